This design comes from an exercise in tuning for a short achievable clock period and few clock cycles on the open sky130 flow, not from production work. At most, simulation tests tie the RTL to the original design; equivalence was not proved. The runs stand in the order in which they began. Some may have run side by side, so a run need not build on the results above it, and the first need not be the original design. The series may have gaps, and a smaller design here may also do less where the tests do not look. Function not checked in runs 2, 3, 7, 9 to 11, 18 and 21: the RTL went through the layout flow alone. In runs 8 to 13, 15, 18 to 21, 24, 27 to 31 and 34 to 37 the design's own scripts or RTL, not TritonCTS, make the clock network. No driver is modelled on the clock port, so clock power and skew are understated where the tree is cut down; a real chip needs a root buffer or a tree. Power is estimated from default activity; no workload was simulated.

==> flow/design.v <==
module TopLevel(
  input        CLK,
  input        reset,
  input        start,
  output       halt,
  output [7:0] mem_addr,
  output       mem_re,
  output       mem_we,
  output [7:0] mem_wdata,
  input  [7:0] mem_rdata
);
  localparam logic [3:0] K_NONE = 4'd0, K_RLO = 4'd1, K_RHI = 4'd2,
                         K_WLO = 4'd3, K_WHI = 4'd4, K_RPAT = 4'd5,
                         K_RSTR = 4'd6, K_W193 = 4'd7, K_W192 = 4'd8,
                         K_W194 = 4'd9;
  function automatic logic [5:0] last_step(input logic [1:0] p);
    last_step = (p == 2'd2) ? 6'd35 : 6'd59;
  endfunction
  function automatic logic [15:0] encode(input logic [10:0] d);
    logic p1, p2, p4, p8, p16;
    p8  = ^d[10:4];
    p4  = (^d[10:7]) ^ (^d[3:1]);
    p2  = d[10]^d[9]^d[6]^d[5]^d[3]^d[2]^d[0];
    p1  = d[10]^d[8]^d[6]^d[4]^d[3]^d[1]^d[0];
    p16 = ^d ^ p8 ^ p4 ^ p2 ^ p1;
    encode = {d[10:4], p8, d[3:1], p4, d[0], p2, p1, p16};
  endfunction
  function automatic logic [15:0] decode(input logic [15:0] c);
    logic [3:0]  s;
    logic        par, dbl;
    logic [15:0] e;
    logic [10:0] d;
    s = '0;
    for (int k = 1; k < 16; k++)
      if (c[k]) s = s ^ 4'(k);
    par = ^c;
    e = par ? (16'h1 << s) : 16'h0;
    e = c ^ e;
    d = {e[15:9], e[7:5], e[3]};
    dbl = !par && (s != 4'd0);
    if (dbl) begin
      if (s == 4'd11) d = d ^ 11'h030;
      if (s == 4'd13) d = d ^ 11'h090;
      if (s == 4'd14) d = d ^ 11'h0a0;
    end
    decode = {dbl, 4'b0, d};
  endfunction
  function automatic logic [3:0] in_hits(input logic [7:0] b, input logic [4:0] pt);
    logic [3:0] h;
    for (int o = 0; o < 4; o++)
      h[o] = (b[7-o -: 5] == pt);
    in_hits = h;
  endfunction
  function automatic logic [3:0] cross_hits(input logic [7:0] a, input logic [7:0] b, input logic [4:0] pt);
    logic [15:0] w;
    logic [3:0]  h;
    w = {a, b};
    for (int o = 0; o < 4; o++)
      h[o] = (w[11-o -: 5] == pt);
    cross_hits = h;
  endfunction
  function automatic logic [2:0] cnt4(input logic [3:0] h);
    cnt4 = {2'b0, h[0]} + {2'b0, h[1]} + {2'b0, h[2]} + {2'b0, h[3]};
  endfunction
  logic       halt_r;
  logic [1:0] prog_r;           
  logic [5:0] step_r;           
  logic       re_r, we_r;
  logic [7:0] addr_r, wdata_r;
  logic [3:0] kind_r;
  logic [7:0]  lo_r;            
  logic [15:0] raw_r;           
  logic [15:0] proc_r;          
  logic [4:0]  pat_r;           
  logic [7:0]  cur_r, prev_r;   
  logic [7:0]  c1_r;            
  logic [5:0]  c2_r;            
  logic [6:0]  cx_r;            
  wire        run   = !halt_r;
  wire        last  = (step_r == last_step(prog_r));
  wire [1:0]  prog_n = (prog_r == 2'd0) ? 2'd1 : 2'd2;
  wire        vld   = (prog_r == 2'd2) && run && (step_r >= 6'd2) && (step_r <= 6'd33);
  wire        first = (step_r == 6'd2);
  wire [3:0]  hin   = in_hits(cur_r, pat_r);
  wire [3:0]  hx    = first ? 4'b0 : cross_hits(prev_r, cur_r, pat_r);
  wire [7:0]  c1_n  = c1_r + (vld ? {5'b0, cnt4(hin)} : 8'd0);
  wire [5:0]  c2_n  = c2_r + (vld ? {5'b0, |hin} : 6'd0);
  wire [6:0]  cx_n  = cx_r + (vld ? {4'b0, cnt4(hx)} : 7'd0);
  wire        hit_rd = |in_hits(mem_rdata, pat_r);
  logic [1:0] np;
  logic [5:0] ns;
  always_comb begin
    if (halt_r) begin
      np = prog_r; ns = 6'd1;                     
    end else if (last) begin
      np = prog_n; ns = 6'd0;                     
    end else begin
      np = prog_r; ns = step_r + 6'd1;
    end
  end
  logic       n_re, n_we;
  logic [7:0] n_addr;
  logic [3:0] n_kind;
  logic [7:0] ib, ob, oi, ot;
  always_comb begin
    n_re = 1'b0; n_we = 1'b0; n_addr = 8'd0; n_kind = K_NONE;
    ib = (np == 2'd0) ? 8'd0  : 8'd64;
    ob = (np == 2'd0) ? 8'd30 : 8'd94;
    ot = {2'b0, ns} - 8'd2;
    oi = {2'b0, ot[7:2]} + 8'd1;
    if (np == 2'd2) begin
      if (ns == 6'd0) begin
        n_re = 1'b1; n_addr = 8'd160; n_kind = K_RPAT;
      end else if (ns <= 6'd32) begin
        n_re = 1'b1; n_addr = 8'd127 + {2'b0, ns}; n_kind = K_RSTR;
      end else if (ns == 6'd33) begin
        n_we = 1'b1; n_addr = 8'd193; n_kind = K_W193;
      end else if (ns == 6'd34) begin
        n_we = 1'b1; n_addr = 8'd192; n_kind = K_W192;
      end else begin
        n_we = 1'b1; n_addr = 8'd194; n_kind = K_W194;
      end
    end else if (ns == 6'd0) begin
      n_re = 1'b1; n_addr = ib; n_kind = K_RLO;
    end else if (ns == 6'd1) begin
      n_re = 1'b1; n_addr = ib + 8'd1; n_kind = K_RHI;
    end else if (ns >= 6'd58) begin
      n_we = 1'b1; n_addr = ob + 8'd28 + {7'b0, ns[0]}; n_kind = ns[0] ? K_WHI : K_WLO;
    end else begin
      case (ot[1:0])
        2'd0: begin n_re = 1'b1; n_addr = ib + {oi[6:0], 1'b0};        n_kind = K_RLO; end
        2'd1: begin n_re = 1'b1; n_addr = ib + {oi[6:0], 1'b0} + 8'd1; n_kind = K_RHI; end
        2'd2: begin n_we = 1'b1; n_addr = ob + {oi[6:0], 1'b0} - 8'd2; n_kind = K_WLO; end
        default: begin n_we = 1'b1; n_addr = ob + {oi[6:0], 1'b0} - 8'd1; n_kind = K_WHI; end
      endcase
    end
  end
  logic [7:0] wdata_n;
  always_comb begin
    case (n_kind)
      K_WLO:   wdata_n = proc_r[7:0];
      K_WHI:   wdata_n = proc_r[15:8];
      K_W193:  wdata_n = {2'b0, c2_n} + {7'b0, hit_rd};
      K_W192:  wdata_n = c1_n;
      K_W194:  wdata_n = c1_r + {1'b0, cx_r};
      default: wdata_n = 8'h00;
    endcase
  end
  always_ff @(posedge CLK) begin
    if (reset) begin
      halt_r <= 1'b1;
      prog_r <= 2'd0;
      step_r <= 6'd0;
      re_r   <= 1'b1;
      we_r   <= 1'b0;
      addr_r <= 8'd0;
      kind_r <= K_RLO;
    end else if (halt_r) begin
      if (start) begin
        halt_r <= 1'b0;
        step_r <= 6'd1;
        re_r   <= n_re;
        we_r   <= n_we;
        addr_r <= n_addr;
        kind_r <= n_kind;
      end
    end else begin
      if (last) begin
        halt_r <= 1'b1;
        prog_r <= prog_n;
        step_r <= 6'd0;
      end else
        step_r <= step_r + 6'd1;
      re_r   <= n_re;
      we_r   <= n_we;
      addr_r <= n_addr;
      kind_r <= n_kind;
    end
  end
  always_ff @(posedge CLK) begin
    wdata_r <= wdata_n;
    if (kind_r == K_RLO)  lo_r  <= mem_rdata;
    if (kind_r == K_RHI)  raw_r <= {mem_rdata, lo_r};
    proc_r <= (prog_r == 2'd0) ? encode(raw_r[10:0]) : decode(raw_r);
    if (kind_r == K_RPAT) pat_r <= mem_rdata[4:0];
    if (kind_r == K_RSTR) begin
      cur_r  <= mem_rdata;
      prev_r <= cur_r;
    end
    if (kind_r == K_RPAT) begin
      c1_r <= '0; c2_r <= '0; cx_r <= '0;
    end else begin
      c1_r <= c1_n; c2_r <= c2_n; cx_r <= cx_n;
    end
  end
  assign halt      = halt_r;
  assign mem_addr  = addr_r;
  assign mem_re    = re_r;
  assign mem_we    = we_r;
  assign mem_wdata = wdata_r;
endmodule
==> flow/run.sh <==
#!/bin/bash
# synth_recipe.tcl (not shown) runs the flow's synth.tcl, then flattens the netlist and writes it again
# the make line also repeats each setting of config.mk as NAME=value (left out here)
make -C /OpenROAD-flow-scripts/flow DESIGN_CONFIG=/design/flow/config.mk WORK_HOME=/design/flow/orfs CLKGATE_MAP_FILE= SYNTH_SCRIPT=/design/flow/synth_recipe.tcl finish
==> flow/config.mk <==
export PLATFORM = sky130hd
export DESIGN_NAME = TopLevel
export DESIGN_NICKNAME = TopLevel
export VERILOG_FILES = /design/flow/design.v
export SDC_FILE = /design/flow/constraint.sdc
export NUM_CORES = 4
export LEC_CHECK = 0
export CAP_MARGIN = 40
export CORE_MARGIN = 2
export CORE_UTILIZATION = 25
export SLEW_MARGIN = 40
export SYNTH_MEMORY_MAX_BITS = 16384
==> flow/constraint.sdc <==
create_clock -name core_clock -period 10.0 [get_ports {CLK}]
set_input_delay 2.0000 -clock core_clock [delete_from_list [all_inputs] [get_ports {CLK}]]
set_output_delay 2.0000 -clock core_clock [all_outputs]
set_load 0.01 [all_outputs]
==> qor.csv, run 1 <==
metric;value;unit
outcome;no timing/DRC/antenna violations;
clock_latency;0.37;ns
dp_hpwl;12900;µm
crit_arrival;4.83;ns
ys.flop_type;dfxtp_1;
antenna_found_initial;0;
p_total;1115;µW
hold_path.class;flop to flop;
p_int;776.0;µW
ys_async_sr_fraction;0;
p_comb_frac;0.193;
drtIter0Drc;449;
yosys.area.top_type;dfxtp_1;
portBuffers;29;
fill_cells;2980;
cts_setup_buffers;0;
io_pins;30;
finalSetupViolCount;0;
startpoint;mem_rdata[3];
cp_slowest_stage_delay;0.68;ns
cts_max_path_buffers;2;
postSynthCellCount;792;
power.net_switching;339.0;µW
numCtsBuffers;9;
grt_max_degree;27;
synth_commonest_cells;xnor2_1, xor2_1, dfxtp_1;
cts.htree.levels;3;
final.setup.tns;0;ns
area_delta_synth_final;13.51;%
clock-skew-final;0.01676;ns
rows;62;
report.final.slew_viol_count;0;
ys_types;89;
critPathSlowestCell;clkdlybuf4s50_1;
critPathLaunchType;input port;
drc;0;
power_leakage;0.003078;µW
grt_pass1_vias;5484;
initial_core_util;0.2545;
relSlewSlack;0.4528;
fmax;218.2;MHz
ctsResizeCount;0;
yosysTopAreaCellShare;0.1859;
rr_worst_depth;14;
ant_nets;0;
grt_pass1_wl;28650;µm
r2r_start;step_r[0]$_SDFFE_PP0P_;
seqPwrFrac;0.455;
endpoint;wdata_r[5]$_DFF_P_;
rrSetupSlack;5.48;ns
cp.required;10.25;ns
tightest_slew;0.8146;ns
cts_tree;done;
crit_fanout;8;
hold_path_startpoint;lo_r[5]$_DFFE_PN_;
p_per_area;134.1;nW/µm²
avgViaCountPerCell;4.713;
n_antenna_cell;0;
netlist_area;7323;µm²
first_pass_iters;5;
layout_min_cycle_time;4.582;ns
yosys_register_bits;109;
drv_cap;0;
yosysWarnings;1;
layout-drive-gt1-share;0.06807;
path_clk_slew;0.08;ns
ys_seq_area_frac;0.3540;
timing_hold_violations_final;0;
r2r-end;addr_r[6]$_SDFFE_PP0P_;
wirelength;17390;µm
die-area;30680;µm²
vias;5618;
holdWs;0.4260;ns
avgRoutedWirePerCell;14.59;µm
root_buffer;clkbuf_16;
synth_nets;845;
nets;856;
yosysMostFrequentCell;xnor2_1;
p_clk_frac;0.352;
fp.dieH;175.2;µm
hold_buffers;0;
place_congestion;0.8722;
cp_cell_sequence;clkdlybuf4s50_1 > xnor2_1 > nand3_1 > o311ai_1 > ha_1 > nand3_1 > nor3_1 > xnor2_1 > mux2_1 > a221o_1;
grt_setup_unrepaired;no;
yosys-top-cells-area;dfxtp_1, edfxtp_1, xnor2_1, xor2_1, ha_1;
die_x;175.2;µm
setup_ws;5.418;ns
synth_edf_count;41;
dp_slack;4.828;ns
swShare;0.3040;
cts_sinks;109;
end_kind;flop;
grt_overflow_total;0;
synth.avg_cell_area;9.247;µm²
critPathKind;input port to flop;
finalCritPeriodShare;0.4582;
grt_usage;0.1152;
irDropWorstVdd;67.67;µV
core;28780;µm²
-- placed cells by master, fill, tap and decap left out, types with 5 or more instances in the layout --
master and count:
mux2_1 7, a21oi_1 29, inv_1 30, ha_1 37, a21o_1 7, nor3_1 27
a31oi_1 8, or2_2 5, o21ai_0 38, edfxtp_1 41, nand4_1 9, xnor2_1 71
nor2_1 64, nor2b_1 8, a211oi_1 5, nand2_1 66, and2_1 13, mux2i_1 6
clkbuf_16 10, buf_4 8, nand3_1 18, nand3b_1 6, a221o_1 9, xor2_1 70
o22ai_1 9, dfxtp_1 68, inv_8 5, fa_1 5, clkdlybuf4s50_1 29
-- worst min path at each step --
stage                               endpoint  slack [ns]  cells after the start
after floorplan           raw_r[0]$_DFFE_PN_        0.40                      0
after global placement    raw_r[6]$_DFFE_PN_        0.40                      0
after detailed placement  raw_r[5]$_DFFE_PN_        0.41                      0
after CTS                 raw_r[7]$_DFFE_PN_        0.43                      0
after global routing      raw_r[6]$_DFFE_PN_        0.43                      0
final                     raw_r[5]$_DFFE_PN_        0.43                      0
-- cell type report --
cell class	count	area (µm²)	share of cell area
Clock buffer	10	250.2	0.03010
Timing Repair Buffer	37	350.3	0.04214
Sequential cell	109	2592	0.3119
Inverter	30	112.6	0.01355
Multi-Input combinational cell	616	4454	0.5358
Clock inverter	6	72.57	0.008730
Tap cell	384	480.5	0.05780
-- kinds of logic after synthesis --
kind of cell    Yosys count  synth area share
xor+xnor                143            0.1739
buf+inv                  67           0.04237
simple gates            255            0.1772
fa+ha+maj                42           0.07688
compound gates          160            0.1515
mux                      16           0.02409
flops                   109            0.3540
-- power groups by stage --
stage / registers [µW] / logic (µW) / clock network [µW]
floorplan: 509 / 162 / 0
global placement: 518 / 210 / 0
detailed placement: 518 / 213 / 0
CTS: 508 / 214 / 403
global route: 512 / 240 / 422
finish: 508 / 215 / 392
-- metal layers --
metal  wire length [µm]  GRT usage  up-vias
met2               8066     0.1854      103
met3                554    0.02089       25
met4                350    0.03576        0
met5                  0          0        -
met1               8415     0.1563     2662
li1                   -          -     2828
-- critical path: cells and delay by family --
family	cells	cell delay [ns]
and+or+nand+nor	3	0.48
adders and majority gates	1	0.27
buffers and inverters	1	0.68
muxes	1	0.29
xor gates and xnor gates	2	0.25
AOI/OAI and AO/OA	2	0.85
-- flip-flops by register name, summed over array words and instances (netlist names), 7 cells and up --
register / flops
raw_r: 16
cur_r: 8
proc_r: 16
lo_r: 8
wdata_r: 8
addr_r: 8
c1_r: 8
cx_r: 7
-- per-stage QoR --
stage | instance area (µm²) | instances | util
after detailed placement | 7990 | 1176 | 0.2776
after floorplan | 7323 | 792 | -
after CTS | 8313 | 1192 | 0.2888
final | 8313 | 1192 | 0.2888
after global routing | 8313 | 1192 | 0.2888
after global placement | 7990 | 1176 | 0.2776
Testbench counts, summed over its fixed seeds: cycles 5,024.
==> inputs of run 2 (changes only) <==
==> flow/design.v (replaced) <==
module TopLevel(
  input        CLK,
  input        reset,
  input        start,
  output       halt,
  output [7:0] mem_addr,
  output       mem_re,
  output       mem_we,
  output [7:0] mem_wdata,
  input  [7:0] mem_rdata
);
  localparam logic [3:0] K_NONE = 4'd0, K_RLO = 4'd1, K_RHI = 4'd2,
                         K_WLO = 4'd3, K_WHI = 4'd4, K_RPAT = 4'd5,
                         K_RSTR = 4'd6, K_W193 = 4'd7, K_W192 = 4'd8,
                         K_W194 = 4'd9;
  function automatic logic [15:0] encode(input logic [10:0] d);
    logic p1, p2, p4, p8, p16;
    p8  = ^d[10:4];
    p4  = (^d[10:7]) ^ (^d[3:1]);
    p2  = d[10]^d[9]^d[6]^d[5]^d[3]^d[2]^d[0];
    p1  = d[10]^d[8]^d[6]^d[4]^d[3]^d[1]^d[0];
    p16 = ^d ^ p8 ^ p4 ^ p2 ^ p1;
    encode = {d[10:4], p8, d[3:1], p4, d[0], p2, p1, p16};
  endfunction
  function automatic logic [15:0] decode(input logic [15:0] c);
    logic [3:0]  s;
    logic        par, dbl;
    logic [15:0] e;
    logic [10:0] d;
    s = '0;
    for (int k = 1; k < 16; k++)
      if (c[k]) s = s ^ 4'(k);
    par = ^c;
    e = par ? (16'h1 << s) : 16'h0;
    e = c ^ e;
    d = {e[15:9], e[7:5], e[3]};
    dbl = !par && (s != 4'd0);
    if (dbl) begin
      if (s == 4'd11) d = d ^ 11'h030;
      if (s == 4'd13) d = d ^ 11'h090;
      if (s == 4'd14) d = d ^ 11'h0a0;
    end
    decode = {dbl, 4'b0, d};
  endfunction
  function automatic logic [3:0] in_hits(input logic [7:0] b, input logic [4:0] pt);
    logic [3:0] h;
    for (int o = 0; o < 4; o++)
      h[o] = (b[7-o -: 5] == pt);
    in_hits = h;
  endfunction
  function automatic logic [3:0] cross_hits(input logic [7:0] a, input logic [7:0] b, input logic [4:0] pt);
    logic [15:0] w;
    logic [3:0]  h;
    w = {a, b};
    for (int o = 0; o < 4; o++)
      h[o] = (w[11-o -: 5] == pt);
    cross_hits = h;
  endfunction
  function automatic logic [2:0] cnt4(input logic [3:0] h);
    cnt4 = {2'b0, h[0]} + {2'b0, h[1]} + {2'b0, h[2]} + {2'b0, h[3]};
  endfunction
  logic       halt_r;
  logic [1:0] prog_r;           
  logic       re_r, we_r;
  logic [7:0] addr_r, wdata_r;
  logic [3:0] kind_r;
  logic       last_r;           
  logic       nx_re, nx_we, nx_lst;
  logic [7:0] nx_addr;
  logic [3:0] nx_kind;
  logic [5:0] a_step;
  logic [7:0]  lo_r;            
  logic [15:0] raw_r;           
  logic [15:0] proc_r;          
  logic [4:0]  pat_r;           
  logic [7:0]  cur_r, prev_r;   
  logic        vld_r, first_r, pk_pat;
  logic [7:0]  c1_r;            
  logic [5:0]  c2_r;            
  logic [6:0]  cx_r;            
  wire [1:0]  prog_n = (prog_r == 2'd0) ? 2'd1 : 2'd2;
  logic       t_re, t_we, t_lst;
  logic [7:0] t_addr;
  logic [3:0] t_kind;
  logic [7:0] ib, ob, oi, ot;
  always_comb begin
    t_re = 1'b0; t_we = 1'b0; t_addr = 8'd0; t_kind = K_NONE; t_lst = 1'b0;
    ib = (prog_r == 2'd0) ? 8'd0  : 8'd64;
    ob = (prog_r == 2'd0) ? 8'd30 : 8'd94;
    ot = {2'b0, a_step} - 8'd2;
    oi = {2'b0, ot[7:2]} + 8'd1;
    if (prog_r == 2'd2) begin
      if (a_step <= 6'd32) begin
        t_re = 1'b1; t_addr = 8'd127 + {2'b0, a_step}; t_kind = K_RSTR;
      end else if (a_step == 6'd33) begin
        t_we = 1'b1; t_addr = 8'd193; t_kind = K_W193;
      end else if (a_step == 6'd34) begin
        t_we = 1'b1; t_addr = 8'd192; t_kind = K_W192;
      end else begin
        t_we = 1'b1; t_addr = 8'd194; t_kind = K_W194; t_lst = 1'b1;
      end
    end else if (a_step >= 6'd58) begin
      t_we = 1'b1; t_addr = ob + 8'd28 + {7'b0, a_step[0]}; t_kind = a_step[0] ? K_WHI : K_WLO;
      t_lst = a_step[0];
    end else begin
      case (ot[1:0])
        2'd0: begin t_re = 1'b1; t_addr = ib + {oi[6:0], 1'b0};        t_kind = K_RLO; end
        2'd1: begin t_re = 1'b1; t_addr = ib + {oi[6:0], 1'b0} + 8'd1; t_kind = K_RHI; end
        2'd2: begin t_we = 1'b1; t_addr = ob + {oi[6:0], 1'b0} - 8'd2; t_kind = K_WLO; end
        default: begin t_we = 1'b1; t_addr = ob + {oi[6:0], 1'b0} - 8'd1; t_kind = K_WHI; end
      endcase
    end
  end
  wire [3:0]  hin   = in_hits(cur_r, pat_r);
  wire [3:0]  hx    = first_r ? 4'b0 : cross_hits(prev_r, cur_r, pat_r);
  wire [7:0]  c1_n  = c1_r + (vld_r ? {5'b0, cnt4(hin)} : 8'd0);
  wire [5:0]  c2_n  = c2_r + (vld_r ? {5'b0, |hin} : 6'd0);
  wire [6:0]  cx_n  = cx_r + (vld_r ? {4'b0, cnt4(hx)} : 7'd0);
  wire        hit_rd = |in_hits(mem_rdata, pat_r);
  wire [7:0]  w193_0 = {2'b0, c2_n};
  wire [7:0]  w193_1 = {2'b0, c2_n} + 8'd1;
  logic [7:0] wdata_n;
  always_comb begin
    case (nx_kind)
      K_WLO:   wdata_n = proc_r[7:0];
      K_WHI:   wdata_n = proc_r[15:8];
      K_W193:  wdata_n = hit_rd ? w193_1 : w193_0;
      K_W192:  wdata_n = c1_n;
      K_W194:  wdata_n = c1_r + {1'b0, cx_r};
      default: wdata_n = 8'h00;
    endcase
  end
  wire adv = halt_r ? start : !last_r;       
  always_ff @(posedge CLK) begin
    if (reset || (!halt_r && last_r)) begin
      halt_r  <= 1'b1;
      last_r  <= 1'b0;
      a_step  <= 6'd2;
      re_r    <= 1'b1;
      we_r    <= 1'b0;
      nx_re   <= 1'b1;
      nx_we   <= 1'b0;
      nx_lst  <= 1'b0;
      if (reset || prog_r == 2'd2) begin      
        prog_r  <= reset ? 2'd0 : 2'd2;
        addr_r  <= reset ? 8'd0 : 8'd160;
        kind_r  <= reset ? K_RLO : K_RPAT;
        nx_addr <= reset ? 8'd1 : 8'd128;
        nx_kind <= reset ? K_RHI : K_RSTR;
      end else begin
        prog_r  <= prog_n;
        addr_r  <= (prog_r == 2'd0) ? 8'd64 : 8'd160;
        kind_r  <= (prog_r == 2'd0) ? K_RLO : K_RPAT;
        nx_addr <= (prog_r == 2'd0) ? 8'd65 : 8'd128;
        nx_kind <= (prog_r == 2'd0) ? K_RHI : K_RSTR;
      end
    end else if (adv) begin
      halt_r  <= 1'b0;
      re_r    <= nx_re;
      we_r    <= nx_we;
      addr_r  <= nx_addr;
      kind_r  <= nx_kind;
      last_r  <= nx_lst;
      nx_re   <= t_re;
      nx_we   <= t_we;
      nx_addr <= t_addr;
      nx_kind <= t_kind;
      nx_lst  <= t_lst;
      a_step  <= a_step + 6'd1;
    end
  end
  always_ff @(posedge CLK) begin
    wdata_r <= wdata_n;
    if (kind_r == K_RLO)  lo_r  <= mem_rdata;
    if (kind_r == K_RHI)  raw_r <= {mem_rdata, lo_r};
    proc_r <= (prog_r == 2'd0) ? encode(raw_r[10:0]) : decode(raw_r);
    if (kind_r == K_RPAT) pat_r <= mem_rdata[4:0];
    if (kind_r == K_RSTR) begin
      cur_r  <= mem_rdata;
      prev_r <= cur_r;
    end
    pk_pat  <= (kind_r == K_RPAT);
    vld_r   <= (kind_r == K_RSTR);
    first_r <= (kind_r == K_RSTR) && pk_pat;
    if (kind_r == K_RPAT) begin
      c1_r <= '0; c2_r <= '0; cx_r <= '0;
    end else begin
      c1_r <= c1_n; c2_r <= c2_n; cx_r <= cx_n;
    end
  end
  assign halt      = halt_r;
  assign mem_addr  = addr_r;
  assign mem_re    = re_r;
  assign mem_we    = we_r;
  assign mem_wdata = wdata_r;
endmodule
==> flow/flow/run.sh (new file) <==
#!/bin/bash
# Standard ORFS layout, with timing repair aimed well below the 10 ns
# constraint (the clock period and I/O constraints are unchanged) and port
# buffers that are plain buffers. Each tool's output goes to its own log.
set -euo pipefail
bash standard.sh \
  SETUP_SLACK_MARGIN=7.3 \
  MATCH_CELL_FOOTPRINT=0 \
  "BUFFER_PORTS_ARGS=-buffer_cell sky130_fd_sc_hd__buf_4" \
  finish > make_finish.log 2>&1
==> flow/standard.sh (new file) <==
#!/bin/bash
# synth_recipe.tcl (not shown) runs the flow's synth.tcl, then flattens the netlist and writes it again
# the make line also repeats each setting of config.mk as NAME=value (left out here)
make -C /OpenROAD-flow-scripts/flow DESIGN_CONFIG=/design/flow/config.mk WORK_HOME=/design/flow/orfs CLKGATE_MAP_FILE= SYNTH_SCRIPT=/design/flow/synth_recipe.tcl "${@:-finish}"
--- a/flow/config.mk
+++ b/flow/config.mk
@@ -5,8 +5,10 @@
 export SDC_FILE = /design/flow/constraint.sdc
 export NUM_CORES = 4
 export LEC_CHECK = 0
+export ABC_CLOCK_PERIOD_IN_PS = 2000
 export CAP_MARGIN = 40
 export CORE_MARGIN = 2
 export CORE_UTILIZATION = 25
+export SETUP_SLACK_MARGIN = 5
 export SLEW_MARGIN = 40
 export SYNTH_MEMORY_MAX_BITS = 16384
removed: flow/run.sh
==> qor.csv, run 2 <==
metric;value;unit;change
synth_commonest_cells;xnor2_1, edfxtp_1, nor2_1;;
critPathLaunchType;flop;;
place_area;8175;µm²;+2.3%
p_comb_frac;0.190;;-0.003
crit_fanout;4;;-4
grt_usage;0.1134;;-0.001791
io_pins;30;;unchanged
fill_cells;2883;;-3.3%
regArea;3258;µm²;+26%
relSlewSlack;0.5385;;+0.08577
reg.largest.list;proc_r: 16 flops, raw_r: 16 flops;;
drc;0;;unchanged
yosysMostFrequentCell;xnor2_1;;
power_leakage;0.003592;µW;+17%
ys_seq_area_frac;0.4369;;+0.08292
cp.required;10.28;ns;+0.03 ns
numCtsBuffers;17;;+8
p_int;1144;µW;+47%
dp_hpwl;11940;µm;-7.4%
report.final.slew_viol_count;0;;unchanged
finalCritPeriodShare;0.3552;;-0.1030
first_pass_iters;5;;unchanged
cts.htree.levels;4;;+1
portBuffers;29;;unchanged
cts_sinks;128;;+17%
core;28940;µm²;+0.54%
tightest_slew;0.6908;ns;-0.1238 ns
power.net_switching;454.8;µW;+34%
die-area;30990;µm²;+1.0%
initial_core_util;0.2557;;+0.001273
multi_input_area;4354;µm²;-2.2%
clock_latency;0.42;ns;+0.05 ns
layout_common_cells;xnor2_1, edfxtp_1, buf_4, nor2_1, nand2_1;;
layout_commonest_cell;xnor2_1;;
swShare;0.2845;;-0.01954
p_total;1599;µW;+43%
cts_max_path_buffers;2;;unchanged
ant_nets;0;;unchanged
grt_use_met3;0.02089;;about the same
p_per_area;166.6;nW/µm²;+24%
grt_util_met1;0.1505;;-0.005841
met2_usage;0.1858;;+0.0004169
place_congestion;0.8342;;-4.4%
root_buffer;clkbuf_16;;
fmax;281.5;MHz;+29%
grt_pass1_vias;5442;;-0.77%
yosys_register_bits;128;;+17%
grt_overflow_total;0;;unchanged
grt_max_degree;28;;+3.7%
yosys-top-cells-area;edfxtp_1, dfxtp_1, xnor2_1, xor2_1, ha_1;;
synth_nets;789;;-6.6%
grt_setup_unrepaired;yes;;
finalSetupViolCount;0;;unchanged
antenna_found_initial;0;;unchanged
yosysTopAreaCellShare;0.2719;;+0.08601
area_delta_synth_final;29.66;%;
yosys.area.top_type;edfxtp_1;;
cts_tree;done;;
ys_async_sr_fraction;0;;unchanged
crit_arrival;3.84;ns;-0.99 ns
top_usage_layer;met2;;
stdcell_area;9594;µm²;+15%
outcome;no timing/DRC/antenna violations;;
ys_types;60;;-33%
n_antenna_cell;0;;unchanged
vias;5561;;-1.0%
ys.flop_type;edfxtp_1;;
p_clk_frac;0.415;;+0.063
avgRoutedWirePerCell;14.52;µm;-0.46%
critPathKind;flop to flop;;
synth.avg_cell_area;9.999;µm²;+8.1%
final.setup.tns;0;ns;unchanged
netlist_area;7400;µm²;+1.0%
layout-drive-gt1-share;0.2651;;+0.1970
nets;866;;+1.2%
end_kind;flop;;
hold_path.class;flop to flop;;
avgViaCountPerCell;4.581;;-2.8%
yosysWarnings;1;;unchanged
drtIter0Drc;298;;-34%
postSynthCellCount;740;;-6.6%
rows;62;;unchanged
die_x;176.0;µm;+0.51%
drv_cap;0;;unchanged
grt_pass1_wl;27880;µm;-2.7%
clock-skew-final;0.01736;ns;+0.0006007 ns
timing_hold_violations_final;0;;unchanged
wirelength;17630;µm;+1.4%
synth_edf_count;67;;+63%
layout_min_cycle_time;3.552;ns;-1.030 ns
fp.dieH;176.0;µm;+0.51%
seqPwrFrac;0.396;;-0.059
irDropWorstVdd;111.0;µV;+64%
path_clk_slew;0.07;ns;about the same
[run 2: cell count changes after synthesis, moves of 11 or more]
| cell | change |
|---|---|
| edfxtp_1 | +26 |
| a22oi_1 | +11 |
| nand2b_1 | +11 |
| xnor2_1 | +12 |
| nand2_1 | -14 |
| xor2_1 | -20 |
| o21ai_0 | -11 |
[run 2: cells by family after synthesis]
group                      Yosys count  share of synthesized area
buffers and inverters               56                    0.03027
xor gates and xnor gates           140                     0.1799
AOI/OAI and AO/OA                  135                     0.1167
muxes                                7                   0.009469
and+or+nand+nor                    236                     0.1574
DFF                                128                     0.4369
adders and majority gates           38                    0.06933
[run 2: layer usage]
metal  up-vias  share of wire
li1       2741              -
met3        18          0.033
met4         0          0.014
met2       112           0.48
met5         -              0
met1      2690           0.48
[run 2: area by class of cell]
| type | count | share of cell area |
|---|---|---|
| sequential | 128 | 0.3396 |
| clock inverter | 14 | 0.02021 |
| tap | 384 | 0.05008 |
| multi-input combinational | 556 | 0.4538 |
| inverter | 24 | 0.01056 |
| clock buffer | 18 | 0.04473 |
| timing repair buffer | 90 | 0.08099 |
[run 2: path summary, 6_finish.rpt]
path / startpoint / endpoint / slack, ns / depth (start not counted)
setup / recovery: pat_r[1]$_DFFE_PP_ / wdata_r[3]$_DFF_P_ / 6.45 / 17
setup reg to reg: pat_r[1]$_DFFE_PP_ / wdata_r[3]$_DFF_P_ / 6.45 / 17
hold / removal: lo_r[0]$_DFFE_PN_ / raw_r[0]$_DFFE_PN_ / 0.42 / 0
hold reg to reg: lo_r[0]$_DFFE_PN_ / raw_r[0]$_DFFE_PN_ / 0.42 / 0
[run 2: metrics by stage]
| step | util | setup WS [ns] | instances | hold WS (ns) |
|---|---|---|---|---|
| 6_report | 0.3316 | 6.448 | 1214 | 0.4202 |
| 5_1_grt | 0.3316 | 6.269 | 1214 | 0.4278 |
| 4_1_cts | 0.3190 | 6.488 | 1188 | 0.4205 |
| 3_5_place_dp | 0.2825 | 6.242 | 1127 | 0.4045 |
| 3_3_place_gp | 0.2825 | 6.283 | 1127 | 0.4028 |
| 2_1_floorplan | - | 6.578 | 740 | 0.4003 |
[run 2: repair_timing]
item | 4_1_cts | 5_1_grt
gates cloned | 0 | 0
hold buffers | 0 | 0
gates resized for setup | 58 | 40
endpoints found under the setup margin | 53 | 48
pin swaps | 28 | 29
buffers inserted | 29 | 26
[run 2: worst max-delay path: stages (launching register included)]
cell and delay [ns]:
edfxtp_1 0.40, buf_4 0.17, xor2_1 0.14, nor3_1 0.19, nand3_1 0.15, fa_1 0.57
inv_2 0.05, ha_4 0.15, ha_4 0.26, nand2_4 0.05, inv_2 0.07, ha_4 0.19
a21o_1 0.16, a21oi_2 0.19, xor2_1 0.25, o22ai_1 0.15, a21oi_2 0.18, o21ai_2 0.08
[run 2: power by group through the flow]
stage | sequential (µW) | clock, µW | combinational, µW
floorplan | 634 | 0 | 202
detailed placement | 645 | 0 | 264
finish | 632 | 663 | 303
global placement | 644 | 0 | 261
CTS | 633 | 673 | 282
global route | 637 | 697 | 332
==> inputs of run 3 (changes only) <==
==> flow/run.sh (new file) <==
#!/bin/bash
# synth_recipe.tcl (not shown) runs the flow's synth.tcl, then flattens the netlist and writes it again
# the make line also repeats each setting of config.mk as NAME=value (left out here)
make -C /OpenROAD-flow-scripts/flow DESIGN_CONFIG=/design/flow/config.mk WORK_HOME=/design/flow/orfs CLKGATE_MAP_FILE= SYNTH_SCRIPT=/design/flow/synth_recipe.tcl finish
removed: flow/flow/run.sh
removed: flow/standard.sh
==> qor.csv, run 3 <==
metric;value;unit;change
outcome;no timing/DRC/antenna violations;;
avgViaCountPerCell;4.463;;-2.6%
dp_slack;5.251;ns;-0.9912 ns
place_congestion;0.8827;;+5.8%
reg.largest.list;proc_r: 16 flops, raw_r: 16 flops;;
initial_core_util;0.2557;;unchanged
core;28940;µm²;unchanged
yosysWarnings;1;;unchanged
synth_compound_area_frac;0.1167;;unchanged
n_antenna_cell;0;;unchanged
netlist_area;7400;µm²;unchanged
drtIter0Drc;310;;+4.0%
grt_usage;0.1058;;-0.007584
startpoint;reset;;
crit_arrival;4.55;ns;+0.71 ns
hold_path_startpoint;lo_r[1]$_DFFE_PN_;;
wirelength;15780;µm;-10%
grt_use_met3;0.02584;;+0.004953
fmax;232.9;MHz;-17%
ctsResizeCount;0;;-100%
dp_hpwl;11540;µm;-3.4%
synth_top_family_by_area;XOR/XNOR gates;;
p_clk_frac;0.415;;about the same
layout.cells.non_filler;1158;;-4.6%
root_buffer;clkbuf_16;;
path_clk_slew;0.06;ns;about the same
power_leakage;0.003177;µW;-12%
report.final.slew_viol_count;0;;unchanged
yosys_register_bits;128;;unchanged
p_int;1112;µW;-2.8%
avgRoutedWirePerCell;13.63;µm;-6.1%
power.net_switching;417.8;µW;-8.1%
cp_cell_sequence;clkdlybuf4s50_1 > nor2_2 > clkinv_1 > a31oi_1 > mux2i_1 > o221ai_1;;
synth.avg_cell_area;9.999;µm²;unchanged
ys.flop_type;edfxtp_1;;
met2_usage;0.1647;;-0.02108
drc;0;;unchanged
grt_max_degree;28;;unchanged
r2r_start;pat_r[0]$_DFFE_PP_;;
io_pins;30;;unchanged
tightest_slew;0.6759;ns;-0.01489 ns
relSlewSlack;0.5462;;+0.007638
cts_sinks;128;;unchanged
worst-path-buf-inv;2;;-1
nets;810;;-6.5%
ys_async_sr_fraction;0;;unchanged
dp_cells;1126;;-0.089%
layout_min_cycle_time;4.294;ns;+0.7425 ns
cp_slowest_stage_delay;0.64;ns;+0.07 ns
fp.dieH;176.0;µm;unchanged
postSynthCellCount;740;;unchanged
synth_edf_count;67;;unchanged
ys_types;60;;unchanged
clock-skew-final;0.006928;ns;-0.01044 ns
ant_nets;0;;unchanged
p_comb_frac;0.172;;-0.018
hold_buffers;0;;unchanged
irDropWorstVdd;121.8;µV;+9.7%
cp.required;10.26;ns;-0.02 ns
final.setup.tns;0;ns;unchanged
cts_max_path_buffers;2;;unchanged
critPathKind;input port to flop;;
numCtsBuffers;17;;unchanged
p_per_area;175.6;nW/µm²;+5.4%
yosys.area_share.adder;0.06933;;unchanged
area_delta_synth_final;17.72;%;
layout-drive-gt1-share;0.07106;;-0.1940
fill_cells;2949;;+2.3%
grt_overflow_total;0;;unchanged
timing_hold_violations_final;0;;unchanged
cp_top_family;buffers and inverters;;
grt_pass1_wl;26030;µm;-6.6%
finalSetupViolCount;0;;unchanged
critPathSlowestCell;clkinv_1;;
antenna_found_initial;0;;unchanged
yosysMostFrequentCell;xnor2_1;;
grt_util_met1;0.1410;;-0.009510
seqPwrFrac;0.414;;+0.018
cts.htree.levels;4;;unchanged
layout_common_cells;xnor2_1, edfxtp_1, nor2_1, dfxtp_1, nand2_1;;
drv_cap;0;;unchanged
yosys.area.top_type;edfxtp_1;;
cts_setup_buffers;0;;-100%
end_kind;flop;;
rows;62;;unchanged
top_usage_layer;met2;;
hold_path.class;flop to flop;;
critPathLaunchType;input port;;
die_x;176.0;µm;unchanged
clock_latency;0.42;ns;about the same
synthSimpleGateAreaFrac;0.1574;;unchanged
cts_tree;done;;
synth.area.mux_share;0.009469;;unchanged
vias;5168;;-7.1%
ys_seq_area_frac;0.4369;;unchanged
portBuffers;29;;unchanged
finalCritPeriodShare;0.4294;;+0.07425
synth_xor_area_frac;0.1799;;unchanged
yosys-top-cells-area;edfxtp_1, dfxtp_1, xnor2_1, xor2_1, ha_1;;
die-area;30990;µm²;unchanged
first_pass_iters;5;;unchanged
grt_pass1_vias;5071;;-6.8%
yosysTopAreaCellShare;0.2719;;unchanged
grt_setup_unrepaired;no;;
synth_commonest_cells;xnor2_1, edfxtp_1, nor2_1;;
holdWs;0.4139;ns;-0.006353 ns
setup_ws;5.706;ns;-0.7425 ns
crit_fanout;18;;+14
layout_commonest_cell;xnor2_1;;
swShare;0.2731;;-0.01135
synth_nets;789;;unchanged
[run 3: changes by cell type in the layout (fill, tap and decap cells not counted), moves of 10 or more]
cell	delta
dfxtp_2	-11
buf_4	-58
ha_1	+10
dfxtp_1	+14
clkdlybuf4s50_1	+29
buf_6	-27
[run 3: per-stage QoR]
stage	area (µm²)	total power, µW	utilization
floorplan	7400	827.2	-
global placement	8087	901.5	0.2795
detailed placement	8092	905.8	0.2796
CTS	8700	1544	0.3007
global route	8711	1603	0.3010
finish	8711	1530	0.3010
[run 3: worst paths after layout]
| check | to | slack [ns] | cells past startpoint |
|---|---|---|---|
| worst max-delay path | nx_addr[6]$_DFFE_PP_ | 5.71 | 6 |
| worst min-delay path | raw_r[1]$_DFFE_PN_ | 0.41 | 0 |
| worst max register to register | wdata_r[7]$_DFF_P_ | 5.86 | 17 |
| worst min register to register | raw_r[1]$_DFFE_PN_ | 0.41 | 0 |
[run 3: logic make-up after synthesis]
family / Yosys count
multiplexers: 7
XOR/XNOR: 140
buffers and inverters: 56
adder cells (fa/ha/maj): 38
AND/OR/NAND/NOR: 236
flip-flops: 128
AO/OA/AOI/OAI: 135
[run 3: area by class of cell]
class	count	area (µm²)	share of cell area
tap	384	480.5	0.05516
multi-input combinational	556	3971	0.4559
sequential	128	3233	0.3712
timing repair buffer	34	327.8	0.03763
clock inverter	15	182.7	0.02097
inverter	24	90.09	0.01034
clock buffer	17	425.4	0.04884
[run 3: power groups by stage]
| stage | Clock [µW] | Sequential (µW) | Combinational [µW] |
|---|---|---|---|
| 3_3_place_gp | 0 | 643 | 258 |
| 2_1_floorplan | 0 | 633 | 194 |
| 3_5_place_dp | 0 | 644 | 262 |
| 5_1_grt | 673 | 639 | 292 |
| 4_1_cts | 648 | 633 | 263 |
| 6_report | 634 | 633 | 263 |
[run 3: routing by layer]
metal / up-vias / part of all wire
met5: - / 0
met4: 0 / 0.019
met3: 19 / 0.042
met2: 97 / 0.46
met1: 2421 / 0.48
li1: 2631 / -
==> inputs of run 4 (changes only) <==
--- a/flow/design.v
+++ b/flow/design.v
@@ -73,7 +73,7 @@
   logic [15:0] raw_r;           
   logic [15:0] proc_r;          
   logic [4:0]  pat_r;           
-  logic [7:0]  cur_r, prev_r;   
+  logic [7:0]  cur_r;           
   logic        vld_r, first_r, pk_pat;
   logic [7:0]  c1_r;            
   logic [5:0]  c2_r;            
@@ -111,51 +111,39 @@
       endcase
     end
   end
-  wire [3:0]  hin   = in_hits(cur_r, pat_r);
-  wire [3:0]  hx    = first_r ? 4'b0 : cross_hits(prev_r, cur_r, pat_r);
-  wire [7:0]  c1_n  = c1_r + (vld_r ? {5'b0, cnt4(hin)} : 8'd0);
-  wire [5:0]  c2_n  = c2_r + (vld_r ? {5'b0, |hin} : 6'd0);
-  wire [6:0]  cx_n  = cx_r + (vld_r ? {4'b0, cnt4(hx)} : 7'd0);
-  wire        hit_rd = |in_hits(mem_rdata, pat_r);
-  wire [7:0]  w193_0 = {2'b0, c2_n};
-  wire [7:0]  w193_1 = {2'b0, c2_n} + 8'd1;
+  wire [3:0]  hit_in = in_hits(mem_rdata, pat_r);
+  wire [3:0]  hit_x  = cross_hits(cur_r, mem_rdata, pat_r);
+  wire        hit_any = |hit_in;
+  logic [3:0] hin_r, hx_r;
+  logic [5:0] c2p1_r;           
+  wire [7:0]  c1_n  = c1_r + (vld_r ? {5'b0, cnt4(hin_r)} : 8'd0);
+  wire [6:0]  cx_n  = cx_r + ((vld_r && !first_r) ? {4'b0, cnt4(hx_r)} : 7'd0);
+  logic [1:0] ip;
+  always_comb begin
+    if (reset)                    ip = 2'd0;
+    else if (halt_r || !last_r)   ip = prog_r;
+    else                          ip = prog_n;
+  end
+  wire [7:0] ip_addr  = (ip == 2'd0) ? 8'd0  : (ip == 2'd1) ? 8'd64 : 8'd160;
+  wire [3:0] ip_kind  = (ip == 2'd2) ? K_RPAT : K_RLO;
+  wire [7:0] ip_naddr = (ip == 2'd0) ? 8'd1  : (ip == 2'd1) ? 8'd65 : 8'd128;
+  wire [3:0] ip_nkind = (ip == 2'd2) ? K_RSTR : K_RHI;
+  wire go   = !reset && (halt_r ? start : !last_r);    
   logic [7:0] wdata_n;
   always_comb begin
     case (nx_kind)
       K_WLO:   wdata_n = proc_r[7:0];
       K_WHI:   wdata_n = proc_r[15:8];
-      K_W193:  wdata_n = hit_rd ? w193_1 : w193_0;
+      K_W193:  wdata_n = {2'b0, hit_any ? c2p1_r : c2_r};
       K_W192:  wdata_n = c1_n;
       K_W194:  wdata_n = c1_r + {1'b0, cx_r};
       default: wdata_n = 8'h00;
     endcase
   end
-  wire adv = halt_r ? start : !last_r;       
   always_ff @(posedge CLK) begin
-    if (reset || (!halt_r && last_r)) begin
-      halt_r  <= 1'b1;
-      last_r  <= 1'b0;
-      a_step  <= 6'd2;
-      re_r    <= 1'b1;
-      we_r    <= 1'b0;
-      nx_re   <= 1'b1;
-      nx_we   <= 1'b0;
-      nx_lst  <= 1'b0;
-      if (reset || prog_r == 2'd2) begin      
-        prog_r  <= reset ? 2'd0 : 2'd2;
-        addr_r  <= reset ? 8'd0 : 8'd160;
-        kind_r  <= reset ? K_RLO : K_RPAT;
-        nx_addr <= reset ? 8'd1 : 8'd128;
-        nx_kind <= reset ? K_RHI : K_RSTR;
-      end else begin
-        prog_r  <= prog_n;
-        addr_r  <= (prog_r == 2'd0) ? 8'd64 : 8'd160;
-        kind_r  <= (prog_r == 2'd0) ? K_RLO : K_RPAT;
-        nx_addr <= (prog_r == 2'd0) ? 8'd65 : 8'd128;
-        nx_kind <= (prog_r == 2'd0) ? K_RHI : K_RSTR;
-      end
-    end else if (adv) begin
-      halt_r  <= 1'b0;
+    halt_r  <= reset || (halt_r ? !start : last_r);
+    prog_r  <= reset ? 2'd0 : ip;
+    if (go) begin
       re_r    <= nx_re;
       we_r    <= nx_we;
       addr_r  <= nx_addr;
@@ -167,6 +155,18 @@
       nx_kind <= t_kind;
       nx_lst  <= t_lst;
       a_step  <= a_step + 6'd1;
+    end else begin
+      re_r    <= 1'b1;
+      we_r    <= 1'b0;
+      addr_r  <= ip_addr;
+      kind_r  <= ip_kind;
+      last_r  <= 1'b0;
+      nx_re   <= 1'b1;
+      nx_we   <= 1'b0;
+      nx_addr <= ip_naddr;
+      nx_kind <= ip_nkind;
+      nx_lst  <= 1'b0;
+      a_step  <= 6'd2;
     end
   end
   always_ff @(posedge CLK) begin
@@ -176,16 +176,20 @@
     proc_r <= (prog_r == 2'd0) ? encode(raw_r[10:0]) : decode(raw_r);
     if (kind_r == K_RPAT) pat_r <= mem_rdata[4:0];
     if (kind_r == K_RSTR) begin
-      cur_r  <= mem_rdata;
-      prev_r <= cur_r;
+      cur_r <= mem_rdata;
+      hin_r <= hit_in;
+      hx_r  <= hit_x;
     end
     pk_pat  <= (kind_r == K_RPAT);
     vld_r   <= (kind_r == K_RSTR);
     first_r <= (kind_r == K_RSTR) && pk_pat;
     if (kind_r == K_RPAT) begin
-      c1_r <= '0; c2_r <= '0; cx_r <= '0;
+      c1_r <= '0; c2_r <= '0; c2p1_r <= 6'd1; cx_r <= '0;
     end else begin
-      c1_r <= c1_n; c2_r <= c2_n; cx_r <= cx_n;
+      c1_r <= c1_n; cx_r <= cx_n;
+      if (kind_r == K_RSTR && hit_any) begin
+        c2_r <= c2p1_r; c2p1_r <= c2p1_r + 6'd1;
+      end
     end
   end
   assign halt      = halt_r;
==> flow/flow/run.sh (new file) <==
#!/bin/bash
# Standard ORFS layout, with timing repair aimed well below the 10 ns
# constraint (the clock period and I/O constraints are unchanged) and port
# buffers that are plain buffers. Each tool's output goes to its own log.
set -euo pipefail
bash standard.sh \
  SETUP_SLACK_MARGIN=7.3 \
  MATCH_CELL_FOOTPRINT=0 \
  "BUFFER_PORTS_ARGS=-buffer_cell sky130_fd_sc_hd__buf_4" \
  finish > make_finish.log 2>&1
==> flow/standard.sh (new file) <==
#!/bin/bash
# synth_recipe.tcl (not shown) runs the flow's synth.tcl, then flattens the netlist and writes it again
# the make line also repeats each setting of config.mk as NAME=value (left out here)
make -C /OpenROAD-flow-scripts/flow DESIGN_CONFIG=/design/flow/config.mk WORK_HOME=/design/flow/orfs CLKGATE_MAP_FILE= SYNTH_SCRIPT=/design/flow/synth_recipe.tcl "${@:-finish}"
removed: flow/run.sh
==> qor.csv, run 4 <==
metric;value;unit;change
outcome;no timing/DRC/antenna violations;;
yosys_register_bits;134;;+4.7%
ys_seq_area_frac;0.4338;;-0.003093
ys_types;68;;+13%
layout_commonest_cell;dfxtp_1;;
worst-path-buf-inv;2;;unchanged
cts_tree;done;;
hold_path.class;flop to flop;;
core;27930;µm²;-3.5%
cp_cell_sequence;buf_12 > xnor2_4 > nand3_2 > nor3_4 > buf_6 > o41a_4 > nand4_1 > xor2_1 > nor2_1;;
synth_edf_count;41;;-39%
hold_depth;1;;+1
p_int;1086;µW;-2.3%
synth_commonest_cells;dfxtp_1, xnor2_1, nor2_1;;
final.setup.tns;0;ns;unchanged
ys.flop_type;dfxtp_1;;
p_clk_frac;0.474;;+0.059
synth_xor_area_frac;0.1632;;-0.01670
numCtsBuffers;17;;unchanged
irDropWorstVdd;123.0;µV;+1.0%
avgRoutedWirePerCell;14.84;µm;+8.9%
grt_usage;0.1146;;+0.008775
report.final.slew_viol_count;0;;unchanged
wl_met1;8312;µm;+9.7%
cts.htree.levels;4;;unchanged
power.net_switching;368.6;µW;-12%
synthSimpleGateAreaFrac;0.1578;;+0.0003516
postSynthCellCount;728;;-1.6%
synth.area.mux_share;0.02545;;+0.01598
layout.cells.non_filler;1168;;+0.86%
relSlewSlack;0.4684;;-0.07778
synth_top_family_by_area;XOR/XNOR gates;;
yosys.area_share.adder;0.06845;;-0.0008820
hold_buffers;0;;unchanged
critPathKind;input port to flop;;
grt_pass1_vias;5121;;+0.99%
timing_hold_violations_final;0;;unchanged
met3_length;559;µm;-16%
portBuffers;29;;unchanged
nets;824;;+1.7%
clock-skew-final;0.01672;ns;+0.009795 ns
first_pass_iters;5;;unchanged
top_layer_used;met4;;
final_util;0.3363;;+0.03524
critPathSlowestCell;o41a_4;;
layout-drive-gt1-share;0.2557;;+0.1846
netlist_area;7129;µm²;-3.7%
grt_overflow_total;0;;unchanged
fp.dieH;172.9;µm;-1.8%
cp_slowest_stage_delay;0.48;ns;-0.16 ns
rows;61;;-1.6%
ant_nets;0;;unchanged
drc;0;;unchanged
stdcell_area;9394;µm²;+7.8%
cp.required;10.29;ns;+0.03 ns
yosys.area.top_type;dfxtp_1;;
yosysMostFrequentCell;dfxtp_1;;
initial_core_util;0.2552;;-0.0005113
end_kind;flop;;
power_leakage;0.003597;µW;+13%
crit_cells;9;;+3
finalSetupViolCount;0;;unchanged
avgViaCountPerCell;4.579;;+2.6%
wirelength;17340;µm;+9.8%
ys_async_sr_fraction;0;;unchanged
crit_arrival;3.41;ns;-1.14 ns
path_clk_slew;0.06;ns;about the same
reg.largest.list;proc_r: 16 flops, raw_r: 16 flops;;
vias;5348;;+3.5%
cts_max_path_buffers;2;;unchanged
yosysWarnings;1;;unchanged
die-area;29880;µm²;-3.6%
drtIter0Drc;320;;+3.2%
synth_compound_area_frac;0.1214;;+0.004774
yosysTopAreaCellShare;0.2611;;-0.01075
seqPwrFrac;0.412;;-0.002
swShare;0.2534;;-0.01974
layout_min_cycle_time;3.116;ns;-1.178 ns
finalCritPeriodShare;0.3116;;-0.1178
cp_top_family;compound AO/OA/AOI/OAI gates;;
fmax;320.9;MHz;+38%
crit_fanout;5;;-13
synth_nets;775;;-1.8%
n_antenna_cell;0;;unchanged
place_congestion;0.8393;;-4.9%
cts_sinks;134;;+4.7%
grt_pass1_wl;27530;µm;+5.8%
dp_slack;6.159;ns;+0.9081 ns
p_per_area;154.9;nW/µm²;-12%
dp_cells;1106;;-1.8%
io_pins;30;;unchanged
grt_max_degree;22;;-21%
drv_cap;0;;unchanged
fill_cells;2833;;-3.9%
yosys-top-cells-area;dfxtp_1, edfxtp_1, xnor2_1, ha_1, xor2_1;;
synth.avg_cell_area;9.793;µm²;-2.1%
area_delta_synth_final;31.77;%;
root_buffer;clkbuf_16;;
layout_common_cells;dfxtp_1, nor2_1, xnor2_1, nand2_1, edfxtp_1;;
critPathLaunchType;input port;;
antenna_found_initial;0;;unchanged
p_comb_frac;0.115;;-0.057
dp_hpwl;11710;µm;+1.5%
place_area;7915;µm²;-2.2%
die_x;172.9;µm;-1.8%
setup_ws;6.884;ns;+1.178 ns
grt_setup_unrepaired;yes;;
rr_worst_depth;12;;-5
clock_latency;0.42;ns;about the same
met2_length;8207;µm;+13%
tightest_slew;0.7913;ns;+0.1154 ns
[run 4: per-layer routing]
layer	GRT usage	up-vias
li1	-	2641
met1	0.1563	2587
met2	0.1813	103
met3	0.02199	17
met4	0.03955	0
met5	0	-
[run 4: cell families (layout without fill, tap and decap cells)]
family                     count (synthesis)  after routing
and+or+nand+nor                          231            231
muxes                                     18             18
AOI/OAI and AO/OA                        130            131
buffers and inverters                     54            115
xor gates and xnor gates                 125            125
adders and majority gates                 36             36
DFF                                      134            134
[run 4: per-stage QoR]
stage               total power [µW]  hold WS, ns
floorplan                      712.6       0.3899
global placement               748.4       0.3983
detailed placement             749.4       0.3969
CTS                             1454       0.4114
global route                    1509       0.4253
finish                          1455       0.4086
[run 4: timing repair]
action,in CTS,in global routing
pin swaps,32,15
endpoints found under the hold margin,0,0
setup endpoints to repair,51,49
resized for setup,86,46
buffers inserted,18,10
cloned,2,0
[run 4: path summary, 6_finish.rpt]
kind                            end  slack [ns]                from
min reg2reg         re_r$_SDFF_PN1_        0.41    nx_re$_SDFF_PN1_
max          c2p1_r[4]$_SDFFE_PP0P_        6.88        mem_rdata[4]
min                 re_r$_SDFF_PN1_        0.41    nx_re$_SDFF_PN1_
max reg2reg      wdata_r[7]$_DFF_P_        7.00  hin_r[0]$_DFFE_PP_
[run 4: power groups by stage]
stage               logic, µW  registers (µW)  clock network (µW)
floorplan                 110             602                   0
global placement          138             610                   0
detailed placement        140             610                   0
CTS                       155             599                 700
global route              183             601                 726
finish                    167             599                 689
[run 4: area by class of cell]
cell class                 count  area, µm²  area share
clock buffer                  18      429.2     0.04568
clock inverter                14      215.2     0.02291
inverter                      20      83.83    0.008924
multi-input combinational    541       4414      0.4699
sequential                   134       3132      0.3334
tap                          378      473.0     0.05035
timing repair buffer          62      641.9     0.06833
timing repair inverter         1      5.005   0.0005328
[run 4: worst reg2reg max path, stage by stage (launching register included)]
cell,delay [ns]
edfxtp_1,0.40
fa_1,0.55
ha_2,0.19
ha_4,0.19
and2_4,0.14
ha_4,0.25
a21o_1,0.12
a21oi_2,0.08
nor2_2,0.11
and3_4,0.20
o22ai_2,0.08
or4_1,0.50
o211ai_1,0.09
Testbench counts for the RTL of run 4, summed over its fixed seeds: cycles 5,024.
==> inputs of run 5 (changes only) <==
--- a/flow/config.mk
+++ b/flow/config.mk
@@ -9,6 +9,8 @@
 export CAP_MARGIN = 40
 export CORE_MARGIN = 2
 export CORE_UTILIZATION = 25
+export CTS_CLUSTER_DIAMETER = 300
+export CTS_CLUSTER_SIZE = 40
 export SETUP_SLACK_MARGIN = 5
 export SLEW_MARGIN = 40
 export SYNTH_MEMORY_MAX_BITS = 16384
==> qor.csv, run 5 <==
metric;value;unit;change
outcome;no timing/DRC/antenna violations;;
drc;0;;unchanged
cts.htree.levels;4;;unchanged
grt_max_degree;22;;unchanged
cts_sinks;134;;unchanged
critPathLaunchType;input port;;
final_util;0.3363;;unchanged
ys_async_sr_fraction;0;;unchanged
finalCritPeriodShare;0.3116;;unchanged
tightest_slew;0.7913;ns;unchanged
antenna_found_initial;0;;unchanged
path_clk_slew;0.06;ns;about the same
grt_util_met1;0.1563;;unchanged
startpoint;mem_rdata[4];;
netlist_area;7129;µm²;unchanged
synth.avg_cell_area;9.793;µm²;unchanged
fmax;320.9;MHz;unchanged
critPathKind;input port to flop;;
p_total;1455;µW;unchanged
synth_edf_count;41;;unchanged
layout.cells.non_filler;1168;;unchanged
ant_nets;0;;unchanged
regArea;3132;µm²;unchanged
die_x;172.9;µm;unchanged
wirelength;17340;µm;unchanged
cts_max_path_buffers;2;;unchanged
crit_fanout;5;;unchanged
p_per_area;154.9;nW/µm²;unchanged
final.setup.tns;0;ns;unchanged
irDropWorstVdd;123.0;µV;unchanged
postSynthCellCount;728;;unchanged
layout_common_cells;dfxtp_1, nor2_1, xnor2_1, nand2_1, edfxtp_1;;
first_pass_iters;5;;unchanged
layout_min_cycle_time;3.116;ns;unchanged
numCtsBuffers;17;;unchanged
finalSetupViolCount;0;;unchanged
met2_usage;0.1813;;unchanged
hold_path_startpoint;nx_re$_SDFF_PN1_;;
nets;824;;unchanged
root_buffer;clkbuf_16;;
cts_tree;done;;
yosys-top-cells-area;dfxtp_1, edfxtp_1, xnor2_1, ha_1, xor2_1;;
end_kind;flop;;
rr_worst_depth;12;;unchanged
drv_cap;0;;unchanged
n_antenna_cell;0;;unchanged
grt_setup_unrepaired;yes;;
yosysMostFrequentCell;dfxtp_1;;
power_leakage;0.003597;µW;unchanged
yosys_register_bits;134;;unchanged
clock-skew-final;0.01672;ns;unchanged
hold_path.class;flop to flop;;
place_congestion;0.8393;;unchanged
clock_latency;0.42;ns;about the same
io_pins;30;;unchanged
dp_hpwl;11710;µm;unchanged
avgViaCountPerCell;4.579;;unchanged
top_usage_layer;met2;;
report.final.slew_viol_count;0;;unchanged
vias;5348;;unchanged
synth_commonest_cells;dfxtp_1, xnor2_1, nor2_1;;
layout-drive-gt1-share;0.2557;;unchanged
portBuffers;29;;unchanged
core;27930;µm²;unchanged
grt_use_met3;0.02199;;unchanged
yosysTopAreaCellShare;0.2611;;unchanged
rrSetupSlack;7.00;ns;about the same
synth_nets;775;;unchanged
timing_hold_violations_final;0;;unchanged
yosys.area.top_type;dfxtp_1;;
layout_commonest_cell;dfxtp_1;;
ys.flop_type;dfxtp_1;;
yosysWarnings;1;;unchanged
crit_arrival;3.41;ns;about the same
grt_pass1_wl;27530;µm;unchanged
area_delta_synth_final;31.77;%;unchanged
r2r_start;hin_r[0]$_DFFE_PP_;;
relSlewSlack;0.4684;;unchanged
grt_usage;0.1146;;unchanged
grt_pass1_vias;5121;;unchanged
ys_seq_area_frac;0.4338;;unchanged
reg.largest.list;proc_r: 16 flops, raw_r: 16 flops;;
grt_overflow_total;0;;unchanged
initial_core_util;0.2552;;unchanged
hold_buffers;0;;unchanged
multi_input_area;4414;µm²;unchanged
dp_cells;1106;;unchanged
fill_cells;2833;;unchanged
r2r-end;wdata_r[7]$_DFF_P_;;
rows;61;;unchanged
endpoint;c2p1_r[4]$_SDFFE_PP0P_;;
drtIter0Drc;320;;unchanged
die-area;29880;µm²;unchanged
cp.required;10.29;ns;about the same
fp.dieH;172.9;µm;unchanged
ys_types;68;;unchanged
avgRoutedWirePerCell;14.84;µm;unchanged
==> run 5: final cells by class <==
class | instances | share of cell area
multi-input combinational | 541 | 0.4699
sequential | 134 | 0.3334
timing repair buffer | 62 | 0.06833
tap | 378 | 0.05035
clock buffer | 18 | 0.04568
clock inverter | 14 | 0.02291
inverter | 20 | 0.008924
timing repair inverter | 1 | 0.0005328
==> run 5: timing repair <==
action	in CTS	in global routing
gates resized for setup	86	46
pin swaps	32	15
cloned	2	0
setup endpoints to repair	51	49
buffers inserted	18	10
==> run 5: how the worst min path moves through the flow <==
stage / cells past startpoint / to
after global routing: 0 / raw_r[2]$_DFFE_PN_
after global placement: 1 / re_r$_SDFF_PN1_
after CTS: 1 / re_r$_SDFF_PN1_
final: 1 / re_r$_SDFF_PN1_
after floorplan: 1 / re_r$_SDFF_PN1_
after detailed placement: 1 / re_r$_SDFF_PN1_
==> run 5: power breakdown <==
| part | switching (µW) | total (µW) | internal (µW) |
|---|---|---|---|
| Sequential | 17.1 | 599 | 582 |
| Clock | 263 | 689 | 426 |
| Combinational | 88.6 | 167 | 78.1 |
==> run 5: worst max-delay path, cell delays in order <==
cell,delay [ns]
buf_12,0.13
xnor2_4,0.12
nand3_2,0.13
nor3_4,0.06
buf_6,0.13
o41a_4,0.48
nand4_1,0.14
xor2_1,0.15
nor2_1,0.06
==> run 5: kinds of logic after synthesis <==
| family | after synthesis | synth area share |
|---|---|---|
| mux | 18 | 0.02545 |
| simple gates | 231 | 0.1578 |
| flops | 134 | 0.4338 |
| compound gates | 130 | 0.1214 |
| fa+ha+maj | 36 | 0.06845 |
| xor+xnor | 125 | 0.1632 |
| buf+inv | 54 | 0.02983 |
==> run 5: stage by stage <==
| stage | instance area, µm² | hold slack [ns] | setup slack, ns |
|---|---|---|---|
| floorplan | 7390 | 0.3899 | 6.603 |
| global placement | 7910 | 0.3983 | 6.180 |
| detailed placement | 7915 | 0.3969 | 6.159 |
| CTS | 9077 | 0.4114 | 6.951 |
| global route | 9394 | 0.4253 | 6.840 |
| finish | 9394 | 0.4086 | 6.884 |
==> run 5: layer usage <==
metal	vias up	routed length, µm
met2	103	8207
met1	2587	8312
li1	2641	-
met3	17	559
met5	-	0
met4	0	257
==> inputs of run 6 (changes only) <==
--- a/flow/config.mk
+++ b/flow/config.mk
@@ -8,9 +8,9 @@
 export ABC_CLOCK_PERIOD_IN_PS = 2000
 export CAP_MARGIN = 40
 export CORE_MARGIN = 2
-export CORE_UTILIZATION = 25
-export CTS_CLUSTER_DIAMETER = 300
-export CTS_CLUSTER_SIZE = 40
+export CORE_UTILIZATION = 60
+export CTS_CLUSTER_DIAMETER = 150
+export CTS_CLUSTER_SIZE = 30
 export SETUP_SLACK_MARGIN = 5
 export SLEW_MARGIN = 40
 export SYNTH_MEMORY_MAX_BITS = 16384
==> qor.csv, run 6 <==
metric;value;unit;change
fp.dieH;113.0;µm;-35%
wirelength;16030;µm;-7.6%
end_kind;flop;;
first_pass_iters;16;;+11
p_int;965.7;µW;-11%
synth_xor_area_frac;0.1632;;unchanged
synthSimpleGateAreaFrac;0.1578;;unchanged
synth_compound_area_frac;0.1214;;unchanged
n_antenna_cell;0;;unchanged
grt_usage;0.2541;;+0.1395
outcome;no timing/DRC/antenna violations;;
tightest_slew;0.7150;ns;-0.07635 ns
ant_nets;0;;unchanged
startpoint;mem_rdata[4];;
finalCritPeriodShare;0.3138;;+0.002218
crit_arrival;3.44;ns;+0.03 ns
p_clk_frac;0.418;;-0.056
final_util;0.7603;;+0.4240
timing_hold_violations_final;0;;unchanged
grt_overflow_total;0;;unchanged
die_x;113.0;µm;-35%
layout-drive-gt1-share;0.2330;;-0.02266
drc;0;;unchanged
cp.required;10.30;ns;about the same
place_area;7614;µm²;-3.8%
seqPwrFrac;0.462;;+0.050
cts_tree;done;;
rows;39;;-36%
avgRoutedWirePerCell;17.35;µm;+17%
area_delta_synth_final;22.82;%;
rrSetupSlack;7.00;ns;about the same
ys.flop_type;dfxtp_1;;
cts.htree.levels;4;;unchanged
fmax;318.6;MHz;-0.71%
die-area;12770;µm²;-57%
grt_setup_unrepaired;yes;;
netlist_area;7129;µm²;unchanged
report.final.slew_viol_count;0;;unchanged
core;11520;µm²;-59%
synth_top_family_by_area;XOR/XNOR gates;;
reg.largest.list;proc_r: 16 flops, raw_r: 16 flops;;
ys_types;68;;unchanged
portBuffers;29;;unchanged
clock-skew-final;0.007235;ns;-0.009488 ns
cts_sinks;134;;unchanged
synth_commonest_cells;dfxtp_1, xnor2_1, nor2_1;;
cts_max_path_buffers;2;;unchanged
swShare;0.2538;;+0.0004079
postSynthCellCount;728;;unchanged
synth_nets;775;;unchanged
synth.avg_cell_area;9.793;µm²;unchanged
irDropWorstVdd;105.2;µV;-15%
power_leakage;0.003470;µW;-3.5%
final.setup.tns;0;ns;unchanged
rr_worst_depth;12;;unchanged
layout_common_cells;dfxtp_1, nor2_1, xnor2_1, nand2_1, edfxtp_1;;
grt_max_degree;22;;unchanged
p_per_area;147.8;nW/µm²;-4.5%
vias;5367;;+0.36%
yosys.area.top_type;dfxtp_1;;
p_comb_frac;0.120;;+0.005
io_pins;30;;unchanged
ys_seq_area_frac;0.4338;;unchanged
layout_commonest_cell;dfxtp_1;;
drv_cap;0;;unchanged
numCtsBuffers;17;;unchanged
initial_core_util;0.6191;;+0.3639
power.net_switching;328.5;µW;-11%
yosysWarnings;1;;unchanged
crit_fanout;5;;unchanged
grt_pass1_wl;25540;µm;-7.2%
relSlewSlack;0.5227;;+0.05430
stdcell_area;8756;µm²;-6.8%
synth_edf_count;41;;unchanged
nets;815;;-1.1%
grt_pass1_vias;5042;;-1.5%
clock_latency;0.41;ns;about the same
critPathKind;input port to flop;;
holdWs;0.4118;ns;+0.003203 ns
r2r_start;hin_r[3]$_DFFE_PP_;;
setup_ws;6.862;ns;-0.02218 ns
avgViaCountPerCell;5.808;;+27%
yosysMostFrequentCell;dfxtp_1;;
hold_path.class;flop to flop;;
yosys_register_bits;134;;unchanged
yosysTopAreaCellShare;0.2611;;unchanged
path_clk_slew;0.06;ns;about the same
finalSetupViolCount;0;;unchanged
dp_slack;6.176;ns;+0.01761 ns
endpoint;c2_r[0]$_SDFFE_PP0P_;;
yosys.area_share.adder;0.06845;;unchanged
yosys-top-cells-area;dfxtp_1, edfxtp_1, xnor2_1, ha_1, xor2_1;;
drtIter0Drc;367;;+15%
place_congestion;0.8874;;+5.7%
dp_hpwl;10850;µm;-7.3%
root_buffer;clkbuf_16;;
ys_async_sr_fraction;0;;unchanged
synth.area.mux_share;0.02545;;unchanged
layout_min_cycle_time;3.138;ns;+0.02218 ns
critPathLaunchType;input port;;
antenna_found_initial;0;;unchanged
r2r-end;wdata_r[7]$_DFF_P_;;
-- run 6: worst max-delay path, stage by stage --
cell and delay [ns]:
buf_12 0.12, xnor2_4 0.12, nand3_2 0.12, nor3_4 0.05, buf_6 0.13, o41a_4 0.53
buf_4 0.16, mux2i_1 0.15, nor2_1 0.06
-- run 6: worst min-delay path by stage --
| stage | from | endpoint | slack (ns) | depth (start not counted) |
|---|---|---|---|---|
| 2_1_floorplan | nx_re$_SDFF_PN1_ | re_r$_SDFF_PN1_ | 0.39 | 1 |
| 3_3_place_gp | nx_re$_SDFF_PN1_ | re_r$_SDFF_PN1_ | 0.40 | 1 |
| 3_5_place_dp | lo_r[0]$_DFFE_PN_ | raw_r[0]$_DFFE_PN_ | 0.41 | 0 |
| 4_1_cts | nx_re$_SDFF_PN1_ | re_r$_SDFF_PN1_ | 0.42 | 1 |
| 5_1_grt | lo_r[3]$_DFFE_PN_ | raw_r[3]$_DFFE_PN_ | 0.43 | 0 |
| 6_report | nx_re$_SDFF_PN1_ | re_r$_SDFF_PN1_ | 0.41 | 1 |
-- run 6: logic make-up (layout without fill, tap and decap cells) --
group,count (synthesis),in the layout
AOI/OAI and AO/OA,130,131
xor gates and xnor gates,125,125
adders and majority gates,36,36
buffers and inverters,54,106
DFF,134,134
muxes,18,18
and+or+nand+nor,231,231
-- run 6: power groups by stage --
stage	clock network, µW	registers (µW)	logic [µW]
3_5_place_dp	0	609	138
3_3_place_gp	0	608	136
2_1_floorplan	0	602	110
6_report	541	598	155
4_1_cts	550	598	150
5_1_grt	574	600	170
-- run 6: repair_timing --
item                                    CTS  global route
gates cloned                              2             0
buffers inserted                         13             7
pin swaps                                30            19
endpoints found under the setup margin   46            51
hold endpoints to repair                  0             0
gates resized for setup                  71            31
hold buffers                              0             0
-- run 6: stage by stage --
stage,power [µW],cells
final,1294,924
after global routing,1344,924
after CTS,1298,917
after detailed placement,747.3,870
after global placement,744.4,870
after floorplan,712.6,728
-- run 6: cell type report --
type / instances / area (µm²)
multi-input combinational: 541 / 4320
fill: 776 / 2760
timing repair inverter: 1 / 5.005
tap: 143 / 178.9
clock inverter: 13 / 86.33
clock buffer: 19 / 432.9
sequential: 134 / 3123
timing repair buffer: 53 / 529.3
inverter: 20 / 80.08
-- run 6: routing by layer --
layer	wire [µm]	share of wire	global-route usage
met1	7147	0.45	0.3423
met2	7864	0.49	0.4124
met4	286	0.018	0.09756
met5	0	0	0
met3	729	0.045	0.04499
==> inputs of run 7 (changes only) <==
--- a/flow/design.v
+++ b/flow/design.v
@@ -115,7 +115,8 @@
   wire [3:0]  hit_x  = cross_hits(cur_r, mem_rdata, pat_r);
   wire        hit_any = |hit_in;
   logic [3:0] hin_r, hx_r;
-  logic [5:0] c2p1_r;           
+  logic       hany_r;           
+  logic [5:0] c2p1_r, c2p2_r;   
   wire [7:0]  c1_n  = c1_r + (vld_r ? {5'b0, cnt4(hin_r)} : 8'd0);
   wire [6:0]  cx_n  = cx_r + ((vld_r && !first_r) ? {4'b0, cnt4(hx_r)} : 7'd0);
   logic [1:0] ip;
@@ -134,7 +135,8 @@
     case (nx_kind)
       K_WLO:   wdata_n = proc_r[7:0];
       K_WHI:   wdata_n = proc_r[15:8];
-      K_W193:  wdata_n = {2'b0, hit_any ? c2p1_r : c2_r};
+      K_W193:  wdata_n = {2'b0, hit_any ? (hany_r ? c2p2_r : c2p1_r)
+                                        : (hany_r ? c2p1_r : c2_r)};
       K_W192:  wdata_n = c1_n;
       K_W194:  wdata_n = c1_r + {1'b0, cx_r};
       default: wdata_n = 8'h00;
@@ -179,16 +181,17 @@
       cur_r <= mem_rdata;
       hin_r <= hit_in;
       hx_r  <= hit_x;
+      hany_r <= hit_any;
     end
     pk_pat  <= (kind_r == K_RPAT);
     vld_r   <= (kind_r == K_RSTR);
     first_r <= (kind_r == K_RSTR) && pk_pat;
     if (kind_r == K_RPAT) begin
-      c1_r <= '0; c2_r <= '0; c2p1_r <= 6'd1; cx_r <= '0;
+      c1_r <= '0; c2_r <= '0; c2p1_r <= 6'd1; c2p2_r <= 6'd2; cx_r <= '0;
     end else begin
       c1_r <= c1_n; cx_r <= cx_n;
-      if (kind_r == K_RSTR && hit_any) begin
-        c2_r <= c2p1_r; c2p1_r <= c2p1_r + 6'd1;
+      if (vld_r && hany_r) begin
+        c2_r <= c2p1_r; c2p1_r <= c2p2_r; c2p2_r <= c2p2_r + 6'd1;
       end
     end
   end
--- a/flow/config.mk
+++ b/flow/config.mk
@@ -8,9 +8,7 @@
 export ABC_CLOCK_PERIOD_IN_PS = 2000
 export CAP_MARGIN = 40
 export CORE_MARGIN = 2
-export CORE_UTILIZATION = 60
-export CTS_CLUSTER_DIAMETER = 150
-export CTS_CLUSTER_SIZE = 30
+export CORE_UTILIZATION = 25
 export SETUP_SLACK_MARGIN = 5
 export SLEW_MARGIN = 40
 export SYNTH_MEMORY_MAX_BITS = 16384
==> qor.csv, run 7 <==
metric;value;unit;change
dp_hpwl;11850;µm;+9.2%
finalCritPeriodShare;0.3092;;-0.004629
drv_cap;0;;unchanged
power.net_switching;371.2;µW;+13%
avgRoutedWirePerCell;13.90;µm;-20%
irDropWorstVdd;83.35;µV;-21%
fp.dieH;177.3;µm;+57%
p_comb_frac;0.118;;-0.002
cp_cell_sequence;buf_12 > xnor2_4 > nand3_2 > nor3_4 > nor4_4 > buf_6 > xor2_1 > nor2_1 > o31ai_1;;
yosys-top-cells-area;dfxtp_1, edfxtp_1, xnor2_1, xor2_1, ha_1;;
n_antenna_cell;0;;unchanged
area_delta_synth_final;27.38;%;
p_clk_frac;0.441;;+0.023
crit_fanout;7;;+2
grt_pass1_vias;5414;;+7.4%
critPathLaunchType;input port;;
cts_max_path_buffers;2;;unchanged
yosys.area.top_type;dfxtp_1;;
drc;0;;unchanged
final_util;0.3227;;-0.4377
layout-drive-gt1-share;0.2408;;+0.007772
cp_top_family;simple AND/OR/NAND/NOR gates;;
layout_min_cycle_time;3.092;ns;-0.04629 ns
grt_overflow_total;0;;unchanged
wirelength;17140;µm;+7.0%
final.setup.tns;0;ns;unchanged
end_kind;flop;;
drtIter0Drc;227;;-38%
outcome;no timing/DRC/antenna violations;;
synth_edf_count;42;;+2.4%
grt_max_degree;37;;+68%
numCtsBuffers;17;;unchanged
rrSetupSlack;7.15;ns;+0.15 ns
synth_commonest_cells;dfxtp_1, xnor2_1, nand2_1;;
yosysMostFrequentCell;dfxtp_1;;
grt_pass1_wl;27910;µm;+9.3%
clock-skew-final;0.01112;ns;+0.003889 ns
cts.htree.levels;4;;unchanged
multi_input_area;4501;µm²;+4.2%
yosys_register_bits;141;;+5.2%
regArea;3282;µm²;+5.1%
postSynthCellCount;789;;+8.4%
ys_async_sr_fraction;0;;unchanged
tightest_slew;0.7679;ns;+0.05293 ns
nets;877;;+7.6%
ys_seq_area_frac;0.4320;;-0.001836
first_pass_iters;5;;-11
cts_tree;done;;
p_per_area;148.3;nW/µm²;+0.35%
critPathSlowestCell;nor4_4;;
synth_nets;836;;+7.9%
rows;63;;+62%
holdWs;0.4136;ns;+0.001832 ns
cp.required;10.33;ns;+0.03 ns
layout_commonest_cell;dfxtp_1;;
yosysTopAreaCellShare;0.2640;;+0.002856
die_x;177.3;µm;+57%
critPathKind;input port to flop;;
rr_worst_depth;11;;-1
vias;5589;;+4.1%
ys_types;60;;-12%
report.final.slew_viol_count;0;;unchanged
hold_depth;1;;unchanged
layout_common_cells;dfxtp_1, nand2_1, nor2_1, xnor2_1, edfxtp_1;;
die-area;31430;µm²;+150%
netlist_area;7507;µm²;+5.3%
core;29640;µm²;+160%
crit_cells;9;;unchanged
worst-path-buf-inv;2;;-1
fill_cells;3035;;+290%
crit_arrival;3.42;ns;-0.02 ns
cp_slowest_stage_delay;0.39;ns;-0.14 ns
timing_hold_violations_final;0;;unchanged
initial_core_util;0.2533;;-0.3658
seqPwrFrac;0.440;;-0.022
cts_sinks;141;;+5.2%
grt_setup_unrepaired;yes;;
antenna_found_initial;0;;unchanged
fmax;323.4;MHz;+1.5%
yosysWarnings;1;;unchanged
relSlewSlack;0.4841;;-0.03857
io_pins;30;;unchanged
clock_latency;0.43;ns;+0.02 ns
grt_usage;0.1120;;-0.1421
p_int;1047;µW;+8.4%
avgViaCountPerCell;4.533;;-22%
root_buffer;clkbuf_16;;
swShare;0.2617;;+0.007891
reg.largest.list;proc_r: 16 flops, raw_r: 16 flops;;
portBuffers;29;;unchanged
path_clk_slew;0.06;ns;about the same
ant_nets;0;;unchanged
hold_path.class;flop to flop;;
place_congestion;0.8334;;-6.1%
ys.flop_type;dfxtp_1;;
synth.avg_cell_area;9.515;µm²;-2.8%
power_leakage;0.003643;µW;+5.0%
finalSetupViolCount;0;;unchanged
==> run 7: cells by family (layout without fill, tap and decap cells) <==
family                     Yosys count  after routing  share of synthesized area
AOI/OAI and AO/OA                  147            147                     0.1260
DFF                                141            141                     0.4320
and+or+nand+nor                    260            260                     0.1647
muxes                               11             11                    0.01500
buffers and inverters               62            116                    0.03383
xor gates and xnor gates           132            132                     0.1635
adders and majority gates           36             36                    0.06500
==> run 7: final cells by class <==
class | instances | area share
clock buffer | 18 | 0.04592
tap | 390 | 0.05103
inverter | 19 | 0.008243
timing repair buffer | 65 | 0.06516
multi-input combinational | 586 | 0.4706
clock inverter | 14 | 0.01583
sequential | 141 | 0.3432
==> run 7: through the flow <==
stage	area, µm²	total power (µW)	worst slack [ns]	cells
2_1_floorplan	7661	742.5	6.632	789
3_3_place_gp	8185	778.1	6.394	1170
3_5_place_dp	8185	779.5	6.338	1170
4_1_cts	9193	1419	6.938	1217
5_1_grt	9563	1476	6.822	1233
6_report	9563	1418	6.908	1233
==> run 7: final timing paths <==
check,from,end
worst max register to register,hin_r[0]$_DFFE_PP_,wdata_r[4]$_DFF_P_
worst min-delay path,nx_re$_SDFF_PN1_,re_r$_SDFF_PN1_
worst max-delay path,mem_rdata[1],wdata_r[4]$_DFF_P_
worst min register to register,nx_re$_SDFF_PN1_,re_r$_SDFF_PN1_
==> run 7: repair_timing <==
item / CTS / global route
pin swaps: 18 / 24
hold buffers: 0 / 0
resized for setup: 81 / 46
cloned: 1 / 0
setup endpoints to repair: 32 / 44
buffers inserted: 14 / 16
==> run 7: power groups by stage <==
stage               clock, µW  sequential [µW]  combinational, µW
global route              664              627                185
global placement            0              638                140
finish                    626              625                168
floorplan                   0              633                110
detailed placement          0              638                141
CTS                       640              625                154
==> run 7: metal layers <==
| metal | track usage | routed length [µm] |
|---|---|---|
| met1 | 0.1489 | 8172 |
| met2 | 0.1806 | 8065 |
| met3 | 0.02421 | 647 |
| met4 | 0.03689 | 258 |
| met5 | 0 | 0 |
==> inputs of run 8 (changes only) <==
==> flow/design.v (replaced) <==
module TopLevel(
  input        CLK,
  input        reset,
  input        start,
  output       halt,
  output [7:0] mem_addr,
  output       mem_re,
  output       mem_we,
  output [7:0] mem_wdata,
  input  [7:0] mem_rdata
);
  localparam logic [2:0] K_RLO = 3'd0, K_RHI = 3'd1, K_WLO = 3'd2, K_WHI = 3'd3,
                         K_RPAT = 3'd4, K_RSTR = 3'd5, K_NONE = 3'd6, K_WP3 = 3'd7;
  function automatic logic [15:0] encode(input logic [10:0] d);
    logic p1, p2, p4, p8, p16;
    p8  = ^d[10:4];
    p4  = (^d[10:7]) ^ (^d[3:1]);
    p2  = d[10]^d[9]^d[6]^d[5]^d[3]^d[2]^d[0];
    p1  = d[10]^d[8]^d[6]^d[4]^d[3]^d[1]^d[0];
    p16 = ^d ^ p8 ^ p4 ^ p2 ^ p1;
    encode = {d[10:4], p8, d[3:1], p4, d[0], p2, p1, p16};
  endfunction
  function automatic logic [15:0] decode(input logic [15:0] c);
    logic [3:0]  s;
    logic        par, dbl;
    logic [15:0] e;
    logic [10:0] d;
    s = '0;
    for (int k = 1; k < 16; k++)
      if (c[k]) s = s ^ 4'(k);
    par = ^c;
    e = par ? (16'h1 << s) : 16'h0;
    e = c ^ e;
    d = {e[15:9], e[7:5], e[3]};
    dbl = !par && (s != 4'd0);
    if (dbl) begin
      if (s == 4'd11) d = d ^ 11'h030;
      if (s == 4'd13) d = d ^ 11'h090;
      if (s == 4'd14) d = d ^ 11'h0a0;
    end
    decode = {dbl, 4'b0, d};
  endfunction
  function automatic logic [3:0] in_hits(input logic [7:0] b, input logic [4:0] pt);
    logic [3:0] h;
    for (int o = 0; o < 4; o++)
      h[o] = (b[7-o -: 5] == pt);
    in_hits = h;
  endfunction
  function automatic logic [3:0] cross_hits(input logic [7:0] a, input logic [7:0] b, input logic [4:0] pt);
    logic [15:0] w;
    logic [3:0]  h;
    w = {a, b};
    for (int o = 0; o < 4; o++)
      h[o] = (w[11-o -: 5] == pt);
    cross_hits = h;
  endfunction
  function automatic logic [2:0] cnt4(input logic [3:0] h);
    cnt4 = {2'b0, h[0]} + {2'b0, h[1]} + {2'b0, h[2]} + {2'b0, h[3]};
  endfunction
  logic       halt_r;
  logic [1:0] prog_r;           
  logic       re_r, we_r;
  logic [7:0] addr_r, wdata_r;
  logic [2:0] kind_r;
  logic       last_r;           
  logic       nx_re, nx_we, nx_lst;
  logic [7:0] nx_addr;
  logic [2:0] nx_kind;
  logic [5:0] a_step;
  logic [7:0] rp, wp;
  wire        p3     = (prog_r == 2'd2);
  wire [1:0]  prog_n = (prog_r == 2'd0) ? 2'd1 : 2'd2;
  wire [5:0]  s  = a_step;
  wire        t_wr  = p3 ? (s >= 6'd34) : ((s >= 6'd58) || s[0]);
  wire        t_rd  = p3 ? (s <= 6'd32) : !((s >= 6'd58) || s[0]);
  wire        t_hi  = (s >= 6'd58) ? s[0] : !s[1];
  wire [2:0]  t_kind = p3 ? (t_rd ? K_RSTR : t_wr ? K_WP3 : K_NONE) : {1'b0, t_wr, t_hi};
  wire [7:0]  t_p3w  = (s == 6'd34) ? 8'd193 : (s == 6'd35) ? 8'd192 : 8'd194;
  wire [7:0]  t_addr = t_rd ? rp : (p3 ? t_p3w : wp);
  wire        t_lst  = p3 ? (s == 6'd36) : (s == 6'd59);
  logic [15:0] raw_r;           
  logic [7:0]  hi_r;            
  logic [4:0]  pat_r;           
  logic        pk_pat, s1_vld, s1_first, s2_vld, hany_r;
  logic [2:0]  hcnt_r, xcnt_r;  
  logic [7:0]  c1_r;            
  logic [5:0]  c2_r;            
  logic [6:0]  cx_r;            
  wire [15:0] code    = (prog_r == 2'd0) ? encode(raw_r[10:0]) : decode(raw_r);
  wire [3:0]  hit_cur = in_hits(raw_r[7:0], pat_r);
  wire [3:0]  hit_x   = s1_first ? 4'b0 : cross_hits(raw_r[15:8], raw_r[7:0], pat_r);
  logic [7:0] wdata_n;
  always_comb begin
    case (nx_kind)
      K_WLO:   wdata_n = code[7:0];
      K_WHI:   wdata_n = hi_r;
      K_WP3:   case (nx_addr[1:0])
                 2'd1:    wdata_n = {2'b0, c2_r} + {7'b0, hany_r} + {7'b0, |hit_cur};
                 2'd0:    wdata_n = c1_r + {5'b0, hcnt_r};
                 default: wdata_n = c1_r + {1'b0, cx_r};
               endcase
      default: wdata_n = 8'h00;
    endcase
  end
  function automatic logic [7:0] first_addr(input logic [1:0] p, input logic [1:0] k);
    case (p)
      2'd0:    first_addr = {6'd0, k};
      2'd1:    first_addr = 8'd64 + {6'd0, k};
      default: first_addr = (k == 2'd0) ? 8'd160 : 8'd127 + {6'd0, k};
    endcase
  endfunction
  function automatic logic [2:0] first_kind(input logic [1:0] p, input logic [1:0] k);
    if (p == 2'd2) first_kind = (k == 2'd0) ? K_RPAT : K_RSTR;
    else           first_kind = k[0] ? K_RHI : K_RLO;
  endfunction
  wire [1:0] ip = (halt_r || !last_r) ? prog_r : prog_n;    
  always_ff @(posedge CLK) begin
    if (reset) begin
      halt_r  <= 1'b1;
      prog_r  <= 2'd0;
      last_r  <= 1'b0;
      re_r    <= 1'b1;
      we_r    <= 1'b0;
      addr_r  <= first_addr(2'd0, 2'd0);
      kind_r  <= first_kind(2'd0, 2'd0);
      nx_re   <= 1'b1;
      nx_we   <= 1'b0;
      nx_lst  <= 1'b0;
      nx_addr <= first_addr(2'd0, 2'd1);
      nx_kind <= first_kind(2'd0, 2'd1);
      a_step  <= 6'd2;
      rp      <= first_addr(2'd0, 2'd2);
      wp      <= 8'd30;
    end else if (halt_r || last_r) begin
      halt_r  <= halt_r ? !start : 1'b1;
      prog_r  <= ip;
      last_r  <= 1'b0;
      re_r    <= 1'b1;
      we_r    <= 1'b0;
      nx_re   <= 1'b1;
      nx_we   <= 1'b0;
      nx_lst  <= 1'b0;
      wp      <= (ip == 2'd0) ? 8'd30 : 8'd94;
      if (halt_r && start) begin
        addr_r  <= first_addr(ip, 2'd1);
        kind_r  <= first_kind(ip, 2'd1);
        nx_addr <= first_addr(ip, 2'd2);
        nx_kind <= first_kind(ip, 2'd2);
        a_step  <= 6'd3;
        rp      <= first_addr(ip, 2'd3);
      end else begin
        addr_r  <= first_addr(ip, 2'd0);
        kind_r  <= first_kind(ip, 2'd0);
        nx_addr <= first_addr(ip, 2'd1);
        nx_kind <= first_kind(ip, 2'd1);
        a_step  <= 6'd2;
        rp      <= first_addr(ip, 2'd2);
      end
    end else begin
      re_r    <= nx_re;
      we_r    <= nx_we;
      addr_r  <= nx_addr;
      kind_r  <= nx_kind;
      last_r  <= nx_lst;
      nx_re   <= t_rd;
      nx_we   <= t_wr;
      nx_addr <= t_addr;
      nx_kind <= t_kind;
      nx_lst  <= t_lst;
      a_step  <= a_step + 6'd1;
      if (t_rd) rp <= rp + 8'd1;
      if (t_wr) wp <= wp + 8'd1;
    end
  end
  always_ff @(posedge CLK) begin
    wdata_r <= wdata_n;
    if (nx_kind == K_WLO) hi_r <= code[15:8];
    if (kind_r == K_RLO || kind_r == K_RSTR) raw_r[7:0] <= mem_rdata;
    if (kind_r == K_RHI) raw_r[15:8] <= mem_rdata;
    if (kind_r == K_RSTR) raw_r[15:8] <= raw_r[7:0];
    if (kind_r == K_RPAT) pat_r <= mem_rdata[4:0];
    pk_pat   <= (kind_r == K_RPAT);
    s1_vld   <= (kind_r == K_RSTR);
    s1_first <= (kind_r == K_RSTR) && pk_pat;
    hany_r   <= |hit_cur;
    hcnt_r   <= cnt4(hit_cur);
    xcnt_r   <= cnt4(hit_x);
    s2_vld   <= s1_vld;
    if (kind_r == K_RPAT) begin
      c1_r <= '0; c2_r <= '0; cx_r <= '0;
    end else if (s2_vld) begin
      c1_r <= c1_r + {5'b0, hcnt_r};
      c2_r <= c2_r + {5'b0, hany_r};
      cx_r <= cx_r + {4'b0, xcnt_r};
    end
  end
  assign halt      = halt_r;
  assign mem_addr  = addr_r;
  assign mem_re    = re_r;
  assign mem_we    = we_r;
  assign mem_wdata = wdata_r;
endmodule
==> flow/flow/run.sh (replaced) <==
#!/bin/bash
# Standard ORFS layout (standard.sh) with three changes to how it is
# made; the clock period and I/O constraints are unchanged:
#  - timing repair aims at a 7.3 ns setup margin instead of stopping at the
#    10 ns constraint, and may resize cells across footprints;
#  - port buffers are sky130_fd_sc_hd__buf_4;
#  - at the end of the CTS step, flow/cts_tree.tcl replaces the clock tree
#    with a balanced two-level tree of clkbuf_16 (4 fed by the clock port,
#    12 leaf buffers).
# make's output goes to make_finish.log; each ORFS step keeps its own log
# under orfs/logs.
set -euo pipefail
bash standard.sh \
  SETUP_SLACK_MARGIN=7.3 \
  MATCH_CELL_FOOTPRINT=0 \
  "BUFFER_PORTS_ARGS=-buffer_cell sky130_fd_sc_hd__buf_4" \
  POST_CTS_TCL=$PWD/flow/cts_tree.tcl \
  finish > make_finish.log 2>&1
==> flow/flow/cts_tree.tcl (new file) <==
# POST_CTS hook: replace the clock tree that clock_tree_synthesis built with a
# balanced two-level tree of clkbuf_16. The flip-flops are split into NLEAF
# equal groups by location (by x, then by y, in turn), each driven by a leaf
# buffer at its centre; the leaves are split the same way among NBUF first
# level buffers, which the clock port drives. Timing is then repaired as the
# CTS step does.
set nbuf 4
set nleaf 12
if {[info exists ::env(MAN_CTS_NBUF)]} { set nbuf $::env(MAN_CTS_NBUF) }
if {[info exists ::env(MAN_CTS_NLEAF)]} { set nleaf $::env(MAN_CTS_NLEAF) }
set ::block [ord::get_db_block]
set ::db [ord::get_db]
set block $::block
set db $::db
set clk_net [[[$block findBTerm CLK] getNet] getName]
set root [$block findNet $clk_net]

# walk the tree from the port: buffers to remove, and the sink pins
set ::bufs {}
set ::sinks {}
proc walk {net} {
  global bufs sinks
  foreach it [$net getITerms] {
    if {[$it isOutputSignal]} { continue }
    set inst [$it getInst]
    set m [[$inst getMaster] getName]
    if {[string match "sky130_fd_sc_hd__clkbuf_*" $m] || [string match "sky130_fd_sc_hd__buf_*" $m] || [string match "sky130_fd_sc_hd__clkinv*" $m]} {
      lappend bufs $inst
      foreach o [$inst getITerms] {
        if {[$o isOutputSignal] && [$o getNet] ne "NULL"} {
          # an inverter may only be an unloaded dummy load
          if {[string match "sky130_fd_sc_hd__clkinv*" $m] && [llength [[$o getNet] getITerms]] > 1} {
            error "inverter in clock tree"
          }
          walk [$o getNet]
        }
      }
    } else {
      lappend sinks $it
    }
  }
}
walk $root
puts "man_cts: [llength $::bufs] clock buffers removed, [llength $::sinks] sinks"

# remove the buffers and their output nets
foreach inst $::bufs {
  foreach o [$inst getITerms] {
    if {[$o isOutputSignal] && [$o getNet] ne "NULL"} {
      set n [$o getNet]
      foreach it [$n getITerms] { $it disconnect }
      odb::dbNet_destroy $n
    }
  }
  odb::dbInst_destroy $inst
}

# split the sinks into nbuf equal groups by location
proc center {it} {
  set b [[$it getInst] getBBox]
  return [list [expr {([$b xMin] + [$b xMax]) / 2}] [expr {([$b yMin] + [$b yMax]) / 2}]]
}
set pts {}
foreach it $::sinks { lappend pts [concat [center $it] [list $it]] }
proc split_groups {pts n axis} {
  if {$n <= 1} { return [list $pts] }
  set s [lsort -integer -index $axis $pts]
  set h [expr {[llength $s] * ($n / 2) / $n}]
  set a [lrange $s 0 [expr {$h - 1}]]
  set b [lrange $s $h end]
  set na [expr {$n / 2}]
  set nb [expr {$n - $na}]
  return [concat [split_groups $a $na [expr {1 - $axis}]] [split_groups $b $nb [expr {1 - $axis}]]]
}
set groups [split_groups $pts $nbuf 0]

set ::master [$db findMaster sky130_fd_sc_hd__clkbuf_16]
proc add_buf {name cx cy in_net} {
  global block master
  set inst [odb::dbInst_create $block $master $name]
  $inst setLocation [expr {$cx - [$master getWidth] / 2}] [expr {$cy - [$master getHeight] / 2}]
  $inst setPlacementStatus PLACED
  [$inst findITerm A] connect $in_net
  set net [odb::dbNet_create $block "${name}_net"]
  $net setSigType CLOCK
  [$inst findITerm X] connect $net
  return $net
}
proc centroid {g} {
  set sx 0; set sy 0
  foreach p $g { incr sx [lindex $p 0]; incr sy [lindex $p 1] }
  return [list [expr {$sx / [llength $g]}] [expr {$sy / [llength $g]}]]
}
# leaf groups of flip-flops, then the leaves split among the first level
set leaves [split_groups $pts $nleaf 0]
set lpts {}
set j 0
foreach g $leaves { lappend lpts [concat [centroid $g] [list $j]]; incr j }
set tops [split_groups $lpts $nbuf 0]
set i 0
foreach t $tops {
  set c [centroid $t]
  set tnet [add_buf "clkbuf_man_$i" [lindex $c 0] [lindex $c 1] $root]
  puts "man_cts: clkbuf_man_$i at ($c) drives [llength $t] leaf buffers"
  foreach lp $t {
    set j [lindex $lp 2]
    set g [lindex $leaves $j]
    set lnet [add_buf "clkbuf_man_${i}_$j" [lindex $lp 0] [lindex $lp 1] $tnet]
    foreach p $g { [lindex $p 2] connect $lnet }
    puts "man_cts: clkbuf_man_${i}_$j drives [llength $g] sinks"
  }
  incr i
}

detailed_placement
check_placement -verbose
estimate_parasitics -placement
report_clock_min_period
report_worst_slack -max
repair_timing_helper
detailed_placement
check_placement -verbose
estimate_parasitics -placement
report_worst_slack -max
report_worst_slack -min
==> qor.csv, run 8 <==
metric;value;unit;change
fp.dieH;169.8;µm;-4.2%
rrSetupSlack;7.13;ns;-0.02 ns
dp_cells;1055;;-9.8%
end_kind;flop;;
grt_overflow_total;0;;unchanged
first_pass_iters;5;;unchanged
place_congestion;0.8458;;+1.5%
ys.flop_type;dfxtp_1;;
yosys_register_bits;122;;-13%
holdWs;0.3287;ns;-0.08486 ns
crit_fanout;4;;-3
fmax;349.0;MHz;+7.9%
final.setup.tns;0;ns;unchanged
grt_pass1_vias;5223;;-3.5%
power.net_switching;418.3;µW;+13%
cp_top_family;compound AO/OA/AOI/OAI gates;;
synth_nets;773;;-7.5%
r2r_start;raw_r[3]$_DFFE_PP_;;
relSlewSlack;0.4658;;-0.01831
layout_common_cells;nor2_1, dfxtp_1, xnor2_1, nand2_1, buf_4;;
nets;827;;-5.7%
grt_setup_unrepaired;yes;;
yosys.area.top_type;dfxtp_1;;
swShare;0.2986;;+0.03692
ant_nets;0;;unchanged
worst-path-buf-inv;4;;+2
clock-skew-final;0.02193;ns;+0.01080 ns
antenna_found_initial;0;;unchanged
drtIter0Drc;276;;+22%
yosysMostFrequentCell;dfxtp_1;;
rr_worst_depth;16;;+5
finalCritPeriodShare;0.2865;;-0.02270
ys_async_sr_fraction;0;;unchanged
p_total;1401;µW;-1.2%
regMostFlops;raw_r;;
yosysTopAreaCellShare;0.2710;;+0.007038
grt_usage;0.1182;;+0.006178
critPathSlowestCell;edfxtp_1;;
die_x;169.8;µm;-4.2%
layout_min_cycle_time;2.865;ns;-0.2270 ns
avgRoutedWirePerCell;14.98;µm;+7.8%
seqPwrFrac;0.403;;-0.037
timing_hold_violations_final;0;;unchanged
critPathKind;flop to flop;;
synth.avg_cell_area;9.436;µm²;-0.83%
irDropWorstVdd;81.68;µV;-2.0%
wirelength;16840;µm;-1.7%
hold_path.class;flop to flop;;
netlist_area;6869;µm²;-8.5%
cp.required;10.15;ns;-0.18 ns
layout-drive-gt1-share;0.2158;;-0.02497
critPathLaunchType;flop;;
report.final.slew_viol_count;0;;unchanged
p_clk_frac;0.341;;-0.100
avgViaCountPerCell;4.697;;+3.6%
die-area;28820;µm²;-8.3%
postSynthCellCount;728;;-7.7%
fill_cells;2751;;-9.4%
portBuffers;29;;unchanged
drv_cap;0;;unchanged
yosys-top-cells-area;dfxtp_1, edfxtp_1, xnor2_1, xor2_1, ha_1;;
crit_arrival;3.01;ns;-0.41 ns
p_comb_frac;0.256;;+0.138
layout.cells.non_filler;1124;;-8.8%
dp_hpwl;11430;µm;-3.6%
synth_edf_count;29;;-31%
final_util;0.3134;;-0.009236
clock_latency;0.28;ns;-0.15 ns
startpoint;raw_r[3]$_DFFE_PP_;;
area_delta_synth_final;22.97;%;
ys_seq_area_frac;0.3978;;-0.03419
largest_reg_flops;16;;
endpoint;wdata_r[2]$_DFF_P_;;
power_leakage;0.003302;µW;-9.4%
ys_types;62;;+3.3%
drc;0;;unchanged
finalSetupViolCount;0;;unchanged
rows;60;;-4.8%
crit_cells;16;;+7
p_per_area;165.8;nW/µm²;+12%
synth_commonest_cells;dfxtp_1, nor2_1, xnor2_1;;
initial_core_util;0.2549;;+0.001582
yosysWarnings;1;;unchanged
cts_sinks;122;;-13%
cp_cell_sequence;buf_4 > xor2_1 > nor3_1 > nand3_1 > nand3_2 > inv_2 > fa_2 > inv_2 > ha_4 > buf_4 > xnor2_2 > a211oi_2 > a21oi_2 > nor2_1 > a221oi_1 > o21ai_1;;
path_clk_slew;0.07;ns;about the same
r2r-end;wdata_r[2]$_DFF_P_;;
p_int;982.5;µW;-6.2%
tightest_slew;0.7996;ns;+0.03173 ns
grt_max_degree;22;;-41%
outcome;no timing/DRC/antenna violations;;
grt_pass1_wl;27220;µm;-2.5%
cp_slowest_stage_delay;0.46;ns;+0.07 ns
io_pins;30;;unchanged
n_antenna_cell;0;;unchanged
core;26950;µm²;-9.1%
vias;5279;;-5.5%
## run 8: worst min path at each step
stage | start | depth (start not counted) | endpoint
2_1_floorplan | s1_vld$_DFF_P_ | 0 | s2_vld$_DFF_P_
3_3_place_gp | s1_vld$_DFF_P_ | 0 | s2_vld$_DFF_P_
3_5_place_dp | s1_vld$_DFF_P_ | 0 | s2_vld$_DFF_P_
5_1_grt | s1_vld$_DFF_P_ | 0 | s2_vld$_DFF_P_
6_report | s1_vld$_DFF_P_ | 0 | s2_vld$_DFF_P_
## run 8: per-stage QoR
| step | instance area, µm² | setup slack (ns) |
|---|---|---|
| floorplan | 6933 | 7.082 |
| global placement | 7363 | 6.717 |
| detailed placement | 7371 | 6.697 |
| global route | 8447 | 6.962 |
| finish | 8447 | 7.135 |
## run 8: kinds of logic (layout without fill, tap and decap cells)
logic type,after synthesis,count (layout),share of synthesized area
AO/OA/AOI/OAI,113,113,0.1040
XOR/XNOR,134,134,0.1909
adder cells (fa/ha/maj),34,34,0.06849
buffers and inverters,66,121,0.04025
flip-flops,122,122,0.3978
multiplexers,24,24,0.03643
AND/OR/NAND/NOR,235,235,0.1621
## run 8: final cells by class
type / count / area [µm²] / area share
Multi-Input combinational cell: 540 / 4030 / 0.4771
Sequential cell: 122 / 2759 / 0.3266
Timing Repair Buffer: 82 / 729.5 / 0.08636
Tap cell: 341 / 426.7 / 0.05051
Buffer: 16 / 400.4 / 0.04740
Inverter: 20 / 75.07 / 0.008888
Clock inverter: 3 / 26.28 / 0.003111
## run 8: power groups by stage
| stage | sequential (µW) | clock (µW) | combinational (µW) |
|---|---|---|---|
| global placement | 586 | 0 | 300 |
| global route | 567 | 511 | 392 |
| detailed placement | 587 | 0 | 307 |
| floorplan | 556 | 0 | 272 |
| finish | 564 | 478 | 359 |
## run 8: metal layers
layer  up-vias  part of all wire  track usage
met3        37             0.043      0.01796
li1       2592                 -            -
met1      2517              0.45       0.1526
met4         0             0.032      0.04608
met5         -                 0            0
met2       133              0.48       0.1988
Testbench counts for the RTL of run 8, summed over its fixed seeds: cycles 5,056.
==> inputs of run 9 (changes only) <==
==> flow/design.v (replaced) <==
module TopLevel(
  input        CLK,
  input        reset,
  input        start,
  output       halt,
  output [7:0] mem_addr,
  output       mem_re,
  output       mem_we,
  output [7:0] mem_wdata,
  input  [7:0] mem_rdata
);
  localparam logic [2:0] K_RLO = 3'd0, K_RHI = 3'd1, K_WLO = 3'd2, K_WHI = 3'd3,
                         K_RPAT = 3'd4, K_RSTR = 3'd5, K_NONE = 3'd6, K_WP3 = 3'd7;
  function automatic logic [15:0] encode(input logic [10:0] d);
    logic p1, p2, p4, p8, p16;
    p8  = ^d[10:4];
    p4  = (^d[10:7]) ^ (^d[3:1]);
    p2  = d[10]^d[9]^d[6]^d[5]^d[3]^d[2]^d[0];
    p1  = d[10]^d[8]^d[6]^d[4]^d[3]^d[1]^d[0];
    p16 = ^d ^ p8 ^ p4 ^ p2 ^ p1;
    encode = {d[10:4], p8, d[3:1], p4, d[0], p2, p1, p16};
  endfunction
  function automatic logic [15:0] decode(input logic [15:0] c);
    logic [3:0]  s;
    logic        par, dbl;
    logic [15:0] e;
    logic [10:0] d;
    s = '0;
    for (int k = 1; k < 16; k++)
      if (c[k]) s = s ^ 4'(k);
    par = ^c;
    e = par ? (16'h1 << s) : 16'h0;
    e = c ^ e;
    d = {e[15:9], e[7:5], e[3]};
    dbl = !par && (s != 4'd0);
    if (dbl) begin
      if (s == 4'd11) d = d ^ 11'h030;
      if (s == 4'd13) d = d ^ 11'h090;
      if (s == 4'd14) d = d ^ 11'h0a0;
    end
    decode = {dbl, 4'b0, d};
  endfunction
  function automatic logic [3:0] in_hits(input logic [7:0] b, input logic [4:0] pt);
    logic [3:0] h;
    for (int o = 0; o < 4; o++)
      h[o] = (b[7-o -: 5] == pt);
    in_hits = h;
  endfunction
  function automatic logic [3:0] cross_hits(input logic [7:0] a, input logic [7:0] b, input logic [4:0] pt);
    logic [15:0] w;
    logic [3:0]  h;
    w = {a, b};
    for (int o = 0; o < 4; o++)
      h[o] = (w[11-o -: 5] == pt);
    cross_hits = h;
  endfunction
  function automatic logic [2:0] cnt4(input logic [3:0] h);
    cnt4 = {2'b0, h[0]} + {2'b0, h[1]} + {2'b0, h[2]} + {2'b0, h[3]};
  endfunction
  logic       halt_r;
  logic [1:0] prog_r;           
  logic       re_r, we_r;
  logic [7:0] addr_r, wdata_r;
  logic [2:0] kind_r;
  logic       last_r;           
  logic [5:0] a_step;
  logic [4:0] rp;
  logic [7:0] wp;
  wire        p3     = (prog_r == 2'd2);
  wire [1:0]  prog_n = (prog_r == 2'd0) ? 2'd1 : 2'd2;
  wire [5:0]  s  = a_step;
  wire        t_wr  = p3 ? (s >= 6'd34) : ((s >= 6'd58) || s[0]);
  wire        t_rd  = p3 ? (s <= 6'd32) : !((s >= 6'd58) || s[0]);
  wire        t_hi  = (s >= 6'd58) ? s[0] : !s[1];
  wire [2:0]  t_kind = p3 ? (t_rd ? K_RSTR : t_wr ? K_WP3 : K_NONE) : {1'b0, t_wr, t_hi};
  wire [7:0]  t_p3w  = (s == 6'd34) ? 8'd193 : (s == 6'd35) ? 8'd192 : 8'd194;
  wire [7:0]  t_rda  = {p3, prog_r[0], 1'b0, rp};
  wire [7:0]  t_addr = t_rd ? t_rda : (p3 ? t_p3w : wp);
  wire        t_lst  = p3 ? (s == 6'd36) : (s == 6'd59);
  logic [15:0] raw_r;           
  logic [7:0]  hi_r;            
  logic [4:0]  pat_r;           
  logic [7:0]  c1_r;            
  logic [5:0]  c2_r;            
  logic [6:0]  cx_r;            
  wire [15:0] code    = (prog_r == 2'd0) ? encode(raw_r[10:0]) : decode(raw_r);
  wire        cnt_on  = p3 && !halt_r && (a_step >= 6'd3) && (a_step <= 6'd34);
  wire        first   = (a_step == 6'd3);
  wire [3:0]  hit_cur = in_hits(raw_r[7:0], pat_r);
  wire [3:0]  hit_x   = first ? 4'b0 : cross_hits(raw_r[15:8], raw_r[7:0], pat_r);
  wire [7:0]  c1_n    = c1_r + (cnt_on ? {5'b0, cnt4(hit_cur)} : 8'd0);
  wire [5:0]  c2_n    = c2_r + {5'b0, cnt_on && (|hit_cur)};
  wire [6:0]  cx_n    = cx_r + (cnt_on ? {4'b0, cnt4(hit_x)} : 7'd0);
  logic [7:0] wdata_n;
  always_comb begin
    case (t_kind)
      K_WLO:   wdata_n = code[7:0];
      K_WHI:   wdata_n = hi_r;
      K_WP3:   case (s[1:0])
                 2'd2:    wdata_n = {2'b0, c2_n};        
                 2'd3:    wdata_n = c1_r;                
                 default: wdata_n = c1_r + {1'b0, cx_r};  
               endcase
      default: wdata_n = 8'h00;
    endcase
  end
  function automatic logic [7:0] first_addr(input logic [1:0] p, input logic k);
    case (p)
      2'd0:    first_addr = {7'd0, k};
      2'd1:    first_addr = {7'd32, k};
      default: first_addr = k ? 8'd128 : 8'd160;
    endcase
  endfunction
  function automatic logic [2:0] first_kind(input logic [1:0] p, input logic k);
    if (p == 2'd2) first_kind = k ? K_RSTR : K_RPAT;
    else           first_kind = k ? K_RHI : K_RLO;
  endfunction
  wire [1:0] ip = (halt_r || !last_r) ? prog_r : prog_n;    
  always_ff @(posedge CLK) begin
    if (reset) begin
      halt_r  <= 1'b1;
      prog_r  <= 2'd0;
      last_r  <= 1'b0;
      re_r    <= 1'b1;
      we_r    <= 1'b0;
      addr_r  <= first_addr(2'd0, 1'b0);
      kind_r  <= first_kind(2'd0, 1'b0);
      a_step  <= 6'd1;
      rp      <= 5'd1;
      wp      <= 8'd30;
    end else if (halt_r || last_r) begin
      halt_r  <= halt_r ? !start : 1'b1;
      prog_r  <= ip;
      last_r  <= 1'b0;
      re_r    <= 1'b1;
      we_r    <= 1'b0;
      wp      <= (ip == 2'd0) ? 8'd30 : 8'd94;
      if (halt_r && start) begin
        addr_r  <= first_addr(ip, 1'b1);
        kind_r  <= first_kind(ip, 1'b1);
        a_step  <= 6'd2;
        rp      <= (ip == 2'd2) ? 5'd1 : 5'd2;
      end else begin
        addr_r  <= first_addr(ip, 1'b0);
        kind_r  <= first_kind(ip, 1'b0);
        a_step  <= 6'd1;
        rp      <= (ip == 2'd2) ? 5'd0 : 5'd1;
      end
    end else begin
      re_r    <= t_rd;
      we_r    <= t_wr;
      addr_r  <= t_addr;
      kind_r  <= t_kind;
      last_r  <= t_lst;
      a_step  <= a_step + 6'd1;
      if (t_rd) rp <= rp + 5'd1;
      if (t_wr) wp <= wp + 8'd1;
    end
  end
  always_ff @(posedge CLK) begin
    wdata_r <= wdata_n;
    if (t_kind == K_WLO) hi_r <= code[15:8];
    if (kind_r == K_RLO || kind_r == K_RSTR) raw_r[7:0] <= mem_rdata;
    if (kind_r == K_RHI) raw_r[15:8] <= mem_rdata;
    if (kind_r == K_RSTR) raw_r[15:8] <= raw_r[7:0];
    if (kind_r == K_RPAT) pat_r <= mem_rdata[4:0];
    if (kind_r == K_RPAT) begin
      c1_r <= '0; c2_r <= '0; cx_r <= '0;
    end else begin
      c1_r <= c1_n; c2_r <= c2_n; cx_r <= cx_n;
    end
  end
  assign halt      = halt_r;
  assign mem_addr  = addr_r;
  assign mem_re    = re_r;
  assign mem_we    = we_r;
  assign mem_wdata = wdata_r;
endmodule
--- a/flow/flow/run.sh
+++ b/flow/flow/run.sh
@@ -5,11 +5,12 @@
 #    10 ns constraint, and may resize cells across footprints;
 #  - port buffers are sky130_fd_sc_hd__buf_4;
 #  - at the end of the CTS step, flow/cts_tree.tcl replaces the clock tree
-#    with a balanced two-level tree of clkbuf_16 (4 fed by the clock port,
-#    12 leaf buffers).
+#    with a balanced one-level tree: the clock port feeds 4 clkbuf_16, each
+#    driving a quarter of the flip-flops.
 # make's output goes to make_finish.log; each ORFS step keeps its own log
 # under orfs/logs.
 set -euo pipefail
+export MAN_CTS_NBUF=4 MAN_CTS_NLEAF=0
 bash standard.sh \
   SETUP_SLACK_MARGIN=7.3 \
   MATCH_CELL_FOOTPRINT=0 \
--- a/flow/flow/cts_tree.tcl
+++ b/flow/flow/cts_tree.tcl
@@ -1,5 +1,6 @@
 # POST_CTS hook: replace the clock tree that clock_tree_synthesis built with a
-# balanced two-level tree of clkbuf_16. The flip-flops are split into NLEAF
+# balanced two-level tree of clkbuf_16 (or, with NLEAF 0, a one-level tree of
+# NBUF buffers). The flip-flops are split into NLEAF
 # equal groups by location (by x, then by y, in turn), each driven by a leaf
 # buffer at its centre; the leaves are split the same way among NBUF first
 # level buffers, which the clock port drives. Timing is then repaired as the
@@ -91,6 +92,18 @@
   foreach p $g { incr sx [lindex $p 0]; incr sy [lindex $p 1] }
   return [list [expr {$sx / [llength $g]}] [expr {$sy / [llength $g]}]]
 }
+if {$nleaf == 0} {
+  # one level: the clock port drives nbuf buffers, each driving its group
+  set i 0
+  foreach g [split_groups $pts $nbuf 0] {
+    set c [centroid $g]
+    set net [add_buf "clkbuf_man_$i" [lindex $c 0] [lindex $c 1] $root]
+    foreach p $g { [lindex $p 2] connect $net }
+    puts "man_cts: clkbuf_man_$i at ($c) drives [llength $g] sinks"
+    incr i
+  }
+  set tops {}
+} else {
 # leaf groups of flip-flops, then the leaves split among the first level
 set leaves [split_groups $pts $nleaf 0]
 set lpts {}
@@ -111,6 +124,7 @@
   }
   incr i
 }
+}
 
 detailed_placement
 check_placement -verbose
==> qor.csv, run 9 <==
metric;value;unit;change
outcome;no timing/DRC/antenna violations;;
rrSetupSlack;6.74;ns;-0.39 ns
nets;738;;-11%
cts_sinks;94;;-23%
multi_input_area;3953;µm²;-1.9%
die_x;157.9;µm;-7.0%
synth_commonest_cells;dfxtp_1, nor2_1, xor2_1;;
regMostFlops;raw_r;;
p_total;942.9;µW;-33%
cp.required;10.05;ns;-0.10 ns
grt_setup_unrepaired;yes;;
first_pass_iters;4;;-1
dp_hpwl;10450;µm;-8.5%
crit_arrival;3.31;ns;+0.30 ns
yosys_register_bits;94;;-23%
avgViaCountPerCell;4.627;;-1.5%
grt_use_met3;0.01725;;-0.0007110
top_usage_layer;met2;;
report.final.slew_viol_count;0;;unchanged
layout_commonest_cell;nor2_1;;
relSlewSlack;0.5038;;+0.03798
yosysTopAreaCellShare;0.2196;;-0.05140
avgRoutedWirePerCell;14.60;µm;-2.6%
die-area;24950;µm²;-13%
p_per_area;127.3;nW/µm²;-23%
endpoint;cx_r[6]$_SDFF_PN0_;;
yosysMostFrequentCell;dfxtp_1;;
grt_pass1_vias;4744;;-9.2%
stdcell_area;7405;µm²;-12%
r2r_start;pat_r[2]$_DFFE_PN_;;
synth_nets;689;;-11%
vias;4687;;-11%
area_delta_synth_final;24.98;%;
drv_cap;0;;unchanged
antenna_found_initial;0;;unchanged
yosys-top-cells-area;dfxtp_1, edfxtp_1, xor2_1, xnor2_1, ha_1;;
grt_usage;0.1201;;+0.001855
place_congestion;0.8240;;-2.6%
ys_async_sr_fraction;0;;unchanged
layout.cells.non_filler;1013;;-9.9%
place_area;6529;µm²;-11%
r2r-end;cx_r[6]$_SDFF_PN0_;;
grt_util_met1;0.1541;;+0.001507
ys_types;58;;-6.5%
yosysWarnings;1;;unchanged
layout_common_cells;nor2_1, buf_4, xor2_1, xnor2_1, nand2_1;;
grt_pass1_wl;23940;µm;-12%
tightest_slew;0.7428;ns;-0.05685 ns
ant_nets;0;;unchanged
grt_overflow_total;0;;unchanged
timing_hold_violations_final;0;;unchanged
fmax;306.9;MHz;-12%
rows;56;;-6.7%
power_leakage;0.002745;µW;-17%
crit_fanout;5;;+1
postSynthCellCount;646;;-11%
ys_seq_area_frac;0.3666;;-0.03118
core;23400;µm²;-13%
grt_max_degree;27;;+23%
fp.dieH;157.9;µm;-7.0%
final.setup.tns;0;ns;unchanged
drc;0;;unchanged
regArea;2198;µm²;-20%
end_kind;flop;;
n_antenna_cell;0;;unchanged
yosys.area.top_type;dfxtp_1;;
startpoint;pat_r[2]$_DFFE_PN_;;
io_pins;30;;unchanged
clock-skew-final;0.02433;ns;+0.002407 ns
synth_edf_count;29;;unchanged
synth.avg_cell_area;9.171;µm²;-2.8%
hold_path.class;flop to flop;;
netlist_area;5924;µm²;-14%
irDropWorstVdd;103.7;µV;+27%
largest_reg_flops;16;;unchanged
finalSetupViolCount;0;;unchanged
critPathLaunchType;flop;;
layout-drive-gt1-share;0.2853;;+0.06947
path_clk_slew;0.09;ns;+0.02 ns
portBuffers;29;;unchanged
drtIter0Drc;185;;-33%
fill_cells;2413;;-12%
clock_latency;0.17;ns;-0.11 ns
dp_cells;960;;-9.0%
initial_core_util;0.2532;;-0.001720
ys.flop_type;dfxtp_1;;
rr_worst_depth;15;;-1
layout_min_cycle_time;3.258;ns;+0.3928 ns
critPathKind;flop to flop;;
met2_usage;0.2114;;+0.01263
finalCritPeriodShare;0.3258;;+0.03928
wirelength;14790;µm;-12%
## run 9: layout make-up
| type | instances | share of cell area |
|---|---|---|
| timing repair buffer | 78 | 0.09074 |
| tap | 319 | 0.05390 |
| inverter | 19 | 0.009970 |
| clock inverter | 1 | 0.001183 |
| sequential | 94 | 0.2969 |
| buffer | 4 | 0.01352 |
| multi-input combinational | 498 | 0.5338 |
## run 9: cell families after synthesis
kind of cell / Yosys count / share of synthesized area
and+or+nand+nor: 216 / 0.1723
xor gates and xnor gates: 123 / 0.2015
AOI/OAI and AO/OA: 115 / 0.1242
DFF: 94 / 0.3666
buffers and inverters: 55 / 0.04118
adders and majority gates: 32 / 0.07392
muxes: 11 / 0.02028
## run 9: worst min path at each step
stage | start | endpoint | slack (ns) | cells past startpoint
after detailed placement | hi_r[4]$_SDFFCE_PN0P_ | wdata_r[4]$_DFF_P_ | 0.47 | 2
after floorplan | hi_r[4]$_SDFFCE_PN0P_ | wdata_r[4]$_DFF_P_ | 0.44 | 2
after global routing | rp[4]$_SDFFE_PP0P_ | addr_r[4]$_SDFF_PP0_ | 0.50 | 2
after global placement | rp[4]$_SDFFE_PP0P_ | addr_r[4]$_SDFF_PP0_ | 0.47 | 2
final | rp[4]$_SDFFE_PP0P_ | addr_r[4]$_SDFF_PP0_ | 0.47 | 2
## run 9: metal layers
layer | up-vias | wire length, µm
met5 | - | 0
met4 | 0 | 239
met3 | 16 | 506
met2 | 72 | 7338
met1 | 2278 | 6701
li1 | 2321 | -
## run 9: worst max-delay path, cell delays in order (launching register included)
cell       delay [ns]
edfxtp_1         0.47
buf_4            0.18
xor2_1           0.16
nor3_1           0.21
nand4_1          0.16
fa_1             0.52
inv_2            0.06
ha_4             0.24
and2_4           0.14
ha_4             0.12
inv_2            0.03
fa_2             0.35
nor2b_4          0.16
o2111ai_2        0.12
xor2_1           0.16
nor2_1           0.05
## run 9: per-stage QoR
stage | util | setup WS, ns | hold slack [ns]
floorplan | - | 6.953 | 0.4375
global placement | 0.2787 | 6.443 | 0.4654
detailed placement | 0.2790 | 6.433 | 0.4746
global route | 0.3164 | 6.583 | 0.5029
finish | 0.3164 | 6.742 | 0.4748
## run 9: power breakdown
group          leakage, µW  total, µW  internal (µW)  switching (µW)
combinational      0.00188        326            143             183
sequential        0.000809        441            418            22.6
clock            0.0000538        177           75.8             101
total              0.00275        943            637             306
==> inputs of run 10 (changes only) <==
--- a/flow/flow/run.sh
+++ b/flow/flow/run.sh
@@ -10,7 +10,7 @@
 # make's output goes to make_finish.log; each ORFS step keeps its own log
 # under orfs/logs.
 set -euo pipefail
-export MAN_CTS_NBUF=4 MAN_CTS_NLEAF=0
+export MAN_CTS_NBUF=4 MAN_CTS_NLEAF=8
 bash standard.sh \
   SETUP_SLACK_MARGIN=7.3 \
   MATCH_CELL_FOOTPRINT=0 \
==> qor.csv, run 10 <==
metric;value;unit;change
dp_hpwl;10450;µm;unchanged
crit_fanout;5;;unchanged
p_per_area;145.3;nW/µm²;+14%
initial_core_util;0.2532;;unchanged
drc;0;;unchanged
cp.required;10.14;ns;+0.09 ns
core;23400;µm²;unchanged
rows;56;;unchanged
antenna_found_initial;0;;unchanged
grt_setup_unrepaired;yes;;
cts_sinks;94;;unchanged
dp_slack;6.433;ns;unchanged
report.final.slew_viol_count;0;;unchanged
wirelength;15350;µm;+3.8%
synth_nets;689;;unchanged
die-area;24950;µm²;unchanged
synth.avg_cell_area;9.171;µm²;unchanged
ys_seq_area_frac;0.3666;;unchanged
yosysWarnings;1;;unchanged
grt_pass1_wl;24250;µm;+1.3%
synth_edf_count;29;;unchanged
ys_async_sr_fraction;0;;unchanged
crit_arrival;3.43;ns;+0.12 ns
io_pins;30;;unchanged
drtIter0Drc;190;;+2.7%
fmax;303.8;MHz;-1.0%
drv_cap;0;;unchanged
avgViaCountPerCell;4.680;;+1.1%
finalCritPeriodShare;0.3292;;+0.003370
netlist_area;5924;µm²;unchanged
fp.dieH;157.9;µm;unchanged
nets;750;;+1.6%
hold_path.class;flop to flop;;
grt_max_degree;27;;unchanged
place_congestion;0.8240;;unchanged
layout_commonest_cell;nor2_1;;
synth_commonest_cells;dfxtp_1, nor2_1, xor2_1;;
place_area;6529;µm²;unchanged
rr_worst_depth;16;;+1
path_clk_slew;0.06;ns;-0.03 ns
outcome;no timing/DRC/antenna violations;;
portBuffers;29;;unchanged
ys_types;58;;unchanged
clock-skew-final;0.01999;ns;-0.004339 ns
critPathLaunchType;flop;;
ys.flop_type;dfxtp_1;;
area_delta_synth_final;29.63;%;
relSlewSlack;0.5130;;+0.009225
endpoint;c1_r[4]$_SDFF_PN0_;;
largest_reg_flops;16;;unchanged
yosys.area.top_type;dfxtp_1;;
finalSetupViolCount;0;;unchanged
n_antenna_cell;0;;unchanged
yosys-top-cells-area;dfxtp_1, edfxtp_1, xor2_1, xnor2_1, ha_1;;
yosysTopAreaCellShare;0.2196;;unchanged
clock_latency;0.27;ns;+0.10 ns
layout_min_cycle_time;3.292;ns;+0.03370 ns
end_kind;flop;;
regMostFlops;raw_r;;
postSynthCellCount;646;;unchanged
tightest_slew;0.7290;ns;-0.01381 ns
yosysMostFrequentCell;dfxtp_1;;
rrSetupSlack;6.71;ns;-0.03 ns
stdcell_area;7680;µm²;+3.7%
startpoint;pat_r[2]$_DFFE_PN_;;
critPathKind;flop to flop;;
r2r-end;c1_r[4]$_SDFF_PN0_;;
grt_overflow_total;0;;unchanged
r2r_start;pat_r[2]$_DFFE_PN_;;
timing_hold_violations_final;0;;unchanged
yosys_register_bits;94;;unchanged
ant_nets;0;;unchanged
irDropWorstVdd;163.1;µV;+57%
layout-drive-gt1-share;0.3017;;+0.01640
avgRoutedWirePerCell;14.98;µm;+2.6%
power_leakage;0.002877;µW;+4.8%
die_x;157.9;µm;unchanged
grt_pass1_vias;4794;;+1.1%
setup_ws;6.708;ns;-0.03370 ns
layout_common_cells;nor2_1, buf_4, xor2_1, xnor2_1, nand2_1;;
final.setup.tns;0;ns;unchanged
first_pass_iters;5;;+1
vias;4797;;+2.3%
grt_usage;0.1220;;+0.001909
run 10: cell counts after synthesis:
No cell type changed its count.
run 10: per-stage QoR:
| step | cells | utilization | hold WS [ns] | total power, µW |
|---|---|---|---|---|
| after detailed placement | 960 | 0.2790 | 0.4746 | 733.4 |
| final | 1025 | 0.3282 | 0.4714 | 1116 |
| after global placement | 960 | 0.2787 | 0.4654 | 732.8 |
| after floorplan | 646 | - | 0.4375 | 669.9 |
| after global routing | 1025 | 0.3282 | 0.4967 | 1173 |
run 10: area by class of cell:
| type | count | area [µm²] |
|---|---|---|
| Clock inverter | 1 | 8.758 |
| Sequential cell | 94 | 2201 |
| Buffer | 12 | 300.3 |
| Fill cell | 2383 | 15720 |
| Tap cell | 319 | 399.1 |
| Timing Repair Buffer | 83 | 716.9 |
| Multi-Input combinational cell | 497 | 3983 |
| Inverter | 19 | 71.32 |
run 10: report_power, final:
| part | switching, µW | internal (µW) | total [µW] |
|---|---|---|---|
| clock network | 132 | 214 | 346 |
| logic | 185 | 144 | 329 |
| registers | 22.7 | 419 | 442 |
run 10: logic make-up (layout without fill, tap and decap cells):
family                   Yosys count  in the layout  share of synthesized area
multiplexers                      11             11                    0.02028
XOR/XNOR                         123            123                     0.2015
AND/OR/NAND/NOR                  216            216                     0.1723
flip-flops                        94             94                     0.3666
adder cells (fa/ha/maj)           32             32                    0.07392
AO/OA/AOI/OAI                    115            115                     0.1242
buffers and inverters             55            115                    0.04118
run 10: how the worst min path moves through the flow:
stage	depth (start not counted)	startpoint	to	slack, ns
5_1_grt	2	rp[4]$_SDFFE_PP0P_	addr_r[4]$_SDFF_PP0_	0.50
3_5_place_dp	2	hi_r[4]$_SDFFCE_PN0P_	wdata_r[4]$_DFF_P_	0.47
6_report	2	rp[4]$_SDFFE_PP0P_	addr_r[4]$_SDFF_PP0_	0.47
3_3_place_gp	2	rp[4]$_SDFFE_PP0P_	addr_r[4]$_SDFF_PP0_	0.47
2_1_floorplan	2	hi_r[4]$_SDFFCE_PN0P_	wdata_r[4]$_DFF_P_	0.44
run 10: critical path, stage by stage, from the launching register on:
cell,delay (ns)
edfxtp_1,0.49
buf_6,0.17
xor2_1,0.15
nor3_2,0.27
nand3_2,0.14
fa_1,0.51
inv_2,0.05
ha_4,0.24
and2_4,0.13
ha_4,0.12
inv_2,0.04
fa_2,0.37
nor2b_4,0.16
buf_6,0.12
o21ai_2,0.05
xor2_1,0.13
nor2_1,0.06
run 10: layer usage:
layer,share of wire,track usage,wire (µm)
met2,0.49,0.2145,7569
met3,0.046,0.02272,709
met5,0,0,0
met1,0.44,0.1529,6725
met4,0.023,0.03260,350
==> inputs of run 11 (changes only) <==
--- a/flow/design.v
+++ b/flow/design.v
@@ -84,21 +84,20 @@
   logic [5:0]  c2_r;            
   logic [6:0]  cx_r;            
   wire [15:0] code    = (prog_r == 2'd0) ? encode(raw_r[10:0]) : decode(raw_r);
-  wire        cnt_on  = p3 && !halt_r && (a_step >= 6'd3) && (a_step <= 6'd34);
+  logic        hany_r;          
+  logic [2:0]  hcnt_r, xcnt_r;  
+  wire        acc_on  = p3 && !halt_r && (a_step >= 6'd4) && (a_step <= 6'd35);
   wire        first   = (a_step == 6'd3);
   wire [3:0]  hit_cur = in_hits(raw_r[7:0], pat_r);
   wire [3:0]  hit_x   = first ? 4'b0 : cross_hits(raw_r[15:8], raw_r[7:0], pat_r);
-  wire [7:0]  c1_n    = c1_r + (cnt_on ? {5'b0, cnt4(hit_cur)} : 8'd0);
-  wire [5:0]  c2_n    = c2_r + {5'b0, cnt_on && (|hit_cur)};
-  wire [6:0]  cx_n    = cx_r + (cnt_on ? {4'b0, cnt4(hit_x)} : 7'd0);
   logic [7:0] wdata_n;
   always_comb begin
     case (t_kind)
       K_WLO:   wdata_n = code[7:0];
       K_WHI:   wdata_n = hi_r;
       K_WP3:   case (s[1:0])
-                 2'd2:    wdata_n = {2'b0, c2_n};        
-                 2'd3:    wdata_n = c1_r;                
+                 2'd2:    wdata_n = {2'b0, c2_r} + {7'b0, hany_r} + {7'b0, |hit_cur};  
+                 2'd3:    wdata_n = c1_r + {5'b0, hcnt_r};   
                  default: wdata_n = c1_r + {1'b0, cx_r};  
                endcase
       default: wdata_n = 8'h00;
@@ -164,10 +163,15 @@
     if (kind_r == K_RHI) raw_r[15:8] <= mem_rdata;
     if (kind_r == K_RSTR) raw_r[15:8] <= raw_r[7:0];
     if (kind_r == K_RPAT) pat_r <= mem_rdata[4:0];
+    hany_r <= |hit_cur;
+    hcnt_r <= cnt4(hit_cur);
+    xcnt_r <= cnt4(hit_x);
     if (kind_r == K_RPAT) begin
       c1_r <= '0; c2_r <= '0; cx_r <= '0;
-    end else begin
-      c1_r <= c1_n; c2_r <= c2_n; cx_r <= cx_n;
+    end else if (acc_on) begin
+      c1_r <= c1_r + {5'b0, hcnt_r};
+      c2_r <= c2_r + {5'b0, hany_r};
+      cx_r <= cx_r + {4'b0, xcnt_r};
     end
   end
   assign halt      = halt_r;
--- a/flow/flow/run.sh
+++ b/flow/flow/run.sh
@@ -10,7 +10,7 @@
 # make's output goes to make_finish.log; each ORFS step keeps its own log
 # under orfs/logs.
 set -euo pipefail
-export MAN_CTS_NBUF=4 MAN_CTS_NLEAF=8
+export MAN_CTS_NBUF=4 MAN_CTS_NLEAF=0
 bash standard.sh \
   SETUP_SLACK_MARGIN=7.3 \
   MATCH_CELL_FOOTPRINT=0 \
==> qor.csv, run 11 <==
metric;value;unit;change
outcome;no timing/DRC/antenna violations;;
multi_input_area;4178;µm²;+4.9%
io_pins;30;;unchanged
critPathKind;flop to flop;;
tightest_slew;0.7137;ns;-0.01529 ns
ant_nets;0;;unchanged
ys_seq_area_frac;0.3597;;-0.006888
initial_core_util;0.2552;;+0.002088
path_clk_slew;0.12;ns;+0.06 ns
fmax;326.8;MHz;+7.6%
die_x;164.3;µm;+4.1%
power.net_switching;360.4;µW;+6.2%
synth.area.mux_share;0.02180;;+0.001528
synthSimpleGateAreaFrac;0.1721;;-0.0002488
yosys_register_bits;101;;+7.4%
die-area;27010;µm²;+8.3%
layout.cells.non_filler;1089;;+6.2%
avgRoutedWirePerCell;15.71;µm;+4.9%
p_per_area;135.7;nW/µm²;-6.6%
seqPwrFrac;0.434;;+0.038
grt_usage;0.1267;;+0.004685
yosys-top-cells-area;dfxtp_1, edfxtp_1, xnor2_1, xor2_1, ha_1;;
synth.avg_cell_area;9.182;µm²;+0.12%
end_kind;flop;;
core;25180;µm²;+7.6%
crit_arrival;3.14;ns;-0.29 ns
layout_min_cycle_time;3.060;ns;-0.2313 ns
first_pass_iters;5;;unchanged
irDropWorstVdd;92.35;µV;-43%
drtIter0Drc;326;;+72%
ys.flop_type;dfxtp_1;;
postSynthCellCount;700;;+8.4%
yosys.area.top_type;dfxtp_1;;
ys_types;70;;+21%
grt_pass1_vias;5013;;+4.6%
synth_nets;744;;+8.0%
wirelength;17110;µm;+11%
relSlewSlack;0.5225;;+0.009434
regMostFlops;raw_r;;
synth_edf_count;29;;unchanged
p_comb_frac;0.381;;+0.086
finalCritPeriodShare;0.3060;;-0.02313
largest_reg_flops;16;;unchanged
critPathLaunchType;flop;;
synth_compound_area_frac;0.1312;;+0.007023
cp.required;10.08;ns;-0.06 ns
swShare;0.3358;;+0.03178
antenna_found_initial;0;;unchanged
report.final.slew_viol_count;0;;unchanged
clock_latency;0.18;ns;-0.09 ns
vias;5253;;+9.5%
rows;58;;+3.6%
n_antenna_cell;0;;unchanged
fp.dieH;164.3;µm;+4.1%
yosys.area_share.adder;0.07125;;-0.002670
crit_fanout;4;;-1
hold_path.class;flop to flop;;
nets;803;;+7.1%
timing_hold_violations_final;0;;unchanged
dp_cells;1024;;+6.7%
synth_commonest_cells;dfxtp_1, xnor2_1, nand2_1, nor2_1, xor2_1;;
drv_cap;0;;unchanged
drc;0;;unchanged
regArea;2335;µm²;+6.1%
stdcell_area;7908;µm²;+3.0%
final.setup.tns;0;ns;unchanged
finalSetupViolCount;0;;unchanged
grt_overflow_total;0;;unchanged
yosysTopAreaCellShare;0.2243;;+0.004614
synth_xor_area_frac;0.2025;;+0.0009744
layout-drive-gt1-share;0.2411;;-0.06059
grt_setup_unrepaired;yes;;
place_congestion;0.8335;;+1.2%
netlist_area;6427;µm²;+8.5%
p_int;712.9;µW;-8.2%
p_clk_frac;0.184;;-0.126
power_leakage;0.003068;µW;+6.6%
grt_pass1_wl;27040;µm;+11%
ys_async_sr_fraction;0;;unchanged
avgViaCountPerCell;4.824;;+3.1%
portBuffers;29;;unchanged
layout_commonest_cell;xnor2_1;;
clock-skew-final;0.02751;ns;+0.007519 ns
grt_max_degree;27;;unchanged
place_area;6944;µm²;+6.4%
synth_top_family_by_area;XOR/XNOR gates;;
layout_common_cells;xnor2_1, nand2_1, buf_4, dfxtp_1, nor2_1;;
cts_sinks;101;;+7.4%
yosysWarnings;1;;unchanged
dp_hpwl;11530;µm;+10%
yosysMostFrequentCell;dfxtp_1;;
area_delta_synth_final;23.03;%;
fill_cells;2546;;+6.8%
run 11: changes by cell type in the layout (fill, tap and decap cells not counted), sizes merged, moves of 11 or more:
| cell | before | now |
|---|---|---|
| nand2 | 52 | 63 |
| xor2 | 61 | 50 |
| xnor2 | 59 | 77 |
| o21ai | 21 | 32 |
| a21oi | 47 | 34 |
run 11: worst paths after layout:
check	from	end	slack, ns	cells past startpoint
min	rp[4]$_SDFFE_PP0P_	addr_r[4]$_SDFF_PP0_	0.48	2
max reg2reg	raw_r[4]$_DFFE_PP_	wdata_r[4]$_DFF_P_	6.94	15
max	raw_r[4]$_DFFE_PP_	wdata_r[4]$_DFF_P_	6.94	15
min reg2reg	rp[4]$_SDFFE_PP0P_	addr_r[4]$_SDFF_PP0_	0.48	2
run 11: through the flow:
stage	hold slack, ns	power, µW	worst slack [ns]	utilization
floorplan	0.4410	719.8	7.079	-
global placement	0.4566	786.8	6.776	0.2756
detailed placement	0.4666	790.9	6.712	0.2758
global route	0.5077	1130	6.807	0.3140
finish	0.4757	1073	6.940	0.3140
run 11: cells by family after synthesis:
logic type               count (synthesis)
flip-flops                             101
AO/OA/AOI/OAI                          131
buffers and inverters                   60
XOR/XNOR                               130
AND/OR/NAND/NOR                        232
adder cells (fa/ha/maj)                 33
multiplexers                            13
run 11: power groups by stage:
stage	sequential, µW	combinational [µW]	clock [µW]
final	466	409	198
after global routing	469	443	219
after detailed placement	484	307	0
after global placement	484	303	0
after floorplan	467	253	0
run 11: per-layer routing:
layer / GRT usage / wire [µm]
met1: 0.1739 / 8013
met3: 0.01641 / 633
met5: 0 / 0
met4: 0.03429 / 248
met2: 0.2086 / 8213
run 11: worst max-delay path: stages, from the launching register on:
cell      delay, ns
edfxtp_1       0.49
buf_4          0.18
xor2_1         0.16
nor3_1         0.24
nand3_1        0.19
nand3_2        0.14
inv_2          0.04
fa_2           0.35
inv_2          0.07
ha_4           0.12
nand3_2        0.09
xnor2_1        0.14
a22oi_1        0.18
a21boi_1       0.09
a221o_1        0.27
a211o_1        0.22
run 11: layout make-up:
type,instances,area share
Clock inverter,2,0.002532
Buffer,4,0.01266
Inverter,22,0.01076
Timing Repair Buffer,89,0.09826
Multi-Input combinational cell,541,0.5283
Tap cell,330,0.05222
Sequential cell,101,0.2953
==> inputs of run 12 (changes only) <==
--- a/flow/design.v
+++ b/flow/design.v
@@ -84,8 +84,8 @@
   logic [5:0]  c2_r;            
   logic [6:0]  cx_r;            
   wire [15:0] code    = (prog_r == 2'd0) ? encode(raw_r[10:0]) : decode(raw_r);
-  logic        hany_r;          
   logic [2:0]  hcnt_r, xcnt_r;  
+  wire        hit_on  = p3 && !halt_r && (a_step >= 6'd3) && (a_step <= 6'd34);
   wire        acc_on  = p3 && !halt_r && (a_step >= 6'd4) && (a_step <= 6'd35);
   wire        first   = (a_step == 6'd3);
   wire [3:0]  hit_cur = in_hits(raw_r[7:0], pat_r);
@@ -96,25 +96,18 @@
       K_WLO:   wdata_n = code[7:0];
       K_WHI:   wdata_n = hi_r;
       K_WP3:   case (s[1:0])
-                 2'd2:    wdata_n = {2'b0, c2_r} + {7'b0, hany_r} + {7'b0, |hit_cur};  
+                 2'd2:    wdata_n = {2'b0, (|hit_cur) ? c2_r + 6'd1 : c2_r};    
                  2'd3:    wdata_n = c1_r + {5'b0, hcnt_r};   
                  default: wdata_n = c1_r + {1'b0, cx_r};  
                endcase
       default: wdata_n = 8'h00;
     endcase
   end
-  function automatic logic [7:0] first_addr(input logic [1:0] p, input logic k);
-    case (p)
-      2'd0:    first_addr = {7'd0, k};
-      2'd1:    first_addr = {7'd32, k};
-      default: first_addr = k ? 8'd128 : 8'd160;
-    endcase
-  endfunction
-  function automatic logic [2:0] first_kind(input logic [1:0] p, input logic k);
-    if (p == 2'd2) first_kind = k ? K_RSTR : K_RPAT;
-    else           first_kind = k ? K_RHI : K_RLO;
-  endfunction
   wire [1:0] ip = (halt_r || !last_r) ? prog_r : prog_n;    
+  wire [7:0] ip_addr  = (ip == 2'd0) ? 8'd0 : (ip == 2'd1) ? 8'd64 : 8'd160;
+  wire [7:0] ip_delta = (ip == 2'd2) ? 8'h20 : 8'h01;
+  wire [2:0] ip_kind  = (ip == 2'd2) ? K_RPAT : K_RLO;
+  wire       go1      = halt_r && start;
   always_ff @(posedge CLK) begin
     if (reset) begin
       halt_r  <= 1'b1;
@@ -122,10 +115,10 @@
       last_r  <= 1'b0;
       re_r    <= 1'b1;
       we_r    <= 1'b0;
-      addr_r  <= first_addr(2'd0, 1'b0);
-      kind_r  <= first_kind(2'd0, 1'b0);
-      a_step  <= 6'd1;
-      rp      <= 5'd1;
+      addr_r  <= 8'd0;
+      kind_r  <= K_RLO;
+      a_step  <= 6'd2;
+      rp      <= 5'd2;
       wp      <= 8'd30;
     end else if (halt_r || last_r) begin
       halt_r  <= halt_r ? !start : 1'b1;
@@ -133,18 +126,11 @@
       last_r  <= 1'b0;
       re_r    <= 1'b1;
       we_r    <= 1'b0;
+      addr_r  <= ip_addr ^ (go1 ? ip_delta : 8'h00);
+      kind_r  <= {ip_kind[2:1], go1};
+      a_step  <= 6'd2;
+      rp      <= (ip == 2'd2) ? 5'd1 : 5'd2;
       wp      <= (ip == 2'd0) ? 8'd30 : 8'd94;
-      if (halt_r && start) begin
-        addr_r  <= first_addr(ip, 1'b1);
-        kind_r  <= first_kind(ip, 1'b1);
-        a_step  <= 6'd2;
-        rp      <= (ip == 2'd2) ? 5'd1 : 5'd2;
-      end else begin
-        addr_r  <= first_addr(ip, 1'b0);
-        kind_r  <= first_kind(ip, 1'b0);
-        a_step  <= 6'd1;
-        rp      <= (ip == 2'd2) ? 5'd0 : 5'd1;
-      end
     end else begin
       re_r    <= t_rd;
       we_r    <= t_wr;
@@ -163,15 +149,16 @@
     if (kind_r == K_RHI) raw_r[15:8] <= mem_rdata;
     if (kind_r == K_RSTR) raw_r[15:8] <= raw_r[7:0];
     if (kind_r == K_RPAT) pat_r <= mem_rdata[4:0];
-    hany_r <= |hit_cur;
     hcnt_r <= cnt4(hit_cur);
     xcnt_r <= cnt4(hit_x);
     if (kind_r == K_RPAT) begin
       c1_r <= '0; c2_r <= '0; cx_r <= '0;
-    end else if (acc_on) begin
-      c1_r <= c1_r + {5'b0, hcnt_r};
-      c2_r <= c2_r + {5'b0, hany_r};
-      cx_r <= cx_r + {4'b0, xcnt_r};
+    end else begin
+      if (acc_on) begin
+        c1_r <= c1_r + {5'b0, hcnt_r};
+        cx_r <= cx_r + {4'b0, xcnt_r};
+      end
+      if (hit_on && (|hit_cur)) c2_r <= c2_r + 6'd1;
     end
   end
   assign halt      = halt_r;
--- a/flow/config.mk
+++ b/flow/config.mk
@@ -8,7 +8,7 @@
 export ABC_CLOCK_PERIOD_IN_PS = 2000
 export CAP_MARGIN = 40
 export CORE_MARGIN = 2
-export CORE_UTILIZATION = 25
+export CORE_UTILIZATION = 35
 export SETUP_SLACK_MARGIN = 5
 export SLEW_MARGIN = 40
 export SYNTH_MEMORY_MAX_BITS = 16384
==> qor.csv, run 12 <==
metric;value;unit;change
grt_overflow_total;0;;unchanged
swShare;0.3020;;-0.03374
largest_reg_flops;16;;unchanged
worst-path-buf-inv;1;;-2
ys_async_sr_fraction;0;;unchanged
yosysTopAreaCellShare;0.2131;;-0.01116
synth_commonest_cells;nor2_1, dfxtp_1, xnor2_1;;
critPathSlowestCell;dfxtp_4;;
layout_min_cycle_time;2.670;ns;-0.3900 ns
relSlewSlack;0.5130;;-0.009493
yosys_register_bits;100;;-0.99%
regMostFlops;raw_r;;
avgViaCountPerCell;5.274;;+9.3%
ant_nets;0;;unchanged
crit_cells;1;;-14
cp_top_family;flip-flops;;
p_comb_frac;0.305;;-0.076
n_antenna_cell;0;;unchanged
clock-skew-final;0.01992;ns;-0.007592 ns
outcome;no timing/DRC/antenna violations;;
power.net_switching;288.6;µW;-20%
nets;781;;-2.7%
grt_pass1_vias;4906;;-2.1%
rows;50;;-14%
ys_types;72;;+2.9%
finalCritPeriodShare;0.2670;;-0.03900
grt_usage;0.1641;;+0.03739
wirelength;16480;µm;-3.7%
timing_hold_violations_final;0;;unchanged
cp_cell_sequence;buf_6;;
endpoint;mem_wdata[6];;
grt_use_met3;0.01750;;+0.001082
clock_latency;0.18;ns;about the same
startpoint;wdata_r[6]$_DFF_P_;;
portBuffers;29;;unchanged
grt_pass1_wl;26360;µm;-2.5%
report.final.slew_viol_count;0;;unchanged
die_x;142.1;µm;-14%
hold_path.class;flop to flop;;
drc;0;;unchanged
p_int;667.0;µW;-6.4%
r2r-end;wdata_r[5]$_DFF_P_;;
netlist_area;6670;µm²;+3.8%
postSynthCellCount;706;;+0.86%
power_leakage;0.003004;µW;-2.1%
irDropWorstVdd;79.37;µV;-14%
top_usage_layer;met2;;
fp.dieH;142.1;µm;-14%
p_clk_frac;0.230;;+0.046
critPathKind;flop to primary output;;
path_clk_slew;0.11;ns;about the same
tightest_slew;0.7291;ns;+0.01537 ns
end_kind;primary output;;
die-area;20180;µm²;-25%
finalSetupViolCount;0;;unchanged
dp_hpwl;11770;µm;+2.1%
rr_worst_depth;8;;-7
first_pass_iters;5;;unchanged
crit_fanout;1;;-3
cts_sinks;100;;-0.99%
vias;5142;;-2.1%
yosysWarnings;1;;unchanged
rrSetupSlack;7.41;ns;+0.47 ns
ys_seq_area_frac;0.3437;;-0.01609
grt_setup_unrepaired;yes;;
core;18710;µm²;-26%
synth_nets;746;;+0.27%
layout-drive-gt1-share;0.1795;;-0.06162
grt_max_degree;27;;unchanged
p_per_area;125.2;nW/µm²;-7.8%
critPathLaunchType;flop;;
layout_common_cells;nor2_1, dfxtp_1, xnor2_1, nand2_1, buf_4;;
r2r_start;raw_r[3]$_DFFE_PP_;;
synth_edf_count;29;;unchanged
antenna_found_initial;0;;unchanged
cp.required;8.00;ns;-2.08 ns
initial_core_util;0.3566;;+0.1013
io_pins;30;;unchanged
drtIter0Drc;278;;-15%
yosys.area.top_type;dfxtp_1;;
area_delta_synth_final;14.43;%;
fmax;374.5;MHz;+15%
grt_util_met1;0.2326;;+0.05869
seqPwrFrac;0.466;;+0.032
yosysMostFrequentCell;nor2_1;;
drv_cap;0;;unchanged
ys.flop_type;dfxtp_1;;
place_area;7015;µm²;+1.0%
layout_commonest_cell;nor2_1;;
fill_cells;1817;;-29%
synth.avg_cell_area;9.448;µm²;+2.9%
yosys-top-cells-area;dfxtp_1, edfxtp_1, xnor2_1, xor2_1, ha_1;;
final.setup.tns;0;ns;unchanged
met2_usage;0.2599;;+0.05122
place_congestion;0.9157;;+9.9%
avgRoutedWirePerCell;16.91;µm;+7.6%
stdcell_area;7632;µm²;-3.5%
cp_slowest_stage_delay;0.38;ns;-0.11 ns
crit_arrival;0.67;ns;-2.47 ns
run 12: changes by cell type after synthesis, moves of 5 or more:
cell | previous run | this run
clkbuf_1 | 26 | 18
xnor2_1 | 69 | 62
mux2i_1 | 5 | 18
o21ai_1 | 8 | 2
nand2_1 | 62 | 53
and3_1 | 9 | 4
inv_1 | 22 | 15
o22ai_1 | 9 | 4
o21ai_0 | 24 | 30
buf_2 | 6 | 13
nor3_1 | 21 | 12
nor2_1 | 62 | 73
run 12: cell type report:
class | count | area (µm²) | share of cell area
multi-input cells | 552 | 4239 | 0.5554
plain buffers | 4 | 100.1 | 0.01311
flip-flops and latches | 100 | 2312 | 0.3030
clock inverters | 2 | 38.79 | 0.005082
inverters | 15 | 58.81 | 0.007705
repair buffers | 68 | 590.6 | 0.07738
well taps | 234 | 292.8 | 0.03836
run 12: power by group through the flow:
stage / sequential, µW / clock, µW / combinational, µW
finish: 445 / 219 / 291
floorplan: 446 / 0 / 217
detailed placement: 463 / 0 / 252
global route: 446 / 238 / 316
global placement: 463 / 0 / 251
run 12: layer usage:
layer,part of all wire,wire length (µm),up-vias
met5,0,0,-
met4,0.025,415,0
met3,0.039,635,22
met2,0.47,7668,116
met1,0.47,7763,2446
li1,-,-,2558
run 12: worst min-delay path by stage:
stage,startpoint,endpoint,cells after the start
3_5_place_dp,rp[3]$_SDFFE_PP0P_,addr_r[3]$_SDFF_PP0_,2
3_3_place_gp,rp[4]$_SDFFE_PP0P_,addr_r[4]$_SDFF_PP0_,2
6_report,rp[4]$_SDFFE_PP0P_,addr_r[4]$_SDFF_PP0_,2
2_1_floorplan,rp[4]$_SDFFE_PP0P_,addr_r[4]$_SDFF_PP0_,2
5_1_grt,rp[4]$_SDFFE_PP0P_,addr_r[4]$_SDFF_PP0_,2
run 12: per-stage QoR:
stage | cells | utilization | total power, µW | worst slack (ns) | hold slack [ns]
finish | 975 | 0.4080 | 955.6 | 7.330 | 0.4823
global route | 975 | 0.4080 | 999.7 | 7.175 | 0.5044
global placement | 932 | 0.3748 | 713.1 | 7.153 | 0.4831
detailed placement | 932 | 0.3751 | 714.7 | 7.100 | 0.4798
floorplan | 706 | - | 662.9 | 7.309 | 0.4430
run 12: cells by family after synthesis:
| logic type | share of synthesized area |
|---|---|
| xor gates and xnor gates | 0.2099 |
| buffers and inverters | 0.03901 |
| and+or+nand+nor | 0.1594 |
| DFF | 0.3437 |
| adders and majority gates | 0.06003 |
| muxes | 0.04596 |
| AOI/OAI and AO/OA | 0.1420 |
Testbench counts for the RTL of run 12, summed over its fixed seeds: cycles 5,056.
==> inputs of run 13 (changes only) <==
--- a/flow/config.mk
+++ b/flow/config.mk
@@ -8,7 +8,7 @@
 export ABC_CLOCK_PERIOD_IN_PS = 2000
 export CAP_MARGIN = 40
 export CORE_MARGIN = 2
-export CORE_UTILIZATION = 35
+export CORE_UTILIZATION = 25
 export SETUP_SLACK_MARGIN = 5
 export SLEW_MARGIN = 40
 export SYNTH_MEMORY_MAX_BITS = 16384
==> qor.csv, run 13 <==
metric;value;unit;change
final_util;0.2957;;-0.1123
end_kind;primary output;;
clock-skew-final;0.01631;ns;-0.003608 ns
whs_endpoint;addr_r[4]$_SDFF_PP0_;;
ys_async_sr_fraction;0;;unchanged
synth_edf_count;29;;unchanged
seqPwrFrac;0.474;;+0.008
irDropWorstVdd;73.89;µV;-6.9%
rr_worst_depth;8;;unchanged
grt_use_met3;0.01654;;-0.0009521
synth_commonest_cells;nor2_1, dfxtp_1, xnor2_1;;
place_congestion;0.8343;;-8.9%
relSlewSlack;0.4962;;-0.01678
hold_depth;2;;unchanged
yosys.area_share.adder;0.06003;;unchanged
grt_usage;0.1178;;-0.04628
r2r_start;raw_r[4]$_DFFE_PP_;;
cp.required;8.00;ns;about the same
antenna_found_initial;0;;unchanged
grt_overflow_total;0;;unchanged
vias;5212;;+1.4%
io_pins;30;;unchanged
p_int;660.1;µW;-1.0%
nets;782;;+0.13%
grt_max_degree;27;;unchanged
rrSetupSlack;7.45;ns;+0.04 ns
drv_cap;0;;unchanged
avgViaCountPerCell;4.844;;-8.2%
synth_compound_area_frac;0.1420;;unchanged
synthSimpleGateAreaFrac;0.1594;;unchanged
cp_cell_sequence;buf_6;;
rows;59;;+18%
clock_latency;0.18;ns;about the same
cts_sinks;100;;unchanged
final.setup.tns;0;ns;unchanged
hold_path_startpoint;rp[4]$_SDFFE_PP0P_;;
ys_types;72;;unchanged
drtIter0Drc;395;;+42%
grt_util_met1;0.1613;;-0.07130
regMostFlops;raw_r;;
initial_core_util;0.2552;;-0.1013
grt_pass1_vias;5028;;+2.5%
outcome;no timing/DRC/antenna violations;;
wirelength;16650;µm;+0.99%
p_total;940.1;µW;-1.6%
r2r-end;wdata_r[5]$_DFF_P_;;
n_antenna_cell;0;;unchanged
area_delta_synth_final;15.85;%;
power.net_switching;280.0;µW;-3.0%
p_comb_frac;0.303;;-0.002
crit_arrival;0.68;ns;about the same
hold_path.class;flop to flop;;
layout_commonest_cell;nor2_1;;
netlist_area;6670;µm²;unchanged
synth.avg_cell_area;9.448;µm²;unchanged
critPathLaunchType;flop;;
finalCritPeriodShare;0.2683;;+0.001227
finalSetupViolCount;0;;unchanged
layout_min_cycle_time;2.683;ns;+0.01227 ns
layout-drive-gt1-share;0.1862;;+0.006748
fmax;372.8;MHz;-0.46%
path_clk_slew;0.11;ns;about the same
swShare;0.2978;;-0.004182
synth_nets;746;;unchanged
crit_fanout;1;;unchanged
yosys-top-cells-area;dfxtp_1, edfxtp_1, xnor2_1, xor2_1, ha_1;;
yosysMostFrequentCell;nor2_1;;
worst-path-buf-inv;1;;unchanged
critPathKind;flop to primary output;;
die-area;28000;µm²;+39%
report.final.slew_viol_count;0;;unchanged
ys.flop_type;dfxtp_1;;
ys_seq_area_frac;0.3437;;unchanged
yosys.area.top_type;dfxtp_1;;
met2_usage;0.1936;;-0.06628
tightest_slew;0.7529;ns;+0.02389 ns
cp_top_family;flip-flops;;
yosysTopAreaCellShare;0.2131;;unchanged
avgRoutedWirePerCell;15.47;µm;-8.5%
fp.dieH;167.3;µm;+18%
grt_setup_unrepaired;yes;;
crit_cells;1;;unchanged
synth_xor_area_frac;0.2099;;unchanged
synth_top_family_by_area;XOR/XNOR gates;;
p_per_area;121.7;nW/µm²;-2.8%
dp_hpwl;12030;µm;+2.2%
portBuffers;29;;unchanged
die_x;167.3;µm;+18%
critPathSlowestCell;dfxtp_4;;
p_clk_frac;0.223;;-0.007
synth.area.mux_share;0.04596;;unchanged
timing_hold_violations_final;0;;unchanged
postSynthCellCount;706;;unchanged
grt_pass1_wl;26750;µm;+1.5%
top_usage_layer;met2;;
ant_nets;0;;unchanged
layout_common_cells;nor2_1, xnor2_1, dfxtp_1, nand2_1, buf_4;;
core;26130;µm²;+40%
power_leakage;0.002993;µW;-0.37%
largest_reg_flops;16;;unchanged
holdWs;0.4790;ns;-0.003351 ns
yosysWarnings;1;;unchanged
yosys_register_bits;100;;unchanged
cp_slowest_stage_delay;0.38;ns;about the same
drc;0;;unchanged
first_pass_iters;23;;+18
==> run 13: cell type report <==
type | count | area [µm²]
Buffer | 4 | 100.1
Clock inverter | 1 | 30.03
Fill cell | 2731 | 18410
Inverter | 15 | 58.81
Multi-Input combinational cell | 552 | 4219
Sequential cell | 100 | 2315
Tap cell | 335 | 419.2
Timing Repair Buffer | 69 | 585.6
==> run 13: cells by family (layout without fill, tap and decap cells) <==
family                   after synthesis  count (layout)
AO/OA/AOI/OAI                        140             140
XOR/XNOR                             128             128
adder cells (fa/ha/maj)               29              29
buffers and inverters                 54              89
flip-flops                           100             100
multiplexers                          29              29
AND/OR/NAND/NOR                      226             226
==> run 13: worst max path at each step <==
stage                                    start              endpoint  slack (ns)
after detailed placement  a_step[1]$_SDFF_PP1_     xcnt_r[1]$_DFF_P_        6.96
after floorplan                          reset  addr_r[5]$_SDFF_PP0_        7.31
final                       wdata_r[6]$_DFF_P_          mem_wdata[6]        7.32
after global placement    a_step[1]$_SDFF_PP1_     xcnt_r[1]$_DFF_P_        6.97
after global routing        raw_r[5]$_DFFE_PP_    wdata_r[3]$_DFF_P_        7.27
==> run 13: routing by layer <==
metal	routed length, µm	vias up
li1	-	2554
met1	7862	2511
met2	7906	133
met3	651	14
met4	227	0
met5	0	-
==> run 13: power by group through the flow <==
stage	sequential (µW)	clock (µW)	combinational [µW]
6_report	446	210	284
5_1_grt	447	229	308
3_5_place_dp	463	0	253
3_3_place_gp	463	0	251
2_1_floorplan	446	0	217
==> run 13: per-stage QoR <==
step           cell area, µm²  setup slack [ns]  instances
2_1_floorplan            6690             7.309        706
5_1_grt                  7727             7.270       1076
6_report                 7727             7.317       1076
3_3_place_gp             7138             6.966       1033
3_5_place_dp             7142             6.959       1033
==> inputs of run 14 (changes only) <==
--- a/flow/config.mk
+++ b/flow/config.mk
@@ -8,7 +8,8 @@
 export ABC_CLOCK_PERIOD_IN_PS = 2000
 export CAP_MARGIN = 40
 export CORE_MARGIN = 2
-export CORE_UTILIZATION = 25
+export CORE_UTILIZATION = 55
+export PLACE_DENSITY = 0.7
 export SETUP_SLACK_MARGIN = 5
 export SLEW_MARGIN = 40
 export SYNTH_MEMORY_MAX_BITS = 16384
==> qor.csv, run 14 <==
metric;value;unit;change
outcome;no timing/DRC/antenna violations;;
fp.dieH;114.1;µm;-32%
met2_usage;0.4381;;+0.2445
end_kind;flop;;
cp_top_family;compound AO/OA/AOI/OAI gates;;
drtIter0Drc;509;;+29%
finalSetupViolCount;0;;unchanged
die_x;114.1;µm;-32%
grt_pass1_vias;5122;;+1.9%
grt_util_met1;0.3313;;+0.1700
crit_arrival;2.76;ns;+2.08 ns
first_pass_iters;6;;-74%
hold_path.class;flop to flop;;
area_delta_synth_final;11.05;%;
worst-path-buf-inv;1;;unchanged
yosys.area.top_type;dfxtp_1;;
synth_nets;746;;unchanged
layout_common_cells;nor2_1, xnor2_1, dfxtp_1, nand2_1, xor2_1;;
die-area;13020;µm²;-53%
crit_fanout;8;;+7
drv_cap;0;;unchanged
ys.flop_type;dfxtp_1;;
layout-drive-gt1-share;0.1760;;-0.01025
top_usage_layer;met2;;
ys_seq_area_frac;0.3437;;unchanged
power_leakage;0.002950;µW;-1.4%
yosys_register_bits;100;;unchanged
layout.cells.non_filler;880;;-18%
hold_depth;2;;unchanged
initial_core_util;0.5600;;+0.3047
finalCritPeriodShare;0.2720;;+0.003752
nets;771;;-1.4%
r2r_start;pat_r[1]$_DFFE_PN_;;
critPathSlowestCell;edfxtp_1;;
cp_slowest_stage_delay;0.59;ns;+0.21 ns
ys_types;72;;unchanged
cts_sinks;100;;unchanged
tightest_slew;0.7681;ns;+0.01518 ns
final.setup.tns;0;ns;unchanged
cp.required;10.04;ns;+2.04 ns
dp_hpwl;11550;µm;-4.0%
vias;5258;;+0.88%
netlist_area;6670;µm²;unchanged
dp_slack;7.081;ns;+0.1220 ns
p_per_area;126.1;nW/µm²;+3.6%
synth_commonest_cells;nor2_1, dfxtp_1, xnor2_1;;
dp_cells;844;;-18%
grt_setup_unrepaired;yes;;
yosysTopAreaCellShare;0.2131;;unchanged
postSynthCellCount;706;;unchanged
wirelength;16130;µm;-3.1%
ys_async_sr_fraction;0;;unchanged
grt_overflow_total;0;;unchanged
grt_use_met3;0.02276;;+0.006219
ant_nets;0;;unchanged
n_antenna_cell;0;;unchanged
hold_path_startpoint;rp[4]$_SDFFE_PP0P_;;
clock_latency;0.17;ns;about the same
fmax;367.6;MHz;-1.4%
largest_reg_flops;16;;unchanged
rr_worst_depth;10;;+2
regMostFlops;raw_r;;
layout_commonest_cell;nor2_1;;
io_pins;30;;unchanged
timing_hold_violations_final;0;;unchanged
avgRoutedWirePerCell;18.32;µm;+18%
relSlewSlack;0.4869;;-0.009317
portBuffers;29;;unchanged
rows;40;;-32%
critPathLaunchType;flop;;
whs_endpoint;addr_r[4]$_SDFF_PP0_;;
r2r-end;wdata_r[3]$_DFF_P_;;
synth.avg_cell_area;9.448;µm²;unchanged
avgViaCountPerCell;5.975;;+23%
critPathMostFrequentCell;o21ai_0;;
drc;0;;unchanged
grt_max_degree;27;;unchanged
synth_edf_count;29;;unchanged
place_congestion;0.9067;;+8.7%
yosys-top-cells-area;dfxtp_1, edfxtp_1, xnor2_1, xor2_1, ha_1;;
antenna_found_initial;0;;unchanged
grt_usage;0.2566;;+0.1388
grt_pass1_wl;26340;µm;-1.5%
path_clk_slew;0.11;ns;about the same
clock-skew-final;0.01451;ns;-0.001800 ns
rrSetupSlack;7.28;ns;-0.17 ns
report.final.slew_viol_count;0;;unchanged
yosysMostFrequentCell;nor2_1;;
critPathKind;flop to flop;;
yosysWarnings;1;;unchanged
layout_min_cycle_time;2.720;ns;+0.03752 ns
setup_ws;7.280;ns;-0.03752 ns
cp_cell_sequence;xor2_1 > nor2_1 > and4_1 > inv_1 > ha_1 > o21ai_0 > o21ai_0 > xnor2_1 > a222oi_1 > o221ai_1;;
core;11910;µm²;-54%
irDropWorstVdd;100.5;µV;+36%
## run 14: cell counts after synthesis
No cell type changed its count.
## run 14: report_power, final
| group | internal (µW) | leakage (µW) | switching, µW | total [µW] |
|---|---|---|---|---|
| clock network | 80.8 | 0.0000672 | 117 | 198 |
| registers | 430 | 0.000854 | 14.6 | 445 |
| logic | 130 | 0.00203 | 161 | 291 |
## run 14: cells by family after synthesis
group | Yosys count | synth area share
multiplexers | 29 | 0.04596
AO/OA/AOI/OAI | 140 | 0.1420
XOR/XNOR | 128 | 0.2099
flip-flops | 100 | 0.3437
buffers and inverters | 54 | 0.03901
adder cells (fa/ha/maj) | 29 | 0.06003
AND/OR/NAND/NOR | 226 | 0.1594
## run 14: worst register-to-register path, stage by stage, from the launching register on
cell	delay [ns]
edfxtp_1	0.59
xor2_1	0.23
nor2_1	0.10
and4_1	0.24
inv_1	0.06
ha_1	0.20
o21ai_0	0.20
o21ai_0	0.18
xnor2_1	0.17
a222oi_1	0.41
o221ai_1	0.21
## run 14: final cells by class
class / count / area [µm²]
clock inverters: 4 / 27.53
multi-input cells: 552 / 4222
well taps: 147 / 183.9
inverters: 15 / 58.81
flip-flops and latches: 100 / 2312
plain buffers: 4 / 100.1
repair buffers: 58 / 503.0
fillers: 1003 / 4504
## run 14: worst max path at each step
stage | startpoint | end | cells past startpoint
finish | pat_r[1]$_DFFE_PN_ | wdata_r[3]$_DFF_P_ | 10
global route | pat_r[1]$_DFFE_PN_ | wdata_r[3]$_DFF_P_ | 10
detailed placement | a_step[1]$_SDFF_PP1_ | xcnt_r[1]$_DFF_P_ | 6
global placement | reset | wp[2]$_SDFFE_PP1P_ | 3
floorplan | reset | addr_r[5]$_SDFF_PP0_ | 6
## run 14: per-layer routing
| metal | vias up | wire length (µm) |
|---|---|---|
| li1 | 2531 | - |
| met4 | 0 | 556 |
| met2 | 172 | 7926 |
| met3 | 26 | 702 |
| met5 | - | 0 |
| met1 | 2529 | 6938 |
## run 14: through the flow
stage	hold WS (ns)	util	total power (µW)	instance area, µm²
floorplan	0.4430	-	662.9	6690
global placement	0.4657	0.5789	709.5	6895
detailed placement	0.4664	0.5795	715.6	6903
global route	0.4996	0.6218	976.2	7407
finish	0.4853	0.6218	933.8	7407
==> inputs of run 15 (changes only) <==
--- a/flow/design.v
+++ b/flow/design.v
@@ -108,6 +108,7 @@
   wire [7:0] ip_delta = (ip == 2'd2) ? 8'h20 : 8'h01;
   wire [2:0] ip_kind  = (ip == 2'd2) ? K_RPAT : K_RLO;
   wire       go1      = halt_r && start;
+  wire idle = halt_r || last_r;    
   always_ff @(posedge CLK) begin
     if (reset) begin
       halt_r  <= 1'b1;
@@ -117,10 +118,7 @@
       we_r    <= 1'b0;
       addr_r  <= 8'd0;
       kind_r  <= K_RLO;
-      a_step  <= 6'd2;
-      rp      <= 5'd2;
-      wp      <= 8'd30;
-    end else if (halt_r || last_r) begin
+    end else if (idle) begin
       halt_r  <= halt_r ? !start : 1'b1;
       prog_r  <= ip;
       last_r  <= 1'b0;
@@ -128,15 +126,20 @@
       we_r    <= 1'b0;
       addr_r  <= ip_addr ^ (go1 ? ip_delta : 8'h00);
       kind_r  <= {ip_kind[2:1], go1};
-      a_step  <= 6'd2;
-      rp      <= (ip == 2'd2) ? 5'd1 : 5'd2;
-      wp      <= (ip == 2'd0) ? 8'd30 : 8'd94;
     end else begin
       re_r    <= t_rd;
       we_r    <= t_wr;
       addr_r  <= t_addr;
       kind_r  <= t_kind;
       last_r  <= t_lst;
+    end
+  end
+  always_ff @(posedge CLK) begin
+    if (idle) begin
+      a_step  <= 6'd2;
+      rp      <= (ip == 2'd2) ? 5'd1 : 5'd2;
+      wp      <= (ip == 2'd0) ? 8'd30 : 8'd94;
+    end else begin
       a_step  <= a_step + 6'd1;
       if (t_rd) rp <= rp + 5'd1;
       if (t_wr) wp <= wp + 8'd1;
--- a/flow/config.mk
+++ b/flow/config.mk
@@ -8,8 +8,7 @@
 export ABC_CLOCK_PERIOD_IN_PS = 2000
 export CAP_MARGIN = 40
 export CORE_MARGIN = 2
-export CORE_UTILIZATION = 55
-export PLACE_DENSITY = 0.7
+export CORE_UTILIZATION = 25
 export SETUP_SLACK_MARGIN = 5
 export SLEW_MARGIN = 40
 export SYNTH_MEMORY_MAX_BITS = 16384
==> qor.csv, run 15 <==
metric;value;unit;change
irDropWorstVdd;96.28;µV;-4.2%
hold_path_startpoint;hi_r[0]$_DFFE_PP_;;
netlist_area;6461;µm²;-3.1%
critPathLaunchType;flop;;
top_layer_used;met4;;
met2_length;7574;µm;-4.4%
tightest_slew;0.7908;ns;+0.02268 ns
wirelength;15730;µm;-2.4%
path_clk_slew;0.12;ns;about the same
n_antenna_cell;0;;unchanged
clock-skew-final;0.01454;ns;+0.00003210 ns
finalSetupViolCount;0;;unchanged
yosys_register_bits;100;;unchanged
cp_top_family;flip-flops;;
yosys-top-cells-area;edfxtp_1, dfxtp_1, xnor2_1, xor2_1, ha_1;;
antenna_found_initial;0;;unchanged
drc;0;;unchanged
grt_pass1_vias;4634;;-9.5%
wl_met1;7506;µm;+8.2%
layout-drive-gt1-share;0.1881;;+0.01213
vias;4908;;-6.7%
fp.dieH;164.8;µm;+44%
hold_path.class;flop to flop;;
synth_edf_count;42;;+45%
p_total;991.1;µW;+6.1%
cp_cell_sequence;buf_6;;
place_area;6944;µm²;+0.60%
cp_slowest_stage_delay;0.37;ns;-0.22 ns
timing_hold_violations_final;0;;unchanged
grt_overflow_total;0;;unchanged
crit_arrival;0.65;ns;-2.11 ns
synth.avg_cell_area;9.644;µm²;+2.1%
area_delta_synth_final;16.89;%;
synth_commonest_cells;nor2_1, xnor2_1, dfxtp_1;;
ys_types;71;;-1.4%
p_per_area;131.2;nW/µm²;+4.1%
layout_min_cycle_time;2.649;ns;-0.07126 ns
grt_usage;0.1149;;-0.1417
nets;746;;-3.2%
core;25250;µm²;+110%
outcome;no timing/DRC/antenna violations;;
synth_nets;710;;-4.8%
grt_setup_unrepaired;yes;;
io_pins;30;;unchanged
grt_pass1_wl;24950;µm;-5.3%
largest_reg_flops;16;;unchanged
final.setup.tns;0;ns;unchanged
avgRoutedWirePerCell;15.17;µm;-17%
yosysWarnings;1;;unchanged
critPathKind;flop to primary output;;
fmax;377.5;MHz;+2.7%
clock_latency;0.17;ns;about the same
ys.flop_type;dfxtp_1;;
regMostFlops;raw_r;;
avgViaCountPerCell;4.733;;-21%
die_x;164.8;µm;+44%
crit_fanout;1;;-7
relSlewSlack;0.4717;;-0.01515
layout_commonest_cell;nor2_1;;
yosys.area.top_type;edfxtp_1;;
initial_core_util;0.2558;;-0.3041
fill_cells;2674;;+170%
dp_hpwl;11380;µm;-1.5%
first_pass_iters;4;;-2
worst-path-buf-inv;1;;unchanged
layout_common_cells;nor2_1, xnor2_1, buf_4, xor2_1, nand2_1;;
critPathSlowestCell;dfxtp_2;;
die-area;27150;µm²;+110%
ys_async_sr_fraction;0;;unchanged
rows;58;;+45%
yosysMostFrequentCell;nor2_1;;
postSynthCellCount;670;;-5.1%
multi_input_area;3914;µm²;-7.3%
startpoint;wdata_r[0]$_DFF_P_;;
r2r_start;raw_r[9]$_DFFE_PP_;;
ant_nets;0;;unchanged
drv_cap;0;;unchanged
drtIter0Drc;349;;-31%
grt_max_degree;27;;unchanged
finalCritPeriodShare;0.2649;;-0.007126
cts_sinks;100;;unchanged
met3_length;439;µm;-37%
cp.required;8.00;ns;-2.04 ns
report.final.slew_viol_count;0;;unchanged
yosysTopAreaCellShare;0.1952;;-0.01790
stdcell_area;7552;µm²;+2.0%
place_congestion;0.8869;;-2.2%
portBuffers;29;;unchanged
ys_seq_area_frac;0.3749;;+0.03125
regArea;2446;µm²;+5.8%
power_leakage;0.002936;µW;-0.48%
end_kind;primary output;;
run 15: changes by cell type after synthesis, sizes merged, moves of 6 or more:
cell	before	now
a21o	7	13
dfxtp	71	58
edfxtp	29	42
mux2i	19	9
nand2	53	46
nand4	11	5
o21ai	34	15
run 15: per-layer routing:
metal,vias to the layer above,GRT usage
li1,2430,-
met1,2375,0.1603
met2,87,0.1906
met3,16,0.01406
met4,0,0.02451
met5,-,0
run 15: metrics by stage:
stage	hold slack, ns	utilization	instances	setup WS, ns
2_1_floorplan	0.4486	-	670	7.329
3_3_place_gp	0.4611	0.2744	993	7.153
3_5_place_dp	0.4620	0.2750	993	7.136
5_1_grt	0.5238	0.2990	1037	7.288
6_report	0.4917	0.2990	1037	7.351
run 15: power by group:
group | switching [µW] | leakage [µW] | internal, µW | total, µW
registers | 24.9 | 0.000885 | 451 | 476
logic | 162 | 0.00198 | 131 | 292
clock network | 118 | 0.0000725 | 105 | 223
total | 304 | 0.00294 | 687 | 991
run 15: cell families (layout without fill, tap and decap cells):
family          count (synthesis)  after routing  synth area share
flops                         100            100            0.3749
compound gates                124            124            0.1323
xor+xnor                      132            132            0.2053
fa+ha+maj                      29             29           0.06197
mux                            19             19           0.03137
buf+inv                        49             86           0.03408
simple gates                  217            217            0.1601
run 15: final cells by class:
| cell class | count | share of cell area |
|---|---|---|
| tap | 330 | 0.05467 |
| inverter | 12 | 0.005964 |
| buffer | 4 | 0.01325 |
| timing repair buffer | 67 | 0.07770 |
| clock inverter | 3 | 0.006296 |
| multi-input combinational | 521 | 0.5182 |
| sequential | 100 | 0.3239 |
run 15: final timing paths:
kind,endpoint,slack (ns),cells after the start
setup / recovery,mem_wdata[0],7.35,1
hold / removal,wdata_r[0]$_DFF_P_,0.49,1
setup reg to reg,wdata_r[6]$_DFF_P_,7.41,7
hold reg to reg,wdata_r[0]$_DFF_P_,0.49,1
run 15: worst register-to-register path, delay by kind of cell, from the launching register on:
family	cells	cell delay [ns]
compound gates	2	0.50
simple gates	3	0.51
xor+xnor	2	0.91
flops	1	0.52
Testbench counts for the RTL of run 15, summed over its fixed seeds: cycles 5,056.
==> inputs of run 16 (changes only) <==
--- a/flow/flow/run.sh
+++ b/flow/flow/run.sh
@@ -12,7 +12,7 @@
 set -euo pipefail
 export MAN_CTS_NBUF=4 MAN_CTS_NLEAF=0
 bash standard.sh \
-  SETUP_SLACK_MARGIN=7.3 \
+  SETUP_SLACK_MARGIN=7.6 \
   MATCH_CELL_FOOTPRINT=0 \
   "BUFFER_PORTS_ARGS=-buffer_cell sky130_fd_sc_hd__buf_4" \
   POST_CTS_TCL=$PWD/flow/cts_tree.tcl \
==> qor.csv, run 16 <==
metric;value;unit;change
ys_async_sr_fraction;0;;unchanged
dp_hpwl;11330;µm;-0.47%
crit_arrival;0.67;ns;+0.02 ns
netlist_area;6461;µm²;unchanged
clock_latency;0.18;ns;about the same
finalSetupViolCount;0;;unchanged
portBuffers;29;;unchanged
rrSetupSlack;7.42;ns;about the same
synth_compound_area_frac;0.1323;;unchanged
largest_reg_flops;16;;unchanged
synth_edf_count;42;;unchanged
die_x;164.8;µm;unchanged
io_pins;30;;unchanged
drtIter0Drc;422;;+21%
layout_min_cycle_time;2.667;ns;+0.01829 ns
hold_depth;1;;unchanged
final.setup.tns;0;ns;unchanged
layout_commonest_cell;buf_4;;
synth_nets;710;;unchanged
hold_path_startpoint;hi_r[0]$_DFFE_PP_;;
fp.dieH;164.8;µm;unchanged
drv_cap;0;;unchanged
synth_xor_area_frac;0.2053;;unchanged
yosys.area_share.adder;0.06197;;unchanged
yosys-top-cells-area;edfxtp_1, dfxtp_1, xnor2_1, xor2_1, ha_1;;
synth.area.mux_share;0.03137;;unchanged
fmax;374.9;MHz;-0.69%
critPathLaunchType;flop;;
whs_endpoint;wdata_r[0]$_DFF_P_;;
power_leakage;0.003419;µW;+16%
cp.required;8.00;ns;about the same
rows;58;;unchanged
worst-path-buf-inv;1;;unchanged
grt_pass1_wl;26780;µm;+7.3%
finalCritPeriodShare;0.2667;;+0.001829
yosys_register_bits;100;;unchanged
drc;0;;unchanged
grt_overflow_total;0;;unchanged
antenna_found_initial;0;;unchanged
yosysTopAreaCellShare;0.1952;;unchanged
grt_setup_unrepaired;yes;;
grt_usage;0.1242;;+0.009334
first_pass_iters;4;;unchanged
p_per_area;128.1;nW/µm²;-2.4%
relSlewSlack;0.4842;;+0.01245
yosys.area.top_type;edfxtp_1;;
irDropWorstVdd;99.30;µV;+3.1%
outcome;no timing/DRC/antenna violations;;
die-area;27150;µm²;unchanged
rr_worst_depth;9;;+2
cp_top_family;flip-flops;;
avgRoutedWirePerCell;16.04;µm;+5.8%
ys_types;71;;unchanged
ys.flop_type;dfxtp_1;;
cts_sinks;100;;unchanged
timing_hold_violations_final;0;;unchanged
cp_slowest_stage_delay;0.38;ns;about the same
initial_core_util;0.2558;;unchanged
postSynthCellCount;670;;unchanged
grt_max_degree;27;;unchanged
core;25250;µm²;unchanged
grt_pass1_vias;4868;;+5.0%
synth.avg_cell_area;9.644;µm²;unchanged
crit_fanout;1;;unchanged
report.final.slew_viol_count;0;;unchanged
synthSimpleGateAreaFrac;0.1601;;unchanged
r2r-end;wdata_r[7]$_DFF_P_;;
p_total;1112;µW;+12%
ys_seq_area_frac;0.3749;;unchanged
r2r_start;raw_r[9]$_DFFE_PP_;;
clock-skew-final;0.01706;ns;+0.002511 ns
critPathKind;flop to primary output;;
layout_common_cells;buf_4, xnor2_1, nor2_1, edfxtp_1, xor2_1;;
end_kind;primary output;;
critPathSlowestCell;dfxtp_4;;
ant_nets;0;;unchanged
synth_top_family_by_area;XOR/XNOR gates;;
wirelength;17390;µm;+11%
n_antenna_cell;0;;unchanged
path_clk_slew;0.11;ns;about the same
holdWs;0.4962;ns;+0.004506 ns
yosysWarnings;1;;unchanged
area_delta_synth_final;34.28;%;
cp_cell_sequence;buf_6;;
tightest_slew;0.7722;ns;-0.01863 ns
setup_ws;7.333;ns;-0.01829 ns
synth_commonest_cells;nor2_1, xnor2_1, dfxtp_1;;
layout-drive-gt1-share;0.3515;;+0.1633
regMostFlops;raw_r;;
avgViaCountPerCell;4.775;;+0.89%
dp_slack;7.123;ns;-0.01272 ns
yosysMostFrequentCell;nor2_1;;
nets;792;;+6.2%
place_congestion;0.8157;;-8.0%
hold_path.class;flop to flop;;
vias;5176;;+5.5%
==> run 16: kinds of logic (layout without fill, tap and decap cells) <==
kind of cell | after synthesis | count (layout)
AOI/OAI and AO/OA | 124 | 124
xor gates and xnor gates | 132 | 132
adders and majority gates | 29 | 29
buffers and inverters | 49 | 133
DFF | 100 | 100
muxes | 19 | 19
and+or+nand+nor | 217 | 217
==> run 16: worst max path at each step <==
| stage | cells past startpoint | from | slack [ns] | to |
|---|---|---|---|---|
| after floorplan | 3 | reset | 7.36 | last_r$_SDFF_PP0_ |
| after global placement | 3 | reset | 7.15 | addr_r[3]$_SDFF_PP0_ |
| after detailed placement | 3 | reset | 7.12 | addr_r[3]$_SDFF_PP0_ |
| after global routing | 1 | wdata_r[0]$_DFF_P_ | 7.32 | mem_wdata[0] |
| final | 1 | wdata_r[0]$_DFF_P_ | 7.33 | mem_wdata[0] |
==> run 16: report_power, final <==
| group | total [µW] | leakage, µW | switching, µW | internal (µW) |
|---|---|---|---|---|
| sequential | 472 | 0.000888 | 20.5 | 451 |
| combinational | 429 | 0.00246 | 226 | 203 |
| clock | 211 | 0.0000755 | 118 | 92.8 |
| total | 1110 | 0.00342 | 364 | 747 |
==> run 16: routing by layer <==
metal / GRT usage / wire [µm] / share of wire
met1: 0.1702 / 8027 / 0.46
met2: 0.2130 / 8659 / 0.50
met3: 0.01507 / 517 / 0.030
met4: 0.02055 / 186 / 0.011
met5: 0 / 0 / 0
==> run 16: through the flow <==
step                std cells  utilization  cell area (µm²)
global route             1084       0.3435             8676
floorplan                 670            -             6528
finish                   1084       0.3435             8676
global placement          993       0.2766             6984
detailed placement        993       0.2766             6984
==> run 16: final cells by class <==
type / count / area, µm²
Fill cell: 2509 / 16580
Multi-Input combinational cell: 521 / 4569
Sequential cell: 100 / 2459
Timing Repair Buffer: 113 / 1051
Tap cell: 330 / 412.9
Buffer: 4 / 100.1
Inverter: 12 / 45.04
Clock inverter: 4 / 38.79
==> inputs of run 17 (changes only) <==
--- a/flow/flow/run.sh
+++ b/flow/flow/run.sh
@@ -12,7 +12,7 @@
 set -euo pipefail
 export MAN_CTS_NBUF=4 MAN_CTS_NLEAF=0
 bash standard.sh \
-  SETUP_SLACK_MARGIN=7.6 \
+  SETUP_SLACK_MARGIN=8.0 \
   MATCH_CELL_FOOTPRINT=0 \
   "BUFFER_PORTS_ARGS=-buffer_cell sky130_fd_sc_hd__buf_4" \
   POST_CTS_TCL=$PWD/flow/cts_tree.tcl \
==> qor.csv, run 17 <==
metric;value;unit;change
clock-skew-final;0.01927;ns;+0.002211 ns
critPathLaunchType;flop;;
cp_slowest_stage_delay;0.38;ns;about the same
p_per_area;129.9;nW/µm²;+1.3%
crit_arrival;0.67;ns;about the same
yosys-top-cells-area;edfxtp_1, dfxtp_1, xnor2_1, xor2_1, ha_1;;
postSynthCellCount;670;;unchanged
ant_nets;0;;unchanged
swShare;0.3197;;-0.008153
io_pins;30;;unchanged
p_comb_frac;0.390;;+0.004
irDropWorstVdd;119.5;µV;+20%
yosysTopAreaCellShare;0.1952;;unchanged
worst-path-buf-inv;1;;unchanged
relSlewSlack;0.5755;;+0.09132
crit_fanout;1;;unchanged
regMostFlops;raw_r;;
p_int;846.1;µW;+13%
report.final.slew_viol_count;0;;unchanged
layout.cells.non_filler;1124;;+3.7%
place_congestion;0.8523;;+4.5%
area_delta_synth_final;48.22;%;
power.net_switching;397.6;µW;+9.1%
seqPwrFrac;0.380;;-0.044
place_area;7345;µm²;+5.2%
portBuffers;29;;unchanged
ys_async_sr_fraction;0;;unchanged
yosysWarnings;1;;unchanged
final.setup.tns;0;ns;unchanged
yosys.area.top_type;edfxtp_1;;
vias;5421;;+4.7%
synth_edf_count;42;;unchanged
ys.flop_type;dfxtp_1;;
layout-drive-gt1-share;0.4395;;+0.08809
antenna_found_initial;0;;unchanged
netlist_area;6461;µm²;unchanged
yosys_register_bits;100;;unchanged
grt_pass1_wl;29420;µm;+9.9%
layout_common_cells;buf_4, buf_6, nor2_1, xnor2_1, edfxtp_1;;
nets;831;;+4.9%
n_antenna_cell;0;;unchanged
grt_max_degree;28;;+3.7%
p_clk_frac;0.230;;+0.040
layout_min_cycle_time;2.669;ns;+0.002080 ns
drv_cap;0;;unchanged
cp_cell_sequence;buf_6;;
cts_sinks;100;;unchanged
outcome;no timing/DRC/antenna violations;;
path_clk_slew;0.12;ns;about the same
avgViaCountPerCell;4.823;;+1.0%
initial_core_util;0.2558;;unchanged
fp.dieH;164.8;µm;unchanged
critPathKind;flop to primary output;;
synth_commonest_cells;nor2_1, xnor2_1, dfxtp_1;;
core;25250;µm²;unchanged
grt_pass1_vias;5361;;+10%
grt_setup_unrepaired;yes;;
die_x;164.8;µm;unchanged
grt_overflow_total;0;;unchanged
dp_hpwl;11830;µm;+4.5%
first_pass_iters;5;;+1
dp_cells;993;;unchanged
cp_top_family;flip-flops;;
grt_usage;0.1381;;+0.01388
critPathSlowestCell;dfxtp_2;;
yosysMostFrequentCell;nor2_1;;
fmax;374.7;MHz;about the same
clock_latency;0.19;ns;about the same
finalSetupViolCount;0;;unchanged
avgRoutedWirePerCell;16.79;µm;+4.7%
power_leakage;0.003778;µW;+10%
cp.required;8.00;ns;about the same
hold_path.class;flop to flop;;
wirelength;18870;µm;+8.5%
tightest_slew;0.6349;ns;-0.1373 ns
drtIter0Drc;350;;-17%
finalCritPeriodShare;0.2669;;about the same
synth_nets;710;;unchanged
end_kind;primary output;;
timing_hold_violations_final;0;;unchanged
rows;58;;unchanged
largest_reg_flops;16;;unchanged
ys_seq_area_frac;0.3749;;unchanged
ys_types;71;;unchanged
die-area;27150;µm²;unchanged
drc;0;;unchanged
layout_commonest_cell;buf_4;;
stdcell_area;9577;µm²;+10%
synth.avg_cell_area;9.644;µm²;unchanged
run 17: kinds of logic (layout without fill, tap and decap cells):
kind of cell | after synthesis | count (layout) | share of synthesized area
adders and majority gates | 29 | 29 | 0.06197
DFF | 100 | 100 | 0.3749
and+or+nand+nor | 217 | 217 | 0.1601
muxes | 19 | 19 | 0.03137
AOI/OAI and AO/OA | 124 | 124 | 0.1323
buffers and inverters | 49 | 173 | 0.03408
xor gates and xnor gates | 132 | 132 | 0.2053
run 17: worst paths after layout:
kind                           start  slack [ns]                  to  cells past startpoint
setup / recovery  wdata_r[0]$_DFF_P_        7.33        mem_wdata[0]                      1
hold / removal     hi_r[0]$_DFFE_PP_        0.52  wdata_r[0]$_DFF_P_                      1
setup reg to reg  raw_r[9]$_DFFE_PP_        7.50  wdata_r[0]$_DFF_P_                     10
hold reg to reg    hi_r[0]$_DFFE_PP_        0.52  wdata_r[0]$_DFF_P_                      1
run 17: layout make-up:
class	instances	area, µm²
Inverter	12	47.55
Multi-Input combinational cell	521	4921
Buffer	4	100.1
Tap cell	330	412.9
Clock inverter	5	107.6
Timing Repair Buffer	152	1525
Fill cell	2377	15680
Sequential cell	100	2462
run 17: metrics by stage:
step / worst slack (ns) / hold WS, ns / util / power (µW)
floorplan: 7.364 / 0.4485 / - / 723.0
global placement: 7.123 / 0.4693 / 0.2905 / 784.0
detailed placement: 7.109 / 0.4759 / 0.2908 / 784.9
global route: 7.312 / 0.5479 / 0.3792 / 1296
finish: 7.331 / 0.5222 / 0.3792 / 1244
run 17: per-layer routing:
metal	up-vias	GRT usage	wire [µm]
met1	2640	0.1869	8415
met2	149	0.2284	9184
met3	31	0.02310	830
li1	2601	-	-
met4	0	0.03636	442
met5	-	0	0
run 17: worst reg2reg max path, stage by stage, from the launching register on:
cell and delay, ns:
edfxtp_1 0.50, buf_6 0.16, buf_6 0.10, xnor3_2 0.33, buf_4 0.19, buf_6 0.12, xnor2_4 0.15, xnor3_1 0.41
o21ai_1 0.12, a21oi_1 0.06, a221o_1 0.27
run 17: power groups by stage:
stage          clock (µW)  sequential, µW  combinational, µW
2_1_floorplan           0             475                248
3_3_place_gp            0             494                290
3_5_place_dp            0             494                291
5_1_grt               305             476                515
6_report              286             473                486
==> inputs of run 18 (changes only) <==
--- a/flow/design.v
+++ b/flow/design.v
@@ -64,8 +64,6 @@
   logic [2:0] kind_r;
   logic       last_r;           
   logic [5:0] a_step;
-  logic [4:0] rp;
-  logic [7:0] wp;
   wire        p3     = (prog_r == 2'd2);
   wire [1:0]  prog_n = (prog_r == 2'd0) ? 2'd1 : 2'd2;
   wire [5:0]  s  = a_step;
@@ -74,8 +72,10 @@
   wire        t_hi  = (s >= 6'd58) ? s[0] : !s[1];
   wire [2:0]  t_kind = p3 ? (t_rd ? K_RSTR : t_wr ? K_WP3 : K_NONE) : {1'b0, t_wr, t_hi};
   wire [7:0]  t_p3w  = (s == 6'd34) ? 8'd193 : (s == 6'd35) ? 8'd192 : 8'd194;
-  wire [7:0]  t_rda  = {p3, prog_r[0], 1'b0, rp};
-  wire [7:0]  t_addr = t_rd ? t_rda : (p3 ? t_p3w : wp);
+  wire [4:0]  t_rdo  = p3 ? s[4:0] - 5'd1 : s[5:1] + 5'd1;
+  wire [7:0]  t_rda  = {p3, prog_r[0], 1'b0, t_rdo};
+  wire [7:0]  t_wra  = ((prog_r == 2'd0) ? 8'd29 : 8'd93) + {3'b0, s[5:1]} + {7'b0, s == 6'd59};
+  wire [7:0]  t_addr = t_rd ? t_rda : (p3 ? t_p3w : t_wra);
   wire        t_lst  = p3 ? (s == 6'd36) : (s == 6'd59);
   logic [15:0] raw_r;           
   logic [7:0]  hi_r;            
@@ -134,17 +134,8 @@
       last_r  <= t_lst;
     end
   end
-  always_ff @(posedge CLK) begin
-    if (idle) begin
-      a_step  <= 6'd2;
-      rp      <= (ip == 2'd2) ? 5'd1 : 5'd2;
-      wp      <= (ip == 2'd0) ? 8'd30 : 8'd94;
-    end else begin
-      a_step  <= a_step + 6'd1;
-      if (t_rd) rp <= rp + 5'd1;
-      if (t_wr) wp <= wp + 8'd1;
-    end
-  end
+  always_ff @(posedge CLK)
+    a_step <= idle ? 6'd2 : a_step + 6'd1;
   always_ff @(posedge CLK) begin
     wdata_r <= wdata_n;
     if (t_kind == K_WLO) hi_r <= code[15:8];
--- a/flow/flow/run.sh
+++ b/flow/flow/run.sh
@@ -12,7 +12,7 @@
 set -euo pipefail
 export MAN_CTS_NBUF=4 MAN_CTS_NLEAF=0
 bash standard.sh \
-  SETUP_SLACK_MARGIN=8.0 \
+  SETUP_SLACK_MARGIN=7.3 \
   MATCH_CELL_FOOTPRINT=0 \
   "BUFFER_PORTS_ARGS=-buffer_cell sky130_fd_sc_hd__buf_4" \
   POST_CTS_TCL=$PWD/flow/cts_tree.tcl \
==> qor.csv, run 18 <==
metric;value;unit;change
p_int;576.5;µW;-32%
critPathKind;input port to flop;;
grt_setup_unrepaired;yes;;
crit_fanout;10;;+9
fp.dieH;158.3;µm;-3.9%
place_congestion;0.8630;;+1.3%
largest_reg_flops;16;;unchanged
n_antenna_cell;0;;unchanged
drv_cap;0;;unchanged
p_per_area;119.5;nW/µm²;-8.0%
grt_max_degree;27;;-3.6%
dp_hpwl;10460;µm;-12%
cp_cell_sequence;buf_4 > or3_4 > nor2_4 > inv_1;;
avgRoutedWirePerCell;14.41;µm;-14%
setup_ws;7.338;ns;+0.006660 ns
critPathSlowestCell;or3_4;;
relSlewSlack;0.5161;;-0.05939
ant_nets;0;;unchanged
avgViaCountPerCell;4.587;;-4.9%
grt_pass1_wl;22870;µm;-22%
yosys_register_bits;87;;-13%
initial_core_util;0.2545;;-0.001355
report.final.slew_viol_count;0;;unchanged
p_clk_frac;0.214;;-0.016
place_area;6424;µm²;-13%
synth_nets;668;;-5.9%
rows;56;;-3.4%
cp_slowest_stage_delay;0.42;ns;+0.04 ns
dp_slack;7.018;ns;-0.09130 ns
finalSetupViolCount;0;;unchanged
regMostFlops;raw_r;;
clock-skew-final;0.01200;ns;-0.007267 ns
power_leakage;0.002734;µW;-28%
swShare;0.3086;;-0.01111
path_clk_slew;0.10;ns;-0.02 ns
final.setup.tns;0;ns;unchanged
clock_latency;0.16;ns;-0.03 ns
layout_commonest_cell;nor2_1;;
layout_min_cycle_time;2.662;ns;-0.006660 ns
yosysMostFrequentCell;nor2_1;;
area_delta_synth_final;17.14;%;
stdcell_area;6977;µm²;-27%
irDropWorstVdd;93.55;µV;-22%
grt_overflow_total;0;;unchanged
synth_edf_count;29;;-31%
yosys-top-cells-area;dfxtp_1, edfxtp_1, xnor2_1, xor2_1, ha_1;;
nets;703;;-15%
seqPwrFrac;0.479;;+0.099
postSynthCellCount;625;;-6.7%
ys_async_sr_fraction;0;;unchanged
yosys.area.top_type;dfxtp_1;;
layout-drive-gt1-share;0.2163;;-0.2232
cts_sinks;87;;-13%
grt_pass1_vias;4299;;-20%
p_total;833.8;µW;-33%
synth.avg_cell_area;9.529;µm²;-1.2%
antenna_found_initial;0;;unchanged
grt_usage;0.1153;;-0.02280
fmax;375.6;MHz;+0.25%
p_comb_frac;0.308;;-0.082
outcome;no timing/DRC/antenna violations;;
ys.flop_type;dfxtp_1;;
wirelength;14120;µm;-25%
die-area;25070;µm²;-7.6%
ys_types;75;;+5.6%
drc;0;;unchanged
yosysWarnings;1;;unchanged
ys_seq_area_frac;0.3412;;-0.03373
power.net_switching;257.3;µW;-35%
synth_commonest_cells;nor2_1, xnor2_1, dfxtp_1;;
timing_hold_violations_final;0;;unchanged
finalCritPeriodShare;0.2662;;-0.0006660
layout_common_cells;nor2_1, xnor2_1, xor2_1, buf_4, dfxtp_1;;
portBuffers;29;;unchanged
vias;4495;;-17%
final_util;0.2981;;-0.08109
first_pass_iters;5;;unchanged
tightest_slew;0.7238;ns;+0.08898 ns
io_pins;30;;unchanged
netlist_area;5956;µm²;-7.8%
cp.required;10.06;ns;+2.06 ns
drtIter0Drc;280;;-20%
core;23400;µm²;-7.3%
crit_arrival;2.72;ns;+2.05 ns
yosysTopAreaCellShare;0.1950;;-0.0002395
die_x;158.3;µm;-3.9%
hold_path.class;flop to flop;;
end_kind;flop;;
critPathLaunchType;input port;;
run 18: per-stage QoR:
step                cells  hold slack, ns
finish                980          0.5433
global route          980          0.5654
global placement      940          0.5099
floorplan             625          0.4542
detailed placement    940          0.5160
run 18: kinds of logic after synthesis:
| kind of cell | share of synthesized area |
|---|---|
| mux | 0.04118 |
| fa+ha+maj | 0.07353 |
| flops | 0.3412 |
| buf+inv | 0.04097 |
| xor+xnor | 0.2120 |
| compound gates | 0.1305 |
| simple gates | 0.1607 |
run 18: cell type report:
cell class / instances / area (µm²)
buffer: 4 / 100.1
sequential: 87 / 2059
fill: 2490 / 16430
inverter: 16 / 60.06
tap: 319 / 399.1
multi-input combinational: 487 / 3787
timing repair buffer: 64 / 551.8
clock inverter: 3 / 18.77
run 18: per-layer routing:
metal  vias up  global-route usage  wire length [µm]
met5         -                   0                 0
li1       2250                   -                 -
met3        13             0.01606               634
met4         0             0.02531               187
met2        91              0.1915              6728
met1      2141              0.1592              6573
run 18: power groups by stage:
stage          clock, µW  combinational (µW)  sequential [µW]
2_1_floorplan          0                 183              398
3_3_place_gp           0                 216              413
3_5_place_dp           0                 218              414
5_1_grt              198                 280              401
6_report             178                 256              399
run 18: final timing paths:
kind | cells past startpoint | end | from | slack (ns)
hold / removal | 2 | wdata_r[2]$_DFF_P_ | hi_r[2]$_DFFE_PP_ | 0.54
hold reg to reg | 2 | wdata_r[2]$_DFF_P_ | hi_r[2]$_DFFE_PP_ | 0.54
setup reg to reg | 7 | wdata_r[7]$_DFF_P_ | raw_r[8]$_DFFE_PP_ | 7.34
setup / recovery | 4 | re_r$_SDFF_PP1_ | reset | 7.34
run 18: critical path: cells and delay by family:
family	cells	cell delay, ns
simple gates	2	0.52
buf+inv	2	0.19
==> inputs of run 19 (changes only) <==
--- a/flow/design.v
+++ b/flow/design.v
@@ -87,7 +87,7 @@
   logic [2:0]  hcnt_r, xcnt_r;  
   wire        hit_on  = p3 && !halt_r && (a_step >= 6'd3) && (a_step <= 6'd34);
   wire        acc_on  = p3 && !halt_r && (a_step >= 6'd4) && (a_step <= 6'd35);
-  wire        first   = (a_step == 6'd3);
+  logic       first;            
   wire [3:0]  hit_cur = in_hits(raw_r[7:0], pat_r);
   wire [3:0]  hit_x   = first ? 4'b0 : cross_hits(raw_r[15:8], raw_r[7:0], pat_r);
   logic [7:0] wdata_n;
@@ -134,8 +134,10 @@
       last_r  <= t_lst;
     end
   end
-  always_ff @(posedge CLK)
+  always_ff @(posedge CLK) begin
     a_step <= idle ? 6'd2 : a_step + 6'd1;
+    first  <= !idle && (a_step == 6'd2);
+  end
   always_ff @(posedge CLK) begin
     wdata_r <= wdata_n;
     if (t_kind == K_WLO) hi_r <= code[15:8];
==> qor.csv, run 19 <==
metric;value;unit;change
rows;57;;+1.8%
layout.cells.non_filler;994;;+1.4%
die-area;25900;µm²;+3.3%
tightest_slew;0.7563;ns;+0.03250 ns
drv_cap;0;;unchanged
critPathKind;input port to flop;;
drtIter0Drc;371;;+33%
ys_async_sr_fraction;0;;unchanged
n_antenna_cell;0;;unchanged
crit_arrival;2.78;ns;+0.06 ns
grt_pass1_wl;23540;µm;+2.9%
timing_hold_violations_final;0;;unchanged
netlist_area;6158;µm²;+3.4%
synth_nets;668;;unchanged
p_per_area;135.1;nW/µm²;+13%
hold_path.class;flop to flop;;
synth.avg_cell_area;9.853;µm²;+3.4%
final.setup.tns;0;ns;unchanged
stdcell_area;7192;µm²;+3.1%
outcome;no timing/DRC/antenna violations;;
first_pass_iters;5;;unchanged
initial_core_util;0.2540;;-0.0005179
avgRoutedWirePerCell;14.89;µm;+3.3%
yosysWarnings;1;;unchanged
dp_hpwl;10510;µm;+0.56%
fmax;373.6;MHz;-0.54%
cts_sinks;88;;+1.1%
clock_latency;0.18;ns;+0.02 ns
yosysMostFrequentCell;xnor2_1;;
ys.flop_type;dfxtp_1;;
finalCritPeriodShare;0.2677;;+0.001446
dp_cells;943;;+0.32%
startpoint;reset;;
relSlewSlack;0.4947;;-0.02136
fp.dieH;161.0;µm;+1.6%
core;24250;µm²;+3.6%
area_delta_synth_final;16.78;%;
clock-skew-final;0.02723;ns;+0.01523 ns
holdWs;0.5418;ns;-0.001512 ns
synth_commonest_cells;xnor2_1, nor2_1, dfxtp_1;;
power_leakage;0.002793;µW;+2.2%
layout_commonest_cell;xnor2_1;;
synth_edf_count;29;;unchanged
grt_usage;0.1131;;-0.002182
report.final.slew_viol_count;0;;unchanged
place_congestion;0.8444;;-2.2%
yosys-top-cells-area;dfxtp_1, edfxtp_1, xnor2_1, ha_1, xor2_1;;
regMostFlops;raw_r;;
layout-drive-gt1-share;0.2388;;+0.02247
ant_nets;0;;unchanged
grt_max_degree;27;;unchanged
finalSetupViolCount;0;;unchanged
layout_common_cells;xnor2_1, nor2_1, buf_4, dfxtp_1, nand2_1;;
io_pins;30;;unchanged
ys_types;76;;+1.3%
r2r_start;raw_r[9]$_DFFE_PP_;;
crit_fanout;8;;-2
end_kind;flop;;
layout_min_cycle_time;2.677;ns;+0.01446 ns
cp.required;10.10;ns;+0.04 ns
grt_setup_unrepaired;no;;
nets;712;;+1.3%
antenna_found_initial;0;;unchanged
irDropWorstVdd;83.52;µV;-11%
portBuffers;29;;unchanged
avgViaCountPerCell;4.658;;+1.6%
critPathLaunchType;input port;;
hold_path_startpoint;cx_r[6]$_SDFFE_PN0P_;;
drc;0;;unchanged
yosys.area.top_type;dfxtp_1;;
wirelength;14800;µm;+4.8%
largest_reg_flops;16;;unchanged
yosys_register_bits;88;;+1.1%
final_util;0.2966;;-0.001524
die_x;161.0;µm;+1.6%
ys_seq_area_frac;0.3332;;-0.007979
grt_overflow_total;0;;unchanged
fill_cells;2589;;+4.0%
vias;4630;;+3.0%
place_area;6590;µm²;+2.6%
path_clk_slew;0.11;ns;about the same
grt_pass1_vias;4389;;+2.1%
yosysTopAreaCellShare;0.1918;;-0.003166
postSynthCellCount;625;;unchanged
## run 19: cell types whose count changed after synthesis, moves of 6 or more
cell,before,now
xor2_1,50,31
nor4_1,0,9
o21ai_1,0,6
nand2_1,26,34
nor2_1,78,70
o21ai_0,19,7
## run 19: worst paths after layout
kind / to / slack, ns / cells past startpoint
max: kind_r[0]$_SDFF_PP0_ / 7.32 / 4
min: cx_r[6]$_SDFFE_PN0P_ / 0.54 / 2
max reg2reg: wdata_r[3]$_DFF_P_ / 7.41 / 7
min reg2reg: cx_r[6]$_SDFFE_PN0P_ / 0.54 / 2
## run 19: power by group
group          switching, µW  total, µW  internal [µW]
sequential              21.5        416            395
combinational            188        343            155
clock                    107        212            105
## run 19: cells by family after synthesis
kind of cell | count (synthesis) | share of synthesized area
xor gates and xnor gates | 127 | 0.2343
muxes | 17 | 0.02946
and+or+nand+nor | 202 | 0.1615
buffers and inverters | 50 | 0.04409
adders and majority gates | 32 | 0.07111
DFF | 88 | 0.3332
AOI/OAI and AO/OA | 109 | 0.1264
## run 19: area by class of cell
class | count | area (µm²) | area share
plain buffers | 4 | 100.1 | 0.01392
clock inverters | 3 | 50.05 | 0.006959
inverters | 13 | 48.80 | 0.006785
multi-input cells | 487 | 3876 | 0.5390
flip-flops and latches | 88 | 2077 | 0.2888
well taps | 324 | 405.4 | 0.05637
repair buffers | 75 | 634.4 | 0.08820
## run 19: critical path: stages
cell	delay, ns
buf_4	0.14
or3_4	0.41
a21oi_2	0.11
a21o_1	0.11
## run 19: through the flow
step,setup WS [ns],power [µW]
5_1_grt,7.286,1026
6_report,7.323,971.3
3_5_place_dp,7.110,741.0
2_1_floorplan,7.252,675.0
3_3_place_gp,7.116,738.4
## run 19: routing by layer
layer | track usage | part of all wire | vias to the layer above
met4 | 0.02313 | 0.012 | 0
met5 | 0 | 0 | -
met2 | 0.1769 | 0.46 | 117
met1 | 0.1646 | 0.49 | 2224
li1 | - | - | 2275
met3 | 0.01808 | 0.043 | 14
Testbench counts for the RTL of run 19, summed over its fixed seeds: cycles 5,056.
==> inputs of run 20 (changes only) <==
--- a/flow/config.mk
+++ b/flow/config.mk
@@ -5,7 +5,7 @@
 export SDC_FILE = /design/flow/constraint.sdc
 export NUM_CORES = 4
 export LEC_CHECK = 0
-export ABC_CLOCK_PERIOD_IN_PS = 2000
+export ABC_CLOCK_PERIOD_IN_PS = 1000
 export CAP_MARGIN = 40
 export CORE_MARGIN = 2
 export CORE_UTILIZATION = 25
==> qor.csv, run 20 <==
metric;value;unit;change
first_pass_iters;5;;unchanged
layout_commonest_cell;xnor2_1;;
fp.dieH;161.0;µm;unchanged
clock-skew-final;0.02723;ns;unchanged
synth_commonest_cells;xnor2_1, nor2_1, dfxtp_1;;
report.final.slew_viol_count;0;;unchanged
io_pins;30;;unchanged
p_int;655.4;µW;unchanged
finalCritPeriodShare;0.2677;;unchanged
portBuffers;29;;unchanged
hold_path.class;flop to flop;;
regArea;2077;µm²;unchanged
fill_cells;2589;;unchanged
nets;712;;unchanged
drv_cap;0;;unchanged
yosys-top-cells-area;dfxtp_1, edfxtp_1, xnor2_1, ha_1, xor2_1;;
yosys.area.top_type;dfxtp_1;;
crit_arrival;2.78;ns;about the same
layout_common_cells;xnor2_1, nor2_1, buf_4, dfxtp_1, nand2_1;;
avgViaCountPerCell;4.658;;unchanged
ant_nets;0;;unchanged
ys_async_sr_fraction;0;;unchanged
layout-drive-gt1-share;0.2388;;unchanged
swShare;0.3252;;unchanged
grt_usage;0.1131;;unchanged
multi_input_area;3876;µm²;unchanged
outcome;no timing/DRC/antenna violations;;
yosysTopAreaCellShare;0.1918;;unchanged
critPathKind;input port to flop;;
netlist_area;6158;µm²;unchanged
finalSetupViolCount;0;;unchanged
clock_latency;0.18;ns;about the same
p_comb_frac;0.353;;about the same
cts_sinks;88;;unchanged
drtIter0Drc;371;;unchanged
grt_pass1_vias;4389;;unchanged
die_x;161.0;µm;unchanged
core;24250;µm²;unchanged
yosysMostFrequentCell;xnor2_1;;
place_area;6590;µm²;unchanged
initial_core_util;0.2540;;unchanged
stdcell_area;7192;µm²;unchanged
die-area;25900;µm²;unchanged
postSynthCellCount;625;;unchanged
crit_fanout;8;;unchanged
synth_edf_count;29;;unchanged
fmax;373.6;MHz;unchanged
drc;0;;unchanged
antenna_found_initial;0;;unchanged
critPathLaunchType;input port;;
p_total;971.3;µW;unchanged
rows;57;;unchanged
p_per_area;135.1;nW/µm²;unchanged
p_clk_frac;0.218;;about the same
layout_min_cycle_time;2.677;ns;unchanged
wirelength;14800;µm;unchanged
grt_setup_unrepaired;no;;
relSlewSlack;0.4947;;unchanged
dp_hpwl;10510;µm;unchanged
setup_ws;7.323;ns;unchanged
n_antenna_cell;0;;unchanged
ys_seq_area_frac;0.3332;;unchanged
dp_slack;7.110;ns;unchanged
grt_overflow_total;0;;unchanged
place_congestion;0.8444;;unchanged
area_delta_synth_final;16.78;%;unchanged
yosys_register_bits;88;;unchanged
timing_hold_violations_final;0;;unchanged
tightest_slew;0.7563;ns;unchanged
yosysWarnings;1;;unchanged
end_kind;flop;;
power_leakage;0.002793;µW;unchanged
irDropWorstVdd;83.52;µV;unchanged
ys.flop_type;dfxtp_1;;
regMostFlops;raw_r;;
final.setup.tns;0;ns;unchanged
seqPwrFrac;0.429;;about the same
vias;4630;;unchanged
synth.avg_cell_area;9.853;µm²;unchanged
path_clk_slew;0.11;ns;about the same
grt_max_degree;27;;unchanged
power.net_switching;315.8;µW;unchanged
grt_pass1_wl;23540;µm;unchanged
largest_reg_flops;16;;unchanged
ys_types;76;;unchanged
synth_nets;668;;unchanged
avgRoutedWirePerCell;14.89;µm;unchanged
cp.required;10.10;ns;about the same
run 20: cell counts in the layout (fill, tap and decap cells not counted):
Identical to the previous run, type by type.
run 20: kinds of logic (layout without fill, tap and decap cells):
logic type,count (synthesis),after routing,share of synthesized area
AOI/OAI and AO/OA,109,109,0.1264
xor gates and xnor gates,127,127,0.2343
adders and majority gates,32,32,0.07111
buffers and inverters,50,95,0.04409
DFF,88,88,0.3332
muxes,17,17,0.02946
and+or+nand+nor,202,202,0.1615
run 20: final timing paths:
path                                              to  cells past startpoint                 start  slack (ns)
worst max-delay path            kind_r[0]$_SDFF_PP0_                      4                 reset        7.32
worst min-delay path            cx_r[6]$_SDFFE_PN0P_                      2  cx_r[6]$_SDFFE_PN0P_        0.54
worst max register to register    wdata_r[3]$_DFF_P_                      7    raw_r[9]$_DFFE_PP_        7.41
worst min register to register  cx_r[6]$_SDFFE_PN0P_                      2  cx_r[6]$_SDFFE_PN0P_        0.54
run 20: stage by stage:
stage	util	cells	hold slack, ns
floorplan	-	625	0.4697
global placement	0.2718	943	0.5080
detailed placement	0.2718	943	0.5200
global route	0.2966	994	0.5738
finish	0.2966	994	0.5418
run 20: layout make-up:
cell class                 count  area share
inverter                      13    0.006785
tap                          324     0.05637
clock inverter                 3    0.006959
timing repair buffer          75     0.08820
sequential                    88      0.2888
multi-input combinational    487      0.5390
buffer                         4     0.01392
run 20: power groups by stage:
| stage | Clock, µW | Sequential [µW] | Combinational, µW |
|---|---|---|---|
| after floorplan | 0 | 415 | 260 |
| after global placement | 0 | 433 | 305 |
| after detailed placement | 0 | 434 | 307 |
| after global routing | 232 | 419 | 375 |
| final | 212 | 416 | 343 |
run 20: layer usage:
metal  global-route usage  part of all wire
met1               0.1646              0.49
met3              0.01808             0.043
met4              0.02313             0.012
met5                    0                 0
met2               0.1769              0.46
run 20: worst max-delay path, stage by stage:
cell,delay (ns)
buf_4,0.14
or3_4,0.41
a21oi_2,0.11
a21o_1,0.11
==> inputs of run 21 (changes only) <==
--- a/flow/design.v
+++ b/flow/design.v
@@ -57,7 +57,8 @@
   function automatic logic [2:0] cnt4(input logic [3:0] h);
     cnt4 = {2'b0, h[0]} + {2'b0, h[1]} + {2'b0, h[2]} + {2'b0, h[3]};
   endfunction
-  logic       halt_r;
+  logic       halt_r;           
+  logic       run_r;            
   logic [1:0] prog_r;           
   logic       re_r, we_r;
   logic [7:0] addr_r, wdata_r;
@@ -85,8 +86,8 @@
   logic [6:0]  cx_r;            
   wire [15:0] code    = (prog_r == 2'd0) ? encode(raw_r[10:0]) : decode(raw_r);
   logic [2:0]  hcnt_r, xcnt_r;  
-  wire        hit_on  = p3 && !halt_r && (a_step >= 6'd3) && (a_step <= 6'd34);
-  wire        acc_on  = p3 && !halt_r && (a_step >= 6'd4) && (a_step <= 6'd35);
+  wire        hit_on  = p3 && run_r && (a_step >= 6'd3) && (a_step <= 6'd34);
+  wire        acc_on  = p3 && run_r && (a_step >= 6'd4) && (a_step <= 6'd35);
   logic       first;            
   wire [3:0]  hit_cur = in_hits(raw_r[7:0], pat_r);
   wire [3:0]  hit_x   = first ? 4'b0 : cross_hits(raw_r[15:8], raw_r[7:0], pat_r);
@@ -103,15 +104,16 @@
       default: wdata_n = 8'h00;
     endcase
   end
-  wire [1:0] ip = (halt_r || !last_r) ? prog_r : prog_n;    
+  wire [1:0] ip = (!run_r || !last_r) ? prog_r : prog_n;    
   wire [7:0] ip_addr  = (ip == 2'd0) ? 8'd0 : (ip == 2'd1) ? 8'd64 : 8'd160;
   wire [7:0] ip_delta = (ip == 2'd2) ? 8'h20 : 8'h01;
   wire [2:0] ip_kind  = (ip == 2'd2) ? K_RPAT : K_RLO;
-  wire       go1      = halt_r && start;
-  wire idle = halt_r || last_r;    
+  wire       go1      = !run_r && start;
+  wire idle = !run_r || last_r;    
   always_ff @(posedge CLK) begin
     if (reset) begin
       halt_r  <= 1'b1;
+      run_r   <= 1'b0;
       prog_r  <= 2'd0;
       last_r  <= 1'b0;
       re_r    <= 1'b1;
@@ -119,7 +121,8 @@
       addr_r  <= 8'd0;
       kind_r  <= K_RLO;
     end else if (idle) begin
-      halt_r  <= halt_r ? !start : 1'b1;
+      halt_r  <= run_r ? 1'b1 : !start;
+      run_r   <= run_r ? 1'b0 : start;
       prog_r  <= ip;
       last_r  <= 1'b0;
       re_r    <= 1'b1;
--- a/flow/flow/run.sh
+++ b/flow/flow/run.sh
@@ -1,7 +1,7 @@
 #!/bin/bash
 # Standard ORFS layout (standard.sh) with three changes to how it is
 # made; the clock period and I/O constraints are unchanged:
-#  - timing repair aims at a 7.3 ns setup margin instead of stopping at the
+#  - timing repair aims at a 7.6 ns setup margin instead of stopping at the
 #    10 ns constraint, and may resize cells across footprints;
 #  - port buffers are sky130_fd_sc_hd__buf_4;
 #  - at the end of the CTS step, flow/cts_tree.tcl replaces the clock tree
@@ -12,7 +12,7 @@
 set -euo pipefail
 export MAN_CTS_NBUF=4 MAN_CTS_NLEAF=0
 bash standard.sh \
-  SETUP_SLACK_MARGIN=7.3 \
+  SETUP_SLACK_MARGIN=7.6 \
   MATCH_CELL_FOOTPRINT=0 \
   "BUFFER_PORTS_ARGS=-buffer_cell sky130_fd_sc_hd__buf_4" \
   POST_CTS_TCL=$PWD/flow/cts_tree.tcl \
--- a/flow/config.mk
+++ b/flow/config.mk
@@ -5,7 +5,7 @@
 export SDC_FILE = /design/flow/constraint.sdc
 export NUM_CORES = 4
 export LEC_CHECK = 0
-export ABC_CLOCK_PERIOD_IN_PS = 1000
+export ABC_CLOCK_PERIOD_IN_PS = 2000
 export CAP_MARGIN = 40
 export CORE_MARGIN = 2
 export CORE_UTILIZATION = 25
==> qor.csv, run 21 <==
metric;value;unit;change
outcome;no timing/DRC/antenna violations;;
ys.flop_type;dfxtp_1;;
grt_usage;0.1197;;+0.006600
rr_worst_depth;8;;+1
clock-skew-final;0.01433;ns;-0.01290 ns
grt_pass1_vias;4590;;+4.6%
drc;0;;unchanged
finalSetupViolCount;0;;unchanged
avgRoutedWirePerCell;15.35;µm;+3.1%
largest_reg_flops;16;;unchanged
fill_cells;2440;;-5.8%
critPathSlowestCell;or2_4;;
critPathKind;input port to flop;;
initial_core_util;0.2520;;-0.001975
cp_slowest_stage_delay;0.25;ns;-0.16 ns
crit_fanout;3;;-5
die_x;159.9;µm;-0.66%
drtIter0Drc;396;;+6.7%
die-area;25560;µm²;-1.3%
wirelength;16040;µm;+8.4%
hold_path.class;flop to flop;;
timing_hold_violations_final;0;;unchanged
yosysMostFrequentCell;dfxtp_1;;
ys_async_sr_fraction;0;;unchanged
crit_arrival;2.80;ns;+0.02 ns
ys_types;69;;-9.2%
grt_max_degree;24;;-11%
critPathLaunchType;input port;;
rows;57;;unchanged
area_delta_synth_final;33.96;%;
fp.dieH;159.9;µm;-0.66%
yosysTopAreaCellShare;0.1977;;+0.005942
synth_nets;670;;+0.30%
relSlewSlack;0.5012;;+0.006489
dp_hpwl;10750;µm;+2.2%
regMostFlops;raw_r;;
synth.avg_cell_area;9.688;µm²;-1.7%
vias;4846;;+4.7%
netlist_area;6075;µm²;-1.4%
grt_pass1_wl;24960;µm;+6.0%
fmax;372.2;MHz;-0.36%
grt_setup_unrepaired;yes;;
grt_overflow_total;0;;unchanged
synth_commonest_cells;dfxtp_1, xnor2_1, nor2_1;;
cp_cell_sequence;buf_8 > or2_4 > nor2_4 > o21ai_1 > a21oi_1 > a31o_2;;
core;24110;µm²;-0.59%
layout_commonest_cell;buf_4;;
place_congestion;0.9020;;+6.8%
n_antenna_cell;0;;unchanged
tightest_slew;0.7466;ns;-0.009713 ns
clock_latency;0.17;ns;about the same
irDropWorstVdd;104.1;µV;+25%
ant_nets;0;;unchanged
io_pins;30;;unchanged
avgViaCountPerCell;4.637;;-0.44%
ys_seq_area_frac;0.3411;;+0.007894
yosys_register_bits;89;;+1.1%
first_pass_iters;6;;+1
nets;763;;+7.2%
layout-drive-gt1-share;0.3675;;+0.1287
grt_util_met1;0.1623;;-0.002292
path_clk_slew;0.10;ns;about the same
report.final.slew_viol_count;0;;unchanged
postSynthCellCount;627;;+0.32%
grt_use_met3;0.01584;;-0.002234
yosys.area.top_type;dfxtp_1;;
hold_depth;2;;unchanged
portBuffers;29;;unchanged
drv_cap;0;;unchanged
stdcell_area;8138;µm²;+13%
final.setup.tns;0;ns;unchanged
place_area;6579;µm²;-0.17%
p_per_area;124.6;nW/µm²;-7.8%
top_usage_layer;met2;;
antenna_found_initial;0;;unchanged
yosysWarnings;1;;unchanged
power_leakage;0.003231;µW;+16%
layout_min_cycle_time;2.687;ns;+0.009780 ns
finalCritPeriodShare;0.2687;;+0.0009780
end_kind;flop;;
synth_edf_count;29;;unchanged
cts_sinks;89;;+1.1%
met2_usage;0.2066;;+0.02967
yosys-top-cells-area;dfxtp_1, edfxtp_1, xnor2_1, xor2_1, ha_1;;
layout_common_cells;buf_4, xnor2_1, nor2_1, xor2_1, dfxtp_1;;
cp.required;10.11;ns;about the same
-- run 21: changes by cell type after synthesis, sizes merged, moves of 5 or more --
cell   before  now
xnor2      84   70
nand2      34   27
xor2       37   53
or3         3   10
inv        13   18
a31oi       1    7
nor4        9    4
nor2       74   58
o21ai      14   30
a22o        8    1
nand3      12   18
-- run 21: cell type report --
class                           instances  area, µm²  area share
Buffer                                  4      100.1     0.01230
Multi-Input combinational cell        482       4290      0.5272
Tap cell                              324      405.4     0.04982
Timing Repair Buffer                  125       1109      0.1362
Sequential cell                        89       2116      0.2600
Inverter                               18      75.07    0.009225
Clock inverter                          3      42.54    0.005228
-- run 21: stage by stage --
step	setup slack, ns	cells	hold WS [ns]	util	power, µW
2_1_floorplan	7.105	627	0.4703	-	637.9
3_3_place_gp	7.040	945	0.4947	0.2727	690.6
3_5_place_dp	7.004	945	0.4909	0.2729	694.2
5_1_grt	7.295	1045	0.5688	0.3376	1057
6_report	7.313	1045	0.5199	0.3376	1014
-- run 21: power breakdown --
| part | leakage [µW] | switching, µW | internal, µW |
|---|---|---|---|
| Combinational | 0.00239 | 205 | 191 |
| Sequential | 0.000773 | 15.4 | 392 |
| Clock | 0.0000724 | 107 | 103 |
-- run 21: final timing paths --
check	start	end	slack [ns]
setup / recovery	reset	addr_r[5]$_SDFF_PP0_	7.31
hold / removal	cx_r[0]$_SDFFE_PN0P_	cx_r[0]$_SDFFE_PN0P_	0.52
hold reg to reg	cx_r[0]$_SDFFE_PN0P_	cx_r[0]$_SDFFE_PN0P_	0.52
setup reg to reg	raw_r[0]$_DFFE_PP_	wdata_r[7]$_DFF_P_	7.56
-- run 21: cells by family after synthesis --
family          count (synthesis)  share of synthesized area
simple gates                  186                     0.1588
xor+xnor                      125                     0.2227
compound gates                121                     0.1294
flops                          89                     0.3411
buf+inv                        56                    0.04428
fa+ha+maj                      32                    0.07209
mux                            18                    0.03172
-- run 21: routing by layer --
layer	routed length (µm)	vias to the layer above	share of wire
li1	-	2380	-
met1	7360	2365	0.46
met2	8045	88	0.50
met3	435	13	0.027
met4	194	0	0.012
met5	0	-	0
-- run 21: worst max-delay path, delay by kind of cell --
| family | cells | cell delay, ns |
|---|---|---|
| AO/OA/AOI/OAI | 3 | 0.35 |
| AND/OR/NAND/NOR | 2 | 0.34 |
| buffers and inverters | 1 | 0.10 |
==> inputs of run 22 (changes only) <==
--- a/flow/design.v
+++ b/flow/design.v
@@ -57,8 +57,7 @@
   function automatic logic [2:0] cnt4(input logic [3:0] h);
     cnt4 = {2'b0, h[0]} + {2'b0, h[1]} + {2'b0, h[2]} + {2'b0, h[3]};
   endfunction
-  logic       halt_r;           
-  logic       run_r;            
+  logic       halt_r;
   logic [1:0] prog_r;           
   logic       re_r, we_r;
   logic [7:0] addr_r, wdata_r;
@@ -86,8 +85,8 @@
   logic [6:0]  cx_r;            
   wire [15:0] code    = (prog_r == 2'd0) ? encode(raw_r[10:0]) : decode(raw_r);
   logic [2:0]  hcnt_r, xcnt_r;  
-  wire        hit_on  = p3 && run_r && (a_step >= 6'd3) && (a_step <= 6'd34);
-  wire        acc_on  = p3 && run_r && (a_step >= 6'd4) && (a_step <= 6'd35);
+  wire        hit_on  = p3 && !halt_r && (a_step >= 6'd3) && (a_step <= 6'd34);
+  wire        acc_on  = p3 && !halt_r && (a_step >= 6'd4) && (a_step <= 6'd35);
   logic       first;            
   wire [3:0]  hit_cur = in_hits(raw_r[7:0], pat_r);
   wire [3:0]  hit_x   = first ? 4'b0 : cross_hits(raw_r[15:8], raw_r[7:0], pat_r);
@@ -104,16 +103,15 @@
       default: wdata_n = 8'h00;
     endcase
   end
-  wire [1:0] ip = (!run_r || !last_r) ? prog_r : prog_n;    
+  wire [1:0] ip = (halt_r || !last_r) ? prog_r : prog_n;    
   wire [7:0] ip_addr  = (ip == 2'd0) ? 8'd0 : (ip == 2'd1) ? 8'd64 : 8'd160;
   wire [7:0] ip_delta = (ip == 2'd2) ? 8'h20 : 8'h01;
   wire [2:0] ip_kind  = (ip == 2'd2) ? K_RPAT : K_RLO;
-  wire       go1      = !run_r && start;
-  wire idle = !run_r || last_r;    
+  wire       go1      = halt_r && start;
+  wire idle = halt_r || last_r;    
   always_ff @(posedge CLK) begin
     if (reset) begin
       halt_r  <= 1'b1;
-      run_r   <= 1'b0;
       prog_r  <= 2'd0;
       last_r  <= 1'b0;
       re_r    <= 1'b1;
@@ -121,8 +119,7 @@
       addr_r  <= 8'd0;
       kind_r  <= K_RLO;
     end else if (idle) begin
-      halt_r  <= run_r ? 1'b1 : !start;
-      run_r   <= run_r ? 1'b0 : start;
+      halt_r  <= halt_r ? !start : 1'b1;
       prog_r  <= ip;
       last_r  <= 1'b0;
       re_r    <= 1'b1;
--- a/flow/flow/run.sh
+++ b/flow/flow/run.sh
@@ -1,7 +1,7 @@
 #!/bin/bash
 # Standard ORFS layout (standard.sh) with three changes to how it is
 # made; the clock period and I/O constraints are unchanged:
-#  - timing repair aims at a 7.6 ns setup margin instead of stopping at the
+#  - timing repair aims at a 7.3 ns setup margin instead of stopping at the
 #    10 ns constraint, and may resize cells across footprints;
 #  - port buffers are sky130_fd_sc_hd__buf_4;
 #  - at the end of the CTS step, flow/cts_tree.tcl replaces the clock tree
==> qor.csv, run 22 <==
metric;value;unit;change
yosys-top-cells-area;dfxtp_1, edfxtp_1, xnor2_1, ha_1, xor2_1;;
p_per_area;139.4;nW/µm²;+12%
report.final.slew_viol_count;0;;unchanged
cp.required;8.00;ns;-2.11 ns
netlist_area;6158;µm²;+1.4%
hold_path.class;flop to flop;;
path_clk_slew;0.10;ns;about the same
io_pins;30;;unchanged
endpoint;halt;;
grt_pass1_wl;25130;µm;+0.69%
regArea;2083;µm²;-1.5%
end_kind;primary output;;
final.setup.tns;0;ns;unchanged
layout_min_cycle_time;2.638;ns;-0.04903 ns
clock-skew-final;0.02396;ns;+0.009634 ns
crit_arrival;0.64;ns;-2.16 ns
portBuffers;29;;unchanged
fill_cells;2450;;+0.41%
postSynthCellCount;625;;-0.32%
power_leakage;0.003195;µW;-1.1%
dp_hpwl;10570;µm;-1.7%
tightest_slew;0.7984;ns;+0.05182 ns
setup_ws;7.362;ns;+0.04903 ns
layout_common_cells;buf_4, xnor2_1, nor2_1, dfxtp_1, buf_6;;
irDropWorstVdd;81.92;µV;-21%
multi_input_area;4382;µm²;+2.1%
largest_reg_flops;16;;unchanged
holdWs;0.5298;ns;+0.009884 ns
grt_max_degree;27;;+13%
yosys.area.top_type;dfxtp_1;;
synth_commonest_cells;xnor2_1, nor2_1, dfxtp_1;;
finalCritPeriodShare;0.2638;;-0.004903
die_x;161.0;µm;+0.67%
first_pass_iters;6;;unchanged
synth_edf_count;29;;unchanged
ys_types;76;;+10%
drc;0;;unchanged
r2r-end;hi_r[1]$_DFFE_PP_;;
crit_fanout;2;;-1
outcome;no timing/DRC/antenna violations;;
hold_path_startpoint;a_step[0]$_SDFF_PN0_;;
n_antenna_cell;0;;unchanged
place_area;6620;µm²;+0.63%
grt_overflow_total;0;;unchanged
antenna_found_initial;0;;unchanged
relSlewSlack;0.4666;;-0.03462
core;24250;µm²;+0.59%
dp_slack;6.961;ns;-0.04270 ns
cts_sinks;88;;-1.1%
nets;751;;-1.6%
final_util;0.3347;;-0.002863
rows;57;;unchanged
yosysTopAreaCellShare;0.1918;;-0.005942
rr_worst_depth;9;;+1
grt_usage;0.1215;;+0.001792
hold_depth;1;;-1
layout-drive-gt1-share;0.3606;;-0.006982
synth_nets;668;;-0.30%
timing_hold_violations_final;0;;unchanged
ys_async_sr_fraction;0;;unchanged
cp_cell_sequence;buf_6;;
wirelength;16100;µm;+0.41%
crit_cells;1;;-5
stdcell_area;8117;µm²;-0.26%
startpoint;halt_r$_SDFFE_PP1N_;;
ys_seq_area_frac;0.3332;;-0.007894
grt_setup_unrepaired;yes;;
clock_latency;0.18;ns;about the same
regMostFlops;raw_r;;
avgViaCountPerCell;4.708;;+1.5%
fmax;379.1;MHz;+1.9%
r2r_start;raw_r[1]$_DFFE_PP_;;
critPathKind;flop to primary output;;
rrSetupSlack;7.51;ns;-0.05 ns
vias;4868;;+0.45%
yosys_register_bits;88;;-1.1%
cp_top_family;flip-flops;;
finalSetupViolCount;0;;unchanged
area_delta_synth_final;31.80;%;
critPathLaunchType;flop;;
place_congestion;0.8294;;-8.0%
critPathSlowestCell;dfxtp_4;;
avgRoutedWirePerCell;15.57;µm;+1.5%
ant_nets;0;;unchanged
yosysWarnings;1;;unchanged
synth.avg_cell_area;9.853;µm²;+1.7%
drv_cap;0;;unchanged
drtIter0Drc;407;;+2.8%
layout_commonest_cell;buf_4;;
fp.dieH;161.0;µm;+0.67%
yosysMostFrequentCell;xnor2_1;;
ys.flop_type;dfxtp_1;;
worst-path-buf-inv;1;;unchanged
cp_slowest_stage_delay;0.36;ns;+0.11 ns
die-area;25900;µm²;+1.3%
initial_core_util;0.2540;;+0.001975
grt_pass1_vias;4604;;+0.31%
==> run 22: metrics by stage <==
stage	instances	power, µW
finish	1034	1131
global placement	942	740.2
detailed placement	942	743.7
floorplan	625	676.1
global route	1034	1185
==> run 22: layout make-up <==
cell class	count	area share
multi-input cells	489	0.5398
flip-flops and latches	88	0.2567
clock inverters	4	0.007245
plain buffers	4	0.01233
well taps	324	0.04995
inverters	13	0.006012
repair buffers	112	0.1279
==> run 22: logic make-up after synthesis <==
kind of cell | synth area share
fa+ha+maj | 0.07111
compound gates | 0.1264
xor+xnor | 0.2343
simple gates | 0.1615
mux | 0.02946
flops | 0.3332
buf+inv | 0.04409
==> run 22: worst min path at each step <==
stage / end / slack, ns
floorplan: wdata_r[6]$_DFF_P_ / 0.47
global placement: wdata_r[3]$_DFF_P_ / 0.51
detailed placement: cx_r[6]$_SDFFE_PN0P_ / 0.52
global route: a_step[0]$_SDFF_PN0_ / 0.58
finish: a_step[0]$_SDFF_PN0_ / 0.53
==> run 22: power by group <==
part	switching [µW]	internal [µW]	leakage (µW)	total, µW
clock network	114	108	0.0000785	222
logic	257	238	0.00235	495
registers	19.1	395	0.000762	414
==> run 22: per-layer routing <==
layer / wire, µm / up-vias / GRT usage
met5: 0 / - / 0
met1: 7489 / 2358 / 0.1700
li1: - / 2366 / -
met3: 753 / 14 / 0.01679
met4: 218 / 0 / 0.02841
met2: 7641 / 130 / 0.1986
Testbench counts for the RTL of run 22, summed over its fixed seeds: cycles 5,056.
==> inputs of run 23 (changes only) <==
--- a/flow/flow/run.sh
+++ b/flow/flow/run.sh
@@ -1,7 +1,7 @@
 #!/bin/bash
 # Standard ORFS layout (standard.sh) with three changes to how it is
 # made; the clock period and I/O constraints are unchanged:
-#  - timing repair aims at a 7.3 ns setup margin instead of stopping at the
+#  - timing repair aims at a 7.6 ns setup margin instead of stopping at the
 #    10 ns constraint, and may resize cells across footprints;
 #  - port buffers are sky130_fd_sc_hd__buf_4;
 #  - at the end of the CTS step, flow/cts_tree.tcl replaces the clock tree
==> qor.csv, run 23 <==
metric;value;unit;change
outcome;no timing/DRC/antenna violations;;
yosys_register_bits;88;;unchanged
layout_common_cells;buf_4, xnor2_1, nor2_1, dfxtp_1, buf_6;;
rrSetupSlack;7.51;ns;about the same
drv_cap;0;;unchanged
yosysWarnings;1;;unchanged
p_per_area;139.4;nW/µm²;unchanged
grt_usage;0.1215;;unchanged
report.final.slew_viol_count;0;;unchanged
end_kind;primary output;;
yosys-top-cells-area;dfxtp_1, edfxtp_1, xnor2_1, ha_1, xor2_1;;
dp_cells;942;;unchanged
power_leakage;0.003195;µW;unchanged
antenna_found_initial;0;;unchanged
grt_max_degree;27;;unchanged
ys_types;76;;unchanged
ys_async_sr_fraction;0;;unchanged
finalCritPeriodShare;0.2638;;unchanged
layout_min_cycle_time;2.638;ns;unchanged
crit_fanout;2;;unchanged
area_delta_synth_final;31.80;%;unchanged
final.setup.tns;0;ns;unchanged
io_pins;30;;unchanged
clock_latency;0.18;ns;about the same
finalSetupViolCount;0;;unchanged
netlist_area;6158;µm²;unchanged
grt_setup_unrepaired;yes;;
critPathLaunchType;flop;;
yosys.area.top_type;dfxtp_1;;
dp_hpwl;10570;µm;unchanged
nets;751;;unchanged
portBuffers;29;;unchanged
yosysTopAreaCellShare;0.1918;;unchanged
n_antenna_cell;0;;unchanged
ys_seq_area_frac;0.3332;;unchanged
first_pass_iters;6;;unchanged
crit_arrival;0.64;ns;about the same
cp_cell_sequence;buf_6;;
fmax;379.1;MHz;unchanged
path_clk_slew;0.10;ns;about the same
p_total;1131;µW;unchanged
synth_edf_count;29;;unchanged
grt_pass1_wl;25130;µm;unchanged
rows;57;;unchanged
hold_path.class;flop to flop;;
cts_sinks;88;;unchanged
synth.avg_cell_area;9.853;µm²;unchanged
layout-drive-gt1-share;0.3606;;unchanged
drtIter0Drc;407;;unchanged
critPathSlowestCell;dfxtp_4;;
die-area;25900;µm²;unchanged
postSynthCellCount;625;;unchanged
irDropWorstVdd;81.92;µV;unchanged
layout.cells.non_filler;1034;;unchanged
regMostFlops;raw_r;;
final_util;0.3347;;unchanged
ant_nets;0;;unchanged
stdcell_area;8117;µm²;unchanged
avgRoutedWirePerCell;15.57;µm;unchanged
yosysMostFrequentCell;xnor2_1;;
ys.flop_type;dfxtp_1;;
grt_pass1_vias;4604;;unchanged
timing_hold_violations_final;0;;unchanged
synth_nets;668;;unchanged
tightest_slew;0.7984;ns;unchanged
synth_commonest_cells;xnor2_1, nor2_1, dfxtp_1;;
layout_commonest_cell;buf_4;;
initial_core_util;0.2540;;unchanged
vias;4868;;unchanged
critPathKind;flop to primary output;;
die_x;161.0;µm;unchanged
core;24250;µm²;unchanged
largest_reg_flops;16;;unchanged
place_congestion;0.8294;;unchanged
cp_slowest_stage_delay;0.36;ns;about the same
cp_top_family;flip-flops;;
cp.required;8.00;ns;about the same
avgViaCountPerCell;4.708;;unchanged
worst-path-buf-inv;1;;unchanged
relSlewSlack;0.4666;;unchanged
grt_overflow_total;0;;unchanged
clock-skew-final;0.02396;ns;unchanged
place_area;6620;µm²;unchanged
drc;0;;unchanged
fp.dieH;161.0;µm;unchanged
wirelength;16100;µm;unchanged
[run 23: layout make-up]
type,count,area (µm²)
Timing Repair Buffer,112,1039
Inverter,13,48.80
Sequential cell,88,2083
Buffer,4,100.1
Multi-Input combinational cell,489,4382
Fill cell,2450,16130
Tap cell,324,405.4
Clock inverter,4,58.81
[run 23: worst paths after layout]
check	start	endpoint	cells past startpoint
setup reg to reg	raw_r[1]$_DFFE_PP_	hi_r[1]$_DFFE_PP_	9
hold reg to reg	a_step[0]$_SDFF_PN0_	a_step[0]$_SDFF_PN0_	1
hold / removal	a_step[0]$_SDFF_PN0_	a_step[0]$_SDFF_PN0_	1
setup / recovery	halt_r$_SDFFE_PP1N_	halt	1
[run 23: power breakdown]
part	leakage (µW)	switching [µW]	internal, µW
logic	0.00235	257	238
clock network	0.0000785	114	108
registers	0.000762	19.1	395
[run 23: logic make-up after synthesis]
family,Yosys count,share of synthesized area
compound gates,109,0.1264
xor+xnor,127,0.2343
mux,17,0.02946
simple gates,202,0.1615
buf+inv,50,0.04409
flops,88,0.3332
fa+ha+maj,32,0.07111
[run 23: layer usage]
metal | up-vias | GRT usage | routed length (µm)
met1 | 2358 | 0.1700 | 7489
met4 | 0 | 0.02841 | 218
li1 | 2366 | - | -
met5 | - | 0 | 0
met2 | 130 | 0.1986 | 7641
met3 | 14 | 0.01679 | 753
[run 23: per-stage QoR]
stage	setup WS, ns	hold slack [ns]
finish	7.362	0.5298
global route	7.333	0.5847
detailed placement	6.961	0.5235
global placement	7.082	0.5066
floorplan	7.253	0.4697
==> inputs of run 24 (changes only) <==
--- a/flow/design.v
+++ b/flow/design.v
@@ -59,13 +59,13 @@
   endfunction
   logic       halt_r;
   logic [1:0] prog_r;           
+  logic [1:0] cur_r;            
   logic       re_r, we_r;
   logic [7:0] addr_r, wdata_r;
   logic [2:0] kind_r;
   logic       last_r;           
   logic [5:0] a_step;
-  wire        p3     = (prog_r == 2'd2);
-  wire [1:0]  prog_n = (prog_r == 2'd0) ? 2'd1 : 2'd2;
+  wire        p3     = (cur_r == 2'd2);
   wire [5:0]  s  = a_step;
   wire        t_wr  = p3 ? (s >= 6'd34) : ((s >= 6'd58) || s[0]);
   wire        t_rd  = p3 ? (s <= 6'd32) : !((s >= 6'd58) || s[0]);
@@ -73,8 +73,8 @@
   wire [2:0]  t_kind = p3 ? (t_rd ? K_RSTR : t_wr ? K_WP3 : K_NONE) : {1'b0, t_wr, t_hi};
   wire [7:0]  t_p3w  = (s == 6'd34) ? 8'd193 : (s == 6'd35) ? 8'd192 : 8'd194;
   wire [4:0]  t_rdo  = p3 ? s[4:0] - 5'd1 : s[5:1] + 5'd1;
-  wire [7:0]  t_rda  = {p3, prog_r[0], 1'b0, t_rdo};
-  wire [7:0]  t_wra  = ((prog_r == 2'd0) ? 8'd29 : 8'd93) + {3'b0, s[5:1]} + {7'b0, s == 6'd59};
+  wire [7:0]  t_rda  = {p3, cur_r[0], 1'b0, t_rdo};
+  wire [7:0]  t_wra  = ((cur_r == 2'd0) ? 8'd29 : 8'd93) + {3'b0, s[5:1]} + {7'b0, s == 6'd59};
   wire [7:0]  t_addr = t_rd ? t_rda : (p3 ? t_p3w : t_wra);
   wire        t_lst  = p3 ? (s == 6'd36) : (s == 6'd59);
   logic [15:0] raw_r;           
@@ -83,7 +83,7 @@
   logic [7:0]  c1_r;            
   logic [5:0]  c2_r;            
   logic [6:0]  cx_r;            
-  wire [15:0] code    = (prog_r == 2'd0) ? encode(raw_r[10:0]) : decode(raw_r);
+  wire [15:0] code    = (cur_r == 2'd0) ? encode(raw_r[10:0]) : decode(raw_r);
   logic [2:0]  hcnt_r, xcnt_r;  
   wire        hit_on  = p3 && !halt_r && (a_step >= 6'd3) && (a_step <= 6'd34);
   wire        acc_on  = p3 && !halt_r && (a_step >= 6'd4) && (a_step <= 6'd35);
@@ -103,25 +103,22 @@
       default: wdata_n = 8'h00;
     endcase
   end
-  wire [1:0] ip = (halt_r || !last_r) ? prog_r : prog_n;    
-  wire [7:0] ip_addr  = (ip == 2'd0) ? 8'd0 : (ip == 2'd1) ? 8'd64 : 8'd160;
-  wire [7:0] ip_delta = (ip == 2'd2) ? 8'h20 : 8'h01;
-  wire [2:0] ip_kind  = (ip == 2'd2) ? K_RPAT : K_RLO;
+  wire [7:0] ip_addr  = (prog_r == 2'd0) ? 8'd0 : (prog_r == 2'd1) ? 8'd64 : 8'd160;
+  wire [7:0] ip_delta = (prog_r == 2'd2) ? 8'h20 : 8'h01;
+  wire [2:0] ip_kind  = (prog_r == 2'd2) ? K_RPAT : K_RLO;
   wire       go1      = halt_r && start;
   wire idle = halt_r || last_r;    
   always_ff @(posedge CLK) begin
     if (reset) begin
       halt_r  <= 1'b1;
       prog_r  <= 2'd0;
-      last_r  <= 1'b0;
       re_r    <= 1'b1;
       we_r    <= 1'b0;
       addr_r  <= 8'd0;
       kind_r  <= K_RLO;
     end else if (idle) begin
       halt_r  <= halt_r ? !start : 1'b1;
-      prog_r  <= ip;
-      last_r  <= 1'b0;
+      if (go1) prog_r <= (prog_r == 2'd0) ? 2'd1 : 2'd2;
       re_r    <= 1'b1;
       we_r    <= 1'b0;
       addr_r  <= ip_addr ^ (go1 ? ip_delta : 8'h00);
@@ -131,8 +128,11 @@
       we_r    <= t_wr;
       addr_r  <= t_addr;
       kind_r  <= t_kind;
-      last_r  <= t_lst;
     end
+  end
+  always_ff @(posedge CLK) begin
+    if (go1) cur_r <= prog_r;
+    last_r <= !idle && t_lst;
   end
   always_ff @(posedge CLK) begin
     a_step <= idle ? 6'd2 : a_step + 6'd1;
==> qor.csv, run 24 <==
metric;value;unit;change
end_kind;primary output;;
yosys-top-cells-area;dfxtp_1, edfxtp_1, xnor2_1, xor2_1, ha_1;;
yosysMostFrequentCell;xnor2_1;;
synth_nets;657;;-1.6%
yosysTopAreaCellShare;0.1965;;+0.004711
clock_latency;0.16;ns;-0.02 ns
dp_hpwl;10380;µm;-1.8%
layout_commonest_cell;buf_4;;
die-area;25300;µm²;-2.3%
worst-path-buf-inv;1;;unchanged
crit_arrival;0.65;ns;about the same
cts_sinks;90;;+2.3%
portBuffers;29;;unchanged
grt_overflow_total;0;;unchanged
largest_reg_flops;16;;unchanged
finalCritPeriodShare;0.2652;;+0.001439
path_clk_slew;0.09;ns;about the same
ys.flop_type;dfxtp_1;;
final_util;0.3498;;+0.01503
netlist_area;6011;µm²;-2.4%
fmax;377.1;MHz;-0.54%
cp_cell_sequence;buf_6;;
grt_max_degree;27;;unchanged
cp.required;8.00;ns;about the same
cp_top_family;flip-flops;;
dp_slack;6.929;ns;-0.03161 ns
fp.dieH;159.1;µm;-1.2%
clock-skew-final;0.01077;ns;-0.01320 ns
final.setup.tns;0;ns;unchanged
critPathKind;flop to primary output;;
n_antenna_cell;0;;unchanged
layout_min_cycle_time;2.652;ns;+0.01439 ns
place_congestion;0.8529;;+2.8%
ant_nets;0;;unchanged
area_delta_synth_final;36.99;%;
rows;56;;-1.8%
io_pins;30;;unchanged
regMostFlops;raw_r;;
p_total;1278;µW;+13%
drv_cap;0;;unchanged
drtIter0Drc;312;;-23%
wirelength;16890;µm;+4.9%
avgViaCountPerCell;4.711;;about the same
outcome;no timing/DRC/antenna violations;;
cp_slowest_stage_delay;0.37;ns;about the same
critPathSlowestCell;dfxtp_4;;
yosysWarnings;1;;unchanged
critPathLaunchType;flop;;
power_leakage;0.003274;µW;+2.5%
layout-drive-gt1-share;0.3703;;+0.009703
grt_pass1_wl;26230;µm;+4.4%
grt_pass1_vias;4816;;+4.6%
hold_path.class;flop to flop;;
grt_setup_unrepaired;yes;;
core;23540;µm²;-2.9%
die_x;159.1;µm;-1.2%
tightest_slew;0.8885;ns;+0.09010 ns
ys_types;68;;-11%
yosys.area.top_type;dfxtp_1;;
timing_hold_violations_final;0;;unchanged
setup_ws;7.348;ns;-0.01439 ns
nets;758;;+0.93%
finalSetupViolCount;0;;unchanged
initial_core_util;0.2553;;+0.001341
synth_commonest_cells;xnor2_1, nor2_1, dfxtp_1;;
synth.avg_cell_area;9.790;µm²;-0.65%
vias;4862;;-0.12%
grt_usage;0.1279;;+0.006373
synth_edf_count;31;;+6.9%
p_per_area;155.2;nW/µm²;+11%
antenna_found_initial;0;;unchanged
postSynthCellCount;614;;-1.8%
relSlewSlack;0.4041;;-0.06255
avgRoutedWirePerCell;16.37;µm;+5.1%
layout_common_cells;buf_4, xnor2_1, nor2_1, buf_6, xor2_1;;
irDropWorstVdd;119.9;µV;+46%
ys_async_sr_fraction;0;;unchanged
drc;0;;unchanged
ys_seq_area_frac;0.3514;;+0.01818
yosys_register_bits;90;;+2.3%
report.final.slew_viol_count;0;;unchanged
first_pass_iters;5;;-1
crit_fanout;1;;-1
## run 24: cell count changes after synthesis, sizes merged, moves of 4 or more
| cell | delta |
|---|---|
| a31oi | +4 |
| o21ai | +5 |
| buf | -5 |
| nand2b | +4 |
| xnor2 | -9 |
| xor2 | +10 |
| nor4 | -7 |
| nor2 | -8 |
| a21oi | -4 |
| nand2 | -5 |
| a211oi | +4 |
## run 24: worst paths after layout
kind,from,end,slack (ns),cells past startpoint
worst max-delay path,wdata_r[6]$_DFF_P_,mem_wdata[6],7.35,1
worst min-delay path,last_r$_DFF_P_,a_step[1]$_SDFF_PN1_,0.49,1
worst max register to register,raw_r[10]$_DFFE_PP_,wdata_r[4]$_DFF_P_,7.42,10
worst min register to register,last_r$_DFF_P_,a_step[1]$_SDFF_PN1_,0.49,1
## run 24: kinds of logic after synthesis
kind of cell | count (synthesis) | synth area share
compound gates | 112 | 0.1274
xor+xnor | 128 | 0.2236
fa+ha+maj | 32 | 0.07286
buf+inv | 50 | 0.04226
flops | 90 | 0.3514
mux | 22 | 0.03893
simple gates | 180 | 0.1436
## run 24: layout make-up
cell class	instances	area [µm²]
inverter	16	62.56
fill	2342	15310
sequential	90	2148
buffer	4	100.1
timing repair buffer	129	1206
multi-input combinational	474	4318
tap	319	399.1
## run 24: worst register-to-register path, cell delays in order (launching register included)
cell,delay [ns]
edfxtp_1,0.50
buf_6,0.18
xnor3_1,0.37
xor2_2,0.18
buf_6,0.13
xor2_4,0.29
buf_6,0.17
mux2_4,0.31
mux2i_4,0.15
a211oi_2,0.08
o21ai_1,0.15
## run 24: metal layers
metal / global-route usage / part of all wire
met5: 0 / 0
met4: 0.04215 / 0.034
met3: 0.02292 / 0.039
met2: 0.2221 / 0.50
met1: 0.1602 / 0.42
## run 24: stage by stage
| step | instances | area (µm²) | hold WS [ns] |
|---|---|---|---|
| 2_1_floorplan | 614 | 6095 | 0.4489 |
| 3_3_place_gp | 930 | 6521 | 0.4715 |
| 3_5_place_dp | 930 | 6531 | 0.4737 |
| 5_1_grt | 1032 | 8234 | 0.5451 |
| 6_report | 1032 | 8234 | 0.4930 |
## run 24: power breakdown
part | switching [µW] | internal (µW) | leakage, µW
Clock | 98.0 | 73.5 | 0.0000493
Sequential | 22.3 | 404 | 0.000784
Combinational | 340 | 340 | 0.00244
Total | 461 | 817 | 0.00327
Testbench counts for the RTL of run 24, summed over its fixed seeds: cycles 5,056.
==> inputs of run 25 (changes only) <==
==> flow/flow/run.sh (replaced) <==
#!/bin/bash
# Standard ORFS layout (standard.sh) with four changes to how it is
# made; the clock period and I/O constraints are unchanged:
#  - timing repair aims at a 7.6 ns setup margin instead of stopping at the
#    10 ns constraint, and may resize cells across footprints;
#  - port buffers are sky130_fd_sc_hd__buf_4;
#  - at the end of the CTS step, flow/cts_tree.tcl replaces the clock tree
#    with a balanced one-level tree: the clock port feeds 4 clkbuf_16, each
#    driving a quarter of the flip-flops;
#  - flow/io_pins.tcl, run before pin placement, keeps all ports together on
#    the middle of the left edge.
# make's output goes to make_finish.log; each ORFS step keeps its own log
# under orfs/logs.
set -euo pipefail
export MAN_CTS_NBUF=4 MAN_CTS_NLEAF=0
bash standard.sh \
  SETUP_SLACK_MARGIN=7.6 \
  MATCH_CELL_FOOTPRINT=0 \
  "BUFFER_PORTS_ARGS=-buffer_cell sky130_fd_sc_hd__buf_4" \
  POST_CTS_TCL=$PWD/flow/cts_tree.tcl \
  PRE_IO_PLACEMENT_TCL=$PWD/flow/io_pins.tcl \
  finish > make_finish.log 2>&1
==> flow/flow/io_pins.tcl (new file) <==
# PRE_IO_PLACEMENT hook: keep all ports together on the middle of the left
# edge, so that the logic gathers next to them.
set blk [ord::get_db_block]
set u [$blk getDbUnitsPerMicron]
set h [expr {[[$blk getDieArea] yMax] / double($u)}]
set lo [expr {round($h / 2 - 16)}]
set hi [expr {round($h / 2 + 16)}]
set names {}
foreach bt [$blk getBTerms] { lappend names [$bt getName] }
set_io_pin_constraint -region left:$lo-$hi -pin_names $names
puts "io_pins: [llength $names] ports on the left edge from $lo to $hi um"
==> qor.csv, run 25 <==
metric;value;unit;change
synth_top_family_by_area;XOR/XNOR gates;;
yosysMostFrequentCell;xnor2_1;;
postSynthCellCount;614;;unchanged
synth.area.mux_share;0.03893;;unchanged
die_x;159.1;µm;unchanged
synth_edf_count;31;;unchanged
ys_types;68;;unchanged
ys_async_sr_fraction;0;;unchanged
synth_compound_area_frac;0.1274;;unchanged
synth.avg_cell_area;9.790;µm²;unchanged
yosys.area.top_type;dfxtp_1;;
yosys.area_share.adder;0.07286;;unchanged
yosys-top-cells-area;dfxtp_1, edfxtp_1, xnor2_1, xor2_1, ha_1;;
synth_xor_area_frac;0.2236;;unchanged
yosys_register_bits;90;;unchanged
yosysWarnings;1;;unchanged
yosysTopAreaCellShare;0.1965;;unchanged
fp.dieH;159.1;µm;unchanged
synth_nets;657;;unchanged
outcome;did not finish;;
tool.error;[ERROR PPL-0111] 1 constraint(s) does not have available slots for the pins.;;
synth_commonest_cells;xnor2_1, nor2_1, dfxtp_1;;
ys_seq_area_frac;0.3514;;unchanged
netlist_area;6011;µm²;unchanged
ys.flop_type;dfxtp_1;;
synthSimpleGateAreaFrac;0.1436;;unchanged
rows;56;;unchanged
haltStage;I/O pin placement;;
initial_core_util;0.2553;;unchanged
==> run 25: cell counts after synthesis <==
No cell type changed its count.
==> run 25: cell families after synthesis <==
kind of cell | after synthesis
xor gates and xnor gates | 128
adders and majority gates | 32
and+or+nand+nor | 180
muxes | 22
buffers and inverters | 50
AOI/OAI and AO/OA | 112
DFF | 90
==> inputs of run 26 (changes only) <==
--- a/flow/config.mk
+++ b/flow/config.mk
@@ -8,7 +8,7 @@
 export ABC_CLOCK_PERIOD_IN_PS = 2000
 export CAP_MARGIN = 40
 export CORE_MARGIN = 2
-export CORE_UTILIZATION = 25
+export CORE_UTILIZATION = 45
 export SETUP_SLACK_MARGIN = 5
 export SLEW_MARGIN = 40
 export SYNTH_MEMORY_MAX_BITS = 16384
==> qor.csv, run 26 <==
metric;value;unit;change
ys.flop_type;dfxtp_1;;
tool.error;[ERROR PPL-0111] 1 constraint(s) does not have available slots for the pins.;;
netlist_area;6011;µm²;unchanged
ys_types;68;;unchanged
synth_commonest_cells;xnor2_1, nor2_1, dfxtp_1;;
yosys_register_bits;90;;unchanged
yosysWarnings;1;;unchanged
synth.avg_cell_area;9.790;µm²;unchanged
yosysTopAreaCellShare;0.1965;;unchanged
ys_async_sr_fraction;0;;unchanged
haltStage;I/O pin placement;;
yosysMostFrequentCell;xnor2_1;;
initial_core_util;0.4575;;+0.2022
ys_seq_area_frac;0.3514;;unchanged
rows;42;;-25%
outcome;did not finish;;
postSynthCellCount;614;;unchanged
yosys-top-cells-area;dfxtp_1, edfxtp_1, xnor2_1, xor2_1, ha_1;;
fp.dieH;119.6;µm;-25%
synth_nets;657;;unchanged
yosys.area.top_type;dfxtp_1;;
synth_edf_count;31;;unchanged
die_x;119.6;µm;-25%
run 26: cell counts after synthesis:
Identical to the previous run, type by type.
run 26: cell families after synthesis:
| group | Yosys count | share of synthesized area |
|---|---|---|
| DFF | 90 | 0.3514 |
| AOI/OAI and AO/OA | 112 | 0.1274 |
| and+or+nand+nor | 180 | 0.1436 |
| muxes | 22 | 0.03893 |
| xor gates and xnor gates | 128 | 0.2236 |
| adders and majority gates | 32 | 0.07286 |
| buffers and inverters | 50 | 0.04226 |
==> inputs of run 27 (changes only) <==
--- a/flow/flow/io_pins.tcl
+++ b/flow/flow/io_pins.tcl
@@ -3,8 +3,8 @@
 set blk [ord::get_db_block]
 set u [$blk getDbUnitsPerMicron]
 set h [expr {[[$blk getDieArea] yMax] / double($u)}]
-set lo [expr {round($h / 2 - 16)}]
-set hi [expr {round($h / 2 + 16)}]
+set lo [expr {round($h / 2 - 35)}]
+set hi [expr {round($h / 2 + 35)}]
 set names {}
 foreach bt [$blk getBTerms] { lappend names [$bt getName] }
 set_io_pin_constraint -region left:$lo-$hi -pin_names $names
==> qor.csv, run 27 <==
metric;value;unit;change
worst-path-buf-inv;1;;
antenna_found_initial;0;;
p_int;884.5;µW;
dp_hpwl;10260;µm;
outcome;no timing/DRC/antenna violations;;
hold_depth;1;;
largest_reg_flops;16;;
drc;0;;
final_util;0.6219;;
swShare;0.3471;;
area_delta_synth_final;35.93;%;
yosysMostFrequentCell;xnor2_1;;
fill_cells;1011;;
synth_xor_area_frac;0.2236;;unchanged
layout_commonest_cell;buf_4;;
cp.required;8.00;ns;
vias;5067;;
n_antenna_cell;0;;
synth.area.mux_share;0.03893;;unchanged
irDropWorstVdd;155.8;µV;
report.final.slew_viol_count;0;;
rr_worst_depth;9;;
synth.avg_cell_area;9.790;µm²;unchanged
initial_core_util;0.4575;;unchanged
ys_types;68;;unchanged
p_total;1355;µW;
setup_ws;7.330;ns;
synth_nets;657;;unchanged
grt_pass1_vias;4887;;
synth_compound_area_frac;0.1274;;unchanged
cp_cell_sequence;buf_6;;
grt_setup_unrepaired;yes;;
clock_latency;0.17;ns;
layout_min_cycle_time;2.670;ns;
tightest_slew;0.7908;ns;
rows;42;;unchanged
die-area;14300;µm²;
regMostFlops;raw_r;;
layout-drive-gt1-share;0.3798;;
timing_hold_violations_final;0;;
critPathKind;flop to primary output;;
hold_path.class;flop to flop;;
critPathLaunchType;flop;;
ys_seq_area_frac;0.3514;;unchanged
yosys_register_bits;90;;unchanged
yosysWarnings;1;;unchanged
die_x;119.6;µm;unchanged
stdcell_area;8170;µm²;
synth_top_family_by_area;XOR/XNOR gates;;
nets;766;;
final.setup.tns;0;ns;
endpoint;mem_wdata[0];;
core;13140;µm²;
grt_overflow_total;0;;
rrSetupSlack;7.46;ns;
synthSimpleGateAreaFrac;0.1436;;unchanged
avgViaCountPerCell;5.630;;
ant_nets;0;;
p_per_area;165.8;nW/µm²;
cp_slowest_stage_delay;0.39;ns;
finalSetupViolCount;0;;
place_area;6342;µm²;
portBuffers;29;;
critPathSlowestCell;dfxtp_2;;
wirelength;17530;µm;
power_leakage;0.003354;µW;
yosys.area.top_type;dfxtp_1;;
crit_cells;1;;
yosys.area_share.adder;0.07286;;unchanged
synth_commonest_cells;xnor2_1, nor2_1, dfxtp_1;;
finalCritPeriodShare;0.2670;;
dp_slack;6.906;ns;
path_clk_slew;0.11;ns;
grt_pass1_wl;26280;µm;
crit_arrival;0.67;ns;
power.net_switching;470.2;µW;
fp.dieH;119.6;µm;unchanged
drv_cap;0;;
drtIter0Drc;554;;
p_clk_frac;0.172;;
end_kind;primary output;;
clock-skew-final;0.02188;ns;
first_pass_iters;5;;
relSlewSlack;0.4717;;
ys.flop_type;dfxtp_1;;
layout_common_cells;buf_4, xnor2_1, nor2_1, buf_6, xor2_1;;
p_comb_frac;0.512;;
postSynthCellCount;614;;unchanged
yosysTopAreaCellShare;0.1965;;unchanged
yosys-top-cells-area;dfxtp_1, edfxtp_1, xnor2_1, xor2_1, ha_1;;
io_pins;30;;
synth_edf_count;31;;unchanged
startpoint;wdata_r[0]$_DFF_P_;;
crit_fanout;1;;
r2r-end;wdata_r[4]$_DFF_P_;;
avgRoutedWirePerCell;19.47;µm;
grt_max_degree;27;;
cts_sinks;90;;
cp_top_family;flip-flops;;
fmax;374.6;MHz;
netlist_area;6011;µm²;unchanged
place_congestion;0.8648;;
r2r_start;raw_r[5]$_DFFE_PP_;;
grt_usage;0.2330;;
ys_async_sr_fraction;0;;unchanged
seqPwrFrac;0.317;;
-- run 27: cell counts after synthesis --
No cell type changed its count.
-- run 27: kinds of logic after synthesis --
| family | count (synthesis) |
|---|---|
| buffers and inverters | 50 |
| DFF | 90 |
| xor gates and xnor gates | 128 |
| and+or+nand+nor | 180 |
| muxes | 22 |
| AOI/OAI and AO/OA | 112 |
| adders and majority gates | 32 |
-- run 27: worst min path at each step --
stage / start / endpoint / slack, ns
6_report: last_r$_DFF_P_ / a_step[1]$_SDFF_PN1_ / 0.50
5_1_grt: last_r$_DFF_P_ / a_step[1]$_SDFF_PN1_ / 0.54
2_1_floorplan: last_r$_DFF_P_ / a_step[1]$_SDFF_PN1_ / 0.45
3_5_place_dp: last_r$_DFF_P_ / a_step[1]$_SDFF_PN1_ / 0.48
3_3_place_gp: last_r$_DFF_P_ / a_step[1]$_SDFF_PN1_ / 0.46
-- run 27: power groups by stage --
stage / Sequential, µW / Combinational (µW) / Clock, µW
2_1_floorplan: 424 / 280 / 0
3_3_place_gp: 448 / 323 / 0
3_5_place_dp: 448 / 327 / 0
5_1_grt: 431 / 722 / 246
6_report: 429 / 693 / 232
-- run 27: per-layer routing --
metal | wire, µm | track usage
met5 | 0 | 0
met4 | 606 | 0.06618
met3 | 913 | 0.02757
met2 | 8407 | 0.3854
met1 | 7599 | 0.3233
-- run 27: final cells by class --
| cell class | count | area, µm² | share of cell area |
|---|---|---|---|
| Inverter | 16 | 62.56 | 0.007657 |
| Multi-Input combinational cell | 474 | 4249 | 0.5201 |
| Clock inverter | 3 | 68.82 | 0.008423 |
| Tap cell | 176 | 220.2 | 0.02695 |
| Timing Repair Buffer | 137 | 1316 | 0.1611 |
| Sequential cell | 90 | 2153 | 0.2636 |
| Buffer | 4 | 100.1 | 0.01225 |
-- run 27: metrics by stage --
stage                     std cells  hold slack, ns
after detailed placement        786          0.4786
after floorplan                 614          0.4489
final                           900          0.4986
after global routing            900          0.5376
after global placement          786          0.4622
-- run 27: worst reg2reg max path, cell delays in order, from the launching register on --
cell and delay [ns]:
edfxtp_1 0.44, buf_6 0.16, xnor3_2 0.43, xor2_4 0.25, xor2_4 0.31, nand2b_4 0.09
buf_4 0.16, o41ai_2 0.32, a211oi_1 0.09, o21ai_1 0.20
==> inputs of run 28 (changes only) <==
--- a/flow/config.mk
+++ b/flow/config.mk
@@ -8,7 +8,7 @@
 export ABC_CLOCK_PERIOD_IN_PS = 2000
 export CAP_MARGIN = 40
 export CORE_MARGIN = 2
-export CORE_UTILIZATION = 45
+export CORE_UTILIZATION = 25
 export SETUP_SLACK_MARGIN = 5
 export SLEW_MARGIN = 40
 export SYNTH_MEMORY_MAX_BITS = 16384
==> qor.csv, run 28 <==
metric;value;unit;change
yosysWarnings;1;;unchanged
yosysTopAreaCellShare;0.1965;;unchanged
dp_hpwl;10270;µm;about the same
vias;4919;;-2.9%
layout.cells.non_filler;1042;;+16%
hold_path.class;flop to flop;;
grt_setup_unrepaired;yes;;
synth.avg_cell_area;9.790;µm²;unchanged
p_per_area;154.5;nW/µm²;-6.8%
drtIter0Drc;402;;-27%
rrSetupSlack;7.27;ns;-0.19 ns
ys.flop_type;dfxtp_1;;
drv_cap;0;;unchanged
ant_nets;0;;unchanged
end_kind;flop;;
n_antenna_cell;0;;unchanged
hold_depth;2;;+1
synth_commonest_cells;xnor2_1, nor2_1, dfxtp_1;;
power.net_switching;458.5;µW;-2.5%
multi_input_area;4243;µm²;-0.15%
yosys.area.top_type;dfxtp_1;;
area_delta_synth_final;36.80;%;
finalCritPeriodShare;0.2725;;+0.005536
ys_async_sr_fraction;0;;unchanged
yosys_register_bits;90;;unchanged
swShare;0.3609;;+0.01381
initial_core_util;0.2553;;-0.2022
outcome;no timing/DRC/antenna violations;;
timing_hold_violations_final;0;;unchanged
grt_pass1_wl;25880;µm;-1.5%
grt_pass1_vias;4776;;-2.3%
whs_endpoint;c1_r[7]$_SDFFE_PN0P_;;
fill_cells;2317;;+130%
hold_path_startpoint;c1_r[7]$_SDFFE_PN0P_;;
irDropWorstVdd;133.9;µV;-14%
finalSetupViolCount;0;;unchanged
regMostFlops;raw_r;;
first_pass_iters;5;;unchanged
layout_commonest_cell;buf_4;;
place_congestion;0.8776;;+1.5%
synth_edf_count;31;;unchanged
ys_seq_area_frac;0.3514;;unchanged
drc;0;;unchanged
die_x;159.1;µm;+33%
grt_usage;0.1254;;-0.1076
dp_cells;930;;+18%
grt_overflow_total;0;;unchanged
p_comb_frac;0.519;;+0.007
rows;56;;+33%
crit_arrival;2.80;ns;+2.13 ns
antenna_found_initial;0;;unchanged
postSynthCellCount;614;;unchanged
rr_worst_depth;11;;+2
fmax;367.0;MHz;-2.0%
yosysMostFrequentCell;xnor2_1;;
layout_common_cells;buf_4, nor2_1, xnor2_1, buf_6, xor2_1;;
final.setup.tns;0;ns;unchanged
synth_nets;657;;unchanged
p_int;812.0;µW;-8.2%
cp.required;10.08;ns;+2.08 ns
netlist_area;6011;µm²;unchanged
tightest_slew;0.7887;ns;-0.002122 ns
yosys-top-cells-area;dfxtp_1, edfxtp_1, xnor2_1, xor2_1, ha_1;;
power_leakage;0.003304;µW;-1.5%
seqPwrFrac;0.338;;+0.021
cts_sinks;90;;unchanged
layout-drive-gt1-share;0.3748;;-0.005007
r2r_start;raw_r[3]$_DFFE_PP_;;
regArea;2153;µm²;unchanged
relSlewSlack;0.4731;;+0.001418
r2r-end;wdata_r[4]$_DFF_P_;;
fp.dieH;159.1;µm;+33%
die-area;25300;µm²;+77%
core;23540;µm²;+79%
crit_fanout;6;;+5
avgViaCountPerCell;4.721;;-16%
grt_max_degree;24;;-11%
avgRoutedWirePerCell;16.27;µm;-16%
io_pins;30;;unchanged
critPathLaunchType;flop;;
final_util;0.3493;;-0.2726
nets;766;;unchanged
report.final.slew_viol_count;0;;unchanged
clock-skew-final;0.01653;ns;-0.005353 ns
largest_reg_flops;16;;unchanged
wirelength;16960;µm;-3.2%
setup_ws;7.275;ns;-0.05536 ns
layout_min_cycle_time;2.725;ns;+0.05536 ns
p_clk_frac;0.143;;-0.029
path_clk_slew;0.11;ns;about the same
portBuffers;29;;unchanged
p_total;1270;µW;-6.2%
critPathKind;flop to flop;;
dp_slack;6.973;ns;+0.06665 ns
ys_types;68;;unchanged
clock_latency;0.17;ns;about the same
## run 28: cell count changes in the layout (fill, tap and decap cells not counted), moves of 3 or more
cell and delta:
xnor2_2 +5, nor2_1 +3, xnor2_1 -4, o21ai_0 +3, buf_12 -6, buf_4 +5
## run 28: through the flow
step / area [µm²] / hold WS (ns)
2_1_floorplan: 6095 / 0.4489
3_3_place_gp: 6521 / 0.4815
3_5_place_dp: 6533 / 0.4960
5_1_grt: 8223 / 0.5430
6_report: 8223 / 0.5178
## run 28: how the worst max path moves through the flow
stage / startpoint / slack [ns] / end
finish: raw_r[3]$_DFFE_PP_ / 7.27 / wdata_r[4]$_DFF_P_
global route: raw_r[3]$_DFFE_PP_ / 7.18 / wdata_r[4]$_DFF_P_
detailed placement: raw_r[3]$_DFFE_PP_ / 6.97 / wdata_r[3]$_DFF_P_
global placement: raw_r[6]$_DFFE_PP_ / 6.99 / wdata_r[6]$_DFF_P_
floorplan: reset / 7.45 / we_r$_SDFF_PP0_
## run 28: power by group through the flow
stage | Combinational (µW) | Sequential (µW) | Clock [µW]
6_report | 659 | 429 | 182
2_1_floorplan | 280 | 424 | 0
3_3_place_gp | 324 | 448 | 0
5_1_grt | 692 | 431 | 196
3_5_place_dp | 324 | 447 | 0
## run 28: final cells by class
| type | count | area share |
|---|---|---|
| well taps | 319 | 0.04854 |
| plain buffers | 4 | 0.01217 |
| flip-flops and latches | 90 | 0.2619 |
| clock inverters | 2 | 0.001826 |
| repair buffers | 137 | 0.1514 |
| multi-input cells | 474 | 0.5160 |
| inverters | 16 | 0.008217 |
## run 28: kinds of logic (layout without fill, tap and decap cells)
| group | Yosys count | in the layout | synth area share |
|---|---|---|---|
| simple gates | 180 | 180 | 0.1436 |
| mux | 22 | 22 | 0.03893 |
| buf+inv | 50 | 159 | 0.04226 |
| fa+ha+maj | 32 | 32 | 0.07286 |
| xor+xnor | 128 | 128 | 0.2236 |
| flops | 90 | 90 | 0.3514 |
| compound gates | 112 | 112 | 0.1274 |
## run 28: metal layers
metal	part of all wire	track usage
met1	0.45	0.1735
met2	0.48	0.2040
met3	0.053	0.01875
met4	0.019	0.03471
met5	0	0
## run 28: critical path: stages (launching register included)
cell and delay (ns):
edfxtp_1 0.52, buf_4 0.19, buf_6 0.10, buf_6 0.11, xnor3_2 0.27, xor2_4 0.23, buf_6 0.14, xor2_4 0.28
nand2_1 0.15, nor4_1 0.38, a211oi_2 0.08, o21ai_1 0.18
==> inputs of run 29 (changes only) <==
==> flow/flow/run.sh (replaced) <==
#!/bin/bash
# Standard ORFS layout (standard.sh) with three changes to how it is
# made; the clock period and I/O constraints are unchanged:
#  - timing repair aims at a 7.6 ns setup margin instead of stopping at the
#    10 ns constraint, and may resize cells across footprints;
#  - port buffers are sky130_fd_sc_hd__buf_4;
#  - at the end of the CTS step, flow/cts_tree.tcl replaces the clock tree
#    with a balanced one-level tree: the clock port feeds 4 clkbuf_16, each
#    driving a quarter of the flip-flops.
# make's output goes to make_finish.log; each ORFS step keeps its own log
# under orfs/logs.
set -euo pipefail
export MAN_CTS_NBUF=4 MAN_CTS_NLEAF=0
bash standard.sh \
  SETUP_SLACK_MARGIN=7.6 \
  MATCH_CELL_FOOTPRINT=0 \
  "BUFFER_PORTS_ARGS=-buffer_cell sky130_fd_sc_hd__buf_4" \
  POST_CTS_TCL=$PWD/flow/cts_tree.tcl \
  finish > make_finish.log 2>&1
--- a/flow/flow/cts_tree.tcl
+++ b/flow/flow/cts_tree.tcl
@@ -15,6 +15,28 @@
 set db $::db
 set clk_net [[[$block findBTerm CLK] getNet] getName]
 set root [$block findNet $clk_net]
+
+# output port buffers: move each next to the flip-flop that drives it, so
+# that the flip-flop drives a short wire and the buffer the long one to the
+# pin (detailed placement below makes the placement legal again)
+if {![info exists ::env(MAN_OUTBUF_MOVE)] || $::env(MAN_OUTBUF_MOVE)} {
+  foreach bt [$block getBTerms] {
+    if {[$bt getIoType] ne "OUTPUT"} { continue }
+    set onet [$bt getNet]
+    set buf ""
+    foreach it [$onet getITerms] { if {[$it isOutputSignal]} { set buf [$it getInst] } }
+    if {$buf eq ""} { continue }
+    set ff ""
+    foreach a [$buf getITerms] {
+      if {![$a isInputSignal] || [$a getNet] eq "NULL"} { continue }
+      foreach it [[$a getNet] getITerms] { if {[$it isOutputSignal]} { set ff [$it getInst] } }
+    }
+    if {$ff eq "" || ![string match "*dfxtp*" [[$ff getMaster] getName]]} { continue }
+    set fb [$ff getBBox]
+    $buf setLocation [$fb xMax] [$fb yMin]
+    puts "man_cts: output buffer [$buf getName] moved next to [$ff getName]"
+  }
+}
 
 # walk the tree from the port: buffers to remove, and the sink pins
 set ::bufs {}
removed: flow/flow/io_pins.tcl
==> qor.csv, run 29 <==
metric;value;unit;change
outcome;no timing/DRC/antenna violations;;
antenna_found_initial;0;;unchanged
layout_min_cycle_time;2.632;ns;-0.09338 ns
ys_types;68;;unchanged
layout_common_cells;buf_4, xnor2_1, nor2_1, buf_6, xor2_1;;
fmax;380.0;MHz;+3.5%
netlist_area;6011;µm²;unchanged
first_pass_iters;5;;unchanged
finalCritPeriodShare;0.2632;;-0.009338
nets;758;;-1.0%
wirelength;16970;µm;about the same
path_clk_slew;0.09;ns;-0.02 ns
drc;0;;unchanged
largest_reg_flops;16;;unchanged
avgRoutedWirePerCell;16.44;µm;+1.0%
die_x;159.1;µm;unchanged
grt_overflow_total;0;;unchanged
critPathLaunchType;flop;;
layout_commonest_cell;buf_4;;
worst-path-buf-inv;1;;-3
power_leakage;0.003279;µW;-0.77%
crit_fanout;1;;-5
drv_cap;0;;unchanged
synth_nets;657;;unchanged
synth.avg_cell_area;9.790;µm²;unchanged
fill_cells;2333;;+0.69%
grt_pass1_wl;26330;µm;+1.8%
initial_core_util;0.2553;;unchanged
end_kind;primary output;;
yosys.area.top_type;dfxtp_1;;
synth_commonest_cells;xnor2_1, nor2_1, dfxtp_1;;
regMostFlops;raw_r;;
place_area;6531;µm²;about the same
clock_latency;0.16;ns;about the same
area_delta_synth_final;37.51;%;
hold_path.class;flop to flop;;
ys.flop_type;dfxtp_1;;
portBuffers;29;;unchanged
yosys_register_bits;90;;unchanged
cp_slowest_stage_delay;0.35;ns;-0.17 ns
cts_sinks;90;;unchanged
p_per_area;156.8;nW/µm²;+1.5%
avgViaCountPerCell;4.725;;about the same
stdcell_area;8265;µm²;+0.52%
report.final.slew_viol_count;0;;unchanged
yosysWarnings;1;;unchanged
cp_cell_sequence;buf_6;;
cp_top_family;flip-flops;;
irDropWorstVdd;123.2;µV;-8.0%
yosysMostFrequentCell;xnor2_1;;
finalSetupViolCount;0;;unchanged
n_antenna_cell;0;;unchanged
die-area;25300;µm²;unchanged
critPathSlowestCell;dfxtp_4;;
ant_nets;0;;unchanged
io_pins;30;;unchanged
ys_async_sr_fraction;0;;unchanged
grt_max_degree;27;;+13%
fp.dieH;159.1;µm;unchanged
dp_hpwl;10380;µm;+1.0%
core;23540;µm²;unchanged
timing_hold_violations_final;0;;unchanged
crit_arrival;0.63;ns;-2.17 ns
cp.required;8.00;ns;-2.08 ns
layout-drive-gt1-share;0.3689;;-0.005963
yosys-top-cells-area;dfxtp_1, edfxtp_1, xnor2_1, xor2_1, ha_1;;
place_congestion;0.8529;;-2.8%
final.setup.tns;0;ns;unchanged
clock-skew-final;0.009400;ns;-0.007128 ns
postSynthCellCount;614;;unchanged
tightest_slew;0.8226;ns;+0.03392 ns
relSlewSlack;0.4483;;-0.02484
grt_setup_unrepaired;yes;;
ys_seq_area_frac;0.3514;;unchanged
synth_edf_count;31;;unchanged
rows;56;;unchanged
grt_pass1_vias;4814;;+0.80%
drtIter0Drc;322;;-20%
yosysTopAreaCellShare;0.1965;;unchanged
p_total;1296;µW;+2.0%
vias;4876;;-0.87%
grt_usage;0.1289;;+0.003490
critPathKind;flop to primary output;;
-- run 29: changes by cell type in the layout (fill, tap and decap cells not counted), moves of 2 or more --
cell,delta
mux2i_2,-2
buf_4,-12
ha_1,-3
nor3_2,-2
mux2i_4,+2
o41ai_2,-2
nor2_1,-2
buf_6,+3
ha_4,+3
-- run 29: metrics by stage --
| step | utilization | hold WS [ns] | cells | setup slack (ns) |
|---|---|---|---|---|
| final | 0.3511 | 0.4961 | 1032 | 7.368 |
| after global routing | 0.3511 | 0.5451 | 1032 | 7.337 |
| after detailed placement | 0.2774 | 0.4737 | 930 | 6.929 |
| after global placement | 0.2770 | 0.4715 | 930 | 7.025 |
| after floorplan | - | 0.4489 | 614 | 7.445 |
-- run 29: layer usage --
layer / up-vias / GRT usage / part of all wire / wire, µm
met1: 2398 / 0.1594 / 0.43 / 7322
met4: 0 / 0.05041 / 0.036 / 608
met2: 104 / 0.2213 / 0.50 / 8481
li1: 2341 / - / - / -
met3: 33 / 0.02501 / 0.033 / 557
met5: - / 0 / 0 / 0
-- run 29: path summary, 6_finish.rpt --
kind	start	end	slack (ns)	cells past startpoint
setup / recovery	wdata_r[6]$_DFF_P_	mem_wdata[6]	7.37	1
hold / removal	last_r$_DFF_P_	a_step[1]$_SDFF_PN1_	0.50	1
setup reg to reg	raw_r[1]$_DFFE_PP_	wdata_r[4]$_DFF_P_	7.45	9
hold reg to reg	last_r$_DFF_P_	a_step[1]$_SDFF_PN1_	0.50	1
-- run 29: cell families (layout without fill, tap and decap cells) --
| group | Yosys count | after routing | synth area share |
|---|---|---|---|
| adder cells (fa/ha/maj) | 32 | 32 | 0.07286 |
| XOR/XNOR | 128 | 128 | 0.2236 |
| AND/OR/NAND/NOR | 180 | 180 | 0.1436 |
| multiplexers | 22 | 22 | 0.03893 |
| buffers and inverters | 50 | 149 | 0.04226 |
| flip-flops | 90 | 90 | 0.3514 |
| AO/OA/AOI/OAI | 112 | 112 | 0.1274 |
-- run 29: power breakdown --
group	switching, µW	internal, µW
clock	97.4	73.5
combinational	349	351
sequential	21.3	404
-- run 29: area by class of cell --
cell class | count | area [µm²] | area share
inverters | 16 | 62.56 | 0.007569
flip-flops and latches | 90 | 2150 | 0.2601
multi-input cells | 474 | 4340 | 0.5251
plain buffers | 4 | 100.1 | 0.01211
well taps | 319 | 399.1 | 0.04829
repair buffers | 129 | 1214 | 0.1468
-- run 29: worst reg2reg max path: stages, from the launching register on --
cell      delay, ns
edfxtp_1       0.46
xnor3_2        0.52
xor2_4         0.29
buf_12         0.15
xor2_4         0.29
buf_4          0.20
nand2_1        0.12
nor4_2         0.22
a211oi_2       0.09
o21ai_1        0.14
==> inputs of run 30 (changes only) <==
--- a/flow/flow/run.sh
+++ b/flow/flow/run.sh
@@ -4,9 +4,10 @@
 #  - timing repair aims at a 7.6 ns setup margin instead of stopping at the
 #    10 ns constraint, and may resize cells across footprints;
 #  - port buffers are sky130_fd_sc_hd__buf_4;
-#  - at the end of the CTS step, flow/cts_tree.tcl replaces the clock tree
-#    with a balanced one-level tree: the clock port feeds 4 clkbuf_16, each
-#    driving a quarter of the flip-flops.
+#  - at the end of the CTS step, flow/cts_tree.tcl moves each output port
+#    buffer next to the flip-flop that drives it, and replaces the clock
+#    tree with a balanced one-level tree: the clock port feeds 4 clkbuf_16,
+#    each driving a quarter of the flip-flops.
 # make's output goes to make_finish.log; each ORFS step keeps its own log
 # under orfs/logs.
 set -euo pipefail
==> qor.csv, run 30 <==
metric;value;unit;change
outcome;no timing/DRC/antenna violations;;
rows;56;;unchanged
critPathLaunchType;flop;;
end_kind;primary output;;
nets;758;;unchanged
p_per_area;156.8;nW/µm²;unchanged
area_delta_synth_final;37.51;%;unchanged
multi_input_area;4340;µm²;unchanged
yosysTopAreaCellShare;0.1965;;unchanged
cp.required;8.00;ns;about the same
cp_top_family;flip-flops;;
yosysMostFrequentCell;xnor2_1;;
ys_seq_area_frac;0.3514;;unchanged
rrSetupSlack;7.45;ns;about the same
drc;0;;unchanged
fmax;380.0;MHz;unchanged
worst-path-buf-inv;1;;unchanged
layout_commonest_cell;buf_4;;
yosys.area.top_type;dfxtp_1;;
finalSetupViolCount;0;;unchanged
grt_max_degree;27;;unchanged
regMostFlops;raw_r;;
layout_min_cycle_time;2.632;ns;unchanged
drv_cap;0;;unchanged
yosysWarnings;1;;unchanged
die_x;159.1;µm;unchanged
grt_overflow_total;0;;unchanged
io_pins;30;;unchanged
layout_common_cells;buf_4, xnor2_1, nor2_1, buf_6, xor2_1;;
path_clk_slew;0.09;ns;about the same
fill_cells;2333;;unchanged
ant_nets;0;;unchanged
critPathKind;flop to primary output;;
clock-skew-final;0.009400;ns;unchanged
final.setup.tns;0;ns;unchanged
tightest_slew;0.8226;ns;unchanged
synth_nets;657;;unchanged
setup_ws;7.368;ns;unchanged
dp_slack;6.929;ns;unchanged
ys_types;68;;unchanged
antenna_found_initial;0;;unchanged
ys.flop_type;dfxtp_1;;
die-area;25300;µm²;unchanged
fp.dieH;159.1;µm;unchanged
netlist_area;6011;µm²;unchanged
hold_path.class;flop to flop;;
clock_latency;0.16;ns;about the same
cp_slowest_stage_delay;0.35;ns;about the same
drtIter0Drc;322;;unchanged
cts_sinks;90;;unchanged
vias;4876;;unchanged
report.final.slew_viol_count;0;;unchanged
initial_core_util;0.2553;;unchanged
critPathSlowestCell;dfxtp_4;;
regArea;2150;µm²;unchanged
cp_cell_sequence;buf_6;;
irDropWorstVdd;123.2;µV;unchanged
first_pass_iters;5;;unchanged
relSlewSlack;0.4483;;unchanged
finalCritPeriodShare;0.2632;;unchanged
crit_arrival;0.63;ns;about the same
grt_setup_unrepaired;yes;;
timing_hold_violations_final;0;;unchanged
dp_hpwl;10380;µm;unchanged
wirelength;16970;µm;unchanged
grt_pass1_wl;26330;µm;unchanged
synth.avg_cell_area;9.790;µm²;unchanged
stdcell_area;8265;µm²;unchanged
synth_edf_count;31;;unchanged
layout-drive-gt1-share;0.3689;;unchanged
place_area;6531;µm²;unchanged
largest_reg_flops;16;;unchanged
postSynthCellCount;614;;unchanged
portBuffers;29;;unchanged
n_antenna_cell;0;;unchanged
core;23540;µm²;unchanged
power_leakage;0.003279;µW;unchanged
crit_fanout;1;;unchanged
yosys_register_bits;90;;unchanged
ys_async_sr_fraction;0;;unchanged
avgViaCountPerCell;4.725;;unchanged
avgRoutedWirePerCell;16.44;µm;unchanged
place_congestion;0.8529;;unchanged
synth_commonest_cells;xnor2_1, nor2_1, dfxtp_1;;
grt_pass1_vias;4814;;unchanged
grt_usage;0.1289;;unchanged
yosys-top-cells-area;dfxtp_1, edfxtp_1, xnor2_1, xor2_1, ha_1;;
==> run 30: cell counts in the layout (fill, tap and decap cells not counted) <==
No cell type changed its count.
==> run 30: cell families after synthesis <==
family,synth area share
AOI/OAI and AO/OA,0.1274
xor gates and xnor gates,0.2236
adders and majority gates,0.07286
buffers and inverters,0.04226
DFF,0.3514
muxes,0.03893
and+or+nand+nor,0.1436
==> run 30: path summary, 6_finish.rpt <==
check | end | cells past startpoint | startpoint
hold / removal | a_step[1]$_SDFF_PN1_ | 1 | last_r$_DFF_P_
hold reg to reg | a_step[1]$_SDFF_PN1_ | 1 | last_r$_DFF_P_
setup reg to reg | wdata_r[4]$_DFF_P_ | 9 | raw_r[1]$_DFFE_PP_
setup / recovery | mem_wdata[6] | 1 | wdata_r[6]$_DFF_P_
==> run 30: layout make-up <==
type                    count  share of cell area
inverters                  16            0.007569
repair buffers            129              0.1468
well taps                 319             0.04829
plain buffers               4             0.01211
multi-input cells         474              0.5251
flip-flops and latches     90              0.2601
==> run 30: layer usage <==
layer / vias up / GRT usage / share of wire
met4: 0 / 0.05041 / 0.036
met3: 33 / 0.02501 / 0.033
li1: 2341 / - / -
met2: 104 / 0.2213 / 0.50
met5: - / 0 / 0
met1: 2398 / 0.1594 / 0.43
==> run 30: report_power, final <==
part | total, µW | switching, µW | internal [µW]
Combinational | 700 | 349 | 351
Clock | 171 | 97.4 | 73.5
Sequential | 425 | 21.3 | 404
==> run 30: through the flow <==
stage | total power, µW | hold slack, ns | cells | utilization
global route | 1354 | 0.5451 | 1032 | 0.3511
finish | 1296 | 0.4961 | 1032 | 0.3511
detailed placement | 775.1 | 0.4737 | 930 | 0.2774
global placement | 770.1 | 0.4715 | 930 | 0.2770
floorplan | 704.5 | 0.4489 | 614 | -
==> inputs of run 31 (changes only) <==
--- a/flow/config.mk
+++ b/flow/config.mk
@@ -8,7 +8,7 @@
 export ABC_CLOCK_PERIOD_IN_PS = 2000
 export CAP_MARGIN = 40
 export CORE_MARGIN = 2
-export CORE_UTILIZATION = 25
+export CORE_UTILIZATION = 35
 export SETUP_SLACK_MARGIN = 5
 export SLEW_MARGIN = 40
 export SYNTH_MEMORY_MAX_BITS = 16384
==> qor.csv, run 31 <==
metric;value;unit;change
ys.flop_type;dfxtp_1;;
cts_sinks;90;;unchanged
endpoint;mem_wdata[1];;
postSynthCellCount;614;;unchanged
relSlewSlack;0.4593;;+0.01103
final_util;0.5035;;+0.1524
cp.required;8.00;ns;about the same
holdWs;0.4949;ns;-0.001181 ns
grt_usage;0.1952;;+0.06629
vias;5103;;+4.7%
ys_async_sr_fraction;0;;unchanged
grt_overflow_total;0;;unchanged
critPathSlowestCell;dfxtp_2;;
tightest_slew;0.8081;ns;-0.01456 ns
critPathLaunchType;flop;;
layout_common_cells;buf_4, nor2_1, xnor2_1, buf_6, dfxtp_1;;
rr_worst_depth;12;;+3
drc;0;;unchanged
io_pins;30;;unchanged
dp_hpwl;10470;µm;+0.90%
rrSetupSlack;7.37;ns;-0.08 ns
clock-skew-final;0.02504;ns;+0.01564 ns
drv_cap;0;;unchanged
cp_cell_sequence;buf_6;;
cp_slowest_stage_delay;0.37;ns;+0.02 ns
p_comb_frac;0.560;;+0.020
yosysTopAreaCellShare;0.1965;;unchanged
core;16700;µm²;-29%
fp.dieH;135.1;µm;-15%
irDropWorstVdd;156.8;µV;+27%
ys_types;68;;unchanged
first_pass_iters;5;;unchanged
synth_nets;657;;unchanged
area_delta_synth_final;39.90;%;
crit_arrival;0.67;ns;+0.04 ns
grt_max_degree;27;;unchanged
startpoint;wdata_r[1]$_DFF_P_;;
netlist_area;6011;µm²;unchanged
rows;47;;-16%
critPathKind;flop to primary output;;
yosys.area.top_type;dfxtp_1;;
p_clk_frac;0.137;;+0.005
timing_hold_violations_final;0;;unchanged
layout_min_cycle_time;2.666;ns;+0.03404 ns
grt_pass1_wl;27730;µm;+5.3%
hold_path.class;flop to flop;;
worst-path-buf-inv;1;;unchanged
crit_cells;1;;unchanged
grt_pass1_vias;5060;;+5.1%
yosysMostFrequentCell;xnor2_1;;
p_per_area;167.4;nW/µm²;+6.8%
synth.avg_cell_area;9.790;µm²;unchanged
avgViaCountPerCell;5.349;;+13%
largest_reg_flops;16;;unchanged
power.net_switching;524.2;µW;+12%
grt_setup_unrepaired;yes;;
finalCritPeriodShare;0.2666;;+0.003404
synth_commonest_cells;xnor2_1, nor2_1, dfxtp_1;;
path_clk_slew;0.12;ns;+0.03 ns
crit_fanout;1;;unchanged
finalSetupViolCount;0;;unchanged
p_int;883.8;µW;+6.7%
antenna_found_initial;0;;unchanged
portBuffers;29;;unchanged
synth_edf_count;31;;unchanged
wirelength;18490;µm;+9.0%
ant_nets;0;;unchanged
end_kind;primary output;;
cp_top_family;flip-flops;;
initial_core_util;0.3599;;+0.1046
report.final.slew_viol_count;0;;unchanged
fmax;375.1;MHz;-1.3%
nets;776;;+2.4%
clock_latency;0.18;ns;+0.02 ns
avgRoutedWirePerCell;19.38;µm;+18%
n_antenna_cell;0;;unchanged
drtIter0Drc;372;;+16%
layout-drive-gt1-share;0.3992;;+0.03032
fill_cells;1432;;-39%
outcome;no timing/DRC/antenna violations;;
swShare;0.3723;;+0.01141
layout_commonest_cell;buf_4;;
die-area;18240;µm²;-28%
r2r_start;raw_r[3]$_DFFE_PP_;;
yosys_register_bits;90;;unchanged
place_congestion;0.9152;;+7.3%
die_x;135.1;µm;-15%
ys_seq_area_frac;0.3514;;unchanged
final.setup.tns;0;ns;unchanged
r2r-end;wdata_r[3]$_DFF_P_;;
yosysWarnings;1;;unchanged
seqPwrFrac;0.303;;-0.025
power_leakage;0.003434;µW;+4.7%
regMostFlops;raw_r;;
yosys-top-cells-area;dfxtp_1, edfxtp_1, xnor2_1, xor2_1, ha_1;;
[run 31: power groups by stage]
stage                     Combinational (µW)  Clock [µW]  Sequential, µW
after floorplan                          280           0             424
after global placement                   323           0             446
after detailed placement                 329           0             446
after global routing                     817         212             428
final                                    788         193             426
[run 31: final cells by class]
type,count,area [µm²],share of cell area
Inverter,16,62.56,0.007439
Multi-Input combinational cell,474,4389,0.5219
Clock inverter,3,26.28,0.003125
Timing Repair Buffer,147,1406,0.1672
Tap cell,220,275.3,0.03273
Buffer,4,100.1,0.01190
Sequential cell,90,2150,0.2556
[run 31: kinds of logic (layout without fill, tap and decap cells)]
group / after synthesis / count (layout) / synth area share
simple gates: 180 / 180 / 0.1436
xor+xnor: 128 / 128 / 0.2236
compound gates: 112 / 112 / 0.1274
flops: 90 / 90 / 0.3514
buf+inv: 50 / 170 / 0.04226
fa+ha+maj: 32 / 32 / 0.07286
mux: 22 / 22 / 0.03893
[run 31: worst min path at each step]
stage	startpoint	endpoint	slack, ns	cells past startpoint
6_report	last_r$_DFF_P_	a_step[1]$_SDFF_PN1_	0.49	1
5_1_grt	hi_r[1]$_DFFE_PP_	wdata_r[1]$_DFF_P_	0.53	2
3_3_place_gp	last_r$_DFF_P_	a_step[1]$_SDFF_PN1_	0.48	1
2_1_floorplan	last_r$_DFF_P_	a_step[1]$_SDFF_PN1_	0.45	1
3_5_place_dp	last_r$_DFF_P_	a_step[1]$_SDFF_PN1_	0.47	1
[run 31: metal layers]
| metal | wire length (µm) | vias to the layer above | global-route usage | part of all wire |
|---|---|---|---|---|
| met2 | 9079 | 166 | 0.3246 | 0.49 |
| li1 | - | 2376 | - | - |
| met5 | 0 | - | 0 | 0 |
| met4 | 720 | 0 | 0.08044 | 0.039 |
| met3 | 895 | 51 | 0.03866 | 0.048 |
| met1 | 7795 | 2510 | 0.2484 | 0.42 |
[run 31: worst reg2reg max path, cell delays in order (launching register included)]
cell and delay, ns:
edfxtp_1 0.46, buf_6 0.16, buf_6 0.10, xor2_1 0.13
nor2_1 0.10, and4_1 0.21, inv_1 0.05, ha_2 0.15
o31a_1 0.14, and2_4 0.17, or4b_4 0.51, a31oi_2 0.22
a221o_1 0.17
[run 31: through the flow]
step | total power, µW | worst slack [ns] | cells | cell area [µm²]
6_report | 1408 | 7.334 | 954 | 8409
5_1_grt | 1457 | 7.300 | 954 | 8409
3_5_place_dp | 775.6 | 6.944 | 830 | 6402
3_3_place_gp | 768.6 | 7.035 | 830 | 6390
2_1_floorplan | 704.5 | 7.445 | 614 | 6095
==> inputs of run 32 (changes only) <==
==> flow/run.sh (new file) <==
#!/bin/bash
# synth_recipe.tcl (not shown) runs the flow's synth.tcl, then flattens the netlist and writes it again
# the make line also repeats each setting of config.mk as NAME=value (left out here)
make -C /OpenROAD-flow-scripts/flow DESIGN_CONFIG=/design/flow/config.mk WORK_HOME=/design/flow/orfs CLKGATE_MAP_FILE= SYNTH_SCRIPT=/design/flow/synth_recipe.tcl finish
==> flow/config.mk (replaced) <==
export PLATFORM = sky130hd
export DESIGN_NAME = TopLevel
export DESIGN_NICKNAME = TopLevel
export VERILOG_FILES = /design/flow/design.v
export SDC_FILE = /design/flow/constraint.sdc
export NUM_CORES = 4
export LEC_CHECK = 0
export CAP_MARGIN = 40
export CORE_MARGIN = 2
export CORE_UTILIZATION = 25
export SETUP_SLACK_MARGIN = 5
export SLEW_MARGIN = 40
export SYNTH_MEMORY_MAX_BITS = 16384
removed: flow/flow/run.sh
removed: flow/flow/cts_tree.tcl
removed: flow/standard.sh
==> qor.csv, run 32 <==
metric;value;unit;change
antenna_found_initial;0;;unchanged
hold_path.class;flop to flop;;
synth_edf_count;31;;unchanged
yosysWarnings;1;;unchanged
final_util;0.2891;;-0.2144
portBuffers;29;;unchanged
crit_fanout;1;;unchanged
avgRoutedWirePerCell;15.29;µm;-21%
finalSetupViolCount;0;;unchanged
timing_hold_violations_final;0;;unchanged
grt_pass1_wl;23420;µm;-16%
n_antenna_cell;0;;unchanged
yosys_register_bits;90;;unchanged
clock-skew-final;0.006372;ns;-0.01866 ns
tightest_slew;0.7849;ns;-0.02321 ns
cp_slowest_stage_delay;0.59;ns;+0.22 ns
critPathSlowestCell;clkdlybuf4s50_1;;
worst-path-buf-inv;1;;unchanged
top_layer_used;met4;;
cts_max_path_buffers;2;;
place_congestion;0.8482;;-7.3%
layout_common_cells;xnor2_1, nor2_1, dfxtp_1, xor2_1, edfxtp_1;;
layout_commonest_cell;xnor2_1;;
report.final.slew_viol_count;0;;unchanged
grt_overflow_total;0;;unchanged
drtIter0Drc;291;;-22%
end_kind;primary output;;
stdcell_area;6807;µm²;-19%
ys_seq_area_frac;0.3514;;unchanged
avgViaCountPerCell;4.653;;-13%
place_area;6536;µm²;+2.1%
relSlewSlack;0.4748;;+0.01553
grt_setup_unrepaired;no;;
dp_hpwl;10620;µm;+1.4%
drv_cap;0;;unchanged
met2_length;6684;µm;-26%
p_per_area;158.8;nW/µm²;-5.2%
cts_tree;done;;
ant_nets;0;;unchanged
first_pass_iters;5;;unchanged
yosysTopAreaCellShare;0.1965;;unchanged
yosysMostFrequentCell;xnor2_1;;
irDropWorstVdd;76.27;µV;-51%
outcome;no timing/DRC/antenna violations;;
yosys-top-cells-area;dfxtp_1, edfxtp_1, xnor2_1, xor2_1, ha_1;;
cp.required;8.00;ns;about the same
drc;0;;unchanged
grt_usage;0.1163;;-0.07894
regMostFlops;raw_r;;
vias;4402;;-14%
grt_pass1_vias;4290;;-15%
crit_arrival;1.36;ns;+0.69 ns
initial_core_util;0.2553;;-0.1046
largest_reg_flops;16;;unchanged
final.setup.tns;0;ns;unchanged
nets;665;;-14%
ctsResizeCount;0;;
wirelength;14460;µm;-22%
root_buffer;clkbuf_16;;
io_pins;30;;unchanged
clock_latency;0.35;ns;+0.17 ns
wl_met1;7041;µm;-9.7%
finalCritPeriodShare;0.3359;;+0.06929
critPathLaunchType;flop;;
grt_max_degree;27;;unchanged
area_delta_synth_final;13.24;%;
layout_min_cycle_time;3.359;ns;+0.6929 ns
cts_sinks;90;;unchanged
met3_length;533;µm;-40%
core;23540;µm²;+41%
layout-drive-gt1-share;0.08453;;-0.3147
die_x;159.1;µm;+18%
netlist_area;6011;µm²;unchanged
ys_async_sr_fraction;0;;unchanged
critPathKind;flop to primary output;;
fp.dieH;159.1;µm;+18%
numCtsBuffers;9;;
yosys.area.top_type;dfxtp_1;;
p_total;1081;µW;-23%
rows;56;;+19%
cts.htree.levels;3;;
synth.avg_cell_area;9.790;µm²;unchanged
power_leakage;0.002576;µW;-25%
path_clk_slew;0.06;ns;-0.06 ns
die-area;25300;µm²;+39%
ys.flop_type;dfxtp_1;;
cp_top_family;buffers and inverters;;
hold_buffers;0;;
fmax;297.7;MHz;-21%
cts_setup_buffers;0;;
synth_nets;657;;unchanged
cp_cell_sequence;clkdlybuf4s50_1;;
ys_types;68;;unchanged
synth_commonest_cells;xnor2_1, nor2_1, dfxtp_1;;
postSynthCellCount;614;;unchanged
run 32: cell count changes in the layout (fill, tap and decap cells not counted), sizes merged:
cell	change
buf	-145
clkbuf	+9
clkdlybuf4s50	+29
clkinv	+3
inv	-3
run 32: power by group:
part | switching [µW] | internal, µW
logic | 177 | 152
clock network | 137 | 174
registers | 36.8 | 403
run 32: worst register-to-register path, stage by stage (launching register included):
cell and delay (ns):
edfxtp_1 0.77, xnor3_2 0.59, xor2_2 0.44, xor2_1 0.42
nand3_1 0.22, nor2_1 0.16, xor2_1 0.08, a221o_1 0.33
run 32: cell families after synthesis:
logic type / count (synthesis) / share of synthesized area
AO/OA/AOI/OAI: 112 / 0.1274
XOR/XNOR: 128 / 0.2236
adder cells (fa/ha/maj): 32 / 0.07286
buffers and inverters: 50 / 0.04226
flip-flops: 90 / 0.3514
multiplexers: 22 / 0.03893
AND/OR/NAND/NOR: 180 / 0.1436
run 32: metal layers:
layer / vias up / track usage
met5: - / 0
met4: 0 / 0.03223
met3: 18 / 0.02631
met2: 91 / 0.1842
met1: 2140 / 0.1591
li1: 2153 / -
run 32: layout make-up:
cell class | instances | area (µm²)
inverter | 16 | 60.06
timing repair buffer | 31 | 305.3
clock inverter | 3 | 15.01
sequential | 90 | 2112
clock buffer | 13 | 250.2
fill | 2546 | 16740
multi-input combinational | 474 | 3665
tap | 319 | 399.1
run 32: per-stage QoR:
stage	hold slack [ns]	cells	setup WS, ns
global placement	0.4655	930	6.646
detailed placement	0.4666	930	6.585
global route	0.5094	946	6.575
floorplan	0.4414	614	7.373
finish	0.4824	946	6.641
CTS	0.4825	946	6.601
run 32: path summary, 6_finish.rpt:
check	slack, ns	startpoint	cells after the start	to
max	6.64	wdata_r[7]$_DFF_P_	1	mem_wdata[7]
min	0.48	last_r$_DFF_P_	1	a_step[1]$_SDFF_PN1_
max reg2reg	6.88	raw_r[3]$_DFFE_PP_	7	wdata_r[3]$_DFF_P_
min reg2reg	0.48	last_r$_DFF_P_	1	a_step[1]$_SDFF_PN1_
==> inputs of run 33 (changes only) <==
==> flow/flow/run.sh (new file) <==
#!/bin/bash
# Standard ORFS layout (standard.sh) with three changes to how it is
# made; the clock period and I/O constraints are unchanged:
#  - timing repair aims at a 7.6 ns setup margin instead of stopping at the
#    10 ns constraint, and may resize cells across footprints;
#  - port buffers are sky130_fd_sc_hd__buf_4;
#  - at the end of the CTS step, flow/cts_tree.tcl moves each output port
#    buffer next to the flip-flop that drives it, and replaces the clock
#    tree with a balanced one-level tree: the clock port feeds 4 clkbuf_16,
#    each driving a quarter of the flip-flops.
# make's output goes to make_finish.log; each ORFS step keeps its own log
# under orfs/logs.
set -euo pipefail
export MAN_CTS_NBUF=4 MAN_CTS_NLEAF=0
bash standard.sh \
  SETUP_SLACK_MARGIN=7.6 \
  MATCH_CELL_FOOTPRINT=0 \
  "BUFFER_PORTS_ARGS=-buffer_cell sky130_fd_sc_hd__buf_4" \
  POST_CTS_TCL=$PWD/flow/cts_tree.tcl \
  finish > make_finish.log 2>&1
==> flow/flow/cts_tree.tcl (new file) <==
# POST_CTS hook: replace the clock tree that clock_tree_synthesis built with a
# balanced two-level tree of clkbuf_16 (or, with NLEAF 0, a one-level tree of
# NBUF buffers). The flip-flops are split into NLEAF
# equal groups by location (by x, then by y, in turn), each driven by a leaf
# buffer at its centre; the leaves are split the same way among NBUF first
# level buffers, which the clock port drives. Timing is then repaired as the
# CTS step does.
set nbuf 4
set nleaf 12
if {[info exists ::env(MAN_CTS_NBUF)]} { set nbuf $::env(MAN_CTS_NBUF) }
if {[info exists ::env(MAN_CTS_NLEAF)]} { set nleaf $::env(MAN_CTS_NLEAF) }
set ::block [ord::get_db_block]
set ::db [ord::get_db]
set block $::block
set db $::db
set clk_net [[[$block findBTerm CLK] getNet] getName]
set root [$block findNet $clk_net]

# output port buffers: move each next to the flip-flop that drives it, so
# that the flip-flop drives a short wire and the buffer the long one to the
# pin (detailed placement below makes the placement legal again)
if {![info exists ::env(MAN_OUTBUF_MOVE)] || $::env(MAN_OUTBUF_MOVE)} {
  foreach bt [$block getBTerms] {
    if {[$bt getIoType] ne "OUTPUT"} { continue }
    set onet [$bt getNet]
    set buf ""
    foreach it [$onet getITerms] { if {[$it isOutputSignal]} { set buf [$it getInst] } }
    if {$buf eq ""} { continue }
    set ff ""
    foreach a [$buf getITerms] {
      if {![$a isInputSignal] || [$a getNet] eq "NULL"} { continue }
      foreach it [[$a getNet] getITerms] { if {[$it isOutputSignal]} { set ff [$it getInst] } }
    }
    if {$ff eq "" || ![string match "*dfxtp*" [[$ff getMaster] getName]]} { continue }
    # a light flip-flop drives the short wire fastest: fix the pair as
    # dfxtp_2 + buf_6 so that later repair does not upsize them
    if {[string match "sky130_fd_sc_hd__dfxtp_*" [[$ff getMaster] getName]]} {
      $ff swapMaster [$db findMaster sky130_fd_sc_hd__dfxtp_2]
    }
    $buf swapMaster [$db findMaster sky130_fd_sc_hd__buf_6]
    set fb [$ff getBBox]
    $buf setLocation [$fb xMax] [$fb yMin]
    $ff setDoNotTouch 1
    $buf setDoNotTouch 1
    puts "man_cts: output buffer [$buf getName] moved next to [$ff getName]"
  }
}

# walk the tree from the port: buffers to remove, and the sink pins
set ::bufs {}
set ::sinks {}
proc walk {net} {
  global bufs sinks
  foreach it [$net getITerms] {
    if {[$it isOutputSignal]} { continue }
    set inst [$it getInst]
    set m [[$inst getMaster] getName]
    if {[string match "sky130_fd_sc_hd__clkbuf_*" $m] || [string match "sky130_fd_sc_hd__buf_*" $m] || [string match "sky130_fd_sc_hd__clkinv*" $m]} {
      lappend bufs $inst
      foreach o [$inst getITerms] {
        if {[$o isOutputSignal] && [$o getNet] ne "NULL"} {
          # an inverter may only be an unloaded dummy load
          if {[string match "sky130_fd_sc_hd__clkinv*" $m] && [llength [[$o getNet] getITerms]] > 1} {
            error "inverter in clock tree"
          }
          walk [$o getNet]
        }
      }
    } else {
      lappend sinks $it
    }
  }
}
walk $root
puts "man_cts: [llength $::bufs] clock buffers removed, [llength $::sinks] sinks"

# remove the buffers and their output nets
foreach inst $::bufs {
  foreach o [$inst getITerms] {
    if {[$o isOutputSignal] && [$o getNet] ne "NULL"} {
      set n [$o getNet]
      foreach it [$n getITerms] { $it disconnect }
      odb::dbNet_destroy $n
    }
  }
  odb::dbInst_destroy $inst
}

# split the sinks into nbuf equal groups by location
proc center {it} {
  set b [[$it getInst] getBBox]
  return [list [expr {([$b xMin] + [$b xMax]) / 2}] [expr {([$b yMin] + [$b yMax]) / 2}]]
}
set pts {}
foreach it $::sinks { lappend pts [concat [center $it] [list $it]] }
proc split_groups {pts n axis} {
  if {$n <= 1} { return [list $pts] }
  set s [lsort -integer -index $axis $pts]
  set h [expr {[llength $s] * ($n / 2) / $n}]
  set a [lrange $s 0 [expr {$h - 1}]]
  set b [lrange $s $h end]
  set na [expr {$n / 2}]
  set nb [expr {$n - $na}]
  return [concat [split_groups $a $na [expr {1 - $axis}]] [split_groups $b $nb [expr {1 - $axis}]]]
}
set groups [split_groups $pts $nbuf 0]

set ::master [$db findMaster sky130_fd_sc_hd__clkbuf_16]
proc add_buf {name cx cy in_net} {
  global block master
  set inst [odb::dbInst_create $block $master $name]
  $inst setLocation [expr {$cx - [$master getWidth] / 2}] [expr {$cy - [$master getHeight] / 2}]
  $inst setPlacementStatus PLACED
  [$inst findITerm A] connect $in_net
  set net [odb::dbNet_create $block "${name}_net"]
  $net setSigType CLOCK
  [$inst findITerm X] connect $net
  return $net
}
proc centroid {g} {
  set sx 0; set sy 0
  foreach p $g { incr sx [lindex $p 0]; incr sy [lindex $p 1] }
  return [list [expr {$sx / [llength $g]}] [expr {$sy / [llength $g]}]]
}
if {$nleaf == 0} {
  # one level: the clock port drives nbuf buffers, each driving its group
  set i 0
  foreach g [split_groups $pts $nbuf 0] {
    set c [centroid $g]
    set net [add_buf "clkbuf_man_$i" [lindex $c 0] [lindex $c 1] $root]
    foreach p $g { [lindex $p 2] connect $net }
    puts "man_cts: clkbuf_man_$i at ($c) drives [llength $g] sinks"
    incr i
  }
  set tops {}
} else {
# leaf groups of flip-flops, then the leaves split among the first level
set leaves [split_groups $pts $nleaf 0]
set lpts {}
set j 0
foreach g $leaves { lappend lpts [concat [centroid $g] [list $j]]; incr j }
set tops [split_groups $lpts $nbuf 0]
set i 0
foreach t $tops {
  set c [centroid $t]
  set tnet [add_buf "clkbuf_man_$i" [lindex $c 0] [lindex $c 1] $root]
  puts "man_cts: clkbuf_man_$i at ($c) drives [llength $t] leaf buffers"
  foreach lp $t {
    set j [lindex $lp 2]
    set g [lindex $leaves $j]
    set lnet [add_buf "clkbuf_man_${i}_$j" [lindex $lp 0] [lindex $lp 1] $tnet]
    foreach p $g { [lindex $p 2] connect $lnet }
    puts "man_cts: clkbuf_man_${i}_$j drives [llength $g] sinks"
  }
  incr i
}
}

detailed_placement
check_placement -verbose
estimate_parasitics -placement
report_clock_min_period
report_worst_slack -max
repair_timing_helper
detailed_placement
check_placement -verbose
estimate_parasitics -placement
report_worst_slack -max
report_worst_slack -min
==> flow/standard.sh (new file) <==
#!/bin/bash
# synth_recipe.tcl (not shown) runs the flow's synth.tcl, then flattens the netlist and writes it again
# the make line also repeats each setting of config.mk as NAME=value (left out here)
make -C /OpenROAD-flow-scripts/flow DESIGN_CONFIG=/design/flow/config.mk WORK_HOME=/design/flow/orfs CLKGATE_MAP_FILE= SYNTH_SCRIPT=/design/flow/synth_recipe.tcl "${@:-finish}"
--- a/flow/config.mk
+++ b/flow/config.mk
@@ -5,6 +5,7 @@
 export SDC_FILE = /design/flow/constraint.sdc
 export NUM_CORES = 4
 export LEC_CHECK = 0
+export ABC_CLOCK_PERIOD_IN_PS = 2000
 export CAP_MARGIN = 40
 export CORE_MARGIN = 2
 export CORE_UTILIZATION = 25
removed: flow/run.sh
==> qor.csv, run 33 <==
metric;value;unit;change
fp.dieH;159.1;µm;unchanged
synth_nets;657;;unchanged
synth.avg_cell_area;9.790;µm²;unchanged
tool.error;[ERROR ODB-0370] Attempt to disconnect term CLK of dont_touch instance addr_r\[0\]$_SDFF_PP0_;;
place_congestion;0.8529;;+0.55%
ys_async_sr_fraction;0;;unchanged
io_pins;30;;unchanged
yosys-top-cells-area;dfxtp_1, edfxtp_1, xnor2_1, xor2_1, ha_1;;
ys_types;68;;unchanged
yosysTopAreaCellShare;0.1965;;unchanged
yosysMostFrequentCell;xnor2_1;;
yosysWarnings;1;;unchanged
portBuffers;29;;unchanged
ys_seq_area_frac;0.3514;;unchanged
ys.flop_type;dfxtp_1;;
netlist_area;6011;µm²;unchanged
dp_slack;6.929;ns;+0.3442 ns
outcome;did not finish;;
haltStage;clock tree synthesis;;
yosys_register_bits;90;;unchanged
rows;56;;unchanged
yosys.area.top_type;dfxtp_1;;
postSynthCellCount;614;;unchanged
synth_commonest_cells;xnor2_1, nor2_1, dfxtp_1;;
synth_edf_count;31;;unchanged
cts_sinks;90;;unchanged
die_x;159.1;µm;unchanged
dp_hpwl;10380;µm;-2.3%
initial_core_util;0.2553;;unchanged
[run 33: worst min-delay path by stage]
stage | slack (ns) | end
2_1_floorplan | 0.45 | a_step[1]$_SDFF_PN1_
3_3_place_gp | 0.47 | a_step[1]$_SDFF_PN1_
3_5_place_dp | 0.47 | a_step[1]$_SDFF_PN1_
[run 33: power groups by stage]
stage               Combinational [µW]  Sequential (µW)  Clock [µW]
floorplan                          280              424           0
global placement                   323              447           0
detailed placement                 328              447           0
[run 33: per-stage QoR]
stage               area [µm²]  std cells
floorplan                 6095        614
global placement          6521        930
detailed placement        6531        930
[run 33: kinds of logic after synthesis]
logic type,count (synthesis),share of synthesized area
and+or+nand+nor,180,0.1436
xor gates and xnor gates,128,0.2236
AOI/OAI and AO/OA,112,0.1274
DFF,90,0.3514
buffers and inverters,50,0.04226
adders and majority gates,32,0.07286
muxes,22,0.03893
==> inputs of run 34 (changes only) <==
==> flow/flow/run.sh (replaced) <==
#!/bin/bash
# Standard ORFS layout (standard.sh) with three changes to how it is
# made; the clock period and I/O constraints are unchanged:
#  - timing repair aims at a 7.6 ns setup margin instead of stopping at the
#    10 ns constraint, and may resize cells across footprints;
#  - port buffers are sky130_fd_sc_hd__buf_4;
#  - at the end of the CTS step, flow/cts_tree.tcl replaces the clock tree
#    with a balanced one-level tree (the clock port feeds 4 clkbuf_16, each
#    driving a quarter of the flip-flops), and sets each output port's
#    flip-flop and buffer to dfxtp_2 + buf_6 with the buffer next to the
#    flip-flop, kept from resizing until global routing is done
#    (flow/grt_post.tcl frees them).
# make's output goes to make_finish.log; each ORFS step keeps its own log
# under orfs/logs.
set -euo pipefail
export MAN_CTS_NBUF=4 MAN_CTS_NLEAF=0
bash standard.sh \
  SETUP_SLACK_MARGIN=7.6 \
  MATCH_CELL_FOOTPRINT=0 \
  "BUFFER_PORTS_ARGS=-buffer_cell sky130_fd_sc_hd__buf_4" \
  POST_CTS_TCL=$PWD/flow/cts_tree.tcl \
  POST_GLOBAL_ROUTE_TCL=$PWD/flow/grt_post.tcl \
  finish > make_finish.log 2>&1
--- a/flow/flow/cts_tree.tcl
+++ b/flow/flow/cts_tree.tcl
@@ -15,36 +15,6 @@
 set db $::db
 set clk_net [[[$block findBTerm CLK] getNet] getName]
 set root [$block findNet $clk_net]
-
-# output port buffers: move each next to the flip-flop that drives it, so
-# that the flip-flop drives a short wire and the buffer the long one to the
-# pin (detailed placement below makes the placement legal again)
-if {![info exists ::env(MAN_OUTBUF_MOVE)] || $::env(MAN_OUTBUF_MOVE)} {
-  foreach bt [$block getBTerms] {
-    if {[$bt getIoType] ne "OUTPUT"} { continue }
-    set onet [$bt getNet]
-    set buf ""
-    foreach it [$onet getITerms] { if {[$it isOutputSignal]} { set buf [$it getInst] } }
-    if {$buf eq ""} { continue }
-    set ff ""
-    foreach a [$buf getITerms] {
-      if {![$a isInputSignal] || [$a getNet] eq "NULL"} { continue }
-      foreach it [[$a getNet] getITerms] { if {[$it isOutputSignal]} { set ff [$it getInst] } }
-    }
-    if {$ff eq "" || ![string match "*dfxtp*" [[$ff getMaster] getName]]} { continue }
-    # a light flip-flop drives the short wire fastest: fix the pair as
-    # dfxtp_2 + buf_6 so that later repair does not upsize them
-    if {[string match "sky130_fd_sc_hd__dfxtp_*" [[$ff getMaster] getName]]} {
-      $ff swapMaster [$db findMaster sky130_fd_sc_hd__dfxtp_2]
-    }
-    $buf swapMaster [$db findMaster sky130_fd_sc_hd__buf_6]
-    set fb [$ff getBBox]
-    $buf setLocation [$fb xMax] [$fb yMin]
-    $ff setDoNotTouch 1
-    $buf setDoNotTouch 1
-    puts "man_cts: output buffer [$buf getName] moved next to [$ff getName]"
-  }
-}
 
 # walk the tree from the port: buffers to remove, and the sink pins
 set ::bufs {}
@@ -156,6 +126,36 @@
 }
 }
 
+# output port buffers: move each next to the flip-flop that drives it, so
+# that the flip-flop drives a short wire and the buffer the long one to the
+# pin (detailed placement below makes the placement legal again)
+if {![info exists ::env(MAN_OUTBUF_MOVE)] || $::env(MAN_OUTBUF_MOVE)} {
+  foreach bt [$block getBTerms] {
+    if {[$bt getIoType] ne "OUTPUT"} { continue }
+    set onet [$bt getNet]
+    set buf ""
+    foreach it [$onet getITerms] { if {[$it isOutputSignal]} { set buf [$it getInst] } }
+    if {$buf eq ""} { continue }
+    set ff ""
+    foreach a [$buf getITerms] {
+      if {![$a isInputSignal] || [$a getNet] eq "NULL"} { continue }
+      foreach it [[$a getNet] getITerms] { if {[$it isOutputSignal]} { set ff [$it getInst] } }
+    }
+    if {$ff eq "" || ![string match "*dfxtp*" [[$ff getMaster] getName]]} { continue }
+    # a light flip-flop drives the short wire fastest: fix the pair as
+    # dfxtp_2 + buf_6 so that later repair does not upsize them
+    if {[string match "sky130_fd_sc_hd__dfxtp_*" [[$ff getMaster] getName]]} {
+      $ff swapMaster [$db findMaster sky130_fd_sc_hd__dfxtp_2]
+    }
+    $buf swapMaster [$db findMaster sky130_fd_sc_hd__buf_6]
+    set fb [$ff getBBox]
+    $buf setLocation [$fb xMax] [$fb yMin]
+    $ff setDoNotTouch 1
+    $buf setDoNotTouch 1
+    puts "man_cts: output buffer [$buf getName] moved next to [$ff getName]"
+  }
+}
+
 detailed_placement
 check_placement -verbose
 estimate_parasitics -placement
==> flow/flow/grt_post.tcl (new file) <==
# POST_GLOBAL_ROUTE hook: the output flip-flops and port buffers that
# flow/cts_tree.tcl fixed are free again for the rest of the flow.
foreach inst [[ord::get_db_block] getInsts] {
  if {[$inst isDoNotTouch]} { $inst setDoNotTouch 0 }
}
==> qor.csv, run 34 <==
metric;value;unit;change
outcome;no timing/DRC/antenna violations;;
whs_endpoint;a_step[1]$_SDFF_PN1_;;
layout_min_cycle_time;2.610;ns;
critPathSlowestCell;dfxtp_2;;
cts_sinks;90;;unchanged
core;23540;µm²;
antenna_found_initial;0;;
grt_util_met1;0.1633;;
ys_async_sr_fraction;0;;unchanged
io_pins;30;;unchanged
rows;56;;unchanged
path_clk_slew;0.09;ns;
grt_overflow_total;0;;
hold_path_startpoint;last_r$_DFF_P_;;
fmax;383.1;MHz;
rrSetupSlack;7.42;ns;
grt_pass1_wl;26100;µm;
ys_seq_area_frac;0.3514;;unchanged
timing_hold_violations_final;0;;
finalSetupViolCount;0;;
r2r_start;raw_r[6]$_DFFE_PP_;;
synth_nets;657;;unchanged
grt_use_met3;0.02188;;
layout-drive-gt1-share;0.3752;;
drc;0;;
avgRoutedWirePerCell;16.59;µm;
postSynthCellCount;614;;unchanged
ys.flop_type;dfxtp_1;;
synth_edf_count;31;;unchanged
cp_cell_sequence;buf_6;;
drtIter0Drc;301;;
critPathLaunchType;flop;;
cp_top_family;flip-flops;;
dp_cells;930;;unchanged
ys_types;68;;unchanged
die_x;159.1;µm;unchanged
cp_slowest_stage_delay;0.33;ns;
yosys_register_bits;90;;unchanged
initial_core_util;0.2553;;unchanged
yosys-top-cells-area;dfxtp_1, edfxtp_1, xnor2_1, xor2_1, ha_1;;
wirelength;17190;µm;
worst-path-buf-inv;1;;
rr_worst_depth;11;;
end_kind;primary output;;
grt_pass1_vias;4738;;
largest_reg_flops;16;;
layout.cells.non_filler;1036;;
power_leakage;0.003316;µW;
yosysWarnings;1;;unchanged
r2r-end;wdata_r[4]$_DFF_P_;;
final.setup.tns;0;ns;
met2_usage;0.2229;;
crit_fanout;1;;
crit_arrival;0.61;ns;
layout_commonest_cell;buf_4;;
layout_common_cells;buf_4, nor2_1, xnor2_1, buf_6, xor2_1;;
yosysMostFrequentCell;xnor2_1;;
ant_nets;0;;
hold_path.class;flop to flop;;
top_usage_layer;met2;;
cp.required;8.00;ns;
clock_latency;0.16;ns;
avgViaCountPerCell;4.761;;
yosysTopAreaCellShare;0.1965;;unchanged
netlist_area;6011;µm²;unchanged
regMostFlops;raw_r;;
fp.dieH;159.1;µm;unchanged
place_congestion;0.8529;;unchanged
die-area;25300;µm²;
dp_hpwl;10380;µm;unchanged
synth_commonest_cells;xnor2_1, nor2_1, dfxtp_1;;
hold_depth;1;;
irDropWorstVdd;129.2;µV;
clock-skew-final;0.009607;ns;
critPathKind;flop to primary output;;
area_delta_synth_final;38.16;%;
tightest_slew;0.8195;ns;
report.final.slew_viol_count;0;;
fill_cells;2344;;
relSlewSlack;0.4504;;
portBuffers;29;;unchanged
finalCritPeriodShare;0.2610;;
grt_usage;0.1276;;
nets;762;;
drv_cap;0;;
yosys.area.top_type;dfxtp_1;;
synth.avg_cell_area;9.790;µm²;unchanged
p_per_area;159.9;nW/µm²;
n_antenna_cell;0;;
grt_max_degree;27;;
vias;4932;;
first_pass_iters;5;;
-- run 34: cell families (layout without fill, tap and decap cells) --
family | count (synthesis) | after routing | synth area share
adder cells (fa/ha/maj) | 32 | 32 | 0.07286
buffers and inverters | 50 | 153 | 0.04226
multiplexers | 22 | 22 | 0.03893
AND/OR/NAND/NOR | 180 | 180 | 0.1436
flip-flops | 90 | 90 | 0.3514
XOR/XNOR | 128 | 128 | 0.2236
AO/OA/AOI/OAI | 112 | 112 | 0.1274
-- run 34: per-layer routing --
layer | share of wire | vias to the layer above
li1 | - | 2359
met1 | 0.42 | 2416
met2 | 0.51 | 123
met4 | 0.028 | 0
met5 | 0 | -
met3 | 0.039 | 34
-- run 34: stage by stage --
stage          power, µW  setup slack, ns  hold WS (ns)  instance area (µm²)  utilization
2_1_floorplan      704.5            7.445        0.4489                 6095            -
3_3_place_gp       770.1            7.025        0.4715                 6521       0.2770
3_5_place_dp       775.1            6.929        0.4737                 6531       0.2774
6_report            1327            7.390        0.4903                 8304       0.3527
-- run 34: worst max path at each step --
stage / to / start / slack, ns / cells past startpoint
after detailed placement: wdata_r[3]$_DFF_P_ / raw_r[3]$_DFFE_PP_ / 6.93 / 7
final: mem_wdata[6] / wdata_r[6]$_DFF_P_ / 7.39 / 1
after floorplan: we_r$_SDFF_PP0_ / reset / 7.45 / 2
after global placement: wdata_r[3]$_DFF_P_ / raw_r[3]$_DFFE_PP_ / 7.03 / 7
-- run 34: area by class of cell --
cell class	count	area, µm²	share of cell area
buffer	4	100.1	0.01205
inverter	16	62.56	0.007534
multi-input combinational	474	4334	0.5219
sequential	90	2148	0.2587
tap	319	399.1	0.04806
timing repair buffer	133	1260	0.1517
-- run 34: power breakdown --
part	switching, µW	internal [µW]
sequential	20.1	404
clock	98.1	73.5
combinational	362	369
==> inputs of run 35 (changes only) <==
--- a/flow/design.v
+++ b/flow/design.v
@@ -107,7 +107,9 @@
   wire [7:0] ip_delta = (prog_r == 2'd2) ? 8'h20 : 8'h01;
   wire [2:0] ip_kind  = (prog_r == 2'd2) ? K_RPAT : K_RLO;
   wire       go1      = halt_r && start;
-  wire idle = halt_r || last_r;    
+  logic idle;
+  always_ff @(posedge CLK)
+    idle <= reset || (idle ? !go1 : t_lst);
   always_ff @(posedge CLK) begin
     if (reset) begin
       halt_r  <= 1'b1;
--- a/flow/flow/run.sh
+++ b/flow/flow/run.sh
@@ -13,7 +13,7 @@
 # make's output goes to make_finish.log; each ORFS step keeps its own log
 # under orfs/logs.
 set -euo pipefail
-export MAN_CTS_NBUF=4 MAN_CTS_NLEAF=0
+export MAN_CTS_NBUF=4 MAN_CTS_NLEAF=0 MAN_CTS_CELL=sky130_fd_sc_hd__buf_16
 bash standard.sh \
   SETUP_SLACK_MARGIN=7.6 \
   MATCH_CELL_FOOTPRINT=0 \
--- a/flow/flow/cts_tree.tcl
+++ b/flow/flow/cts_tree.tcl
@@ -75,7 +75,9 @@
 }
 set groups [split_groups $pts $nbuf 0]
 
-set ::master [$db findMaster sky130_fd_sc_hd__clkbuf_16]
+set ctscell sky130_fd_sc_hd__clkbuf_16
+if {[info exists ::env(MAN_CTS_CELL)]} { set ctscell $::env(MAN_CTS_CELL) }
+set ::master [$db findMaster $ctscell]
 proc add_buf {name cx cy in_net} {
   global block master
   set inst [odb::dbInst_create $block $master $name]
==> qor.csv, run 35 <==
metric;value;unit;change
synth_commonest_cells;xnor2_1, nor2_1, dfxtp_1;;
r2r-end;wdata_r[0]$_DFF_P_;;
avgRoutedWirePerCell;15.62;µm;-5.9%
path_clk_slew;0.10;ns;about the same
wl_met1;7592;µm;+4.4%
crit_arrival;0.59;ns;-0.02 ns
crit_fanout;1;;unchanged
cp_cell_sequence;buf_6;;
yosysTopAreaCellShare;0.1977;;+0.001152
cp_top_family;flip-flops;;
clock_latency;0.14;ns;-0.02 ns
io_pins;30;;unchanged
top_layer_used;met4;;
avgViaCountPerCell;4.668;;-1.9%
rr_worst_depth;8;;-3
synth_edf_count;31;;unchanged
n_antenna_cell;0;;unchanged
finalCritPeriodShare;0.2592;;-0.001822
grt_pass1_wl;24850;µm;-4.8%
synth.avg_cell_area;9.352;µm²;-4.5%
ys_async_sr_fraction;0;;unchanged
area_delta_synth_final;35.28;%;
dp_hpwl;10470;µm;+0.92%
vias;4864;;-1.4%
ys.flop_type;dfxtp_1;;
met3_length;579;µm;-13%
end_kind;primary output;;
die-area;25160;µm²;-0.57%
die_x;158.6;µm;-0.29%
yosysMostFrequentCell;xnor2_1;;
grt_overflow_total;0;;unchanged
nets;766;;+0.52%
grt_max_degree;27;;unchanged
postSynthCellCount;639;;+4.1%
layout_common_cells;buf_4, nor2_1, xnor2_1, xor2_1, dfxtp_1;;
setup_ws;7.408;ns;+0.01822 ns
cp_slowest_stage_delay;0.33;ns;about the same
initial_core_util;0.2546;;-0.0007304
layout_min_cycle_time;2.592;ns;-0.01822 ns
irDropWorstVdd;86.74;µV;-33%
ys_seq_area_frac;0.3534;;+0.002060
rrSetupSlack;7.43;ns;about the same
p_per_area;141.5;nW/µm²;-11%
critPathSlowestCell;dfxtp_2;;
synth_nets;682;;+3.8%
drtIter0Drc;346;;+15%
hold_path.class;flop to flop;;
layout-drive-gt1-share;0.3472;;-0.02801
yosysWarnings;1;;unchanged
largest_reg_flops;16;;unchanged
worst-path-buf-inv;1;;unchanged
final.setup.tns;0;ns;unchanged
drc;0;;unchanged
finalSetupViolCount;0;;unchanged
cts_sinks;90;;unchanged
regMostFlops;raw_r;;
rows;56;;unchanged
dp_slack;6.960;ns;+0.03073 ns
tightest_slew;0.7480;ns;-0.07141 ns
yosys.area.top_type;dfxtp_1;;
critPathKind;flop to primary output;;
fmax;385.8;MHz;+0.70%
antenna_found_initial;0;;unchanged
core;23470;µm²;-0.30%
place_congestion;0.8683;;+1.8%
clock-skew-final;0.009525;ns;-0.00008224 ns
layout_commonest_cell;buf_4;;
grt_pass1_vias;4602;;-2.9%
wirelength;16280;µm;-5.3%
critPathLaunchType;flop;;
power_leakage;0.003175;µW;-4.2%
r2r_start;raw_r[3]$_DFFE_PP_;;
cp.required;8.00;ns;about the same
timing_hold_violations_final;0;;unchanged
yosys_register_bits;90;;unchanged
netlist_area;5976;µm²;-0.58%
crit_cells;1;;unchanged
portBuffers;29;;unchanged
yosys-top-cells-area;dfxtp_1, edfxtp_1, xnor2_1, xor2_1, ha_1;;
ys_types;71;;+4.4%
first_pass_iters;4;;-1
fp.dieH;158.6;µm;-0.29%
grt_usage;0.1257;;-0.001925
hold_depth;1;;unchanged
endpoint;mem_wdata[7];;
relSlewSlack;0.4983;;+0.04790
drv_cap;0;;unchanged
startpoint;wdata_r[7]$_DFF_P_;;
ant_nets;0;;unchanged
met2_length;7841;µm;-11%
outcome;no timing/DRC/antenna violations;;
report.final.slew_viol_count;0;;unchanged
==> run 35: cell types whose count changed in the layout (fill, tap and decap cells not counted), sizes merged, moves of 5 or more <==
| cell | previous run | this run |
|---|---|---|
| xnor2 | 75 | 81 |
| nor3b | 1 | 7 |
| clkbuf | 5 | 0 |
| nor2 | 66 | 73 |
| o21ai | 19 | 26 |
| a22o | 6 | 1 |
| buf | 132 | 119 |
| nand2b | 10 | 4 |
| a21boi | 0 | 5 |
==> run 35: layout make-up <==
| cell class | count | area [µm²] |
|---|---|---|
| Buffer | 4 | 110.1 |
| Tap cell | 319 | 399.1 |
| Multi-Input combinational cell | 496 | 4258 |
| Fill cell | 2305 | 15390 |
| Sequential cell | 90 | 2157 |
| Clock inverter | 2 | 38.79 |
| Inverter | 16 | 67.56 |
| Timing Repair Buffer | 115 | 1054 |
==> run 35: where the power goes <==
group	leakage, µW	total (µW)	switching, µW	internal (µW)
clock network	0.0000694	226	106	120
registers	0.000784	429	25.0	404
logic	0.00232	489	249	239
total	0.00318	1140	381	763
==> run 35: kinds of logic after synthesis <==
| group | Yosys count | share of synthesized area |
|---|---|---|
| simple gates | 190 | 0.1568 |
| xor+xnor | 133 | 0.2081 |
| compound gates | 123 | 0.1355 |
| flops | 90 | 0.3534 |
| buf+inv | 53 | 0.04041 |
| fa+ha+maj | 32 | 0.07328 |
| mux | 18 | 0.03245 |
==> run 35: layer usage <==
layer,vias to the layer above,track usage
met5,-,0
met4,0,0.03132
met3,14,0.01824
met2,91,0.2103
met1,2363,0.1702
li1,2396,-
==> run 35: per-stage QoR <==
| step | hold slack [ns] | power [µW] | area, µm² | instances | util |
|---|---|---|---|---|---|
| after floorplan | 0.4542 | 669.2 | 6068 | 639 | - |
| after global placement | 0.5186 | 736.6 | 6510 | 951 | 0.2773 |
| after detailed placement | 0.5253 | 740.8 | 6518 | 951 | 0.2777 |
| final | 0.5352 | 1144 | 8084 | 1042 | 0.3444 |
==> run 35: worst min path at each step <==
stage | from | end | slack [ns]
after global placement | c2_r[5]$_SDFFE_PN0P_ | c2_r[5]$_SDFFE_PN0P_ | 0.52
after detailed placement | c2_r[5]$_SDFFE_PN0P_ | c2_r[5]$_SDFFE_PN0P_ | 0.53
after floorplan | hi_r[6]$_SDFFCE_PN0P_ | wdata_r[6]$_DFF_P_ | 0.45
final | a_step[0]$_SDFF_PP0_ | a_step[0]$_SDFF_PP0_ | 0.54
Testbench counts for the RTL of run 35, summed over its fixed seeds: cycles 5,056.
==> inputs of run 36 (changes only) <==
--- a/flow/flow/run.sh
+++ b/flow/flow/run.sh
@@ -13,7 +13,7 @@
 # make's output goes to make_finish.log; each ORFS step keeps its own log
 # under orfs/logs.
 set -euo pipefail
-export MAN_CTS_NBUF=4 MAN_CTS_NLEAF=0 MAN_CTS_CELL=sky130_fd_sc_hd__buf_16
+export MAN_CTS_NBUF=4 MAN_CTS_NLEAF=0
 bash standard.sh \
   SETUP_SLACK_MARGIN=7.6 \
   MATCH_CELL_FOOTPRINT=0 \
==> qor.csv, run 36 <==
metric;value;unit;change
layout_min_cycle_time;2.616;ns;+0.02350 ns
cp.required;8.00;ns;about the same
cp_slowest_stage_delay;0.33;ns;about the same
ys.flop_type;dfxtp_1;;
grt_usage;0.1248;;-0.0008673
n_antenna_cell;0;;unchanged
clock_latency;0.16;ns;+0.02 ns
path_clk_slew;0.10;ns;about the same
layout_commonest_cell;buf_4;;
critPathLaunchType;flop;;
avgRoutedWirePerCell;15.61;µm;-0.12%
yosys.area.top_type;dfxtp_1;;
layout-drive-gt1-share;0.3394;;-0.007804
cts_sinks;90;;unchanged
ys_seq_area_frac;0.3534;;unchanged
synth.avg_cell_area;9.352;µm²;unchanged
finalCritPeriodShare;0.2616;;+0.002350
ys_async_sr_fraction;0;;unchanged
dp_hpwl;10470;µm;unchanged
rr_worst_depth;8;;unchanged
netlist_area;5976;µm²;unchanged
relSlewSlack;0.5008;;+0.002543
core;23470;µm²;unchanged
yosysWarnings;1;;unchanged
r2r_start;raw_r[3]$_DFFE_PP_;;
yosysMostFrequentCell;xnor2_1;;
portBuffers;29;;unchanged
grt_pass1_vias;4548;;-1.2%
r2r-end;wdata_r[0]$_DFF_P_;;
grt_overflow_total;0;;unchanged
yosysTopAreaCellShare;0.1977;;unchanged
postSynthCellCount;639;;unchanged
final.setup.tns;0;ns;unchanged
die-area;25160;µm²;unchanged
irDropWorstVdd;89.30;µV;+3.0%
vias;4792;;-1.5%
critPathSlowestCell;dfxtp_2;;
fmax;382.3;MHz;-0.90%
ant_nets;0;;unchanged
critPathKind;flop to primary output;;
crit_fanout;1;;unchanged
worst-path-buf-inv;1;;unchanged
finalSetupViolCount;0;;unchanged
initial_core_util;0.2546;;unchanged
nets;762;;-0.52%
drtIter0Drc;376;;+8.7%
final_util;0.3430;;-0.001439
synth_nets;682;;unchanged
cp_cell_sequence;buf_6;;
antenna_found_initial;0;;unchanged
fp.dieH;158.6;µm;unchanged
rows;56;;unchanged
layout_common_cells;buf_4, nor2_1, xnor2_1, xor2_1;;
whs_endpoint;a_step[0]$_SDFF_PP0_;;
timing_hold_violations_final;0;;unchanged
synth_edf_count;31;;unchanged
first_pass_iters;4;;unchanged
grt_max_degree;27;;unchanged
tightest_slew;0.7442;ns;-0.003792 ns
hold_path.class;flop to flop;;
area_delta_synth_final;34.72;%;
drv_cap;0;;unchanged
rrSetupSlack;7.41;ns;-0.02 ns
yosys-top-cells-area;dfxtp_1, edfxtp_1, xnor2_1, xor2_1, ha_1;;
die_x;158.6;µm;unchanged
setup_ws;7.384;ns;-0.02350 ns
ys_types;71;;unchanged
avgViaCountPerCell;4.617;;-1.1%
crit_arrival;0.62;ns;+0.03 ns
clock-skew-final;0.009323;ns;-0.0002020 ns
drc;0;;unchanged
hold_path_startpoint;a_step[0]$_SDFF_PP0_;;
yosys_register_bits;90;;unchanged
regMostFlops;raw_r;;
synth_commonest_cells;xnor2_1, nor2_1, dfxtp_1;;
outcome;no timing/DRC/antenna violations;;
cp_top_family;flip-flops;;
dp_slack;6.960;ns;unchanged
largest_reg_flops;16;;unchanged
wirelength;16200;µm;-0.50%
place_congestion;0.8683;;unchanged
grt_pass1_wl;24650;µm;-0.80%
p_per_area;140.5;nW/µm²;-0.69%
hold_depth;1;;unchanged
end_kind;primary output;;
io_pins;30;;unchanged
power_leakage;0.003163;µW;-0.40%
report.final.slew_viol_count;0;;unchanged
-- run 36: cell counts after synthesis --
No cell type changed its count.
-- run 36: per-stage QoR --
step | instance area (µm²) | std cells | hold WS (ns) | power, µW
2_1_floorplan | 6068 | 639 | 0.4542 | 669.2
6_report | 8050 | 1038 | 0.5361 | 1131
3_5_place_dp | 6518 | 951 | 0.5253 | 740.8
3_3_place_gp | 6510 | 951 | 0.5186 | 736.6
-- run 36: layer usage --
layer | GRT usage | part of all wire | vias up | wire, µm
li1 | - | - | 2375 | -
met5 | 0 | 0 | - | 0
met1 | 0.1697 | 0.47 | 2331 | 7618
met2 | 0.2088 | 0.49 | 68 | 7868
met3 | 0.01796 | 0.028 | 18 | 446
met4 | 0.02960 | 0.016 | 0 | 264
-- run 36: area by class of cell --
class,instances,area (µm²)
repair buffers,111,1047
clock inverters,2,38.79
flip-flops and latches,90,2157
well taps,319,399.1
inverters,16,67.56
fillers,2298,15420
multi-input cells,496,4240
plain buffers,4,100.1
-- run 36: worst max-delay path by stage --
stage                       startpoint                    to  slack (ns)  cells past startpoint
floorplan                        reset  addr_r[2]$_SDFF_PP0_        7.36                      2
global placement    raw_r[5]$_DFFE_PP_    wdata_r[0]$_DFF_P_        6.93                      7
detailed placement  raw_r[5]$_DFFE_PP_    wdata_r[0]$_DFF_P_        6.96                      7
finish              wdata_r[4]$_DFF_P_          mem_wdata[4]        7.38                      1
-- run 36: cells by family after synthesis --
group / share of synthesized area
AND/OR/NAND/NOR: 0.1568
XOR/XNOR: 0.2081
AO/OA/AOI/OAI: 0.1355
flip-flops: 0.3534
buffers and inverters: 0.04041
adder cells (fa/ha/maj): 0.07328
multiplexers: 0.03245
-- run 36: where the power goes --
| group | leakage, µW | internal (µW) | total [µW] | switching, µW |
|---|---|---|---|---|
| sequential | 0.000784 | 404 | 430 | 25.3 |
| combinational | 0.00231 | 242 | 494 | 252 |
| clock | 0.0000680 | 102 | 208 | 105 |
| total | 0.00316 | 749 | 1130 | 382 |
==> inputs of run 37 (changes only) <==
--- a/flow/flow/run.sh
+++ b/flow/flow/run.sh
@@ -5,7 +5,7 @@
 #    10 ns constraint, and may resize cells across footprints;
 #  - port buffers are sky130_fd_sc_hd__buf_4;
 #  - at the end of the CTS step, flow/cts_tree.tcl replaces the clock tree
-#    with a balanced one-level tree (the clock port feeds 4 clkbuf_16, each
+#    with a balanced one-level tree (the clock port feeds 4 buf_16, each
 #    driving a quarter of the flip-flops), and sets each output port's
 #    flip-flop and buffer to dfxtp_2 + buf_6 with the buffer next to the
 #    flip-flop, kept from resizing until global routing is done
@@ -13,7 +13,7 @@
 # make's output goes to make_finish.log; each ORFS step keeps its own log
 # under orfs/logs.
 set -euo pipefail
-export MAN_CTS_NBUF=4 MAN_CTS_NLEAF=0
+export MAN_CTS_NBUF=4 MAN_CTS_NLEAF=0 MAN_CTS_CELL=sky130_fd_sc_hd__buf_16
 bash standard.sh \
   SETUP_SLACK_MARGIN=7.6 \
   MATCH_CELL_FOOTPRINT=0 \
==> qor.csv, run 37 <==
metric;value;unit;change
outcome;no timing/DRC/antenna violations;;
finalSetupViolCount;0;;unchanged
ys_types;71;;unchanged
antenna_found_initial;0;;unchanged
ant_nets;0;;unchanged
initial_core_util;0.2546;;unchanged
relSlewSlack;0.4983;;-0.002543
irDropWorstVdd;86.74;µV;-2.9%
critPathSlowestCell;dfxtp_2;;
p_per_area;141.5;nW/µm²;+0.69%
drc;0;;unchanged
p_clk_frac;0.198;;+0.014
dp_hpwl;10470;µm;unchanged
synth_nets;682;;unchanged
die-area;25160;µm²;unchanged
report.final.slew_viol_count;0;;unchanged
yosysMostFrequentCell;xnor2_1;;
yosys_register_bits;90;;unchanged
swShare;0.3328;;-0.005307
portBuffers;29;;unchanged
rows;56;;unchanged
clock_latency;0.14;ns;-0.02 ns
avgViaCountPerCell;4.668;;+1.1%
layout-drive-gt1-share;0.3472;;+0.007804
core;23470;µm²;unchanged
regMostFlops;raw_r;;
avgRoutedWirePerCell;15.62;µm;+0.12%
ys_seq_area_frac;0.3534;;unchanged
timing_hold_violations_final;0;;unchanged
area_delta_synth_final;35.28;%;
layout_commonest_cell;buf_4;;
power_leakage;0.003175;µW;+0.40%
synth_commonest_cells;xnor2_1, nor2_1, dfxtp_1;;
yosysTopAreaCellShare;0.1977;;unchanged
yosys-top-cells-area;dfxtp_1, edfxtp_1, xnor2_1, xor2_1, ha_1;;
n_antenna_cell;0;;unchanged
power.net_switching;380.6;µW;-0.47%
multi_input_area;4258;µm²;+0.41%
worst-path-buf-inv;1;;unchanged
die_x;158.6;µm;unchanged
io_pins;30;;unchanged
finalCritPeriodShare;0.2592;;-0.002350
critPathKind;flop to primary output;;
grt_pass1_vias;4602;;+1.2%
layout_common_cells;buf_4, nor2_1, xnor2_1, xor2_1, dfxtp_1;;
end_kind;primary output;;
synth.avg_cell_area;9.352;µm²;unchanged
regArea;2157;µm²;unchanged
layout_min_cycle_time;2.592;ns;-0.02350 ns
first_pass_iters;4;;unchanged
cp.required;8.00;ns;about the same
place_congestion;0.8683;;unchanged
tightest_slew;0.7480;ns;+0.003792 ns
yosys.area.top_type;dfxtp_1;;
cp_slowest_stage_delay;0.33;ns;about the same
vias;4864;;+1.5%
nets;766;;+0.52%
grt_max_degree;27;;unchanged
cts_sinks;90;;unchanged
drv_cap;0;;unchanged
path_clk_slew;0.10;ns;about the same
seqPwrFrac;0.375;;-0.005
critPathLaunchType;flop;;
ys.flop_type;dfxtp_1;;
hold_path.class;flop to flop;;
p_int;763.2;µW;+1.9%
p_comb_frac;0.427;;-0.009
fmax;385.8;MHz;+0.91%
fp.dieH;158.6;µm;unchanged
grt_usage;0.1257;;+0.0008673
wirelength;16280;µm;+0.51%
cp_top_family;flip-flops;;
final.setup.tns;0;ns;unchanged
netlist_area;5976;µm²;unchanged
synth_edf_count;31;;unchanged
cp_cell_sequence;buf_6;;
grt_overflow_total;0;;unchanged
ys_async_sr_fraction;0;;unchanged
largest_reg_flops;16;;unchanged
fill_cells;2305;;+0.30%
crit_arrival;0.59;ns;-0.03 ns
grt_pass1_wl;24850;µm;+0.81%
holdWs;0.5352;ns;-0.0008740 ns
crit_fanout;1;;unchanged
clock-skew-final;0.009525;ns;+0.0002020 ns
yosysWarnings;1;;unchanged
postSynthCellCount;639;;unchanged
drtIter0Drc;346;;-8.0%
## run 37: cell counts after synthesis
Identical to the previous run, type by type.
## run 37: worst reg2reg max path: cells and delay by family (launching register included)
family                 cells  cell delay [ns]
flip-flops                 1             0.43
multiplexers               1             0.16
buffers and inverters      1             0.16
XOR/XNOR                   2             0.70
AND/OR/NAND/NOR            3             0.81
AO/OA/AOI/OAI              1             0.16
## run 37: layout make-up
class	instances	share of cell area
clock inverter	2	0.004798
timing repair buffer	115	0.1303
tap	319	0.04937
sequential	90	0.2668
multi-input combinational	496	0.5267
buffer	4	0.01362
inverter	16	0.008358
## run 37: cell families (layout without fill, tap and decap cells)
kind of cell,Yosys count,in the layout,synth area share
AO/OA/AOI/OAI,123,123,0.1355
XOR/XNOR,133,133,0.2081
adder cells (fa/ha/maj),32,32,0.07328
buffers and inverters,53,137,0.04041
flip-flops,90,90,0.3534
multiplexers,18,18,0.03245
AND/OR/NAND/NOR,190,190,0.1568
## run 37: worst paths after layout
kind | startpoint | end | slack [ns] | cells after the start
max | wdata_r[7]$_DFF_P_ | mem_wdata[7] | 7.41 | 1
min | a_step[0]$_SDFF_PP0_ | a_step[0]$_SDFF_PP0_ | 0.54 | 1
max reg2reg | raw_r[3]$_DFFE_PP_ | wdata_r[0]$_DFF_P_ | 7.43 | 8
min reg2reg | a_step[0]$_SDFF_PP0_ | a_step[0]$_SDFF_PP0_ | 0.54 | 1
## run 37: power groups by stage
stage,combinational (µW),sequential (µW),clock [µW]
2_1_floorplan,243,426,0
3_3_place_gp,286,450,0
3_5_place_dp,290,451,0
6_report,489,429,226
## run 37: per-layer routing
layer	vias up	GRT usage	wire, µm
li1	2396	-	-
met1	2363	0.1702	7592
met2	91	0.2103	7841
met3	14	0.01824	579
met4	0	0.03132	267
met5	-	0	0
## run 37: per-stage QoR
step                area [µm²]  utilization  setup WS (ns)  power (µW)  cells
floorplan                 6068            -          7.364       669.2    639
global placement          6510       0.2773          6.931       736.6    951
detailed placement        6518       0.2777          6.960       740.8    951
finish                    8084       0.3444          7.408        1144   1042

[port drivers added, routing unchanged]
Ports are ideal in the flow. The routed layouts listed here were re-timed in OpenROAD. Step 1 sets driving cells, clkbuf_16 on the clock port and buf_2 on the other inputs (assumed; they add their load-dependent delay and slew). Step 2, shift: input delay + t, output delay - t, t = (earliest + latest rising clock arrival at the registers) / 2. This alone moves slack from input paths to output paths. Slacks: ideal ports / drivers / drivers and shift; pairs: ideal ports / drivers.
| run | t (ns) | setup slack, ns | worst hold slack (ns) | clock arrival spread, ns | worst slew at a driven data input, ns |
|---|---|---|---|---|---|
| run 1 | 0.403 | 5.418 / 5.435 / 5.032 | 0.426 / 0.426 / 0.426 | 0.017 / 0.017 | 0.04 |
| run 2 | 0.456 | 6.448 / 6.448 / 6.448 | 0.420 / 0.420 / 0.420 | 0.018 / 0.017 | 0.04 |
| run 3 | 0.458 | 5.706 / 5.715 / 5.257 | 0.414 / 0.414 / 0.414 | 0.007 / 0.007 | 0.04 |
| run 4 | 0.461 | 6.884 / 6.881 / 6.421 | 0.409 / 0.409 / 0.409 | 0.019 / 0.019 | 0.06 |
| run 5 | 0.461 | 6.884 / 6.881 / 6.421 | 0.409 / 0.409 / 0.409 | 0.019 / 0.019 | 0.06 |
| run 6 | 0.452 | 6.862 / 6.859 / 6.408 | 0.412 / 0.412 / 0.412 | 0.008 / 0.007 | 0.06 |
| run 7 | 0.465 | 6.908 / 6.903 / 6.439 | 0.414 / 0.414 / 0.414 | 0.013 / 0.013 | 0.06 |
| run 8 | 0.365 | 7.135 / 7.135 / 7.020 | 0.329 / 0.329 / 0.329 | 0.023 / 0.023 | 0.05 |
| run 9 | 0.243 | 6.742 / 6.742 / 6.742 | 0.475 / 0.475 / 0.475 | 0.024 / 0.024 | 0.04 |
| run 10 | 0.340 | 6.708 / 6.708 / 6.708 | 0.471 / 0.471 / 0.471 | 0.020 / 0.020 | 0.03 |
| run 11 | 0.253 | 6.940 / 6.940 / 6.940 | 0.476 / 0.476 / 0.476 | 0.027 / 0.028 | 0.04 |
| run 12 | 0.258 | 7.330 / 7.241 / 7.208 | 0.482 / 0.482 / 0.482 | 0.020 / 0.021 | 0.03 |
| run 13 | 0.254 | 7.317 / 7.233 / 7.218 | 0.479 / 0.479 / 0.479 | 0.017 / 0.018 | 0.05 |
| run 14 | 0.256 | 7.280 / 7.240 / 7.179 | 0.485 / 0.485 / 0.485 | 0.016 / 0.016 | 0.03 |
| run 15 | 0.255 | 7.351 / 7.263 / 7.173 | 0.492 / 0.492 / 0.492 | 0.016 / 0.016 | 0.03 |
| run 16 | 0.258 | 7.333 / 7.242 / 7.255 | 0.496 / 0.496 / 0.496 | 0.017 / 0.018 | 0.07 |
| run 17 | 0.271 | 7.331 / 7.236 / 7.258 | 0.522 / 0.522 / 0.522 | 0.020 / 0.020 | 0.07 |
| run 18 | 0.242 | 7.338 / 7.299 / 7.158 | 0.543 / 0.543 / 0.543 | 0.012 / 0.013 | 0.03 |
| run 19 | 0.251 | 7.323 / 7.274 / 7.138 | 0.542 / 0.542 / 0.542 | 0.028 / 0.028 | 0.04 |
| run 20 | 0.251 | 7.323 / 7.274 / 7.138 | 0.542 / 0.542 / 0.542 | 0.028 / 0.028 | 0.04 |
| run 21 | 0.252 | 7.313 / 7.278 / 7.114 | 0.520 / 0.520 / 0.520 | 0.015 / 0.015 | 0.05 |
| run 22 | 0.257 | 7.362 / 7.272 / 7.159 | 0.530 / 0.530 / 0.530 | 0.025 / 0.024 | 0.05 |
| run 23 | 0.257 | 7.362 / 7.272 / 7.159 | 0.530 / 0.530 / 0.530 | 0.025 / 0.024 | 0.05 |
| run 24 | 0.247 | 7.348 / 7.259 / 7.180 | 0.493 / 0.493 / 0.493 | 0.011 / 0.010 | 0.06 |
| run 27 | 0.243 | 7.330 / 7.246 / 7.152 | 0.499 / 0.499 / 0.499 | 0.022 / 0.021 | 0.07 |
| run 28 | 0.246 | 7.275 / 7.248 / 7.175 | 0.518 / 0.518 / 0.518 | 0.016 / 0.017 | 0.07 |
| run 29 | 0.246 | 7.368 / 7.278 / 7.189 | 0.496 / 0.496 / 0.496 | 0.010 / 0.010 | 0.06 |
| run 30 | 0.246 | 7.368 / 7.278 / 7.189 | 0.496 / 0.496 / 0.496 | 0.010 / 0.010 | 0.06 |
| run 31 | 0.256 | 7.334 / 7.243 / 7.209 | 0.495 / 0.495 / 0.495 | 0.025 / 0.026 | 0.06 |
| run 32 | 0.386 | 6.641 / 6.600 / 6.588 | 0.482 / 0.482 / 0.482 | 0.006 / 0.007 | 0.03 |
| run 34 | 0.245 | 7.390 / 7.299 / 7.218 | 0.490 / 0.490 / 0.490 | 0.010 / 0.010 | 0.06 |
| run 35 | 0.248 | 7.408 / 7.292 / 7.256 | 0.535 / 0.535 / 0.535 | 0.011 / 0.011 | 0.06 |
| run 36 | 0.249 | 7.384 / 7.293 / 7.271 | 0.536 / 0.536 / 0.536 | 0.009 / 0.009 | 0.06 |
| run 37 | 0.248 | 7.408 / 7.292 / 7.256 | 0.535 / 0.535 / 0.535 | 0.011 / 0.011 | 0.06 |
After both steps setup and hold are still met in every run listed. For run 7, which loses most, drivers alone change the setup slack by -0.005 ns; drivers and shift together by -0.469 ns.
